This is an optimization exercise on Yosys and OpenROAD, whose aim is small area, a short achievable clock period and few clock cycles per item, not a production implementation. RTL that was checked went through simulation tests only; none was proved equivalent to the original. Runs are listed by start time; runs that overlapped did not see each other's results, and the first one shown may already differ from the original design. Not every run is shown, and edits may drop behaviour that the tests do not exercise. No functional check of the RTL was part of runs 3 to 6, 8, 11 to 13, 21, 24, 25, 30 to 32, 38, 39, 41, 42 and 45. Power figures rest on the tool's default switching activity, not on a simulated workload.

==> design.v <==
module calculator(
    input wire clk,          
    input wire rst_n,        
    input wire start,        
    input wire[1:0] op,      
    input wire [15:0] a,     
    input wire [15:0] b,     
    output reg [15:0] result,    
    output reg overflow,
    output reg done,         
    output reg error         
);
localparam IDLE = 3'b000;
localparam CALC = 3'b001;
localparam DONE = 3'b010;
reg [2:0] state, next_state;
reg [4:0] count;
reg [15:0] temp_a, temp_b;
reg [31:0] product;
reg [15:0] quotient, remainder;
reg a_lost, mul_big;     
wire [15:0] sum  = temp_a + temp_b;
wire [15:0] diff = temp_a - temp_b;
always @(posedge clk or negedge rst_n) begin
    if (!rst_n) begin
        state <= IDLE;
        count <= 5'd0;
    end else begin
        state <= next_state;
        if (state == IDLE) begin
            count <= 5'd0;
        end
        else if (state == CALC && (op == 2'b10 || op == 2'b11)) begin
            count <= count + 1'b1;
        end
    end
end
always @(*) begin
    next_state = state;
    case (state)
        IDLE: begin
            if (start)
                next_state = CALC;
        end
        CALC: begin
            if (op == 2'b00 || op == 2'b01)    
                next_state = DONE;
            else if (count == 5'd16)          
                next_state = DONE;
        end
        DONE: begin
            if (!start)
                next_state = IDLE;
        end
        default: next_state = IDLE;
    endcase
end
always @(posedge clk or negedge rst_n) begin
    if (!rst_n) begin
        result    <= 16'd0;
        done      <= 1'b0;
        error     <= 1'b0;
        overflow  <= 1'b0;
        temp_a    <= 16'd0;
        temp_b    <= 16'd0;
        product   <= 32'd0;
        quotient  <= 16'd0;
        remainder <= 16'd0;
        a_lost    <= 1'b0;
        mul_big   <= 1'b0;
    end else begin
        case (state)
            IDLE: begin
                done     <= 1'b0;
                error    <= 1'b0;
                overflow <= 1'b0;
                if (start) begin
                    temp_a <= a;
                    temp_b <= b;
                    if (op == 2'b10) begin
                        product <= 32'd0;
                        a_lost  <= 1'b0;
                        mul_big <= 1'b0;
                    end
                    if (op == 2'b11) begin
                        quotient  <= 16'd0;
                        remainder <= 16'd0;
                    end
                end
            end
            CALC: begin
                case(op)
                    2'b00: begin     
                        result <= sum;
                        overflow <= (temp_a[15] == temp_b[15]) && (sum[15] != temp_a[15]);   
                    end
                    2'b01: begin         
                        result <= diff;
                        overflow <= (temp_a[15] != temp_b[15]) && (diff[15] != temp_a[15]);   
                    end
                    2'b10: begin         
                        if (count < 5'd16) begin
                            if (temp_b[0]) begin
                                product <= product + {16'd0, temp_a};
                                if (a_lost)
                                    mul_big <= 1'b1;
                            end
                            a_lost  <= a_lost | temp_a[15];
                            temp_b  <= temp_b >> 1;
                            temp_a  <= temp_a << 1;
                        end else begin
                            result   <= product[15:0];   
                            overflow <= (|product[31:16]) | mul_big;  
                        end
                    end
                    2'b11: begin   
                        if (temp_b == 16'd0) begin
                            error  <= 1'b1;
                            result <= 16'd0;
                        end else begin
                            if (count < 5'd16) begin
                                remainder <= {remainder[14:0], temp_a[15]};
                                temp_a    <= {temp_a[14:0], 1'b0};   
                                if ({remainder[14:0], temp_a[15]} >= temp_b) begin
                                    remainder <= {remainder[14:0], temp_a[15]} - temp_b;
                                    quotient  <= {quotient[14:0], 1'b1};   
                                end else begin
                                    quotient  <= {quotient[14:0], 1'b0};   
                                end
                            end else begin
                                result <= quotient;
                                error  <= 1'b0;
                            end
                        end
                    end
                endcase   
            end   
            DONE: begin
                done <= 1'b1;
            end
            default: begin
                result <= 16'd0;
                done <= 1'b0;
                error <= 1'b0;
                overflow <= 1'b0;
            end
        endcase
    end
end
endmodule
==> run.sh <==
#!/bin/bash
# synth_recipe.tcl (not shown) runs the flow's synth.tcl, then flattens the netlist and writes it again
# the make line also repeats each setting of config.mk as NAME=value (left out here)
make -C /OpenROAD-flow-scripts/flow DESIGN_CONFIG=/design/flow/config.mk WORK_HOME=/design/flow/orfs CLKGATE_MAP_FILE= SYNTH_SCRIPT=/design/flow/synth_recipe.tcl finish
==> config.mk <==
export PLATFORM = sky130hd
export DESIGN_NAME = calculator
export DESIGN_NICKNAME = calculator
export VERILOG_FILES = /design/flow/design.v
export SDC_FILE = /design/flow/constraint.sdc
export NUM_CORES = 4
export LEC_CHECK = 0
export CAP_MARGIN = 20
export CORE_MARGIN = 2
export CORE_UTILIZATION = 40
export SLEW_MARGIN = 20
==> constraint.sdc <==
create_clock -name core_clock -period 4.0 [get_ports {clk}]
set_input_delay 0.8000 -clock core_clock [delete_from_list [all_inputs] [get_ports {clk}]]
set_output_delay 0.8000 -clock core_clock [all_outputs]
set_load 0.01 [all_outputs]
==> out/results.tsv, run 1 <==
stage	metric	value	unit
synthesis	Yosys reg bits	123	
worst_setup_path	largest stage delay on the critical path	0.64	ns
worst_setup_path	kind of critical path	reg2reg	
synthesis	Avg Cell Area, Syn	8.52	sq um
clocking	TritonCTS clock tree	built	
run_status	status	no timing/DRC/antenna violations	
drt	drt first pass iters	5	
sta	Final Hold Fails	0	
synthesis	sequential area share after synthesis	34.1	%
synthesis	Post-synth top cells	nand2_1 (160), dfrtp_1 (123), nor2_1 (87), ha_1 (68), a21oi_1 (53)	
pwr	Logic pwr share	59.6	%
sta	worst-margin pin slew	1.04	ns
floorplan	I/O pin cnt	56	
pwr	share of power burned in registers	24.0	%
run	Max Cap Viol	0	
finish	fin nets	1204	
floorplan	Chip Height	154	um
drt	drt wl/cell	18.8	um
floorplan	initial core utilization	41.1	%
worst_setup_path	buffers and inverters on the worst path	1	
grt	All-Layer GR Usage	22.6	%
worst_setup_path	CP max-delay cell	o41ai_1	
grt	largest net degree at the start of global routing	70	
worst_setup_path	crit-path max FO	8	
sta	fin crit share	84.0	%
drt	final WL	26100	um
floorplan	row count	54	
clocking	Longest Clk Path Bufs	2	
drt	drt via density	5.86	
synthesis	post-synth design cell area	9030	sq um
placed_design	placer congestion estimate	0.892	
grt	first-pass GRT wire length	42600	um
pwr	Net Sw Power	4.39	mW
grt	vias in the first global route	7729	
floorplan	DIE AREA	23800	sq um
synthesis	number of library cell types mapped by synthesis	71	
worst_setup_path	CP delay by family, top	compound AO/OA/AOI/OAI gates	
worst_setup_path	critical-path cell list	inv_1 -> ha_1 -> nor2b_1 -> o31ai_1 -> a21oi_1 -> o41ai_1 -> mux2i_1 -> a221oi_1 -> o31ai_1	
sta	final setup vio count	0	
synthesis	cells after synthesis	1059	
synthesis	Yosys top cell by area	dfrtp_1	
hold_path	hold_sp	result[10]$_DFFE_PN0P_	
sta	relative slew slack	30.9	%
synthesis	largest cells by area after synthesis	dfrtp_1 (34%), ha_1 (9.4%), nand2_1 (6.7%)	
clocking	# hold bufs at CTS	0	
finish	diodes inserted	0	
finish	fill count	2121	
clocking	setup repair bufs after CTS	0	
worst_setup_path	CP Launch Type	register	
worst_setup_path	Crit. Startpoint	temp_b[1]$_DFFE_PN0P_	
sta	Max Fclk	0.298	GHz
placed_design	DP HPWL	19400	um
worst_setup_path	FF-to-FF Start	temp_b[1]$_DFFE_PN0P_	
sta	RSZ-0062 raised after global routing	false	
finish	Final Core Density	47.7	%
finish	Layout area overhead	15.9	%
hold_path	worst min path class	reg2reg	
sta	Min Hold Slack	0.479	ns
drt	DR DRC count	0	
finish	layout cells sized above 1	7.22	%
pwr	peak supply drop	0.000371	V
clocking	post-CTS sizing	0	
clocking	total CTS buffers	17	
pwr	Pwr per Cell Area	879	nW/um^2
floorplan	Core ar.	22000	sq um
worst_setup_path	Crit. End Element	register	
grt	initial antenna violation count	0	
worst_setup_path	crit-path most repeated cell	o31ai_1	
drt	routed vias	8137	
pwr	Int Pwr	4.81	mW
sta	Worst Skew	0.00986	ns
synthesis	Post-synth EDFFs	0	
pwr	Clock Power Share	16.4	%
clocking	clk sink count	123	
worst_setup_path	Worst Path Required	4.30	ns
pwr	switching portion of total power	47.7	%
synthesis	total number of yosys warnings	1	
synthesis	Mapped Nets	1168	
sta	max-slew violation count	0	
synthesis	count leader, synth	nand2_1	
pwr	Pleak	4.64	nW
floorplan	DIE WIDTH	154	um
drt	post-route ant nets	0	
worst_setup_path	Critical Path AT	3.65	ns
grt	global route overflow	0	
synthesis	top_reg_cell synth	dfrtp_1	
placed_design	IO buf count	55	
clocking	htree depth	4	
clocking	clock-pin slew on the worst setup and hold paths	0.06	ns
sta	crit path time final	3.36	ns
synthesis	post-synth top area share	34.1	%
sta	Final TNS setup	0	ns
clocking	clock latency at the later pin of the worst-skew pair	0.43	ns
drt	DR iter-0 viols	571	
clocking	Root Driver	clkbuf_16	
synthesis	asr flop ratio synth	100	%
## worst reg2reg max path, cell delays in order, from the launching register on
cell,delay [ns]
dfrtp_1,0.57
inv_1,0.14
ha_1,0.30
nor2b_1,0.15
o31ai_1,0.47
a21oi_1,0.22
o41ai_1,0.64
mux2i_1,0.16
a221oi_1,0.47
o31ai_1,0.11
## metrics by stage
| stage | total power, mW | std cells | setup WS (ns) | cell area (sq um) |
|---|---|---|---|---|
| 2_1_floorplan | 6.09 | 1059 | 1.24 | 9030 |
| 3_3_place_gp | 7.55 | 1354 | 0.329 | 9880 |
| 3_5_place_dp | 7.60 | 1354 | 0.257 | 9880 |
| 4_1_cts | 9.15 | 1386 | 0.702 | 10400 |
| 5_1_grt | 9.94 | 1388 | 0.431 | 10500 |
| 6_report | 9.20 | 1388 | 0.642 | 10500 |
## cells in the final DEF, fill, tap and decap left out, types with 20 or more instances in the layout
master,Yosys,routed
a21oi_1,53,53
nor2_1,87,86
nand2_1,160,160
xnor2_1,29,29
dfrtp_1,123,123
nand4_1,21,21
xor2_1,20,20
inv_1,52,52
a31oi_1,40,40
ha_1,68,68
o21ai_0,51,51
nor3_1,21,21
clkdlybuf4s50_1,0,54
## path summary, 6_finish.rpt
| kind | to | slack, ns | cells past startpoint |
|---|---|---|---|
| worst max-delay path | result[13]$_DFFE_PN0P_ | 0.64 | 9 |
| worst min-delay path | result[10]$_DFFE_PN0P_ | 0.48 | 2 |
| worst max register to register | result[13]$_DFFE_PN0P_ | 0.64 | 9 |
| worst min register to register | result[10]$_DFFE_PN0P_ | 0.48 | 2 |
| max in group asynchronous | product[6]$_DFFE_PN0P_ | 2.70 | 2 |
| min in group asynchronous | remainder[7]$_DFFE_PN0P_ | 0.49 | 1 |
## kinds of logic (layout without fill, tap and decap cells)
kind of cell | after synthesis | count (layout) | share of synthesized area, %
simple gates | 386 | 386 | 20.4
compound gates | 307 | 307 | 24.4
flops | 123 | 123 | 34.1
buf+inv | 108 | 157 | 4.52
fa+ha+maj | 72 | 72 | 10.3
xor+xnor | 49 | 49 | 4.75
mux | 14 | 14 | 1.58
## power by group through the flow
stage | logic, mW | registers (mW) | clock network (mW)
after floorplan | 4.10 | 1.99 | 0
after global placement | 5.33 | 2.22 | 0
after detailed placement | 5.38 | 2.22 | 0
after CTS | 5.41 | 2.20 | 1.53
after global routing | 6.10 | 2.26 | 1.59
final | 5.48 | 2.21 | 1.51
## cell type report
class,instances,area [sq um],share of cell area [%]
multi-input cells,828,5570,53.3
inverters,52,195,1.87
clock inverters,12,125,1.20
clock buffers,20,437,4.17
flip-flops and latches,123,3080,29.4
repair buffers,73,707,6.76
well taps,280,350,3.35
## flip-flops by register name (all words and copies together), names as in the netlist
signal	cells
a_lost	1
count	5
done	1
error	1
mul_big	1
overflow	1
product	32
quotient	16
remainder	15
result	16
state	2
temp_a	16
temp_b	16
## layer usage
metal  global-route usage (%)  wire [um]
met5                        0          0
met4                     7.17        557
met3                     3.53       1320
met2                     34.7      11500
met1                     32.9      12700
Testbench counts, summed over its fixed seeds: cycles 35,000, ops 3,200.
==> run 2, diff against run 1 <==
==> design.v (replaced) <==
module calculator(
    input  wire        clk,
    input  wire        rst_n,
    input  wire        start,
    input  wire [1:0]  op,
    input  wire [15:0] a,
    input  wire [15:0] b,
    output wire [15:0] result,
    output reg         overflow,
    output reg         done,
    output reg         error
);
reg  [15:0] X, Y, R;
reg  [4:0]  cnt;         
reg         sel_q;       
wire is_add = (op == 2'b00);
wire is_sub = (op == 2'b01);
wire is_mul = (op == 2'b10);
wire is_div = (op == 2'b11);
wire addsub = ~op[1];
wire subtr  = is_sub | is_div;
wire [16:0] A  = {R, Y[15] & ~is_mul};
wire [16:0] B  = subtr ? {1'b1, ~X} : {1'b0, X};
wire [17:0] T  = {1'b0, A} + {1'b0, B} + {17'd0, subtr};
wire        cy = T[17];                  
wire use_t  = addsub | (is_mul ? Y[15] : cy);
wire q      = is_div & cy;
wire [16:0] cmp = {1'b0, R[11:0], Y[15:12]} - {1'b0, X};
wire cnt_ge4 = |cnt[4:2];
wire skip = cnt_ge4 & (is_mul ? (Y[15:12] == 4'd0)
                              : (is_div & (R[15:12] == 4'd0) & cmp[16]));
wire last = skip ? (cnt == 5'd4) : (cnt == 5'd1);
wire busy = |cnt;
wire b_zero = (b == 16'd0);
always @(posedge clk) begin
    if (start) begin
        X     <= b;
        Y     <= {addsub ? a[0] : a[15], a[14:0]};
        R     <= addsub ? {1'b0, a[15:1]} : 16'd0;
        sel_q <= is_div & ~b_zero;
        error <= is_div & b_zero;
        overflow <= 1'b0;
    end else begin
        if (skip) begin
            R <= {R[11:0], Y[15:12]};
            Y <= {Y[11:0], 4'd0};
        end else begin
            R <= use_t ? T[15:0] : {R[14:0], Y[15]};
            Y <= {Y[14:0], q};
        end
        if (busy) begin
            if (addsub)
                overflow <= (R[14] ^ T[15]) & ~(R[14] ^ X[15] ^ is_sub);
            else if (is_mul)
                overflow <= overflow | R[15] | (skip ? |R[14:12] : (Y[15] & T[16]));
        end
    end
end
always @(posedge clk or negedge rst_n) begin
    if (!rst_n) begin
        cnt  <= 5'd0;
        done <= 1'b0;
    end else if (start) begin
        cnt  <= (is_div & b_zero) ? 5'd0 : (addsub ? 5'd1 : 5'd16);
        done <= is_div & b_zero;
    end else begin
        cnt  <= busy ? cnt - (skip ? 5'd4 : 5'd1) : 5'd0;
        done <= busy & last;
    end
end
assign result = sel_q ? Y : R;
endmodule
==> run 2 against run 1 <==
Effect of this change: still clean on timing, DRC and antenna; synthesized cell count fell by 59%; combinational power down 71%; routed wire length fell by 59%; critical path type is now in2reg.
==> out/results.tsv, run 2 <==
stage	metric	value	unit	change
pwr	Logic pwr share	52.5	%	-7.1 points
worst_setup_path	largest stage delay on the critical path	0.51	ns	-0.13 ns
worst_setup_path	Crit. End Element	register		
hold_path	worst min path class	reg2reg		
synthesis	total number of yosys warnings	1		unchanged
placed_design	IO buf count	55		unchanged
grt	largest net degree at the start of global routing	46		-34%
worst_setup_path	CP max-delay cell	clkdlybuf4s50_1		
drt	drt first pass iters	4		-1
worst_setup_path	CP Launch Type	input pin		
drt	DR iter-0 viols	123		-78%
pwr	Clock Power Share	16.6	%	+0.2 points
synthesis	number of library cell types mapped by synthesis	58		-18%
clocking	htree depth	3		-1
sta	crit path time final	3.75	ns	+0.389 ns
pwr	Net Sw Power	1.23	mW	-72%
run	Max Cap Viol	0		unchanged
pwr	share of power burned in registers	30.8	%	+6.8 points
drt	drt via density	5.39		-8.0%
floorplan	Core ar.	9730	sq um	-56%
sta	fin crit share	93.7	%	+9.7 points
finish	FF/Latch Area	1350	sq um	-56%
clocking	setup repair bufs after CTS	0		unchanged
sta	worst-margin pin slew	0.787	ns	-0.250 ns
drt	routed vias	3436		-58%
worst_setup_path	Critical Path AT	3.98	ns	+0.33 ns
synthesis	top_reg_cell synth	dfxtp_1		
sta	max-slew violation count	0		unchanged
sta	RSZ-0062 raised after global routing	false		
worst_setup_path	buffers and inverters on the worst path	3		+2
placed_design	DP HPWL	8480	um	-56%
floorplan	DIE AREA	10800	sq um	-55%
clocking	clk sink count	57		-54%
synthesis	largest cells by area after synthesis	dfxtp_1 (17%), edfxtp_1 (14%), ha_1 (11%)		
clocking	Longest Clk Path Bufs	2		unchanged
synthesis	post-synth top area share	16.5	%	-18 points
clocking	# hold bufs at CTS	0		unchanged
grt	first-pass GRT wire length	17300	um	-59%
synthesis	Post-synth top cells	nand2_1 (37), ha_1 (34), dfxtp_1 (33), o21ai_0 (32), mux2i_1 (29)		
synthesis	Yosys reg bits	57		-54%
synthesis	simple-gate share of the synthesized area	12.6	%	-7.8 points
finish	Final Cell Area	4990	sq um	-52%
worst_setup_path	kind of critical path	in2reg		
pwr	Pwr per Cell Area	614	nW/um^2	-30%
finish	commonest cells after routing, fill and taps aside	clkdlybuf4s50_1 (54), nand2_1 (37), ha_1 (34)		
synthesis	Avg Cell Area, Syn	9.25	sq um	+8.5%
clocking	Root Driver	clkbuf_8		
worst_setup_path	crit-path max FO	21		+13
sta	Final TNS setup	0	ns	unchanged
synthesis	count leader, synth	nand2_1		
run_status	status	no timing/DRC/antenna violations		
worst_setup_path	crit-path most repeated cell	xor2_1		
worst_setup_path	Worst Path Required	4.23	ns	-0.07 ns
finish	layout cells sized above 1	11.9	%	+4.7 points
synthesis	cells after synthesis	432		-59%
synthesis	sequential area share after synthesis	33.8	%	-0.28 points
synthesis	Yosys top cell by area	dfxtp_1		
pwr	Pleak	2.21	nW	-52%
placed_design	Placed Area	4790	sq um	-52%
pwr	Final Power	3.06	mW	-67%
drt	DR DRC count	0		unchanged
clocking	TritonCTS clock tree	built		
grt	global route overflow	0		unchanged
grt	initial antenna violation count	0		unchanged
drt	drt wl/cell	17.0	um	-9.7%
worst_setup_path	critical-path cell list	clkdlybuf4s50_1 -> buf_12 -> buf_4 -> xor2_1 -> ha_1 -> o21a_1 -> o31a_1 -> o41a_1 -> o311ai_4 -> o21ai_0 -> xor2_1 -> nand4_1 -> and3_1 -> a311oi_1		
synthesis	Synth Area in XOR/XNOR	6.79	%	+2.0 points
finish	Layout area overhead	24.9	%	
pwr	peak supply drop	0.000228	V	-39%
sta	relative slew slack	47.6	%	+17 points
sta	Final Hold Fails	0		unchanged
sta	Worst Skew	0.0126	ns	+0.00271 ns
finish	Regs by FF count	R (16), X (16), Y (16)		
finish	most common cell after layout, fill and taps aside	clkdlybuf4s50_1		
synthesis	Post-synth EDFFs	18		+18
synthesis	post-synthesis compound-gate area fraction	19.4	%	-4.9 points
finish	fin nets	571		-53%
pwr	switching portion of total power	40.1	%	-7.7 points
clocking	clock latency at the later pin of the worst-skew pair	0.34	ns	-0.09 ns
grt	vias in the first global route	3403		-56%
floorplan	row count	36		-33%
synthesis	Post-Synth Adder-Cell Area	11.1	%	+0.83 points
synthesis	Mapped Nets	504		-57%
synthesis	post-synth design cell area	4000	sq um	-56%
sta	Max Fclk	0.267	GHz	-10%
synthesis	main combinational cell family by area after synthesis	compound AO/OA/AOI/OAI gates		
synthesis	fraction of synthesized area in multiplexers	11.5	%	+9.9 points
worst_setup_path	CP delay by family, top	compound AO/OA/AOI/OAI gates		
pwr	Int Pwr	1.84	mW	-62%
sta	final setup vio count	0		unchanged
finish	fill count	939		-56%
clocking	total CTS buffers	9		-8
placed_design	placer congestion estimate	0.907		+1.6%
sta	Min Hold Slack	0.469	ns	-0.00932 ns
floorplan	initial core utilization	41.1	%	about the same
synthesis	asr flop ratio synth	10.5	%	-89 points
finish	Multi-input gate area	2470	sq um	-56%
finish	diodes inserted	0		unchanged
floorplan	I/O pin cnt	56		unchanged
drt	post-route ant nets	0		unchanged
drt	final WL	10800	um	-59%
clocking	clock-pin slew on the worst setup and hold paths	0.07	ns	about the same
finish	Final Core Density	51.3	%	+3.6 points
grt	All-Layer GR Usage	20.0	%	-2.6 points
floorplan	DIE WIDTH	104	um	-33%
floorplan	Chip Height	104	um	-33%
## run 2: changes by cell type after synthesis, moves of 19 or more
| cell | before | now |
|---|---|---|
| a21oi_1 | 53 | 20 |
| clkbuf_1 | 50 | 16 |
| dfxtp_1 | 0 | 33 |
| ha_1 | 68 | 34 |
| nor2_1 | 87 | 18 |
| dfrtp_1 | 123 | 6 |
| inv_1 | 52 | 21 |
| a31oi_1 | 40 | 4 |
| o21ai_0 | 51 | 32 |
| nand2_1 | 160 | 37 |
## run 2: power groups by stage
stage | registers [mW] | logic, mW | clock network (mW)
2_1_floorplan | 0.853 | 1.14 | 0
5_1_grt | 0.963 | 1.78 | 0.541
3_5_place_dp | 0.957 | 1.58 | 0
3_3_place_gp | 0.959 | 1.56 | 0
6_report | 0.944 | 1.61 | 0.510
4_1_cts | 0.946 | 1.59 | 0.518
## run 2: metal layers
metal / GRT usage, % / share of wire, % / up-vias
met5: 0 / 0 / -
met4: 6.47 / 1.1 / 0
met3: 3.07 / 4.1 / 11
met2: 32.9 / 47 / 78
met1: 27.0 / 48 / 1628
li1: - / - / 1719
## run 2: final timing paths
| kind | endpoint | slack, ns | startpoint | depth (start not counted) |
|---|---|---|---|---|
| hold reg to reg | Y[3]$_DFF_P_ | 0.47 | Y[2]$_DFF_P_ | 2 |
| min in group asynchronous | done$_DFF_PN0_ | 0.69 | rst_n | 1 |
| setup / recovery | overflow$_SDFFE_PP0P_ | 0.25 | op[0] | 14 |
| max in group asynchronous | cnt[3]$_DFF_PN0_ | 3.11 | rst_n | 1 |
| hold / removal | Y[3]$_DFF_P_ | 0.47 | Y[2]$_DFF_P_ | 2 |
| setup reg to reg | overflow$_SDFFE_PP0P_ | 0.82 | X[0]$_DFFE_PP_ | 12 |
## run 2: timing repair
action,CTS,global route
resized for setup,0,2
endpoints found under the setup margin,0,1
endpoints found under the hold margin,0,0
## run 2: cell type report
cell class	instances	share of cell area, %
Clock buffer	14	3.48
Tap cell	133	3.33
Sequential cell	57	27.1
Clock inverter	2	0.201
Multi-Input combinational cell	333	49.6
Timing Repair Buffer	77	14.7
Inverter	21	1.58
## run 2: kinds of logic (layout without fill, tap and decap cells)
group / count (synthesis) / in the layout
AO/OA/AOI/OAI: 118 / 118
AND/OR/NAND/NOR: 105 / 105
flip-flops: 57 / 57
multiplexers: 44 / 44
buffers and inverters: 42 / 114
adder cells (fa/ha/maj): 35 / 35
XOR/XNOR: 31 / 31
## run 2: tightest hold or removal path, stage by stage (launching register included)
cell and delay [ns]:
dfxtp_1 0.32, nand2_1 0.05, o21ai_0 0.05
## run 2: stage by stage
step                std cells  setup slack (ns)
finish                    637             0.253
global route              637            0.0276
CTS                       637            0.0429
detailed placement        621            -0.277
global placement          621            -0.228
floorplan                 432           0.00436
Testbench counts for the RTL of run 2, summed over its fixed seeds: cycles 19,963, ops 3,200.
==> run 3, diff against run 2 <==
--- a/design.v
+++ b/design.v
@@ -15,8 +15,4 @@
 reg         sel_q;       
-wire is_add = (op == 2'b00);
-wire is_sub = (op == 2'b01);
-wire is_mul = (op == 2'b10);
-wire is_div = (op == 2'b11);
-wire addsub = ~op[1];
-wire subtr  = is_sub | is_div;
+reg  is_sub, is_mul, is_div, subtr;
+wire addsub = ~(is_mul | is_div);
 wire [16:0] A  = {R, Y[15] & ~is_mul};
@@ -34,2 +30,4 @@
 wire b_zero = (b == 16'd0);
+wire st_div = (op == 2'b11);
+wire st_addsub = ~op[1];
 always @(posedge clk) begin
@@ -37,6 +35,10 @@
         X     <= b;
-        Y     <= {addsub ? a[0] : a[15], a[14:0]};
-        R     <= addsub ? {1'b0, a[15:1]} : 16'd0;
-        sel_q <= is_div & ~b_zero;
-        error <= is_div & b_zero;
+        Y     <= {st_addsub ? a[0] : a[15], a[14:0]};
+        R     <= st_addsub ? {1'b0, a[15:1]} : 16'd0;
+        is_sub <= (op == 2'b01);
+        is_mul <= (op == 2'b10);
+        is_div <= st_div;
+        subtr  <= op[0];
+        sel_q <= st_div & ~b_zero;
+        error <= st_div & b_zero;
         overflow <= 1'b0;
@@ -63,4 +65,4 @@
     end else if (start) begin
-        cnt  <= (is_div & b_zero) ? 5'd0 : (addsub ? 5'd1 : 5'd16);
-        done <= is_div & b_zero;
+        cnt  <= (st_div & b_zero) ? 5'd0 : (st_addsub ? 5'd1 : 5'd16);
+        done <= st_div & b_zero;
     end else begin
--- a/config.mk
+++ b/config.mk
@@ -7,2 +7,3 @@
 export LEC_CHECK = 0
+export ABC_CLOCK_PERIOD_IN_PS = 1800
 export CAP_MARGIN = 20
@@ -10,2 +11,3 @@
 export CORE_UTILIZATION = 40
+export SETUP_SLACK_MARGIN = 2.0
 export SLEW_MARGIN = 20
==> run 3 against run 2 <==
Effect of this change: maximum frequency rose by 28%; routed wire length rose by 20%; sequential power increased by 9%; total power up 35%; setup slack better by 0.81 ns; synthesized area is 4.3% higher.
==> out/results.tsv, run 3 <==
stage	metric	value	unit	change
finish	diodes inserted	0		unchanged
sta	fin crit share	73.4	%	-20 points
finish	layout cells sized above 1	30.7	%	+19 points
clocking	Root Driver	clkbuf_8		
sta	worst-margin pin slew	0.710	ns	-0.0768 ns
sta	Worst Skew	0.0159	ns	+0.00330 ns
grt	largest net degree at the start of global routing	64		+39%
pwr	peak supply drop	0.000273	V	+20%
clocking	clock-pin slew on the worst setup and hold paths	0.08	ns	about the same
sta	relative slew slack	52.7	%	+5.1 points
finish	commonest cells after routing, fill and taps aside	nand2_1 (37), clkdlybuf4s50_1 (33), buf_4 (30)		
synthesis	Post-synth top cells	nand2_1 (43), ha_1 (34), dfxtp_1 (33), o21ai_0 (33), nor2_1 (29)		
worst_setup_path	crit-path max FO	14		-33%
synthesis	top_reg_cell synth	dfxtp_1		
synthesis	total number of yosys warnings	1		unchanged
synthesis	largest cells by area after synthesis	dfxtp_1 (16%), edfxtp_1 (16%), ha_1 (10%)		
drt	drt via density	5.66		+4.8%
hold_path	worst min path class	reg2reg		
finish	Regs by FF count	R (16), X (16), Y (16)		
grt	first-pass GRT wire length	20200	um	+16%
synthesis	count leader, synth	nand2_1		
clocking	# hold bufs at CTS	0		unchanged
drt	DR iter-0 viols	162		+32%
placed_design	Placed Area	4920	sq um	+2.8%
grt	global route overflow	0		unchanged
sta	Final Hold Fails	0		unchanged
grt	vias in the first global route	3858		+13%
clocking	clk sink count	61		+7.0%
drt	routed vias	3970		+16%
synthesis	Mapped Nets	534		+6.0%
synthesis	post-synth top area share	15.9	%	-0.68 points
floorplan	DIE WIDTH	106	um	+2.0%
pwr	Pwr per Cell Area	687	nW/um^2	+12%
clocking	Longest Clk Path Bufs	2		unchanged
worst_setup_path	CP Launch Type	register		
worst_setup_path	largest stage delay on the critical path	0.41	ns	-0.10 ns
synthesis	asr flop ratio synth	9.84	%	-0.69 points
clocking	total CTS buffers	9		unchanged
worst_setup_path	kind of critical path	reg2reg		
finish	fin nets	633		+11%
floorplan	Core ar.	10200	sq um	+5.2%
worst_setup_path	critical-path cell list	buf_12 -> xor2_1 -> ha_1 -> a21o_1 -> or3_1 -> o211ai_1 -> a31oi_2 -> o21a_1 -> o21a_1 -> o31a_1 -> o21ai_1		
synthesis	cells after synthesis	462		+6.9%
drt	drt wl/cell	18.5	um	+8.5%
sta	RSZ-0062 raised after global routing	true		
sta	final setup vio count	0		unchanged
drt	DR DRC count	0		unchanged
finish	most common cell after layout, fill and taps aside	nand2_1		
placed_design	IO buf count	55		unchanged
pwr	Pleak	2.49	nW	+13%
drt	drt first pass iters	4		unchanged
floorplan	row count	37		+2.8%
clocking	clock latency at the later pin of the worst-skew pair	0.36	ns	+0.02 ns
synthesis	Avg Cell Area, Syn	9.02	sq um	-2.5%
worst_setup_path	CP max-delay cell	edfxtp_1		
worst_setup_path	Critical Path AT	3.21	ns	-0.77 ns
drt	final WL	13000	um	+20%
placed_design	DP HPWL	8650	um	+2.0%
run	Max Cap Viol	0		unchanged
grt	All-Layer GR Usage	23.1	%	+3.1 points
worst_setup_path	CP delay by family, top	compound AO/OA/AOI/OAI gates		
sta	Max Fclk	0.341	GHz	+28%
finish	Layout area overhead	44.4	%	
synthesis	Yosys reg bits	61		+7.0%
finish	Layout Cells excl Fill	702		+10%
grt	initial antenna violation count	0		unchanged
floorplan	DIE AREA	11300	sq um	+4.1%
synthesis	Post-synth EDFFs	22		+4
finish	Final Cell Area	6020	sq um	+21%
floorplan	initial core utilization	40.7	%	-0.34 points
clocking	htree depth	3		unchanged
floorplan	Chip Height	106	um	+2.0%
drt	post-route ant nets	0		unchanged
sta	crit path time final	2.94	ns	-0.810 ns
synthesis	post-synth design cell area	4170	sq um	+4.3%
placed_design	dpl cells	641		+3.2%
worst_setup_path	buffers and inverters on the worst path	1		-2
floorplan	I/O pin cnt	56		unchanged
synthesis	Yosys top cell by area	dfxtp_1		
worst_setup_path	crit-path most repeated cell	o21a_1		
worst_setup_path	Worst Path Required	4.27	ns	+0.04 ns
clocking	TritonCTS clock tree	built		
run_status	status	no timing/DRC/antenna violations		
finish	Final Core Density	58.8	%	+7.5 points
placed_design	placer congestion estimate	0.900		-0.71%
worst_setup_path	Crit. End Element	register		
sta	Final TNS setup	0	ns	unchanged
synthesis	sequential area share after synthesis	35.3	%	+1.5 points
synthesis	number of library cell types mapped by synthesis	62		+6.9%
sta	max-slew violation count	0		unchanged
## run 3: changes by cell type after synthesis, sizes merged, moves of 5 or more
cell    delta
nand3      +9
o21ai      -8
a21oi      +7
nor2      +11
inv        +7
o221ai     +7
o211ai     +5
a22oi      -8
xnor2      -8
nand2      +6
mux2i     -13
xor2       +6
## run 3: kinds of logic after synthesis
kind of cell	synth area share, %
xor gates and xnor gates	6.09
and+or+nand+nor	17.3
adders and majority gates	10.7
muxes	7.63
DFF	35.3
AOI/OAI and AO/OA	18.1
buffers and inverters	4.86
## run 3: final cells by class
type                    count  area, sq um
well taps                 136          170
inverters                  29          116
clock inverters             6         65.1
repair buffers            107         1140
flip-flops and latches     61         1480
fillers                   875         4210
multi-input cells         353         2900
clock buffers              10          149
## run 3: what timing repair did
| item | 4_1_cts | 5_1_grt |
|---|---|---|
| setup buffers | 30 | 11 |
| gates resized for setup | 133 | 47 |
| hold endpoints to repair | 0 | 0 |
| pin swaps | 22 | 19 |
| setup endpoints to repair | 60 | 56 |
| gates cloned | 4 | 0 |
## run 3: layer usage
metal | global-route usage (%) | share of wire [%] | vias up
met3 | 3.80 | 5.0 | 29
met2 | 39.9 | 49 | 140
met5 | 0 | 0 | -
li1 | - | - | 1893
met1 | 30.1 | 43 | 1908
met4 | 6.11 | 2.3 | 0
## run 3: worst paths after layout
check | slack (ns) | endpoint | start | depth (start not counted)
max in group asynchronous | 3.09 | cnt[4]$_DFF_PN0_ | rst_n | 1
setup reg to reg | 1.06 | R[14]$_DFF_P_ | subtr$_DFFE_PP_ | 11
setup / recovery | 1.06 | R[14]$_DFF_P_ | subtr$_DFFE_PP_ | 11
hold / removal | 0.49 | Y[2]$_DFF_P_ | Y[1]$_DFF_P_ | 2
min in group asynchronous | 0.68 | cnt[2]$_DFF_PN0_ | rst_n | 1
hold reg to reg | 0.49 | Y[2]$_DFF_P_ | Y[1]$_DFF_P_ | 2
## run 3: report_power, final
group          internal [mW]  switching, mW  leakage, nW
combinational           1.25           1.24         1.81
clock                  0.329          0.285        0.113
sequential             0.801          0.230        0.569
total                   2.38           1.75         2.49
## run 3: per-stage QoR
step	hold WS [ns]	setup WS, ns	power, mW
2_1_floorplan	0.445	1.23	2.33
3_3_place_gp	0.468	0.565	2.84
3_5_place_dp	0.485	0.549	2.86
4_1_cts	0.496	1.11	3.85
5_1_grt	0.509	0.961	4.39
6_report	0.487	1.06	4.14
## run 3: worst min-delay path, cell delays in order (launching register included)
cell and delay (ns):
dfxtp_1 0.33, nand2_1 0.06, o21ai_0 0.06
==> run 4, diff against run 3 <==
--- a/config.mk
+++ b/config.mk
@@ -7,3 +7,2 @@
 export LEC_CHECK = 0
-export ABC_CLOCK_PERIOD_IN_PS = 1800
 export CAP_MARGIN = 20
@@ -11,3 +10,2 @@
 export CORE_UTILIZATION = 40
-export SETUP_SLACK_MARGIN = 2.0
 export SLEW_MARGIN = 20
==> run 4 against run 3 <==
Effect of this change: largest power group unchanged; utilization fell by 9.4 points; sequential share of layout area increased by 4.6 points; maximum frequency down 18%; non-clock buffer count decreased by 47; clock power grew 3%; largest cell class unchanged; via count fell by 7.9%; first-iteration DRC count increased by 8.6%; flip-flop and latch count is the same; total power decreased by 17%.
==> out/results.tsv, run 4 <==
stage	metric	value	unit	change
run_status	status	no timing/DRC/antenna violations		
finish	commonest cells after routing, fill and taps aside	clkdlybuf4s50_1 (54), nand2_1 (43), ha_1 (34)		
grt	All-Layer GR Usage	22.1	%	-1.1 points
floorplan	Core ar.	10200	sq um	unchanged
grt	vias in the first global route	3634		-5.8%
drt	final WL	11900	um	-8.0%
synthesis	count leader, synth	nand2_1		
clocking	clock latency at the later pin of the worst-skew pair	0.35	ns	about the same
synthesis	Yosys reg bits	61		unchanged
synthesis	total number of yosys warnings	1		unchanged
pwr	peak supply drop	0.000331	V	+21%
drt	routed vias	3656		-7.9%
sta	final setup vio count	0		unchanged
drt	drt wl/cell	18.2	um	-1.4%
sta	Max Fclk	0.280	GHz	-18%
worst_setup_path	CP Launch Type	register		
synthesis	sequential area share after synthesis	35.3	%	unchanged
finish	Regs by FF count	R (16), X (16), Y (16)		
pwr	Net Sw Power	1.48	mW	-15%
grt	initial antenna violation count	0		unchanged
worst_setup_path	flop2flop setup slack	0.43	ns	-0.63 ns
synthesis	asr flop ratio synth	9.84	%	unchanged
sta	fin crit share	89.2	%	+16 points
clocking	setup repair bufs after CTS	0		-100%
floorplan	DIE AREA	11300	sq um	unchanged
finish	diodes inserted	0		unchanged
grt	largest net degree at the start of global routing	64		unchanged
synthesis	top_reg_cell synth	dfxtp_1		
drt	post-route ant nets	0		unchanged
worst_setup_path	kind of critical path	reg2reg		
synthesis	post-synth top area share	15.9	%	unchanged
synthesis	Avg Cell Area, Syn	9.02	sq um	unchanged
pwr	switching portion of total power	43.1	%	+0.73 points
drt	drt via density	5.58		-1.3%
placed_design	IO buf count	55		unchanged
pwr	Logic pwr share	51.4	%	-8.8 points
clocking	clock-pin slew on the worst setup and hold paths	0.08	ns	about the same
synthesis	Post-synth top cells	nand2_1 (43), ha_1 (34), dfxtp_1 (33), o21ai_0 (33), nor2_1 (29)		
finish	Final Core Density	49.4	%	-9.4 points
floorplan	I/O pin cnt	56		unchanged
synthesis	Mapped Nets	534		unchanged
run	Max Cap Viol	0		unchanged
finish	layout cells sized above 1	9.25	%	-21 points
worst_setup_path	largest stage delay on the critical path	0.81	ns	+0.40 ns
sta	worst-margin pin slew	0.957	ns	+0.247 ns
sta	crit path time final	3.57	ns	+0.633 ns
worst_setup_path	crit-path most repeated cell	buf_4		
finish	fin nets	586		-7.4%
sta	max-slew violation count	0		unchanged
floorplan	Chip Height	106	um	unchanged
synthesis	Yosys top cell by area	dfxtp_1		
clocking	post-CTS sizing	0		-100%
placed_design	placer congestion estimate	0.900		about the same
pwr	Int Pwr	1.96	mW	-18%
floorplan	initial core utilization	40.7	%	unchanged
placed_design	DP HPWL	9020	um	+4.3%
synthesis	cells after synthesis	462		unchanged
clocking	total CTS buffers	9		unchanged
finish	most common cell after layout, fill and taps aside	clkdlybuf4s50_1		
drt	DR DRC count	0		unchanged
worst_setup_path	Worst Path Required	4.27	ns	about the same
floorplan	DIE WIDTH	106	um	unchanged
clocking	# hold bufs at CTS	0		unchanged
worst_setup_path	crit-path max FO	16		+2
pwr	Final Power	3.44	mW	-17%
pwr	Clock Power Share	18.4	%	+3.6 points
synthesis	Post-synth EDFFs	22		unchanged
pwr	share of power burned in registers	30.3	%	+5.4 points
sta	Final Hold Fails	0		unchanged
synthesis	post-synth design cell area	4170	sq um	unchanged
worst_setup_path	Critical Path AT	3.84	ns	+0.63 ns
synthesis	number of library cell types mapped by synthesis	62		unchanged
clocking	Longest Clk Path Bufs	2		unchanged
sta	RSZ-0062 raised after global routing	false		
clocking	Root Driver	clkbuf_8		
worst_setup_path	CP delay by family, top	compound AO/OA/AOI/OAI gates		
clocking	TritonCTS clock tree	built		
drt	drt first pass iters	4		unchanged
sta	Final TNS setup	0	ns	unchanged
worst_setup_path	buffers and inverters on the worst path	2		+1
clocking	clk sink count	61		unchanged
grt	global route overflow	0		unchanged
sta	Worst Skew	0.0173	ns	+0.00142 ns
worst_setup_path	CP max-delay cell	edfxtp_1		
worst_setup_path	critical-path cell list	xor2_1 -> ha_1 -> a21oi_1 -> o21ai_0 -> a211oi_1 -> buf_4 -> nand4_2 -> a31oi_4 -> buf_4 -> nor2_1 -> a211o_1 -> o211ai_1		
clocking	htree depth	3		unchanged
hold_path	worst min path class	reg2reg		
grt	first-pass GRT wire length	19100	um	-5.5%
pwr	Pwr per Cell Area	680	nW/um^2	-1.0%
synthesis	largest cells by area after synthesis	dfxtp_1 (16%), edfxtp_1 (16%), ha_1 (10%)		
floorplan	row count	37		unchanged
finish	Layout area overhead	21.3	%	
pwr	Pleak	2.06	nW	-17%
worst_setup_path	Crit. End Element	register		
sta	relative slew slack	35.7	%	-17 points
drt	DR iter-0 viols	176		+8.6%
==> run 4: cell counts after synthesis <==
Identical to the previous run, type by type.
==> run 4: path summary, 6_finish.rpt <==
path                                     to  depth (start not counted)            start
setup / recovery               R[8]$_DFF_P_                         12  subtr$_DFFE_PP_
hold / removal                 Y[3]$_DFF_P_                          2     Y[2]$_DFF_P_
setup reg to reg               R[8]$_DFF_P_                         12  subtr$_DFFE_PP_
hold reg to reg                Y[3]$_DFF_P_                          2     Y[2]$_DFF_P_
max in group asynchronous  cnt[1]$_DFF_PN0_                          1            rst_n
min in group asynchronous  cnt[2]$_DFF_PN0_                          1            rst_n
==> run 4: layout make-up <==
cell class	instances	area (sq um)
Fill cell	962	5180
Multi-Input combinational cell	353	2490
Sequential cell	61	1470
Timing Repair Buffer	60	583
Tap cell	136	170
Clock buffer	11	163
Inverter	29	109
Clock inverter	5	63.8
==> run 4: logic make-up after synthesis <==
kind of cell | count (synthesis) | share of synthesized area, %
buffers and inverters | 48 | 4.86
muxes | 30 | 7.63
AOI/OAI and AO/OA | 114 | 18.1
adders and majority gates | 35 | 10.7
and+or+nand+nor | 145 | 17.3
DFF | 61 | 35.3
xor gates and xnor gates | 29 | 6.09
==> run 4: power by group through the flow <==
stage                     Clock (mW)  Sequential [mW]  Combinational (mW)
after detailed placement           0             1.06                1.74
after CTS                      0.642             1.04                1.76
after global placement             0             1.06                1.74
final                          0.632             1.04                1.77
after floorplan                    0            0.926                1.29
after global routing           0.673             1.06                1.96
==> run 4: metrics by stage <==
step	hold WS, ns	area [sq um]	setup WS, ns	std cells
5_1_grt	0.522	5050	0.203	655
2_1_floorplan	0.445	4170	0.736	462
3_5_place_dp	0.482	4830	0.508	639
4_1_cts	0.487	5050	0.483	655
3_3_place_gp	0.472	4830	0.465	639
6_report	0.492	5050	0.430	655
==> run 4: worst min-delay path, stage by stage (launching register included) <==
cell	delay (ns)
dfxtp_1	0.34
nand2_1	0.06
o21ai_0	0.06
==> run 4: layer usage <==
metal	share of wire (%)	vias up	global-route usage [%]
li1	-	1805	-
met5	0	-	0
met2	48	85	35.6
met1	45	1746	29.2
met3	4.4	20	5.03
met4	2.4	0	7.33
==> run 5, diff against run 4 <==
--- a/design.v
+++ b/design.v
@@ -15,7 +15,6 @@
 reg         sel_q;       
-reg  is_sub, is_mul, is_div, subtr;
+reg         is_mul, is_div, subtr;    
 wire addsub = ~(is_mul | is_div);
 wire [16:0] A  = {R, Y[15] & ~is_mul};
-wire [16:0] B  = subtr ? {1'b1, ~X} : {1'b0, X};
-wire [17:0] T  = {1'b0, A} + {1'b0, B} + {17'd0, subtr};
+wire [17:0] T  = {1'b0, A} + {1'b0, subtr, X} + {17'd0, subtr};
 wire        cy = T[17];                  
@@ -23,10 +22,10 @@
 wire q      = is_div & cy;
-wire [16:0] cmp = {1'b0, R[11:0], Y[15:12]} - {1'b0, X};
+wire [16:0] cmp = {1'b0, R[11:0], Y[15:12]} + {1'b0, X} + 17'd1;
 wire cnt_ge4 = |cnt[4:2];
 wire skip = cnt_ge4 & (is_mul ? (Y[15:12] == 4'd0)
-                              : (is_div & (R[15:12] == 4'd0) & cmp[16]));
+                              : (is_div & (R[15:12] == 4'd0) & ~cmp[16]));
 wire last = skip ? (cnt == 5'd4) : (cnt == 5'd1);
 wire busy = |cnt;
-wire b_zero = (b == 16'd0);
-wire st_div = (op == 2'b11);
+wire b_zero    = (b == 16'd0);
+wire st_div    = (op == 2'b11);
 wire st_addsub = ~op[1];
@@ -34,6 +33,5 @@
     if (start) begin
-        X     <= b;
-        Y     <= {st_addsub ? a[0] : a[15], a[14:0]};
-        R     <= st_addsub ? {1'b0, a[15:1]} : 16'd0;
-        is_sub <= (op == 2'b01);
+        X      <= op[0] ? ~b : b;
+        Y      <= {st_addsub ? a[0] : a[15], a[14:0]};
+        R      <= st_addsub ? {1'b0, a[15:1]} : 16'd0;
         is_mul <= (op == 2'b10);
@@ -41,4 +39,4 @@
         subtr  <= op[0];
-        sel_q <= st_div & ~b_zero;
-        error <= st_div & b_zero;
+        sel_q  <= st_div & ~b_zero;
+        error  <= st_div & b_zero;
         overflow <= 1'b0;
@@ -54,3 +52,3 @@
             if (addsub)
-                overflow <= (R[14] ^ T[15]) & ~(R[14] ^ X[15] ^ is_sub);
+                overflow <= ~(R[14] ^ X[15]) & (R[14] ^ T[15]);
             else if (is_mul)
--- a/config.mk
+++ b/config.mk
@@ -7,2 +7,3 @@
 export LEC_CHECK = 0
+export ABC_CLOCK_PERIOD_IN_PS = 1500
 export CAP_MARGIN = 20
@@ -10,2 +11,3 @@
 export CORE_UTILIZATION = 40
+export SETUP_SLACK_MARGIN = 1.5
 export SLEW_MARGIN = 20
==> run 5 against run 4 <==
Effect of this change: synthesized cell count fell by 6.7%; first-iteration DRC count decreased by 22%; count of clock-buffer cells in the layout increased by 1; global-route usage fell by 0.79 points; clock power fell by 16%; sequential share of layout area shrank 2.7 points; setup slack gained 0.76 ns; routed wire length rose by 1.3%; maximum frequency is 27% higher; critical path type unchanged; highest routed layer unchanged.
==> out/results.tsv, run 5 <==
stage	metric	value	unit	change
worst_setup_path	FF-to-FF path depth	12		unchanged
worst_setup_path	Critical Path AT	3.06	ns	-0.78 ns
clocking	clk sink count	60		-1.6%
floorplan	initial core utilization	41.6	%	+0.87 points
clocking	clock latency at the later pin of the worst-skew pair	0.35	ns	about the same
floorplan	Core ar.	9860	sq um	-3.6%
clocking	TritonCTS clock tree	built		
sta	Worst Skew	0.0120	ns	-0.00532 ns
synthesis	Post-Synth Adder-Cell Area	11.3	%	+0.65 points
synthesis	post-synth design cell area	4100	sq um	-1.5%
sta	final setup vio count	0		unchanged
clocking	total CTS buffers	9		unchanged
clocking	# hold bufs at CTS	0		unchanged
drt	post-route ant nets	0		unchanged
synthesis	Post-synth EDFFs	21		-4.5%
synthesis	sequential area share after synthesis	35.1	%	-0.18 points
floorplan	DIE AREA	11100	sq um	-1.5%
finish	diodes inserted	0		unchanged
drt	DR iter-0 viols	137		-22%
finish	fin nets	585		-0.17%
worst_setup_path	crit-path max FO	3		-13
sta	Final Hold Fails	0		unchanged
drt	routed vias	3615		-1.1%
finish	Regs by FF count	R (16), X (16), Y (16)		
finish	Final Core Density	55.4	%	+6.0 points
floorplan	I/O pin cnt	56		unchanged
grt	vias in the first global route	3459		-4.8%
sta	max-slew violation count	0		unchanged
floorplan	Chip Height	105	um	-0.74%
synthesis	Yosys top cell by area	dfxtp_1		
pwr	peak supply drop	0.000224	V	-32%
placed_design	DP HPWL	8580	um	-4.8%
clocking	htree depth	3		unchanged
finish	commonest cells after routing, fill and taps aside	nand2_1 (45), clkdlybuf4s50_1 (38), dfxtp_1 (30)		
sta	Min Hold Slack	0.497	ns	+0.00513 ns
drt	drt via density	5.56		-0.36%
hold_path	hold_sp	Y[0]$_DFF_P_		
grt	initial antenna violation count	0		unchanged
synthesis	main combinational cell family by area after synthesis	compound AO/OA/AOI/OAI gates		
synthesis	largest cells by area after synthesis	dfxtp_1 (16%), edfxtp_1 (15%), ha_1 (10%)		
hold_path	worst min path class	reg2reg		
pwr	Pleak	2.30	nW	+12%
synthesis	post-synthesis compound-gate area fraction	19.6	%	+1.5 points
synthesis	total number of yosys warnings	1		unchanged
floorplan	DIE WIDTH	105	um	-0.74%
clocking	clock-pin slew on the worst setup and hold paths	0.08	ns	about the same
floorplan	row count	36		-2.7%
drt	DR DRC count	0		unchanged
grt	first-pass GRT wire length	18400	um	-3.4%
hold_path	Worst Hold End	Y[1]$_DFF_P_		
synthesis	Synth Area in XOR/XNOR	6.83	%	+0.74 points
sta	RSZ-0062 raised after global routing	true		
synthesis	fraction of synthesized area in multiplexers	9.54	%	+1.9 points
sta	Final TNS setup	0	ns	unchanged
worst_setup_path	kind of critical path	reg2reg		
worst_setup_path	CP Launch Type	register		
worst_setup_path	largest stage delay on the critical path	0.37	ns	-0.44 ns
synthesis	asr flop ratio synth	10.0	%	+0.16 points
grt	All-Layer GR Usage	21.3	%	-0.79 points
sta	fin crit share	70.2	%	-19 points
worst_setup_path	Crit. End Element	register		
worst_setup_path	FF-to-FF Start	is_mul$_DFFE_PP_		
clocking	Longest Clk Path Bufs	2		unchanged
finish	layout cells sized above 1	22.6	%	+13 points
synthesis	Yosys reg bits	60		-1.6%
synthesis	Avg Cell Area, Syn	9.52	sq um	+5.6%
synthesis	top_reg_cell synth	dfxtp_1		
synthesis	Post-synth top cells	nand2_1 (45), ha_1 (34), dfxtp_1 (33), o21ai_0 (33), xor2_1 (26)		
synthesis	cells after synthesis	431		-6.7%
synthesis	Mapped Nets	504		-5.6%
grt	global route overflow	0		unchanged
sta	relative slew slack	40.6	%	+4.9 points
pwr	Pwr per Cell Area	666	nW/um^2	-2.1%
synthesis	number of library cell types mapped by synthesis	65		+4.8%
placed_design	IO buf count	55		unchanged
placed_design	placer congestion estimate	0.881		-2.2%
hold_path	Hold Crit Depth	2		unchanged
run_status	status	no timing/DRC/antenna violations		
clocking	Root Driver	clkbuf_8		
sta	Max Fclk	0.356	GHz	+27%
worst_setup_path	FF-to-FF End	overflow$_SDFFE_PP0P_		
worst_setup_path	flop2flop setup slack	1.19	ns	+0.76 ns
synthesis	count leader, synth	nand2_1		
worst_setup_path	Worst Path Required	4.25	ns	-0.02 ns
run	Max Cap Viol	0		unchanged
synthesis	simple-gate share of the synthesized area	14.0	%	-3.3 points
sta	crit path time final	2.81	ns	-0.763 ns
worst_setup_path	CP max-delay cell	edfxtp_1		
grt	largest net degree at the start of global routing	38		-41%
sta	worst-margin pin slew	0.888	ns	-0.0685 ns
finish	most common cell after layout, fill and taps aside	nand2_1		
drt	drt wl/cell	18.6	um	+2.0%
drt	drt first pass iters	4		unchanged
worst_setup_path	critical-path cell list	nand2b_4 -> fa_2 -> inv_2 -> fa_2 -> a211oi_2 -> o21bai_2 -> a211oi_2 -> o21ai_2 -> o41ai_2 -> xnor2_1 -> a31oi_1 -> nor4_1		
drt	final WL	12100	um	+1.3%
finish	Layout area overhead	33.2	%	
synthesis	post-synth top area share	16.1	%	+0.25 points
## run 5: what timing repair did
item / 4_1_cts / 5_1_grt
gates resized for setup: 39 / 23
cloned: 0 / 1
buffers inserted: 26 / 2
endpoints found under the setup margin: 50 / 37
pin swaps: 13 / 15
## run 5: worst max-delay path, delay by kind of cell (launching register included)
kind,cells,cell delay (ns)
buffers and inverters,1,0.04
AOI/OAI and AO/OA,6,1.16
DFF,1,0.37
and+or+nand+nor,2,0.40
xor gates and xnor gates,1,0.16
adders and majority gates,2,0.59
## run 5: report_power, final
part / leakage (nW) / switching, mW / internal [mW]
registers: 0.559 / 0.220 / 0.789
logic: 1.64 / 1.05 / 1.05
clock network: 0.102 / 0.257 / 0.277
total: 2.30 / 1.53 / 2.11
## run 5: logic make-up (layout without fill, tap and decap cells)
group / after synthesis / in the layout
xor gates and xnor gates: 32 / 32
muxes: 37 / 37
buffers and inverters: 31 / 117
DFF: 60 / 60
AOI/OAI and AO/OA: 116 / 116
and+or+nand+nor: 119 / 119
adders and majority gates: 36 / 36
## run 5: area by class of cell
class / count / area [sq um]
Fill cell: 909 / 4400
Clock inverter: 4 / 21.3
Tap cell: 133 / 166
Sequential cell: 60 / 1450
Timing Repair Buffer: 87 / 842
Inverter: 14 / 66.3
Clock buffer: 12 / 166
Multi-Input combinational cell: 340 / 2760
## run 5: how the worst max path moves through the flow
stage | startpoint | depth (start not counted) | endpoint | slack (ns)
2_1_floorplan | X[13]$_DFFE_PP_ | 13 | cnt[4]$_DFF_PN0_ | 1.43
3_3_place_gp | X[1]$_DFFE_PP_ | 9 | R[10]$_DFF_P_ | 1.11
3_5_place_dp | R[0]$_DFF_P_ | 9 | R[10]$_DFF_P_ | 1.04
4_1_cts | is_mul$_DFFE_PP_ | 12 | R[10]$_DFF_P_ | 1.14
5_1_grt | is_mul$_DFFE_PP_ | 12 | overflow$_SDFFE_PP0P_ | 1.03
6_report | is_mul$_DFFE_PP_ | 12 | overflow$_SDFFE_PP0P_ | 1.19
## run 5: layer usage
metal  GRT usage (%)  wire length [um]
met1            30.3              5710
met2            33.3              5470
met4            6.48               239
met5               0                 0
met3            3.15               654
## run 5: stage by stage
step / cells / area (sq um) / setup WS (ns) / power (mW)
2_1_floorplan: 431 / 4200 / 1.43 / 2.28
3_3_place_gp: 605 / 4840 / 1.11 / 2.79
3_5_place_dp: 605 / 4840 / 1.04 / 2.81
4_1_cts: 647 / 5330 / 1.14 / 3.51
5_1_grt: 650 / 5470 / 1.03 / 3.87
6_report: 650 / 5470 / 1.19 / 3.64
==> run 6, diff against run 5 <==
--- a/config.mk
+++ b/config.mk
@@ -7,3 +7,3 @@
 export LEC_CHECK = 0
-export ABC_CLOCK_PERIOD_IN_PS = 1500
+export ABC_CLOCK_PERIOD_IN_PS = 1000
 export CAP_MARGIN = 20
@@ -11,3 +11,3 @@
 export CORE_UTILIZATION = 40
-export SETUP_SLACK_MARGIN = 1.5
+export SETUP_SLACK_MARGIN = 2.0
 export SLEW_MARGIN = 20
==> run 6 against run 5 <==
Effect of this change: maximum frequency is 3.0% higher; setup slack better by 0.082 ns; global-route usage up 1.7 points; via count up 3.3%; critical path depth is 1 higher; critical path type unchanged; register-to-register slack better by 0.08 ns; utilization rose by 2.8 points; cell count increased by 1.5%; sequential power about the same; clock skew is 0.0026 ns higher; highest routed layer unchanged.
==> out/results.tsv, run 6 <==
stage	metric	value	unit	change
run_status	status	no timing/DRC/antenna violations		
clocking	htree depth	3		unchanged
finish	Layout area overhead	40.0	%	
synthesis	sequential area share after synthesis	35.1	%	unchanged
synthesis	asr flop ratio synth	10.0	%	unchanged
sta	RSZ-0062 raised after global routing	true		
worst_setup_path	FF-to-FF End	R[3]$_DFF_P_		
clocking	total CTS buffers	9		unchanged
pwr	peak supply drop	0.000211	V	-5.6%
drt	final WL	12700	um	+5.5%
synthesis	cells after synthesis	431		unchanged
hold_path	Worst Hold End	Y[1]$_DFF_P_		
grt	global route overflow	0		unchanged
sta	Max Fclk	0.367	GHz	+3.0%
sta	max-slew violation count	0		unchanged
drt	drt via density	5.66		+1.7%
finish	diodes inserted	0		unchanged
synthesis	Yosys top cell by area	dfxtp_1		
pwr	Final Power	3.88	mW	+6.5%
pwr	Pwr per Cell Area	675	nW/um^2	+1.3%
synthesis	post-synth top area share	16.1	%	unchanged
floorplan	Core ar.	9860	sq um	unchanged
grt	first-pass GRT wire length	19500	um	+6.0%
clocking	clock latency at the later pin of the worst-skew pair	0.36	ns	about the same
placed_design	DP HPWL	8590	um	about the same
synthesis	Post-synth EDFFs	21		unchanged
drt	drt wl/cell	19.3	um	+3.9%
synthesis	post-synth design cell area	4100	sq um	unchanged
sta	fin crit share	68.1	%	-2.1 points
grt	largest net degree at the start of global routing	36		-5.3%
finish	Regs by FF count	R (16), X (16), Y (16)		
synthesis	total number of yosys warnings	1		unchanged
clocking	# hold bufs at CTS	0		unchanged
sta	worst-margin pin slew	0.597	ns	-0.292 ns
worst_setup_path	flop2flop setup slack	1.28	ns	+0.08 ns
finish	most common cell after layout, fill and taps aside	nand2_1		
finish	layout cells sized above 1	28.7	%	+6.0 points
sta	Worst Skew	0.0146	ns	+0.00259 ns
hold_path	hold_sp	Y[0]$_DFF_P_		
floorplan	I/O pin cnt	56		unchanged
hold_path	worst min path class	reg2reg		
synthesis	Mapped Nets	504		unchanged
synthesis	number of library cell types mapped by synthesis	65		unchanged
finish	fin nets	595		+1.7%
placed_design	placer congestion estimate	0.873		-0.92%
sta	final setup vio count	0		unchanged
finish	fill count	850		-6.5%
synthesis	top_reg_cell synth	dfxtp_1		
drt	routed vias	3733		+3.3%
synthesis	largest cells by area after synthesis	dfxtp_1 (16%), edfxtp_1 (15%), ha_1 (10%)		
clocking	clock-pin slew on the worst setup and hold paths	0.08	ns	about the same
placed_design	IO buf count	55		unchanged
drt	DR DRC count	0		unchanged
grt	All-Layer GR Usage	23.0	%	+1.7 points
drt	drt first pass iters	5		+1
floorplan	initial core utilization	41.6	%	unchanged
sta	crit path time final	2.72	ns	-0.0823 ns
placed_design	dpl cells	606		+0.17%
finish	commonest cells after routing, fill and taps aside	nand2_1 (45), clkdlybuf4s50_1 (35), dfxtp_1 (30)		
synthesis	Yosys reg bits	60		unchanged
sta	Final TNS setup	0	ns	unchanged
worst_setup_path	CP Launch Type	register		
synthesis	Post-synth top cells	nand2_1 (45), ha_1 (34), dfxtp_1 (33), o21ai_0 (33), xor2_1 (26)		
floorplan	DIE WIDTH	105	um	unchanged
worst_setup_path	Critical Path AT	3.00	ns	-0.06 ns
clocking	Longest Clk Path Bufs	2		unchanged
worst_setup_path	FF-to-FF Start	is_mul$_DFFE_PP_		
grt	initial antenna violation count	0		unchanged
sta	Min Hold Slack	0.505	ns	+0.00738 ns
worst_setup_path	kind of critical path	reg2reg		
sta	relative slew slack	60.2	%	+20 points
hold_path	Hold Crit Depth	2		unchanged
clocking	Root Driver	clkbuf_8		
synthesis	Avg Cell Area, Syn	9.52	sq um	unchanged
floorplan	Chip Height	105	um	unchanged
worst_setup_path	Crit. End Element	register		
run	Max Cap Viol	0		unchanged
worst_setup_path	Worst Path Required	4.28	ns	+0.03 ns
finish	Layout Cells excl Fill	660		+1.5%
synthesis	count leader, synth	nand2_1		
pwr	Pleak	2.38	nW	+3.5%
drt	post-route ant nets	0		unchanged
clocking	TritonCTS clock tree	built		
worst_setup_path	FF-to-FF path depth	13		+1
grt	vias in the first global route	3674		+6.2%
clocking	clk sink count	60		unchanged
worst_setup_path	crit-path max FO	4		+1
floorplan	DIE AREA	11100	sq um	unchanged
drt	DR iter-0 viols	183		+34%
floorplan	row count	36		unchanged
sta	Final Hold Fails	0		unchanged
[run 6: cell counts after synthesis]
No cell type changed its count.
[run 6: critical path, cell delays in order, from the launching register on]
cell and delay (ns):
edfxtp_1 0.41, nand2b_4 0.17, fa_2 0.35, buf_4 0.15, nor2b_4 0.10, o31a_1 0.20, o31ai_4 0.09, a31oi_4 0.27
buf_12 0.15, o21ai_4 0.07, buf_6 0.15, a211o_4 0.28, a31oi_4 0.16, o2bb2ai_2 0.11
[run 6: per-layer routing]
layer	global-route usage [%]	vias to the layer above	routed length, um
met5	0	-	0
met4	7.52	0	319
met3	4.27	24	965
met2	37.9	172	5860
met1	30.4	1756	5590
li1	-	1781	-
[run 6: cells by family after synthesis]
kind of cell,count (synthesis),synth area share (%)
AOI/OAI and AO/OA,116,19.6
xor gates and xnor gates,32,6.83
adders and majority gates,36,11.3
buffers and inverters,31,3.57
DFF,60,35.1
muxes,37,9.54
and+or+nand+nor,119,14.0
[run 6: worst max path at each step]
stage | startpoint | end | depth (start not counted)
floorplan | X[13]$_DFFE_PP_ | cnt[4]$_DFF_PN0_ | 13
global placement | R[0]$_DFF_P_ | R[10]$_DFF_P_ | 9
detailed placement | R[0]$_DFF_P_ | R[10]$_DFF_P_ | 9
CTS | subtr$_DFFE_PP_ | overflow$_SDFFE_PP0P_ | 12
global route | subtr$_DFFE_PP_ | overflow$_SDFFE_PP0P_ | 12
finish | is_mul$_DFFE_PP_ | R[3]$_DFF_P_ | 13
[run 6: layout make-up]
cell class	instances	area, sq um	area share [%]
timing repair buffer	96	1050	18.2
multi-input combinational	341	2850	49.6
clock inverter	4	22.5	0.392
sequential	60	1450	25.2
clock buffer	12	155	2.70
inverter	14	57.6	1.00
tap	133	166	2.90
[run 6: timing repair]
| item | CTS | global route |
|---|---|---|
| cloned | 3 | 1 |
| endpoints found under the setup margin | 59 | 56 |
| buffers inserted | 21 | 13 |
| gates resized for setup | 118 | 32 |
| pin swaps | 21 | 19 |
[run 6: power breakdown]
group | switching [mW] | internal (mW)
clock | 0.266 | 0.258
combinational | 1.14 | 1.21
sequential | 0.222 | 0.788
[run 6: stage by stage]
step	setup slack (ns)	util [%]	cell area [sq um]
after floorplan	1.43	-	4210
after global placement	1.16	49.3	4860
after detailed placement	1.12	49.3	4860
after CTS	1.29	55.7	5490
after global routing	1.07	58.2	5740
final	1.28	58.2	5740
==> run 7, diff against run 6 <==
--- a/design.v
+++ b/design.v
@@ -18,3 +18,4 @@
 wire [16:0] A  = {R, Y[15] & ~is_mul};
-wire [17:0] T  = {1'b0, A} + {1'b0, subtr, X} + {17'd0, subtr};
+wire [17:0] T;
+pfx_add #(.W(17)) u_add (.a(A), .b({subtr, X}), .ci(subtr), .s(T[16:0]), .co(T[17]));
 wire        cy = T[17];                  
@@ -22,3 +23,4 @@
 wire q      = is_div & cy;
-wire [16:0] cmp = {1'b0, R[11:0], Y[15:12]} + {1'b0, X} + 17'd1;
+wire [16:0] cmp;
+pfx_add #(.W(16)) u_cmp (.a({R[11:0], Y[15:12]}), .b(X), .ci(1'b1), .s(cmp[15:0]), .co(cmp[16]));
 wire cnt_ge4 = |cnt[4:2];
@@ -26,2 +28,4 @@
                               : (is_div & (R[15:12] == 4'd0) & ~cmp[16]));
+wire [4:0] cnt_m1 = cnt - 5'd1;
+wire [4:0] cnt_m4 = cnt - 5'd4;
 wire last = skip ? (cnt == 5'd4) : (cnt == 5'd1);
@@ -66,3 +70,3 @@
     end else begin
-        cnt  <= busy ? cnt - (skip ? 5'd4 : 5'd1) : 5'd0;
+        cnt  <= ~busy ? 5'd0 : (skip ? cnt_m4 : cnt_m1);
         done <= busy & last;
@@ -72 +76,29 @@
 endmodule
+module pfx_add #(parameter W = 16) (
+    input  wire [W-1:0] a,
+    input  wire [W-1:0] b,
+    input  wire         ci,
+    output wire [W-1:0] s,
+    output wire         co
+);
+    wire [W:0] g [0:5];
+    wire [W:0] p [0:5];
+    assign g[0] = {a & b, ci};
+    assign p[0] = {a ^ b, 1'b0};
+    genvar l, i;
+    generate
+        for (l = 0; l < 5; l = l + 1) begin : lvl
+            for (i = 0; i <= W; i = i + 1) begin : bt
+                if (i >= (1 << l)) begin : mg
+                    assign g[l+1][i] = g[l][i] | (p[l][i] & g[l][i - (1 << l)]);
+                    assign p[l+1][i] = p[l][i] & p[l][i - (1 << l)];
+                end else begin : cp
+                    assign g[l+1][i] = g[l][i];
+                    assign p[l+1][i] = p[l][i];
+                end
+            end
+        end
+    endgenerate
+    assign s  = p[0][W:1] ^ g[5][W-1:0];
+    assign co = g[5][W];
+endmodule
--- a/config.mk
+++ b/config.mk
@@ -7,3 +7,3 @@
 export LEC_CHECK = 0
-export ABC_CLOCK_PERIOD_IN_PS = 1000
+export ABC_CLOCK_PERIOD_IN_PS = 1500
 export CAP_MARGIN = 20
@@ -11,3 +11,3 @@
 export CORE_UTILIZATION = 40
-export SETUP_SLACK_MARGIN = 2.0
+export SETUP_SLACK_MARGIN = 1.5
 export SLEW_MARGIN = 20
==> run 7 against run 6 <==
Effect of this change: still clean; utilization is 4.0 points lower; routed wire length up 1.6%; combinational power fell by 14%; cell count rose by 3.8%; maximum frequency up 3.3%; total power is 6.6% lower; flip-flop and latch count is the same; largest cell class unchanged; highest routed layer unchanged.
==> out/results.tsv, run 7 <==
stage	metric	value	unit	change
run_status	status	no timing/DRC/antenna violations		
placed_design	dpl cells	640		+5.6%
clocking	Longest Clk Path Bufs	2		unchanged
synthesis	count leader, synth	nand2_1		
pwr	Pleak	2.41	nW	+1.3%
sta	Worst Skew	0.0100	ns	-0.00454 ns
drt	drt via density	5.75		+1.7%
worst_setup_path	CP delay by family, top	compound AO/OA/AOI/OAI gates		
worst_setup_path	CP Launch Type	register		
clocking	# hold bufs at CTS	0		unchanged
drt	post-route ant nets	0		unchanged
clocking	total CTS buffers	9		unchanged
floorplan	initial core utilization	41.3	%	-0.33 points
floorplan	DIE WIDTH	107	um	+2.0%
synthesis	Post-synth EDFFs	21		unchanged
synthesis	post-synth top area share	15.4	%	-0.66 points
sta	max-slew violation count	0		unchanged
finish	Regs by FF count	R (16), X (16), Y (16)		
sta	Final TNS setup	0	ns	unchanged
placed_design	placer congestion estimate	0.884		+1.3%
finish	commonest cells after routing, fill and taps aside	nand2_1 (44), clkdlybuf4s50_1 (39), ha_1 (34)		
grt	vias in the first global route	3751		+2.1%
sta	worst-margin pin slew	1.07	ns	+0.474 ns
sta	fin crit share	65.9	%	-2.2 points
synthesis	Mapped Nets	534		+6.0%
floorplan	DIE AREA	11500	sq um	+4.1%
pwr	Clock Power Share	16.9	%	+3.4 points
sta	Final Hold Fails	0		unchanged
clocking	clock latency at the later pin of the worst-skew pair	0.35	ns	about the same
worst_setup_path	FF-to-FF Start	cnt[2]$_DFF_PN0_		
worst_setup_path	Critical Path AT	2.92	ns	-0.08 ns
drt	DR DRC count	0		unchanged
worst_setup_path	critical-path cell list	inv_2 -> ha_4 -> ha_4 -> or3_1 -> a2111o_1 -> a2111oi_4 -> a21oi_4 -> buf_6 -> buf_6 -> o32a_1 -> o21ai_0		
sta	final setup vio count	0		unchanged
run	Max Cap Viol	0		unchanged
placed_design	IO buf count	55		unchanged
synthesis	largest cells by area after synthesis	dfxtp_1 (15%), edfxtp_1 (15%), ha_1 (11%)		
hold_path	hold_sp	cnt[4]$_DFF_PN0_		
worst_setup_path	buffers and inverters on the worst path	3		unchanged
clocking	clk sink count	60		unchanged
finish	Layout area overhead	31.5	%	
pwr	share of power burned in registers	27.7	%	+1.6 points
worst_setup_path	FF-to-FF path depth	11		-2
drt	DR iter-0 viols	137		-25%
clocking	clock-pin slew on the worst setup and hold paths	0.08	ns	about the same
worst_setup_path	Crit. End Element	register		
grt	first-pass GRT wire length	20000	um	+2.6%
drt	routed vias	3939		+5.5%
finish	most common cell after layout, fill and taps aside	nand2_1		
worst_setup_path	flop2flop setup slack	1.36	ns	+0.09 ns
grt	largest net degree at the start of global routing	69		+92%
drt	drt first pass iters	4		-1
sta	Final WS setup	1.36	ns	+0.0869 ns
synthesis	total number of yosys warnings	3		+2
finish	fin nets	621		+4.4%
synthesis	number of library cell types mapped by synthesis	61		-6.2%
pwr	Int Pwr	2.08	mW	-7.6%
synthesis	Avg Cell Area, Syn	9.37	sq um	-1.6%
finish	diodes inserted	0		unchanged
synthesis	Yosys reg bits	60		unchanged
placed_design	pre-CTS setup slack	1.06	ns	-0.0584 ns
sta	relative slew slack	28.5	%	-32 points
floorplan	row count	37		+2.8%
hold_path	Hold Crit Depth	1		-1
grt	global route overflow	0		unchanged
hold_path	worst min path class	reg2reg		
pwr	Logic pwr share	55.4	%	-5.0 points
worst_setup_path	CP max-delay cell	dfrtp_1		
synthesis	Yosys top cell by area	dfxtp_1		
grt	initial antenna violation count	0		unchanged
drt	final WL	12900	um	+1.6%
worst_setup_path	kind of critical path	reg2reg		
synthesis	Post-synth top cells	nand2_1 (44), ha_1 (39), o21ai_0 (35), dfxtp_1 (33), a21oi_1 (28)		
worst_setup_path	largest stage delay on the critical path	0.39	ns	-0.02 ns
finish	layout cells sized above 1	18.4	%	-10 points
drt	drt wl/cell	18.9	um	-2.1%
clocking	TritonCTS clock tree	built		
synthesis	top_reg_cell synth	dfxtp_1		
worst_setup_path	Worst Path Required	4.28	ns	about the same
finish	Final Cell Area	5630	sq um	-2.0%
synthesis	cells after synthesis	457		+6.0%
synthesis	asr flop ratio synth	10.0	%	unchanged
clocking	Root Driver	clkbuf_8		
synthesis	post-synth design cell area	4280	sq um	+4.3%
floorplan	Chip Height	107	um	+2.0%
pwr	Net Sw Power	1.54	mW	-5.1%
worst_setup_path	FF-to-FF End	R[2]$_DFF_P_		
pwr	switching portion of total power	42.5	%	+0.65 points
sta	Max Fclk	0.379	GHz	+3.3%
floorplan	I/O pin cnt	56		unchanged
placed_design	DP HPWL	9200	um	+7.1%
synthesis	sequential area share after synthesis	33.7	%	-1.4 points
floorplan	Core ar.	10400	sq um	+5.1%
worst_setup_path	crit-path max FO	11		+7
sta	crit path time final	2.64	ns	-0.0869 ns
clocking	htree depth	3		unchanged
pwr	Final Power	3.62	mW	-6.6%
grt	All-Layer GR Usage	22.8	%	-0.19 points
hold_path	Worst Hold End	done$_DFF_PN0_		
finish	Layout Cells excl Fill	685		+3.8%
placed_design	Placed Area	4990	sq um	+2.6%
pwr	peak supply drop	0.000259	V	+23%
pwr	Pwr per Cell Area	644	nW/um^2	-4.6%
sta	RSZ-0062 raised after global routing	true		
[run 7: cell count changes in the layout (fill, tap and decap cells not counted), moves of 7 or more]
| cell | change |
|---|---|
| buf_6 | -18 |
| o21ai_0 | +13 |
| dlygate4sd2_1 | +12 |
| a21oi_1 | +11 |
| a22oi_1 | +10 |
| o21ai_1 | -9 |
| mux2i_1 | +7 |
[run 7: kinds of logic after synthesis]
kind of cell	Yosys count	synth area share (%)
and+or+nand+nor	125	14.6
DFF	60	33.7
muxes	42	10.4
buffers and inverters	33	3.71
AOI/OAI and AO/OA	125	19.2
adders and majority gates	40	11.9
xor gates and xnor gates	32	6.55
[run 7: metrics by stage]
stage	util, %	hold slack, ns
2_1_floorplan	-	0.431
3_3_place_gp	48.1	0.461
3_5_place_dp	48.1	0.463
4_1_cts	52.1	0.473
5_1_grt	54.3	0.495
6_report	54.3	0.466
[run 7: layout make-up]
class,count,area [sq um]
fill,975,4740
timing repair buffer,91,881
inverter,15,56.3
sequential,60,1450
tap,136,170
multi-input combinational,367,2860
clock inverter,6,67.6
clock buffer,10,149
[run 7: timing repair]
action                                  CTS  global route
pin swaps                                 8            10
gates cloned                              2             4
resized for setup                        34            23
buffers inserted                         12            11
endpoints found under the setup margin   55            40
[run 7: routing by layer]
metal / up-vias / wire length, um / global-route usage, %
met4: 0 / 290 / 5.86
met1: 1916 / 5950 / 30.7
met5: - / 0 / 0
met2: 117 / 6100 / 37.0
met3: 24 / 602 / 5.21
li1: 1882 / - / -
[run 7: worst max-delay path by stage]
stage / start / end / slack, ns / cells after the start
final: cnt[2]$_DFF_PN0_ / R[2]$_DFF_P_ / 1.36 / 11
after global routing: cnt[2]$_DFF_PN0_ / done$_DFF_PN0_ / 1.27 / 11
after CTS: cnt[2]$_DFF_PN0_ / cnt[4]$_DFF_PN0_ / 1.25 / 10
after detailed placement: cnt[2]$_DFF_PN0_ / cnt[2]$_DFF_PN0_ / 1.06 / 11
after global placement: cnt[2]$_DFF_PN0_ / R[12]$_DFF_P_ / 1.12 / 9
after floorplan: is_mul$_DFFE_PP_ / R[15]$_SDFF_PP0_ / 1.39 / 10
[run 7: power by group through the flow]
stage                     registers, mW  clock network, mW  logic [mW]
after floorplan                   0.915                  0        1.28
after global placement             1.01                  0        1.72
after detailed placement           1.01                  0        1.75
after CTS                         0.992              0.615        1.85
after global routing               1.02              0.642        2.20
final                              1.00              0.611        2.01
Testbench counts for the RTL of run 7, summed over its fixed seeds: cycles 19,963, ops 3,200.
==> run 8, diff against run 7 <==
--- a/design.v
+++ b/design.v
@@ -14,6 +14,8 @@
 reg  [4:0]  cnt;         
-reg         sel_q;       
 reg         is_mul, is_div, subtr;    
 wire addsub = ~(is_mul | is_div);
-wire [16:0] A  = {R, Y[15] & ~is_mul};
+wire cnt_ge2 = |cnt[4:1];
+wire cnt_ge4 = |cnt[4:2];
+wire sh2 = is_mul & ~Y[15] & cnt_ge2;
+wire [16:0] A = sh2 ? {R[14:0], 2'b00} : {R, Y[15] & ~is_mul};
 wire [17:0] T;
@@ -21,7 +23,7 @@
 wire        cy = T[17];                  
-wire use_t  = addsub | (is_mul ? Y[15] : cy);
-wire q      = is_div & cy;
+wire mul_bit = sh2 ? Y[14] : Y[15];
+wire use_t   = addsub | (is_mul ? mul_bit : cy);
+wire q       = is_div & cy;
 wire [16:0] cmp;
 pfx_add #(.W(16)) u_cmp (.a({R[11:0], Y[15:12]}), .b(X), .ci(1'b1), .s(cmp[15:0]), .co(cmp[16]));
-wire cnt_ge4 = |cnt[4:2];
 wire skip = cnt_ge4 & (is_mul ? (Y[15:12] == 4'd0)
@@ -29,4 +31,5 @@
 wire [4:0] cnt_m1 = cnt - 5'd1;
+wire [4:0] cnt_m2 = cnt - 5'd2;
 wire [4:0] cnt_m4 = cnt - 5'd4;
-wire last = skip ? (cnt == 5'd4) : (cnt == 5'd1);
+wire last = skip ? (cnt == 5'd4) : sh2 ? (cnt == 5'd2) : (cnt == 5'd1);
 wire busy = |cnt;
@@ -43,3 +46,2 @@
         subtr  <= op[0];
-        sel_q  <= st_div & ~b_zero;
         error  <= st_div & b_zero;
@@ -51,4 +53,4 @@
         end else begin
-            R <= use_t ? T[15:0] : {R[14:0], Y[15]};
-            Y <= {Y[14:0], q};
+            R <= use_t ? T[15:0] : A[15:0];
+            Y <= sh2 ? {Y[13:0], 2'b00} : {Y[14:0], q};
         end
@@ -58,3 +60,3 @@
             else if (is_mul)
-                overflow <= overflow | R[15] | (skip ? |R[14:12] : (Y[15] & T[16]));
+                overflow <= overflow | R[15] | (skip ? |R[14:12] : (A[16] | (use_t & T[16])));
         end
@@ -70,3 +72,3 @@
     end else begin
-        cnt  <= ~busy ? 5'd0 : (skip ? cnt_m4 : cnt_m1);
+        cnt  <= ~busy ? 5'd0 : skip ? cnt_m4 : sh2 ? cnt_m2 : cnt_m1;
         done <= busy & last;
@@ -74,3 +76,3 @@
 end
-assign result = sel_q ? Y : R;
+assign result = (is_div & ~error) ? Y : R;
 endmodule
==> run 8 against run 7 <==
Effect of this change: synthesized area grew 9.8%; routed wire length rose by 34%; die area up 9.4%; cell area up 25%; flip-flop and latch count fell by 1; largest cell class unchanged; synthesized cell count rose by 24%; utilization up 7.2 points; critical endpoint is now R[7]$_DFF_P_; non-clock buffer count grew 50; maximum frequency shrank 22%; combinational power is 95% higher; register-to-register slack worse by 0.75 ns; highest routed layer unchanged; clock skew shrank 0.0023 ns.
==> out/results.tsv, run 8 <==
stage	metric	value	unit	change
run_status	status	no timing/DRC/antenna violations		
finish	fin nets	776		+25%
clocking	Longest Clk Path Bufs	2		unchanged
floorplan	DIE AREA	12600	sq um	+9.4%
sta	max-slew violation count	0		unchanged
sta	Final Hold Fails	0		unchanged
clocking	TritonCTS clock tree	built		
drt	drt first pass iters	6		+2
floorplan	DIE WIDTH	112	um	+4.6%
synthesis	Post-synth EDFFs	20		-4.8%
synthesis	asr flop ratio synth	10.2	%	+0.17 points
drt	post-route ant nets	0		unchanged
clocking	clk sink count	59		-1.7%
worst_setup_path	kind of critical path	reg2reg		
floorplan	initial core utilization	41.0	%	-0.28 points
clocking	htree depth	3		unchanged
floorplan	Chip Height	112	um	+4.6%
sta	RSZ-0062 raised after global routing	true		
floorplan	Core ar.	11500	sq um	+11%
finish	most common cell after layout, fill and taps aside	nand2_1		
synthesis	post-synth design cell area	4700	sq um	+9.8%
drt	drt wl/cell	20.6	um	+8.8%
worst_setup_path	Crit. End Element	register		
hold_path	worst min path class	reg2reg		
clocking	# hold bufs at CTS	0		unchanged
finish	fill count	926		-5.0%
grt	first-pass GRT wire length	26100	um	+30%
synthesis	number of library cell types mapped by synthesis	69		+13%
sta	worst-margin pin slew	0.771	ns	-0.300 ns
grt	largest net degree at the start of global routing	47		-32%
clocking	Root Driver	clkbuf_16		
run	Max Cap Viol	0		unchanged
finish	Regs by FF count	R (16), X (16), Y (16)		
synthesis	main combinational cell family by area after synthesis	compound AO/OA/AOI/OAI gates		
pwr	peak supply drop	0.000374	V	+44%
synthesis	post-synth top area share	14.1	%	-1.4 points
worst_setup_path	Worst Path Required	4.26	ns	-0.02 ns
synthesis	count leader, synth	nand2_1		
clocking	clock latency at the later pin of the worst-skew pair	0.34	ns	about the same
sta	fin crit share	84.8	%	+19 points
synthesis	fraction of synthesized area in multiplexers	7.08	%	-3.3 points
pwr	Pleak	3.02	nW	+25%
drt	final WL	17400	um	+34%
pwr	Pwr per Cell Area	812	nW/um^2	+26%
drt	routed vias	5083		+29%
worst_setup_path	FF-to-FF End	R[7]$_DFF_P_		
drt	DR iter-0 viols	534		+290%
worst_setup_path	FF-to-FF Start	is_mul$_DFFE_PP_		
worst_setup_path	critical-path cell list	or2b_4 -> a21oi_4 -> buf_6 -> nand2_4 -> nand2_4 -> ha_4 -> a21o_1 -> a221o_1 -> a311oi_4 -> buf_4 -> o211ai_4 -> nor2b_4 -> buf_12 -> mux2i_4 -> o21ai_1		
finish	diodes inserted	0		unchanged
sta	crit path time final	3.39	ns	+0.753 ns
hold_path	Worst Hold End	done$_DFF_PN0_		
synthesis	Yosys reg bits	59		-1.7%
synthesis	total number of yosys warnings	3		unchanged
grt	global route overflow	0		unchanged
placed_design	pre-CTS setup slack	0.279	ns	-0.782 ns
sta	final setup vio count	0		unchanged
synthesis	Yosys top cell by area	dfxtp_1		
synthesis	Avg Cell Area, Syn	8.32	sq um	-11%
pwr	Final Power	5.73	mW	+58%
drt	DR DRC count	0		unchanged
worst_setup_path	CP max-delay cell	a221o_1		
worst_setup_path	crit-path most repeated cell	nand2_4		
floorplan	row count	39		+5.4%
hold_path	hold_sp	cnt[4]$_DFF_PN0_		
finish	Layout area overhead	50.0	%	
grt	All-Layer GR Usage	26.7	%	+3.9 points
synthesis	Mapped Nets	644		+21%
synthesis	simple-gate share of the synthesized area	20.5	%	+5.9 points
worst_setup_path	flop2flop setup slack	0.61	ns	-0.75 ns
worst_setup_path	largest stage delay on the critical path	0.39	ns	about the same
worst_setup_path	FF-to-FF path depth	15		+4
worst_setup_path	CP Launch Type	register		
drt	drt via density	6.02		+4.6%
finish	layout cells sized above 1	31.8	%	+13 points
clocking	clock-pin slew on the worst setup and hold paths	0.06	ns	-0.02 ns
synthesis	post-synthesis compound-gate area fraction	20.7	%	+1.4 points
clocking	total CTS buffers	9		unchanged
synthesis	Synth Area in XOR/XNOR	5.78	%	-0.77 points
synthesis	Post-Synth Adder-Cell Area	11.3	%	-0.53 points
floorplan	I/O pin cnt	56		unchanged
finish	commonest cells after routing, fill and taps aside	nand2_1 (96), buf_4 (65), clkdlybuf4s50_1 (38)		
worst_setup_path	crit-path max FO	5		-6
grt	initial antenna violation count	0		unchanged
grt	vias in the first global route	4886		+30%
sta	Final TNS setup	0	ns	unchanged
sta	Worst Skew	0.00776	ns	-0.00226 ns
placed_design	placer congestion estimate	0.967		+9.4%
synthesis	largest cells by area after synthesis	dfxtp_1 (14%), edfxtp_1 (13%), ha_1 (11%)		
sta	Final WS setup	0.609	ns	-0.753 ns
synthesis	Post-synth top cells	nand2_1 (113), o21ai_0 (48), ha_1 (41), a21oi_1 (37), dfxtp_1 (33)		
synthesis	top_reg_cell synth	dfxtp_1		
sta	Max Fclk	0.295	GHz	-22%
placed_design	DP HPWL	10700	um	+16%
sta	relative slew slack	48.6	%	+20 points
synthesis	cells after synthesis	565		+24%
finish	Final Core Density	61.5	%	+7.2 points
worst_setup_path	Critical Path AT	3.66	ns	+0.74 ns
placed_design	IO buf count	55		unchanged
synthesis	sequential area share after synthesis	30.0	%	-3.7 points
hold_path	Hold Crit Depth	1		unchanged
[run 8: cell types whose count changed in the layout (fill, tap and decap cells not counted), sizes merged, moves of 5 or more]
| cell | change |
|---|---|
| a21oi | +7 |
| nor2 | +9 |
| a22oi | -9 |
| nor3b | +10 |
| nand2 | +69 |
| clkbuf | +5 |
| mux2i | -13 |
| o21ai | +17 |
| dlygate4sd2 | -11 |
| buf | +54 |
[run 8: logic make-up after synthesis]
kind of cell	Yosys count
AO/OA/AOI/OAI	150
flip-flops	59
buffers and inverters	43
adder cells (fa/ha/maj)	42
XOR/XNOR	31
AND/OR/NAND/NOR	209
multiplexers	31
[run 8: layout make-up]
type,instances,area (sq um),share of cell area [%]
Clock buffer,11,254,3.60
Clock inverter,5,48.8,0.692
Inverter,15,56.3,0.798
Multi-Input combinational cell,471,3800,53.8
Sequential cell,59,1410,20.0
Tap cell,143,179,2.54
Timing Repair Buffer,141,1310,18.5
[run 8: worst max-delay path: cells and delay by family, from the launching register on]
family | cells | cell delay (ns)
compound gates | 6 | 1.38
buf+inv | 3 | 0.54
fa+ha+maj | 1 | 0.21
mux | 1 | 0.19
simple gates | 4 | 0.61
flops | 1 | 0.36
[run 8: per-stage QoR]
step / cells / area, sq um / hold slack [ns]
2_1_floorplan: 565 / 4800 / 0.453
3_3_place_gp: 744 / 5430 / 0.470
3_5_place_dp: 744 / 5430 / 0.471
4_1_cts: 814 / 6600 / 0.497
5_1_grt: 845 / 7050 / 0.556
6_report: 845 / 7050 / 0.527
[run 8: per-layer routing]
layer	track usage (%)	routed length [um]
met5	0	0
met1	32.2	6810
met3	7.40	1360
met2	44.6	8430
met4	11.9	776
[run 8: what timing repair did]
item / in CTS / in global routing
resized for setup: 108 / 72
pin swaps: 26 / 21
setup buffers: 45 / 31
endpoints found under the setup margin: 55 / 51
hold endpoints to repair: 0 / 0
cloned: 9 / 0
[run 8: power breakdown]
part	internal [mW]	switching (mW)	total [mW]
sequential	0.796	0.219	1.02
combinational	1.89	2.01	3.91
clock	0.515	0.287	0.801
[run 8: worst max-delay path by stage]
stage / startpoint / depth (start not counted) / slack [ns] / endpoint
after floorplan: is_mul$_DFFE_PP_ / 14 / 0.62 / overflow$_SDFFE_PP0P_
after global placement: is_mul$_DFFE_PP_ / 13 / 0.41 / R[12]$_DFF_P_
after detailed placement: is_mul$_DFFE_PP_ / 13 / 0.28 / R[1]$_DFF_P_
after CTS: is_mul$_DFFE_PP_ / 13 / 0.71 / overflow$_SDFFE_PP0P_
after global routing: is_mul$_DFFE_PP_ / 15 / 0.46 / overflow$_SDFFE_PP0P_
final: is_mul$_DFFE_PP_ / 15 / 0.61 / R[7]$_DFF_P_
==> run 9, diff against run 8 <==
--- a/design.v
+++ b/design.v
@@ -14,8 +14,6 @@
 reg  [4:0]  cnt;         
+reg         sel_q;       
 reg         is_mul, is_div, subtr;    
 wire addsub = ~(is_mul | is_div);
-wire cnt_ge2 = |cnt[4:1];
-wire cnt_ge4 = |cnt[4:2];
-wire sh2 = is_mul & ~Y[15] & cnt_ge2;
-wire [16:0] A = sh2 ? {R[14:0], 2'b00} : {R, Y[15] & ~is_mul};
+wire [16:0] A  = {R, Y[15] & ~is_mul};
 wire [17:0] T;
@@ -23,7 +21,7 @@
 wire        cy = T[17];                  
-wire mul_bit = sh2 ? Y[14] : Y[15];
-wire use_t   = addsub | (is_mul ? mul_bit : cy);
-wire q       = is_div & cy;
+wire use_t  = addsub | (is_mul ? Y[15] : cy);
+wire q      = is_div & cy;
 wire [16:0] cmp;
 pfx_add #(.W(16)) u_cmp (.a({R[11:0], Y[15:12]}), .b(X), .ci(1'b1), .s(cmp[15:0]), .co(cmp[16]));
+wire cnt_ge4 = |cnt[4:2];
 wire skip = cnt_ge4 & (is_mul ? (Y[15:12] == 4'd0)
@@ -31,5 +29,4 @@
 wire [4:0] cnt_m1 = cnt - 5'd1;
-wire [4:0] cnt_m2 = cnt - 5'd2;
 wire [4:0] cnt_m4 = cnt - 5'd4;
-wire last = skip ? (cnt == 5'd4) : sh2 ? (cnt == 5'd2) : (cnt == 5'd1);
+wire last = skip ? (cnt == 5'd4) : (cnt == 5'd1);
 wire busy = |cnt;
@@ -46,2 +43,3 @@
         subtr  <= op[0];
+        sel_q  <= st_div & ~b_zero;
         error  <= st_div & b_zero;
@@ -53,4 +51,4 @@
         end else begin
-            R <= use_t ? T[15:0] : A[15:0];
-            Y <= sh2 ? {Y[13:0], 2'b00} : {Y[14:0], q};
+            R <= use_t ? T[15:0] : {R[14:0], Y[15]};
+            Y <= {Y[14:0], q};
         end
@@ -60,3 +58,3 @@
             else if (is_mul)
-                overflow <= overflow | R[15] | (skip ? |R[14:12] : (A[16] | (use_t & T[16])));
+                overflow <= overflow | R[15] | (skip ? |R[14:12] : (Y[15] & T[16]));
         end
@@ -72,3 +70,3 @@
     end else begin
-        cnt  <= ~busy ? 5'd0 : skip ? cnt_m4 : sh2 ? cnt_m2 : cnt_m1;
+        cnt  <= ~busy ? 5'd0 : (skip ? cnt_m4 : cnt_m1);
         done <= busy & last;
@@ -76,3 +74,3 @@
 end
-assign result = (is_div & ~error) ? Y : R;
+assign result = sel_q ? Y : R;
 endmodule
--- a/config.mk
+++ b/config.mk
@@ -7,3 +7,3 @@
 export LEC_CHECK = 0
-export ABC_CLOCK_PERIOD_IN_PS = 1500
+export ABC_CLOCK_PERIOD_IN_PS = 2000
 export CAP_MARGIN = 20
@@ -11,3 +11,3 @@
 export CORE_UTILIZATION = 40
-export SETUP_SLACK_MARGIN = 1.5
+export SETUP_SLACK_MARGIN = 1.0
 export SLEW_MARGIN = 20
==> run 9 against run 8 <==
Effect of this change: setup slack improved by 0.50 ns; utilization fell by 11 points; largest cell class unchanged; routed wire length fell by 32%; flip-flop and latch count rose by 1; clock skew rose by 0.013 ns; highest routed layer unchanged; critical endpoint is now R[9]$_DFF_P_.
==> out/results.tsv, run 9 <==
stage	metric	value	unit	change
synthesis	post-synth design cell area	4280	sq um	-8.9%
pwr	share of power burned in registers	30.4	%	+13 points
pwr	Pwr per Cell Area	635	nW/um^2	-22%
floorplan	Chip Height	107	um	-4.4%
grt	largest net degree at the start of global routing	47		unchanged
worst_setup_path	kind of critical path	reg2reg		
synthesis	largest cells by area after synthesis	dfxtp_1 (15%), edfxtp_1 (15%), ha_1 (11%)		
floorplan	Core ar.	10400	sq um	-9.6%
synthesis	total number of yosys warnings	3		unchanged
pwr	Clock Power Share	16.0	%	+2.0 points
worst_setup_path	FF-to-FF Start	cnt[2]$_DFF_PN0_		
drt	drt wl/cell	17.8	um	-13%
floorplan	initial core utilization	41.3	%	+0.28 points
grt	initial antenna violation count	0		unchanged
synthesis	Post-synth top cells	nand2_1 (44), ha_1 (39), o21ai_0 (35), dfxtp_1 (33), a21oi_1 (28)		
pwr	Pleak	2.20	nW	-27%
clocking	Root Driver	clkbuf_8		
hold_path	hold_sp	Y[1]$_DFF_P_		
finish	fin nets	595		-23%
sta	Max Fclk	0.346	GHz	+17%
pwr	Clk power	0.530	mW	-34%
worst_setup_path	largest stage delay on the critical path	0.39	ns	about the same
sta	fin crit share	72.3	%	-13 points
worst_setup_path	critical-path cell list	inv_1 -> ha_1 -> ha_1 -> or3_1 -> a2111o_1 -> a2111oi_4 -> a21oi_4 -> buf_6 -> nor2_2 -> a22oi_1 -> o21ai_0		
pwr	Main power group	combinational logic		
sta	Final WS setup	1.11	ns	+0.500 ns
floorplan	DIE AREA	11500	sq um	-8.6%
floorplan	I/O pin cnt	56		unchanged
worst_setup_path	flop2flop setup slack	1.11	ns	+0.50 ns
drt	post-route ant nets	0		unchanged
drt	final WL	11700	um	-32%
placed_design	pre-CTS setup slack	0.924	ns	+0.645 ns
pwr	switching portion of total power	43.2	%	-0.80 points
worst_setup_path	crit-path max FO	15		+10
clocking	clk sink count	60		+1.7%
finish	diodes inserted	0		unchanged
finish	Layout area overhead	22.0	%	
finish	commonest cells after routing, fill and taps aside	clkdlybuf4s50_1 (54), nand2_1 (44), ha_1 (39)		
worst_setup_path	Crit. End Element	register		
finish	most common cell after layout, fill and taps aside	clkdlybuf4s50_1		
hold_path	worst min path class	reg2reg		
finish	Regs by FF count	R (16), X (16), Y (16)		
finish	layout cells sized above 1	10.5	%	-21 points
worst_setup_path	CP delay by family, top	compound AO/OA/AOI/OAI gates		
grt	global route overflow	0		unchanged
synthesis	sequential area share after synthesis	33.7	%	+3.7 points
drt	routed vias	3653		-28%
sta	Final Hold Fails	0		unchanged
sta	Worst Skew	0.0204	ns	+0.0127 ns
worst_setup_path	FF-to-FF path depth	11		-4
synthesis	number of library cell types mapped by synthesis	61		-12%
worst_setup_path	buffers and inverters on the worst path	2		-1
hold_path	Hold Crit Depth	2		+1
floorplan	DIE WIDTH	107	um	-4.4%
placed_design	IO buf count	55		unchanged
synthesis	Yosys top cell by area	dfxtp_1		
grt	All-Layer GR Usage	21.0	%	-5.7 points
sta	worst-margin pin slew	0.944	ns	+0.173 ns
pwr	Int Pwr	1.88	mW	-41%
finish	fill count	1015		+9.6%
drt	DR iter-0 viols	254		-52%
synthesis	count leader, synth	nand2_1		
sta	RSZ-0062 raised after global routing	false		
worst_setup_path	crit-path most repeated cell	ha_1		
worst_setup_path	Critical Path AT	3.16	ns	-0.50 ns
sta	max-slew violation count	0		unchanged
synthesis	post-synth top area share	15.4	%	+1.4 points
finish	FF/Latch Area	1440	sq um	+2.2%
grt	vias in the first global route	3479		-29%
clocking	total CTS buffers	9		unchanged
hold_path	Worst Hold End	Y[2]$_DFF_P_		
clocking	TritonCTS clock tree	built		
worst_setup_path	FF-to-FF End	R[9]$_DFF_P_		
synthesis	Post-synth EDFFs	21		+5.0%
run	Max Cap Viol	0		unchanged
pwr	Net Sw Power	1.43	mW	-43%
clocking	htree depth	3		unchanged
finish	Layout Cells excl Fill	659		-22%
sta	relative slew slack	37.0	%	-12 points
placed_design	placer congestion estimate	0.878		-9.3%
worst_setup_path	CP max-delay cell	a2111oi_4		
synthesis	cells after synthesis	457		-19%
drt	drt first pass iters	5		-1
clocking	clock latency at the later pin of the worst-skew pair	0.36	ns	+0.02 ns
clocking	Longest Clk Path Bufs	2		unchanged
placed_design	dpl cells	635		-15%
pwr	peak supply drop	0.000208	V	-44%
pwr	seq pwr	1.01	mW	about the same
sta	Final TNS setup	0	ns	unchanged
finish	Multi-input gate area	2720	sq um	-28%
pwr	Comb power	1.78	mW	-54%
worst_setup_path	Worst Path Required	4.27	ns	about the same
synthesis	Yosys reg bits	60		+1.7%
drt	DR DRC count	0		unchanged
clocking	clock-pin slew on the worst setup and hold paths	0.09	ns	+0.03 ns
synthesis	Mapped Nets	534		-17%
sta	crit path time final	2.89	ns	-0.500 ns
worst_setup_path	CP Launch Type	register		
synthesis	Avg Cell Area, Syn	9.37	sq um	+13%
clocking	# hold bufs at CTS	0		unchanged
floorplan	row count	37		-5.1%
placed_design	DP HPWL	8790	um	-18%
grt	first-pass GRT wire length	18600	um	-29%
sta	final setup vio count	0		unchanged
synthesis	asr flop ratio synth	10.0	%	-0.17 points
drt	drt via density	5.54		-7.8%
synthesis	top_reg_cell synth	dfxtp_1		
pwr	Logic pwr share	53.6	%	-15 points
run_status	status	no timing/DRC/antenna violations		
run 9: cell count changes after synthesis, moves of 9 or more:
| cell | before | now |
|---|---|---|
| nand2_1 | 113 | 44 |
| mux2i_1 | 13 | 26 |
| o21ai_0 | 48 | 35 |
| nor2_1 | 30 | 19 |
| nor3b_1 | 11 | 0 |
| a21oi_1 | 37 | 28 |
| a22oi_1 | 1 | 10 |
run 9: through the flow:
stage | util, % | instance area, sq um | hold slack (ns) | total power, mW
finish | 50.3 | 5220 | 0.480 | 3.32
global route | 50.3 | 5220 | 0.513 | 3.54
CTS | 49.7 | 5150 | 0.480 | 3.27
detailed placement | 47.7 | 4940 | 0.468 | 2.72
global placement | 47.7 | 4940 | 0.455 | 2.70
floorplan | - | 4280 | 0.431 | 2.19
run 9: layout make-up:
cell class	instances	area share (%)
Multi-Input combinational cell	366	52.1
Sequential cell	60	27.6
Timing Repair Buffer	66	12.4
Tap cell	136	3.26
Clock buffer	11	2.90
Inverter	15	1.08
Clock inverter	5	0.647
run 9: worst register-to-register path, delay by kind of cell (launching register included):
kind | cells | cell delay (ns)
compound gates | 5 | 1.07
simple gates | 2 | 0.58
fa+ha+maj | 2 | 0.46
flops | 1 | 0.38
buf+inv | 2 | 0.31
run 9: logic make-up (layout without fill, tap and decap cells):
family / after synthesis / in the layout / synth area share [%]
XOR/XNOR: 32 / 32 / 6.55
adder cells (fa/ha/maj): 40 / 40 / 11.9
buffers and inverters: 33 / 97 / 3.71
AND/OR/NAND/NOR: 125 / 126 / 14.6
AO/OA/AOI/OAI: 125 / 126 / 19.2
flip-flops: 60 / 60 / 33.7
multiplexers: 42 / 42 / 10.4
run 9: what timing repair did:
action | CTS | global route
pin swaps | 2 | 3
setup endpoints to repair | 16 | 19
cloned | 1 | 1
setup buffers | 0 | 6
gates resized for setup | 2 | 2
run 9: per-layer routing:
| metal | share of wire (%) | vias to the layer above | track usage (%) | wire length [um] |
|---|---|---|---|---|
| met2 | 43 | 120 | 31.2 | 5040 |
| met5 | 0 | - | 0 | 0 |
| met3 | 5.8 | 16 | 3.03 | 682 |
| met4 | 1.6 | 0 | 7.51 | 193 |
| li1 | - | 1812 | - | - |
| met1 | 50 | 1705 | 31.0 | 5820 |
run 9: worst max path at each step:
stage	from	end	cells past startpoint
detailed placement	cnt[2]$_DFF_PN0_	R[9]$_DFF_P_	11
finish	cnt[2]$_DFF_PN0_	R[9]$_DFF_P_	11
global placement	cnt[2]$_DFF_PN0_	R[3]$_DFF_P_	11
global route	cnt[2]$_DFF_PN0_	done$_DFF_PN0_	11
CTS	cnt[2]$_DFF_PN0_	R[9]$_DFF_P_	11
floorplan	is_mul$_DFFE_PP_	R[15]$_SDFF_PP0_	10
Testbench counts for the RTL of run 9, summed over its fixed seeds: cycles 19,963, ops 3,200.
==> run 10, diff against run 9 <==
--- a/config.mk
+++ b/config.mk
@@ -7,3 +7,3 @@
 export LEC_CHECK = 0
-export ABC_CLOCK_PERIOD_IN_PS = 2000
+export ABC_CLOCK_PERIOD_IN_PS = 1200
 export CAP_MARGIN = 20
@@ -11,3 +11,3 @@
 export CORE_UTILIZATION = 40
-export SETUP_SLACK_MARGIN = 1.0
+export SETUP_SLACK_MARGIN = 1.8
 export SLEW_MARGIN = 20
==> run 10 against run 9 <==
Effect of this change: still clean on timing, DRC and antenna; worst hold slack lost 0.0052 ns; routed wire length grew 14%; global-route usage grew 3.0 points; first-iteration DRC count grew 4.7%; critical path depth shrank 1; sequential share of layout area shrank 2.6 points; clock power grew 8.5%; critical endpoint is now R[2]$_DFF_P_.
==> out/results.tsv, run 10 <==
stage	metric	value	unit	change
worst_setup_path	Worst Path Required	4.22	ns	-0.05 ns
worst_setup_path	crit-path max FO	13		-2
synthesis	cells after synthesis	457		unchanged
finish	commonest cells after routing, fill and taps aside	nand2_1 (40), clkdlybuf4s50_1 (38), ha_1 (34)		
clocking	clk sink count	60		unchanged
floorplan	I/O pin cnt	56		unchanged
placed_design	Placed Area	5060	sq um	+2.4%
drt	routed vias	3888		+6.4%
synthesis	top_reg_cell synth	dfxtp_1		
drt	final WL	13300	um	+14%
synthesis	post-synth top area share	15.4	%	unchanged
drt	DR DRC count	0		unchanged
floorplan	Chip Height	107	um	unchanged
run_status	status	no timing/DRC/antenna violations		
grt	largest net degree at the start of global routing	56		+19%
worst_setup_path	crit-path most repeated cell	ha_4		
floorplan	Core ar.	10400	sq um	unchanged
worst_setup_path	kind of critical path	reg2reg		
drt	drt first pass iters	4		-1
drt	drt wl/cell	19.6	um	+9.9%
sta	worst-margin pin slew	0.731	ns	-0.213 ns
placed_design	placer congestion estimate	0.880		+0.28%
grt	All-Layer GR Usage	24.0	%	+3.0 points
sta	Final Hold Fails	0		unchanged
finish	Layout area overhead	34.6	%	
run	Max Cap Viol	0		unchanged
sta	fin crit share	66.2	%	-6.1 points
synthesis	Yosys reg bits	60		unchanged
finish	layout cells sized above 1	24.5	%	+14 points
drt	drt via density	5.70		+2.8%
worst_setup_path	CP max-delay cell	a2111o_1		
synthesis	Mapped Nets	534		unchanged
finish	diodes inserted	0		unchanged
grt	initial antenna violation count	0		unchanged
finish	Final Cell Area	5760	sq um	+10%
drt	DR iter-0 viols	266		+4.7%
drt	post-route ant nets	0		unchanged
worst_setup_path	Crit. End Element	register		
synthesis	Post-synth top cells	nand2_1 (44), ha_1 (39), o21ai_0 (35), dfxtp_1 (33), a21oi_1 (28)		
floorplan	initial core utilization	41.3	%	unchanged
synthesis	Yosys top cell by area	dfxtp_1		
grt	first-pass GRT wire length	21000	um	+13%
clocking	clock latency at the later pin of the worst-skew pair	0.36	ns	about the same
worst_setup_path	CP Launch Type	register		
sta	relative slew slack	51.0	%	+14 points
synthesis	Avg Cell Area, Syn	9.37	sq um	unchanged
worst_setup_path	buffers and inverters on the worst path	2		unchanged
grt	global route overflow	0		unchanged
clocking	TritonCTS clock tree	built		
sta	final setup vio count	0		unchanged
clocking	Root Driver	clkbuf_8		
synthesis	largest cells by area after synthesis	dfxtp_1 (15%), edfxtp_1 (15%), ha_1 (11%)		
sta	Max Fclk	0.378	GHz	+9.2%
clocking	clock-pin slew on the worst setup and hold paths	0.07	ns	-0.02 ns
synthesis	number of library cell types mapped by synthesis	61		unchanged
sta	max-slew violation count	0		unchanged
placed_design	DP HPWL	9360	um	+6.5%
clocking	setup repair bufs after CTS	15		+15
clocking	# hold bufs at CTS	0		unchanged
synthesis	post-synth design cell area	4280	sq um	unchanged
finish	fill count	949		-6.5%
floorplan	DIE AREA	11500	sq um	unchanged
clocking	total CTS buffers	9		unchanged
synthesis	asr flop ratio synth	10.0	%	unchanged
worst_setup_path	critical-path cell list	inv_2 -> ha_4 -> ha_4 -> or3_1 -> a2111o_1 -> a2111oi_4 -> buf_6 -> a21oi_4 -> nand2b_2 -> o21ai_0		
finish	Regs by FF count	R (16), X (16), Y (16)		
synthesis	total number of yosys warnings	3		unchanged
finish	fin nets	619		+4.0%
synthesis	count leader, synth	nand2_1		
finish	most common cell after layout, fill and taps aside	nand2_1		
sta	RSZ-0062 raised after global routing	true		
sta	crit path time final	2.65	ns	-0.242 ns
pwr	peak supply drop	0.000249	V	+20%
floorplan	DIE WIDTH	107	um	unchanged
pwr	Pleak	2.43	nW	+10%
synthesis	sequential area share after synthesis	33.7	%	unchanged
floorplan	row count	37		unchanged
clocking	post-CTS sizing	119		+117
grt	vias in the first global route	3929		+13%
worst_setup_path	CP delay by family, top	compound AO/OA/AOI/OAI gates		
clocking	Longest Clk Path Bufs	2		unchanged
placed_design	IO buf count	55		unchanged
sta	Final TNS setup	0	ns	unchanged
worst_setup_path	largest stage delay on the critical path	0.37	ns	-0.02 ns
worst_setup_path	Critical Path AT	2.87	ns	-0.29 ns
pwr	Pwr per Cell Area	647	nW/um^2	+1.8%
clocking	htree depth	3		unchanged
synthesis	Post-synth EDFFs	21		unchanged
sta	Worst Skew	0.00637	ns	-0.0141 ns
hold_path	worst min path class	reg2reg		
## run 10: cell types whose count changed in the layout (fill, tap and decap cells not counted), moves of 5 or more
cell	delta
o21ai_0	-20
ha_1	-5
o21ai_1	+19
buf_6	+21
buf_4	+12
clkdlybuf4s50_1	-16
## run 10: metrics by stage
| step | total power, mW | hold WS, ns | util, % | setup slack [ns] | std cells |
|---|---|---|---|---|---|
| 2_1_floorplan | 2.26 | 0.431 | - | 1.39 | 457 |
| 3_3_place_gp | 2.82 | 0.468 | 48.8 | 1.08 | 641 |
| 3_5_place_dp | 2.84 | 0.464 | 48.8 | 1.04 | 641 |
| 4_1_cts | 3.65 | 0.483 | 54.6 | 1.39 | 677 |
| 5_1_grt | 3.96 | 0.496 | 55.5 | 1.22 | 682 |
| 6_report | 3.73 | 0.475 | 55.5 | 1.35 | 682 |
## run 10: layer usage
layer | part of all wire [%] | up-vias | wire length, um | track usage (%)
met1 | 44 | 1862 | 5880 | 31.9
met4 | 2.8 | 0 | 379 | 9.16
met3 | 6.1 | 28 | 809 | 4.36
met2 | 47 | 128 | 6270 | 38.8
met5 | 0 | - | 0 | 0
li1 | - | 1870 | - | -
## run 10: path summary, 6_finish.rpt
path	startpoint	endpoint	slack, ns	cells after the start
min in group asynchronous	rst_n	done$_DFF_PN0_	0.68	1
worst min-delay path	cnt[4]$_DFF_PN0_	done$_DFF_PN0_	0.47	1
worst min register to register	cnt[4]$_DFF_PN0_	done$_DFF_PN0_	0.47	1
worst max-delay path	cnt[3]$_DFF_PN0_	R[2]$_DFF_P_	1.35	10
max in group asynchronous	rst_n	cnt[4]$_DFF_PN0_	3.10	1
worst max register to register	cnt[3]$_DFF_PN0_	R[2]$_DFF_P_	1.35	10
## run 10: logic make-up after synthesis
kind of cell	Yosys count	share of synthesized area (%)
DFF	60	33.7
muxes	42	10.4
AOI/OAI and AO/OA	125	19.2
and+or+nand+nor	125	14.6
xor gates and xnor gates	32	6.55
adders and majority gates	40	11.9
buffers and inverters	33	3.71
## run 10: worst reg2reg max path, cell delays in order (launching register included)
cell	delay, ns
dfrtp_1	0.36
inv_2	0.06
ha_4	0.17
ha_4	0.16
or3_1	0.31
a2111o_1	0.37
a2111oi_4	0.32
buf_6	0.20
a21oi_4	0.13
nand2b_2	0.28
o21ai_0	0.15
## run 10: where the power goes
part	switching, mW	internal [mW]
registers	0.217	0.791
clock network	0.260	0.314
logic	1.12	1.02
total	1.60	2.13
## run 10: area by class of cell
class	count	area, sq um	area share [%]
well taps	136	170	2.95
clock inverters	2	13.8	0.239
repair buffers	88	900	15.6
multi-input cells	368	2980	51.8
flip-flops and latches	60	1440	25.1
inverters	15	56.3	0.978
clock buffers	13	191	3.32
==> run 11, diff against run 10 <==
--- a/design.v
+++ b/design.v
@@ -16,2 +16,3 @@
 reg         is_mul, is_div, subtr;    
+reg         cnt_ge4;     
 wire addsub = ~(is_mul | is_div);
@@ -25,3 +26,2 @@
 pfx_add #(.W(16)) u_cmp (.a({R[11:0], Y[15:12]}), .b(X), .ci(1'b1), .s(cmp[15:0]), .co(cmp[16]));
-wire cnt_ge4 = |cnt[4:2];
 wire skip = cnt_ge4 & (is_mul ? (Y[15:12] == 4'd0)
@@ -45,2 +45,3 @@
         error  <= st_div & b_zero;
+        cnt_ge4 <= op[1] & ~(st_div & b_zero);
         overflow <= 1'b0;
@@ -54,2 +55,4 @@
         end
+        cnt_ge4 <= busy & (skip ? (cnt[4] | cnt[3])
+                                : (cnt[4] | cnt[3] | (cnt[2] & (cnt[1] | cnt[0]))));
         if (busy) begin
--- a/config.mk
+++ b/config.mk
@@ -7,3 +7,3 @@
 export LEC_CHECK = 0
-export ABC_CLOCK_PERIOD_IN_PS = 1200
+export ABC_CLOCK_PERIOD_IN_PS = 1500
 export CAP_MARGIN = 20
@@ -11,3 +11,3 @@
 export CORE_UTILIZATION = 40
-export SETUP_SLACK_MARGIN = 1.8
+export SETUP_SLACK_MARGIN = 1.5
 export SLEW_MARGIN = 20
==> run 11 against run 10 <==
Effect of this change: flip-flop and latch count grew 1; clock skew grew 0.0054 ns; total power shrank 6.6%; die area shrank 2.8%; critical path depth grew 2; worst hold slack lost 0.0036 ns; first-iteration DRC count shrank 33%; critical path type unchanged; largest cell class unchanged; highest routed layer unchanged.
==> out/results.tsv, run 11 <==
stage	metric	value	unit	change
synthesis	count leader, synth	nand2_1		
synthesis	largest cells by area after synthesis	dfxtp_1 (16%), edfxtp_1 (15%), ha_1 (11%)		
floorplan	row count	37		unchanged
floorplan	Chip Height	106	um	-1.4%
finish	diodes inserted	0		unchanged
worst_setup_path	FF-to-FF path depth	12		+2
worst_setup_path	Worst Path Required	4.24	ns	+0.02 ns
sta	Final TNS setup	0	ns	unchanged
finish	Final Core Density	53.8	%	-1.7 points
hold_path	worst min path class	reg2reg		
synthesis	post-synth top area share	16.4	%	+0.95 points
grt	largest net degree at the start of global routing	37		-34%
clocking	total CTS buffers	9		unchanged
placed_design	IO buf count	55		unchanged
drt	drt wl/cell	18.6	um	-5.1%
sta	fin crit share	70.0	%	+3.8 points
sta	Final Hold Fails	0		unchanged
synthesis	Post-synth EDFFs	21		unchanged
synthesis	cells after synthesis	435		-4.8%
sta	max-slew violation count	0		unchanged
synthesis	total number of yosys warnings	3		unchanged
finish	layout cells sized above 1	19.2	%	-5.3 points
sta	Worst Skew	0.0117	ns	+0.00537 ns
sta	final setup vio count	0		unchanged
finish	Multi-input gate area	2720	sq um	-8.9%
floorplan	DIE AREA	11200	sq um	-2.8%
worst_setup_path	Crit. End Element	register		
run_status	status	no timing/DRC/antenna violations		
placed_design	DP HPWL	8930	um	-4.6%
run	Max Cap Viol	0		unchanged
sta	Max Fclk	0.357	GHz	-5.5%
hold_path	Hold Crit Depth	2		+1
synthesis	Mapped Nets	511		-4.3%
sta	RSZ-0062 raised after global routing	true		
synthesis	Avg Cell Area, Syn	9.55	sq um	+2.0%
synthesis	Post-Synth Adder-Cell Area	11.9	%	+0.056 points
synthesis	Yosys reg bits	61		+1.7%
synthesis	sequential area share after synthesis	35.2	%	+1.5 points
worst_setup_path	crit-path max FO	8		-5
grt	first-pass GRT wire length	19300	um	-7.9%
drt	post-route ant nets	0		unchanged
drt	drt first pass iters	5		+1
floorplan	initial core utilization	40.8	%	-0.48 points
placed_design	placer congestion estimate	0.892		+1.3%
floorplan	Core ar.	10200	sq um	-1.8%
clocking	clock latency at the later pin of the worst-skew pair	0.35	ns	about the same
synthesis	fraction of synthesized area in multiplexers	11.3	%	+0.94 points
clocking	TritonCTS clock tree	built		
drt	DR iter-0 viols	178		-33%
pwr	Pwr per Cell Area	635	nW/um^2	-1.8%
synthesis	Synth Area in XOR/XNOR	6.32	%	-0.22 points
synthesis	post-synthesis compound-gate area fraction	19.0	%	-0.23 points
drt	final WL	12200	um	-8.6%
synthesis	simple-gate share of the synthesized area	13.0	%	-1.6 points
synthesis	asr flop ratio synth	9.84	%	-0.16 points
clocking	clk sink count	61		+1.7%
synthesis	Yosys top cell by area	dfxtp_1		
floorplan	DIE WIDTH	106	um	-1.4%
floorplan	I/O pin cnt	56		unchanged
worst_setup_path	Critical Path AT	3.04	ns	+0.17 ns
clocking	htree depth	3		unchanged
finish	commonest cells after routing, fill and taps aside	nand2_1 (39), clkdlybuf4s50_1 (38), ha_1 (35)		
grt	global route overflow	0		unchanged
finish	Layout area overhead	31.9	%	
pwr	peak supply drop	0.000252	V	+1.0%
finish	fill count	949		unchanged
synthesis	top_reg_cell synth	dfxtp_1		
clocking	clock-pin slew on the worst setup and hold paths	0.08	ns	about the same
finish	most common cell after layout, fill and taps aside	nand2_1		
sta	relative slew slack	35.3	%	-16 points
grt	vias in the first global route	3624		-7.8%
finish	Regs by FF count	R (16), X (16), Y (16)		
synthesis	post-synth design cell area	4160	sq um	-2.9%
synthesis	number of library cell types mapped by synthesis	60		-1.6%
finish	FF/Latch Area	1470	sq um	+1.6%
clocking	Root Driver	clkbuf_8		
sta	crit path time final	2.80	ns	+0.154 ns
pwr	Pleak	2.29	nW	-5.9%
drt	drt via density	5.66		-0.71%
finish	fin nets	592		-4.4%
clocking	Longest Clk Path Bufs	2		unchanged
worst_setup_path	kind of critical path	reg2reg		
drt	DR DRC count	0		unchanged
drt	routed vias	3719		-4.3%
sta	worst-margin pin slew	0.968	ns	+0.237 ns
grt	All-Layer GR Usage	22.5	%	-1.5 points
synthesis	main combinational cell family by area after synthesis	compound AO/OA/AOI/OAI gates		
worst_setup_path	CP Launch Type	register		
grt	initial antenna violation count	0		unchanged
synthesis	Post-synth top cells	nand2_1 (39), ha_1 (38), dfxtp_1 (34), o21ai_0 (31), mux2i_1 (29)		
==> run 11: cell families after synthesis <==
family,Yosys count
AOI/OAI and AO/OA,119
and+or+nand+nor,110
DFF,61
muxes,45
adders and majority gates,39
buffers and inverters,31
xor gates and xnor gates,30
==> run 11: per-layer routing <==
metal | up-vias | wire [um] | track usage, %
met5 | - | 0 | 0
met4 | 0 | 382 | 9.77
met3 | 28 | 557 | 3.19
met2 | 128 | 5770 | 35.8
met1 | 1781 | 5480 | 30.5
li1 | 1782 | - | -
==> run 11: what timing repair did <==
action	CTS	global route
hold buffers	0	0
setup buffers	14	8
cloned	2	0
pin swaps	11	5
setup endpoints to repair	53	35
resized for setup	48	9
==> run 11: critical path: stages (launching register included) <==
cell,delay [ns]
edfxtp_1,0.40
nand2b_4,0.17
fa_2,0.36
nor2b_2,0.13
o31a_1,0.19
o21ai_2,0.10
a2111oi_4,0.36
o21ai_2,0.13
a211oi_4,0.24
buf_4,0.16
buf_12,0.13
nor3b_2,0.05
a211o_2,0.27
==> run 11: report_power, final <==
part / internal (mW) / total [mW] / switching (mW) / leakage, nW
Clock: 0.348 / 0.635 / 0.287 / 0.112
Sequential: 0.798 / 1.02 / 0.225 / 0.568
Combinational: 0.885 / 1.82 / 0.938 / 1.61
Total: 2.03 / 3.48 / 1.45 / 2.29
==> run 11: area by class of cell <==
class,instances,area share [%]
multi-input combinational,343,49.6
sequential,61,26.8
timing repair buffer,85,15.3
tap,136,3.10
clock buffer,11,2.97
clock inverter,5,1.16
inverter,16,1.10
==> run 11: metrics by stage <==
| stage | std cells | total power [mW] | instance area (sq um) | setup slack, ns | hold WS, ns |
|---|---|---|---|---|---|
| after floorplan | 435 | 2.09 | 4170 | 1.25 | 0.432 |
| after global placement | 617 | 2.57 | 4860 | 1.12 | 0.444 |
| after detailed placement | 617 | 2.60 | 4860 | 1.02 | 0.460 |
| after CTS | 649 | 3.39 | 5380 | 1.26 | 0.479 |
| after global routing | 657 | 3.72 | 5480 | 1.07 | 0.491 |
| final | 657 | 3.48 | 5480 | 1.20 | 0.471 |
==> run 11: path summary, 6_finish.rpt <==
| path | start | slack, ns | to |
|---|---|---|---|
| min reg2reg | Y[2]$_DFF_P_ | 0.47 | Y[3]$_DFF_P_ |
| max in group asynchronous | rst_n | 3.10 | cnt[4]$_DFF_PN0_ |
| min in group asynchronous | rst_n | 0.68 | cnt[2]$_DFF_PN0_ |
| min | Y[2]$_DFF_P_ | 0.47 | Y[3]$_DFF_P_ |
| max reg2reg | is_mul$_DFFE_PP_ | 1.20 | R[11]$_DFF_P_ |
| max | is_mul$_DFFE_PP_ | 1.20 | R[11]$_DFF_P_ |
==> run 12, diff against run 11 <==
--- a/design.v
+++ b/design.v
@@ -13,17 +13,17 @@
 reg  [15:0] X, Y, R;
+reg         sgn;         
 reg  [4:0]  cnt;         
-reg         sel_q;       
 reg         is_mul, is_div, subtr;    
-reg         cnt_ge4;     
+reg         en;          
 wire addsub = ~(is_mul | is_div);
-wire [16:0] A  = {R, Y[15] & ~is_mul};
+wire cin  = subtr & ~sgn;
+wire [16:0] B = {cin, X & {16{en}}};
+wire [16:0] A = {R, Y[15] & ~is_mul};
 wire [17:0] T;
-pfx_add #(.W(17)) u_add (.a(A), .b({subtr, X}), .ci(subtr), .s(T[16:0]), .co(T[17]));
-wire        cy = T[17];                  
-wire use_t  = addsub | (is_mul ? Y[15] : cy);
-wire q      = is_div & cy;
+pfx_add #(.W(17)) u_add (.a(A), .b(B), .ci(cin), .s(T[16:0]), .co(T[17]));
 wire [16:0] cmp;
 pfx_add #(.W(16)) u_cmp (.a({R[11:0], Y[15:12]}), .b(X), .ci(1'b1), .s(cmp[15:0]), .co(cmp[16]));
+wire cnt_ge4 = |cnt[4:2];
 wire skip = cnt_ge4 & (is_mul ? (Y[15:12] == 4'd0)
-                              : (is_div & (R[15:12] == 4'd0) & ~cmp[16]));
+                              : (is_div & ~sgn & (R[15:12] == 4'd0) & ~cmp[16]));
 wire [4:0] cnt_m1 = cnt - 5'd1;
@@ -38,4 +38,6 @@
         X      <= op[0] ? ~b : b;
+        en     <= op != 2'b10 | a[15];
         Y      <= {st_addsub ? a[0] : a[15], a[14:0]};
         R      <= st_addsub ? {1'b0, a[15:1]} : 16'd0;
+        sgn    <= 1'b0;
         is_mul <= (op == 2'b10);
@@ -43,5 +45,3 @@
         subtr  <= op[0];
-        sel_q  <= st_div & ~b_zero;
         error  <= st_div & b_zero;
-        cnt_ge4 <= op[1] & ~(st_div & b_zero);
         overflow <= 1'b0;
@@ -51,8 +51,10 @@
             Y <= {Y[11:0], 4'd0};
+            en <= ~is_mul | Y[11];
         end else begin
-            R <= use_t ? T[15:0] : {R[14:0], Y[15]};
-            Y <= {Y[14:0], q};
+            R   <= T[15:0];
+            sgn <= is_div & T[16];
+            X   <= X ^ {16{is_div & (T[16] ^ sgn)}};
+            Y   <= {Y[14:0], is_div & ~T[16]};
+            en <= ~is_mul | Y[14];
         end
-        cnt_ge4 <= busy & (skip ? (cnt[4] | cnt[3])
-                                : (cnt[4] | cnt[3] | (cnt[2] & (cnt[1] | cnt[0]))));
         if (busy) begin
@@ -61,3 +63,3 @@
             else if (is_mul)
-                overflow <= overflow | R[15] | (skip ? |R[14:12] : (Y[15] & T[16]));
+                overflow <= overflow | R[15] | (skip ? |R[14:12] : T[16]);
         end
@@ -77,3 +79,3 @@
 end
-assign result = sel_q ? Y : R;
+assign result = (is_div & ~error) ? Y : R;
 endmodule
==> flow/run.sh (new file) <==
#!/bin/bash
# Own layout flow: the standard ORFS layout (standard.sh), with the port
# buffers that global placement inserts made plain buffers
# (sky130_fd_sc_hd__buf_1) instead of the delay cell buffer_ports picks by
# default. Every input and output port still gets its own buffer.
# Full tool output goes to flow.log in the work folder; ORFS's per-step logs
# stay under orfs/logs/.
set -euo pipefail
cd "$(dirname "$0")/.."
bash standard.sh "BUFFER_PORTS_ARGS=-buffer_cell sky130_fd_sc_hd__buf_1" finish > flow.log 2>&1
==> standard.sh (new file) <==
#!/bin/bash
# synth_recipe.tcl (not shown) runs the flow's synth.tcl, then flattens the netlist and writes it again
# the make line also repeats each setting of config.mk as NAME=value (left out here)
make -C /OpenROAD-flow-scripts/flow DESIGN_CONFIG=/design/flow/config.mk WORK_HOME=/design/flow/orfs CLKGATE_MAP_FILE= SYNTH_SCRIPT=/design/flow/synth_recipe.tcl "${@:-finish}"
removed: run.sh
==> run 12 against run 11 <==
Effect of this change: non-clock buffer count is 35 higher; die area increased by 9.1%; sequential share of layout area fell by 3.3 points; synthesized area increased by 9.4%; critical endpoint is now X[10]$_DFFE_PP_.
==> out/results.tsv, run 12 <==
stage	metric	value	unit	change
synthesis	post-synth design cell area	4550	sq um	+9.4%
synthesis	simple-gate share of the synthesized area	17.8	%	+4.8 points
sta	max-slew violation count	0		unchanged
clocking	TritonCTS clock tree	built		
sta	Max Fclk	0.338	GHz	-5.4%
worst_setup_path	CP delay by family, top	compound AO/OA/AOI/OAI gates		
synthesis	Avg Cell Area, Syn	8.92	sq um	-6.7%
synthesis	top_reg_cell synth	dfxtp_1		
sta	RSZ-0062 raised after global routing	true		
finish	commonest cells after routing, fill and taps aside	buf_1 (54), buf_4 (41), dfxtp_1 (32), nor2_1 (32)		
sta	fin crit share	74.0	%	+4.0 points
sta	final setup vio count	0		unchanged
worst_setup_path	Worst Path Required	4.17	ns	-0.07 ns
placed_design	pre-CTS setup slack	0.871	ns	-0.152 ns
synthesis	asr flop ratio synth	9.84	%	unchanged
finish	Regs by FF count	R (16), X (16), Y (16)		
floorplan	row count	38		+2.7%
clocking	htree depth	3		unchanged
clocking	Longest Clk Path Bufs	2		unchanged
floorplan	I/O pin cnt	56		unchanged
pwr	Pleak	2.44	nW	+6.7%
worst_setup_path	buffers and inverters on the worst path	1		-1
synthesis	Mapped Nets	586		+15%
synthesis	Post-Synth Adder-Cell Area	10.9	%	-1.0 points
finish	most common cell after layout, fill and taps aside	buf_1		
floorplan	Chip Height	111	um	+4.4%
clocking	clock-pin slew on the worst setup and hold paths	0.06	ns	-0.02 ns
grt	vias in the first global route	4351		+20%
grt	initial antenna violation count	0		unchanged
synthesis	Post-synth EDFFs	20		-4.8%
synthesis	Yosys reg bits	61		unchanged
placed_design	DP HPWL	9520	um	+6.6%
drt	drt wl/cell	19.8	um	+6.6%
pwr	Pwr per Cell Area	883	nW/um^2	+39%
clocking	# hold bufs at CTS	0		unchanged
grt	largest net degree at the start of global routing	55		+49%
finish	Multi-input gate area	3370	sq um	+24%
synthesis	post-synth top area share	15.4	%	-0.97 points
worst_setup_path	CP max-delay cell	edfxtp_1		
sta	Worst Skew	0.00730	ns	-0.00444 ns
finish	layout cells sized above 1	26.6	%	+7.4 points
worst_setup_path	kind of critical path	reg2reg		
run_status	status	no timing/DRC/antenna violations		
clocking	clock latency at the later pin of the worst-skew pair	0.33	ns	-0.02 ns
synthesis	Post-synth top cells	ha_1 (38), dfxtp_1 (35), nor2_1 (34), nand2_1 (31)		
clocking	clk sink count	61		unchanged
grt	global route overflow	0		unchanged
drt	drt first pass iters	5		unchanged
worst_setup_path	crit-path max FO	16		+8
finish	Layout area overhead	36.8	%	
clocking	Root Driver	clkbuf_16		
sta	worst-margin pin slew	0.958	ns	-0.00996 ns
pwr	share of power burned in registers	21.5	%	-7.9 points
finish	fill count	958		+0.95%
drt	routed vias	4443		+19%
synthesis	cells after synthesis	510		+17%
run	Max Cap Viol	0		unchanged
floorplan	DIE WIDTH	111	um	+4.4%
pwr	Logic pwr share	64.3	%	+12 points
sta	crit path time final	2.96	ns	+0.161 ns
synthesis	sequential area share after synthesis	31.9	%	-3.2 points
drt	post-route ant nets	0		unchanged
finish	fin nets	688		+16%
sta	Final Hold Fails	0		unchanged
worst_setup_path	critical-path cell list	and2_4 -> ha_4 -> a21o_1 -> a31oi_2 -> a21oi_2 -> or2_4 -> a221oi_4 -> xor2_2 -> buf_6 -> o21ai_1 -> a31oi_2		
pwr	Final Power	5.50	mW	+58%
drt	DR DRC count	0		unchanged
synthesis	number of library cell types mapped by synthesis	58		-3.3%
drt	drt via density	5.87		+3.7%
drt	final WL	15000	um	+23%
synthesis	main combinational cell family by area after synthesis	compound AO/OA/AOI/OAI gates		
worst_setup_path	Crit. End Element	register		
floorplan	DIE AREA	12200	sq um	+9.1%
synthesis	post-synthesis compound-gate area fraction	19.3	%	+0.29 points
pwr	switching portion of total power	43.1	%	+1.5 points
worst_setup_path	Critical Path AT	3.14	ns	+0.10 ns
synthesis	Yosys top cell by area	dfxtp_1		
sta	Final TNS setup	0	ns	unchanged
synthesis	fraction of synthesized area in multiplexers	9.49	%	-1.8 points
floorplan	Core ar.	11000	sq um	+7.8%
synthesis	total number of yosys warnings	3		unchanged
worst_setup_path	CP Launch Type	register		
drt	DR iter-0 viols	308		+73%
hold_path	worst min path class	in2async		
synthesis	count leader, synth	ha_1		
grt	first-pass GRT wire length	23500	um	+22%
synthesis	Synth Area in XOR/XNOR	6.91	%	+0.58 points
clocking	total CTS buffers	9		unchanged
pwr	Clock Power Share	14.2	%	-4.0 points
worst_setup_path	crit-path most repeated cell	a31oi_2		
placed_design	placer congestion estimate	0.878		-1.5%
synthesis	largest cells by area after synthesis	dfxtp_1 (15%), edfxtp_1 (13%), ha_1 (10%)		
worst_setup_path	FF-to-FF path depth	11		-1
finish	FF/Latch Area	1460	sq um	-0.68%
pwr	peak supply drop	0.000569	V	+130%
finish	diodes inserted	0		unchanged
placed_design	IO buf count	55		unchanged
sta	Final WS setup	1.04	ns	-0.161 ns
worst_setup_path	Crit. path cell count	11		-1
floorplan	initial core utilization	41.4	%	+0.60 points
pwr	Net Sw Power	2.37	mW	+64%
worst_setup_path	largest stage delay on the critical path	0.44	ns	+0.04 ns
grt	All-Layer GR Usage	24.2	%	+1.7 points
pwr	Int Pwr	3.13	mW	+54%
sta	relative slew slack	36.1	%	+0.80 points
-- run 12: changes by cell type after synthesis, sizes merged, moves of 8 or more --
| cell | before | now |
|---|---|---|
| or3 | 1 | 18 |
| and2 | 4 | 20 |
| a31oi | 5 | 19 |
| o22ai | 2 | 15 |
| a22oi | 11 | 0 |
| nor2 | 25 | 34 |
| clkbuf | 13 | 21 |
| inv | 16 | 8 |
| nand2 | 39 | 31 |
-- run 12: worst paths after layout --
check	from	end	slack (ns)
worst min-delay path	rst_n	cnt[2]$_DFF_PN0_	0.34
worst max-delay path	X[3]$_DFFE_PP_	X[10]$_DFFE_PP_	1.04
min in group core_clock	cnt[4]$_DFF_PN0_	done$_DFF_PN0_	0.47
worst min register to register	cnt[4]$_DFF_PN0_	done$_DFF_PN0_	0.47
worst max register to register	X[3]$_DFFE_PP_	X[10]$_DFFE_PP_	1.04
max in group asynchronous	rst_n	cnt[4]$_DFF_PN0_	3.41
-- run 12: layout make-up --
| class | instances | share of cell area, % |
|---|---|---|
| timing repair buffer | 120 | 14.2 |
| clock inverter | 4 | 0.462 |
| tap | 140 | 2.82 |
| sequential | 61 | 23.4 |
| multi-input combinational | 412 | 54.1 |
| clock buffer | 12 | 4.46 |
| inverter | 8 | 0.483 |
-- run 12: cells by family (layout without fill, tap and decap cells) --
logic type                 after synthesis  in the layout
xor gates and xnor gates                35             35
and+or+nand+nor                        157            158
AOI/OAI and AO/OA                      139            139
adders and majority gates               39             39
muxes                                   41             41
buffers and inverters                   38            144
DFF                                     61             61
-- run 12: power by group through the flow --
| stage | sequential [mW] | clock [mW] | combinational [mW] |
|---|---|---|---|
| after floorplan | 1.04 | 0 | 2.00 |
| after global placement | 1.19 | 0 | 2.40 |
| after detailed placement | 1.19 | 0 | 2.43 |
| after CTS | 1.16 | 0.786 | 3.14 |
| after global routing | 1.20 | 0.812 | 3.84 |
| final | 1.18 | 0.781 | 3.53 |
-- run 12: per-layer routing --
metal  vias to the layer above  GRT usage, %  share of wire (%)
li1                       2117             -                  -
met4                         0          8.75                2.3
met2                       164          39.7                 48
met3                        29          5.43                6.3
met1                      2133          31.2                 43
met5                         -             0                  0
-- run 12: timing repair --
item / in CTS / in global routing
resized for setup: 79 / 39
setup endpoints to repair: 88 / 73
gates cloned: 6 / 1
pin swaps: 25 / 26
buffers inserted: 40 / 11
-- run 12: through the flow --
| step | std cells | hold WS (ns) | cell area [sq um] | utilization (%) |
|---|---|---|---|---|
| after floorplan | 510 | 0.432 | 4600 | - |
| after global placement | 683 | 0.464 | 4890 | 44.6 |
| final | 757 | 0.337 | 6220 | 56.7 |
| after global routing | 757 | 0.364 | 6220 | 56.7 |
| after CTS | 745 | 0.347 | 5960 | 54.3 |
| after detailed placement | 683 | 0.463 | 4890 | 44.6 |
==> run 13, diff against run 12 <==
--- a/design.v
+++ b/design.v
@@ -16,6 +16,7 @@
 reg         is_mul, is_div, subtr;    
-reg         en;          
 wire addsub = ~(is_mul | is_div);
-wire cin  = subtr & ~sgn;
-wire [16:0] B = {cin, X & {16{en}}};
+wire flip = is_div & sgn;
+wire en   = ~is_mul | Y[15];
+wire cin  = subtr & ~flip;
+wire [16:0] B = {cin, (X ^ {16{flip}}) & {16{en}}};
 wire [16:0] A = {R, Y[15] & ~is_mul};
@@ -38,3 +39,2 @@
         X      <= op[0] ? ~b : b;
-        en     <= op != 2'b10 | a[15];
         Y      <= {st_addsub ? a[0] : a[15], a[14:0]};
@@ -51,9 +51,6 @@
             Y <= {Y[11:0], 4'd0};
-            en <= ~is_mul | Y[11];
         end else begin
             R   <= T[15:0];
-            sgn <= is_div & T[16];
-            X   <= X ^ {16{is_div & (T[16] ^ sgn)}};
+            sgn <= T[16];
             Y   <= {Y[14:0], is_div & ~T[16]};
-            en <= ~is_mul | Y[14];
         end
==> run 13 against run 12 <==
Effect of this change: still clean; sequential share of layout area grew 1.7 points; die area decreased by 7.8%; register-to-register slack gained 0.10 ns; count of clock-buffer cells in the layout fell by 3; via count fell by 12%; routed wire length decreased by 13%; sequential power is 14% lower; total power is 24% lower; global-route usage down 1.7 points; utilization fell by 0.80 points.
==> out/results.tsv, run 13 <==
stage	metric	value	unit	change
clocking	total CTS buffers	9		unchanged
placed_design	IO buf count	55		unchanged
finish	Regs by FF count	R (16), X (16), Y (16)		
clocking	Longest Clk Path Bufs	2		unchanged
synthesis	Yosys reg bits	60		-1.6%
pwr	Net Sw Power	1.80	mW	-24%
run_status	status	no timing/DRC/antenna violations		
pwr	Final Power	4.15	mW	-24%
floorplan	DIE AREA	11300	sq um	-7.8%
finish	Final Core Density	55.9	%	-0.80 points
worst_setup_path	buffers and inverters on the worst path	2		+1
grt	vias in the first global route	3596		-17%
sta	final setup vio count	0		unchanged
drt	final WL	13100	um	-13%
synthesis	post-synth design cell area	4180	sq um	-8.1%
pwr	share of power burned in registers	24.5	%	+3.0 points
finish	Layout Cells excl Fill	702		-7.3%
synthesis	total number of yosys warnings	3		unchanged
sta	Worst Skew	0.0155	ns	+0.00819 ns
worst_setup_path	largest stage delay on the critical path	0.42	ns	-0.02 ns
sta	relative slew slack	62.1	%	+26 points
clocking	clk sink count	60		-1.6%
sta	max-slew violation count	0		unchanged
sta	RSZ-0062 raised after global routing	true		
drt	drt via density	5.60		-4.7%
worst_setup_path	Critical Path AT	3.14	ns	about the same
worst_setup_path	critical-path cell list	buf_12 -> nand2_8 -> xor2_2 -> nor2_2 -> fa_2 -> a211oi_4 -> o21ai_2 -> a21oi_2 -> o31ai_2 -> xor2_1 -> buf_4 -> o2111a_1 -> a211oi_2		
synthesis	top_reg_cell synth	dfxtp_1		
finish	layout cells sized above 1	30.7	%	+4.2 points
pwr	switching portion of total power	43.3	%	+0.17 points
pwr	Int Pwr	2.35	mW	-25%
finish	fin nets	637		-7.4%
placed_design	Placed Area	4580	sq um	-6.4%
grt	global route overflow	0		unchanged
drt	DR iter-0 viols	243		-21%
placed_design	placer congestion estimate	0.911		+3.8%
clocking	Root Driver	clkbuf_8		
synthesis	asr flop ratio synth	10.0	%	+0.16 points
sta	Max Fclk	0.350	GHz	+3.5%
synthesis	count leader, synth	nand2_1		
floorplan	I/O pin cnt	56		unchanged
worst_setup_path	Worst Path Required	4.28	ns	+0.11 ns
synthesis	Post-synth top cells	nand2_1 (45), nor2_1 (39), ha_1 (38), xor2_1 (38), dfxtp_1 (34)		
sta	Final Hold Fails	0		unchanged
clocking	clock latency at the later pin of the worst-skew pair	0.36	ns	+0.03 ns
synthesis	cells after synthesis	455		-11%
drt	drt wl/cell	18.7	um	-5.7%
hold_path	worst min path class	in2async		
finish	diodes inserted	0		unchanged
worst_setup_path	FF-to-FF Start	is_div$_DFFE_PP_		
floorplan	initial core utilization	40.8	%	-0.56 points
drt	DR DRC count	0		unchanged
worst_setup_path	crit-path max FO	7		-9
sta	crit path time final	2.86	ns	-0.101 ns
worst_setup_path	CP max-delay cell	edfxtp_1		
placed_design	pre-CTS setup slack	1.07	ns	+0.196 ns
floorplan	DIE WIDTH	106	um	-4.0%
finish	most common cell after layout, fill and taps aside	buf_4		
finish	Final Cell Area	5710	sq um	-8.2%
worst_setup_path	kind of critical path	reg2reg		
pwr	peak supply drop	0.000274	V	-52%
sta	Min Hold Slack	0.310	ns	-0.0265 ns
worst_setup_path	flop2flop setup slack	1.14	ns	+0.10 ns
synthesis	Post-synth EDFFs	20		unchanged
clocking	htree depth	3		unchanged
synthesis	sequential area share after synthesis	34.3	%	+2.3 points
drt	drt first pass iters	5		unchanged
worst_setup_path	FF-to-FF End	overflow$_SDFFE_PP0P_		
finish	Layout area overhead	36.8	%	about the same
sta	Final TNS setup	0	ns	unchanged
grt	largest net degree at the start of global routing	35		-36%
synthesis	Yosys top cell by area	dfxtp_1		
sta	fin crit share	71.5	%	-2.5 points
sta	Final WS setup	1.14	ns	+0.101 ns
synthesis	Mapped Nets	531		-9.4%
worst_setup_path	CP delay by family, top	compound AO/OA/AOI/OAI gates		
sta	worst-margin pin slew	0.569	ns	-0.389 ns
run	Max Cap Viol	0		unchanged
worst_setup_path	Crit. End Element	register		
drt	routed vias	3928		-12%
drt	post-route ant nets	0		unchanged
floorplan	row count	37		-2.6%
finish	commonest cells after routing, fill and taps aside	buf_4 (44), nand2_1 (42), buf_1 (39)		
pwr	Clock Power Share	14.1	%	about the same
finish	fill count	854		-11%
grt	All-Layer GR Usage	22.5	%	-1.7 points
placed_design	DP HPWL	8560	um	-10%
clocking	clock-pin slew on the worst setup and hold paths	0.09	ns	+0.03 ns
pwr	Logic pwr share	61.4	%	-2.9 points
grt	initial antenna violation count	0		unchanged
pwr	Pleak	2.50	nW	+2.5%
worst_setup_path	FF-to-FF path depth	13		+2
synthesis	post-synth top area share	16.3	%	+0.88 points
clocking	TritonCTS clock tree	built		
synthesis	largest cells by area after synthesis	dfxtp_1 (16%), edfxtp_1 (14%), ha_1 (11%)		
worst_setup_path	CP Launch Type	register		
synthesis	number of library cell types mapped by synthesis	52		-10%
pwr	Pwr per Cell Area	726	nW/um^2	-18%
synthesis	Avg Cell Area, Syn	9.18	sq um	+3.0%
placed_design	dpl cells	639		-6.4%
floorplan	Core ar.	10200	sq um	-6.8%
grt	first-pass GRT wire length	19200	um	-18%
floorplan	Chip Height	106	um	-4.0%
run 13: changes by cell type after synthesis, moves of 4 or more:
cell | previous run | this run
and2_1 | 20 | 1
nor2b_1 | 7 | 12
clkbuf_1 | 21 | 14
o22ai_1 | 15 | 11
a31oi_1 | 19 | 2
xor2_1 | 21 | 38
mux2i_1 | 24 | 19
or3_1 | 18 | 2
and3_1 | 6 | 1
nand2_1 | 31 | 45
nor4_1 | 9 | 5
o21a_1 | 2 | 6
nor2_1 | 34 | 39
o21ai_1 | 21 | 17
run 13: cell families after synthesis:
group,count (synthesis),synth area share [%]
and+or+nand+nor,130,14.2
AOI/OAI and AO/OA,113,17.2
DFF,60,34.3
xor gates and xnor gates,49,10.3
adders and majority gates,39,11.9
muxes,35,8.86
buffers and inverters,29,3.35
run 13: worst max path at each step:
stage / depth (start not counted) / end / from / slack [ns]
after floorplan: 13 / R[14]$_DFF_P_ / is_div$_DFFE_PP_ / 1.36
after global placement: 10 / cnt[2]$_DFF_PN0_ / cnt[2]$_DFF_PN0_ / 1.11
after detailed placement: 12 / R[6]$_DFF_P_ / is_div$_DFFE_PP_ / 1.07
after CTS: 12 / overflow$_SDFFE_PP0P_ / is_div$_DFFE_PP_ / 1.29
after global routing: 13 / overflow$_SDFFE_PP0P_ / is_div$_DFFE_PP_ / 1.05
final: 13 / overflow$_SDFFE_PP0P_ / is_div$_DFFE_PP_ / 1.14
run 13: final cells by class:
type	instances	area, sq um	share of cell area [%]
Clock inverter	7	75.1	1.31
Timing Repair Buffer	111	807	14.1
Multi-Input combinational cell	370	3070	53.7
Tap cell	136	170	2.98
Inverter	9	33.8	0.591
Clock buffer	9	124	2.17
Sequential cell	60	1440	25.1
run 13: power by group through the flow:
stage / sequential, mW / clock (mW) / combinational (mW)
2_1_floorplan: 0.911 / 0 / 1.42
3_3_place_gp: 1.00 / 0 / 1.75
3_5_place_dp: 1.00 / 0 / 1.78
4_1_cts: 1.00 / 0.584 / 1.99
5_1_grt: 1.04 / 0.613 / 2.74
6_report: 1.02 / 0.583 / 2.55
run 13: routing by layer:
metal  wire [um]  vias up  GRT usage, %
li1            -     1845             -
met4         365        0          7.80
met5           0        -             0
met1        5580     1889          29.4
met2        6280      160          36.9
met3         865       34          4.48
run 13: timing repair:
action,in CTS,in global routing
setup buffers,19,24
gates resized for setup,30,110
endpoints found under the setup margin,56,55
hold buffers,0,0
gates cloned,4,0
pin swaps,26,52
endpoints found under the hold margin,0,0
==> run 14, diff against run 13 <==
--- a/design.v
+++ b/design.v
@@ -13,13 +13,12 @@
 reg  [15:0] X, Y, R;
-reg         sgn;         
 reg  [4:0]  cnt;         
+reg         sel_q;       
 reg         is_mul, is_div, subtr;    
 wire addsub = ~(is_mul | is_div);
-wire flip = is_div & sgn;
-wire en   = ~is_mul | Y[15];
-wire cin  = subtr & ~flip;
-wire [16:0] B = {cin, (X ^ {16{flip}}) & {16{en}}};
-wire [16:0] A = {R, Y[15] & ~is_mul};
+wire [16:0] A  = {R, Y[15] & ~is_mul};
 wire [17:0] T;
-pfx_add #(.W(17)) u_add (.a(A), .b(B), .ci(cin), .s(T[16:0]), .co(T[17]));
+pfx_add #(.W(17)) u_add (.a(A), .b({subtr, X}), .ci(subtr), .s(T[16:0]), .co(T[17]));
+wire        cy = T[17];                  
+wire use_t  = addsub | (is_mul ? Y[15] : cy);
+wire q      = is_div & cy;
 wire [16:0] cmp;
@@ -28,3 +27,3 @@
 wire skip = cnt_ge4 & (is_mul ? (Y[15:12] == 4'd0)
-                              : (is_div & ~sgn & (R[15:12] == 4'd0) & ~cmp[16]));
+                              : (is_div & (R[15:12] == 4'd0) & ~cmp[16]));
 wire [4:0] cnt_m1 = cnt - 5'd1;
@@ -41,3 +40,2 @@
         R      <= st_addsub ? {1'b0, a[15:1]} : 16'd0;
-        sgn    <= 1'b0;
         is_mul <= (op == 2'b10);
@@ -45,2 +43,3 @@
         subtr  <= op[0];
+        sel_q  <= st_div & ~b_zero;
         error  <= st_div & b_zero;
@@ -52,5 +51,4 @@
         end else begin
-            R   <= T[15:0];
-            sgn <= T[16];
-            Y   <= {Y[14:0], is_div & ~T[16]};
+            R <= use_t ? T[15:0] : {R[14:0], Y[15]};
+            Y <= {Y[14:0], q};
         end
@@ -60,3 +58,3 @@
             else if (is_mul)
-                overflow <= overflow | R[15] | (skip ? |R[14:12] : T[16]);
+                overflow <= overflow | R[15] | (skip ? |R[14:12] : (Y[15] & T[16]));
         end
@@ -76,3 +74,3 @@
 end
-assign result = (is_div & ~error) ? Y : R;
+assign result = sel_q ? Y : R;
 endmodule
==> run 14 against run 13 <==
Effect of this change: global-route usage decreased by 0.089 points; routed wire length down 0.49%; maximum frequency increased by 8.5%; clock skew fell by 0.0031 ns; highest routed layer unchanged; clock power increased by 2%; still clean on timing, DRC and antenna; non-clock buffer count shrank 29; first-iteration DRC count rose by 5.8%.
==> out/results.tsv, run 14 <==
stage	metric	value	unit	change
synthesis	Yosys top cell by area	dfxtp_1		
synthesis	Synth Area in XOR/XNOR	6.55	%	-3.7 points
sta	fin crit share	65.9	%	-5.6 points
sta	final setup vio count	0		unchanged
sta	Worst Skew	0.0124	ns	-0.00306 ns
finish	Final Cell Area	5310	sq um	-7.1%
run	Max Cap Viol	0		unchanged
finish	layout cells sized above 1	18.2	%	-13 points
finish	most common cell after layout, fill and taps aside	buf_1		
grt	vias in the first global route	3712		+3.2%
placed_design	IO buf count	55		unchanged
synthesis	sequential area share after synthesis	33.7	%	-0.59 points
floorplan	Core ar.	10400	sq um	+1.4%
synthesis	Avg Cell Area, Syn	9.37	sq um	+2.0%
placed_design	DP HPWL	9290	um	+8.5%
floorplan	Chip Height	107	um	+1.2%
grt	initial antenna violation count	0		unchanged
synthesis	post-synth design cell area	4280	sq um	+2.5%
drt	final WL	13000	um	-0.49%
synthesis	Mapped Nets	534		+0.56%
synthesis	simple-gate share of the synthesized area	14.6	%	+0.36 points
finish	Layout Cells excl Fill	674		-4.0%
clocking	clock latency at the later pin of the worst-skew pair	0.34	ns	-0.02 ns
drt	post-route ant nets	0		unchanged
worst_setup_path	kind of critical path	reg2reg		
clocking	clk sink count	60		unchanged
placed_design	dpl cells	635		-0.63%
finish	Regs by FF count	R (16), X (16), Y (16)		
floorplan	initial core utilization	41.3	%	+0.44 points
sta	relative slew slack	23.4	%	-39 points
clocking	total CTS buffers	9		unchanged
floorplan	row count	37		unchanged
worst_setup_path	Worst Path Required	4.23	ns	-0.05 ns
drt	drt wl/cell	19.3	um	+3.6%
pwr	Net Sw Power	1.54	mW	-14%
drt	drt first pass iters	5		unchanged
pwr	Pwr per Cell Area	678	nW/um^2	-6.6%
sta	worst-margin pin slew	1.15	ns	+0.577 ns
grt	global route overflow	0		unchanged
synthesis	largest cells by area after synthesis	dfxtp_1 (15%), edfxtp_1 (15%), ha_1 (11%)		
synthesis	cells after synthesis	457		+0.44%
drt	drt via density	5.68		+1.6%
synthesis	post-synthesis compound-gate area fraction	19.2	%	+2.1 points
pwr	Clock Power Share	16.6	%	+2.5 points
clocking	Root Driver	clkbuf_8		
hold_path	worst min path class	in2async		
synthesis	number of library cell types mapped by synthesis	61		+17%
grt	All-Layer GR Usage	22.4	%	-0.089 points
finish	Layout area overhead	24.0	%	
sta	RSZ-0062 raised after global routing	true		
worst_setup_path	Crit. End Element	register		
placed_design	placer congestion estimate	0.918		+0.74%
synthesis	Post-synth top cells	nand2_1 (44), ha_1 (39), o21ai_0 (35), dfxtp_1 (33), a21oi_1 (28)		
grt	largest net degree at the start of global routing	54		+54%
pwr	Pleak	2.23	nW	-11%
synthesis	top_reg_cell synth	dfxtp_1		
worst_setup_path	FF-to-FF path depth	10		-3
drt	DR DRC count	0		unchanged
finish	fill count	1000		+17%
pwr	Int Pwr	2.06	mW	-13%
pwr	Logic pwr share	54.8	%	-6.6 points
synthesis	Post-Synth Adder-Cell Area	11.9	%	about the same
placed_design	Placed Area	4620	sq um	+0.74%
worst_setup_path	CP Launch Type	register		
synthesis	Yosys reg bits	60		unchanged
synthesis	main combinational cell family by area after synthesis	compound AO/OA/AOI/OAI gates		
synthesis	fraction of synthesized area in multiplexers	10.4	%	+1.5 points
sta	Max Fclk	0.379	GHz	+8.5%
clocking	Longest Clk Path Bufs	2		unchanged
synthesis	asr flop ratio synth	10.0	%	unchanged
drt	routed vias	3831		-2.5%
synthesis	total number of yosys warnings	3		unchanged
clocking	htree depth	3		unchanged
floorplan	I/O pin cnt	56		unchanged
pwr	share of power burned in registers	28.6	%	+4.1 points
floorplan	DIE WIDTH	107	um	+1.2%
pwr	switching portion of total power	42.8	%	-0.46 points
sta	crit path time final	2.64	ns	-0.223 ns
synthesis	Post-synth EDFFs	21		+5.0%
grt	first-pass GRT wire length	19600	um	+2.0%
synthesis	post-synth top area share	15.4	%	-0.86 points
finish	fin nets	610		-4.2%
drt	DR iter-0 viols	257		+5.8%
sta	Final WS setup	1.36	ns	+0.223 ns
run_status	status	no timing/DRC/antenna violations		
placed_design	pre-CTS setup slack	0.979	ns	-0.0878 ns
clocking	TritonCTS clock tree	built		
worst_setup_path	crit-path max FO	8		+1
worst_setup_path	flop2flop setup slack	1.36	ns	+0.22 ns
finish	commonest cells after routing, fill and taps aside	buf_1 (54), nand2_1 (44), ha_1 (34)		
floorplan	DIE AREA	11500	sq um	+2.4%
clocking	clock-pin slew on the worst setup and hold paths	0.08	ns	about the same
sta	Min Hold Slack	0.323	ns	+0.0128 ns
sta	Final TNS setup	0	ns	unchanged
sta	Final Hold Fails	0		unchanged
sta	max-slew violation count	0		unchanged
worst_setup_path	Critical Path AT	2.86	ns	-0.28 ns
finish	diodes inserted	0		unchanged
synthesis	count leader, synth	nand2_1		
pwr	peak supply drop	0.000272	V	-1.1%
[run 14: changes by cell type in the layout (fill, tap and decap cells not counted), sizes merged, moves of 5 or more]
cell	delta
nand2b	+7
a21oi	+5
a22oi	+10
xor2	-16
o21a	-5
mux2i	+7
buf	-29
o22ai	-9
inv	+6
nor2	-18
[run 14: worst max-delay path: stages (launching register included)]
cell and delay (ns):
edfxtp_1 0.40, nand2b_4 0.16, fa_2 0.39, nor2b_4 0.15, o31ai_2 0.08, a211o_1 0.31, and3_4 0.18, o31ai_4 0.31
clkbuf_16 0.24, mux2i_1 0.20, o21ai_0 0.10
[run 14: cells by family after synthesis]
group / Yosys count
fa+ha+maj: 40
flops: 60
mux: 42
buf+inv: 33
compound gates: 125
simple gates: 125
xor+xnor: 32
[run 14: cell type report]
cell class / instances / area [sq um] / share of cell area [%]
clock buffers: 13 / 169 / 3.18
clock inverters: 3 / 42.5 / 0.801
inverters: 15 / 56.3 / 1.06
multi-input cells: 365 / 2880 / 54.3
flip-flops and latches: 60 / 1450 / 27.2
well taps: 136 / 170 / 3.21
repair buffers: 82 / 543 / 10.2
[run 14: path summary, 6_finish.rpt]
path,from,end
setup / recovery,is_mul$_DFFE_PP_,R[2]$_DFF_P_
max in group asynchronous,rst_n,cnt[4]$_DFF_PN0_
hold reg to reg,cnt[4]$_DFF_PN0_,done$_DFF_PN0_
min in group core_clock,cnt[4]$_DFF_PN0_,done$_DFF_PN0_
setup reg to reg,is_mul$_DFFE_PP_,R[2]$_DFF_P_
hold / removal,rst_n,cnt[2]$_DFF_PN0_
[run 14: power groups by stage]
stage | combinational (mW) | sequential (mW) | clock, mW
finish | 1.97 | 1.03 | 0.597
global route | 2.16 | 1.05 | 0.637
CTS | 1.78 | 1.01 | 0.606
detailed placement | 1.62 | 1.03 | 0
global placement | 1.59 | 1.04 | 0
floorplan | 1.28 | 0.915 | 0
[run 14: layer usage]
metal  wire length (um)  track usage [%]  part of all wire [%]
met3                628             3.63                   4.8
met2               6270             36.9                    48
met1               5870             29.3                    45
met5                  0                0                     0
met4                253             8.61                   1.9
[run 14: timing repair]
item / CTS / global route
setup buffers: 12 / 6
resized for setup: 21 / 37
hold buffers: 0 / 0
gates cloned: 2 / 3
pin swaps: 9 / 15
endpoints found under the setup margin: 54 / 39
[run 14: stage by stage]
step,util (%),power [mW]
floorplan,-,2.20
global placement,44.5,2.63
detailed placement,44.5,2.65
CTS,48.9,3.40
global route,51.2,3.84
finish,51.2,3.60
Testbench counts for the RTL of run 14, summed over its fixed seeds: cycles 19,963, ops 3,200.
==> run 15, diff against run 14 <==
--- a/config.mk
+++ b/config.mk
@@ -10,3 +10,3 @@
 export CORE_MARGIN = 2
-export CORE_UTILIZATION = 40
+export CORE_UTILIZATION = 65
 export SETUP_SLACK_MARGIN = 1.5
==> run 15 against run 14 <==
Effect of this change: still clean; count of clock-buffer cells in the layout rose by 1; global-route usage is 12 points higher; critical path depth up 1; cell count down 8.3%; critical path type unchanged; largest cell class unchanged.
==> out/results.tsv, run 15 <==
stage	metric	value	unit	change
sta	Final WS setup	1.26	ns	-0.104 ns
sta	crit path time final	2.74	ns	+0.104 ns
pwr	Net Sw Power	1.67	mW	+8.0%
sta	worst-margin pin slew	1.04	ns	-0.102 ns
hold_path	worst min path class	in2async		
drt	drt via density	6.79		+19%
worst_setup_path	kind of critical path	reg2reg		
placed_design	IO buf count	55		unchanged
drt	drt first pass iters	5		unchanged
pwr	Clock Power Share	15.6	%	-1.0 points
sta	Final Hold Fails	0		unchanged
clocking	clock-pin slew on the worst setup and hold paths	0.09	ns	about the same
synthesis	Yosys top cell by area	dfxtp_1		
sta	RSZ-0062 raised after global routing	true		
drt	drt wl/cell	21.8	um	+13%
floorplan	Chip Height	85.2	um	-21%
worst_setup_path	CP Launch Type	register		
grt	vias in the first global route	3848		+3.7%
finish	Multi-input gate area	2940	sq um	+1.9%
finish	most common cell after layout, fill and taps aside	buf_1		
floorplan	Core ar.	6350	sq um	-39%
clocking	TritonCTS clock tree	built		
placed_design	pre-CTS setup slack	1.04	ns	+0.0577 ns
sta	Final TNS setup	0	ns	unchanged
placed_design	placer congestion estimate	0.969		+5.5%
drt	post-route ant nets	0		unchanged
placed_design	DP HPWL	8560	um	-7.9%
worst_setup_path	FF-to-FF path depth	11		+1
synthesis	Yosys reg bits	60		unchanged
pwr	share of power burned in registers	27.1	%	-1.5 points
clocking	clock latency at the later pin of the worst-skew pair	0.36	ns	+0.02 ns
pwr	peak supply drop	0.000464	V	+71%
finish	Layout area overhead	25.8	%	
clocking	clk sink count	60		unchanged
pwr	Pleak	2.31	nW	+3.6%
pwr	Logic pwr share	57.4	%	+2.6 points
sta	fin crit share	68.5	%	+2.6 points
finish	FF/Latch Area	1450	sq um	unchanged
sta	Worst Skew	0.0208	ns	+0.00834 ns
sta	max-slew violation count	0		unchanged
synthesis	Post-synth EDFFs	21		unchanged
worst_setup_path	Worst Path Required	4.22	ns	about the same
floorplan	row count	29		-22%
pwr	Int Pwr	2.11	mW	+2.4%
synthesis	top_reg_cell synth	dfxtp_1		
grt	All-Layer GR Usage	34.7	%	+12 points
worst_setup_path	crit-path max FO	5		-3
worst_setup_path	CP max-delay cell	edfxtp_1		
clocking	Longest Clk Path Bufs	2		unchanged
sta	relative slew slack	30.3	%	+6.8 points
synthesis	Post-synth top cells	nand2_1 (44), ha_1 (39), o21ai_0 (35), dfxtp_1 (33), a21oi_1 (28)		
synthesis	Avg Cell Area, Syn	9.37	sq um	unchanged
worst_setup_path	largest stage delay on the critical path	0.48	ns	+0.08 ns
drt	routed vias	4195		+9.5%
placed_design	dpl cells	575		-9.4%
floorplan	initial core utilization	67.4	%	+26 points
synthesis	largest cells by area after synthesis	dfxtp_1 (15%), edfxtp_1 (15%), ha_1 (11%)		
synthesis	number of library cell types mapped by synthesis	61		unchanged
finish	fin nets	612		+0.33%
finish	Regs by FF count	R (16), X (16), Y (16)		
clocking	# hold bufs at CTS	0		unchanged
synthesis	Mapped Nets	534		unchanged
run_status	status	no timing/DRC/antenna violations		
finish	Layout Cells excl Fill	618		-8.3%
pwr	Pwr per Cell Area	701	nW/um^2	+3.4%
synthesis	post-synth design cell area	4280	sq um	unchanged
worst_setup_path	Critical Path AT	2.96	ns	+0.10 ns
grt	largest net degree at the start of global routing	51		-5.6%
floorplan	DIE WIDTH	85.2	um	-21%
synthesis	total number of yosys warnings	3		unchanged
sta	Max Fclk	0.365	GHz	-3.8%
drt	DR iter-0 viols	401		+56%
floorplan	DIE AREA	7250	sq um	-37%
clocking	htree depth	3		unchanged
synthesis	asr flop ratio synth	10.0	%	unchanged
floorplan	I/O pin cnt	56		unchanged
synthesis	sequential area share after synthesis	33.7	%	unchanged
finish	layout cells sized above 1	19.8	%	+1.6 points
clocking	Root Driver	clkbuf_8		
drt	DR DRC count	0		unchanged
worst_setup_path	critical-path cell list	inv_1 -> fa_2 -> nor2b_4 -> o31ai_2 -> a211o_1 -> and3_4 -> o31ai_4 -> buf_6 -> buf_12 -> mux2i_4 -> o21ai_1		
grt	initial antenna violation count	1		+1
clocking	total CTS buffers	9		unchanged
synthesis	count leader, synth	nand2_1		
pwr	switching portion of total power	44.1	%	+1.3 points
sta	final setup vio count	0		unchanged
synthesis	cells after synthesis	457		unchanged
grt	global route overflow	0		unchanged
drt	final WL	13500	um	+3.4%
grt	first-pass GRT wire length	19300	um	-1.6%
synthesis	post-synth top area share	15.4	%	unchanged
finish	commonest cells after routing, fill and taps aside	buf_1 (54), nand2_1 (41), ha_1 (36)		
run	Max Cap Viol	0		unchanged
worst_setup_path	Crit. End Element	register		
finish	fill count	361		-64%
run 15: per-stage QoR:
step | hold slack [ns] | area [sq um] | util, % | power (mW)
after floorplan | 0.431 | 4300 | - | 2.20
after global placement | 0.440 | 4540 | 71.4 | 2.57
after detailed placement | 0.451 | 4540 | 71.4 | 2.62
after CTS | 0.327 | 5080 | 80.0 | 3.42
after global routing | 0.332 | 5380 | 84.7 | 3.95
final | 0.303 | 5380 | 84.8 | 3.77
run 15: final timing paths:
path | from | to | slack, ns
worst max-delay path | subtr$_DFFE_PP_ | R[9]$_DFF_P_ | 1.26
worst min-delay path | rst_n | cnt[4]$_DFF_PN0_ | 0.30
worst max register to register | subtr$_DFFE_PP_ | R[9]$_DFF_P_ | 1.26
worst min register to register | Y[0]$_DFF_P_ | Y[1]$_DFF_P_ | 0.49
max in group asynchronous | rst_n | done$_DFF_PN0_ | 3.44
min in group core_clock | Y[0]$_DFF_P_ | Y[1]$_DFF_P_ | 0.49
run 15: worst max-delay path: cells and delay by family (launching register included):
| family | cells | cell delay (ns) |
|---|---|---|
| adder cells (fa/ha/maj) | 1 | 0.40 |
| buffers and inverters | 3 | 0.39 |
| flip-flops | 1 | 0.48 |
| multiplexers | 1 | 0.23 |
| AO/OA/AOI/OAI | 4 | 0.78 |
| AND/OR/NAND/NOR | 2 | 0.33 |
run 15: area by class of cell:
type	instances	area share [%]
Clock inverter	2	0.256
Clock buffer	14	3.63
Tap cell	77	1.79
Antenna cell	1	0.0465
Multi-Input combinational cell	365	54.5
Sequential cell	60	26.9
Timing Repair Buffer	84	11.8
Inverter	15	1.05
run 15: layer usage:
layer	up-vias	GRT usage (%)	share of wire (%)	routed length, um
met3	68	8.46	10	1390
met1	1997	43.8	38	5080
met4	0	15.0	4.7	629
met5	-	0	0	0
met2	258	56.5	47	6380
li1	1872	-	-	-
run 15: repair_timing:
| item | in CTS | in global routing |
|---|---|---|
| setup endpoints to repair | 40 | 39 |
| resized for setup | 43 | 46 |
| gates cloned | 5 | 4 |
| pin swaps | 11 | 14 |
| setup buffers | 11 | 6 |
run 15: cell families (layout without fill, tap and decap cells):
| logic type | Yosys count | in the layout | share of synthesized area, % |
|---|---|---|---|
| simple gates | 125 | 126 | 14.6 |
| xor+xnor | 32 | 32 | 6.55 |
| buf+inv | 33 | 115 | 3.71 |
| flops | 60 | 60 | 33.7 |
| compound gates | 125 | 125 | 19.2 |
| mux | 42 | 42 | 10.4 |
| other cells | 0 | 1 | 0 |
| fa+ha+maj | 40 | 40 | 11.9 |
run 15: power groups by stage:
stage                     logic [mW]  registers (mW)  clock network (mW)
after global placement          1.56            1.01                   0
after global routing            2.31            1.03               0.605
after detailed placement        1.61            1.02                   0
after floorplan                 1.28           0.915                   0
after CTS                       1.85           0.998               0.574
final                           2.16            1.02               0.587
==> run 16, diff against run 15 <==
--- a/design.v
+++ b/design.v
@@ -14,6 +14,8 @@
 reg  [4:0]  cnt;         
-reg         sel_q;       
-reg         is_mul, is_div, subtr;    
-wire addsub = ~(is_mul | is_div);
-wire [16:0] A  = {R, Y[15] & ~is_mul};
+reg  [1:0]  opr;         
+wire is_mul = (opr == 2'b10);
+wire is_div = (opr == 2'b11);
+wire subtr  = opr[0];
+wire addsub = ~opr[1];
+wire [16:0] A = {R, Y[15] & ~is_mul};
 wire [17:0] T;
@@ -21,9 +23,20 @@
 wire        cy = T[17];                  
-wire use_t  = addsub | (is_mul ? Y[15] : cy);
-wire q      = is_div & cy;
-wire [16:0] cmp;
-pfx_add #(.W(16)) u_cmp (.a({R[11:0], Y[15:12]}), .b(X), .ci(1'b1), .s(cmp[15:0]), .co(cmp[16]));
-wire cnt_ge4 = |cnt[4:2];
-wire skip = cnt_ge4 & (is_mul ? (Y[15:12] == 4'd0)
-                              : (is_div & (R[15:12] == 4'd0) & ~cmp[16]));
+wire [15:0] v = {R[11:0], Y[15:12]};
+wire [15:0] top_x;
+genvar gi;
+generate
+    for (gi = 0; gi < 16; gi = gi + 1) begin : tx
+        if (gi == 15) begin : t
+            assign top_x[gi] = 1'b1;
+        end else begin : n
+            assign top_x[gi] = &X[15:gi+1];
+        end
+    end
+endgenerate
+wire cnt_ge4  = |cnt[4:2];
+wire skip_mul = cnt_ge4 & is_mul & (Y[15:12] == 4'd0);
+wire skip_div = cnt_ge4 & is_div & (R[15:12] == 4'd0) & ~|(v & top_x);
+wire skip     = skip_mul | skip_div;
+wire use_t = addsub | (is_mul & Y[15]) | (is_div & cy);
+wire q     = is_div & cy;
 wire [4:0] cnt_m1 = cnt - 5'd1;
@@ -35,3 +48,11 @@
 wire st_addsub = ~op[1];
+wire ov_as  = busy & addsub;
+wire ov_m   = busy & is_mul;
+wire a15    = R[14];
+wire ov_next = (overflow & ~ov_as)
+             | (ov_m & (R[15] | (skip_mul & |R[14:12])))
+             | (ov_m & ~skip_mul & Y[15] & T[16])
+             | (ov_as & (a15 == X[15]) & (T[15] ^ a15));
 always @(posedge clk) begin
+    opr <= op;
     if (start) begin
@@ -40,6 +61,2 @@
         R      <= st_addsub ? {1'b0, a[15:1]} : 16'd0;
-        is_mul <= (op == 2'b10);
-        is_div <= st_div;
-        subtr  <= op[0];
-        sel_q  <= st_div & ~b_zero;
         error  <= st_div & b_zero;
@@ -54,8 +71,3 @@
         end
-        if (busy) begin
-            if (addsub)
-                overflow <= ~(R[14] ^ X[15]) & (R[14] ^ T[15]);
-            else if (is_mul)
-                overflow <= overflow | R[15] | (skip ? |R[14:12] : (Y[15] & T[16]));
-        end
+        overflow <= ov_next;
     end
@@ -74,3 +86,3 @@
 end
-assign result = sel_q ? Y : R;
+assign result = (is_div & ~error) ? Y : R;
 endmodule
--- a/config.mk
+++ b/config.mk
@@ -10,4 +10,4 @@
 export CORE_MARGIN = 2
-export CORE_UTILIZATION = 65
-export SETUP_SLACK_MARGIN = 1.5
+export CORE_UTILIZATION = 40
+export SETUP_SLACK_MARGIN = 1.2
 export SLEW_MARGIN = 20
==> run 16 against run 15 <==
Effect of this change: combinational power shrank 34%; utilization is 38 points lower; count of clock-buffer cells in the layout is 4 lower; first-iteration DRC count down 50%; clock power decreased by 14%; die area is 50% higher; still clean; maximum frequency increased by 0.52%; sequential power shrank 9.9%; total power decreased by 25%; synthesized area shrank 6.3%; sequential share of layout area up 3.0 points; critical endpoint is now R[0]$_DFF_P_.
==> out/results.tsv, run 16 <==
stage	metric	value	unit	change
run_status	status	no timing/DRC/antenna violations		
drt	drt first pass iters	5		unchanged
clocking	clock-pin slew on the worst setup and hold paths	0.07	ns	-0.02 ns
worst_setup_path	largest stage delay on the critical path	0.50	ns	+0.02 ns
synthesis	cells after synthesis	461		+0.88%
drt	DR iter-0 viols	200		-50%
finish	diodes inserted	0		-1
synthesis	simple-gate share of the synthesized area	17.1	%	+2.6 points
synthesis	count leader, synth	nand2_1		
sta	crit path time final	2.73	ns	-0.0141 ns
floorplan	row count	36		+24%
worst_setup_path	critical-path cell list	inv_1 -> ha_1 -> ha_1 -> nor3_2 -> nand4b_4 -> a211oi_2 -> a21oi_4 -> nand2b_2 -> nor4_1 -> a211oi_1		
hold_path	worst min path class	in2async		
sta	Final TNS setup	0	ns	unchanged
sta	Max Fclk	0.367	GHz	+0.52%
drt	drt via density	5.54		-18%
sta	Final WS setup	1.27	ns	+0.0141 ns
finish	Layout area overhead	13.8	%	
finish	most common cell after layout, fill and taps aside	buf_1		
synthesis	number of library cell types mapped by synthesis	65		+6.6%
sta	final setup vio count	0		unchanged
finish	layout cells sized above 1	12.6	%	-7.2 points
worst_setup_path	Critical Path AT	2.93	ns	-0.03 ns
sta	worst-margin pin slew	0.816	ns	-0.228 ns
floorplan	Chip Height	104	um	+22%
drt	drt wl/cell	17.0	um	-22%
grt	All-Layer GR Usage	20.4	%	-14 points
synthesis	Post-Synth Adder-Cell Area	7.67	%	-4.2 points
sta	Worst Skew	0.00648	ns	-0.0143 ns
drt	final WL	11000	um	-18%
floorplan	initial core utilization	41.1	%	-26 points
pwr	peak supply drop	0.000237	V	-49%
pwr	Final Power	2.84	mW	-25%
synthesis	Yosys top cell by area	dfxtp_1		
grt	largest net degree at the start of global routing	28		-45%
synthesis	Yosys reg bits	58		-3.3%
clocking	total CTS buffers	9		unchanged
clocking	clk sink count	58		-3.3%
synthesis	main combinational cell family by area after synthesis	compound AO/OA/AOI/OAI gates		
grt	initial antenna violation count	0		-1
worst_setup_path	kind of critical path	reg2reg		
synthesis	top_reg_cell synth	dfxtp_1		
clocking	TritonCTS clock tree	built		
sta	fin crit share	68.2	%	-0.35 points
worst_setup_path	CP delay by family, top	simple AND/OR/NAND/NOR gates		
clocking	setup repair bufs after CTS	0		-11
drt	post-route ant nets	0		unchanged
synthesis	post-synth top area share	17.5	%	+2.0 points
pwr	Pwr per Cell Area	621	nW/um^2	-11%
finish	commonest cells after routing, fill and taps aside	buf_1 (54), nand2_1 (46), a21oi_1 (41)		
synthesis	largest cells by area after synthesis	dfxtp_1 (17%), edfxtp_1 (13%), ha_1 (7.2%)		
clocking	Root Driver	clkbuf_8		
finish	fin nets	571		-6.7%
synthesis	post-synthesis compound-gate area fraction	21.4	%	+2.1 points
synthesis	Synth Area in XOR/XNOR	7.20	%	+0.66 points
sta	max-slew violation count	0		unchanged
grt	vias in the first global route	3431		-11%
grt	global route overflow	0		unchanged
clocking	# hold bufs at CTS	0		unchanged
worst_setup_path	CP max-delay cell	a21oi_4		
floorplan	Core ar.	9770	sq um	+54%
grt	first-pass GRT wire length	17500	um	-9.4%
floorplan	DIE WIDTH	104	um	+22%
clocking	Longest Clk Path Bufs	2		unchanged
clocking	htree depth	3		unchanged
placed_design	DP HPWL	8230	um	-3.9%
synthesis	post-synth design cell area	4010	sq um	-6.3%
floorplan	DIE AREA	10800	sq um	+50%
worst_setup_path	flop2flop setup slack	1.27	ns	about the same
synthesis	Mapped Nets	522		-2.2%
worst_setup_path	buffers and inverters on the worst path	1		-2
synthesis	Avg Cell Area, Syn	8.70	sq um	-7.1%
worst_setup_path	crit-path max FO	16		+11
sta	relative slew slack	45.2	%	+15 points
sta	RSZ-0062 raised after global routing	true		
synthesis	Post-synth top cells	nand2_1 (47), a21oi_1 (41), o21ai_0 (40), dfxtp_1 (35), nor2_1 (28)		
synthesis	total number of yosys warnings	2		-1
placed_design	IO buf count	55		unchanged
floorplan	I/O pin cnt	56		unchanged
finish	Regs by FF count	R (16), X (16), Y (16)		
synthesis	asr flop ratio synth	10.3	%	+0.34 points
worst_setup_path	CP Launch Type	register		
worst_setup_path	Crit. End Element	register		
clocking	clock latency at the later pin of the worst-skew pair	0.35	ns	about the same
worst_setup_path	crit-path most repeated cell	ha_1		
synthesis	Post-synth EDFFs	17		-19%
drt	DR DRC count	0		unchanged
placed_design	pre-CTS setup slack	1.01	ns	-0.0305 ns
pwr	Pleak	1.89	nW	-18%
run	Max Cap Viol	0		unchanged
drt	routed vias	3587		-14%
worst_setup_path	Worst Path Required	4.20	ns	-0.02 ns
sta	Final Hold Fails	0		unchanged
synthesis	fraction of synthesized area in multiplexers	7.76	%	-2.6 points
synthesis	sequential area share after synthesis	33.9	%	+0.25 points
placed_design	placer congestion estimate	0.977		+0.87%
[run 16: changes by cell type after synthesis, moves of 7 or more]
cell and change:
ha_1 -16, buf_2 +7, mux2i_1 -11, a21oi_1 +13, nor2_1 +9
[run 16: worst reg2reg max path, stage by stage (launching register included)]
cell      delay, ns
dfrtp_1        0.40
inv_1          0.10
ha_1           0.25
ha_1           0.25
nor3_2         0.08
nand4b_4       0.11
a211oi_2       0.06
a21oi_4        0.50
nand2b_2       0.31
nor4_1         0.46
a211oi_1       0.09
[run 16: area by class of cell]
type	instances	area [sq um]
Clock buffer	10	138
Clock inverter	6	40.0
Fill cell	998	5210
Inverter	20	75.1
Multi-Input combinational cell	361	2530
Sequential cell	58	1370
Tap cell	133	166
Timing Repair Buffer	60	245
[run 16: path summary, 6_finish.rpt]
check / startpoint / end / cells past startpoint
max reg2reg: cnt[2]$_DFF_PN0_ / R[0]$_DFF_P_ / 10
min in group core_clock: cnt[4]$_DFF_PN0_ / done$_DFF_PN0_ / 1
min reg2reg: cnt[4]$_DFF_PN0_ / done$_DFF_PN0_ / 1
max: cnt[2]$_DFF_PN0_ / R[0]$_DFF_P_ / 10
min: rst_n / done$_DFF_PN0_ / 1
max in group asynchronous: rst_n / cnt[4]$_DFF_PN0_ / 1
[run 16: repair_timing]
item                       4_1_cts  5_1_grt
pin swaps                        1        2
gates cloned                     0        1
setup endpoints to repair       33       29
resized for setup                6       11
[run 16: cell families (layout without fill, tap and decap cells)]
group           after synthesis  count (layout)
buf+inv                      43              96
fa+ha+maj                    24              24
xor+xnor                     33              33
mux                          29              29
simple gates                137             137
compound gates              137             138
flops                        58              58
[run 16: report_power, final]
group          leakage (nW)  internal, mW  total [mW]  switching [mW]
combinational          1.26         0.598        1.42           0.817
sequential            0.538         0.741       0.919           0.177
clock                0.0890         0.241       0.502           0.260
total                  1.89          1.58        2.84            1.25
[run 16: stage by stage]
stage          hold WS, ns  instance area (sq um)  std cells  util, %
2_1_floorplan        0.441                   4010        461        -
5_1_grt              0.347                   4560        648     46.7
4_1_cts              0.333                   4510        647     46.1
6_report             0.328                   4560        648     46.7
3_3_place_gp         0.447                   4310        631     44.1
3_5_place_dp         0.463                   4310        631     44.1
[run 16: layer usage]
| metal | part of all wire [%] | vias up | track usage, % |
|---|---|---|---|
| met4 | 1.7 | 0 | 6.47 |
| met2 | 48 | 108 | 33.5 |
| met5 | 0 | - | 0 |
| li1 | - | 1765 | - |
| met3 | 4.9 | 20 | 3.82 |
| met1 | 45 | 1694 | 27.1 |
Testbench counts for the RTL of run 16, summed over its fixed seeds: cycles 20,242, ops 3,200.
==> run 17, diff against run 16 <==
--- a/config.mk
+++ b/config.mk
@@ -11,3 +11,3 @@
 export CORE_UTILIZATION = 40
-export SETUP_SLACK_MARGIN = 1.2
+export SETUP_SLACK_MARGIN = 1.7
 export SLEW_MARGIN = 20
==> run 17 against run 16 <==
Effect of this change: flip-flop and latch count stayed put; sequential share of layout area is 5.0 points lower; first-iteration DRC count is 32% higher; via count is 12% higher; cell count is 6.9% higher; synthesized cell count stayed put; synthesized area stayed put; utilization is 10 points higher; critical path depth is 3 higher; largest power group unchanged; highest routed layer unchanged.
==> out/results.tsv, run 17 <==
stage	metric	value	unit	change
synthesis	number of library cell types mapped by synthesis	65		unchanged
synthesis	Mapped Nets	522		unchanged
sta	Max Fclk	0.413	GHz	+13%
worst_setup_path	Worst Path Required	4.29	ns	+0.09 ns
clocking	TritonCTS clock tree	built		
finish	Regs by FF count	R (16), X (16), Y (16)		
clocking	htree depth	3		unchanged
pwr	Pwr per Cell Area	625	nW/um^2	+0.52%
grt	initial antenna violation count	0		unchanged
floorplan	DIE AREA	10800	sq um	unchanged
synthesis	total number of yosys warnings	2		unchanged
grt	vias in the first global route	3875		+13%
floorplan	I/O pin cnt	56		unchanged
drt	drt via density	5.81		+4.9%
drt	routed vias	4023		+12%
finish	Final Core Density	56.7	%	+10 points
grt	All-Layer GR Usage	23.2	%	+2.8 points
worst_setup_path	FF-to-FF Start	opr[0]$_DFF_P_		
synthesis	top_reg_cell synth	dfxtp_1		
worst_setup_path	FF-to-FF path depth	13		+3
finish	most common cell after layout, fill and taps aside	nand2_1		
synthesis	sequential area share after synthesis	33.9	%	unchanged
synthesis	count leader, synth	nand2_1		
synthesis	post-synth design cell area	4010	sq um	unchanged
sta	RSZ-0062 raised after global routing	true		
worst_setup_path	kind of critical path	reg2reg		
synthesis	Yosys top cell by area	dfxtp_1		
finish	Layout Cells excl Fill	693		+6.9%
worst_setup_path	FF-to-FF End	R[12]$_DFF_P_		
placed_design	placer congestion estimate	0.945		-3.3%
floorplan	DIE WIDTH	104	um	unchanged
drt	final WL	13200	um	+19%
sta	final setup vio count	0		unchanged
finish	Layout area overhead	38.2	%	
floorplan	initial core utilization	41.1	%	unchanged
worst_setup_path	crit-path max FO	4		-12
sta	Final TNS setup	0	ns	unchanged
clocking	clock latency at the later pin of the worst-skew pair	0.36	ns	about the same
synthesis	Yosys reg bits	58		unchanged
clocking	clock-pin slew on the worst setup and hold paths	0.08	ns	about the same
synthesis	post-synth top area share	17.5	%	unchanged
sta	crit path time final	2.42	ns	-0.305 ns
clocking	Root Driver	clkbuf_8		
drt	post-route ant nets	0		unchanged
sta	worst-margin pin slew	0.924	ns	+0.108 ns
sta	Worst Skew	0.00974	ns	+0.00326 ns
finish	layout cells sized above 1	34.6	%	+22 points
worst_setup_path	Crit. End Element	register		
placed_design	dpl cells	631		unchanged
sta	relative slew slack	38.0	%	-7.3 points
placed_design	IO buf count	55		unchanged
floorplan	Chip Height	104	um	unchanged
grt	global routing usage on met1	28.8	%	+1.7 points
placed_design	DP HPWL	8380	um	+1.9%
sta	fin crit share	60.6	%	-7.6 points
clocking	total CTS buffers	9		unchanged
grt	largest net degree at the start of global routing	43		+54%
worst_setup_path	Critical Path AT	2.71	ns	-0.22 ns
synthesis	Post-synth top cells	nand2_1 (47), a21oi_1 (41), o21ai_0 (40), dfxtp_1 (35), nor2_1 (28)		
run	Max Cap Viol	0		unchanged
worst_setup_path	CP max-delay cell	dfxtp_4		
sta	Min Hold Slack	0.306	ns	-0.0222 ns
grt	GRT busiest layer	met2		
clocking	Longest Clk Path Bufs	2		unchanged
grt	global route overflow	0		unchanged
grt	first-pass GRT wire length	19800	um	+13%
worst_setup_path	largest stage delay on the critical path	0.37	ns	-0.13 ns
run_status	status	no timing/DRC/antenna violations		
drt	drt wl/cell	19.0	um	+11%
worst_setup_path	flop2flop setup slack	1.58	ns	+0.30 ns
finish	fin nets	616		+7.9%
hold_path	worst min path class	in2async		
finish	commonest cells after routing, fill and taps aside	nand2_1 (42), buf_1 (38), buf_4 (33)		
floorplan	Core ar.	9770	sq um	unchanged
synthesis	largest cells by area after synthesis	dfxtp_1 (17%), edfxtp_1 (13%), ha_1 (7.2%)		
drt	DR iter-0 viols	264		+32%
pwr	peak supply drop	0.000294	V	+24%
drt	DR DRC count	0		unchanged
grt	met2 GRT Util	38.9	%	+5.4 points
grt	met3 Use GR	4.51	%	+0.69 points
worst_setup_path	Crit. Startpoint	opr[0]$_DFF_P_		
worst_setup_path	critical-path cell list	inv_6 -> nand2_8 -> nand2_4 -> inv_2 -> ha_4 -> a21o_1 -> a41oi_2 -> nand3_2 -> a21boi_4 -> o21bai_1 -> mux2i_1 -> or3_1 -> a21oi_1		
finish	diodes inserted	0		unchanged
sta	Final Hold Fails	0		unchanged
synthesis	Avg Cell Area, Syn	8.70	sq um	unchanged
pwr	Pleak	2.32	nW	+23%
worst_setup_path	worst setup path endpoint	R[12]$_DFF_P_		
synthesis	asr flop ratio synth	10.3	%	unchanged
floorplan	row count	36		unchanged
synthesis	Post-synth EDFFs	17		unchanged
drt	drt first pass iters	5		unchanged
worst_setup_path	CP Launch Type	register		
sta	max-slew violation count	0		unchanged
synthesis	cells after synthesis	461		unchanged
clocking	clk sink count	58		unchanged
-- run 17: kinds of logic after synthesis --
kind of cell / share of synthesized area, %
simple gates: 17.1
compound gates: 21.4
mux: 7.76
fa+ha+maj: 7.67
xor+xnor: 7.20
buf+inv: 4.93
flops: 33.9
-- run 17: timing repair --
action,CTS,global route
endpoints found under the setup margin,52,49
hold buffers,0,0
pin swaps,23,26
setup buffers,31,11
hold endpoints to repair,0,0
gates resized for setup,96,92
cloned,3,1
-- run 17: routing by layer --
layer	vias up	part of all wire, %	routed length (um)
met5	-	0	0
met3	46	7.6	998
met1	1901	40	5290
met2	215	49	6400
li1	1861	-	-
met4	0	3.6	472
-- run 17: worst min-delay path by stage --
| stage | startpoint | to | slack [ns] | depth (start not counted) |
|---|---|---|---|---|
| 5_1_grt | rst_n | done$_DFF_PN0_ | 0.33 | 1 |
| 2_1_floorplan | cnt[4]$_DFF_PN0_ | done$_DFF_PN0_ | 0.44 | 1 |
| 6_report | rst_n | cnt[4]$_DFF_PN0_ | 0.31 | 1 |
| 4_1_cts | rst_n | done$_DFF_PN0_ | 0.31 | 1 |
| 3_3_place_gp | cnt[4]$_DFF_PN0_ | done$_DFF_PN0_ | 0.45 | 1 |
| 3_5_place_dp | cnt[4]$_DFF_PN0_ | done$_DFF_PN0_ | 0.46 | 1 |
-- run 17: power by group --
group | switching (mW) | internal (mW) | total [mW]
combinational | 1.03 | 0.973 | 2.00
sequential | 0.201 | 0.747 | 0.947
clock | 0.288 | 0.228 | 0.516
-- run 17: stage by stage --
step	setup slack [ns]	power [mW]	area, sq um
after CTS	1.64	3.09	5130
final	1.58	3.46	5550
after global routing	1.47	3.65	5550
after global placement	1.14	2.27	4320
after detailed placement	1.10	2.28	4320
after floorplan	1.65	1.91	4020
-- run 17: area by class of cell --
cell class | instances | area (sq um)
Clock buffer | 9 | 124
Clock inverter | 7 | 51.3
Fill cell | 872 | 4230
Inverter | 20 | 80.1
Multi-Input combinational cell | 364 | 3020
Sequential cell | 58 | 1380
Tap cell | 133 | 166
Timing Repair Buffer | 102 | 723
-- run 17: critical path: cells and delay by family (launching register included) --
kind,cells,cell delay [ns]
AOI/OAI and AO/OA,5,0.86
and+or+nand+nor,4,0.65
DFF,1,0.37
adders and majority gates,1,0.20
muxes,1,0.15
buffers and inverters,2,0.12
==> run 18, diff against run 17 <==
--- a/config.mk
+++ b/config.mk
@@ -7,3 +7,3 @@
 export LEC_CHECK = 0
-export ABC_CLOCK_PERIOD_IN_PS = 1500
+export ABC_CLOCK_PERIOD_IN_PS = 1300
 export CAP_MARGIN = 20
@@ -11,3 +11,3 @@
 export CORE_UTILIZATION = 40
-export SETUP_SLACK_MARGIN = 1.7
+export SETUP_SLACK_MARGIN = 1.9
 export SLEW_MARGIN = 20
==> run 18 against run 17 <==
Effect of this change: register-to-register slack worse by 0.05 ns; synthesized cell count stayed put; utilization is 2.9 points higher; combinational power is 8% higher; count of clock-buffer cells in the layout is 1 higher; non-clock buffer count is 9 higher; global-route usage is 0.67 points higher; first-iteration DRC count is 46% higher; cell count is 1.2% higher; synthesized area stayed put; worst hold slack better by 0.012 ns; die area stayed put.
==> out/results.tsv, run 18 <==
stage	metric	value	unit	change
sta	Final Hold Fails	0		unchanged
drt	post-route ant nets	0		unchanged
clocking	clock-pin slew on the worst setup and hold paths	0.08	ns	about the same
sta	worst-margin pin slew	0.807	ns	-0.117 ns
pwr	peak supply drop	0.000272	V	-7.3%
pwr	Final Power	3.63	mW	+4.8%
synthesis	simple-gate share of the synthesized area	17.1	%	unchanged
clocking	Root Driver	clkbuf_8		
sta	max-slew violation count	0		unchanged
pwr	Net Sw Power	1.57	mW	+3.8%
grt	vias in the first global route	3915		+1.0%
finish	Final Cell Area	5820	sq um	+5.0%
finish	layout cells sized above 1	39.3	%	+4.6 points
drt	DR DRC count	0		unchanged
finish	fin nets	624		+1.3%
pwr	Logic pwr share	59.5	%	+1.8 points
pwr	Pwr per Cell Area	623	nW/um^2	-0.24%
placed_design	DP HPWL	8360	um	-0.24%
floorplan	Chip Height	104	um	unchanged
sta	final setup vio count	0		unchanged
run	Max Cap Viol	0		unchanged
sta	Max Fclk	0.404	GHz	-2.2%
pwr	Pleak	2.44	nW	+5.2%
synthesis	count leader, synth	nand2_1		
drt	routed vias	4137		+2.8%
synthesis	number of library cell types mapped by synthesis	65		unchanged
clocking	total CTS buffers	9		unchanged
clocking	clock latency at the later pin of the worst-skew pair	0.35	ns	about the same
clocking	Longest Clk Path Bufs	2		unchanged
floorplan	Core ar.	9770	sq um	unchanged
floorplan	row count	36		unchanged
worst_setup_path	kind of critical path	reg2reg		
floorplan	initial core utilization	41.1	%	unchanged
synthesis	largest cells by area after synthesis	dfxtp_1 (17%), edfxtp_1 (13%), ha_1 (7.2%)		
finish	Layout area overhead	45.2	%	
finish	commonest cells after routing, fill and taps aside	nand2_1 (40), buf_1 (38), buf_4 (32)		
synthesis	asr flop ratio synth	10.3	%	unchanged
synthesis	main combinational cell family by area after synthesis	compound AO/OA/AOI/OAI gates		
synthesis	Yosys reg bits	58		unchanged
floorplan	DIE WIDTH	104	um	unchanged
pwr	Int Pwr	2.06	mW	+5.5%
synthesis	post-synthesis compound-gate area fraction	21.4	%	unchanged
pwr	share of power burned in registers	26.4	%	-1.0 points
grt	global route overflow	0		unchanged
worst_setup_path	CP Launch Type	register		
floorplan	I/O pin cnt	56		unchanged
finish	fill count	819		-6.1%
synthesis	post-synth top area share	17.5	%	unchanged
grt	initial antenna violation count	0		unchanged
drt	drt wl/cell	19.5	um	+2.5%
clocking	# hold bufs at CTS	0		unchanged
finish	Regs by FF count	R (16), X (16), Y (16)		
hold_path	worst min path class	in2async		
drt	drt via density	5.90		+1.7%
sta	RSZ-0062 raised after global routing	true		
sta	Worst Skew	0.0170	ns	+0.00727 ns
synthesis	Post-Synth Adder-Cell Area	7.67	%	unchanged
worst_setup_path	Crit. End Element	register		
synthesis	Post-synth EDFFs	17		unchanged
synthesis	Post-synth top cells	nand2_1 (47), a21oi_1 (41), o21ai_0 (40), dfxtp_1 (35), nor2_1 (28)		
synthesis	top_reg_cell synth	dfxtp_1		
synthesis	fraction of synthesized area in multiplexers	7.76	%	unchanged
finish	most common cell after layout, fill and taps aside	nand2_1		
worst_setup_path	crit-path max FO	4		unchanged
synthesis	total number of yosys warnings	2		unchanged
grt	All-Layer GR Usage	23.9	%	+0.67 points
run_status	status	no timing/DRC/antenna violations		
sta	fin crit share	61.9	%	+1.4 points
clocking	htree depth	3		unchanged
synthesis	sequential area share after synthesis	33.9	%	unchanged
synthesis	post-synth design cell area	4010	sq um	unchanged
placed_design	Placed Area	4360	sq um	+1.1%
drt	DR iter-0 viols	386		+46%
sta	Final TNS setup	0	ns	unchanged
pwr	Clock Power Share	14.1	%	-0.8 points
clocking	TritonCTS clock tree	built		
worst_setup_path	Worst Path Required	4.29	ns	about the same
grt	first-pass GRT wire length	20400	um	+2.9%
drt	drt first pass iters	5		unchanged
grt	largest net degree at the start of global routing	48		+12%
sta	crit path time final	2.48	ns	+0.0544 ns
worst_setup_path	Critical Path AT	2.77	ns	+0.06 ns
placed_design	IO buf count	55		unchanged
synthesis	Avg Cell Area, Syn	8.70	sq um	unchanged
synthesis	Mapped Nets	522		unchanged
drt	final WL	13600	um	+3.7%
synthesis	Yosys top cell by area	dfxtp_1		
pwr	switching portion of total power	43.4	%	-0.39 points
finish	diodes inserted	0		unchanged
sta	relative slew slack	46.1	%	+8.2 points
placed_design	placer congestion estimate	0.953		+0.90%
synthesis	Synth Area in XOR/XNOR	7.20	%	unchanged
floorplan	DIE AREA	10800	sq um	unchanged
synthesis	cells after synthesis	461		unchanged
clocking	clk sink count	58		unchanged
-- run 18: cell counts after synthesis --
No cell type changed its count.
-- run 18: layer usage --
layer	vias up	wire (um)	track usage (%)
met2	205	6810	40.5
met5	-	0	0
li1	1874	-	-
met3	40	892	4.76
met1	2018	5580	30.7
met4	0	356	7.43
-- run 18: cells by family (layout without fill, tap and decap cells) --
group,after synthesis,after routing
and+or+nand+nor,137,139
DFF,58,58
xor gates and xnor gates,33,33
buffers and inverters,43,147
adders and majority gates,24,24
muxes,29,29
AOI/OAI and AO/OA,137,138
-- run 18: power groups by stage --
stage	logic (mW)	registers [mW]	clock network, mW
3_3_place_gp	1.38	0.920	0
2_1_floorplan	1.10	0.851	0
4_1_cts	1.83	0.928	0.506
6_report	2.16	0.959	0.511
3_5_place_dp	1.39	0.924	0
5_1_grt	2.31	0.974	0.541
-- run 18: timing repair --
item / 4_1_cts / 5_1_grt
buffers inserted: 36 / 13
setup endpoints to repair: 55 / 55
gates cloned: 5 / 1
gates resized for setup: 146 / 69
pin swaps: 33 / 48
-- run 18: stage by stage --
stage / instances / setup WS [ns] / util [%] / hold WS (ns)
6_report: 701 / 1.52 / 59.6 / 0.318
5_1_grt: 701 / 1.44 / 59.6 / 0.328
4_1_cts: 687 / 1.59 / 55.6 / 0.320
3_5_place_dp: 630 / 1.05 / 44.6 / 0.450
3_3_place_gp: 630 / 1.14 / 44.6 / 0.447
2_1_floorplan: 461 / 1.78 / - / 0.441
-- run 18: layout make-up --
| cell class | count | area (sq um) | share of cell area (%) |
|---|---|---|---|
| tap | 133 | 166 | 2.86 |
| timing repair buffer | 111 | 893 | 15.3 |
| clock buffer | 10 | 138 | 2.36 |
| sequential | 58 | 1380 | 23.7 |
| inverter | 20 | 77.6 | 1.33 |
| multi-input combinational | 363 | 3130 | 53.7 |
| clock inverter | 6 | 41.3 | 0.709 |
-- run 18: final timing paths --
kind / slack, ns / start / depth (start not counted) / end
max in group asynchronous: 3.42 / rst_n / 1 / cnt[0]$_DFFE_PN0P_
setup / recovery: 1.52 / opr[0]$_DFF_P_ / 13 / R[12]$_DFF_P_
hold / removal: 0.32 / rst_n / 1 / done$_DFF_PN0_
setup reg to reg: 1.52 / opr[0]$_DFF_P_ / 13 / R[12]$_DFF_P_
hold reg to reg: 0.46 / cnt[4]$_DFF_PN0_ / 1 / done$_DFF_PN0_
min in group core_clock: 0.46 / cnt[4]$_DFF_PN0_ / 1 / done$_DFF_PN0_
-- run 18: worst max-delay path, stage by stage (launching register included) --
cell,delay (ns)
dfxtp_4,0.38
inv_4,0.06
nand2_4,0.05
nand2_4,0.07
inv_2,0.04
ha_4,0.20
a21o_1,0.20
a41oi_2,0.23
nand3_2,0.16
a21boi_4,0.24
o21bai_1,0.10
mux2i_1,0.15
or3_4,0.39
a21oi_2,0.13
==> run 19, diff against run 18 <==
--- a/config.mk
+++ b/config.mk
@@ -7,3 +7,3 @@
 export LEC_CHECK = 0
-export ABC_CLOCK_PERIOD_IN_PS = 1300
+export ABC_CLOCK_PERIOD_IN_PS = 1500
 export CAP_MARGIN = 20
@@ -11,3 +11,3 @@
 export CORE_UTILIZATION = 40
-export SETUP_SLACK_MARGIN = 1.9
+export SETUP_SLACK_MARGIN = 1.5
 export SLEW_MARGIN = 20
==> run 19 against run 18 <==
Effect of this change: critical path depth increased by 2; clock power fell by 1%; register-to-register slack about the same; sequential share of layout area grew 4.6 points; first-iteration DRC count decreased by 33%; cell area decreased by 17%; setup slack gained 0.0082 ns; synthesized area did not move; critical endpoint is now R[14]$_DFF_P_; largest power group unchanged; highest routed layer unchanged.
==> out/results.tsv, run 19 <==
stage	metric	value	unit	change
clocking	TritonCTS clock tree	built		
synthesis	Avg Cell Area, Syn	8.70	sq um	unchanged
synthesis	sequential area share after synthesis	33.9	%	unchanged
sta	RSZ-0062 raised after global routing	true		
finish	commonest cells after routing, fill and taps aside	buf_1 (54), nand2_1 (45), a21oi_1 (40)		
grt	global route overflow	0		unchanged
sta	Worst Skew	0.00747	ns	-0.00954 ns
synthesis	count leader, synth	nand2_1		
drt	final WL	11500	um	-16%
clocking	Longest Clk Path Bufs	2		unchanged
synthesis	post-synth top area share	17.5	%	unchanged
drt	drt via density	5.53		-6.3%
drt	DR iter-0 viols	258		-33%
sta	crit path time final	2.47	ns	-0.00819 ns
drt	post-route ant nets	0		unchanged
sta	worst-margin pin slew	0.837	ns	+0.0304 ns
finish	Regs by FF count	R (16), X (16), Y (16)		
worst_setup_path	crit-path most repeated cell	buf_4		
floorplan	initial core utilization	41.1	%	unchanged
grt	All-Layer GR Usage	21.1	%	-2.8 points
pwr	Net Sw Power	1.30	mW	-17%
sta	final setup vio count	0		unchanged
sta	Max Fclk	0.405	GHz	+0.33%
worst_setup_path	CP max-delay cell	dfxtp_4		
run	Max Cap Viol	0		unchanged
sta	relative slew slack	43.8	%	-2.3 points
worst_setup_path	kind of critical path	reg2reg		
clocking	Root Driver	clkbuf_8		
floorplan	DIE WIDTH	104	um	unchanged
drt	routed vias	3698		-11%
finish	most common cell after layout, fill and taps aside	buf_1		
synthesis	number of library cell types mapped by synthesis	65		unchanged
synthesis	cells after synthesis	461		unchanged
sta	max-slew violation count	0		unchanged
placed_design	DP HPWL	8230	um	-1.6%
grt	vias in the first global route	3545		-9.5%
clocking	total CTS buffers	9		unchanged
finish	Layout area overhead	21.2	%	
clocking	clk sink count	58		unchanged
drt	drt wl/cell	17.1	um	-12%
pwr	Logic pwr share	52.1	%	-7.4 points
pwr	share of power burned in registers	31.0	%	+4.6 points
synthesis	largest cells by area after synthesis	dfxtp_1 (17%), edfxtp_1 (13%), ha_1 (7.2%)		
placed_design	IO buf count	55		unchanged
synthesis	total number of yosys warnings	2		unchanged
pwr	Pwr per Cell Area	613	nW/um^2	-1.6%
sta	Final TNS setup	0	ns	unchanged
finish	layout cells sized above 1	20.3	%	-19 points
synthesis	asr flop ratio synth	10.3	%	unchanged
grt	initial antenna violation count	0		unchanged
floorplan	Core ar.	9770	sq um	unchanged
worst_setup_path	Worst Path Required	4.25	ns	-0.04 ns
placed_design	placer congestion estimate	0.977		+2.5%
sta	Final Hold Fails	0		unchanged
grt	first-pass GRT wire length	18200	um	-11%
worst_setup_path	critical-path cell list	inv_6 -> nand2_8 -> nand2_4 -> inv_4 -> ha_4 -> a21o_1 -> a41oi_2 -> nand3_2 -> buf_4 -> buf_4 -> nand4_1 -> nand3_1 -> nand3b_1 -> a21oi_1 -> a221o_1		
synthesis	Yosys top cell by area	dfxtp_1		
worst_setup_path	Critical Path AT	2.71	ns	-0.06 ns
floorplan	row count	36		unchanged
clocking	htree depth	3		unchanged
worst_setup_path	crit-path max FO	4		unchanged
pwr	Pleak	2.00	nW	-18%
finish	fin nets	592		-5.1%
synthesis	post-synth design cell area	4010	sq um	unchanged
pwr	switching portion of total power	43.7	%	+0.36 points
sta	fin crit share	61.7	%	-0.20 points
placed_design	Placed Area	4310	sq um	-1.2%
clocking	clock-pin slew on the worst setup and hold paths	0.07	ns	about the same
synthesis	Mapped Nets	522		unchanged
synthesis	Post-synth EDFFs	17		unchanged
floorplan	Chip Height	104	um	unchanged
synthesis	Yosys reg bits	58		unchanged
pwr	Int Pwr	1.68	mW	-18%
worst_setup_path	Crit. End Element	register		
synthesis	top_reg_cell synth	dfxtp_1		
floorplan	I/O pin cnt	56		unchanged
finish	diodes inserted	0		unchanged
worst_setup_path	CP Launch Type	register		
drt	DR DRC count	0		unchanged
grt	largest net degree at the start of global routing	27		-44%
floorplan	DIE AREA	10800	sq um	unchanged
hold_path	worst min path class	in2async		
drt	drt first pass iters	4		-1
pwr	peak supply drop	0.000238	V	-13%
clocking	clock latency at the later pin of the worst-skew pair	0.36	ns	about the same
synthesis	Post-synth top cells	nand2_1 (47), a21oi_1 (41), o21ai_0 (40), dfxtp_1 (35), nor2_1 (28)		
run_status	status	no timing/DRC/antenna violations		
worst_setup_path	largest stage delay on the critical path	0.37	ns	-0.02 ns
finish	Final Cell Area	4860	sq um	-17%
pwr	Clock Power Share	16.9	%	+2.8 points
-- run 19: final cells by class --
type / instances / area, sq um
fill: 957 / 4910
multi-input combinational: 362 / 2650
sequential: 58 / 1380
timing repair buffer: 80 / 412
tap: 133 / 166
clock buffer: 10 / 138
inverter: 20 / 82.6
clock inverter: 6 / 40.0
-- run 19: logic make-up (layout without fill, tap and decap cells) --
| kind of cell | after synthesis | count (layout) | share of synthesized area (%) |
|---|---|---|---|
| compound gates | 137 | 138 | 21.4 |
| buf+inv | 43 | 116 | 4.93 |
| xor+xnor | 33 | 33 | 7.20 |
| flops | 58 | 58 | 33.9 |
| mux | 29 | 29 | 7.76 |
| simple gates | 137 | 138 | 17.1 |
| fa+ha+maj | 24 | 24 | 7.67 |
-- run 19: power groups by stage --
stage	registers (mW)	clock network, mW	logic (mW)
2_1_floorplan	0.849	0	1.06
3_3_place_gp	0.925	0	1.34
3_5_place_dp	0.926	0	1.35
4_1_cts	0.918	0.509	1.43
5_1_grt	0.938	0.538	1.71
6_report	0.924	0.505	1.55
-- run 19: path summary, 6_finish.rpt --
path / startpoint / end / slack (ns) / depth (start not counted)
hold / removal: rst_n / done$_DFF_PN0_ / 0.32 / 1
setup reg to reg: opr[0]$_DFF_P_ / R[14]$_DFF_P_ / 1.53 / 15
max in group asynchronous: rst_n / cnt[4]$_DFF_PN0_ / 3.40 / 1
min in group core_clock: cnt[4]$_DFF_PN0_ / done$_DFF_PN0_ / 0.47 / 1
hold reg to reg: cnt[4]$_DFF_PN0_ / done$_DFF_PN0_ / 0.47 / 1
setup / recovery: opr[0]$_DFF_P_ / R[14]$_DFF_P_ / 1.53 / 15
-- run 19: metrics by stage --
step	util (%)	total power, mW	cells	worst slack [ns]	hold WS [ns]
after floorplan	-	1.91	461	1.55	0.441
after global routing	49.7	3.18	669	1.43	0.340
after global placement	44.1	2.27	631	1.08	0.447
after CTS	47.7	2.85	656	1.51	0.333
after detailed placement	44.1	2.27	631	1.01	0.463
final	49.7	2.98	669	1.53	0.322
-- run 19: per-layer routing --
metal  track usage (%)  share of wire, %  vias up
li1                  -                 -     1814
met3              3.76               5.1       24
met5                 0                 0        -
met1              28.1                45     1747
met4              7.43               2.1        0
met2              34.6                48      113
-- run 19: what timing repair did --
action | in CTS | in global routing
hold buffers | 0 | 0
pin swaps | 9 | 15
cloned | 2 | 0
gates resized for setup | 29 | 28
setup endpoints to repair | 45 | 30
setup buffers | 7 | 13
-- run 19: worst max-delay path, delay by kind of cell, from the launching register on --
family | cells | cell delay [ns]
fa+ha+maj | 1 | 0.22
flops | 1 | 0.37
simple gates | 6 | 0.65
compound gates | 4 | 0.72
buf+inv | 4 | 0.40
==> run 20, diff against run 19 <==
--- a/design.v
+++ b/design.v
@@ -15,2 +15,3 @@
 reg  [1:0]  opr;         
+reg         sel_q;       
 wire is_mul = (opr == 2'b10);
@@ -62,2 +63,3 @@
         error  <= st_div & b_zero;
+        sel_q  <= st_div & ~b_zero;
         overflow <= 1'b0;
@@ -86,3 +88,3 @@
 end
-assign result = (is_div & ~error) ? Y : R;
+assign result = sel_q ? Y : R;
 endmodule
==> run 20 against run 19 <==
Effect of this change: via count rose by 6.9%; global-route usage up 2.1 points; routed wire length rose by 18%; maximum frequency shrank 0.20%; total power is 12% higher; clock power up 15%; utilization rose by 3.6 points; setup slack worse by 0.0049 ns; critical path depth shrank 7; register-to-register slack barely moved; sequential power increased by 3.9%; synthesized area rose by 3.3%; critical endpoint is now R[9]$_DFF_P_.
==> out/results.tsv, run 20 <==
stage	metric	value	unit	change
worst_setup_path	Crit. End Element	register		
worst_setup_path	CP max-delay cell	edfxtp_1		
finish	fin nets	605		+2.2%
worst_setup_path	FF-to-FF End	R[9]$_DFF_P_		
floorplan	Core ar.	10200	sq um	+4.2%
floorplan	row count	37		+2.8%
worst_setup_path	crit-path max FO	9		+5
synthesis	cells after synthesis	462		+0.22%
clocking	total CTS buffers	9		unchanged
pwr	peak supply drop	0.000258	V	+8.4%
synthesis	sequential area share after synthesis	33.6	%	-0.35 points
drt	DR iter-0 viols	219		-15%
pwr	Pleak	2.10	nW	+4.8%
finish	Layout area overhead	31.1	%	
grt	first-pass GRT wire length	20000	um	+10%
worst_setup_path	Crit. Startpoint	X[15]$_DFFE_PP_		
drt	final WL	13600	um	+18%
drt	DR DRC count	0		unchanged
clocking	clk sink count	59		+1.7%
grt	largest net degree at the start of global routing	59		+120%
hold_path	worst min path class	in2async		
sta	Final TNS setup	0	ns	unchanged
worst_setup_path	Worst Path Required	4.24	ns	about the same
sta	fin crit share	61.9	%	+0.12 points
synthesis	number of library cell types mapped by synthesis	69		+6.2%
worst_setup_path	CP delay by family, top	compound AO/OA/AOI/OAI gates		
synthesis	post-synth design cell area	4140	sq um	+3.3%
pwr	Clock Power Share	17.5	%	+0.6 points
placed_design	Placed Area	4450	sq um	+3.3%
sta	final setup vio count	0		unchanged
sta	crit path time final	2.47	ns	+0.00493 ns
grt	met2 GRT Util	38.3	%	+3.7 points
worst_setup_path	buffers and inverters on the worst path	0		-4
floorplan	initial core utilization	40.7	%	-0.36 points
pwr	switching portion of total power	43.0	%	-0.76 points
pwr	Pwr per Cell Area	614	nW/um^2	+0.12%
clocking	clock-pin slew on the worst setup and hold paths	0.08	ns	about the same
synthesis	top_reg_cell synth	dfxtp_1		
floorplan	Chip Height	106	um	+1.6%
run	Max Cap Viol	0		unchanged
finish	diodes inserted	0		unchanged
finish	commonest cells after routing, fill and taps aside	buf_1 (54), nand2_1 (49), o21ai_0 (36)		
drt	post-route ant nets	0		unchanged
synthesis	post-synth top area share	16.9	%	-0.55 points
synthesis	Yosys top cell by area	dfxtp_1		
finish	Final Cell Area	5430	sq um	+12%
worst_setup_path	largest stage delay on the critical path	0.45	ns	+0.08 ns
floorplan	I/O pin cnt	56		unchanged
sta	RSZ-0062 raised after global routing	true		
worst_setup_path	CP Launch Type	register		
grt	met3 Use GR	5.69	%	+1.9 points
sta	worst-margin pin slew	0.669	ns	-0.168 ns
worst_setup_path	flop2flop setup slack	1.53	ns	about the same
worst_setup_path	FF-to-FF Start	X[15]$_DFFE_PP_		
synthesis	count leader, synth	nand2_1		
placed_design	DP HPWL	9500	um	+16%
sta	Max Fclk	0.404	GHz	-0.20%
finish	fill count	971		+1.5%
clocking	clock latency at the later pin of the worst-skew pair	0.35	ns	about the same
synthesis	total number of yosys warnings	2		unchanged
finish	layout cells sized above 1	27.9	%	+7.5 points
finish	Regs by FF count	R (16), X (16), Y (16)		
clocking	Longest Clk Path Bufs	2		unchanged
floorplan	DIE WIDTH	106	um	+1.6%
drt	drt first pass iters	5		+1
grt	initial antenna violation count	0		unchanged
placed_design	IO buf count	55		unchanged
drt	routed vias	3954		+6.9%
sta	Worst Skew	0.0137	ns	+0.00619 ns
finish	most common cell after layout, fill and taps aside	buf_1		
pwr	Int Pwr	1.90	mW	+13%
clocking	TritonCTS clock tree	built		
placed_design	placer congestion estimate	0.903		-7.6%
drt	drt wl/cell	19.8	um	+16%
clocking	# hold bufs at CTS	0		unchanged
synthesis	Mapped Nets	523		+0.19%
grt	All-Layer GR Usage	23.3	%	+2.1 points
synthesis	asr flop ratio synth	10.2	%	-0.18 points
drt	drt via density	5.77		+4.4%
worst_setup_path	Critical Path AT	2.71	ns	about the same
floorplan	DIE AREA	11200	sq um	+3.2%
grt	vias in the first global route	3743		+5.6%
pwr	Net Sw Power	1.43	mW	+10%
grt	global route overflow	0		unchanged
grt	GRT busiest layer	met2		
run_status	status	no timing/DRC/antenna violations		
synthesis	Avg Cell Area, Syn	8.97	sq um	+3.1%
clocking	htree depth	3		unchanged
worst_setup_path	FF-to-FF path depth	8		-7
synthesis	largest cells by area after synthesis	dfxtp_1 (17%), edfxtp_1 (13%), ha_1 (6.9%)		
pwr	share of power burned in registers	28.8	%	-2.2 points
synthesis	Yosys reg bits	59		+1.7%
worst_setup_path	kind of critical path	reg2reg		
sta	max-slew violation count	0		unchanged
pwr	Logic pwr share	53.7	%	+1.6 points
sta	relative slew slack	55.0	%	+11 points
sta	Final Hold Fails	0		unchanged
grt	global routing usage on met1	30.1	%	+2.0 points
worst_setup_path	critical-path cell list	ha_4 -> nand4_4 -> nor4_4 -> o311ai_2 -> o2111a_2 -> nand2_8 -> mux2_4 -> a221o_1		
clocking	Root Driver	clkbuf_8		
synthesis	Post-synth top cells	nand2_1 (52), o21ai_0 (40), dfxtp_1 (35), a21oi_1 (29), xor2_1 (25)		
synthesis	Post-synth EDFFs	18		+1
-- run 20: cell count changes after synthesis, moves of 6 or more --
cell	before	now
inv_1	20	13
nor2_1	28	19
o22ai_1	1	7
a21oi_1	41	29
a211oi_1	5	12
-- run 20: what timing repair did --
| item | in CTS | in global routing |
|---|---|---|
| pin swaps | 9 | 22 |
| endpoints found under the setup margin | 49 | 21 |
| gates resized for setup | 44 | 54 |
| buffers inserted | 12 | 21 |
| cloned | 1 | 1 |
-- run 20: routing by layer --
layer  share of wire (%)  vias up  wire [um]
met5                   0        -          0
met4                 2.4        0        329
li1                    -     1901          -
met3                 4.8       21        656
met1                  45     1898       6080
met2                  48      134       6510
-- run 20: logic make-up after synthesis --
group | share of synthesized area (%)
AND/OR/NAND/NOR | 16.8
multiplexers | 9.24
AO/OA/AOI/OAI | 21.9
adder cells (fa/ha/maj) | 7.43
XOR/XNOR | 6.55
buffers and inverters | 4.56
flip-flops | 33.6
-- run 20: final cells by class --
cell class / instances / area [sq um] / share of cell area (%)
well taps: 136 / 170 / 3.13
repair buffers: 95 / 598 / 11.0
inverters: 14 / 57.6 / 1.06
flip-flops and latches: 59 / 1410 / 25.9
multi-input cells: 365 / 2990 / 55.0
clock inverters: 2 / 16.3 / 0.299
clock buffers: 14 / 194 / 3.57
-- run 20: through the flow --
step	setup slack, ns	cells	hold slack (ns)	utilization, %	power [mW]
floorplan	1.51	462	0.445	-	1.92
global placement	1.14	634	0.470	43.7	2.30
detailed placement	1.04	634	0.481	43.7	2.31
CTS	1.46	663	0.320	49.2	3.07
global route	1.47	685	0.339	53.4	3.53
finish	1.53	685	0.316	53.4	3.34
-- run 20: how the worst max path moves through the flow --
stage | endpoint | depth (start not counted)
2_1_floorplan | R[9]$_DFF_P_ | 12
3_3_place_gp | R[9]$_DFF_P_ | 10
3_5_place_dp | R[9]$_DFF_P_ | 10
4_1_cts | R[9]$_DFF_P_ | 11
5_1_grt | R[9]$_DFF_P_ | 8
6_report | R[9]$_DFF_P_ | 8
-- run 20: power by group through the flow --
stage          combinational [mW]  sequential, mW  clock (mW)
2_1_floorplan                1.06           0.859           0
3_3_place_gp                 1.36           0.942           0
3_5_place_dp                 1.37           0.940           0
4_1_cts                      1.55           0.930       0.587
5_1_grt                      1.94           0.976       0.611
6_report                     1.79           0.960       0.583
Testbench counts for the RTL of run 20, summed over its fixed seeds: cycles 20,242, ops 3,200.
==> run 21, diff against run 20 <==
--- a/design.v
+++ b/design.v
@@ -14,8 +14,4 @@
 reg  [4:0]  cnt;         
-reg  [1:0]  opr;         
+reg         is_mul, is_div, subtr, addsub;    
 reg         sel_q;       
-wire is_mul = (opr == 2'b10);
-wire is_div = (opr == 2'b11);
-wire subtr  = opr[0];
-wire addsub = ~opr[1];
 wire [16:0] A = {R, Y[15] & ~is_mul};
@@ -57,3 +53,6 @@
 always @(posedge clk) begin
-    opr <= op;
+    is_mul <= (op == 2'b10);
+    is_div <= (op == 2'b11);
+    subtr  <= op[0];
+    addsub <= ~op[1];
     if (start) begin
==> run 21 against run 20 <==
Effect of this change: cell count is 5.7% lower; cell area is 9.0% lower; maximum frequency is 8.4% lower; synthesized cell count is 5.4% lower; worst hold slack worse by 0.0031 ns; clock power is 3% lower; global-route usage is 1.4 points lower; largest cell class unchanged; still clean on timing, DRC and antenna; sequential share of layout area is 3.3 points higher.
==> out/results.tsv, run 21 <==
stage	metric	value	unit	change
worst_setup_path	Critical Path AT	2.96	ns	+0.25 ns
pwr	Pleak	1.96	nW	-6.7%
floorplan	Core ar.	9730	sq um	-4.5%
synthesis	Avg Cell Area, Syn	9.11	sq um	+1.6%
synthesis	Post-synth top cells	nand2_1 (40), dfxtp_1 (37), nor2_1 (30), mux2i_1 (27), o21ai_1 (26)		
grt	first-pass GRT wire length	18400	um	-7.8%
synthesis	sequential area share after synthesis	36.0	%	+2.4 points
grt	largest net degree at the start of global routing	34		-42%
grt	vias in the first global route	3570		-4.6%
sta	Min Hold Slack	0.313	ns	-0.00312 ns
finish	most common cell after layout, fill and taps aside	buf_1		
pwr	peak supply drop	0.000256	V	-0.77%
clocking	Root Driver	clkbuf_8		
finish	Final Cell Area	4950	sq um	-9.0%
drt	drt first pass iters	4		-1
drt	drt via density	5.66		-1.9%
floorplan	I/O pin cnt	56		unchanged
grt	met3 Use GR	4.72	%	-0.97 points
sta	crit path time final	2.70	ns	+0.228 ns
synthesis	Mapped Nets	498		-4.8%
synthesis	Yosys reg bits	61		+3.4%
drt	drt wl/cell	18.2	um	-8.0%
grt	global routing usage on met1	27.2	%	-2.9 points
synthesis	largest cells by area after synthesis	dfxtp_1 (19%), edfxtp_1 (14%), ha_1 (7.2%)		
placed_design	IO buf count	55		unchanged
clocking	total CTS buffers	9		unchanged
grt	GRT busiest layer	met2		
synthesis	Post-synth EDFFs	18		unchanged
finish	diodes inserted	0		unchanged
floorplan	row count	36		-2.7%
clocking	TritonCTS clock tree	built		
clocking	# hold bufs at CTS	0		unchanged
placed_design	Placed Area	4380	sq um	-1.7%
synthesis	cells after synthesis	437		-5.4%
grt	All-Layer GR Usage	21.9	%	-1.4 points
sta	Final Hold Fails	0		unchanged
drt	final WL	11800	um	-13%
sta	RSZ-0062 raised after global routing	true		
synthesis	count leader, synth	nand2_1		
floorplan	initial core utilization	40.9	%	+0.23 points
synthesis	number of library cell types mapped by synthesis	60		-13%
placed_design	DP HPWL	8540	um	-10%
drt	DR iter-0 viols	142		-35%
drt	post-route ant nets	0		unchanged
worst_setup_path	Worst Path Required	4.26	ns	+0.02 ns
floorplan	DIE WIDTH	104	um	-1.9%
worst_setup_path	crit-path max FO	7		-2
worst_setup_path	CP Launch Type	register		
worst_setup_path	kind of critical path	reg2reg		
clocking	clock-pin slew on the worst setup and hold paths	0.08	ns	about the same
floorplan	Chip Height	104	um	-1.9%
finish	fill count	954		-1.8%
worst_setup_path	Crit. End Element	register		
clocking	htree depth	3		unchanged
sta	relative slew slack	61.5	%	+6.5 points
synthesis	post-synth design cell area	3980	sq um	-3.9%
hold_path	worst min path class	in2async		
synthesis	total number of yosys warnings	2		unchanged
clocking	Longest Clk Path Bufs	2		unchanged
floorplan	DIE AREA	10800	sq um	-3.8%
grt	met2 GRT Util	36.7	%	-1.6 points
synthesis	top_reg_cell synth	dfxtp_1		
sta	Worst Skew	0.0126	ns	-0.00102 ns
sta	Max Fclk	0.370	GHz	-8.4%
finish	commonest cells after routing, fill and taps aside	buf_1 (54), nand2_1 (39), dfxtp_1 (31)		
pwr	Pwr per Cell Area	623	nW/um^2	+1.5%
synthesis	asr flop ratio synth	9.84	%	-0.33 points
sta	Final TNS setup	0	ns	unchanged
finish	Regs by FF count	R (16), X (16), Y (16)		
placed_design	placer congestion estimate	0.906		+0.28%
synthesis	post-synth top area share	18.6	%	+1.7 points
finish	layout cells sized above 1	18.5	%	-9.4 points
synthesis	Yosys top cell by area	dfxtp_1		
clocking	clock latency at the later pin of the worst-skew pair	0.35	ns	about the same
run	Max Cap Viol	0		unchanged
finish	Layout area overhead	24.2	%	
run_status	status	no timing/DRC/antenna violations		
sta	max-slew violation count	0		unchanged
drt	routed vias	3658		-7.5%
sta	worst-margin pin slew	0.572	ns	-0.0963 ns
sta	final setup vio count	0		unchanged
grt	global route overflow	0		unchanged
clocking	clk sink count	61		+3.4%
finish	fin nets	569		-6.0%
sta	fin crit share	67.6	%	+5.7 points
drt	DR DRC count	0		unchanged
grt	initial antenna violation count	0		unchanged
[run 21: changes by cell type in the layout (fill, tap and decap cells not counted), moves of 8 or more]
cell	change
buf_4	-14
a21oi_1	-12
o21ai_1	+23
ha_1	+8
a31oi_1	+14
nand2_1	-10
o21ai_0	-25
mux2i_1	+8
nor2_1	+11
[run 21: final timing paths]
path	start	endpoint	slack, ns	cells past startpoint
min in group core_clock	cnt[4]$_DFF_PN0_	done$_DFF_PN0_	0.47	1
max	X[10]$_DFFE_PP_	R[15]$_SDFF_PP0_	1.30	7
max in group asynchronous	rst_n	cnt[4]$_DFF_PN0_	3.44	1
min reg2reg	cnt[4]$_DFF_PN0_	done$_DFF_PN0_	0.47	1
min	rst_n	cnt[2]$_DFF_PN0_	0.31	1
max reg2reg	X[10]$_DFFE_PP_	R[15]$_SDFF_PP0_	1.30	7
[run 21: logic make-up (layout without fill, tap and decap cells)]
kind of cell             after synthesis  in the layout  share of synthesized area [%]
AO/OA/AOI/OAI                        122            122                           20.0
AND/OR/NAND/NOR                      122            122                           14.8
flip-flops                            61             61                           36.0
multiplexers                          42             42                           11.0
buffers and inverters                 34            110                           3.46
XOR/XNOR                              32             32                           7.04
adder cells (fa/ha/maj)               24             24                           7.73
[run 21: per-layer routing]
layer / up-vias / routed length (um)
met5: - / 0
met4: 0 / 286
met3: 24 / 479
met2: 90 / 5870
met1: 1781 / 5150
li1: 1763 / -
[run 21: final cells by class]
class	count	area [sq um]	area share [%]
Inverter	15	56.3	1.14
Timing Repair Buffer	79	432	8.73
Clock inverter	4	27.5	0.557
Multi-Input combinational cell	342	2640	53.5
Sequential cell	61	1440	29.2
Tap cell	133	166	3.36
Clock buffer	12	176	3.57
[run 21: report_power, final]
group	internal (mW)	switching (mW)
combinational	0.716	0.796
sequential	0.780	0.220
clock	0.297	0.271
total	1.79	1.29
[run 21: worst max-delay path, cell delays in order, from the launching register on]
cell      delay [ns]
edfxtp_1        0.46
ha_4            0.34
nand4_1         0.17
or3_4           0.44
a311o_1         0.35
o21a_4          0.23
or3b_1          0.36
a311oi_2        0.26
[run 21: what timing repair did]
| item | CTS | global route |
|---|---|---|
| setup endpoints to repair | 44 | 29 |
| buffers inserted | 9 | 7 |
| pin swaps | 8 | 6 |
| hold endpoints to repair | 0 | 0 |
| resized for setup | 25 | 26 |
[run 21: per-stage QoR]
stage	instances	setup slack [ns]	power [mW]	util, %
floorplan	437	1.32	1.92	-
global placement	614	1.08	2.30	45.0
detailed placement	614	0.987	2.31	45.0
CTS	639	1.32	2.97	48.9
global route	646	1.21	3.28	50.8
finish	646	1.30	3.08	50.8
==> run 22, diff against run 21 <==
--- a/design.v
+++ b/design.v
@@ -14,4 +14,7 @@
 reg  [4:0]  cnt;         
-reg         is_mul, is_div, subtr, addsub;    
-reg         sel_q;       
+reg  [1:0]  opr;         
+wire is_mul = (opr == 2'b10);
+wire is_div = (opr == 2'b11);
+wire subtr  = opr[0];
+wire addsub = ~opr[1];
 wire [16:0] A = {R, Y[15] & ~is_mul};
@@ -53,6 +56,3 @@
 always @(posedge clk) begin
-    is_mul <= (op == 2'b10);
-    is_div <= (op == 2'b11);
-    subtr  <= op[0];
-    addsub <= ~op[1];
+    opr <= op;
     if (start) begin
@@ -62,3 +62,2 @@
         error  <= st_div & b_zero;
-        sel_q  <= st_div & ~b_zero;
         overflow <= 1'b0;
@@ -87,3 +86,3 @@
 end
-assign result = sel_q ? Y : R;
+assign result = (is_div & ~error) ? Y : R;
 endmodule
--- a/config.mk
+++ b/config.mk
@@ -11,2 +11,4 @@
 export CORE_UTILIZATION = 40
+export CTS_CLUSTER_DIAMETER = 80
+export CTS_CLUSTER_SIZE = 30
 export SETUP_SLACK_MARGIN = 1.5
==> run 22 against run 21 <==
Effect of this change: utilization is 1.1 points lower; worst hold slack better by 0.0095 ns; cell count is 3.6% higher; sequential share of layout area is 0.89 points lower; synthesized area is 0.79% higher; count of clock-buffer cells in the layout is 2 lower; critical endpoint is now R[14]$_DFF_P_; largest power group unchanged.
==> out/results.tsv, run 22 <==
stage	metric	value	unit	change
sta	RSZ-0062 raised after global routing	true		
synthesis	largest cells by area after synthesis	dfxtp_1 (17%), edfxtp_1 (13%), ha_1 (7.2%)		
worst_setup_path	Critical Path AT	2.71	ns	-0.25 ns
grt	vias in the first global route	3545		-0.70%
placed_design	DP HPWL	8230	um	-3.7%
finish	fin nets	592		+4.0%
grt	GRT busiest layer	met2		
sta	relative slew slack	43.8	%	-18 points
grt	global routing usage on met1	28.1	%	+0.90 points
floorplan	Chip Height	104	um	+0.38%
synthesis	Post-synth top cells	nand2_1 (47), a21oi_1 (41), o21ai_0 (40), dfxtp_1 (35), nor2_1 (28)		
worst_setup_path	CP delay by family, top	compound AO/OA/AOI/OAI gates		
drt	met3 WL	580	um	+21%
drt	routed vias	3698		+1.1%
sta	Final TNS setup	0	ns	unchanged
pwr	Net Sw Power	1.30	mW	+1.2%
worst_setup_path	kind of critical path	reg2reg		
pwr	switching portion of total power	43.7	%	+1.9 points
finish	diodes inserted	0		unchanged
worst_setup_path	buffers and inverters on the worst path	4		+4
sta	worst-margin pin slew	0.837	ns	+0.265 ns
placed_design	IO buf count	55		unchanged
floorplan	DIE AREA	10800	sq um	+0.75%
synthesis	Mapped Nets	522		+4.8%
run_status	status	no timing/DRC/antenna violations		
worst_setup_path	critical-path cell list	inv_6 -> nand2_8 -> nand2_4 -> inv_4 -> ha_4 -> a21o_1 -> a41oi_2 -> nand3_2 -> buf_4 -> buf_4 -> nand4_1 -> nand3_1 -> nand3b_1 -> a21oi_1 -> a221o_1		
clocking	total CTS buffers	9		unchanged
synthesis	cells after synthesis	461		+5.5%
synthesis	top_reg_cell synth	dfxtp_1		
drt	met2 wire len	5450	um	-7.1%
sta	crit path time final	2.47	ns	-0.233 ns
grt	initial antenna violation count	0		unchanged
finish	Final Cell Area	4860	sq um	-1.7%
worst_setup_path	CP max-delay cell	dfxtp_4		
synthesis	Post-synth EDFFs	17		-1
drt	post-route ant nets	0		unchanged
drt	Metal-1 WL	5190	um	+0.83%
pwr	Int Pwr	1.68	mW	-6.5%
synthesis	post-synth design cell area	4010	sq um	+0.79%
sta	max-slew violation count	0		unchanged
worst_setup_path	largest stage delay on the critical path	0.37	ns	-0.09 ns
clocking	Longest Clk Path Bufs	2		unchanged
worst_setup_path	crit-path most repeated cell	buf_4		
synthesis	asr flop ratio synth	10.3	%	+0.51 points
finish	Layout area overhead	21.2	%	
finish	Regs by FF count	R (16), X (16), Y (16)		
finish	layout cells sized above 1	20.3	%	+1.8 points
synthesis	Yosys top cell by area	dfxtp_1		
synthesis	count leader, synth	nand2_1		
floorplan	row count	36		unchanged
grt	first-pass GRT wire length	18200	um	-1.5%
clocking	htree depth	3		unchanged
sta	fin crit share	61.7	%	-5.8 points
clocking	Root Driver	clkbuf_8		
floorplan	initial core utilization	41.1	%	+0.13 points
worst_setup_path	CP Launch Type	register		
finish	most common cell after layout, fill and taps aside	buf_1		
pwr	Clock Power Share	16.9	%	-1.5 points
drt	drt via density	5.53		-2.4%
floorplan	Core ar.	9770	sq um	+0.46%
clocking	clock latency at the later pin of the worst-skew pair	0.36	ns	about the same
clocking	clock-pin slew on the worst setup and hold paths	0.07	ns	about the same
sta	Worst Skew	0.00747	ns	-0.00517 ns
sta	final setup vio count	0		unchanged
sta	Max Fclk	0.405	GHz	+9.4%
worst_setup_path	Worst Path Required	4.25	ns	about the same
pwr	Pwr per Cell Area	613	nW/um^2	-1.6%
synthesis	sequential area share after synthesis	33.9	%	-2.0 points
grt	met2 GRT Util	34.6	%	-2.1 points
drt	DR iter-0 viols	258		+82%
synthesis	post-synth top area share	17.5	%	-1.1 points
synthesis	Avg Cell Area, Syn	8.70	sq um	-4.5%
pwr	Pleak	2.00	nW	+2.2%
finish	commonest cells after routing, fill and taps aside	buf_1 (54), nand2_1 (45), a21oi_1 (40)		
synthesis	number of library cell types mapped by synthesis	65		+8.3%
synthesis	Yosys reg bits	58		-4.9%
synthesis	total number of yosys warnings	2		unchanged
drt	drt first pass iters	4		unchanged
drt	DR DRC count	0		unchanged
grt	global route overflow	0		unchanged
clocking	TritonCTS clock tree	built		
drt	DR top layer	met4		
placed_design	Placed Area	4310	sq um	-1.5%
grt	All-Layer GR Usage	21.1	%	-0.72 points
worst_setup_path	crit-path max FO	4		-3
floorplan	I/O pin cnt	56		unchanged
placed_design	placer congestion estimate	0.977		+7.9%
sta	Final Hold Fails	0		unchanged
drt	final WL	11500	um	-2.7%
clocking	clk sink count	58		-4.9%
clocking	# hold bufs at CTS	0		unchanged
pwr	Logic pwr share	52.1	%	+3.0 points
grt	met3 Use GR	3.76	%	-0.96 points
grt	largest net degree at the start of global routing	27		-21%
pwr	share of power burned in registers	31.0	%	-1.5 points
run	Max Cap Viol	0		unchanged
pwr	peak supply drop	0.000238	V	-7.0%
drt	drt wl/cell	17.1	um	-6.0%
worst_setup_path	Crit. End Element	register		
floorplan	DIE WIDTH	104	um	+0.38%
hold_path	worst min path class	in2async		
run 22: cell types whose count changed in the layout (fill, tap and decap cells not counted), sizes merged, moves of 6 or more:
cell and delta:
a21oi +29, a31oi -14, inv +6, mux2i -12
nand2 +7, nand2b +6, o21a -8, o21ai +6
run 22: final timing paths:
kind	slack [ns]	to	startpoint	depth (start not counted)
min in group core_clock	0.47	done$_DFF_PN0_	cnt[4]$_DFF_PN0_	1
worst min register to register	0.47	done$_DFF_PN0_	cnt[4]$_DFF_PN0_	1
max in group asynchronous	3.40	cnt[4]$_DFF_PN0_	rst_n	1
worst max register to register	1.53	R[14]$_DFF_P_	opr[0]$_DFF_P_	15
worst min-delay path	0.32	done$_DFF_PN0_	rst_n	1
worst max-delay path	1.53	R[14]$_DFF_P_	opr[0]$_DFF_P_	15
run 22: logic make-up (layout without fill, tap and decap cells):
family	count (synthesis)	after routing	synth area share, %
DFF	58	58	33.9
adders and majority gates	24	24	7.67
muxes	29	29	7.76
AOI/OAI and AO/OA	137	138	21.4
and+or+nand+nor	137	138	17.1
buffers and inverters	43	116	4.93
xor gates and xnor gates	33	33	7.20
run 22: power by group through the flow:
stage          Combinational [mW]  Clock [mW]  Sequential [mW]
6_report                     1.55       0.505            0.924
5_1_grt                      1.71       0.538            0.938
4_1_cts                      1.43       0.509            0.918
3_5_place_dp                 1.35           0            0.926
3_3_place_gp                 1.34           0            0.925
2_1_floorplan                1.06           0            0.849
run 22: layout make-up:
class	count	area, sq um
clock buffers	10	138
fillers	957	4910
inverters	20	82.6
repair buffers	80	412
well taps	133	166
clock inverters	6	40.0
multi-input cells	362	2650
flip-flops and latches	58	1380
run 22: through the flow:
step	hold slack (ns)	worst slack [ns]	utilization (%)	std cells	power [mW]
final	0.322	1.53	49.7	669	2.98
after detailed placement	0.463	1.01	44.1	631	2.27
after global placement	0.447	1.08	44.1	631	2.27
after CTS	0.333	1.51	47.7	656	2.85
after global routing	0.340	1.43	49.7	669	3.18
after floorplan	0.441	1.55	-	461	1.91
run 22: worst register-to-register path: stages (launching register included):
cell	delay (ns)
dfxtp_4	0.37
inv_6	0.07
nand2_8	0.06
nand2_4	0.09
inv_4	0.04
ha_4	0.22
a21o_1	0.18
a41oi_2	0.22
nand3_2	0.17
buf_4	0.17
buf_4	0.12
nand4_1	0.10
nand3_1	0.12
nand3b_1	0.11
a21oi_1	0.07
a221o_1	0.25
run 22: timing repair:
item,in CTS,in global routing
setup endpoints to repair,45,30
resized for setup,29,28
pin swaps,9,15
gates cloned,2,0
endpoints found under the hold margin,0,0
buffers inserted,7,13
Testbench counts for the RTL of run 22, summed over its fixed seeds: cycles 20,242, ops 3,200.
==> run 23, diff against run 22 <==
--- a/config.mk
+++ b/config.mk
@@ -7,3 +7,3 @@
 export LEC_CHECK = 0
-export ABC_CLOCK_PERIOD_IN_PS = 1500
+export ABC_CLOCK_PERIOD_IN_PS = 1800
 export CAP_MARGIN = 20
@@ -11,4 +11,2 @@
 export CORE_UTILIZATION = 40
-export CTS_CLUSTER_DIAMETER = 80
-export CTS_CLUSTER_SIZE = 30
 export SETUP_SLACK_MARGIN = 1.5
==> run 23 against run 22 <==
Effect of this change: clock power is essentially flat; synthesized area is the same; combinational power is essentially flat; critical endpoint unchanged.
==> out/results.tsv, run 23 <==
stage	metric	value	unit	change
grt	initial antenna violation count	0		unchanged
hold_path	worst min path class	in2async		
pwr	Pleak	2.00	nW	unchanged
finish	layout cells sized above 1	20.3	%	unchanged
worst_setup_path	largest stage delay on the critical path	0.37	ns	about the same
sta	Final Hold Fails	0		unchanged
drt	post-route ant nets	0		unchanged
floorplan	DIE AREA	10800	sq um	unchanged
worst_setup_path	buffers and inverters on the worst path	4		unchanged
clocking	clk sink count	58		unchanged
sta	Final TNS setup	0	ns	unchanged
floorplan	row count	36		unchanged
synthesis	largest cells by area after synthesis	dfxtp_1 (17%), edfxtp_1 (13%), ha_1 (7.2%)		
placed_design	pre-CTS setup slack	1.01	ns	unchanged
finish	Layout area overhead	21.2	%	unchanged
placed_design	Placed Area	4310	sq um	unchanged
finish	Layout Cells excl Fill	669		unchanged
drt	drt wl/cell	17.1	um	unchanged
sta	crit path time final	2.47	ns	unchanged
grt	largest net degree at the start of global routing	27		unchanged
worst_setup_path	crit-path most repeated cell	buf_4		
grt	All-Layer GR Usage	21.1	%	unchanged
finish	fin nets	592		unchanged
floorplan	I/O pin cnt	56		unchanged
placed_design	dpl cells	631		unchanged
synthesis	Post-synth top cells	nand2_1 (47), a21oi_1 (41), o21ai_0 (40), dfxtp_1 (35), nor2_1 (28)		
worst_setup_path	critical-path cell list	inv_6 -> nand2_8 -> nand2_4 -> inv_4 -> ha_4 -> a21o_1 -> a41oi_2 -> nand3_2 -> buf_4 -> buf_4 -> nand4_1 -> nand3_1 -> nand3b_1 -> a21oi_1 -> a221o_1		
worst_setup_path	kind of critical path	reg2reg		
floorplan	initial core utilization	41.1	%	unchanged
synthesis	post-synth design cell area	4010	sq um	unchanged
synthesis	cells after synthesis	461		unchanged
synthesis	Mapped Nets	522		unchanged
clocking	clock-pin slew on the worst setup and hold paths	0.07	ns	about the same
worst_setup_path	Crit. End Element	register		
clocking	htree depth	3		unchanged
synthesis	number of library cell types mapped by synthesis	65		unchanged
floorplan	DIE WIDTH	104	um	unchanged
pwr	Final Power	2.98	mW	unchanged
clocking	Longest Clk Path Bufs	2		unchanged
finish	commonest cells after routing, fill and taps aside	buf_1 (54), nand2_1 (45), a21oi_1 (40)		
clocking	TritonCTS clock tree	built		
sta	final setup vio count	0		unchanged
sta	relative slew slack	43.8	%	unchanged
placed_design	IO buf count	55		unchanged
worst_setup_path	CP max-delay cell	dfxtp_4		
synthesis	sequential area share after synthesis	33.9	%	unchanged
run_status	status	no timing/DRC/antenna violations		
synthesis	post-synth top area share	17.5	%	unchanged
synthesis	asr flop ratio synth	10.3	%	unchanged
clocking	total CTS buffers	9		unchanged
synthesis	Post-synth EDFFs	17		unchanged
drt	drt first pass iters	4		unchanged
worst_setup_path	Worst Path Required	4.25	ns	about the same
finish	Final Cell Area	4860	sq um	unchanged
drt	DR DRC count	0		unchanged
run	Max Cap Viol	0		unchanged
drt	final WL	11500	um	unchanged
finish	Multi-input gate area	2650	sq um	unchanged
finish	fill count	957		unchanged
worst_setup_path	CP Launch Type	register		
synthesis	Yosys top cell by area	dfxtp_1		
pwr	peak supply drop	0.000238	V	unchanged
pwr	Pwr per Cell Area	613	nW/um^2	unchanged
sta	worst-margin pin slew	0.837	ns	unchanged
grt	vias in the first global route	3545		unchanged
grt	first-pass GRT wire length	18200	um	unchanged
drt	drt via density	5.53		unchanged
clocking	Root Driver	clkbuf_8		
sta	Max Fclk	0.405	GHz	unchanged
sta	Final WS setup	1.53	ns	unchanged
clocking	clock latency at the later pin of the worst-skew pair	0.36	ns	about the same
synthesis	Yosys reg bits	58		unchanged
sta	max-slew violation count	0		unchanged
sta	fin crit share	61.7	%	unchanged
clocking	# hold bufs at CTS	0		unchanged
worst_setup_path	Critical Path AT	2.71	ns	about the same
finish	FF/Latch Area	1380	sq um	unchanged
finish	diodes inserted	0		unchanged
synthesis	total number of yosys warnings	2		unchanged
worst_setup_path	crit-path max FO	4		unchanged
drt	routed vias	3698		unchanged
sta	Worst Skew	0.00747	ns	unchanged
finish	most common cell after layout, fill and taps aside	buf_1		
sta	Min Hold Slack	0.322	ns	unchanged
synthesis	Avg Cell Area, Syn	8.70	sq um	unchanged
finish	Regs by FF count	R (16), X (16), Y (16)		
sta	RSZ-0062 raised after global routing	true		
drt	DR iter-0 viols	258		unchanged
floorplan	Core ar.	9770	sq um	unchanged
placed_design	DP HPWL	8230	um	unchanged
synthesis	top_reg_cell synth	dfxtp_1		
finish	Final Core Density	49.7	%	unchanged
floorplan	Chip Height	104	um	unchanged
worst_setup_path	CP delay by family, top	compound AO/OA/AOI/OAI gates		
synthesis	count leader, synth	nand2_1		
grt	global route overflow	0		unchanged
placed_design	placer congestion estimate	0.977		unchanged
[run 23: cell counts in the layout (fill, tap and decap cells not counted)]
No cell type changed its count.
[run 23: logic make-up (layout without fill, tap and decap cells)]
| family | Yosys count | after routing | synth area share [%] |
|---|---|---|---|
| flops | 58 | 58 | 33.9 |
| xor+xnor | 33 | 33 | 7.20 |
| buf+inv | 43 | 116 | 4.93 |
| compound gates | 137 | 138 | 21.4 |
| fa+ha+maj | 24 | 24 | 7.67 |
| simple gates | 137 | 138 | 17.1 |
| mux | 29 | 29 | 7.76 |
[run 23: cell type report]
type | count | area share, %
timing repair buffer | 80 | 8.47
multi-input combinational | 362 | 54.5
sequential | 58 | 28.3
inverter | 20 | 1.70
tap | 133 | 3.42
clock buffer | 10 | 2.83
clock inverter | 6 | 0.823
[run 23: final timing paths]
check / from / end / slack, ns / cells after the start
max in group asynchronous: rst_n / cnt[4]$_DFF_PN0_ / 3.40 / 1
max: opr[0]$_DFF_P_ / R[14]$_DFF_P_ / 1.53 / 15
min reg2reg: cnt[4]$_DFF_PN0_ / done$_DFF_PN0_ / 0.47 / 1
min: rst_n / done$_DFF_PN0_ / 0.32 / 1
min in group core_clock: cnt[4]$_DFF_PN0_ / done$_DFF_PN0_ / 0.47 / 1
max reg2reg: opr[0]$_DFF_P_ / R[14]$_DFF_P_ / 1.53 / 15
[run 23: layer usage]
metal | share of wire [%] | wire length, um | global-route usage (%)
met2 | 48 | 5450 | 34.6
met1 | 45 | 5190 | 28.1
met5 | 0 | 0 | 0
met3 | 5.1 | 580 | 3.76
met4 | 2.1 | 241 | 7.43
[run 23: report_power, final]
| part | internal (mW) | total, mW | switching, mW |
|---|---|---|---|
| combinational | 0.693 | 1.55 | 0.859 |
| sequential | 0.743 | 0.924 | 0.181 |
| clock | 0.241 | 0.505 | 0.263 |
| total | 1.68 | 2.98 | 1.30 |
[run 23: timing repair]
item                       CTS  global route
hold endpoints to repair     0             0
setup endpoints to repair   45            30
cloned                       2             0
pin swaps                    9            15
gates resized for setup     29            28
setup buffers                7            13
==> run 24, diff against run 23 <==
--- a/design.v
+++ b/design.v
@@ -14,7 +14,4 @@
 reg  [4:0]  cnt;         
-reg  [1:0]  opr;         
-wire is_mul = (opr == 2'b10);
-wire is_div = (opr == 2'b11);
-wire subtr  = opr[0];
-wire addsub = ~opr[1];
+reg         is_mul, is_div, subtr, addsub;    
+reg         sel_q;       
 wire [16:0] A = {R, Y[15] & ~is_mul};
@@ -56,3 +53,6 @@
 always @(posedge clk) begin
-    opr <= op;
+    is_mul <= (op == 2'b10);
+    is_div <= (op == 2'b11);
+    subtr  <= op[0];
+    addsub <= ~op[1];
     if (start) begin
@@ -62,2 +62,3 @@
         error  <= st_div & b_zero;
+        sel_q  <= st_div & ~b_zero;
         overflow <= 1'b0;
@@ -86,3 +87,3 @@
 end
-assign result = (is_div & ~error) ? Y : R;
+assign result = sel_q ? Y : R;
 endmodule
--- a/config.mk
+++ b/config.mk
@@ -7,3 +7,3 @@
 export LEC_CHECK = 0
-export ABC_CLOCK_PERIOD_IN_PS = 1800
+export ABC_CLOCK_PERIOD_IN_PS = 2000
 export CAP_MARGIN = 20
==> run 24 against run 23 <==
Effect of this change: critical path depth down 8; sequential power rose by 8%; worst hold slack worse by 0.0095 ns; critical endpoint is now R[15]$_SDFF_PP0_; maximum frequency decreased by 8.6%; largest cell class unchanged; register-to-register slack worse by 0.23 ns; global-route usage rose by 0.72 points; cell area increased by 1.7%; total power increased by 3.4%; clock power grew 12%.
==> out/results.tsv, run 24 <==
stage	metric	value	unit	change
synthesis	total number of yosys warnings	2		unchanged
synthesis	asr flop ratio synth	9.84	%	-0.51 points
pwr	Logic pwr share	49.1	%	-3.0 points
finish	most common cell after layout, fill and taps aside	buf_1		
finish	Final Core Density	50.8	%	+1.1 points
drt	drt via density	5.66		+2.4%
finish	diodes inserted	0		unchanged
drt	drt first pass iters	4		unchanged
floorplan	I/O pin cnt	56		unchanged
pwr	Final Power	3.08	mW	+3.4%
synthesis	Yosys reg bits	61		+5.2%
clocking	htree depth	3		unchanged
drt	DR DRC count	0		unchanged
sta	max-slew violation count	0		unchanged
finish	Regs by FF count	R (16), X (16), Y (16)		
synthesis	Post-synth EDFFs	18		+1
worst_setup_path	crit-path max FO	7		+3
run	Max Cap Viol	0		unchanged
floorplan	DIE AREA	10800	sq um	-0.75%
worst_setup_path	Crit. End Element	register		
synthesis	top_reg_cell synth	dfxtp_1		
drt	routed vias	3658		-1.1%
grt	largest net degree at the start of global routing	34		+26%
pwr	Net Sw Power	1.29	mW	-1.2%
sta	Final TNS setup	0	ns	unchanged
drt	DR iter-0 viols	142		-45%
finish	layout cells sized above 1	18.5	%	-1.8 points
finish	Layout area overhead	24.2	%	
clocking	# hold bufs at CTS	0		unchanged
run_status	status	no timing/DRC/antenna violations		
pwr	Int Pwr	1.79	mW	+6.9%
grt	initial antenna violation count	0		unchanged
finish	commonest cells after routing, fill and taps aside	buf_1 (54), nand2_1 (39), dfxtp_1 (31)		
drt	post-route ant nets	0		unchanged
worst_setup_path	Crit. Startpoint	X[10]$_DFFE_PP_		
clocking	clock-pin slew on the worst setup and hold paths	0.08	ns	about the same
synthesis	largest cells by area after synthesis	dfxtp_1 (19%), edfxtp_1 (14%), ha_1 (7.2%)		
placed_design	Placed Area	4380	sq um	+1.6%
pwr	share of power burned in registers	32.5	%	+1.5 points
grt	All-Layer GR Usage	21.9	%	+0.72 points
placed_design	placer congestion estimate	0.906		-7.3%
grt	vias in the first global route	3570		+0.71%
worst_setup_path	kind of critical path	reg2reg		
floorplan	DIE WIDTH	104	um	-0.37%
finish	Final Cell Area	4950	sq um	+1.7%
clocking	Root Driver	clkbuf_8		
hold_path	worst min path class	in2async		
grt	global route overflow	0		unchanged
synthesis	post-synth design cell area	3980	sq um	-0.78%
synthesis	Post-synth top cells	nand2_1 (40), dfxtp_1 (37), nor2_1 (30), mux2i_1 (27), o21ai_1 (26)		
drt	final WL	11800	um	+2.8%
placed_design	IO buf count	55		unchanged
worst_setup_path	Critical Path AT	2.96	ns	+0.25 ns
grt	first-pass GRT wire length	18400	um	+1.5%
sta	Worst Skew	0.0126	ns	+0.00517 ns
worst_setup_path	CP Launch Type	register		
worst_setup_path	Worst Path Required	4.26	ns	about the same
pwr	switching portion of total power	41.8	%	-1.9 points
worst_setup_path	FF-to-FF Start	X[10]$_DFFE_PP_		
finish	fin nets	569		-3.9%
placed_design	DP HPWL	8540	um	+3.8%
floorplan	row count	36		unchanged
sta	final setup vio count	0		unchanged
sta	worst-margin pin slew	0.572	ns	-0.265 ns
pwr	peak supply drop	0.000256	V	+7.5%
pwr	Clock Power Share	18.4	%	+1.5 points
clocking	Longest Clk Path Bufs	2		unchanged
sta	Final Hold Fails	0		unchanged
synthesis	number of library cell types mapped by synthesis	60		-7.7%
synthesis	count leader, synth	nand2_1		
synthesis	post-synth top area share	18.6	%	+1.1 points
sta	fin crit share	67.6	%	+5.8 points
sta	Max Fclk	0.370	GHz	-8.6%
synthesis	Yosys top cell by area	dfxtp_1		
sta	crit path time final	2.70	ns	+0.233 ns
sta	RSZ-0062 raised after global routing	true		
floorplan	Chip Height	104	um	-0.37%
synthesis	Avg Cell Area, Syn	9.11	sq um	+4.7%
clocking	clock latency at the later pin of the worst-skew pair	0.35	ns	about the same
sta	relative slew slack	61.5	%	+18 points
drt	drt wl/cell	18.2	um	+6.4%
clocking	clk sink count	61		+5.2%
clocking	TritonCTS clock tree	built		
pwr	Pleak	1.96	nW	-2.2%
clocking	total CTS buffers	9		unchanged
pwr	Pwr per Cell Area	623	nW/um^2	+1.6%
synthesis	cells after synthesis	437		-5.2%
floorplan	Core ar.	9730	sq um	-0.46%
synthesis	Mapped Nets	498		-4.6%
synthesis	sequential area share after synthesis	36.0	%	+2.0 points
floorplan	initial core utilization	40.9	%	-0.13 points
-- run 24: cell type report --
type,count,area (sq um)
repair buffers,79,432
clock inverters,4,27.5
multi-input cells,342,2640
fillers,954,4780
clock buffers,12,176
well taps,133,166
inverters,15,56.3
flip-flops and latches,61,1440
-- run 24: power groups by stage --
stage                     Sequential [mW]  Clock (mW)  Combinational [mW]
after floorplan                     0.897           0                1.02
after global placement              0.993           0                1.30
after detailed placement            0.995           0                1.31
after CTS                           0.989       0.575                1.40
after global routing                 1.02       0.600                1.66
final                                1.00       0.568                1.51
-- run 24: routing by layer --
metal / global-route usage [%] / routed length [um]
met1: 27.2 / 5150
met2: 36.7 / 5870
met3: 4.72 / 479
met4: 9.27 / 286
met5: 0 / 0
-- run 24: logic make-up after synthesis --
group	Yosys count	share of synthesized area (%)
xor gates and xnor gates	32	7.04
buffers and inverters	34	3.46
DFF	61	36.0
AOI/OAI and AO/OA	122	20.0
muxes	42	11.0
adders and majority gates	24	7.73
and+or+nand+nor	122	14.8
-- run 24: worst paths after layout --
kind,end,slack (ns),cells past startpoint
max reg2reg,R[15]$_SDFF_PP0_,1.30,7
max in group asynchronous,cnt[4]$_DFF_PN0_,3.44,1
min reg2reg,done$_DFF_PN0_,0.47,1
min in group core_clock,done$_DFF_PN0_,0.47,1
max,R[15]$_SDFF_PP0_,1.30,7
min,cnt[2]$_DFF_PN0_,0.31,1
-- run 24: repair_timing --
action | CTS | global route
endpoints found under the setup margin | 44 | 29
pin swaps | 8 | 6
resized for setup | 25 | 26
setup buffers | 9 | 7
cloned | 0 | 0
endpoints found under the hold margin | 0 | 0
-- run 24: through the flow --
stage | std cells | hold slack (ns) | setup WS (ns)
3_5_place_dp | 614 | 0.460 | 0.987
5_1_grt | 646 | 0.343 | 1.21
6_report | 646 | 0.313 | 1.30
2_1_floorplan | 437 | 0.433 | 1.32
4_1_cts | 639 | 0.323 | 1.32
3_3_place_gp | 614 | 0.442 | 1.08
-- run 24: critical path, cell delays in order (launching register included) --
cell	delay (ns)
edfxtp_1	0.46
ha_4	0.34
nand4_1	0.17
or3_4	0.44
a311o_1	0.35
o21a_4	0.23
or3b_1	0.36
a311oi_2	0.26
==> run 25, diff against run 24 <==
==> design.v (replaced) <==
module calculator(
    input  wire        clk,
    input  wire        rst_n,
    input  wire        start,
    input  wire [1:0]  op,
    input  wire [15:0] a,
    input  wire [15:0] b,
    output wire [15:0] result,
    output reg         overflow,
    output reg         done,
    output reg         error
);
reg  [15:0] X, Y;
reg  [16:0] Z;
reg         lost;        
reg  [4:0]  cnt;         
reg         sel_q;       
reg         is_mul, is_div, subtr, addsub;    
wire [17:0] T;
pfx_add #(.W(17)) u_add (.a(Z), .b({subtr, X}), .ci(subtr), .s(T[16:0]), .co(T[17]));
wire        cy = T[17];                  
wire [15:0] v = {Z[12:0], Y[15:13]};
wire [15:0] top_x;
genvar gi;
generate
    for (gi = 0; gi < 16; gi = gi + 1) begin : tx
        if (gi == 15) begin : t
            assign top_x[gi] = 1'b1;
        end else begin : n
            assign top_x[gi] = &X[15:gi+1];
        end
    end
endgenerate
wire cnt_ge4 = |cnt[4:2];
wire skip = is_div & cnt_ge4 & (Z[16:13] == 4'd0) & ~|(v & top_x);
wire q    = is_div & cy;
wire k1 = Y[14];
wire k2 = ~Y[14] & Y[13];
wire k3 = ~Y[14] & ~Y[13] & Y[12];
wire madd = Y[15];
wire [3:0] xout = k1 ? {3'b000, X[15]} : k2 ? {2'b00, X[15:14]}
                : k3 ? {1'b0, X[15:13]} : X[15:12];
wire ys1 = is_div ? ~skip : k1;
wire ys2 = ~is_div & k2;
wire ys3 = ~is_div & k3;
wire last = is_mul ? (Y[14:0] == 15'd0)
          : is_div ? (skip ? (cnt == 5'd4) : (cnt == 5'd1))
          : 1'b1;
wire busy = |cnt;
wire b_zero    = (b == 16'd0);
wire st_div    = (op == 2'b11);
wire st_mul    = (op == 2'b10);
wire st_addsub = ~op[1];
integer i;
reg [15:0] a_rev;
always @(*) for (i = 0; i < 16; i = i + 1) a_rev[i] = a[15 - i];
always @(posedge clk) begin
    is_mul <= st_mul;
    is_div <= st_div;
    subtr  <= op[0];
    addsub <= st_addsub;
    if (start) begin
        X      <= op[0] ? ~b : b;
        Y      <= st_mul ? a_rev : {a[14:0], 1'b0};
        Z      <= st_addsub ? {1'b0, a} : {16'd0, st_div & a[15] & ~b_zero};
        lost   <= 1'b0;
        error  <= st_div & b_zero;
        sel_q  <= st_div & ~b_zero;
        overflow <= 1'b0;
    end else begin
        if (is_div)
            Z <= skip ? {Z[12:0], Y[15:12]} : {cy ? T[15:0] : Z[15:0], Y[15]};
        else if (addsub | madd)
            Z <= T[16:0];
        Y <= ys1 ? {Y[14:0], q} : ys2 ? {Y[13:0], 2'b00}
           : ys3 ? {Y[12:0], 3'b000} : {Y[11:0], 4'b0000};
        if (is_mul) begin
            X <= k1 ? {X[14:0], 1'b0} : k2 ? {X[13:0], 2'b00}
               : k3 ? {X[12:0], 3'b000} : {X[11:0], 4'b0000};
            lost <= lost | (|xout);
        end
        if (busy) begin
            if (is_mul)
                overflow <= overflow | (madd & (T[16] | lost));
            else if (addsub)
                overflow <= ~(Z[15] ^ X[15]) & (Z[15] ^ T[15]);
        end
    end
end
always @(posedge clk or negedge rst_n) begin
    if (!rst_n) begin
        cnt  <= 5'd0;
        done <= 1'b0;
    end else if (start) begin
        cnt  <= (st_div & b_zero) ? 5'd0 : (st_div ? 5'd16 : 5'd1);
        done <= st_div & b_zero;
    end else begin
        cnt  <= (~busy | last) ? 5'd0 : ~is_div ? cnt : skip ? cnt - 5'd4 : cnt - 5'd1;
        done <= busy & last;
    end
end
assign result = sel_q ? Y : Z[15:0];
endmodule
module pfx_add #(parameter W = 16) (
    input  wire [W-1:0] a,
    input  wire [W-1:0] b,
    input  wire         ci,
    output wire [W-1:0] s,
    output wire         co
);
    wire [W:0] g [0:5];
    wire [W:0] p [0:5];
    assign g[0] = {a & b, ci};
    assign p[0] = {a ^ b, 1'b0};
    genvar l, i;
    generate
        for (l = 0; l < 5; l = l + 1) begin : lvl
            for (i = 0; i <= W; i = i + 1) begin : bt
                if (i >= (1 << l)) begin : mg
                    assign g[l+1][i] = g[l][i] | (p[l][i] & g[l][i - (1 << l)]);
                    assign p[l+1][i] = p[l][i] & p[l][i - (1 << l)];
                end else begin : cp
                    assign g[l+1][i] = g[l][i];
                    assign p[l+1][i] = p[l][i];
                end
            end
        end
    endgenerate
    assign s  = p[0][W:1] ^ g[5][W-1:0];
    assign co = g[5][W];
endmodule
--- a/config.mk
+++ b/config.mk
@@ -7,3 +7,3 @@
 export LEC_CHECK = 0
-export ABC_CLOCK_PERIOD_IN_PS = 2000
+export ABC_CLOCK_PERIOD_IN_PS = 1500
 export CAP_MARGIN = 20
==> run 25 against run 24 <==
Effect of this change: sequential power grew 5%; combinational power is 58% higher; cell count increased by 41%; critical path type unchanged; routed wire length grew 74%; cell area rose by 43%.
==> out/results.tsv, run 25 <==
stage	metric	value	unit	change
finish	Layout area overhead	30.3	%	
worst_setup_path	CP max-delay cell	edfxtp_1		
synthesis	top_reg_cell synth	edfxtp_1		
pwr	Logic pwr share	56.3	%	+7.2 points
floorplan	Core ar.	13200	sq um	+36%
drt	drt wl/cell	22.4	um	+23%
synthesis	Post-synth EDFFs	35		+17
grt	first-pass GRT wire length	30800	um	+67%
placed_design	Placed Area	5850	sq um	+34%
worst_setup_path	crit-path max FO	6		-1
worst_setup_path	Worst Path Required	4.10	ns	-0.16 ns
sta	Final WS setup	1.35	ns	+0.0507 ns
drt	DR DRC count	0		unchanged
synthesis	Post-synth top cells	a21oi_1 (56), nand2_1 (54), nor2_1 (48), a211oi_1 (35), edfxtp_1 (35)		
synthesis	cells after synthesis	643		+47%
grt	largest net degree at the start of global routing	84		+150%
pwr	Net Sw Power	1.86	mW	+45%
floorplan	DIE WIDTH	121	um	+16%
sta	fin crit share	66.3	%	-1.3 points
placed_design	DP HPWL	13300	um	+56%
synthesis	number of library cell types mapped by synthesis	63		+5.0%
drt	final WL	20500	um	+74%
worst_setup_path	kind of critical path	reg2reg		
drt	routed vias	5908		+62%
drt	drt via density	6.46		+14%
synthesis	Mapped Nets	704		+41%
finish	layout cells sized above 1	23.2	%	+4.7 points
floorplan	Chip Height	121	um	+16%
synthesis	total number of yosys warnings	2		unchanged
worst_setup_path	CP Launch Type	register		
floorplan	row count	42		+17%
finish	commonest cells after routing, fill and taps aside	a21oi_1 (55), buf_1 (54), buf_4 (52)		
drt	drt first pass iters	7		+3
pwr	Pwr per Cell Area	599	nW/um^2	-3.8%
clocking	TritonCTS clock tree	built		
clocking	clock-pin slew on the worst setup and hold paths	0.06	ns	-0.02 ns
floorplan	initial core utilization	41.0	%	+0.11 points
finish	fin nets	794		+40%
floorplan	I/O pin cnt	56		unchanged
grt	global route overflow	0		unchanged
finish	Largest register FFs	17		
placed_design	dpl cells	838		+36%
drt	DR iter-0 viols	633		+350%
sta	Max Fclk	0.377	GHz	+1.9%
finish	Layout Cells excl Fill	914		+41%
pwr	peak supply drop	0.000312	V	+22%
finish	diodes inserted	0		unchanged
grt	vias in the first global route	5449		+53%
finish	largest reg by FF count	Z		
synthesis	Yosys top cell by area	edfxtp_1		
finish	Final Cell Area	7080	sq um	+43%
pwr	Pleak	2.66	nW	+36%
finish	Final Core Density	53.4	%	+2.6 points
synthesis	asr flop ratio synth	9.52	%	-0.31 points
sta	RSZ-0062 raised after global routing	true		
clocking	total CTS buffers	9		unchanged
synthesis	count leader, synth	a21oi_1		
clocking	# hold bufs at CTS	0		unchanged
run	Max Cap Viol	0		unchanged
sta	final setup vio count	0		unchanged
worst_setup_path	critical-path cell list	ha_4 -> a211oi_2 -> nor2_2 -> o41a_1 -> a211o_4 -> a2111o_1 -> o211ai_1 -> a21oi_1		
grt	initial antenna violation count	0		unchanged
pwr	switching portion of total power	44.0	%	+2.2 points
worst_setup_path	Crit. End Element	register		
sta	Min Hold Slack	0.312	ns	-0.000483 ns
clocking	clk sink count	63		+3.3%
clocking	Root Driver	clkbuf_16		
grt	All-Layer GR Usage	27.8	%	+6.0 points
placed_design	IO buf count	55		unchanged
drt	post-route ant nets	0		unchanged
sta	worst-margin pin slew	0.869	ns	+0.296 ns
sta	crit path time final	2.65	ns	-0.0507 ns
clocking	Longest Clk Path Bufs	2		unchanged
placed_design	pre-CTS setup slack	0.989	ns	+0.00161 ns
sta	Worst Skew	0.0102	ns	-0.00244 ns
placed_design	placer congestion estimate	0.967		+6.7%
worst_setup_path	largest stage delay on the critical path	0.51	ns	+0.05 ns
worst_setup_path	Critical Path AT	2.75	ns	-0.21 ns
sta	max-slew violation count	0		unchanged
hold_path	worst min path class	in2async		
sta	Final Hold Fails	0		unchanged
clocking	clock latency at the later pin of the worst-skew pair	0.35	ns	about the same
pwr	Clock Power Share	18.9	%	+0.5 points
finish	Regs by FF count	Z (17), X (16), Y (16)		
finish	most common cell after layout, fill and taps aside	a21oi_1		
synthesis	post-synth design cell area	5430	sq um	+36%
sta	Final TNS setup	0	ns	unchanged
run_status	status	no timing/DRC/antenna violations		
pwr	share of power burned in registers	24.8	%	-7.7 points
clocking	htree depth	3		unchanged
floorplan	DIE AREA	14500	sq um	+35%
synthesis	Yosys reg bits	63		+3.3%
synthesis	post-synth top area share	19.3	%	+0.74 points
sta	relative slew slack	42.0	%	-19 points
pwr	Int Pwr	2.38	mW	+32%
synthesis	sequential area share after synthesis	30.2	%	-5.7 points
synthesis	largest cells by area after synthesis	edfxtp_1 (19%), dfxtp_1 (8.1%), ha_1 (5.3%)		
pwr	Final Power	4.24	mW	+38%
synthesis	Avg Cell Area, Syn	8.45	sq um	-7.2%
[run 25: changes by cell type after synthesis, sizes merged, moves of 14 or more]
cell and delta:
a21o +15, nand2 +14, dfxtp -15, a211oi +31, edfxtp +17, xor2 -19, nor2 +18, xnor2 +18
a21oi +43, clkbuf +20
[run 25: final timing paths]
check	start	end	slack, ns	cells after the start
worst min-delay path	rst_n	cnt[0]$_DFFE_PN0P_	0.31	1
worst max-delay path	X[8]$_DFFE_PP_	Z[15]$_DFFE_PP_	1.35	8
worst min register to register	lost$_SDFFE_PP0P_	lost$_SDFFE_PP0P_	0.56	2
max in group asynchronous	rst_n	cnt[4]$_DFFE_PN0P_	3.43	1
min in group core_clock	lost$_SDFFE_PP0P_	lost$_SDFFE_PP0P_	0.56	2
worst max register to register	X[8]$_DFFE_PP_	Z[15]$_DFFE_PP_	1.35	8
[run 25: layer usage]
layer / global-route usage [%] / up-vias / routed length (um)
li1: - / 2662 / -
met1: 37.8 / 2834 / 8370
met2: 43.1 / 339 / 9270
met3: 5.00 / 73 / 1930
met4: 12.4 / 0 / 935
met5: 0 / - / 0
[run 25: layout make-up]
class                   instances  area (sq um)
clock inverters                 6          61.3
repair buffers                117           741
fillers                      1257          6160
multi-input cells             524          4110
inverters                      18          67.6
clock buffers                  10           229
well taps                     176           220
flip-flops and latches         63          1650
[run 25: kinds of logic after synthesis]
logic type                 Yosys count  share of synthesized area, %
AOI/OAI and AO/OA                  241                          30.2
xor gates and xnor gates            31                          5.00
adders and majority gates           24                          5.66
buffers and inverters               60                          4.47
DFF                                 63                          30.2
muxes                               44                          8.57
and+or+nand+nor                    180                          15.9
[run 25: worst max-delay path: cells and delay by family, from the launching register on]
| family | cells | cell delay [ns] |
|---|---|---|
| adder cells (fa/ha/maj) | 1 | 0.29 |
| AND/OR/NAND/NOR | 1 | 0.07 |
| flip-flops | 1 | 0.51 |
| AO/OA/AOI/OAI | 6 | 1.53 |
[run 25: timing repair]
| item | 4_1_cts | 5_1_grt |
|---|---|---|
| gates cloned | 3 | 1 |
| endpoints found under the setup margin | 55 | 39 |
| gates resized for setup | 48 | 41 |
| buffers inserted | 41 | 15 |
| pin swaps | 33 | 21 |
| endpoints found under the hold margin | 0 | 0 |
[run 25: power by group through the flow]
stage | clock network, mW | registers, mW | logic [mW]
2_1_floorplan | 0 | 0.971 | 1.35
3_3_place_gp | 0 | 1.11 | 1.67
3_5_place_dp | 0 | 1.11 | 1.71
4_1_cts | 0.799 | 1.04 | 2.11
5_1_grt | 0.830 | 1.06 | 2.53
6_report | 0.801 | 1.05 | 2.39
==> run 26, diff against run 25 <==
==> design.v: back to that of run 16 <==
--- a/config.mk
+++ b/config.mk
@@ -7,3 +7,3 @@
 export LEC_CHECK = 0
-export ABC_CLOCK_PERIOD_IN_PS = 1500
+export ABC_AREA = 1
 export CAP_MARGIN = 20
==> run 26 against run 25 <==
Effect of this change: critical endpoint is now result[11]; highest routed layer unchanged; register-to-register slack better by 0.24 ns; cell area fell by 31%; setup slack better by 0.20 ns; total power is 30% lower; flip-flop and latch count is 5 lower; count of clock-buffer cells in the layout up 2; sequential power down 13%; utilization shrank 6.7 points; synthesized cell count increased by 0.31%; critical path depth is 4 lower.
==> out/results.tsv, run 26 <==
stage	metric	value	unit	change
run_status	status	no timing/DRC/antenna violations		
worst_setup_path	Crit. End Element	output port		
clocking	Longest Clk Path Bufs	2		unchanged
worst_setup_path	buffers and inverters on the worst path	1		+1
drt	DR DRC count	0		unchanged
drt	drt via density	5.30		-18%
synthesis	cells after synthesis	645		+0.31%
clocking	Root Driver	clkbuf_8		
drt	final WL	13400	um	-35%
finish	diodes inserted	0		unchanged
worst_setup_path	CP Launch Type	register		
synthesis	Mapped Nets	706		+0.28%
drt	DR iter-0 viols	344		-46%
finish	commonest cells after routing, fill and taps aside	nand2_1 (193), inv_1 (68), nand3_1 (68)		
clocking	clock latency at the later pin of the worst-skew pair	0.36	ns	about the same
sta	RSZ-0062 raised after global routing	true		
sta	final setup vio count	0		unchanged
floorplan	row count	37		-12%
pwr	Final Power	2.97	mW	-30%
worst_setup_path	largest stage delay on the critical path	0.41	ns	-0.10 ns
finish	Multi-input gate area	2560	sq um	-38%
floorplan	I/O pin cnt	56		unchanged
synthesis	fraction of synthesized area in multiplexers	0	%	-8.6 points
grt	largest net degree at the start of global routing	47		-44%
hold_path	worst min path class	in2async		
floorplan	DIE AREA	11600	sq um	-20%
synthesis	main combinational cell family by area after synthesis	simple AND/OR/NAND/NOR gates		
worst_setup_path	crit-path max FO	8		+2
synthesis	Post-Synth Adder-Cell Area	7.16	%	+1.5 points
sta	Final TNS setup	0	ns	unchanged
sta	max-slew violation count	0		unchanged
floorplan	Chip Height	108	um	-11%
floorplan	DIE WIDTH	108	um	-11%
drt	post-route ant nets	0		unchanged
floorplan	Core ar.	10400	sq um	-22%
finish	Regs by FF count	R (16), X (16), Y (16)		
drt	drt wl/cell	16.0	um	-29%
clocking	# hold bufs at CTS	0		unchanged
synthesis	sequential area share after synthesis	31.7	%	+1.5 points
synthesis	Synth Area in XOR/XNOR	5.30	%	+0.30 points
clocking	clock-pin slew on the worst setup and hold paths	0.07	ns	about the same
synthesis	post-synth top area share	17.0	%	-2.3 points
drt	met3 WL	1010	um	-48%
clocking	htree depth	3		unchanged
synthesis	Yosys reg bits	58		-7.9%
finish	Layout area overhead	12.9	%	
drt	DR top layer	met4		
synthesis	count leader, synth	nand2_1		
worst_setup_path	CP max-delay cell	dfxtp_2		
synthesis	total number of yosys warnings	2		unchanged
synthesis	post-synth design cell area	4300	sq um	-21%
sta	Final Hold Fails	0		unchanged
worst_setup_path	critical-path cell list	nand2_2 -> or2_4 -> o21ai_0 -> buf_1		
drt	met2 wire len	6050	um	-35%
placed_design	IO buf count	55		unchanged
worst_setup_path	kind of critical path	reg2out		
sta	crit path time final	2.45	ns	-0.203 ns
worst_setup_path	CP delay by family, top	simple AND/OR/NAND/NOR gates		
synthesis	post-synthesis compound-gate area fraction	13.0	%	-17 points
finish	layout cells sized above 1	7.09	%	-16 points
drt	drt first pass iters	5		-2
synthesis	Yosys top cell by area	nand2_1		
worst_setup_path	Critical Path AT	1.65	ns	-1.10 ns
finish	FF/Latch Area	1370	sq um	-17%
pwr	Pwr per Cell Area	613	nW/um^2	+2.3%
sta	relative slew slack	41.9	%	-0.12 points
synthesis	number of library cell types mapped by synthesis	40		-37%
synthesis	top_reg_cell synth	dfxtp_1		
grt	All-Layer GR Usage	23.9	%	-3.9 points
synthesis	simple-gate share of the synthesized area	33.2	%	+17 points
placed_design	placer congestion estimate	0.898		-7.1%
synthesis	asr flop ratio synth	10.3	%	+0.82 points
sta	Max Fclk	0.408	GHz	+8.3%
clocking	clk sink count	58		-7.9%
floorplan	initial core utilization	41.5	%	+0.42 points
sta	Worst Skew	0.0123	ns	+0.00211 ns
drt	routed vias	4460		-25%
finish	fin nets	761		-4.2%
grt	vias in the first global route	4243		-22%
pwr	peak supply drop	0.000283	V	-9.3%
worst_setup_path	Worst Path Required	3.20	ns	-0.90 ns
drt	Metal-1 WL	6080	um	-27%
finish	most common cell after layout, fill and taps aside	nand2_1		
synthesis	Post-synth top cells	nand2_1 (195), inv_1 (69), nand3_1 (69), nor2_1 (47), a21oi_1 (41)		
synthesis	Avg Cell Area, Syn	6.67	sq um	-21%
placed_design	DP HPWL	10200	um	-23%
finish	fill count	1150		-8.5%
sta	worst-margin pin slew	0.871	ns	+0.00280 ns
clocking	total CTS buffers	9		unchanged
sta	fin crit share	61.2	%	-5.1 points
pwr	Pleak	2.34	nW	-12%
clocking	TritonCTS clock tree	built		
synthesis	Post-synth EDFFs	17		-51%
run	Max Cap Viol	0		unchanged
grt	global route overflow	0		unchanged
grt	initial antenna violation count	0		unchanged
synthesis	largest cells by area after synthesis	nand2_1 (17%), dfxtp_1 (16%), edfxtp_1 (12%)		
grt	first-pass GRT wire length	21300	um	-31%
==> run 26: cells by family (layout without fill, tap and decap cells) <==
| logic type | count (synthesis) | in the layout |
|---|---|---|
| buffers and inverters | 96 | 154 |
| xor gates and xnor gates | 26 | 26 |
| DFF | 58 | 58 |
| AOI/OAI and AO/OA | 104 | 104 |
| and+or+nand+nor | 337 | 339 |
| adders and majority gates | 24 | 24 |
==> run 26: worst paths after layout <==
kind,startpoint,to,slack (ns),cells past startpoint
hold reg to reg,Y[3]$_DFF_P_,Y[4]$_DFF_P_,0.50,2
min in group core_clock,Y[3]$_DFF_P_,Y[4]$_DFF_P_,0.50,2
setup reg to reg,R[7]$_DFF_P_,R[2]$_DFF_P_,1.59,13
max in group asynchronous,rst_n,cnt[4]$_DFF_PN0_,3.48,1
setup / recovery,opr[0]$_DFF_P_,result[11],1.55,4
hold / removal,rst_n,done$_DFF_PN0_,0.29,1
==> run 26: timing repair <==
| action | 4_1_cts | 5_1_grt |
|---|---|---|
| gates cloned | 0 | 2 |
| pin swaps | 0 | 2 |
| setup buffers | 0 | 7 |
| resized for setup | 4 | 14 |
| endpoints found under the hold margin | 0 | 0 |
| endpoints found under the setup margin | 49 | 47 |
==> run 26: layer usage <==
metal / track usage, % / vias up
met5: 0 / -
li1: - / 2216
met3: 5.81 / 30
met4: 9.71 / 0
met2: 36.9 / 180
met1: 32.1 / 2034
==> run 26: final cells by class <==
cell class / count / share of cell area (%)
repair buffers: 66 / 6.06
clock buffers: 12 / 2.99
inverters: 72 / 5.65
well taps: 136 / 3.51
multi-input cells: 493 / 52.8
flip-flops and latches: 58 / 28.2
clock inverters: 4 / 0.877
==> run 26: stage by stage <==
| step | setup WS (ns) | cells | area, sq um | hold slack, ns | util [%] |
|---|---|---|---|---|---|
| floorplan | 1.88 | 645 | 4300 | 0.453 | - |
| global placement | 1.39 | 816 | 4560 | 0.467 | 44.0 |
| detailed placement | 1.31 | 816 | 4560 | 0.485 | 44.0 |
| CTS | 1.46 | 832 | 4760 | 0.283 | 45.9 |
| global route | 1.43 | 841 | 4850 | 0.320 | 46.8 |
| finish | 1.55 | 841 | 4850 | 0.286 | 46.8 |
==> run 26: power breakdown <==
group	internal [mW]	switching (mW)	total (mW)
combinational	0.536	0.978	1.51
sequential	0.745	0.171	0.916
clock	0.300	0.244	0.543
Testbench counts for the RTL of run 26, summed over its fixed seeds: cycles 20,242, ops 3,200.
==> run 27, diff against run 26 <==
--- a/config.mk
+++ b/config.mk
@@ -11,3 +11,3 @@
 export CORE_UTILIZATION = 40
-export SETUP_SLACK_MARGIN = 1.5
+export SETUP_SLACK_MARGIN = 1.6
 export SLEW_MARGIN = 20
==> run 27 against run 26 <==
Effect of this change: utilization increased by 1.0 points; critical path depth unchanged; clock skew is 0.0010 ns higher; count of clock-buffer cells in the layout unchanged; still clean; worst hold slack gained 0.0012 ns.
==> out/results.tsv, run 27 <==
stage	metric	value	unit	change
synthesis	post-synth top area share	17.0	%	unchanged
placed_design	placer congestion estimate	0.898		unchanged
synthesis	asr flop ratio synth	10.3	%	unchanged
floorplan	Core ar.	10400	sq um	unchanged
drt	final WL	13600	um	+1.5%
finish	fin nets	765		+0.53%
sta	fin crit share	60.0	%	-1.2 points
finish	most common cell after layout, fill and taps aside	nand2_1		
synthesis	largest cells by area after synthesis	nand2_1 (17%), dfxtp_1 (16%), edfxtp_1 (12%)		
sta	crit path time final	2.40	ns	-0.0493 ns
floorplan	initial core utilization	41.5	%	unchanged
synthesis	Avg Cell Area, Syn	6.67	sq um	unchanged
finish	diodes inserted	0		unchanged
worst_setup_path	crit-path max FO	8		unchanged
synthesis	sequential area share after synthesis	31.7	%	unchanged
finish	layout cells sized above 1	11.3	%	+4.2 points
grt	All-Layer GR Usage	24.5	%	+0.61 points
synthesis	Yosys top cell by area	nand2_1		
finish	Layout area overhead	15.3	%	
floorplan	DIE WIDTH	108	um	unchanged
finish	fill count	1137		-1.1%
sta	Worst Skew	0.0133	ns	+0.00103 ns
finish	Multi-input gate area	2620	sq um	+2.2%
run_status	status	no timing/DRC/antenna violations		
finish	Regs by FF count	R (16), X (16), Y (16)		
sta	RSZ-0062 raised after global routing	true		
clocking	Longest Clk Path Bufs	2		unchanged
synthesis	Mapped Nets	706		unchanged
placed_design	IO buf count	55		unchanged
synthesis	count leader, synth	nand2_1		
sta	Min Hold Slack	0.287	ns	+0.00120 ns
worst_setup_path	Critical Path AT	1.60	ns	-0.05 ns
sta	Max Fclk	0.417	GHz	+2.1%
grt	first-pass GRT wire length	21700	um	+2.2%
pwr	Pwr per Cell Area	610	nW/um^2	-0.43%
grt	global route overflow	0		unchanged
drt	DR DRC count	0		unchanged
clocking	TritonCTS clock tree	built		
floorplan	row count	37		unchanged
synthesis	cells after synthesis	645		unchanged
drt	post-route ant nets	0		unchanged
sta	relative slew slack	39.5	%	-2.4 points
floorplan	DIE AREA	11600	sq um	unchanged
sta	Final Hold Fails	0		unchanged
grt	vias in the first global route	4266		+0.54%
clocking	total CTS buffers	9		unchanged
clocking	clock-pin slew on the worst setup and hold paths	0.07	ns	about the same
worst_setup_path	Crit. End Element	output port		
worst_setup_path	CP Launch Type	register		
hold_path	worst min path class	in2async		
clocking	clock latency at the later pin of the worst-skew pair	0.36	ns	about the same
grt	largest net degree at the start of global routing	47		unchanged
synthesis	Post-synth top cells	nand2_1 (195), inv_1 (69), nand3_1 (69), nor2_1 (47), a21oi_1 (41)		
sta	final setup vio count	0		unchanged
floorplan	I/O pin cnt	56		unchanged
pwr	Pleak	2.40	nW	+2.5%
finish	FF/Latch Area	1370	sq um	+0.27%
worst_setup_path	kind of critical path	reg2out		
placed_design	DP HPWL	10200	um	unchanged
sta	max-slew violation count	0		unchanged
synthesis	top_reg_cell synth	dfxtp_1		
sta	worst-margin pin slew	0.907	ns	+0.0356 ns
clocking	clk sink count	58		unchanged
synthesis	Yosys reg bits	58		unchanged
synthesis	number of library cell types mapped by synthesis	40		unchanged
drt	DR iter-0 viols	418		+22%
synthesis	post-synth design cell area	4300	sq um	unchanged
sta	Final TNS setup	0	ns	unchanged
floorplan	Chip Height	108	um	unchanged
clocking	# hold bufs at CTS	0		unchanged
finish	commonest cells after routing, fill and taps aside	nand2_1 (193), inv_1 (68), nand3_1 (67)		
clocking	htree depth	3		unchanged
worst_setup_path	Worst Path Required	3.20	ns	about the same
drt	drt first pass iters	5		unchanged
run	Max Cap Viol	0		unchanged
synthesis	Post-synth EDFFs	17		unchanged
pwr	peak supply drop	0.000292	V	+3.3%
drt	drt wl/cell	16.1	um	+0.97%
clocking	Root Driver	clkbuf_8		
drt	drt via density	5.28		-0.47%
drt	routed vias	4460		unchanged
grt	initial antenna violation count	0		unchanged
synthesis	total number of yosys warnings	2		unchanged
==> run 27: cell counts after synthesis <==
Identical to the previous run, type by type.
==> run 27: timing repair <==
item,4_1_cts,5_1_grt
pin swaps,2,4
endpoints found under the setup margin,51,45
buffers inserted,0,9
resized for setup,18,35
cloned,2,2
==> run 27: cells by family after synthesis <==
| kind of cell | synth area share [%] |
|---|---|
| compound gates | 13.0 |
| buf+inv | 9.66 |
| xor+xnor | 5.30 |
| fa+ha+maj | 7.16 |
| simple gates | 33.2 |
| flops | 31.7 |
==> run 27: path summary, 6_finish.rpt <==
path                             startpoint                  to  slack [ns]  cells after the start
min reg2reg                    Y[3]$_DFF_P_        Y[4]$_DFF_P_        0.49                      2
max in group asynchronous             rst_n    cnt[4]$_DFF_PN0_        3.48                      1
max reg2reg                cnt[2]$_DFF_PN0_  cnt[1]$_DFFE_PN0P_        1.68                     14
min                                   rst_n      done$_DFF_PN0_        0.29                      1
max                          opr[0]$_DFF_P_          result[12]        1.60                      4
min in group core_clock        Y[3]$_DFF_P_        Y[4]$_DFF_P_        0.49                      2
==> run 27: layout make-up <==
class / instances / share of cell area [%]
Tap cell: 136 / 3.43
Multi-Input combinational cell: 495 / 52.8
Clock buffer: 12 / 2.93
Clock inverter: 4 / 0.858
Timing Repair Buffer: 68 / 6.86
Inverter: 72 / 5.53
Sequential cell: 58 / 27.6
==> run 27: through the flow <==
step / total power, mW / cell area (sq um) / setup WS [ns] / instances / utilization (%)
2_1_floorplan: 1.96 / 4300 / 1.88 / 645 / -
3_3_place_gp: 2.38 / 4560 / 1.39 / 816 / 44.0
3_5_place_dp: 2.39 / 4560 / 1.31 / 816 / 44.0
4_1_cts: 2.96 / 4800 / 1.60 / 834 / 46.3
5_1_grt: 3.29 / 4960 / 1.55 / 845 / 47.8
6_report: 3.03 / 4960 / 1.60 / 845 / 47.8
==> run 27: layer usage <==
metal	share of wire, %	track usage [%]	vias to the layer above	wire [um]
li1	-	-	2227	-
met1	44	33.6	2037	6060
met2	46	37.6	176	6280
met3	7.6	5.39	20	1030
met4	1.8	9.52	0	247
met5	0	0	-	0
==> run 27: power by group <==
group / switching [mW] / internal [mW] / total (mW)
sequential: 0.174 / 0.746 / 0.919
clock: 0.243 / 0.300 / 0.543
combinational: 0.994 / 0.570 / 1.56
total: 1.41 / 1.62 / 3.03
==> run 27: worst max-delay path: stages (launching register included) <==
cell,delay [ns]
dfxtp_4,0.40
nand2_2,0.14
or2_4,0.34
o21ai_1,0.19
clkbuf_2,0.17
==> run 28, diff against run 27 <==
--- a/config.mk
+++ b/config.mk
@@ -10,4 +10,4 @@
 export CORE_MARGIN = 2
-export CORE_UTILIZATION = 40
-export SETUP_SLACK_MARGIN = 1.6
+export CORE_UTILIZATION = 50
+export SETUP_SLACK_MARGIN = 1.5
 export SLEW_MARGIN = 20
==> run 28 against run 27 <==
Effect of this change: die area is 19% lower; combinational power is 4% lower; worst hold slack better by 0.016 ns; maximum frequency is 1.4% lower; flip-flop and latch count stayed put; synthesized area stayed put; non-clock buffer count is 8 lower; via count is 3.0% lower; first-iteration DRC count is 36% lower.
==> out/results.tsv, run 28 <==
stage	metric	value	unit	change
worst_setup_path	Crit. End Element	output port		
synthesis	count leader, synth	nand2_1		
grt	vias in the first global route	4052		-5.0%
drt	drt first pass iters	5		unchanged
sta	Final Hold Fails	0		unchanged
finish	fin nets	755		-1.3%
worst_setup_path	largest stage delay on the critical path	0.39	ns	about the same
finish	diodes inserted	0		unchanged
finish	commonest cells after routing, fill and taps aside	nand2_1 (194), nand3_1 (69), inv_1 (68)		
floorplan	Core ar.	8260	sq um	-20%
clocking	clk sink count	58		unchanged
synthesis	number of library cell types mapped by synthesis	40		unchanged
finish	layout cells sized above 1	6.29	%	-5.0 points
synthesis	post-synth design cell area	4300	sq um	unchanged
sta	relative slew slack	37.4	%	-2.1 points
clocking	Longest Clk Path Bufs	2		unchanged
drt	DR iter-0 viols	267		-36%
sta	Min Hold Slack	0.303	ns	+0.0161 ns
worst_setup_path	Worst Path Required	3.20	ns	about the same
finish	Layout area overhead	11.4	%	
worst_setup_path	crit-path max FO	16		+8
drt	drt wl/cell	15.9	um	-1.4%
grt	first-pass GRT wire length	20100	um	-7.4%
sta	crit path time final	2.43	ns	+0.0346 ns
synthesis	Post-synth top cells	nand2_1 (195), inv_1 (69), nand3_1 (69), nor2_1 (47), a21oi_1 (41)		
placed_design	DP HPWL	9550	um	-6.6%
drt	DR DRC count	0		unchanged
grt	initial antenna violation count	0		unchanged
synthesis	Post-synth EDFFs	17		unchanged
drt	drt via density	5.38		+1.9%
pwr	switching portion of total power	46.9	%	+0.24 points
drt	final WL	12800	um	-6.2%
run_status	status	no timing/DRC/antenna violations		
run	Max Cap Viol	0		unchanged
pwr	Pleak	2.32	nW	-3.4%
worst_setup_path	CP max-delay cell	dfxtp_2		
worst_setup_path	CP Launch Type	register		
synthesis	Yosys reg bits	58		unchanged
worst_setup_path	FF-to-FF path depth	12		-2
clocking	clock-pin slew on the worst setup and hold paths	0.08	ns	about the same
synthesis	Mapped Nets	706		unchanged
pwr	Int Pwr	1.59	mW	-1.7%
worst_setup_path	FF-to-FF End	Y[2]$_DFF_P_		
pwr	Net Sw Power	1.40	mW	-0.73%
synthesis	largest cells by area after synthesis	nand2_1 (17%), dfxtp_1 (16%), edfxtp_1 (12%)		
worst_setup_path	Critical Path AT	1.63	ns	+0.03 ns
synthesis	Yosys top cell by area	nand2_1		
synthesis	total number of yosys warnings	2		unchanged
floorplan	I/O pin cnt	56		unchanged
synthesis	top_reg_cell synth	dfxtp_1		
worst_setup_path	flop2flop setup slack	1.66	ns	-0.02 ns
floorplan	initial core utilization	52.1	%	+11 points
clocking	total CTS buffers	9		unchanged
hold_path	worst min path class	in2async		
finish	most common cell after layout, fill and taps aside	nand2_1		
pwr	Logic pwr share	50.3	%	-1.4 points
floorplan	Chip Height	96.7	um	-10%
worst_setup_path	kind of critical path	reg2out		
clocking	Root Driver	clkbuf_8		
sta	fin crit share	60.8	%	+0.87 points
sta	worst-margin pin slew	0.939	ns	+0.0318 ns
clocking	# hold bufs at CTS	0		unchanged
finish	fill count	871		-23%
placed_design	IO buf count	55		unchanged
grt	largest net degree at the start of global routing	47		unchanged
floorplan	DIE WIDTH	96.7	um	-10%
synthesis	Avg Cell Area, Syn	6.67	sq um	unchanged
floorplan	DIE AREA	9360	sq um	-19%
grt	All-Layer GR Usage	26.7	%	+2.2 points
finish	Regs by FF count	R (16), X (16), Y (16)		
pwr	share of power burned in registers	30.4	%	about the same
pwr	peak supply drop	0.000292	V	-0.15%
pwr	Clock Power Share	19.3	%	+1.4 points
synthesis	sequential area share after synthesis	31.7	%	unchanged
synthesis	cells after synthesis	645		unchanged
pwr	Pwr per Cell Area	624	nW/um^2	+2.2%
floorplan	row count	33		-11%
sta	Final TNS setup	0	ns	unchanged
worst_setup_path	critical-path cell list	nand2_2 -> or2_4 -> o21ai_1 -> buf_1		
synthesis	asr flop ratio synth	10.3	%	unchanged
sta	final setup vio count	0		unchanged
worst_setup_path	FF-to-FF Start	cnt[2]$_DFF_PN0_		
sta	RSZ-0062 raised after global routing	true		
sta	Worst Skew	0.0125	ns	-0.000858 ns
grt	global route overflow	0		unchanged
drt	post-route ant nets	0		unchanged
clocking	clock latency at the later pin of the worst-skew pair	0.34	ns	-0.02 ns
drt	routed vias	4325		-3.0%
placed_design	placer congestion estimate	0.915		+1.9%
synthesis	post-synth top area share	17.0	%	unchanged
sta	max-slew violation count	0		unchanged
clocking	TritonCTS clock tree	built		
sta	Max Fclk	0.411	GHz	-1.4%
clocking	htree depth	3		unchanged
run 28: cell counts after synthesis:
No cell type changed its count.
run 28: area by class of cell:
type	count	area, sq um	share of cell area [%]
multi-input cells	492	2540	53.1
repair buffers	60	258	5.38
inverters	72	274	5.72
clock buffers	13	191	4.00
flip-flops and latches	58	1360	28.5
repair inverters	1	7.51	0.157
clock inverters	3	18.8	0.392
well taps	105	131	2.74
run 28: worst max path at each step:
stage                     startpoint               end  depth (start not counted)
floorplan             opr[0]$_DFF_P_         result[0]                          5
detailed placement  cnt[2]$_DFF_PN0_  cnt[4]$_DFF_PN0_                         14
CTS                   opr[0]$_DFF_P_        result[15]                          4
finish                opr[0]$_DFF_P_        result[14]                          4
global placement      opr[0]$_DFF_P_        result[15]                          4
global route        cnt[2]$_DFF_PN0_  cnt[4]$_DFF_PN0_                         14
run 28: through the flow:
step / instance area (sq um) / setup WS, ns / instances / power, mW / utilization (%)
floorplan: 4300 / 1.88 / 645 / 1.96 / -
global placement: 4520 / 1.57 / 785 / 2.35 / 54.8
detailed placement: 4520 / 1.56 / 785 / 2.37 / 54.8
CTS: 4740 / 1.49 / 801 / 2.95 / 57.3
global route: 4790 / 1.47 / 804 / 3.23 / 58.0
finish: 4790 / 1.57 / 804 / 2.99 / 58.0
run 28: what timing repair did:
item | CTS | global route
buffers inserted | 0 | 1
pin swaps | 0 | 1
endpoints found under the setup margin | 16 | 52
resized for setup | 4 | 13
cloned | 0 | 2
run 28: cells by family (layout without fill, tap and decap cells):
kind of cell / count (synthesis) / after routing / share of synthesized area (%)
AND/OR/NAND/NOR: 337 / 338 / 33.2
AO/OA/AOI/OAI: 104 / 104 / 13.0
buffers and inverters: 96 / 149 / 9.66
flip-flops: 58 / 58 / 31.7
XOR/XNOR: 26 / 26 / 5.30
adder cells (fa/ha/maj): 24 / 24 / 7.16
run 28: metal layers:
metal | part of all wire (%) | wire length [um] | global-route usage (%)
met5 | 0 | 0 | 0
met4 | 2.2 | 281 | 8.99
met3 | 6.6 | 844 | 5.13
met2 | 46 | 5870 | 42.3
met1 | 45 | 5780 | 36.6
run 28: worst max-delay path, delay by kind of cell, from the launching register on:
kind / cells / cell delay, ns
AOI/OAI and AO/OA: 1 / 0.23
and+or+nand+nor: 2 / 0.49
buffers and inverters: 1 / 0.18
DFF: 1 / 0.39
run 28: power groups by stage:
stage          Sequential (mW)  Combinational (mW)  Clock (mW)
3_3_place_gp             0.915                1.44           0
2_1_floorplan            0.846                1.11           0
6_report                 0.908                1.50       0.578
3_5_place_dp             0.916                1.45           0
4_1_cts                  0.904                1.47       0.583
5_1_grt                  0.919                1.70       0.608
==> run 29, diff against run 28 <==
--- a/config.mk
+++ b/config.mk
@@ -11,3 +11,3 @@
 export CORE_UTILIZATION = 50
-export SETUP_SLACK_MARGIN = 1.5
+export SETUP_SLACK_MARGIN = 1.6
 export SLEW_MARGIN = 20
==> run 29 against run 28 <==
Effect of this change: cell area increased by 2.4%; combinational power is 4% higher; critical path depth shrank 1; critical path type unchanged; via count increased by 3.5%; largest power group unchanged; sequential power about the same; routed wire length increased by 5.0%; count of clock-buffer cells in the layout unchanged; first-iteration DRC count increased by 28%; flip-flop and latch count did not move; highest routed layer unchanged; clock power is 1% higher; register-to-register slack improved by 0.09 ns.
==> out/results.tsv, run 29 <==
stage	metric	value	unit	change
run_status	status	no timing/DRC/antenna violations		
drt	DR iter-0 viols	343		+28%
floorplan	initial core utilization	52.1	%	unchanged
synthesis	Yosys top cell by area	nand2_1		
synthesis	Post-synth EDFFs	17		unchanged
sta	final setup vio count	0		unchanged
drt	drt first pass iters	5		unchanged
pwr	Pleak	2.35	nW	+1.5%
worst_setup_path	kind of critical path	reg2out		
sta	worst-margin pin slew	1.05	ns	+0.113 ns
synthesis	simple-gate share of the synthesized area	33.2	%	unchanged
synthesis	Post-synth top cells	nand2_1 (195), inv_1 (69), nand3_1 (69), nor2_1 (47), a21oi_1 (41)		
synthesis	largest cells by area after synthesis	nand2_1 (17%), dfxtp_1 (16%), edfxtp_1 (12%)		
synthesis	asr flop ratio synth	10.3	%	unchanged
sta	max-slew violation count	0		unchanged
finish	Layout area overhead	14.1	%	
clocking	setup repair bufs after CTS	0		unchanged
synthesis	main combinational cell family by area after synthesis	simple AND/OR/NAND/NOR gates		
clocking	# hold bufs at CTS	0		unchanged
drt	final WL	13400	um	+5.0%
clocking	clock-pin slew on the worst setup and hold paths	0.08	ns	about the same
synthesis	post-synth design cell area	4300	sq um	unchanged
synthesis	top_reg_cell synth	dfxtp_1		
clocking	total CTS buffers	9		unchanged
worst_setup_path	Critical Path AT	1.60	ns	-0.03 ns
drt	routed vias	4477		+3.5%
grt	All-Layer GR Usage	27.6	%	+0.94 points
finish	commonest cells after routing, fill and taps aside	nand2_1 (193), inv_1 (68), nand3_1 (68)		
finish	layout cells sized above 1	8.38	%	+2.1 points
placed_design	IO buf count	55		unchanged
placed_design	pre-CTS setup slack	1.56	ns	unchanged
synthesis	count leader, synth	nand2_1		
pwr	share of power burned in registers	29.8	%	-0.6 points
pwr	Clock Power Share	19.2	%	about the same
clocking	clk sink count	58		unchanged
placed_design	DP HPWL	9550	um	unchanged
floorplan	Core ar.	8260	sq um	unchanged
drt	post-route ant nets	0		unchanged
synthesis	Yosys reg bits	58		unchanged
clocking	Longest Clk Path Bufs	2		unchanged
grt	met3 Use GR	4.48	%	-0.65 points
grt	GRT busiest layer	met2		
synthesis	Avg Cell Area, Syn	6.67	sq um	unchanged
sta	Max Fclk	0.416	GHz	+1.3%
sta	crit path time final	2.40	ns	-0.0307 ns
sta	relative slew slack	29.8	%	-7.6 points
pwr	switching portion of total power	47.0	%	+0.16 points
finish	Final Core Density	59.4	%	+1.4 points
grt	first-pass GRT wire length	20700	um	+3.0%
hold_path	worst min path class	in2async		
grt	met2 GRT Util	43.8	%	+1.5 points
drt	drt wl/cell	16.6	um	+4.3%
sta	Final TNS setup	0	ns	unchanged
sta	fin crit share	60.1	%	-0.77 points
placed_design	placer congestion estimate	0.915		unchanged
pwr	Logic pwr share	51.0	%	+0.7 points
synthesis	post-synthesis compound-gate area fraction	13.0	%	unchanged
pwr	peak supply drop	0.000302	V	+3.4%
synthesis	cells after synthesis	645		unchanged
pwr	Net Sw Power	1.43	mW	+2.3%
sta	Final WS setup	1.60	ns	+0.0307 ns
worst_setup_path	CP Launch Type	register		
run	Max Cap Viol	0		unchanged
synthesis	total number of yosys warnings	2		unchanged
placed_design	Placed Area	4520	sq um	unchanged
synthesis	post-synth top area share	17.0	%	unchanged
finish	fin nets	760		+0.66%
synthesis	Mapped Nets	706		unchanged
synthesis	Synth Area in XOR/XNOR	5.30	%	unchanged
grt	initial antenna violation count	0		unchanged
clocking	Root Driver	clkbuf_8		
sta	RSZ-0062 raised after global routing	true		
finish	Final Cell Area	4910	sq um	+2.4%
floorplan	DIE WIDTH	96.7	um	unchanged
worst_setup_path	Worst Path Required	3.20	ns	about the same
finish	Regs by FF count	R (16), X (16), Y (16)		
floorplan	row count	33		unchanged
clocking	htree depth	3		unchanged
synthesis	number of library cell types mapped by synthesis	40		unchanged
floorplan	DIE AREA	9360	sq um	unchanged
finish	diodes inserted	0		unchanged
pwr	Int Pwr	1.62	mW	+1.7%
drt	drt via density	5.53		+2.9%
synthesis	fraction of synthesized area in multiplexers	0	%	unchanged
synthesis	sequential area share after synthesis	31.7	%	unchanged
pwr	Pwr per Cell Area	621	nW/um^2	-0.42%
grt	global routing usage on met1	38.6	%	+2.0 points
worst_setup_path	Crit. End Element	output port		
clocking	clock latency at the later pin of the worst-skew pair	0.35	ns	about the same
floorplan	I/O pin cnt	56		unchanged
grt	vias in the first global route	4090		+0.94%
worst_setup_path	crit-path max FO	8		-8
finish	most common cell after layout, fill and taps aside	nand2_1		
grt	global route overflow	0		unchanged
drt	DR DRC count	0		unchanged
sta	Worst Skew	0.0138	ns	+0.00134 ns
clocking	TritonCTS clock tree	built		
worst_setup_path	FF-to-FF path depth	12		unchanged
synthesis	Post-Synth Adder-Cell Area	7.16	%	unchanged
grt	largest net degree at the start of global routing	47		unchanged
sta	Final Hold Fails	0		unchanged
floorplan	Chip Height	96.7	um	unchanged
==> run 29: cell counts after synthesis <==
No cell type changed its count.
==> run 29: critical path, cell delays in order, from the launching register on <==
cell	delay (ns)
edfxtp_1	0.51
or2_4	0.36
o21ai_1	0.22
clkbuf_2	0.17
==> run 29: per-layer routing <==
layer | vias up | part of all wire, %
met5 | - | 0
met4 | 0 | 2.7
met3 | 29 | 8.0
met2 | 198 | 45
met1 | 2038 | 44
li1 | 2212 | -
==> run 29: what timing repair did <==
item                                    in CTS  in global routing
pin swaps                                    1                  5
resized for setup                           13                 24
endpoints found under the setup margin      36                 51
cloned                                       3                  5
==> run 29: path summary, 6_finish.rpt <==
path / from / endpoint / slack (ns)
max in group asynchronous: rst_n / cnt[1]$_DFFE_PN0P_ / 3.46
worst min register to register: Y[4]$_DFF_P_ / Y[5]$_DFF_P_ / 0.49
worst max-delay path: error$_DFFE_PP_ / result[14] / 1.60
worst max register to register: cnt[2]$_DFF_PN0_ / Y[2]$_DFF_P_ / 1.75
min in group core_clock: Y[4]$_DFF_P_ / Y[5]$_DFF_P_ / 0.49
worst min-delay path: rst_n / cnt[2]$_DFF_PN0_ / 0.30
==> run 29: final cells by class <==
type                    count  area [sq um]
inverters                  72           274
fillers                   855          3350
clock buffers              13           191
multi-input cells         494          2600
repair buffers             61           305
flip-flops and latches     58          1360
repair inverters            3          22.5
clock inverters             3          18.8
well taps                 105           131
==> run 29: kinds of logic after synthesis <==
kind of cell | count (synthesis)
adder cells (fa/ha/maj) | 24
flip-flops | 58
AO/OA/AOI/OAI | 104
AND/OR/NAND/NOR | 337
XOR/XNOR | 26
buffers and inverters | 96
==> run 29: power by group through the flow <==
| stage | Combinational (mW) | Clock, mW | Sequential [mW] |
|---|---|---|---|
| 6_report | 1.56 | 0.584 | 0.909 |
| 2_1_floorplan | 1.11 | 0 | 0.846 |
| 3_3_place_gp | 1.44 | 0 | 0.915 |
| 5_1_grt | 1.75 | 0.609 | 0.921 |
| 4_1_cts | 1.48 | 0.583 | 0.904 |
| 3_5_place_dp | 1.45 | 0 | 0.916 |
==> run 29: through the flow <==
step	hold slack [ns]	cells	total power, mW
2_1_floorplan	0.453	645	1.96
3_3_place_gp	0.477	785	2.35
3_5_place_dp	0.482	785	2.37
4_1_cts	0.302	804	2.97
5_1_grt	0.327	809	3.28
6_report	0.296	809	3.05
==> run 30, diff against run 29 <==
--- a/design.v
+++ b/design.v
@@ -15,2 +15,3 @@
 reg  [1:0]  opr;         
+reg         sel_q;       
 wire is_mul = (opr == 2'b10);
@@ -39,2 +40,3 @@
 wire skip     = skip_mul | skip_div;
+wire skip16   = is_div & (cnt == 5'd16) & ~|(Y & top_x);    
 wire use_t = addsub | (is_mul & Y[15]) | (is_div & cy);
@@ -43,3 +45,3 @@
 wire [4:0] cnt_m4 = cnt - 5'd4;
-wire last = skip ? (cnt == 5'd4) : (cnt == 5'd1);
+wire last = skip16 | (skip ? (cnt == 5'd4) : (cnt == 5'd1));
 wire busy = |cnt;
@@ -62,2 +64,3 @@
         error  <= st_div & b_zero;
+        sel_q  <= st_div & ~b_zero;
         overflow <= 1'b0;
@@ -66,6 +69,6 @@
             R <= {R[11:0], Y[15:12]};
-            Y <= {Y[11:0], 4'd0};
+            Y <= {Y[11:0], 4'd0} & {16{~skip16}};
         end else begin
             R <= use_t ? T[15:0] : {R[14:0], Y[15]};
-            Y <= {Y[14:0], q};
+            Y <= {Y[14:0], q} & {16{~skip16}};
         end
@@ -82,3 +85,3 @@
     end else begin
-        cnt  <= ~busy ? 5'd0 : (skip ? cnt_m4 : cnt_m1);
+        cnt  <= (~busy | skip16) ? 5'd0 : (skip ? cnt_m4 : cnt_m1);
         done <= busy & last;
@@ -86,3 +89,3 @@
 end
-assign result = (is_div & ~error) ? Y : R;
+assign result = sel_q ? Y : R;
 endmodule
==> run 30 against run 29 <==
Effect of this change: cell count grew 9.9%; utilization fell by 0.15 points; setup slack better by 0.13 ns; non-clock buffer count up 15; total power hardly changed; critical endpoint is now R[2]$_DFF_P_.
==> out/results.tsv, run 30 <==
stage	metric	value	unit	change
sta	relative slew slack	57.6	%	+28 points
synthesis	Mapped Nets	773		+9.5%
worst_setup_path	largest stage delay on the critical path	0.47	ns	-0.04 ns
clocking	htree depth	3		unchanged
clocking	clk sink count	59		+1.7%
synthesis	number of library cell types mapped by synthesis	37		-7.5%
sta	Worst Skew	0.00870	ns	-0.00512 ns
clocking	total CTS buffers	9		unchanged
synthesis	count leader, synth	nand2_1		
drt	drt via density	5.49		-0.81%
worst_setup_path	critical-path cell list	ha_1 -> nand2_1 -> inv_1 -> nand3_1 -> nor3_1 -> nand2_1 -> nand2_1 -> nand2_4 -> buf_4 -> nand3_1 -> nand3_1 -> nand2_1 -> nand2_1		
grt	global route overflow	0		unchanged
worst_setup_path	crit-path max FO	7		-1
sta	Final Hold Fails	0		unchanged
sta	max-slew violation count	0		unchanged
pwr	Net Sw Power	1.41	mW	-1.7%
clocking	clock latency at the later pin of the worst-skew pair	0.35	ns	about the same
grt	initial antenna violation count	0		unchanged
worst_setup_path	CP max-delay cell	edfxtp_1		
drt	DR DRC count	0		unchanged
worst_setup_path	kind of critical path	reg2reg		
pwr	Int Pwr	1.64	mW	+1.4%
floorplan	I/O pin cnt	56		unchanged
synthesis	asr flop ratio synth	10.2	%	-0.18 points
synthesis	total number of yosys warnings	2		unchanged
synthesis	Post-synth top cells	nand2_1 (258), nand3_1 (85), inv_1 (68), nor2_1 (45), a21oi_1 (42)		
clocking	Longest Clk Path Bufs	2		unchanged
run_status	status	no timing/DRC/antenna violations		
placed_design	IO buf count	55		unchanged
synthesis	Post-synth EDFFs	18		+1
drt	drt first pass iters	12		+7
worst_setup_path	Worst Path Required	4.24	ns	+1.04 ns
floorplan	Core ar.	8810	sq um	+6.6%
drt	post-route ant nets	0		unchanged
grt	vias in the first global route	4624		+13%
floorplan	DIE AREA	9930	sq um	+6.1%
synthesis	largest cells by area after synthesis	nand2_1 (21%), dfxtp_1 (15%), edfxtp_1 (12%)		
worst_setup_path	CP Launch Type	register		
clocking	Root Driver	clkbuf_8		
worst_setup_path	Crit. End Element	register		
worst_setup_path	crit-path most repeated cell	nand2_1		
drt	drt wl/cell	16.5	um	-0.52%
finish	commonest cells after routing, fill and taps aside	nand2_1 (258), nand3_1 (85), inv_1 (67)		
sta	Max Fclk	0.440	GHz	+5.7%
hold_path	worst min path class	in2async		
pwr	switching portion of total power	46.2	%	-0.77 points
placed_design	pre-CTS setup slack	1.27	ns	-0.297 ns
pwr	peak supply drop	0.000264	V	-12%
finish	Layout Cells excl Fill	889		+9.9%
pwr	Pwr per Cell Area	584	nW/um^2	-6.1%
floorplan	row count	34		+3.0%
grt	All-Layer GR Usage	30.6	%	+3.0 points
grt	largest net degree at the start of global routing	33		-30%
sta	final setup vio count	0		unchanged
sta	worst-margin pin slew	0.635	ns	-0.418 ns
floorplan	initial core utilization	51.9	%	-0.11 points
placed_design	DP HPWL	11200	um	+17%
finish	Multi-input gate area	2840	sq um	+9.2%
pwr	share of power burned in registers	29.9	%	about the same
clocking	clock-pin slew on the worst setup and hold paths	0.07	ns	about the same
synthesis	cells after synthesis	712		+10%
finish	FF/Latch Area	1400	sq um	+2.4%
synthesis	sequential area share after synthesis	30.4	%	-1.2 points
grt	first-pass GRT wire length	23400	um	+13%
synthesis	top_reg_cell synth	dfxtp_1		
synthesis	Avg Cell Area, Syn	6.42	sq um	-3.6%
finish	Regs by FF count	R (16), X (16), Y (16)		
finish	fill count	903		+5.6%
sta	Final TNS setup	0	ns	unchanged
placed_design	Placed Area	4810	sq um	+6.3%
finish	fin nets	837		+10%
pwr	Logic pwr share	50.2	%	-0.8 points
worst_setup_path	CP delay by family, top	simple AND/OR/NAND/NOR gates		
finish	Layout area overhead	14.1	%	about the same
synthesis	Yosys top cell by area	nand2_1		
pwr	Clock Power Share	19.9	%	+0.7 points
finish	Final Cell Area	5220	sq um	+6.4%
finish	layout cells sized above 1	7.68	%	-0.70 points
synthesis	Yosys reg bits	59		+1.7%
run	Max Cap Viol	0		unchanged
drt	final WL	14700	um	+9.3%
clocking	TritonCTS clock tree	built		
drt	routed vias	4880		+9.0%
placed_design	placer congestion estimate	0.972		+6.2%
pwr	Pleak	2.61	nW	+11%
sta	fin crit share	56.8	%	-3.2 points
placed_design	dpl cells	854		+8.8%
floorplan	DIE WIDTH	99.7	um	+3.0%
floorplan	Chip Height	99.7	um	+3.0%
worst_setup_path	Critical Path AT	2.51	ns	+0.91 ns
finish	most common cell after layout, fill and taps aside	nand2_1		
drt	DR iter-0 viols	373		+8.7%
synthesis	post-synth top area share	21.2	%	+4.1 points
sta	crit path time final	2.27	ns	-0.129 ns
sta	RSZ-0062 raised after global routing	false		
synthesis	post-synth design cell area	4570	sq um	+6.4%
sta	Final WS setup	1.73	ns	+0.129 ns
finish	diodes inserted	0		unchanged
worst_setup_path	buffers and inverters on the worst path	2		+1
## run 30: final timing paths
kind	start	slack [ns]	depth (start not counted)	end
max in group asynchronous	rst_n	3.48	1	cnt[1]$_DFFE_PN0P_
min in group core_clock	Y[2]$_DFF_P_	0.51	2	Y[3]$_DFF_P_
worst max register to register	X[10]$_DFFE_PP_	1.73	13	R[2]$_DFF_P_
worst min-delay path	rst_n	0.30	1	cnt[2]$_DFF_PN0_
worst max-delay path	X[10]$_DFFE_PP_	1.73	13	R[2]$_DFF_P_
worst min register to register	Y[2]$_DFF_P_	0.51	2	Y[3]$_DFF_P_
## run 30: what timing repair did
action | CTS | global route
hold buffers | 0 | 0
resized for setup | 4 | 10
pin swaps | 2 | 3
hold endpoints to repair | 0 | 0
setup buffers | 5 | 13
gates cloned | 1 | 0
setup endpoints to repair | 47 | 39
## run 30: cell families (layout without fill, tap and decap cells)
group                      Yosys count  in the layout  share of synthesized area, %
and+or+nand+nor                    425            426                          39.9
buffers and inverters               95            163                          8.73
AOI/OAI and AO/OA                   83             83                          9.30
DFF                                 59             59                          30.4
xor gates and xnor gates            26             26                          4.98
adders and majority gates           24             24                          6.73
## run 30: power groups by stage
stage / combinational [mW] / clock, mW / sequential [mW]
final: 1.53 / 0.605 / 0.911
after floorplan: 1.09 / 0 / 0.853
after CTS: 1.46 / 0.603 / 0.909
after global placement: 1.42 / 0 / 0.929
after global routing: 1.74 / 0.635 / 0.923
after detailed placement: 1.43 / 0 / 0.928
## run 30: per-layer routing
metal / vias to the layer above / wire length (um) / track usage (%) / part of all wire (%)
met5: - / 0 / 0 / 0
met2: 209 / 6460 / 48.2 / 44
met1: 2204 / 6730 / 43.0 / 46
li1: 2439 / - / - / -
met4: 0 / 386 / 11.8 / 2.6
met3: 28 / 1090 / 3.72 / 7.4
## run 30: per-stage QoR
stage                     total power [mW]  hold WS (ns)  util, %
after floorplan                       1.95         0.456        -
after global placement                2.35         0.481     54.6
after detailed placement              2.36         0.499     54.6
after CTS                             2.97         0.306     57.7
after global routing                  3.30         0.334     59.3
final                                 3.05         0.297     59.3
## run 30: worst register-to-register path, cell delays in order (launching register included)
cell and delay (ns):
edfxtp_1 0.47, ha_1 0.41, nand2_1 0.07, inv_1 0.09, nand3_1 0.12, nor3_1 0.21, nand2_1 0.09, nand2_1 0.12
nand2_4 0.10, buf_4 0.15, nand3_1 0.08, nand3_1 0.10, nand2_1 0.10, nand2_1 0.06
## run 30: cell type report
type	count	area share [%]
clock buffers	10	2.45
clock inverters	6	1.53
inverters	71	5.27
multi-input cells	559	54.4
flip-flops and latches	59	26.8
well taps	108	2.59
repair buffers	76	7.00
==> run 31, diff against run 30 <==
--- a/config.mk
+++ b/config.mk
@@ -11,3 +11,3 @@
 export CORE_UTILIZATION = 50
-export SETUP_SLACK_MARGIN = 1.6
+export SETUP_SLACK_MARGIN = 1.8
 export SLEW_MARGIN = 20
==> run 31 against run 30 <==
Effect of this change: still clean; global-route usage rose by 0.44 points; via count rose by 4.2%; die area did not move; first-iteration DRC count rose by 31%; cell area rose by 8.5%; maximum frequency rose by 5.8%; flip-flop and latch count did not move; critical path depth fell by 10; total power rose by 9.5%; setup slack improved by 0.12 ns; critical path type is now reg2out; largest power group unchanged; highest routed layer unchanged.
==> out/results.tsv, run 31 <==
stage	metric	value	unit	change
grt	met2 GRT Util	48.6	%	+0.42 points
finish	diodes inserted	0		unchanged
placed_design	IO buf count	55		unchanged
pwr	Pleak	2.72	nW	+4.3%
pwr	Final Power	3.34	mW	+9.5%
sta	crit path time final	2.15	ns	-0.124 ns
sta	Final TNS setup	0	ns	unchanged
finish	Layout area overhead	23.8	%	
drt	post-route ant nets	0		unchanged
synthesis	Post-Synth Adder-Cell Area	6.73	%	unchanged
clocking	TritonCTS clock tree	built		
synthesis	sequential area share after synthesis	30.4	%	unchanged
worst_setup_path	Critical Path AT	1.35	ns	-1.16 ns
clocking	total CTS buffers	9		unchanged
placed_design	Placed Area	4810	sq um	unchanged
drt	drt first pass iters	7		-5
sta	Max Fclk	0.465	GHz	+5.8%
synthesis	top_reg_cell synth	dfxtp_1		
floorplan	DIE WIDTH	99.7	um	unchanged
pwr	Pwr per Cell Area	589	nW/um^2	+0.90%
floorplan	I/O pin cnt	56		unchanged
synthesis	count leader, synth	nand2_1		
grt	GRT busiest layer	met2		
finish	most common cell after layout, fill and taps aside	nand2_1		
floorplan	initial core utilization	51.9	%	unchanged
worst_setup_path	kind of critical path	reg2out		
synthesis	Synth Area in XOR/XNOR	4.98	%	unchanged
synthesis	post-synth design cell area	4570	sq um	unchanged
grt	largest net degree at the start of global routing	33		unchanged
finish	fin nets	852		+1.8%
run	Max Cap Viol	0		unchanged
synthesis	largest cells by area after synthesis	nand2_1 (21%), dfxtp_1 (15%), edfxtp_1 (12%)		
synthesis	cells after synthesis	712		unchanged
synthesis	Yosys reg bits	59		unchanged
worst_setup_path	Worst Path Required	3.20	ns	-1.04 ns
placed_design	placer congestion estimate	0.972		unchanged
synthesis	total number of yosys warnings	2		unchanged
worst_setup_path	crit-path max FO	16		+9
finish	fill count	842		-6.8%
finish	Multi-input gate area	3120	sq um	+9.9%
grt	vias in the first global route	4664		+0.87%
synthesis	Yosys top cell by area	nand2_1		
sta	final setup vio count	0		unchanged
clocking	Longest Clk Path Bufs	2		unchanged
grt	global route overflow	0		unchanged
synthesis	simple-gate share of the synthesized area	39.9	%	unchanged
clocking	Root Driver	clkbuf_8		
pwr	peak supply drop	0.000260	V	-1.4%
drt	DR DRC count	0		unchanged
synthesis	fraction of synthesized area in multiplexers	0	%	unchanged
run_status	status	no timing/DRC/antenna violations		
sta	fin crit share	53.7	%	-3.1 points
sta	relative slew slack	53.6	%	-4.0 points
grt	global routing usage on met1	43.7	%	+0.62 points
finish	Regs by FF count	R (16), X (16), Y (16)		
hold_path	worst min path class	in2async		
floorplan	DIE AREA	9930	sq um	unchanged
clocking	clock latency at the later pin of the worst-skew pair	0.35	ns	about the same
worst_setup_path	Crit. End Element	output port		
finish	FF/Latch Area	1400	sq um	+0.36%
synthesis	post-synth top area share	21.2	%	unchanged
sta	RSZ-0062 raised after global routing	true		
drt	drt via density	5.63		+2.5%
drt	DR iter-0 viols	488		+31%
finish	layout cells sized above 1	15.8	%	+8.1 points
floorplan	Chip Height	99.7	um	unchanged
grt	first-pass GRT wire length	23800	um	+1.4%
synthesis	asr flop ratio synth	10.2	%	unchanged
sta	worst-margin pin slew	0.695	ns	+0.0600 ns
clocking	# hold bufs at CTS	0		unchanged
sta	Final Hold Fails	0		unchanged
grt	All-Layer GR Usage	31.1	%	+0.44 points
synthesis	Avg Cell Area, Syn	6.42	sq um	unchanged
placed_design	DP HPWL	11200	um	unchanged
sta	max-slew violation count	0		unchanged
synthesis	Post-synth top cells	nand2_1 (258), nand3_1 (85), inv_1 (68), nor2_1 (45), a21oi_1 (42)		
synthesis	post-synthesis compound-gate area fraction	9.30	%	unchanged
finish	Final Cell Area	5660	sq um	+8.5%
synthesis	Mapped Nets	773		unchanged
worst_setup_path	CP Launch Type	register		
synthesis	main combinational cell family by area after synthesis	simple AND/OR/NAND/NOR gates		
grt	met3 Use GR	3.94	%	+0.21 points
synthesis	number of library cell types mapped by synthesis	37		unchanged
floorplan	row count	34		unchanged
clocking	clock-pin slew on the worst setup and hold paths	0.07	ns	about the same
finish	commonest cells after routing, fill and taps aside	nand2_1 (244), nand3_1 (81), inv_1 (61)		
clocking	htree depth	3		unchanged
grt	initial antenna violation count	0		unchanged
drt	final WL	15300	um	+4.3%
drt	drt wl/cell	16.9	um	+2.6%
sta	Worst Skew	0.0103	ns	+0.00160 ns
floorplan	Core ar.	8810	sq um	unchanged
drt	routed vias	5085		+4.2%
synthesis	Post-synth EDFFs	18		unchanged
clocking	clk sink count	59		unchanged
-- run 31: changes by cell type in the layout (fill, tap and decap cells not counted), moves of 5 or more --
cell and change:
nand2_1 -14, ha_1 -13, nand2_2 +12, ha_4 +11, o21ai_0 -8, buf_4 +7, o21ai_1 +7, inv_1 -6
inv_2 +6, buf_6 +5
-- run 31: path summary, 6_finish.rpt --
kind / start / end / slack (ns) / cells after the start
worst max-delay path: sel_q$_DFFE_PP_ / result[8] / 1.85 / 3
worst min-delay path: rst_n / cnt[2]$_DFF_PN0_ / 0.30 / 1
worst max register to register: X[13]$_DFFE_PP_ / R[2]$_DFF_P_ / 1.85 / 11
worst min register to register: Y[2]$_DFF_P_ / Y[3]$_DFF_P_ / 0.51 / 2
max in group asynchronous: rst_n / cnt[4]$_DFF_PN0_ / 3.46 / 1
min in group core_clock: Y[2]$_DFF_P_ / Y[3]$_DFF_P_ / 0.51 / 2
-- run 31: logic make-up (layout without fill, tap and decap cells) --
logic type | count (synthesis) | count (layout)
AND/OR/NAND/NOR | 425 | 427
flip-flops | 59 | 59
XOR/XNOR | 26 | 26
buffers and inverters | 95 | 177
adder cells (fa/ha/maj) | 24 | 24
AO/OA/AOI/OAI | 83 | 83
-- run 31: cell type report --
| cell class | instances | share of cell area, % |
|---|---|---|
| Clock buffer | 10 | 2.25 |
| Clock inverter | 6 | 1.41 |
| Inverter | 71 | 4.90 |
| Multi-Input combinational cell | 560 | 55.1 |
| Sequential cell | 59 | 24.7 |
| Tap cell | 108 | 2.39 |
| Timing Repair Buffer | 90 | 9.21 |
-- run 31: stage by stage --
step / instances / hold WS, ns / worst slack, ns / utilization, %
2_1_floorplan: 712 / 0.456 / 2.02 / -
6_report: 904 / 0.300 / 1.85 / 64.3
3_5_place_dp: 854 / 0.499 / 1.27 / 54.6
4_1_cts: 882 / 0.306 / 1.81 / 58.9
3_3_place_gp: 854 / 0.481 / 1.31 / 54.6
5_1_grt: 904 / 0.334 / 1.73 / 64.3
-- run 31: power by group --
part           internal, mW  total [mW]  switching (mW)
Combinational         0.700        1.79            1.09
Sequential            0.757       0.935           0.178
Clock                 0.346       0.606           0.260
-- run 31: per-layer routing --
metal / share of wire [%] / routed length (um)
met3: 8.8 / 1340
met5: 0 / 0
met1: 43 / 6650
met4: 3.6 / 555
met2: 44 / 6750
-- run 31: worst max-delay path, stage by stage (launching register included) --
cell	delay (ns)
edfxtp_1	0.39
buf_4	0.21
o21ai_0	0.21
buf_1	0.19
-- run 31: what timing repair did --
| action | in CTS | in global routing |
|---|---|---|
| setup endpoints to repair | 55 | 46 |
| gates resized for setup | 13 | 75 |
| pin swaps | 4 | 22 |
| cloned | 1 | 2 |
| buffers inserted | 11 | 20 |
==> run 32, diff against run 31 <==
--- a/config.mk
+++ b/config.mk
@@ -11,3 +11,3 @@
 export CORE_UTILIZATION = 50
-export SETUP_SLACK_MARGIN = 1.8
+export SETUP_SLACK_MARGIN = 1.5
 export SLEW_MARGIN = 20
==> run 32 against run 31 <==
Effect of this change: total power decreased by 9.3%; register-to-register slack got worse by 0.12 ns; sequential share of layout area increased by 2.2 points; via count decreased by 3.4%; die area unchanged; synthesized area unchanged; worst hold slack got worse by 0.00065 ns; critical endpoint is now R[2]$_DFF_P_; largest cell class unchanged.
==> out/results.tsv, run 32 <==
stage	metric	value	unit	change
synthesis	Post-synth top cells	nand2_1 (258), nand3_1 (85), inv_1 (68), nor2_1 (45), a21oi_1 (42)		
sta	max-slew violation count	0		unchanged
finish	diodes inserted	0		unchanged
clocking	TritonCTS clock tree	built		
worst_setup_path	kind of critical path	reg2reg		
synthesis	number of library cell types mapped by synthesis	37		unchanged
synthesis	cells after synthesis	712		unchanged
floorplan	DIE WIDTH	99.7	um	unchanged
finish	fin nets	834		-2.1%
floorplan	Core ar.	8810	sq um	unchanged
clocking	# hold bufs at CTS	0		unchanged
drt	final WL	14500	um	-4.9%
worst_setup_path	largest stage delay on the critical path	0.40	ns	about the same
sta	relative slew slack	58.8	%	+5.2 points
floorplan	Chip Height	99.7	um	unchanged
worst_setup_path	CP Launch Type	register		
sta	RSZ-0062 raised after global routing	false		
worst_setup_path	critical-path cell list	inv_2 -> nor2_1 -> inv_1 -> fa_1 -> inv_1 -> nand3_1 -> nand3_1 -> nand2_1 -> nand2_1 -> nand2_4 -> buf_4 -> nand3_1 -> nand3_1 -> nand2_1 -> nand2_1		
worst_setup_path	CP delay by family, top	simple AND/OR/NAND/NOR gates		
worst_setup_path	Critical Path AT	2.51	ns	+1.16 ns
floorplan	I/O pin cnt	56		unchanged
synthesis	largest cells by area after synthesis	nand2_1 (21%), dfxtp_1 (15%), edfxtp_1 (12%)		
sta	Worst Skew	0.0104	ns	+0.0000568 ns
grt	initial antenna violation count	0		unchanged
worst_setup_path	Worst Path Required	4.24	ns	+1.04 ns
drt	drt wl/cell	16.4	um	-3.0%
worst_setup_path	FF-to-FF Start	Y[15]$_DFF_P_		
clocking	clock latency at the later pin of the worst-skew pair	0.35	ns	about the same
sta	Final WS setup	1.73	ns	-0.123 ns
drt	DR DRC count	0		unchanged
finish	Regs by FF count	R (16), X (16), Y (16)		
clocking	clk sink count	59		unchanged
synthesis	count leader, synth	nand2_1		
worst_setup_path	crit-path max FO	7		-9
synthesis	top_reg_cell synth	dfxtp_1		
sta	crit path time final	2.27	ns	+0.123 ns
pwr	Pleak	2.59	nW	-4.7%
grt	first-pass GRT wire length	23300	um	-1.8%
sta	Final Hold Fails	0		unchanged
synthesis	Mapped Nets	773		unchanged
worst_setup_path	flop2flop setup slack	1.73	ns	-0.12 ns
finish	Layout area overhead	13.2	%	
synthesis	asr flop ratio synth	10.2	%	unchanged
clocking	htree depth	3		unchanged
placed_design	pre-CTS setup slack	1.27	ns	unchanged
grt	largest net degree at the start of global routing	33		unchanged
worst_setup_path	CP max-delay cell	fa_1		
placed_design	placer congestion estimate	0.972		unchanged
worst_setup_path	FF-to-FF path depth	15		+4
placed_design	DP HPWL	11200	um	unchanged
floorplan	DIE AREA	9930	sq um	unchanged
floorplan	row count	34		unchanged
sta	Final TNS setup	0	ns	unchanged
run	Max Cap Viol	0		unchanged
pwr	peak supply drop	0.000264	V	+1.3%
worst_setup_path	buffers and inverters on the worst path	4		+2
synthesis	Yosys top cell by area	nand2_1		
drt	drt first pass iters	7		unchanged
synthesis	Avg Cell Area, Syn	6.42	sq um	unchanged
worst_setup_path	Crit. End Element	register		
grt	vias in the first global route	4606		-1.2%
finish	layout cells sized above 1	7.07	%	-8.8 points
synthesis	post-synth design cell area	4570	sq um	unchanged
run_status	status	no timing/DRC/antenna violations		
sta	Max Fclk	0.440	GHz	-5.4%
sta	final setup vio count	0		unchanged
clocking	clock-pin slew on the worst setup and hold paths	0.07	ns	about the same
sta	worst-margin pin slew	0.617	ns	-0.0779 ns
drt	post-route ant nets	0		unchanged
clocking	total CTS buffers	9		unchanged
sta	fin crit share	56.8	%	+3.1 points
grt	All-Layer GR Usage	30.5	%	-0.59 points
floorplan	initial core utilization	51.9	%	unchanged
drt	routed vias	4914		-3.4%
synthesis	Yosys reg bits	59		unchanged
placed_design	IO buf count	55		unchanged
drt	DR iter-0 viols	392		-20%
synthesis	sequential area share after synthesis	30.4	%	unchanged
synthesis	total number of yosys warnings	2		unchanged
pwr	Pwr per Cell Area	585	nW/um^2	-0.75%
hold_path	worst min path class	in2async		
synthesis	post-synth top area share	21.2	%	unchanged
clocking	Longest Clk Path Bufs	2		unchanged
worst_setup_path	FF-to-FF End	R[2]$_DFF_P_		
grt	global route overflow	0		unchanged
clocking	Root Driver	clkbuf_8		
finish	commonest cells after routing, fill and taps aside	nand2_1 (258), nand3_1 (85), inv_1 (67)		
drt	drt via density	5.55		-1.4%
synthesis	Post-synth EDFFs	18		unchanged
finish	most common cell after layout, fill and taps aside	nand2_1		
## run 32: cell types whose count changed in the layout (fill, tap and decap cells not counted), sizes merged
cell / previous run / this run
clkbuf: 14 / 11
nand2: 265 / 264
buf: 86 / 72
## run 32: repair_timing
item | in CTS | in global routing
pin swaps | 1 | 4
endpoints found under the setup margin | 38 | 47
setup buffers | 4 | 11
resized for setup | 2 | 7
cloned | 1 | 0
## run 32: how the worst max path moves through the flow
stage / startpoint / end / depth (start not counted)
after detailed placement: cnt[2]$_DFF_PN0_ / R[15]$_SDFF_PP0_ / 11
after CTS: sel_q$_DFFE_PP_ / result[11] / 4
final: Y[15]$_DFF_P_ / R[2]$_DFF_P_ / 15
after floorplan: opr[0]$_DFF_P_ / R[7]$_DFF_P_ / 15
after global routing: Y[15]$_DFF_P_ / R[15]$_SDFF_PP0_ / 16
after global placement: cnt[2]$_DFF_PN0_ / R[15]$_SDFF_PP0_ / 11
## run 32: worst register-to-register path: stages, from the launching register on
cell and delay (ns):
dfxtp_1 0.39, inv_2 0.08, nor2_1 0.15, inv_1 0.07, fa_1 0.40, inv_1 0.09, nand3_1 0.10, nand3_1 0.13
nand2_1 0.07, nand2_1 0.11, nand2_4 0.10, buf_4 0.15, nand3_1 0.08, nand3_1 0.11, nand2_1 0.10, nand2_1 0.05
## run 32: stage by stage
stage	std cells	hold slack (ns)	total power, mW	utilization, %	instance area, sq um
6_report	886	0.300	3.03	58.8	5180
5_1_grt	886	0.334	3.28	58.8	5180
4_1_cts	875	0.306	2.97	57.5	5070
3_5_place_dp	854	0.499	2.36	54.6	4810
3_3_place_gp	854	0.481	2.35	54.6	4810
2_1_floorplan	712	0.456	1.95	-	4570
## run 32: kinds of logic after synthesis
group                    count (synthesis)  synth area share [%]
AO/OA/AOI/OAI                           83                  9.30
AND/OR/NAND/NOR                        425                  39.9
adder cells (fa/ha/maj)                 24                  6.73
flip-flops                              59                  30.4
buffers and inverters                   95                  8.73
XOR/XNOR                                26                  4.98
## run 32: per-layer routing
metal  up-vias  routed length (um)  track usage [%]
met1      2230                6650             42.8
li1       2431                   -                -
met3        31                1040             3.87
met4         0                 404             12.3
met2       222                6450             47.6
met5         -                   0                0
## run 32: area by class of cell
type / count / area, sq um
Fill cell: 905 / 3630
Multi-Input combinational cell: 559 / 2830
Sequential cell: 59 / 1390
Timing Repair Buffer: 73 / 343
Inverter: 71 / 273
Tap cell: 108 / 135
Clock buffer: 10 / 128
Clock inverter: 6 / 80.1
## run 32: power breakdown
| group | internal [mW] | switching [mW] |
|---|---|---|
| combinational | 0.524 | 0.988 |
| sequential | 0.754 | 0.156 |
| clock | 0.346 | 0.259 |
| total | 1.62 | 1.40 |
==> run 33, diff against run 32 <==
--- a/design.v
+++ b/design.v
@@ -40,3 +40,2 @@
 wire skip     = skip_mul | skip_div;
-wire skip16   = is_div & (cnt == 5'd16) & ~|(Y & top_x);    
 wire use_t = addsub | (is_mul & Y[15]) | (is_div & cy);
@@ -45,3 +44,3 @@
 wire [4:0] cnt_m4 = cnt - 5'd4;
-wire last = skip16 | (skip ? (cnt == 5'd4) : (cnt == 5'd1));
+wire last = skip ? (cnt == 5'd4) : (cnt == 5'd1);
 wire busy = |cnt;
@@ -69,6 +68,6 @@
             R <= {R[11:0], Y[15:12]};
-            Y <= {Y[11:0], 4'd0} & {16{~skip16}};
+            Y <= {Y[11:0], 4'd0};
         end else begin
             R <= use_t ? T[15:0] : {R[14:0], Y[15]};
-            Y <= {Y[14:0], q} & {16{~skip16}};
+            Y <= {Y[14:0], q};
         end
@@ -85,3 +84,3 @@
     end else begin
-        cnt  <= (~busy | skip16) ? 5'd0 : (skip ? cnt_m4 : cnt_m1);
+        cnt  <= ~busy ? 5'd0 : (skip ? cnt_m4 : cnt_m1);
         done <= busy & last;
--- a/config.mk
+++ b/config.mk
@@ -11,3 +11,3 @@
 export CORE_UTILIZATION = 50
-export SETUP_SLACK_MARGIN = 1.5
+export SETUP_SLACK_MARGIN = 1.75
 export SLEW_MARGIN = 20
==> run 33 against run 32 <==
Effect of this change: critical path depth fell by 12; register-to-register slack improved by 0.10 ns; maximum frequency rose by 4.7%; count of clock-buffer cells in the layout did not move; clock power fell by 2%; setup slack improved by 0.10 ns; total power rose by 5.5%; largest cell class unchanged; largest power group unchanged; highest routed layer unchanged.
==> out/results.tsv, run 33 <==
stage	metric	value	unit	change
worst_setup_path	critical-path cell list	buf_4 -> o21ai_0 -> buf_1		
synthesis	total number of yosys warnings	2		unchanged
pwr	share of power burned in registers	28.8	%	-1.3 points
worst_setup_path	Worst Path Required	3.20	ns	-1.04 ns
finish	Regs by FF count	R (16), X (16), Y (16)		
worst_setup_path	CP delay by family, top	flip-flops		
finish	most common cell after layout, fill and taps aside	nand2_1		
sta	max-slew violation count	0		unchanged
grt	All-Layer GR Usage	27.6	%	-2.8 points
worst_setup_path	largest stage delay on the critical path	0.44	ns	+0.04 ns
worst_setup_path	kind of critical path	reg2out		
drt	met3 WL	981	um	-5.8%
pwr	switching portion of total power	45.7	%	-0.63 points
grt	initial antenna violation count	0		unchanged
finish	commonest cells after routing, fill and taps aside	nand2_1 (227), nand3_1 (79), inv_1 (66)		
worst_setup_path	CP Launch Type	register		
clocking	Longest Clk Path Bufs	2		unchanged
floorplan	Core ar.	8300	sq um	-5.8%
pwr	Pwr per Cell Area	609	nW/um^2	+4.1%
sta	Max Fclk	0.461	GHz	+4.7%
synthesis	Mapped Nets	722		-6.6%
synthesis	cells after synthesis	661		-7.2%
pwr	Pleak	2.58	nW	-0.26%
finish	layout cells sized above 1	13.0	%	+5.9 points
synthesis	top_reg_cell synth	dfxtp_1		
grt	global route overflow	0		unchanged
synthesis	largest cells by area after synthesis	nand2_1 (20%), dfxtp_1 (16%), edfxtp_1 (12%)		
clocking	TritonCTS clock tree	built		
pwr	Clock Power Share	18.5	%	-1.5 points
finish	Layout area overhead	21.3	%	
clocking	clock latency at the later pin of the worst-skew pair	0.35	ns	about the same
placed_design	placer congestion estimate	0.931		-4.3%
floorplan	initial core utilization	52.1	%	+0.19 points
drt	Metal-1 WL	6120	um	-8.0%
finish	Multi-input gate area	2840	sq um	+0.40%
pwr	peak supply drop	0.000265	V	+0.48%
floorplan	Chip Height	97.0	um	-2.6%
placed_design	DP HPWL	9760	um	-13%
synthesis	Yosys top cell by area	nand2_1		
pwr	Final Power	3.19	mW	+5.5%
synthesis	Post-synth EDFFs	18		unchanged
sta	final setup vio count	0		unchanged
floorplan	I/O pin cnt	56		unchanged
grt	vias in the first global route	4372		-5.1%
sta	relative slew slack	32.9	%	-26 points
clocking	clk sink count	59		unchanged
worst_setup_path	flop2flop setup slack	1.83	ns	+0.10 ns
finish	Final Core Density	63.2	%	+4.4 points
worst_setup_path	Critical Path AT	1.37	ns	-1.14 ns
clocking	# hold bufs at CTS	0		unchanged
pwr	Int Pwr	1.73	mW	+6.7%
drt	drt via density	5.55		+0.12%
drt	DR DRC count	0		unchanged
worst_setup_path	CP max-delay cell	edfxtp_1		
synthesis	Post-synth top cells	nand2_1 (232), nand3_1 (81), inv_1 (71), a21oi_1 (40), nor2_1 (36)		
drt	drt wl/cell	16.3	um	-0.69%
clocking	clock-pin slew on the worst setup and hold paths	0.07	ns	about the same
sta	Final TNS setup	0	ns	unchanged
worst_setup_path	crit-path max FO	16		+9
clocking	total CTS buffers	9		unchanged
synthesis	number of library cell types mapped by synthesis	36		-2.7%
placed_design	Placed Area	4580	sq um	-4.7%
floorplan	DIE AREA	9410	sq um	-5.2%
floorplan	row count	33		-2.9%
finish	fin nets	796		-4.6%
synthesis	post-synth design cell area	4330	sq um	-5.4%
floorplan	DIE WIDTH	97.0	um	-2.6%
drt	DR iter-0 viols	382		-2.6%
sta	RSZ-0062 raised after global routing	true		
drt	DR top layer	met4		
synthesis	post-synth top area share	20.1	%	-1.0 points
pwr	Logic pwr share	52.7	%	+2.7 points
placed_design	IO buf count	55		unchanged
worst_setup_path	Crit. End Element	output port		
drt	post-route ant nets	0		unchanged
sta	Final Hold Fails	0		unchanged
pwr	Net Sw Power	1.46	mW	+4.1%
finish	fill count	801		-11%
drt	routed vias	4692		-4.5%
drt	met2 wire len	6290	um	-2.5%
clocking	htree depth	3		unchanged
run	Max Cap Viol	0		unchanged
hold_path	worst min path class	in2async		
drt	final WL	13800	um	-5.3%
finish	FF/Latch Area	1400	sq um	+0.72%
finish	Final Cell Area	5250	sq um	+1.4%
run_status	status	no timing/DRC/antenna violations		
synthesis	asr flop ratio synth	10.2	%	unchanged
worst_setup_path	buffers and inverters on the worst path	2		-2
finish	diodes inserted	0		unchanged
synthesis	Avg Cell Area, Syn	6.55	sq um	+1.9%
drt	drt first pass iters	5		-2
sta	Worst Skew	0.0106	ns	+0.000283 ns
grt	first-pass GRT wire length	20900	um	-10%
synthesis	count leader, synth	nand2_1		
sta	worst-margin pin slew	1.01	ns	+0.390 ns
sta	fin crit share	54.3	%	-2.6 points
synthesis	sequential area share after synthesis	32.2	%	+1.7 points
synthesis	Yosys reg bits	59		unchanged
sta	crit path time final	2.17	ns	-0.102 ns
grt	largest net degree at the start of global routing	40		+21%
clocking	Root Driver	clkbuf_8		
[run 33: final timing paths]
| check | startpoint | to | cells past startpoint |
|---|---|---|---|
| hold reg to reg | Y[2]$_DFF_P_ | Y[3]$_DFF_P_ | 2 |
| setup reg to reg | X[14]$_DFFE_PP_ | R[11]$_DFF_P_ | 11 |
| max in group asynchronous | rst_n | cnt[4]$_DFF_PN0_ | 1 |
| min in group core_clock | Y[2]$_DFF_P_ | Y[3]$_DFF_P_ | 2 |
| hold / removal | rst_n | cnt[2]$_DFF_PN0_ | 1 |
| setup / recovery | sel_q$_DFFE_PP_ | result[8] | 3 |
[run 33: power by group through the flow]
stage / logic (mW) / clock network [mW] / registers (mW)
3_3_place_gp: 1.42 / 0 / 0.912
2_1_floorplan: 1.09 / 0 / 0.848
4_1_cts: 1.46 / 0.601 / 0.896
3_5_place_dp: 1.43 / 0 / 0.914
5_1_grt: 1.89 / 0.629 / 0.933
6_report: 1.68 / 0.591 / 0.919
[run 33: cell type report]
| class | instances | area share, % |
|---|---|---|
| timing repair buffer | 79 | 7.49 |
| tap | 105 | 2.50 |
| inverter | 73 | 5.22 |
| multi-input combinational | 513 | 54.1 |
| sequential | 59 | 26.7 |
| clock buffer | 10 | 2.43 |
| clock inverter | 6 | 1.55 |
[run 33: cells by family (layout without fill, tap and decap cells)]
kind of cell | after synthesis | after routing | share of synthesized area (%)
XOR/XNOR | 27 | 27 | 5.47
AND/OR/NAND/NOR | 375 | 381 | 36.6
AO/OA/AOI/OAI | 81 | 81 | 9.86
flip-flops | 59 | 59 | 32.2
buffers and inverters | 95 | 168 | 8.82
adder cells (fa/ha/maj) | 24 | 24 | 7.11
[run 33: worst register-to-register path, cell delays in order, from the launching register on]
cell	delay [ns]
edfxtp_1	0.47
ha_1	0.38
a21oi_1	0.21
o21ai_0	0.12
a21oi_2	0.17
nand2_4	0.13
nand2_8	0.14
nand2_4	0.09
nand2_1	0.12
nand3_1	0.09
nand2_1	0.08
nand2_1	0.05
[run 33: stage by stage]
| stage | instances | setup WS (ns) | hold slack (ns) |
|---|---|---|---|
| after floorplan | 661 | 1.98 | 0.478 |
| after global placement | 802 | 1.57 | 0.501 |
| after detailed placement | 802 | 1.53 | 0.506 |
| after CTS | 821 | 1.75 | 0.313 |
| after global routing | 845 | 1.73 | 0.334 |
| final | 845 | 1.83 | 0.317 |
[run 33: timing repair]
item,CTS,global route
pin swaps,0,16
resized for setup,10,45
endpoints found under the setup margin,51,40
cloned,0,7
setup buffers,3,16
[run 33: routing by layer]
layer  global-route usage [%]  up-vias
met4                     11.1        0
met3                     4.41       30
met1                     37.0     2180
li1                         -     2295
met2                     44.7      187
met5                        0        -
Testbench counts for the RTL of run 33, summed over its fixed seeds: cycles 20,242, ops 3,200.
==> run 34, diff against run 33 <==
--- a/config.mk
+++ b/config.mk
@@ -11,3 +11,3 @@
 export CORE_UTILIZATION = 50
-export SETUP_SLACK_MARGIN = 1.75
+export SETUP_SLACK_MARGIN = 1.6
 export SLEW_MARGIN = 20
==> run 34 against run 33 <==
Effect of this change: critical path depth is 10 higher; clock skew is 0.0023 ns lower; still clean on timing, DRC and antenna; clock power hardly changed; setup slack worse by 0.074 ns; utilization is 3.3 points lower; count of clock-buffer cells in the layout stayed put; critical endpoint is now R[14]$_DFF_P_; synthesized area stayed put; largest cell class unchanged; cell area is 5.3% lower.
==> out/results.tsv, run 34 <==
stage	metric	value	unit	change
drt	drt via density	5.50		-0.99%
sta	crit path time final	2.24	ns	+0.0745 ns
worst_setup_path	FF-to-FF path depth	13		+2
synthesis	cells after synthesis	661		unchanged
pwr	Net Sw Power	1.38	mW	-5.3%
clocking	Root Driver	clkbuf_8		
finish	diodes inserted	0		unchanged
run_status	status	no timing/DRC/antenna violations		
grt	largest net degree at the start of global routing	40		unchanged
synthesis	Yosys top cell by area	nand2_1		
sta	relative slew slack	39.4	%	+6.6 points
floorplan	DIE AREA	9410	sq um	unchanged
synthesis	Mapped Nets	722		unchanged
synthesis	largest cells by area after synthesis	nand2_1 (20%), dfxtp_1 (16%), edfxtp_1 (12%)		
run	Max Cap Viol	0		unchanged
finish	Multi-input gate area	2660	sq um	-6.2%
clocking	total CTS buffers	9		unchanged
pwr	share of power burned in registers	29.8	%	+1.0 points
floorplan	row count	33		unchanged
finish	FF/Latch Area	1390	sq um	-0.62%
floorplan	DIE WIDTH	97.0	um	unchanged
sta	Max Fclk	0.445	GHz	-3.3%
synthesis	asr flop ratio synth	10.2	%	unchanged
clocking	TritonCTS clock tree	built		
grt	initial antenna violation count	0		unchanged
finish	most common cell after layout, fill and taps aside	nand2_1		
worst_setup_path	Critical Path AT	2.53	ns	+1.16 ns
pwr	Clock Power Share	19.4	%	+0.9 points
drt	final WL	13000	um	-5.9%
pwr	peak supply drop	0.000260	V	-1.9%
finish	fin nets	779		-2.1%
pwr	Int Pwr	1.66	mW	-4.5%
drt	DR DRC count	0		unchanged
clocking	htree depth	3		unchanged
finish	layout cells sized above 1	7.75	%	-5.2 points
synthesis	post-synth design cell area	4330	sq um	unchanged
worst_setup_path	Worst Path Required	4.28	ns	+1.08 ns
sta	final setup vio count	0		unchanged
worst_setup_path	CP Launch Type	register		
drt	routed vias	4552		-3.0%
finish	fill count	841		+5.0%
grt	vias in the first global route	4351		-0.48%
synthesis	post-synth top area share	20.1	%	unchanged
synthesis	number of library cell types mapped by synthesis	36		unchanged
finish	commonest cells after routing, fill and taps aside	nand2_1 (229), nand3_1 (80), inv_1 (70)		
synthesis	top_reg_cell synth	dfxtp_1		
synthesis	count leader, synth	nand2_1		
synthesis	Post-synth EDFFs	18		unchanged
worst_setup_path	kind of critical path	reg2reg		
grt	first-pass GRT wire length	20900	um	about the same
sta	Min Hold Slack	0.318	ns	+0.00131 ns
sta	RSZ-0062 raised after global routing	false		
sta	worst-margin pin slew	0.908	ns	-0.0983 ns
pwr	Pleak	2.48	nW	-4.0%
finish	Regs by FF count	R (16), X (16), Y (16)		
floorplan	I/O pin cnt	56		unchanged
sta	Worst Skew	0.00832	ns	-0.00233 ns
grt	All-Layer GR Usage	27.6	%	unchanged
placed_design	IO buf count	55		unchanged
clocking	clock latency at the later pin of the worst-skew pair	0.34	ns	about the same
drt	post-route ant nets	0		unchanged
worst_setup_path	FF-to-FF End	R[14]$_DFF_P_		
sta	max-slew violation count	0		unchanged
sta	Final Hold Fails	0		unchanged
worst_setup_path	Crit. End Element	register		
synthesis	Avg Cell Area, Syn	6.55	sq um	unchanged
clocking	Longest Clk Path Bufs	2		unchanged
clocking	# hold bufs at CTS	0		unchanged
synthesis	Yosys reg bits	59		unchanged
pwr	Pwr per Cell Area	611	nW/um^2	+0.45%
worst_setup_path	flop2flop setup slack	1.76	ns	-0.07 ns
finish	Layout area overhead	14.9	%	
sta	Final TNS setup	0	ns	unchanged
synthesis	Post-synth top cells	nand2_1 (232), nand3_1 (81), inv_1 (71), a21oi_1 (40), nor2_1 (36)		
placed_design	placer congestion estimate	0.931		unchanged
placed_design	DP HPWL	9760	um	unchanged
grt	global route overflow	0		unchanged
pwr	Logic pwr share	50.8	%	-1.9 points
worst_setup_path	crit-path max FO	18		+2
pwr	switching portion of total power	45.5	%	-0.21 points
drt	drt first pass iters	5		unchanged
sta	fin crit share	56.1	%	+1.9 points
worst_setup_path	FF-to-FF Start	X[10]$_DFFE_PP_		
clocking	clk sink count	59		unchanged
floorplan	Core ar.	8300	sq um	unchanged
hold_path	worst min path class	in2async		
drt	drt wl/cell	15.6	um	-4.0%
floorplan	initial core utilization	52.1	%	unchanged
synthesis	total number of yosys warnings	2		unchanged
synthesis	sequential area share after synthesis	32.2	%	unchanged
clocking	clock-pin slew on the worst setup and hold paths	0.07	ns	about the same
drt	DR iter-0 viols	387		+1.3%
floorplan	Chip Height	97.0	um	unchanged
run 34: kinds of logic (layout without fill, tap and decap cells):
logic type | count (synthesis) | count (layout) | synth area share, %
fa+ha+maj | 24 | 24 | 7.11
compound gates | 81 | 81 | 9.86
buf+inv | 95 | 156 | 8.82
xor+xnor | 27 | 27 | 5.47
simple gates | 375 | 376 | 36.6
flops | 59 | 59 | 32.2
run 34: worst max path at each step:
stage	cells after the start	to	from
final	13	R[14]$_DFF_P_	X[10]$_DFFE_PP_
after floorplan	15	R[10]$_DFF_P_	Y[15]$_DFF_P_
after global placement	6	Y[6]$_DFF_P_	start
after detailed placement	13	Y[15]$_DFF_P_	cnt[2]$_DFF_PN0_
after global routing	13	R[8]$_DFF_P_	X[4]$_DFFE_PP_
after CTS	16	overflow$_SDFF_PP0_	opr[0]$_DFF_P_
run 34: cell type report:
| cell class | count | area share [%] |
|---|---|---|
| Clock buffer | 10 | 2.57 |
| Clock inverter | 6 | 1.64 |
| Inverter | 73 | 5.51 |
| Multi-Input combinational cell | 508 | 53.5 |
| Sequential cell | 59 | 28.0 |
| Tap cell | 105 | 2.64 |
| Timing Repair Buffer | 67 | 6.07 |
run 34: power groups by stage:
stage	Sequential (mW)	Combinational (mW)	Clock, mW
2_1_floorplan	0.848	1.09	0
3_3_place_gp	0.912	1.42	0
3_5_place_dp	0.914	1.43	0
4_1_cts	0.896	1.45	0.601
5_1_grt	0.919	1.75	0.629
6_report	0.905	1.54	0.590
run 34: worst max-delay path: stages (launching register included):
cell      delay [ns]
edfxtp_1        0.50
ha_4            0.34
nand2_1         0.10
inv_1           0.08
nand3_1         0.16
nor3_1          0.20
nand2_1         0.09
nand2_2         0.12
nand2_8         0.13
nand2_8         0.14
nand2_1         0.07
nand3_1         0.12
nand2_1         0.07
nand2_1         0.05
run 34: metal layers:
layer / GRT usage, % / routed length (um) / up-vias
li1: - / - / 2253
met1: 37.2 / 5820 / 2088
met2: 44.8 / 5980 / 181
met3: 4.26 / 835 / 30
met4: 10.6 / 320 / 0
met5: 0 / 0 / -
run 34: repair_timing:
action                                  4_1_cts  5_1_grt
gates resized for setup                       2       18
endpoints found under the setup margin       48       35
pin swaps                                     0        3
buffers inserted                              3        5
cloned                                        0        1
run 34: metrics by stage:
step	worst slack (ns)	power [mW]	cell area (sq um)	cells	util, %
3_3_place_gp	1.57	2.33	4580	802	55.2
3_5_place_dp	1.53	2.34	4580	802	55.2
6_report	1.76	3.04	4970	828	59.9
2_1_floorplan	1.98	1.94	4330	661	-
5_1_grt	1.59	3.30	4970	828	59.9
4_1_cts	1.62	2.95	4820	821	58.1
==> run 35, diff against run 34 <==
--- a/config.mk
+++ b/config.mk
@@ -11,2 +11,3 @@
 export CORE_UTILIZATION = 50
+export PLACE_DENSITY = 0.75
 export SETUP_SLACK_MARGIN = 1.6
==> run 35 against run 34 <==
Effect of this change: clock skew barely moved; critical path depth did not move; sequential power barely moved; critical path type unchanged; highest routed layer unchanged.
==> out/results.tsv, run 35 <==
stage	metric	value	unit	change
pwr	peak supply drop	0.000351	V	+35%
sta	max-slew violation count	0		unchanged
pwr	Pleak	2.52	nW	+1.4%
pwr	Final Power	3.04	mW	+0.18%
run_status	status	no timing/DRC/antenna violations		
grt	first-pass GRT wire length	20100	um	-4.0%
sta	Min Hold Slack	0.296	ns	-0.0222 ns
worst_setup_path	kind of critical path	reg2reg		
worst_setup_path	Crit. End Element	register		
floorplan	DIE AREA	9410	sq um	unchanged
grt	All-Layer GR Usage	26.3	%	-1.3 points
worst_setup_path	CP max-delay cell	dfrtp_1		
synthesis	Mapped Nets	722		unchanged
synthesis	largest cells by area after synthesis	nand2_1 (20%), dfxtp_1 (16%), edfxtp_1 (12%)		
sta	Worst Skew	0.00851	ns	+0.000191 ns
synthesis	Post-synth EDFFs	18		unchanged
floorplan	Chip Height	97.0	um	unchanged
clocking	Longest Clk Path Bufs	2		unchanged
sta	Final WS setup	1.69	ns	-0.0671 ns
sta	fin crit share	57.8	%	+1.7 points
drt	DR DRC count	0		unchanged
sta	RSZ-0062 raised after global routing	false		
worst_setup_path	buffers and inverters on the worst path	2		+1
finish	diodes inserted	0		unchanged
sta	Max Fclk	0.433	GHz	-2.9%
grt	vias in the first global route	4267		-1.9%
sta	worst-margin pin slew	0.861	ns	-0.0475 ns
synthesis	total number of yosys warnings	2		unchanged
synthesis	count leader, synth	nand2_1		
synthesis	cells after synthesis	661		unchanged
synthesis	asr flop ratio synth	10.2	%	unchanged
drt	DR iter-0 viols	443		+14%
placed_design	Placed Area	4580	sq um	unchanged
placed_design	IO buf count	55		unchanged
synthesis	Yosys reg bits	59		unchanged
finish	Final Cell Area	5040	sq um	+1.5%
grt	initial antenna violation count	0		unchanged
worst_setup_path	CP delay by family, top	simple AND/OR/NAND/NOR gates		
grt	largest net degree at the start of global routing	46		+15%
synthesis	post-synth top area share	20.1	%	unchanged
floorplan	initial core utilization	52.1	%	unchanged
floorplan	I/O pin cnt	56		unchanged
synthesis	Post-synth top cells	nand2_1 (232), nand3_1 (81), inv_1 (71), a21oi_1 (40), nor2_1 (36)		
pwr	switching portion of total power	47.0	%	+1.5 points
worst_setup_path	Worst Path Required	4.25	ns	-0.03 ns
placed_design	placer congestion estimate	0.974		+4.6%
finish	fill count	772		-8.2%
pwr	Logic pwr share	51.8	%	+1.0 points
clocking	Root Driver	clkbuf_8		
clocking	htree depth	3		unchanged
clocking	clock-pin slew on the worst setup and hold paths	0.08	ns	about the same
finish	Final Core Density	60.8	%	+0.87 points
sta	relative slew slack	42.6	%	+3.2 points
placed_design	DP HPWL	9400	um	-3.7%
run	Max Cap Viol	0		unchanged
placed_design	pre-CTS setup slack	1.51	ns	-0.0195 ns
floorplan	DIE WIDTH	97.0	um	unchanged
synthesis	post-synth design cell area	4330	sq um	unchanged
synthesis	sequential area share after synthesis	32.2	%	unchanged
drt	drt via density	5.58		+1.5%
worst_setup_path	critical-path cell list	inv_1 -> ha_2 -> ha_1 -> inv_1 -> nand3_1 -> nor2_2 -> o2111ai_1 -> nor2_2 -> nand2_4 -> nand2_4 -> nand2_1 -> nand3b_1 -> nand2_1		
worst_setup_path	CP Launch Type	register		
floorplan	row count	33		unchanged
finish	fin nets	785		+0.77%
synthesis	top_reg_cell synth	dfxtp_1		
pwr	share of power burned in registers	29.7	%	about the same
worst_setup_path	crit-path max FO	9		-9
pwr	Pwr per Cell Area	604	nW/um^2	-1.3%
worst_setup_path	largest stage delay on the critical path	0.39	ns	-0.11 ns
sta	crit path time final	2.31	ns	+0.0671 ns
finish	Regs by FF count	R (16), X (16), Y (16)		
drt	routed vias	4652		+2.2%
finish	layout cells sized above 1	9.19	%	+1.4 points
pwr	Clock Power Share	18.5	%	-0.9 points
worst_setup_path	Critical Path AT	2.56	ns	+0.03 ns
hold_path	worst min path class	in2async		
pwr	Int Pwr	1.61	mW	-2.5%
placed_design	dpl cells	802		unchanged
synthesis	number of library cell types mapped by synthesis	36		unchanged
finish	Layout area overhead	16.6	%	
synthesis	Avg Cell Area, Syn	6.55	sq um	unchanged
sta	final setup vio count	0		unchanged
synthesis	Yosys top cell by area	nand2_1		
grt	global route overflow	0		unchanged
clocking	TritonCTS clock tree	built		
clocking	clk sink count	59		unchanged
finish	most common cell after layout, fill and taps aside	nand2_1		
floorplan	Core ar.	8300	sq um	unchanged
sta	Final Hold Fails	0		unchanged
drt	post-route ant nets	0		unchanged
sta	Final TNS setup	0	ns	unchanged
clocking	total CTS buffers	9		unchanged
pwr	Net Sw Power	1.43	mW	+3.4%
drt	drt wl/cell	15.5	um	-0.87%
drt	drt first pass iters	7		+2
finish	Layout Cells excl Fill	834		+0.72%
finish	commonest cells after routing, fill and taps aside	nand2_1 (230), nand3_1 (80), inv_1 (70)		
drt	final WL	12900	um	-0.15%
clocking	clock latency at the later pin of the worst-skew pair	0.36	ns	+0.02 ns
-- run 35: cell count changes in the layout (fill, tap and decap cells not counted), sizes merged --
cell / change
clkbuf: -1
bufinv: -1
inv: +3
buf: +4
clkinvlp: +1
nand2: +2
clkinv: -2
-- run 35: final cells by class --
type | count | area (sq um) | share of cell area (%)
sequential | 59 | 1390 | 27.6
multi-input combinational | 510 | 2700 | 53.6
tap | 105 | 131 | 2.60
clock buffer | 9 | 124 | 2.46
clock inverter | 7 | 75.1 | 1.49
timing repair buffer | 71 | 344 | 6.82
inverter | 73 | 274 | 5.43
-- run 35: power by group through the flow --
| stage | Combinational (mW) | Sequential [mW] | Clock (mW) |
|---|---|---|---|
| 2_1_floorplan | 1.09 | 0.848 | 0 |
| 3_3_place_gp | 1.40 | 0.907 | 0 |
| 3_5_place_dp | 1.42 | 0.909 | 0 |
| 4_1_cts | 1.45 | 0.891 | 0.566 |
| 5_1_grt | 1.76 | 0.915 | 0.587 |
| 6_report | 1.58 | 0.904 | 0.563 |
-- run 35: worst reg2reg max path, stage by stage, from the launching register on --
cell and delay (ns):
dfrtp_1 0.39, inv_1 0.07, ha_2 0.21, ha_1 0.17, inv_1 0.09, nand3_1 0.12
nor2_2 0.12, o2111ai_1 0.14, nor2_2 0.28, nand2_4 0.17, nand2_4 0.19, nand2_1 0.09
nand3b_1 0.11, nand2_1 0.06
-- run 35: repair_timing --
action | 4_1_cts | 5_1_grt
gates cloned | 0 | 3
buffers inserted | 2 | 11
resized for setup | 5 | 22
hold buffers | 0 | 0
pin swaps | 0 | 5
setup endpoints to repair | 51 | 39
-- run 35: layer usage --
layer / vias up / GRT usage, % / wire [um]
li1: 2269 / - / -
met1: 2076 / 35.5 / 5430
met2: 277 / 40.9 / 5850
met3: 30 / 5.56 / 1320
met4: 0 / 11.2 / 338
met5: - / 0 / 0
-- run 35: cells by family after synthesis --
group | count (synthesis) | share of synthesized area (%)
and+or+nand+nor | 375 | 36.6
buffers and inverters | 95 | 8.82
AOI/OAI and AO/OA | 81 | 9.86
DFF | 59 | 32.2
xor gates and xnor gates | 27 | 5.47
adders and majority gates | 24 | 7.11
-- run 35: final timing paths --
check,from,endpoint,slack (ns),depth (start not counted)
worst max-delay path,cnt[2]$_DFF_PN0_,done$_DFF_PN0_,1.69,13
worst min-delay path,rst_n,cnt[3]$_DFF_PN0_,0.30,1
worst max register to register,cnt[2]$_DFF_PN0_,done$_DFF_PN0_,1.69,13
worst min register to register,Y[2]$_DFF_P_,Y[3]$_DFF_P_,0.55,2
max in group asynchronous,rst_n,cnt[4]$_DFF_PN0_,3.47,1
min in group core_clock,Y[2]$_DFF_P_,Y[3]$_DFF_P_,0.55,2
==> run 36, diff against run 35 <==
--- a/config.mk
+++ b/config.mk
@@ -10,5 +10,4 @@
 export CORE_MARGIN = 2
-export CORE_UTILIZATION = 50
-export PLACE_DENSITY = 0.75
-export SETUP_SLACK_MARGIN = 1.6
+export CORE_UTILIZATION = 55
+export SETUP_SLACK_MARGIN = 1.65
 export SLEW_MARGIN = 20
==> run 36 against run 35 <==
Effect of this change: register-to-register slack improved by 0.03 ns; flip-flop and latch count unchanged; synthesized area unchanged; cell area decreased by 0.15%; via count decreased by 0.21%; routed wire length increased by 2.5%; synthesized cell count unchanged; utilization increased by 4.7 points; count of clock-buffer cells in the layout increased by 1; clock power increased by 11%; critical path type unchanged; largest power group unchanged.
==> out/results.tsv, run 36 <==
stage	metric	value	unit	change
run_status	status	no timing/DRC/antenna violations		
run	Max Cap Viol	0		unchanged
sta	Final Hold Fails	0		unchanged
pwr	Final Power	3.10	mW	+1.8%
floorplan	Core ar.	7690	sq um	-7.4%
finish	Layout Cells excl Fill	831		-0.36%
clocking	total CTS buffers	9		unchanged
synthesis	top_reg_cell synth	dfxtp_1		
synthesis	number of library cell types mapped by synthesis	36		unchanged
synthesis	asr flop ratio synth	10.2	%	unchanged
finish	Regs by FF count	R (16), X (16), Y (16)		
drt	final WL	13300	um	+2.5%
placed_design	pre-CTS setup slack	1.51	ns	+0.00290 ns
sta	crit path time final	2.28	ns	-0.0301 ns
worst_setup_path	Worst Path Required	4.24	ns	about the same
worst_setup_path	crit-path max FO	16		+7
clocking	clk sink count	59		unchanged
sta	Worst Skew	0.0129	ns	+0.00437 ns
finish	fill count	753		-2.5%
synthesis	Avg Cell Area, Syn	6.55	sq um	unchanged
finish	most common cell after layout, fill and taps aside	nand2_1		
grt	global route overflow	0		unchanged
drt	drt first pass iters	5		-2
placed_design	placer congestion estimate	0.922		-5.3%
sta	relative slew slack	29.5	%	-13 points
synthesis	Mapped Nets	722		unchanged
synthesis	post-synth design cell area	4330	sq um	unchanged
clocking	# hold bufs at CTS	0		unchanged
clocking	htree depth	3		unchanged
sta	fin crit share	57.0	%	-0.75 points
pwr	peak supply drop	0.000313	V	-11%
floorplan	Chip Height	92.7	um	-4.5%
clocking	Longest Clk Path Bufs	2		unchanged
finish	FF/Latch Area	1400	sq um	+0.27%
drt	DR DRC count	0		unchanged
finish	diodes inserted	0		unchanged
pwr	Pwr per Cell Area	615	nW/um^2	+2.0%
synthesis	largest cells by area after synthesis	nand2_1 (20%), dfxtp_1 (16%), edfxtp_1 (12%)		
clocking	Root Driver	clkbuf_8		
worst_setup_path	Critical Path AT	2.52	ns	-0.04 ns
sta	max-slew violation count	0		unchanged
drt	routed vias	4642		-0.21%
clocking	clock-pin slew on the worst setup and hold paths	0.09	ns	about the same
placed_design	DP HPWL	9680	um	+3.0%
synthesis	sequential area share after synthesis	32.2	%	unchanged
finish	Layout area overhead	16.4	%	
sta	Final WS setup	1.72	ns	+0.0301 ns
synthesis	post-synth top area share	20.1	%	unchanged
synthesis	total number of yosys warnings	2		unchanged
synthesis	Post-synth EDFFs	18		unchanged
drt	post-route ant nets	0		unchanged
finish	commonest cells after routing, fill and taps aside	nand2_1 (229), nand3_1 (80), inv_1 (71)		
synthesis	Yosys reg bits	59		unchanged
floorplan	DIE AREA	8590	sq um	-8.7%
hold_path	worst min path class	in2async		
sta	final setup vio count	0		unchanged
synthesis	Yosys top cell by area	nand2_1		
floorplan	I/O pin cnt	56		unchanged
sta	RSZ-0062 raised after global routing	true		
worst_setup_path	CP Launch Type	register		
sta	Max Fclk	0.438	GHz	+1.3%
synthesis	Post-synth top cells	nand2_1 (232), nand3_1 (81), inv_1 (71), a21oi_1 (40), nor2_1 (36)		
drt	DR iter-0 viols	393		-11%
finish	layout cells sized above 1	9.19	%	unchanged
floorplan	row count	32		-3.0%
worst_setup_path	kind of critical path	reg2reg		
grt	All-Layer GR Usage	30.9	%	+4.6 points
pwr	Pleak	2.52	nW	about the same
placed_design	Placed Area	4570	sq um	-0.25%
placed_design	dpl cells	798		-0.50%
sta	worst-margin pin slew	1.06	ns	+0.196 ns
finish	Final Cell Area	5040	sq um	-0.15%
sta	Final TNS setup	0	ns	unchanged
drt	drt via density	5.59		+0.15%
finish	Multi-input gate area	2680	sq um	-0.83%
grt	largest net degree at the start of global routing	57		+24%
grt	first-pass GRT wire length	20600	um	+2.5%
finish	fin nets	785		unchanged
placed_design	IO buf count	55		unchanged
floorplan	initial core utilization	56.3	%	+4.1 points
drt	drt wl/cell	16.0	um	+2.8%
synthesis	cells after synthesis	661		unchanged
worst_setup_path	Crit. End Element	register		
clocking	clock latency at the later pin of the worst-skew pair	0.35	ns	about the same
clocking	TritonCTS clock tree	built		
synthesis	count leader, synth	nand2_1		
floorplan	DIE WIDTH	92.7	um	-4.5%
grt	vias in the first global route	4149		-2.8%
grt	initial antenna violation count	0		unchanged
==> run 36: cell counts after synthesis <==
Identical to the previous run, type by type.
==> run 36: power by group <==
part | switching (mW) | internal (mW) | total [mW]
combinational | 1.01 | 0.558 | 1.57
sequential | 0.150 | 0.756 | 0.906
clock | 0.295 | 0.332 | 0.626
total | 1.45 | 1.65 | 3.10
==> run 36: what timing repair did <==
item,CTS,global route
setup endpoints to repair,50,39
buffers inserted,3,12
cloned,0,2
gates resized for setup,3,22
pin swaps,0,4
==> run 36: final cells by class <==
class                      count  area share [%]
inverter                      73            5.44
timing repair buffer          72            6.73
clock buffer                  10            2.96
clock inverter                 6            1.39
multi-input combinational    509            53.2
sequential                    59            27.8
tap                          102            2.53
==> run 36: worst max-delay path: stages, from the launching register on <==
cell and delay, ns:
edfxtp_1 0.45, ha_1 0.42, nand2_1 0.13, o21ai_0 0.28
a21oi_1 0.15, nand2_2 0.15, nand2_8 0.12, buf_4 0.16
nand3_1 0.06, nand3_1 0.10, nand2_1 0.10, nand2_1 0.05
==> run 36: worst paths after layout <==
| path | slack, ns | end | cells past startpoint | start |
|---|---|---|---|---|
| hold / removal | 0.31 | cnt[3]$_DFF_PN0_ | 1 | rst_n |
| max in group asynchronous | 3.47 | cnt[4]$_DFF_PN0_ | 1 | rst_n |
| setup / recovery | 1.72 | R[14]$_DFF_P_ | 11 | X[11]$_DFFE_PP_ |
| min in group core_clock | 0.52 | Y[3]$_DFF_P_ | 2 | Y[2]$_DFF_P_ |
| hold reg to reg | 0.52 | Y[3]$_DFF_P_ | 2 | Y[2]$_DFF_P_ |
| setup reg to reg | 1.72 | R[14]$_DFF_P_ | 11 | X[11]$_DFFE_PP_ |
==> run 36: stage by stage <==
step                      hold WS [ns]  util (%)
after CTS                        0.306      62.7
after floorplan                  0.478         -
final                            0.306      65.5
after global routing             0.326      65.5
after detailed placement         0.507      59.4
after global placement           0.500      59.4
==> run 36: metal layers <==
metal  track usage, %  vias to the layer above  share of wire (%)
met5                0                        -                  0
met4             9.44                        0                2.5
met3             4.15                       30                7.6
met2             50.8                      226                 46
met1             42.4                     2122                 44
li1                 -                     2264                  -
==> run 36: cells by family (layout without fill, tap and decap cells) <==
kind of cell,count (synthesis),after routing,synth area share (%)
flip-flops,59,59,32.2
AO/OA/AOI/OAI,81,81,9.86
XOR/XNOR,27,27,5.47
buffers and inverters,95,161,8.82
AND/OR/NAND/NOR,375,377,36.6
adder cells (fa/ha/maj),24,24,7.11
==> run 37, diff against run 36 <==
--- a/config.mk
+++ b/config.mk
@@ -8,6 +8,6 @@
 export ABC_AREA = 1
-export CAP_MARGIN = 20
+export CAP_MARGIN = 10
 export CORE_MARGIN = 2
-export CORE_UTILIZATION = 55
-export SETUP_SLACK_MARGIN = 1.65
-export SLEW_MARGIN = 20
+export CORE_UTILIZATION = 50
+export SETUP_SLACK_MARGIN = 1.6
+export SLEW_MARGIN = 10
==> run 37 against run 36 <==
Effect of this change: total power is 2.0% lower; count of clock-buffer cells in the layout stayed put; non-clock buffer count is 6 lower; synthesized cell count stayed put; worst hold slack better by 0.011 ns; cell area is 1.5% lower; sequential share of layout area is 0.35 points higher; maximum frequency is 1.8% higher; combinational power hardly changed.
==> out/results.tsv, run 37 <==
stage	metric	value	unit	change
run_status	status	no timing/DRC/antenna violations		
synthesis	Post-synth EDFFs	18		unchanged
pwr	peak supply drop	0.000260	V	-17%
clocking	total CTS buffers	9		unchanged
grt	vias in the first global route	4351		+4.9%
sta	final setup vio count	0		unchanged
finish	commonest cells after routing, fill and taps aside	nand2_1 (229), nand3_1 (80), inv_1 (70)		
placed_design	placer congestion estimate	0.931		+0.95%
synthesis	Yosys reg bits	59		unchanged
synthesis	total number of yosys warnings	2		unchanged
finish	diodes inserted	0		unchanged
worst_setup_path	FF-to-FF Start	X[4]$_DFFE_PP_		
placed_design	IO buf count	55		unchanged
drt	DR DRC count	0		unchanged
grt	first-pass GRT wire length	20900	um	+1.6%
grt	initial antenna violation count	0		unchanged
grt	global route overflow	0		unchanged
synthesis	number of library cell types mapped by synthesis	36		unchanged
synthesis	top_reg_cell synth	dfxtp_1		
drt	routed vias	4544		-2.1%
sta	Max Fclk	0.446	GHz	+1.8%
sta	Final TNS setup	0	ns	unchanged
run	Max Cap Viol	0		unchanged
sta	RSZ-0062 raised after global routing	false		
worst_setup_path	kind of critical path	reg2reg		
clocking	clk sink count	59		unchanged
grt	largest net degree at the start of global routing	40		-30%
synthesis	Yosys top cell by area	nand2_1		
pwr	Final Power	3.04	mW	-2.0%
worst_setup_path	FF-to-FF path depth	13		+2
synthesis	cells after synthesis	661		unchanged
floorplan	Chip Height	97.0	um	+4.7%
synthesis	Avg Cell Area, Syn	6.55	sq um	unchanged
placed_design	DP HPWL	9760	um	+0.74%
clocking	clock latency at the later pin of the worst-skew pair	0.34	ns	about the same
synthesis	Post-synth top cells	nand2_1 (232), nand3_1 (81), inv_1 (71), a21oi_1 (40), nor2_1 (36)		
drt	drt first pass iters	5		unchanged
worst_setup_path	Crit. End Element	register		
finish	fin nets	778		-0.89%
floorplan	DIE AREA	9410	sq um	+9.6%
worst_setup_path	critical-path cell list	ha_1 -> a21oi_1 -> nand2_1 -> nand2_1 -> nand3_2 -> nand2_1 -> nand2_2 -> nand2_8 -> nand2_8 -> nand2_1 -> nand3_1 -> nand2_1 -> nand2_1		
clocking	htree depth	3		unchanged
drt	post-route ant nets	0		unchanged
worst_setup_path	crit-path max FO	18		+2
worst_setup_path	Critical Path AT	2.48	ns	-0.04 ns
floorplan	initial core utilization	52.1	%	-4.1 points
floorplan	I/O pin cnt	56		unchanged
synthesis	post-synth design cell area	4330	sq um	unchanged
drt	drt wl/cell	15.7	um	-1.7%
grt	All-Layer GR Usage	27.6	%	-3.2 points
clocking	TritonCTS clock tree	built		
drt	DR iter-0 viols	347		-12%
worst_setup_path	flop2flop setup slack	1.76	ns	+0.04 ns
finish	Regs by FF count	R (16), X (16), Y (16)		
worst_setup_path	crit-path most repeated cell	nand2_1		
hold_path	worst min path class	in2async		
synthesis	largest cells by area after synthesis	nand2_1 (20%), dfxtp_1 (16%), edfxtp_1 (12%)		
sta	worst-margin pin slew	1.09	ns	+0.0287 ns
floorplan	DIE WIDTH	97.0	um	+4.7%
synthesis	sequential area share after synthesis	32.2	%	unchanged
synthesis	asr flop ratio synth	10.2	%	unchanged
drt	drt via density	5.49		-1.6%
sta	max-slew violation count	0		unchanged
clocking	Longest Clk Path Bufs	2		unchanged
pwr	Pwr per Cell Area	613	nW/um^2	-0.47%
sta	relative slew slack	27.6	%	-1.9 points
worst_setup_path	largest stage delay on the critical path	0.44	ns	about the same
floorplan	Core ar.	8300	sq um	+8.0%
worst_setup_path	CP delay by family, top	simple AND/OR/NAND/NOR gates		
finish	Layout area overhead	14.6	%	
floorplan	row count	33		+3.1%
finish	fill count	840		+12%
worst_setup_path	buffers and inverters on the worst path	0		-1
finish	most common cell after layout, fill and taps aside	nand2_1		
finish	Final Cell Area	4960	sq um	-1.5%
clocking	clock-pin slew on the worst setup and hold paths	0.07	ns	-0.02 ns
worst_setup_path	Worst Path Required	4.24	ns	about the same
worst_setup_path	CP Launch Type	register		
worst_setup_path	CP max-delay cell	edfxtp_1		
worst_setup_path	FF-to-FF End	R[14]$_DFF_P_		
pwr	Pleak	2.48	nW	-1.7%
sta	Final Hold Fails	0		unchanged
synthesis	post-synth top area share	20.1	%	unchanged
clocking	# hold bufs at CTS	0		unchanged
sta	fin crit share	56.0	%	-1.0 points
sta	crit path time final	2.24	ns	-0.0406 ns
finish	layout cells sized above 1	7.62	%	-1.6 points
worst_setup_path	Crit. Startpoint	X[4]$_DFFE_PP_		
sta	Worst Skew	0.00867	ns	-0.00421 ns
clocking	Root Driver	clkbuf_8		
synthesis	Mapped Nets	722		unchanged
placed_design	Placed Area	4580	sq um	+0.25%
drt	final WL	13000	um	-2.1%
synthesis	count leader, synth	nand2_1		
## run 37: cells by family (layout without fill, tap and decap cells)
| family | Yosys count | count (layout) | synth area share [%] |
|---|---|---|---|
| buffers and inverters | 95 | 155 | 8.82 |
| AND/OR/NAND/NOR | 375 | 376 | 36.6 |
| XOR/XNOR | 27 | 27 | 5.47 |
| adder cells (fa/ha/maj) | 24 | 24 | 7.11 |
| flip-flops | 59 | 59 | 32.2 |
| AO/OA/AOI/OAI | 81 | 81 | 9.86 |
## run 37: worst max-delay path by stage
stage | to | slack [ns] | cells past startpoint
4_1_cts | overflow$_SDFF_PP0_ | 1.62 | 16
2_1_floorplan | R[10]$_DFF_P_ | 1.98 | 15
6_report | R[14]$_DFF_P_ | 1.76 | 13
3_3_place_gp | Y[6]$_DFF_P_ | 1.57 | 6
5_1_grt | R[8]$_DFF_P_ | 1.59 | 13
3_5_place_dp | Y[15]$_DFF_P_ | 1.53 | 13
## run 37: layout make-up
class / count / area (sq um) / share of cell area [%]
clock buffers: 10 / 128 / 2.57
clock inverters: 6 / 81.3 / 1.64
inverters: 73 / 274 / 5.52
flip-flops and latches: 59 / 1390 / 28.1
multi-input cells: 508 / 2660 / 53.7
repair buffers: 66 / 290 / 5.85
well taps: 105 / 131 / 2.65
## run 37: metal layers
metal	share of wire (%)	track usage [%]	up-vias
li1	-	-	2250
met1	45	37.2	2080
met2	46	44.8	184
met3	6.5	4.26	30
met4	2.4	10.6	0
met5	0	0	-
## run 37: worst register-to-register path, stage by stage (launching register included)
cell,delay (ns)
edfxtp_1,0.44
ha_1,0.37
a21oi_1,0.25
nand2_1,0.09
nand2_1,0.07
nand3_2,0.09
nand2_1,0.09
nand2_2,0.09
nand2_8,0.16
nand2_8,0.12
nand2_1,0.11
nand3_1,0.12
nand2_1,0.10
nand2_1,0.04
## run 37: stage by stage
stage | cells | hold slack [ns] | worst slack (ns) | util (%)
global route | 827 | 0.334 | 1.59 | 59.8
detailed placement | 802 | 0.506 | 1.53 | 55.2
CTS | 821 | 0.313 | 1.62 | 58.1
finish | 827 | 0.317 | 1.76 | 59.8
global placement | 802 | 0.501 | 1.57 | 55.2
floorplan | 661 | 0.478 | 1.98 | -
## run 37: power by group
part	internal (mW)	total (mW)	switching [mW]
combinational	0.553	1.54	0.991
sequential	0.756	0.905	0.149
clock	0.347	0.590	0.243
total	1.66	3.04	1.38
## run 37: what timing repair did
action                                  in CTS  in global routing
pin swaps                                    0                  3
gates cloned                                 0                  1
gates resized for setup                      2                 18
endpoints found under the setup margin      48                 35
setup buffers                                3                  5
==> run 38, diff against run 37 <==
--- a/design.v
+++ b/design.v
@@ -14,8 +14,4 @@
 reg  [4:0]  cnt;         
-reg  [1:0]  opr;         
+reg         is_mul, is_div, subtr, addsub;    
 reg         sel_q;       
-wire is_mul = (opr == 2'b10);
-wire is_div = (opr == 2'b11);
-wire subtr  = opr[0];
-wire addsub = ~opr[1];
 wire [16:0] A = {R, Y[15] & ~is_mul};
@@ -57,3 +53,6 @@
 always @(posedge clk) begin
-    opr <= op;
+    is_mul <= (op == 2'b10);
+    is_div <= (op == 2'b11);
+    subtr  <= op[0];
+    addsub <= ~op[1];
     if (start) begin
--- a/config.mk
+++ b/config.mk
@@ -8,3 +8,3 @@
 export ABC_AREA = 1
-export CAP_MARGIN = 10
+export CAP_MARGIN = 20
 export CORE_MARGIN = 2
@@ -12,2 +12,2 @@
 export SETUP_SLACK_MARGIN = 1.6
-export SLEW_MARGIN = 10
+export SLEW_MARGIN = 20
==> run 38 against run 37 <==
Effect of this change: setup slack lost 0.044 ns; flip-flop and latch count grew 2; maximum frequency shrank 1.9%; combinational power shrank 6%; via count shrank 1.3%; utilization shrank 2.2 points; worst hold slack lost 0.0086 ns; clock power shrank 4.2%; still clean.
==> out/results.tsv, run 38 <==
stage	metric	value	unit	change
synthesis	post-synthesis compound-gate area fraction	11.7	%	+1.8 points
drt	DR iter-0 viols	336		-3.2%
floorplan	Core ar.	8590	sq um	+3.5%
pwr	Final Power	2.94	mW	-3.4%
synthesis	simple-gate share of the synthesized area	34.3	%	-2.2 points
synthesis	total number of yosys warnings	2		unchanged
drt	drt first pass iters	8		+3
sta	crit path time final	2.28	ns	+0.0436 ns
pwr	Pwr per Cell Area	594	nW/um^2	-3.1%
worst_setup_path	crit-path max FO	8		-10
clocking	Root Driver	clkbuf_8		
drt	drt via density	5.50		+0.15%
sta	max-slew violation count	0		unchanged
grt	vias in the first global route	4271		-1.8%
synthesis	top_reg_cell synth	dfxtp_1		
drt	post-route ant nets	0		unchanged
synthesis	Mapped Nets	707		-2.1%
grt	largest net degree at the start of global routing	41		+2.5%
floorplan	initial core utilization	50.8	%	-1.3 points
synthesis	count leader, synth	nand2_1		
finish	layout cells sized above 1	7.07	%	-0.55 points
clocking	clock latency at the later pin of the worst-skew pair	0.34	ns	about the same
synthesis	post-synth top area share	18.5	%	-1.6 points
sta	RSZ-0062 raised after global routing	true		
pwr	Pleak	2.38	nW	-3.8%
sta	Final TNS setup	0	ns	unchanged
drt	DR DRC count	0		unchanged
grt	first-pass GRT wire length	21300	um	+1.9%
finish	diodes inserted	0		unchanged
worst_setup_path	CP Launch Type	register		
synthesis	post-synth design cell area	4360	sq um	+0.87%
drt	drt wl/cell	16.3	um	+3.7%
floorplan	Chip Height	97.4	um	+0.41%
synthesis	fraction of synthesized area in multiplexers	0	%	unchanged
grt	global route overflow	0		unchanged
sta	worst-margin pin slew	0.996	ns	-0.0893 ns
floorplan	DIE WIDTH	97.4	um	+0.41%
sta	relative slew slack	33.6	%	+6.0 points
run_status	status	no timing/DRC/antenna violations		
clocking	total CTS buffers	9		unchanged
finish	most common cell after layout, fill and taps aside	nand2_1		
worst_setup_path	FF-to-FF path depth	13		unchanged
drt	final WL	13300	um	+2.2%
grt	initial antenna violation count	0		unchanged
synthesis	asr flop ratio synth	9.84	%	-0.33 points
clocking	TritonCTS clock tree	built		
grt	met3 Use GR	4.32	%	+0.054 points
synthesis	Post-Synth Adder-Cell Area	7.05	%	-0.061 points
drt	DR top layer	met4		
finish	fin nets	763		-1.9%
sta	Max Fclk	0.438	GHz	-1.9%
drt	met3 WL	866	um	+2.6%
worst_setup_path	Crit. End Element	register		
worst_setup_path	kind of critical path	reg2reg		
hold_path	worst min path class	in2async		
drt	routed vias	4485		-1.3%
worst_setup_path	Critical Path AT	2.52	ns	+0.04 ns
drt	Metal-1 WL	5920	um	+1.4%
grt	All-Layer GR Usage	28.5	%	+0.81 points
synthesis	Post-synth top cells	nand2_1 (215), nand3_1 (71), inv_1 (65), a21oi_1 (40)		
sta	Final Hold Fails	0		unchanged
placed_design	IO buf count	55		unchanged
finish	Layout area overhead	13.3	%	
grt	GRT busiest layer	met2		
sta	fin crit share	57.1	%	+1.1 points
floorplan	row count	34		+3.0%
synthesis	main combinational cell family by area after synthesis	simple AND/OR/NAND/NOR gates		
grt	global routing usage on met1	38.5	%	+1.3 points
synthesis	number of library cell types mapped by synthesis	36		unchanged
sta	Worst Skew	0.0119	ns	+0.00325 ns
synthesis	Synth Area in XOR/XNOR	5.22	%	-0.25 points
synthesis	Post-synth EDFFs	18		unchanged
finish	commonest cells after routing, fill and taps aside	nand2_1 (213), nand3_1 (70), inv_1 (64)		
placed_design	placer congestion estimate	0.899		-3.3%
placed_design	DP HPWL	10100	um	+3.8%
finish	Regs by FF count	R (16), X (16), Y (16)		
run	Max Cap Viol	0		unchanged
floorplan	DIE AREA	9490	sq um	+0.83%
sta	final setup vio count	0		unchanged
clocking	htree depth	3		unchanged
clocking	clk sink count	61		+3.4%
grt	met2 GRT Util	46.7	%	+1.9 points
synthesis	Yosys reg bits	61		+3.4%
clocking	Longest Clk Path Bufs	2		unchanged
floorplan	I/O pin cnt	56		unchanged
synthesis	sequential area share after synthesis	32.8	%	+0.64 points
synthesis	Yosys top cell by area	nand2_1		
synthesis	largest cells by area after synthesis	nand2_1 (18%), dfxtp_1 (17%), edfxtp_1 (12%)		
drt	met2 wire len	6190	um	+3.4%
synthesis	cells after synthesis	646		-2.3%
pwr	peak supply drop	0.000272	V	+4.7%
clocking	clock-pin slew on the worst setup and hold paths	0.08	ns	about the same
worst_setup_path	Worst Path Required	4.24	ns	about the same
synthesis	Avg Cell Area, Syn	6.76	sq um	+3.2%
[run 38: cell count changes in the layout (fill, tap and decap cells not counted), moves of 3 or more]
cell        previous run  this run
nand2_1              229       213
nand3_1               80        70
o211ai_1               0         9
inv_1                 70        64
clkinvlp_4             0         4
o21ai_0               29        33
dfxtp_1               33        36
ha_1                  18        21
[run 38: stage by stage]
stage	utilization, %	hold slack (ns)	cells	instance area (sq um)	worst slack [ns]
CTS	56.4	0.308	810	4850	1.59
global route	57.6	0.326	815	4950	1.59
floorplan	-	0.468	646	4360	2.04
global placement	53.5	0.504	789	4590	1.52
detailed placement	53.5	0.505	789	4590	1.51
finish	57.6	0.308	815	4950	1.72
[run 38: power breakdown]
group          internal (mW)  leakage (nW)  total [mW]  switching (mW)
sequential             0.775         0.564       0.929           0.154
clock                  0.290         0.100       0.565           0.275
combinational          0.512          1.72        1.44           0.930
[run 38: cell type report]
class / instances / area [sq um]
Clock buffer: 9 / 124
Clock inverter: 7 / 71.3
Fill cell: 867 / 3650
Inverter: 67 / 255
Multi-Input combinational cell: 495 / 2590
Sequential cell: 61 / 1440
Tap cell: 108 / 135
Timing Repair Buffer: 66 / 315
Timing Repair inverter: 2 / 15.0
[run 38: path summary, 6_finish.rpt]
check | startpoint | slack (ns) | endpoint
worst max-delay path | cnt[2]$_DFF_PN0_ | 1.72 | R[15]$_SDFF_PP0_
worst max register to register | cnt[2]$_DFF_PN0_ | 1.72 | R[15]$_SDFF_PP0_
max in group asynchronous | rst_n | 3.46 | cnt[4]$_DFF_PN0_
worst min-delay path | rst_n | 0.31 | cnt[0]$_DFFE_PN0P_
worst min register to register | Y[1]$_DFF_P_ | 0.52 | Y[2]$_DFF_P_
min in group core_clock | Y[1]$_DFF_P_ | 0.52 | Y[2]$_DFF_P_
[run 38: worst max-delay path, stage by stage, from the launching register on]
cell	delay [ns]
dfrtp_1	0.39
inv_1	0.08
ha_1	0.25
ha_1	0.22
inv_1	0.06
nand4_1	0.09
nor2_1	0.12
nand3_1	0.09
nor2_1	0.10
nand2_1	0.10
nand2_4	0.16
clkinvlp_4	0.24
o21ai_0	0.22
nor2_1	0.06
[run 38: repair_timing]
| item | in CTS | in global routing |
|---|---|---|
| pin swaps | 0 | 1 |
| setup buffers | 4 | 4 |
| resized for setup | 5 | 13 |
| hold endpoints to repair | 0 | 0 |
| gates cloned | 1 | 1 |
| hold buffers | 0 | 0 |
| endpoints found under the setup margin | 46 | 32 |
[run 38: cell families (layout without fill, tap and decap cells)]
kind of cell	Yosys count	after routing
compound gates	93	93
fa+ha+maj	24	24
buf+inv	90	151
flops	61	61
simple gates	352	352
xor+xnor	26	26
==> run 39, diff against run 38 <==
--- a/design.v
+++ b/design.v
@@ -14,4 +14,8 @@
 reg  [4:0]  cnt;         
-reg         is_mul, is_div, subtr, addsub;    
+reg  [1:0]  opr;         
 reg         sel_q;       
+wire is_mul = (opr == 2'b10);
+wire is_div = (opr == 2'b11);
+wire subtr  = opr[0];
+wire addsub = ~opr[1];
 wire [16:0] A = {R, Y[15] & ~is_mul};
@@ -36,2 +40,3 @@
 wire skip     = skip_mul | skip_div;
+wire skip16   = is_div & (cnt == 5'd16) & ~|(Y & top_x);    
 wire use_t = addsub | (is_mul & Y[15]) | (is_div & cy);
@@ -40,3 +45,3 @@
 wire [4:0] cnt_m4 = cnt - 5'd4;
-wire last = skip ? (cnt == 5'd4) : (cnt == 5'd1);
+wire last = skip16 | (skip ? (cnt == 5'd4) : (cnt == 5'd1));
 wire busy = |cnt;
@@ -53,6 +58,3 @@
 always @(posedge clk) begin
-    is_mul <= (op == 2'b10);
-    is_div <= (op == 2'b11);
-    subtr  <= op[0];
-    addsub <= ~op[1];
+    opr <= op;
     if (start) begin
@@ -67,6 +69,6 @@
             R <= {R[11:0], Y[15:12]};
-            Y <= {Y[11:0], 4'd0};
+            Y <= {Y[11:0], 4'd0} & {16{~skip16}};
         end else begin
             R <= use_t ? T[15:0] : {R[14:0], Y[15]};
-            Y <= {Y[14:0], q};
+            Y <= {Y[14:0], q} & {16{~skip16}};
         end
@@ -83,3 +85,3 @@
     end else begin
-        cnt  <= ~busy ? 5'd0 : (skip ? cnt_m4 : cnt_m1);
+        cnt  <= (~busy | skip16) ? 5'd0 : (skip ? cnt_m4 : cnt_m1);
         done <= busy & last;
--- a/config.mk
+++ b/config.mk
@@ -10,3 +10,3 @@
 export CORE_MARGIN = 2
-export CORE_UTILIZATION = 50
+export CORE_UTILIZATION = 40
 export SETUP_SLACK_MARGIN = 1.6
==> run 39 against run 38 <==
Effect of this change: utilization shrank 9.9 points; register-to-register slack about the same; critical endpoint is now R[2]$_DFF_P_; via count up 12%; die area grew 30%.
==> out/results.tsv, run 39 <==
stage	metric	value	unit	change
worst_setup_path	FF-to-FF Start	Y[15]$_DFF_P_		
drt	DR DRC count	0		unchanged
floorplan	initial core utilization	40.6	%	-10 points
synthesis	Yosys reg bits	59		-3.3%
sta	Worst Skew	0.00815	ns	-0.00377 ns
finish	layout cells sized above 1	8.10	%	+1.0 points
placed_design	placer congestion estimate	0.940		+4.5%
synthesis	count leader, synth	nand2_1		
finish	Regs by FF count	R (16), X (16), Y (16)		
synthesis	total number of yosys warnings	2		unchanged
sta	relative slew slack	29.0	%	-4.6 points
clocking	total CTS buffers	9		unchanged
sta	worst-margin pin slew	1.06	ns	+0.0685 ns
placed_design	IO buf count	55		unchanged
clocking	Root Driver	clkbuf_16		
run_status	status	no timing/DRC/antenna violations		
floorplan	Core ar.	11300	sq um	+31%
drt	drt via density	5.44		-1.1%
pwr	peak supply drop	0.000220	V	-19%
worst_setup_path	Critical Path AT	2.52	ns	about the same
drt	final WL	15200	um	+15%
finish	Layout area overhead	17.4	%	
placed_design	pre-CTS setup slack	1.28	ns	-0.226 ns
worst_setup_path	CP Launch Type	register		
grt	largest net degree at the start of global routing	38		-7.3%
floorplan	DIE AREA	12300	sq um	+30%
sta	Max Fclk	0.436	GHz	-0.32%
sta	Final WS setup	1.71	ns	-0.00729 ns
synthesis	top_reg_cell synth	dfxtp_1		
pwr	Pleak	2.63	nW	+11%
synthesis	Yosys top cell by area	nand2_1		
synthesis	sequential area share after synthesis	30.4	%	-2.4 points
drt	DR iter-0 viols	500		+49%
clocking	clk sink count	59		-3.3%
floorplan	Chip Height	111	um	+14%
worst_setup_path	kind of critical path	reg2reg		
synthesis	Post-synth top cells	nand2_1 (258), nand3_1 (85), inv_1 (68), nor2_1 (45), a21oi_1 (42)		
clocking	Longest Clk Path Bufs	2		unchanged
worst_setup_path	FF-to-FF path depth	14		+1
placed_design	DP HPWL	11500	um	+13%
grt	initial antenna violation count	0		unchanged
drt	drt wl/cell	16.5	um	+1.5%
worst_setup_path	Worst Path Required	4.23	ns	about the same
synthesis	cells after synthesis	712		+10%
finish	most common cell after layout, fill and taps aside	nand2_1		
sta	Final Hold Fails	0		unchanged
sta	final setup vio count	0		unchanged
clocking	# hold bufs at CTS	0		unchanged
sta	Min Hold Slack	0.318	ns	+0.0102 ns
synthesis	Avg Cell Area, Syn	6.42	sq um	-4.9%
synthesis	largest cells by area after synthesis	nand2_1 (21%), dfxtp_1 (15%), edfxtp_1 (12%)		
worst_setup_path	crit-path max FO	9		+1
sta	max-slew violation count	0		unchanged
clocking	clock latency at the later pin of the worst-skew pair	0.34	ns	about the same
synthesis	Post-synth EDFFs	18		unchanged
grt	first-pass GRT wire length	23700	um	+11%
finish	commonest cells after routing, fill and taps aside	nand2_1 (258), nand3_1 (84), inv_1 (67)		
hold_path	worst min path class	in2async		
pwr	Pwr per Cell Area	596	nW/um^2	+0.39%
finish	fin nets	834		+9.3%
grt	global route overflow	0		unchanged
finish	diodes inserted	0		unchanged
synthesis	number of library cell types mapped by synthesis	37		+2.8%
floorplan	row count	39		+15%
sta	RSZ-0062 raised after global routing	false		
placed_design	Placed Area	4840	sq um	+5.3%
synthesis	post-synth design cell area	4570	sq um	+4.8%
sta	fin crit share	57.3	%	+0.18 points
worst_setup_path	flop2flop setup slack	1.71	ns	about the same
finish	Final Core Density	47.6	%	-9.9 points
run	Max Cap Viol	0		unchanged
synthesis	asr flop ratio synth	10.2	%	+0.33 points
clocking	clock-pin slew on the worst setup and hold paths	0.06	ns	-0.02 ns
worst_setup_path	Crit. End Element	register		
clocking	htree depth	3		unchanged
drt	drt first pass iters	11		+3
sta	crit path time final	2.29	ns	+0.00729 ns
finish	Final Cell Area	5370	sq um	+8.6%
grt	All-Layer GR Usage	24.3	%	-4.2 points
worst_setup_path	FF-to-FF End	R[2]$_DFF_P_		
synthesis	post-synth top area share	21.2	%	+2.7 points
grt	vias in the first global route	4629		+8.4%
floorplan	I/O pin cnt	56		unchanged
clocking	TritonCTS clock tree	built		
sta	Final TNS setup	0	ns	unchanged
drt	post-route ant nets	0		unchanged
floorplan	DIE WIDTH	111	um	+14%
synthesis	Mapped Nets	773		+9.3%
drt	routed vias	5013		+12%
## run 39: how the worst max path moves through the flow
stage / cells after the start / endpoint / slack [ns] / start
4_1_cts: 11 / R[15]$_SDFF_PP0_ / 1.56 / cnt[2]$_DFF_PN0_
3_5_place_dp: 11 / R[15]$_SDFF_PP0_ / 1.28 / cnt[2]$_DFF_PN0_
2_1_floorplan: 15 / R[7]$_DFF_P_ / 2.02 / opr[0]$_DFF_P_
3_3_place_gp: 11 / R[15]$_SDFF_PP0_ / 1.27 / cnt[2]$_DFF_PN0_
5_1_grt: 14 / R[1]$_DFF_P_ / 1.57 / Y[15]$_DFF_P_
6_report: 14 / R[2]$_DFF_P_ / 1.71 / Y[15]$_DFF_P_
## run 39: final cells by class
class | count | area, sq um
fillers | 1196 | 5900
multi-input cells | 561 | 2890
flip-flops and latches | 59 | 1390
repair buffers | 71 | 357
inverters | 71 | 275
clock buffers | 9 | 225
well taps | 143 | 179
clock inverters | 7 | 52.6
## run 39: repair_timing
item                       CTS  global route
setup buffers                3            12
cloned                       1             2
resized for setup            4            14
setup endpoints to repair   49            39
pin swaps                    1             3
## run 39: logic make-up (layout without fill, tap and decap cells)
kind of cell,Yosys count,count (layout),share of synthesized area [%]
XOR/XNOR,26,26,4.98
AND/OR/NAND/NOR,425,428,39.9
flip-flops,59,59,30.4
buffers and inverters,95,158,8.73
adder cells (fa/ha/maj),24,24,6.73
AO/OA/AOI/OAI,83,83,9.30
## run 39: power breakdown
part / internal, mW / switching, mW
clock network: 0.422 / 0.304
logic: 0.550 / 1.00
registers: 0.756 / 0.165
## run 39: through the flow
step                      power (mW)  cells
after CTS                       3.11    907
after global placement          2.36    887
after floorplan                 1.95    712
after global routing            3.44    921
final                           3.20    921
after detailed placement        2.36    887
## run 39: layer usage
layer  vias to the layer above  wire length (um)  global-route usage [%]
met2                       269              6620                    36.1
met1                      2263              6760                    34.7
met5                         -                 0                       0
li1                       2433                 -                       -
met4                         0               539                    10.5
met3                        48              1290                    3.99
## run 39: critical path, stage by stage (launching register included)
cell and delay [ns]:
dfxtp_2 0.38, inv_2 0.08, nor2_1 0.15, inv_1 0.07, fa_1 0.40, inv_1 0.09
nand3_1 0.08, nand3_1 0.13, nand2_1 0.07, nand2_1 0.19, nand2_2 0.20, nand3_1 0.11
nand3_1 0.10, nand2_1 0.08, nand2_1 0.05
==> run 40, diff against run 39 <==
--- a/design.v
+++ b/design.v
@@ -40,3 +40,2 @@
 wire skip     = skip_mul | skip_div;
-wire skip16   = is_div & (cnt == 5'd16) & ~|(Y & top_x);    
 wire use_t = addsub | (is_mul & Y[15]) | (is_div & cy);
@@ -45,3 +44,3 @@
 wire [4:0] cnt_m4 = cnt - 5'd4;
-wire last = skip16 | (skip ? (cnt == 5'd4) : (cnt == 5'd1));
+wire last = skip ? (cnt == 5'd4) : (cnt == 5'd1);
 wire busy = |cnt;
@@ -69,6 +68,6 @@
             R <= {R[11:0], Y[15:12]};
-            Y <= {Y[11:0], 4'd0} & {16{~skip16}};
+            Y <= {Y[11:0], 4'd0};
         end else begin
             R <= use_t ? T[15:0] : {R[14:0], Y[15]};
-            Y <= {Y[14:0], q} & {16{~skip16}};
+            Y <= {Y[14:0], q};
         end
@@ -85,3 +84,3 @@
     end else begin
-        cnt  <= (~busy | skip16) ? 5'd0 : (skip ? cnt_m4 : cnt_m1);
+        cnt  <= ~busy ? 5'd0 : (skip ? cnt_m4 : cnt_m1);
         done <= busy & last;
--- a/config.mk
+++ b/config.mk
@@ -10,3 +10,4 @@
 export CORE_MARGIN = 2
-export CORE_UTILIZATION = 40
+export CORE_UTILIZATION = 50
+export GPL_ROUTABILITY_DRIVEN = 0
 export SETUP_SLACK_MARGIN = 1.6
==> run 40 against run 39 <==
Effect of this change: maximum frequency is 1.6% higher; critical path depth is 2 higher; synthesized area is 5.4% lower; sequential power is 2% lower; count of clock-buffer cells in the layout is 1 higher; largest power group unchanged.
==> out/results.tsv, run 40 <==
stage	metric	value	unit	change
drt	drt via density	5.47		+0.50%
drt	DR DRC count	0		unchanged
synthesis	sequential area share after synthesis	32.2	%	+1.7 points
synthesis	Post-synth EDFFs	18		unchanged
synthesis	number of library cell types mapped by synthesis	36		-2.7%
sta	Min Hold Slack	0.315	ns	-0.00337 ns
synthesis	Synth Area in XOR/XNOR	5.47	%	+0.49 points
clocking	clk sink count	59		unchanged
run	Max Cap Viol	0		unchanged
finish	layout cells sized above 1	8.25	%	+0.16 points
sta	fin crit share	56.4	%	-0.89 points
synthesis	post-synth top area share	20.1	%	-1.0 points
sta	Final WS setup	1.74	ns	+0.0357 ns
floorplan	DIE AREA	9410	sq um	-24%
synthesis	post-synth design cell area	4330	sq um	-5.4%
floorplan	initial core utilization	52.1	%	+12 points
synthesis	asr flop ratio synth	10.2	%	unchanged
synthesis	main combinational cell family by area after synthesis	simple AND/OR/NAND/NOR gates		
synthesis	simple-gate share of the synthesized area	36.6	%	-3.3 points
synthesis	Avg Cell Area, Syn	6.55	sq um	+1.9%
synthesis	post-synthesis compound-gate area fraction	9.86	%	+0.56 points
floorplan	Chip Height	97.0	um	-13%
placed_design	dpl cells	802		-9.6%
placed_design	DP HPWL	9810	um	-15%
grt	vias in the first global route	4254		-8.1%
sta	max-slew violation count	0		unchanged
clocking	htree depth	3		unchanged
run_status	status	no timing/DRC/antenna violations		
synthesis	total number of yosys warnings	2		unchanged
grt	All-Layer GR Usage	27.7	%	+3.4 points
finish	Final Core Density	60.2	%	+13 points
placed_design	IO buf count	55		unchanged
synthesis	fraction of synthesized area in multiplexers	0	%	unchanged
pwr	Pleak	2.50	nW	-5.0%
synthesis	Post-Synth Adder-Cell Area	7.11	%	+0.39 points
sta	RSZ-0062 raised after global routing	false		
synthesis	top_reg_cell synth	dfxtp_1		
synthesis	count leader, synth	nand2_1		
finish	most common cell after layout, fill and taps aside	nand2_1		
clocking	Root Driver	clkbuf_8		
finish	commonest cells after routing, fill and taps aside	nand2_1 (229), nand3_1 (80), inv_1 (71)		
finish	Regs by FF count	R (16), X (16), Y (16)		
synthesis	largest cells by area after synthesis	nand2_1 (20%), dfxtp_1 (16%), edfxtp_1 (12%)		
drt	drt wl/cell	15.9	um	-3.6%
floorplan	I/O pin cnt	56		unchanged
worst_setup_path	Worst Path Required	4.29	ns	+0.06 ns
grt	global route overflow	0		unchanged
pwr	Pwr per Cell Area	597	nW/um^2	+0.25%
sta	worst-margin pin slew	1.11	ns	+0.0404 ns
worst_setup_path	Critical Path AT	2.55	ns	+0.03 ns
clocking	clock-pin slew on the worst setup and hold paths	0.07	ns	about the same
hold_path	worst min path class	in2async		
drt	post-route ant nets	0		unchanged
pwr	share of power burned in registers	30.3	%	+1.5 points
grt	initial antenna violation count	0		unchanged
grt	largest net degree at the start of global routing	40		+5.3%
pwr	Net Sw Power	1.40	mW	-5.0%
floorplan	Core ar.	8300	sq um	-26%
clocking	clock latency at the later pin of the worst-skew pair	0.34	ns	about the same
finish	diodes inserted	0		unchanged
synthesis	Yosys reg bits	59		unchanged
grt	first-pass GRT wire length	21000	um	-11%
sta	Final TNS setup	0	ns	unchanged
synthesis	Yosys top cell by area	nand2_1		
drt	final WL	13200	um	-13%
clocking	Longest Clk Path Bufs	2		unchanged
drt	drt first pass iters	8		-3
sta	Max Fclk	0.443	GHz	+1.6%
finish	Final Cell Area	4990	sq um	-7.0%
sta	relative slew slack	26.3	%	-2.7 points
placed_design	Placed Area	4580	sq um	-5.3%
drt	routed vias	4551		-9.2%
pwr	Clock Power Share	17.8	%	-4.9 points
floorplan	DIE WIDTH	97.0	um	-13%
worst_setup_path	crit-path max FO	10		+1
drt	DR iter-0 viols	372		-26%
finish	Layout area overhead	15.4	%	
worst_setup_path	kind of critical path	reg2reg		
pwr	Logic pwr share	51.9	%	+3.4 points
pwr	Final Power	2.98	mW	-6.7%
sta	Final Hold Fails	0		unchanged
finish	fin nets	783		-6.1%
pwr	Int Pwr	1.59	mW	-8.2%
pwr	switching portion of total power	46.8	%	+0.84 points
worst_setup_path	CP Launch Type	register		
sta	final setup vio count	0		unchanged
synthesis	cells after synthesis	661		-7.2%
pwr	peak supply drop	0.000306	V	+39%
finish	Layout Cells excl Fill	832		-9.7%
sta	Worst Skew	0.0101	ns	+0.00191 ns
synthesis	Post-synth top cells	nand2_1 (232), nand3_1 (81), inv_1 (71), a21oi_1 (40), nor2_1 (36)		
clocking	total CTS buffers	9		unchanged
clocking	TritonCTS clock tree	built		
placed_design	pre-CTS setup slack	1.52	ns	+0.237 ns
sta	crit path time final	2.26	ns	-0.0357 ns
synthesis	Mapped Nets	722		-6.6%
worst_setup_path	Crit. End Element	register		
floorplan	row count	33		-15%
[run 40: changes by cell type in the layout (fill, tap and decap cells not counted), sizes merged, moves of 2 or more]
| cell | previous run | this run |
|---|---|---|
| nand2 | 266 | 240 |
| o21ai | 37 | 35 |
| nand3b | 3 | 1 |
| inv | 71 | 73 |
| nor2 | 49 | 38 |
| nor3 | 12 | 5 |
| nand3 | 86 | 82 |
| clkinvlp | 2 | 0 |
| buf | 70 | 68 |
[run 40: layout make-up]
type                            instances  area, sq um
Fill cell                             867         3300
Multi-Input combinational cell        510         2690
Sequential cell                        59         1400
Timing Repair Buffer                   69          317
Inverter                               73          274
Tap cell                              105          131
Clock buffer                           10          128
Clock inverter                          6         57.6
[run 40: what timing repair did]
action / 4_1_cts / 5_1_grt
gates cloned: 0 / 3
setup buffers: 3 / 7
hold endpoints to repair: 0 / 0
pin swaps: 0 / 6
resized for setup: 3 / 20
endpoints found under the setup margin: 46 / 35
hold buffers: 0 / 0
[run 40: final timing paths]
| path | startpoint | endpoint | slack (ns) | depth (start not counted) |
|---|---|---|---|---|
| worst max-delay path | opr[1]$_DFF_P_ | R[0]$_DFF_P_ | 1.74 | 16 |
| worst min-delay path | rst_n | cnt[1]$_DFFE_PN0P_ | 0.31 | 1 |
| worst max register to register | opr[1]$_DFF_P_ | R[0]$_DFF_P_ | 1.74 | 16 |
| worst min register to register | Y[2]$_DFF_P_ | Y[3]$_DFF_P_ | 0.53 | 2 |
| max in group asynchronous | rst_n | cnt[4]$_DFF_PN0_ | 3.45 | 1 |
| min in group core_clock | Y[2]$_DFF_P_ | Y[3]$_DFF_P_ | 0.53 | 2 |
[run 40: layer usage]
metal / track usage (%) / share of wire [%] / vias to the layer above
met1: 36.9 / 43 / 2053
met2: 46.1 / 47 / 200
li1: - / - / 2279
met4: 8.56 / 1.7 / 0
met5: 0 / 0 / -
met3: 4.41 / 8.4 / 19
[run 40: critical path: stages, from the launching register on]
cell and delay [ns]:
dfxtp_1 0.32, inv_1 0.10, nor2_1 0.08, nor2_1 0.16, inv_1 0.08, fa_2 0.37
inv_1 0.08, nand3_1 0.11, nand3_2 0.13, nand2_1 0.10, nand2_4 0.15, nand2_8 0.12
nand2_8 0.11, nand2_1 0.07, nand3_1 0.09, nand2_1 0.09, nand2_1 0.06
[run 40: power by group through the flow]
stage	Combinational, mW	Sequential (mW)	Clock (mW)
4_1_cts	1.45	0.896	0.543
2_1_floorplan	1.09	0.848	0
3_5_place_dp	1.43	0.914	0
5_1_grt	1.77	0.916	0.562
3_3_place_gp	1.42	0.912	0
6_report	1.55	0.903	0.531
Testbench counts for the RTL of run 40, summed over its fixed seeds: cycles 20,242, ops 3,200.
==> run 41, diff against run 40 <==
--- a/design.v
+++ b/design.v
@@ -10,3 +10,3 @@
     output reg         done,
-    output reg         error
+    output wire        error
 );
@@ -40,2 +40,3 @@
 wire skip     = skip_mul | skip_div;
+wire skip16   = is_div & (cnt == 5'd16) & ~|(Y & top_x);    
 wire use_t = addsub | (is_mul & Y[15]) | (is_div & cy);
@@ -44,3 +45,3 @@
 wire [4:0] cnt_m4 = cnt - 5'd4;
-wire last = skip ? (cnt == 5'd4) : (cnt == 5'd1);
+wire last = skip16 | (skip ? (cnt == 5'd4) : (cnt == 5'd1));
 wire busy = |cnt;
@@ -62,3 +63,2 @@
         R      <= st_addsub ? {1'b0, a[15:1]} : 16'd0;
-        error  <= st_div & b_zero;
         sel_q  <= st_div & ~b_zero;
@@ -68,6 +68,6 @@
             R <= {R[11:0], Y[15:12]};
-            Y <= {Y[11:0], 4'd0};
+            Y <= {Y[11:0], 4'd0} & {16{~skip16}};
         end else begin
             R <= use_t ? T[15:0] : {R[14:0], Y[15]};
-            Y <= {Y[14:0], q};
+            Y <= {Y[14:0], q} & {16{~skip16}};
         end
@@ -84,3 +84,3 @@
     end else begin
-        cnt  <= ~busy ? 5'd0 : (skip ? cnt_m4 : cnt_m1);
+        cnt  <= (~busy | skip16) ? 5'd0 : (skip ? cnt_m4 : cnt_m1);
         done <= busy & last;
@@ -89,2 +89,3 @@
 assign result = sel_q ? Y : R;
+assign error  = is_div & ~sel_q;         
 endmodule
--- a/config.mk
+++ b/config.mk
@@ -11,3 +11,2 @@
 export CORE_UTILIZATION = 50
-export GPL_ROUTABILITY_DRIVEN = 0
 export SETUP_SLACK_MARGIN = 1.6
==> run 41 against run 40 <==
Effect of this change: critical path depth down 13; still clean on timing, DRC and antenna; first-iteration DRC count up 58%; sequential share of layout area down 3.0 points; register-to-register slack worse by 0.04 ns; largest power group unchanged; total power up 0.71%; count of clock-buffer cells in the layout up 1; die area up 5.7%; cell count up 8.5%; cell area up 9.5%.
==> out/results.tsv, run 41 <==
stage	metric	value	unit	change
run_status	status	no timing/DRC/antenna violations		
worst_setup_path	CP Launch Type	register		
clocking	# hold bufs at CTS	0		unchanged
finish	fin nets	851		+8.7%
worst_setup_path	FF-to-FF Start	cnt[2]$_DFF_PN0_		
drt	DR iter-0 viols	586		+58%
sta	Max Fclk	0.434	GHz	-2.1%
worst_setup_path	buffers and inverters on the worst path	2		-1
finish	Layout Cells excl Fill	903		+8.5%
synthesis	Yosys top cell by area	nand2_1		
sta	Final TNS setup	0	ns	unchanged
grt	first-pass GRT wire length	25000	um	+19%
worst_setup_path	largest stage delay on the critical path	0.47	ns	+0.10 ns
synthesis	asr flop ratio synth	10.3	%	+0.18 points
sta	Min Hold Slack	0.312	ns	-0.00254 ns
synthesis	cells after synthesis	709		+7.3%
synthesis	Mapped Nets	770		+6.6%
finish	FF/Latch Area	1370	sq um	-2.1%
clocking	clk sink count	58		-1.7%
placed_design	DP HPWL	11700	um	+19%
clocking	TritonCTS clock tree	built		
worst_setup_path	flop2flop setup slack	1.70	ns	-0.04 ns
drt	DR DRC count	0		unchanged
floorplan	Chip Height	99.7	um	+2.8%
finish	Regs by FF count	R (16), X (16), Y (16)		
finish	fill count	880		+1.5%
worst_setup_path	Worst Path Required	3.20	ns	-1.09 ns
finish	Final Core Density	62.1	%	+2.0 points
drt	drt first pass iters	12		+4
finish	Layout area overhead	19.4	%	
synthesis	number of library cell types mapped by synthesis	36		unchanged
synthesis	Post-synth top cells	nand2_1 (215), nand3_1 (96), nor2_1 (76), inv_1 (74), dfxtp_1 (35)		
run	Max Cap Viol	0		unchanged
drt	final WL	16500	um	+25%
pwr	peak supply drop	0.000270	V	-12%
synthesis	Post-synth EDFFs	17		-1
placed_design	IO buf count	55		unchanged
clocking	Longest Clk Path Bufs	2		unchanged
pwr	Final Power	3.00	mW	+0.71%
sta	fin crit share	57.6	%	+1.2 points
synthesis	count leader, synth	nand2_1		
worst_setup_path	FF-to-FF End	Y[0]$_DFF_P_		
finish	Multi-input gate area	3070	sq um	+14%
finish	diodes inserted	0		unchanged
grt	vias in the first global route	4910		+15%
worst_setup_path	FF-to-FF path depth	15		-1
sta	Final Hold Fails	0		unchanged
synthesis	post-synth design cell area	4580	sq um	+5.9%
sta	Worst Skew	0.0101	ns	+0.00000270 ns
worst_setup_path	Crit. End Element	output port		
finish	most common cell after layout, fill and taps aside	nand2_1		
clocking	total CTS buffers	9		unchanged
grt	All-Layer GR Usage	32.8	%	+5.1 points
synthesis	largest cells by area after synthesis	nand2_1 (18%), dfxtp_1 (15%), edfxtp_1 (11%)		
worst_setup_path	kind of critical path	reg2out		
floorplan	Core ar.	8810	sq um	+6.1%
synthesis	post-synth top area share	17.6	%	-2.5 points
drt	drt via density	5.82		+6.5%
worst_setup_path	Critical Path AT	1.51	ns	-1.04 ns
floorplan	DIE WIDTH	99.7	um	+2.8%
synthesis	Avg Cell Area, Syn	6.46	sq um	-1.2%
worst_setup_path	CP delay by family, top	flip-flops		
worst_setup_path	crit-path max FO	4		-6
sta	relative slew slack	26.6	%	+0.32 points
floorplan	row count	34		+3.0%
drt	drt wl/cell	18.3	um	+15%
synthesis	top_reg_cell synth	dfxtp_1		
grt	global route overflow	0		unchanged
drt	routed vias	5258		+16%
finish	layout cells sized above 1	12.2	%	+3.9 points
drt	post-route ant nets	0		unchanged
clocking	clock latency at the later pin of the worst-skew pair	0.36	ns	+0.02 ns
sta	max-slew violation count	0		unchanged
hold_path	worst min path class	in2async		
floorplan	initial core utilization	52.0	%	-0.087 points
placed_design	placer congestion estimate	0.944		
floorplan	DIE AREA	9950	sq um	+5.7%
sta	crit path time final	2.31	ns	+0.0490 ns
grt	initial antenna violation count	0		unchanged
sta	worst-margin pin slew	1.09	ns	-0.0120 ns
synthesis	Yosys reg bits	58		-1.7%
worst_setup_path	CP max-delay cell	edfxtp_1		
grt	largest net degree at the start of global routing	47		+18%
placed_design	dpl cells	854		+6.5%
sta	final setup vio count	0		unchanged
clocking	htree depth	3		unchanged
finish	commonest cells after routing, fill and taps aside	nand2_1 (208), nand3_1 (92), nor2_1 (73)		
floorplan	I/O pin cnt	56		unchanged
pwr	Pleak	2.60	nW	+3.7%
clocking	Root Driver	clkbuf_8		
clocking	clock-pin slew on the worst setup and hold paths	0.08	ns	about the same
synthesis	sequential area share after synthesis	29.7	%	-2.5 points
sta	RSZ-0062 raised after global routing	true		
worst_setup_path	critical-path cell list	buf_4 -> o21ai_0 -> buf_1		
pwr	Pwr per Cell Area	549	nW/um^2	-8.1%
synthesis	total number of yosys warnings	2		unchanged
## run 41: cell count changes after synthesis, moves of 6 or more
cell | before | now
nand3_1 | 81 | 96
nand2_1 | 232 | 215
nand4_1 | 4 | 14
a21oi_1 | 40 | 31
nor2_1 | 36 | 76
nand3b_1 | 1 | 7
## run 41: metal layers
layer  wire [um]  part of all wire (%)  global-route usage (%)  vias up
met5           0                     0                       0        -
met4         631                   3.8                    12.8        0
met3        1660                    10                    6.54       45
met2        7410                    45                    53.1      330
met1        6800                    41                    43.3     2391
li1            -                     -                       -     2492
## run 41: repair_timing
| action | 4_1_cts | 5_1_grt |
|---|---|---|
| endpoints found under the setup margin | 56 | 40 |
| resized for setup | 16 | 41 |
| pin swaps | 2 | 19 |
| gates cloned | 4 | 5 |
| setup buffers | 9 | 15 |
## run 41: worst reg2reg max path: cells and delay by family, from the launching register on
family | cells | cell delay (ns)
fa+ha+maj | 2 | 0.33
buf+inv | 2 | 0.11
flops | 1 | 0.37
simple gates | 11 | 1.38
## run 41: worst max path at each step
stage | start | depth (start not counted) | slack [ns] | end
final | sel_q$_DFFE_PP_ | 3 | 1.69 | result[8]
after global routing | X[7]$_DFFE_PP_ | 14 | 1.59 | R[1]$_DFF_P_
after CTS | cnt[2]$_DFF_PN0_ | 12 | 1.63 | overflow$_SDFF_PP0_
after detailed placement | Y[15]$_DFF_P_ | 15 | 0.87 | R[13]$_DFF_P_
after global placement | Y[15]$_DFF_P_ | 15 | 0.93 | R[13]$_DFF_P_
after floorplan | opr[0]$_DFF_P_ | 14 | 1.89 | overflow$_SDFF_PP0_
## run 41: power breakdown
group          internal (mW)  switching [mW]  total, mW
clock network          0.286           0.274      0.560
registers              0.737           0.146      0.883
logic                  0.569           0.992       1.56
total                   1.59            1.41       3.00
## run 41: metrics by stage
step,instance area [sq um],setup slack (ns)
floorplan,4580,1.89
global placement,4820,0.932
detailed placement,4820,0.873
CTS,5180,1.63
global route,5470,1.59
finish,5470,1.69
## run 41: final cells by class
cell class,instances,share of cell area [%]
clock buffer,11,2.40
clock inverter,5,1.01
inverter,74,5.08
multi-input combinational,566,56.1
sequential,58,25.0
tap,108,2.47
timing repair buffer,81,7.94
## run 41: logic make-up (layout without fill, tap and decap cells)
group	Yosys count	count (layout)	share of synthesized area (%)
AO/OA/AOI/OAI	73	73	8.27
XOR/XNOR	27	27	5.16
adder cells (fa/ha/maj)	24	24	6.72
buffers and inverters	94	171	8.74
flip-flops	58	58	29.7
AND/OR/NAND/NOR	433	442	41.4
==> run 42, diff against run 41 <==
--- a/design.v
+++ b/design.v
@@ -40,3 +40,2 @@
 wire skip     = skip_mul | skip_div;
-wire skip16   = is_div & (cnt == 5'd16) & ~|(Y & top_x);    
 wire use_t = addsub | (is_mul & Y[15]) | (is_div & cy);
@@ -45,3 +44,3 @@
 wire [4:0] cnt_m4 = cnt - 5'd4;
-wire last = skip16 | (skip ? (cnt == 5'd4) : (cnt == 5'd1));
+wire last = skip ? (cnt == 5'd4) : (cnt == 5'd1);
 wire busy = |cnt;
@@ -68,6 +67,6 @@
             R <= {R[11:0], Y[15:12]};
-            Y <= {Y[11:0], 4'd0} & {16{~skip16}};
+            Y <= {Y[11:0], 4'd0};
         end else begin
             R <= use_t ? T[15:0] : {R[14:0], Y[15]};
-            Y <= {Y[14:0], q} & {16{~skip16}};
+            Y <= {Y[14:0], q};
         end
@@ -84,3 +83,3 @@
     end else begin
-        cnt  <= (~busy | skip16) ? 5'd0 : (skip ? cnt_m4 : cnt_m1);
+        cnt  <= ~busy ? 5'd0 : (skip ? cnt_m4 : cnt_m1);
         done <= busy & last;
--- a/config.mk
+++ b/config.mk
@@ -13 +13,2 @@
 export SLEW_MARGIN = 20
+export TNS_END_PERCENT = 10
==> run 42 against run 41 <==
Effect of this change: synthesized area decreased by 4.5%; cell area decreased by 9.5%; routed wire length decreased by 21%; global-route usage decreased by 5.2 points; maximum frequency decreased by 2.2%; via count decreased by 16%; critical path depth increased by 8; worst hold slack got worse by 0.0085 ns; sequential share of layout area increased by 2.6 points; critical path type is now reg2reg.
==> out/results.tsv, run 42 <==
stage	metric	value	unit	change
finish	most common cell after layout, fill and taps aside	nand2_1		
placed_design	pre-CTS setup slack	1.54	ns	+0.668 ns
grt	All-Layer GR Usage	27.6	%	-5.2 points
synthesis	number of library cell types mapped by synthesis	38		+5.6%
clocking	Longest Clk Path Bufs	2		unchanged
grt	GRT busiest layer	met2		
floorplan	DIE WIDTH	97.5	um	-2.2%
floorplan	I/O pin cnt	56		unchanged
worst_setup_path	crit-path max FO	37		+33
finish	fill count	867		-1.5%
worst_setup_path	FF-to-FF End	Y[13]$_DFF_P_		
synthesis	largest cells by area after synthesis	nand2_1 (18%), dfxtp_1 (16%), edfxtp_1 (12%)		
clocking	Root Driver	clkbuf_8		
worst_setup_path	Worst Path Required	4.24	ns	+1.04 ns
drt	DR iter-0 viols	309		-47%
worst_setup_path	crit-path most repeated cell	nand2_1		
grt	met2 GRT Util	45.6	%	-7.4 points
worst_setup_path	Critical Path AT	2.60	ns	+1.09 ns
grt	global routing usage on met1	37.1	%	-6.2 points
finish	diodes inserted	0		unchanged
synthesis	Avg Cell Area, Syn	6.62	sq um	+2.4%
placed_design	dpl cells	805		-5.7%
worst_setup_path	flop2flop setup slack	1.64	ns	-0.06 ns
floorplan	Chip Height	97.5	um	-2.2%
drt	routed vias	4442		-16%
clocking	# hold bufs at CTS	0		unchanged
pwr	Pwr per Cell Area	628	nW/um^2	+14%
clocking	total CTS buffers	9		unchanged
drt	drt first pass iters	5		-7
sta	Final WS setup	1.64	ns	-0.0511 ns
clocking	TritonCTS clock tree	built		
placed_design	IO buf count	55		unchanged
placed_design	placer congestion estimate	0.928		-1.6%
grt	global route overflow	0		unchanged
finish	Layout Cells excl Fill	826		-8.5%
grt	met3 Use GR	4.53	%	-2.0 points
sta	fin crit share	58.9	%	+1.3 points
placed_design	DP HPWL	9900	um	-15%
sta	final setup vio count	0		unchanged
floorplan	initial core utilization	50.9	%	-1.1 points
pwr	peak supply drop	0.000292	V	+8.3%
worst_setup_path	FF-to-FF Start	cnt[2]$_DFF_PN0_		
synthesis	post-synth top area share	18.3	%	+0.66 points
drt	post-route ant nets	0		unchanged
clocking	htree depth	3		unchanged
sta	Final Hold Fails	0		unchanged
synthesis	Post-synth EDFFs	17		unchanged
synthesis	asr flop ratio synth	10.3	%	unchanged
drt	drt via density	5.38		-7.6%
run	Max Cap Viol	0		unchanged
sta	crit path time final	2.36	ns	+0.0511 ns
synthesis	cells after synthesis	661		-6.8%
worst_setup_path	critical-path cell list	inv_1 -> ha_1 -> ha_1 -> nor3_1 -> o2111ai_1 -> nor2_2 -> nand2_1 -> nand2_8 -> nand2_1 -> nand3_1 -> nand2_1		
synthesis	Post-synth top cells	nand2_1 (213), nand3_1 (80), inv_1 (70), a21oi_1 (42), dfxtp_1 (35)		
hold_path	worst min path class	in2async		
synthesis	Yosys reg bits	58		unchanged
finish	Layout area overhead	13.2	%	
synthesis	post-synth design cell area	4380	sq um	-4.5%
worst_setup_path	FF-to-FF path depth	11		-4
sta	Final TNS setup	0	ns	unchanged
synthesis	total number of yosys warnings	2		unchanged
clocking	clock-pin slew on the worst setup and hold paths	0.08	ns	about the same
worst_setup_path	largest stage delay on the critical path	0.41	ns	-0.06 ns
clocking	clock latency at the later pin of the worst-skew pair	0.35	ns	about the same
clocking	clk sink count	58		unchanged
sta	Max Fclk	0.424	GHz	-2.2%
grt	first-pass GRT wire length	21000	um	-16%
sta	max-slew violation count	0		unchanged
worst_setup_path	Crit. Startpoint	cnt[2]$_DFF_PN0_		
synthesis	Yosys top cell by area	nand2_1		
drt	drt wl/cell	15.8	um	-13%
run_status	status	no timing/DRC/antenna violations		
finish	fin nets	774		-9.0%
drt	DR DRC count	0		unchanged
grt	vias in the first global route	4207		-14%
floorplan	DIE AREA	9520	sq um	-4.4%
worst_setup_path	kind of critical path	reg2reg		
synthesis	Mapped Nets	722		-6.2%
sta	relative slew slack	53.0	%	+26 points
finish	Regs by FF count	R (16), X (16), Y (16)		
grt	initial antenna violation count	0		unchanged
finish	layout cells sized above 1	8.50	%	-3.7 points
synthesis	sequential area share after synthesis	31.1	%	+1.4 points
pwr	Pleak	2.48	nW	-4.6%
sta	worst-margin pin slew	0.704	ns	-0.389 ns
synthesis	count leader, synth	nand2_1		
synthesis	top_reg_cell synth	dfxtp_1		
sta	RSZ-0062 raised after global routing	true		
sta	Min Hold Slack	0.304	ns	-0.00845 ns
floorplan	Core ar.	8590	sq um	-2.4%
worst_setup_path	Crit. End Element	register		
sta	Worst Skew	0.0151	ns	+0.00505 ns
worst_setup_path	CP max-delay cell	dfrtp_1		
grt	largest net degree at the start of global routing	38		-19%
floorplan	row count	34		unchanged
drt	final WL	13100	um	-21%
finish	commonest cells after routing, fill and taps aside	nand2_1 (213), nand3_1 (79), inv_1 (70)		
worst_setup_path	CP Launch Type	register		
==> run 42: routing by layer <==
metal,part of all wire (%),vias to the layer above
met5,0,-
met3,5.3,35
met2,46,177
li1,-,2243
met1,46,1987
met4,2.8,0
==> run 42: logic make-up (layout without fill, tap and decap cells) <==
| family | Yosys count | in the layout | synth area share, % |
|---|---|---|---|
| AND/OR/NAND/NOR | 368 | 368 | 37.1 |
| flip-flops | 58 | 58 | 31.1 |
| AO/OA/AOI/OAI | 85 | 85 | 10.2 |
| buffers and inverters | 99 | 156 | 9.15 |
| XOR/XNOR | 27 | 27 | 5.40 |
| adder cells (fa/ha/maj) | 24 | 24 | 7.03 |
==> run 42: worst max-delay path by stage <==
stage	to	slack (ns)
finish	Y[13]$_DFF_P_	1.64
global route	R[13]$_DFF_P_	1.49
CTS	R[15]$_SDFF_PP0_	1.55
detailed placement	Y[6]$_DFF_P_	1.54
global placement	Y[6]$_DFF_P_	1.55
floorplan	R[11]$_DFF_P_	1.98
==> run 42: final cells by class <==
type                       instances  area (sq um)  share of cell area [%]
sequential                        58          1370                    27.6
inverter                          77           289                    5.83
timing repair buffer              63           275                    5.56
multi-input combinational        504          2650                    53.5
clock buffer                      11           174                    3.51
tap                              108           135                    2.73
clock inverter                     5          65.1                    1.31
==> run 42: repair_timing <==
action / 4_1_cts / 5_1_grt
endpoints found under the setup margin: 21 / 32
setup buffers: 2 / 2
gates resized for setup: 0 / 10
==> run 42: through the flow <==
step | instance area [sq um] | util [%] | power [mW]
4_1_cts | 4880 | 56.8 | 3.06
3_5_place_dp | 4630 | 53.9 | 2.41
6_report | 4950 | 57.6 | 3.11
5_1_grt | 4950 | 57.6 | 3.35
3_3_place_gp | 4630 | 53.9 | 2.40
2_1_floorplan | 4380 | - | 1.99
==> run 42: power breakdown <==
part	leakage, nW	internal [mW]	switching, mW	total [mW]
combinational	1.82	0.544	1.02	1.57
clock	0.121	0.370	0.279	0.649
sequential	0.537	0.743	0.150	0.893
total	2.48	1.66	1.45	3.11
==> run 42: worst max-delay path, delay by kind of cell (launching register included) <==
kind / cells / cell delay (ns)
and+or+nand+nor: 7 / 1.06
adders and majority gates: 2 / 0.49
DFF: 1 / 0.41
AOI/OAI and AO/OA: 1 / 0.19
buffers and inverters: 1 / 0.08
==> run 43, diff against run 42 <==
--- a/design.v
+++ b/design.v
@@ -10,3 +10,3 @@
     output reg         done,
-    output wire        error
+    output reg         error
 );
@@ -62,2 +62,3 @@
         R      <= st_addsub ? {1'b0, a[15:1]} : 16'd0;
+        error  <= st_div & b_zero;
         sel_q  <= st_div & ~b_zero;
@@ -88,3 +89,2 @@
 assign result = sel_q ? Y : R;
-assign error  = is_div & ~sel_q;         
 endmodule
==> run 43 against run 42 <==
Effect of this change: setup slack better by 0.13 ns; utilization up 1.5 points; sequential share of layout area up 0.83 points; count of clock-buffer cells in the layout is 1 lower; via count grew 0.54%; clock skew fell by 0.0067 ns; largest power group unchanged.
==> out/results.tsv, run 43 <==
stage	metric	value	unit	change
grt	vias in the first global route	4342		+3.2%
synthesis	post-synth top area share	20.1	%	+1.9 points
synthesis	Mapped Nets	722		unchanged
worst_setup_path	FF-to-FF Start	X[4]$_DFFE_PP_		
floorplan	I/O pin cnt	56		unchanged
floorplan	DIE WIDTH	97.0	um	-0.53%
finish	Multi-input gate area	2620	sq um	-1.1%
finish	Regs by FF count	R (16), X (16), Y (16)		
synthesis	top_reg_cell synth	dfxtp_1		
worst_setup_path	Crit. End Element	register		
synthesis	Synth Area in XOR/XNOR	5.47	%	+0.061 points
placed_design	DP HPWL	9760	um	-1.4%
finish	fin nets	775		+0.13%
drt	drt first pass iters	5		unchanged
sta	Max Fclk	0.448	GHz	+5.6%
clocking	htree depth	3		unchanged
clocking	clock-pin slew on the worst setup and hold paths	0.07	ns	about the same
finish	layout cells sized above 1	6.54	%	-2.0 points
floorplan	Core ar.	8300	sq um	-3.4%
grt	met2 GRT Util	45.0	%	-0.64 points
synthesis	post-synth design cell area	4330	sq um	-1.1%
sta	Final Hold Fails	0		unchanged
worst_setup_path	kind of critical path	reg2reg		
synthesis	Yosys top cell by area	nand2_1		
drt	DR iter-0 viols	320		+3.6%
synthesis	sequential area share after synthesis	32.2	%	+1.0 points
finish	fill count	852		-1.7%
worst_setup_path	largest stage delay on the critical path	0.44	ns	+0.03 ns
grt	met3 Use GR	4.48	%	-0.053 points
clocking	Longest Clk Path Bufs	2		unchanged
synthesis	simple-gate share of the synthesized area	36.6	%	-0.48 points
clocking	Root Driver	clkbuf_8		
synthesis	number of library cell types mapped by synthesis	36		-5.3%
synthesis	fraction of synthesized area in multiplexers	0	%	unchanged
clocking	TritonCTS clock tree	built		
synthesis	count leader, synth	nand2_1		
synthesis	asr flop ratio synth	10.2	%	-0.18 points
grt	global routing usage on met1	37.1	%	+0.037 points
grt	global route overflow	0		unchanged
finish	FF/Latch Area	1390	sq um	+2.0%
synthesis	Avg Cell Area, Syn	6.55	sq um	-1.1%
synthesis	largest cells by area after synthesis	nand2_1 (20%), dfxtp_1 (16%), edfxtp_1 (12%)		
sta	final setup vio count	0		unchanged
finish	diodes inserted	0		unchanged
synthesis	Post-synth top cells	nand2_1 (232), nand3_1 (81), inv_1 (71), a21oi_1 (40), nor2_1 (36)		
worst_setup_path	Critical Path AT	2.46	ns	-0.14 ns
drt	routed vias	4466		+0.54%
drt	drt via density	5.42		+0.78%
run_status	status	no timing/DRC/antenna violations		
pwr	Pwr per Cell Area	610	nW/um^2	-2.7%
placed_design	IO buf count	55		unchanged
drt	post-route ant nets	0		unchanged
worst_setup_path	crit-path most repeated cell	nand2_1		
synthesis	total number of yosys warnings	2		unchanged
floorplan	initial core utilization	52.1	%	+1.2 points
floorplan	DIE AREA	9410	sq um	-1.1%
sta	max-slew violation count	0		unchanged
sta	relative slew slack	40.8	%	-12 points
sta	worst-margin pin slew	0.888	ns	+0.184 ns
placed_design	pre-CTS setup slack	1.53	ns	-0.0164 ns
sta	crit path time final	2.23	ns	-0.126 ns
pwr	peak supply drop	0.000260	V	-11%
worst_setup_path	Crit. Startpoint	X[4]$_DFFE_PP_		
grt	GRT busiest layer	met2		
placed_design	placer congestion estimate	0.931		+0.23%
worst_setup_path	CP Launch Type	register		
floorplan	row count	33		-2.9%
grt	initial antenna violation count	0		unchanged
worst_setup_path	critical-path cell list	ha_1 -> a21oi_1 -> nand2_1 -> nand2_1 -> nand3_2 -> nand2_1 -> nand2_2 -> nand2_8 -> nand2_8 -> nand2_1 -> nand3_1 -> nand2_1 -> nand2_1		
synthesis	Post-synth EDFFs	18		+1
synthesis	main combinational cell family by area after synthesis	simple AND/OR/NAND/NOR gates		
clocking	clk sink count	59		+1.7%
floorplan	Chip Height	97.0	um	-0.53%
finish	Layout area overhead	13.4	%	
grt	largest net degree at the start of global routing	40		+5.3%
synthesis	post-synthesis compound-gate area fraction	9.86	%	-0.38 points
finish	most common cell after layout, fill and taps aside	nand2_1		
pwr	Pleak	2.46	nW	-0.68%
worst_setup_path	Worst Path Required	4.23	ns	about the same
grt	All-Layer GR Usage	27.6	%	-0.039 points
sta	RSZ-0062 raised after global routing	true		
synthesis	Yosys reg bits	59		+1.7%
run	Max Cap Viol	0		unchanged
sta	Worst Skew	0.00838	ns	-0.00674 ns
clocking	clock latency at the later pin of the worst-skew pair	0.34	ns	about the same
grt	first-pass GRT wire length	20900	um	-0.23%
worst_setup_path	CP max-delay cell	edfxtp_1		
hold_path	worst min path class	in2async		
worst_setup_path	buffers and inverters on the worst path	0		-1
worst_setup_path	crit-path max FO	18		-51%
drt	DR DRC count	0		unchanged
synthesis	cells after synthesis	661		unchanged
clocking	total CTS buffers	9		unchanged
worst_setup_path	CP delay by family, top	simple AND/OR/NAND/NOR gates		
clocking	# hold bufs at CTS	0		unchanged
finish	Final Core Density	59.1	%	+1.5 points
drt	final WL	12600	um	-3.3%
sta	Final TNS setup	0	ns	unchanged
finish	commonest cells after routing, fill and taps aside	nand2_1 (230), nand3_1 (80), inv_1 (71)		
sta	fin crit share	55.8	%	-3.1 points
synthesis	Post-Synth Adder-Cell Area	7.11	%	+0.079 points
sta	Final WS setup	1.77	ns	+0.126 ns
drt	drt wl/cell	15.3	um	-3.1%
-- run 43: kinds of logic (layout without fill, tap and decap cells) --
kind of cell               count (synthesis)  in the layout
AOI/OAI and AO/OA                         81             81
xor gates and xnor gates                  27             27
adders and majority gates                 24             24
buffers and inverters                     95            153
DFF                                       59             59
and+or+nand+nor                          375            375
-- run 43: worst paths after layout --
kind,end,slack (ns),cells past startpoint
max in group asynchronous,cnt[4]$_DFF_PN0_,3.45,1
max reg2reg,R[14]$_DFF_P_,1.77,13
min in group core_clock,Y[3]$_DFF_P_,0.51,2
min,cnt[2]$_DFF_PN0_,0.32,1
max,R[14]$_DFF_P_,1.77,13
min reg2reg,Y[3]$_DFF_P_,0.51,2
-- run 43: metal layers --
layer,vias to the layer above,wire length [um]
met1,2031,5650
met2,172,5920
met3,20,818
met4,0,249
li1,2243,-
met5,-,0
-- run 43: what timing repair did --
item | in CTS | in global routing
gates resized for setup | 0 | 15
buffers inserted | 3 | 2
endpoints found under the setup margin | 48 | 38
pin swaps | 0 | 3
-- run 43: worst reg2reg max path: cells and delay by family (launching register included) --
kind | cells | cell delay, ns
AND/OR/NAND/NOR | 11 | 1.06
flip-flops | 1 | 0.44
adder cells (fa/ha/maj) | 1 | 0.37
AO/OA/AOI/OAI | 1 | 0.25
-- run 43: through the flow --
step	instances	cell area (sq um)	total power, mW	hold WS (ns)
floorplan	661	4330	1.94	0.478
global placement	802	4580	2.33	0.501
detailed placement	802	4580	2.34	0.506
CTS	821	4810	2.95	0.313
global route	824	4910	3.26	0.335
finish	824	4910	3.00	0.319
-- run 43: cell type report --
type / instances / area share, %
flip-flops and latches: 59 / 28.4
repair buffers: 64 / 5.69
clock buffers: 10 / 2.60
inverters: 73 / 5.59
well taps: 105 / 2.68
multi-input cells: 507 / 53.4
clock inverters: 6 / 1.66
-- run 43: where the power goes --
part | internal, mW | leakage [nW] | switching [mW] | total, mW
combinational | 0.533 | 1.81 | 0.973 | 1.51
sequential | 0.756 | 0.547 | 0.145 | 0.901
clock | 0.347 | 0.105 | 0.242 | 0.589
Testbench counts for the RTL of run 43, summed over its fixed seeds: cycles 20,242, ops 3,200.
==> run 44, diff against run 43 <==
--- a/config.mk
+++ b/config.mk
@@ -11,4 +11,4 @@
 export CORE_UTILIZATION = 50
-export SETUP_SLACK_MARGIN = 1.6
+export SETUP_SLACK_MARGIN = 1.7
 export SLEW_MARGIN = 20
-export TNS_END_PERCENT = 10
+export TNS_END_PERCENT = 5
==> run 44 against run 43 <==
Effect of this change: die area unchanged; synthesized area unchanged; still clean; utilization increased by 2.7 points; largest cell class unchanged; cell count increased by 1.2%; critical endpoint is now result[15]; total power increased by 4.6%; critical path type is now reg2out; largest power group unchanged; via count increased by 2.4%; routed wire length increased by 6.1%; highest routed layer unchanged; synthesized cell count unchanged; non-clock buffer count increased by 6.
==> out/results.tsv, run 44 <==
stage	metric	value	unit	change
finish	Regs by FF count	R (16), X (16), Y (16)		
drt	drt wl/cell	16.1	um	+4.8%
synthesis	Avg Cell Area, Syn	6.55	sq um	unchanged
worst_setup_path	largest stage delay on the critical path	0.43	ns	about the same
drt	drt via density	5.48		+1.1%
synthesis	cells after synthesis	661		unchanged
worst_setup_path	critical-path cell list	buf_4 -> o21ai_0 -> buf_1		
sta	max-slew violation count	0		unchanged
clocking	Root Driver	clkbuf_8		
grt	largest net degree at the start of global routing	40		unchanged
drt	post-route ant nets	0		unchanged
worst_setup_path	FF-to-FF Start	X[8]$_DFFE_PP_		
synthesis	Mapped Nets	722		unchanged
worst_setup_path	Critical Path AT	1.41	ns	-1.05 ns
drt	DR DRC count	0		unchanged
sta	worst-margin pin slew	0.905	ns	+0.0169 ns
run	Max Cap Viol	0		unchanged
run_status	status	no timing/DRC/antenna violations		
clocking	total CTS buffers	9		unchanged
floorplan	DIE WIDTH	97.0	um	unchanged
sta	relative slew slack	39.6	%	-1.1 points
clocking	Longest Clk Path Bufs	2		unchanged
synthesis	count leader, synth	nand2_1		
drt	drt first pass iters	5		unchanged
finish	fin nets	785		+1.3%
worst_setup_path	FF-to-FF End	R[14]$_DFF_P_		
placed_design	Placed Area	4580	sq um	unchanged
worst_setup_path	flop2flop setup slack	1.82	ns	+0.05 ns
placed_design	DP HPWL	9760	um	unchanged
grt	global route overflow	0		unchanged
drt	DR iter-0 viols	345		+7.8%
floorplan	DIE AREA	9410	sq um	unchanged
worst_setup_path	Crit. End Element	output port		
sta	Worst Skew	0.00808	ns	-0.000298 ns
clocking	clock-pin slew on the worst setup and hold paths	0.07	ns	about the same
floorplan	Core ar.	8300	sq um	unchanged
sta	Final TNS setup	0	ns	unchanged
synthesis	total number of yosys warnings	2		unchanged
synthesis	post-synth top area share	20.1	%	unchanged
finish	Layout area overhead	18.7	%	
sta	Max Fclk	0.452	GHz	+0.88%
clocking	clock latency at the later pin of the worst-skew pair	0.34	ns	about the same
clocking	clk sink count	59		unchanged
floorplan	I/O pin cnt	56		unchanged
grt	GRT busiest layer	met2		
drt	final WL	13400	um	+6.1%
worst_setup_path	FF-to-FF path depth	13		unchanged
finish	layout cells sized above 1	10.3	%	+3.8 points
synthesis	asr flop ratio synth	10.2	%	unchanged
placed_design	IO buf count	55		unchanged
finish	diodes inserted	0		unchanged
clocking	TritonCTS clock tree	built		
drt	routed vias	4571		+2.4%
synthesis	number of library cell types mapped by synthesis	36		unchanged
finish	most common cell after layout, fill and taps aside	nand2_1		
synthesis	Post-synth top cells	nand2_1 (232), nand3_1 (81), inv_1 (71), a21oi_1 (40), nor2_1 (36)		
floorplan	Chip Height	97.0	um	unchanged
worst_setup_path	CP max-delay cell	edfxtp_1		
synthesis	Yosys top cell by area	nand2_1		
worst_setup_path	kind of critical path	reg2out		
grt	met3 Use GR	4.48	%	unchanged
sta	final setup vio count	0		unchanged
hold_path	worst min path class	in2async		
grt	All-Layer GR Usage	27.6	%	unchanged
grt	global routing usage on met1	37.1	%	unchanged
worst_setup_path	CP Launch Type	register		
synthesis	Yosys reg bits	59		unchanged
floorplan	row count	33		unchanged
pwr	Pleak	2.53	nW	+2.8%
worst_setup_path	Worst Path Required	3.20	ns	-1.03 ns
grt	vias in the first global route	4342		unchanged
synthesis	Post-synth EDFFs	18		unchanged
grt	first-pass GRT wire length	20900	um	unchanged
sta	RSZ-0062 raised after global routing	true		
grt	initial antenna violation count	0		unchanged
clocking	htree depth	3		unchanged
synthesis	sequential area share after synthesis	32.2	%	unchanged
synthesis	largest cells by area after synthesis	nand2_1 (20%), dfxtp_1 (16%), edfxtp_1 (12%)		
pwr	peak supply drop	0.000263	V	+1.0%
finish	Final Cell Area	5130	sq um	+4.6%
placed_design	placer congestion estimate	0.931		unchanged
synthesis	post-synth design cell area	4330	sq um	unchanged
synthesis	top_reg_cell synth	dfxtp_1		
pwr	Pwr per Cell Area	610	nW/um^2	about the same
sta	crit path time final	2.21	ns	-0.0194 ns
sta	Final Hold Fails	0		unchanged
grt	met2 GRT Util	45.0	%	unchanged
sta	fin crit share	55.3	%	-0.48 points
worst_setup_path	crit-path max FO	5		-13
finish	Final Core Density	61.9	%	+2.7 points
finish	commonest cells after routing, fill and taps aside	nand2_1 (228), nand3_1 (79), inv_1 (70)		
floorplan	initial core utilization	52.1	%	unchanged
## run 44: metrics by stage
step / cells / total power, mW / setup slack, ns / hold WS, ns
finish: 834 / 3.13 / 1.79 / 0.319
global route: 834 / 3.39 / 1.65 / 0.335
CTS: 821 / 2.95 / 1.50 / 0.313
detailed placement: 802 / 2.34 / 1.53 / 0.506
global placement: 802 / 2.33 / 1.57 / 0.501
floorplan: 661 / 1.94 / 1.98 / 0.478
## run 44: worst max-delay path: cells and delay by family (launching register included)
family	cells	cell delay (ns)
flops	1	0.43
compound gates	1	0.27
buf+inv	2	0.38
## run 44: per-layer routing
| metal | routed length [um] | vias to the layer above | part of all wire [%] |
|---|---|---|---|
| met2 | 6170 | 190 | 46 |
| met3 | 964 | 27 | 7.2 |
| li1 | - | 2267 | - |
| met4 | 330 | 0 | 2.5 |
| met1 | 5950 | 2087 | 44 |
| met5 | 0 | - | 0 |
## run 44: how the worst max path moves through the flow
stage                     start       endpoint  cells after the start
6_report        sel_q$_DFFE_PP_     result[15]                      3
5_1_grt            R[6]$_DFF_P_   R[5]$_DFF_P_                     13
4_1_cts        cnt[2]$_DFF_PN0_  Y[15]$_DFF_P_                     13
3_5_place_dp   cnt[2]$_DFF_PN0_  Y[15]$_DFF_P_                     13
3_3_place_gp              start   Y[6]$_DFF_P_                      6
2_1_floorplan     Y[15]$_DFF_P_  R[10]$_DFF_P_                     15
## run 44: area by class of cell
type	instances	area, sq um
Fill cell	815	3170
Multi-Input combinational cell	511	2790
Sequential cell	59	1400
Timing Repair Buffer	70	328
Inverter	73	274
Tap cell	105	131
Clock buffer	10	128
Clock inverter	6	81.3
## run 44: report_power, final
| group | leakage [nW] | switching (mW) | total (mW) | internal [mW] |
|---|---|---|---|---|
| clock | 0.105 | 0.243 | 0.590 | 0.347 |
| sequential | 0.547 | 0.160 | 0.917 | 0.757 |
| combinational | 1.88 | 1.02 | 1.62 | 0.604 |
| total | 2.53 | 1.42 | 3.13 | 1.71 |
## run 44: kinds of logic after synthesis
family                     share of synthesized area, %
adders and majority gates                          7.11
buffers and inverters                              8.82
DFF                                                32.2
xor gates and xnor gates                           5.47
and+or+nand+nor                                    36.6
AOI/OAI and AO/OA                                  9.86
## run 44: what timing repair did
item	4_1_cts	5_1_grt
setup endpoints to repair	51	40
pin swaps	0	9
hold buffers	0	0
gates resized for setup	0	40
gates cloned	0	4
buffers inserted	3	8
==> run 45, diff against run 44 <==
--- a/design.v
+++ b/design.v
@@ -40,2 +40,3 @@
 wire skip     = skip_mul | skip_div;
+wire skip16   = is_div & (cnt == 5'd16) & ~|(Y & top_x);    
 wire use_t = addsub | (is_mul & Y[15]) | (is_div & cy);
@@ -44,3 +45,3 @@
 wire [4:0] cnt_m4 = cnt - 5'd4;
-wire last = skip ? (cnt == 5'd4) : (cnt == 5'd1);
+wire last = skip16 | (skip ? (cnt == 5'd4) : (cnt == 5'd1));
 wire busy = |cnt;
@@ -68,6 +69,6 @@
             R <= {R[11:0], Y[15:12]};
-            Y <= {Y[11:0], 4'd0};
+            Y <= {Y[11:0], 4'd0} & {16{~skip16}};
         end else begin
             R <= use_t ? T[15:0] : {R[14:0], Y[15]};
-            Y <= {Y[14:0], q};
+            Y <= {Y[14:0], q} & {16{~skip16}};
         end
@@ -84,3 +85,3 @@
     end else begin
-        cnt  <= ~busy ? 5'd0 : (skip ? cnt_m4 : cnt_m1);
+        cnt  <= (~busy | skip16) ? 5'd0 : (skip ? cnt_m4 : cnt_m1);
         done <= busy & last;
--- a/config.mk
+++ b/config.mk
@@ -11,4 +11,4 @@
 export CORE_UTILIZATION = 50
-export SETUP_SLACK_MARGIN = 1.7
+export SETUP_SLACK_MARGIN = 1.6
 export SLEW_MARGIN = 20
-export TNS_END_PERCENT = 5
+export TNS_END_PERCENT = 10
==> run 45 against run 44 <==
Effect of this change: still clean on timing, DRC and antenna; non-clock buffer count shrank 2; maximum frequency shrank 6.9%; worst hold slack worse by 0.016 ns; register-to-register slack got worse by 0.19 ns; utilization fell by 3.5 points; die area rose by 5.5%; clock skew rose by 0.0034 ns; critical path depth increased by 10; critical endpoint is now R[2]$_DFF_P_; largest power group unchanged; highest routed layer unchanged.
==> out/results.tsv, run 45 <==
stage	metric	value	unit	change
pwr	share of power burned in registers	30.3	%	+1.0 points
worst_setup_path	critical-path cell list	ha_1 -> a21oi_1 -> nand2_1 -> nand2_1 -> nand3_1 -> nand2_1 -> nand2_1 -> nand2_4 -> nand2_4 -> nand2_1 -> nand3_1 -> nand2_1 -> nand2_1		
grt	GRT busiest layer	met2		
drt	DR DRC count	0		unchanged
pwr	Int Pwr	1.62	mW	-5.4%
clocking	total CTS buffers	9		unchanged
sta	crit path time final	2.37	ns	+0.163 ns
grt	vias in the first global route	4609		+6.1%
worst_setup_path	crit-path max FO	19		+14
floorplan	Core ar.	8810	sq um	+6.1%
finish	layout cells sized above 1	6.34	%	-3.9 points
sta	Final TNS setup	0	ns	unchanged
worst_setup_path	buffers and inverters on the worst path	0		-2
sta	max-slew violation count	0		unchanged
clocking	Root Driver	clkbuf_8		
placed_design	placer congestion estimate	0.972		+4.4%
sta	RSZ-0062 raised after global routing	true		
floorplan	DIE WIDTH	99.7	um	+2.7%
synthesis	asr flop ratio synth	10.2	%	unchanged
synthesis	number of library cell types mapped by synthesis	37		+2.8%
pwr	Pleak	2.57	nW	+1.6%
worst_setup_path	Crit. End Element	register		
finish	most common cell after layout, fill and taps aside	nand2_1		
pwr	Final Power	3.01	mW	-4.0%
floorplan	Chip Height	99.7	um	+2.7%
sta	final setup vio count	0		unchanged
pwr	switching portion of total power	46.3	%	+0.79 points
synthesis	post-synth top area share	21.2	%	+1.0 points
sta	Worst Skew	0.0115	ns	+0.00342 ns
clocking	Longest Clk Path Bufs	2		unchanged
sta	Min Hold Slack	0.303	ns	-0.0157 ns
finish	Layout area overhead	12.3	%	
floorplan	initial core utilization	51.9	%	-0.19 points
finish	Regs by FF count	R (16), X (16), Y (16)		
drt	DR iter-0 viols	383		+11%
floorplan	I/O pin cnt	56		unchanged
drt	drt wl/cell	16.4	um	+2.0%
placed_design	pre-CTS setup slack	1.27	ns	-0.260 ns
pwr	Clock Power Share	19.9	%	+1.1 points
grt	met2 GRT Util	47.7	%	+2.7 points
pwr	Pwr per Cell Area	585	nW/um^2	-4.1%
worst_setup_path	Worst Path Required	4.24	ns	+1.04 ns
drt	final WL	14400	um	+7.7%
sta	Final Hold Fails	0		unchanged
drt	post-route ant nets	0		unchanged
synthesis	largest cells by area after synthesis	nand2_1 (21%), dfxtp_1 (15%), edfxtp_1 (12%)		
grt	initial antenna violation count	0		unchanged
sta	Max Fclk	0.421	GHz	-6.9%
synthesis	cells after synthesis	712		+7.7%
finish	commonest cells after routing, fill and taps aside	nand2_1 (258), nand3_1 (85), inv_1 (67)		
worst_setup_path	CP Launch Type	register		
drt	drt first pass iters	5		unchanged
finish	fin nets	829		+5.6%
clocking	clock-pin slew on the worst setup and hold paths	0.07	ns	about the same
drt	routed vias	4916		+7.5%
pwr	Net Sw Power	1.39	mW	-2.3%
sta	fin crit share	59.4	%	+4.1 points
run	Max Cap Viol	0		unchanged
placed_design	IO buf count	55		unchanged
pwr	peak supply drop	0.000262	V	-0.28%
worst_setup_path	largest stage delay on the critical path	0.50	ns	+0.07 ns
worst_setup_path	FF-to-FF path depth	13		unchanged
sta	relative slew slack	57.9	%	+18 points
clocking	clk sink count	59		unchanged
grt	global routing usage on met1	42.8	%	+5.7 points
worst_setup_path	Crit. path cell count	13		+10
clocking	clock latency at the later pin of the worst-skew pair	0.35	ns	about the same
run_status	status	no timing/DRC/antenna violations		
synthesis	Avg Cell Area, Syn	6.42	sq um	-1.8%
pwr	Logic pwr share	49.8	%	-2.1 points
floorplan	row count	34		+3.0%
synthesis	Post-synth top cells	nand2_1 (258), nand3_1 (85), inv_1 (68), nor2_1 (45), a21oi_1 (42)		
synthesis	sequential area share after synthesis	30.4	%	-1.7 points
synthesis	top_reg_cell synth	dfxtp_1		
worst_setup_path	CP max-delay cell	edfxtp_1		
clocking	TritonCTS clock tree	built		
synthesis	post-synth design cell area	4570	sq um	+5.7%
worst_setup_path	kind of critical path	reg2reg		
hold_path	worst min path class	in2async		
sta	Final WS setup	1.63	ns	-0.163 ns
drt	drt via density	5.58		+1.8%
sta	worst-margin pin slew	0.630	ns	-0.275 ns
worst_setup_path	Critical Path AT	2.61	ns	+1.20 ns
synthesis	Mapped Nets	773		+7.1%
synthesis	Yosys top cell by area	nand2_1		
worst_setup_path	CP delay by family, top	simple AND/OR/NAND/NOR gates		
grt	All-Layer GR Usage	30.5	%	+2.9 points
worst_setup_path	crit-path most repeated cell	nand2_1		
grt	global route overflow	0		unchanged
finish	diodes inserted	0		unchanged
grt	met3 Use GR	3.87	%	-0.61 points
synthesis	Post-synth EDFFs	18		unchanged
clocking	htree depth	3		unchanged
synthesis	total number of yosys warnings	2		unchanged
placed_design	DP HPWL	11200	um	+15%
floorplan	DIE AREA	9930	sq um	+5.5%
synthesis	count leader, synth	nand2_1		
grt	first-pass GRT wire length	23300	um	+12%
synthesis	Yosys reg bits	59		unchanged
grt	largest net degree at the start of global routing	33		-18%
==> run 45: stage by stage <==
step | std cells | util (%) | cell area, sq um
floorplan | 712 | - | 4570
global placement | 854 | 54.6 | 4810
detailed placement | 854 | 54.6 | 4810
CTS | 875 | 57.7 | 5080
global route | 881 | 58.4 | 5140
finish | 881 | 58.4 | 5140
==> run 45: worst register-to-register path, delay by kind of cell (launching register included) <==
family / cells / cell delay (ns)
AOI/OAI and AO/OA: 1 / 0.25
adders and majority gates: 1 / 0.38
and+or+nand+nor: 11 / 1.16
DFF: 1 / 0.50
==> run 45: power by group through the flow <==
stage	sequential [mW]	combinational [mW]	clock (mW)
floorplan	0.853	1.09	0
global route	0.925	1.71	0.633
detailed placement	0.928	1.43	0
finish	0.912	1.50	0.599
CTS	0.913	1.46	0.603
global placement	0.929	1.42	0
==> run 45: path summary, 6_finish.rpt <==
kind,endpoint,slack [ns],startpoint
setup / recovery,R[2]$_DFF_P_,1.63,X[4]$_DFFE_PP_
hold / removal,cnt[2]$_DFF_PN0_,0.30,rst_n
setup reg to reg,R[2]$_DFF_P_,1.63,X[4]$_DFFE_PP_
hold reg to reg,Y[3]$_DFF_P_,0.51,Y[2]$_DFF_P_
max in group asynchronous,cnt[0]$_DFFE_PN0P_,3.48,rst_n
min in group core_clock,Y[3]$_DFF_P_,0.51,Y[2]$_DFF_P_
==> run 45: what timing repair did <==
item	4_1_cts	5_1_grt
hold buffers	0	0
resized for setup	4	4
setup endpoints to repair	47	48
pin swaps	2	2
gates cloned	1	0
buffers inserted	4	6
==> run 45: cell type report <==
cell class,instances,area [sq um]
Fill cell,905,3670
Multi-Input combinational cell,559,2830
Sequential cell,59,1390
Timing Repair Buffer,68,305
Inverter,71,273
Tap cell,108,135
Clock buffer,10,128
Clock inverter,6,80.1
==> run 45: kinds of logic (layout without fill, tap and decap cells) <==
family	count (synthesis)	in the layout	share of synthesized area, %
AND/OR/NAND/NOR	425	426	39.9
buffers and inverters	95	155	8.73
AO/OA/AOI/OAI	83	83	9.30
flip-flops	59	59	30.4
XOR/XNOR	26	26	4.98
adder cells (fa/ha/maj)	24	24	6.73
==> run 45: routing by layer <==
metal  part of all wire (%)  routed length (um)
met1                     45                6530
met2                     45                6450
met3                    7.5                1090
met4                    2.6                 380
met5                      0                   0
==> run 46, diff against run 45 <==
--- a/design.v
+++ b/design.v
@@ -40,3 +40,2 @@
 wire skip     = skip_mul | skip_div;
-wire skip16   = is_div & (cnt == 5'd16) & ~|(Y & top_x);    
 wire use_t = addsub | (is_mul & Y[15]) | (is_div & cy);
@@ -45,3 +44,3 @@
 wire [4:0] cnt_m4 = cnt - 5'd4;
-wire last = skip16 | (skip ? (cnt == 5'd4) : (cnt == 5'd1));
+wire last = skip ? (cnt == 5'd4) : (cnt == 5'd1);
 wire busy = |cnt;
@@ -69,6 +68,6 @@
             R <= {R[11:0], Y[15:12]};
-            Y <= {Y[11:0], 4'd0} & {16{~skip16}};
+            Y <= {Y[11:0], 4'd0};
         end else begin
             R <= use_t ? T[15:0] : {R[14:0], Y[15]};
-            Y <= {Y[14:0], q} & {16{~skip16}};
+            Y <= {Y[14:0], q};
         end
@@ -85,3 +84,3 @@
     end else begin
-        cnt  <= (~busy | skip16) ? 5'd0 : (skip ? cnt_m4 : cnt_m1);
+        cnt  <= ~busy ? 5'd0 : (skip ? cnt_m4 : cnt_m1);
         done <= busy & last;
--- a/config.mk
+++ b/config.mk
@@ -11,3 +11,3 @@
 export CORE_UTILIZATION = 50
-export SETUP_SLACK_MARGIN = 1.6
+export SETUP_SLACK_MARGIN = 1.5
 export SLEW_MARGIN = 20
==> run 46 against run 45 <==
Effect of this change: sequential share of layout area up 1.7 points; still clean; utilization about the same; clock power fell by 1%; routed wire length is 12% lower; cell area fell by 5.7%; largest power group unchanged; register-to-register slack got worse by 0.03 ns; critical path depth grew 3.
==> out/results.tsv, run 46 <==
stage	metric	value	unit	change
finish	fin nets	772		-6.9%
floorplan	DIE WIDTH	97.0	um	-2.6%
clocking	clock latency at the later pin of the worst-skew pair	0.35	ns	about the same
synthesis	count leader, synth	nand2_1		
worst_setup_path	CP Launch Type	register		
floorplan	I/O pin cnt	56		unchanged
synthesis	post-synth design cell area	4330	sq um	-5.4%
sta	crit path time final	2.41	ns	+0.0349 ns
finish	diodes inserted	0		unchanged
worst_setup_path	buffers and inverters on the worst path	3		+3
sta	Worst Skew	0.0122	ns	+0.000708 ns
synthesis	sequential area share after synthesis	32.2	%	+1.7 points
finish	commonest cells after routing, fill and taps aside	nand2_1 (232), nand3_1 (81), inv_1 (71)		
clocking	clock-pin slew on the worst setup and hold paths	0.08	ns	about the same
synthesis	Post-synth top cells	nand2_1 (232), nand3_1 (81), inv_1 (71), a21oi_1 (40), nor2_1 (36)		
finish	most common cell after layout, fill and taps aside	nand2_1		
sta	worst-margin pin slew	0.822	ns	+0.191 ns
worst_setup_path	critical-path cell list	nor2_1 -> nor2_1 -> inv_1 -> fa_1 -> inv_1 -> nand3_1 -> nand3_1 -> nand3_1 -> nand2_1 -> nand2_1 -> nand2_1 -> nand2_1 -> nand3_1 -> nand2_1 -> inv_1 -> a21oi_1		
clocking	total CTS buffers	9		unchanged
drt	routed vias	4449		-9.5%
worst_setup_path	FF-to-FF Start	opr[0]$_DFF_P_		
synthesis	Avg Cell Area, Syn	6.55	sq um	+1.9%
finish	fill count	855		-5.5%
synthesis	Yosys reg bits	59		unchanged
floorplan	initial core utilization	52.1	%	+0.19 points
worst_setup_path	FF-to-FF path depth	16		+3
drt	drt first pass iters	5		unchanged
sta	final setup vio count	0		unchanged
worst_setup_path	kind of critical path	reg2reg		
placed_design	placer congestion estimate	0.931		-4.3%
floorplan	row count	33		-2.9%
worst_setup_path	flop2flop setup slack	1.59	ns	-0.03 ns
synthesis	number of library cell types mapped by synthesis	36		-2.7%
synthesis	Mapped Nets	722		-6.6%
finish	layout cells sized above 1	4.89	%	-1.5 points
sta	Final Hold Fails	0		unchanged
pwr	peak supply drop	0.000262	V	about the same
clocking	htree depth	3		unchanged
synthesis	asr flop ratio synth	10.2	%	unchanged
floorplan	Core ar.	8300	sq um	-5.8%
drt	drt via density	5.42		-2.9%
sta	max-slew violation count	0		unchanged
synthesis	post-synth top area share	20.1	%	-1.0 points
grt	initial antenna violation count	0		unchanged
synthesis	largest cells by area after synthesis	nand2_1 (20%), dfxtp_1 (16%), edfxtp_1 (12%)		
synthesis	Post-synth EDFFs	18		unchanged
hold_path	worst min path class	in2async		
pwr	Pwr per Cell Area	611	nW/um^2	+4.3%
synthesis	total number of yosys warnings	2		unchanged
sta	relative slew slack	45.2	%	-13 points
floorplan	DIE AREA	9410	sq um	-5.2%
drt	drt wl/cell	15.4	um	-6.1%
drt	DR iter-0 viols	294		-23%
clocking	clk sink count	59		unchanged
finish	Final Cell Area	4840	sq um	-5.7%
finish	Regs by FF count	R (16), X (16), Y (16)		
grt	first-pass GRT wire length	20900	um	-11%
placed_design	DP HPWL	9760	um	-13%
worst_setup_path	crit-path max FO	5		-14
worst_setup_path	CP delay by family, top	simple AND/OR/NAND/NOR gates		
run_status	status	no timing/DRC/antenna violations		
synthesis	cells after synthesis	661		-7.2%
worst_setup_path	largest stage delay on the critical path	0.44	ns	-0.06 ns
clocking	Root Driver	clkbuf_8		
pwr	Pleak	2.46	nW	-4.4%
synthesis	top_reg_cell synth	dfxtp_1		
worst_setup_path	FF-to-FF End	overflow$_SDFF_PP0_		
clocking	Longest Clk Path Bufs	2		unchanged
drt	DR DRC count	0		unchanged
sta	fin crit share	60.2	%	+0.87 points
worst_setup_path	Critical Path AT	2.60	ns	about the same
worst_setup_path	crit-path most repeated cell	nand2_1		
sta	Final TNS setup	0	ns	unchanged
grt	All-Layer GR Usage	27.5	%	-2.9 points
worst_setup_path	Crit. End Element	register		
placed_design	IO buf count	55		unchanged
worst_setup_path	CP max-delay cell	dfxtp_1		
drt	final WL	12600	um	-12%
sta	Max Fclk	0.415	GHz	-1.4%
synthesis	Yosys top cell by area	nand2_1		
drt	post-route ant nets	0		unchanged
grt	vias in the first global route	4348		-5.7%
run	Max Cap Viol	0		unchanged
grt	global route overflow	0		unchanged
grt	largest net degree at the start of global routing	40		+21%
sta	RSZ-0062 raised after global routing	true		
worst_setup_path	Worst Path Required	4.19	ns	-0.05 ns
placed_design	Placed Area	4580	sq um	-4.7%
clocking	TritonCTS clock tree	built		
finish	Layout area overhead	11.9	%	
floorplan	Chip Height	97.0	um	-2.6%
[run 46: changes by cell type after synthesis, moves of 2 or more]
cell | previous run | this run
nand3b_1 | 3 | 1
nand3_1 | 85 | 81
buf_6 | 3 | 1
o21ai_0 | 33 | 30
nor2_1 | 45 | 36
a21oi_1 | 42 | 40
nand2_1 | 258 | 232
nor3_1 | 10 | 5
inv_1 | 68 | 71
[run 46: stage by stage]
step	total power, mW	util [%]	setup WS [ns]	hold WS, ns	instances
detailed placement	2.34	55.2	1.53	0.506	802
global route	3.22	58.4	1.38	0.335	821
floorplan	1.94	-	1.98	0.478	661
CTS	2.94	57.8	1.42	0.313	819
global placement	2.33	55.2	1.57	0.501	802
finish	2.96	58.4	1.59	0.316	821
[run 46: how the worst max path moves through the flow]
stage | slack [ns] | from | cells after the start | endpoint
after floorplan | 1.98 | Y[15]$_DFF_P_ | 15 | R[10]$_DFF_P_
after global placement | 1.57 | start | 6 | Y[6]$_DFF_P_
after detailed placement | 1.53 | cnt[2]$_DFF_PN0_ | 13 | Y[15]$_DFF_P_
after CTS | 1.42 | sel_q$_DFFE_PP_ | 4 | result[3]
after global routing | 1.38 | opr[0]$_DFF_P_ | 17 | R[15]$_SDFF_PP0_
final | 1.59 | opr[0]$_DFF_P_ | 16 | overflow$_SDFF_PP0_
[run 46: cell type report]
| type | count | area, sq um | area share, % |
|---|---|---|---|
| Timing Repair Buffer | 61 | 269 | 5.55 |
| Clock inverter | 6 | 81.3 | 1.68 |
| Clock buffer | 10 | 128 | 2.63 |
| Tap cell | 105 | 131 | 2.71 |
| Multi-Input combinational cell | 507 | 2570 | 53.0 |
| Sequential cell | 59 | 1390 | 28.8 |
| Inverter | 73 | 274 | 5.66 |
[run 46: cell families after synthesis]
group,share of synthesized area (%)
fa+ha+maj,7.11
flops,32.2
compound gates,9.86
xor+xnor,5.47
buf+inv,8.82
simple gates,36.6
[run 46: routing by layer]
layer  part of all wire [%]  GRT usage, %
met5                      0             0
met3                    5.7          4.77
met1                     45          36.5
met2                     47          45.4
met4                    2.1          9.64
[run 46: repair_timing]
action / in CTS / in global routing
pin swaps: 0 / 0
setup endpoints to repair: 16 / 47
hold buffers: 0 / 0
setup buffers: 1 / 1
gates resized for setup: 0 / 4
[run 46: power by group]
group          leakage, nW  switching (mW)  internal [mW]
combinational         1.80           0.961          0.508
clock                0.105           0.244          0.347
sequential           0.547           0.141          0.756
total                 2.46            1.35           1.61
Testbench counts for the RTL of run 46, summed over its fixed seeds: cycles 20,242, ops 3,200.
==> run 47, diff against run 46 <==
--- a/config.mk
+++ b/config.mk
@@ -10,5 +10,5 @@
 export CORE_MARGIN = 2
-export CORE_UTILIZATION = 50
-export SETUP_SLACK_MARGIN = 1.5
+export CORE_UTILIZATION = 45
+export SETUP_SLACK_MARGIN = 1.6
 export SLEW_MARGIN = 20
-export TNS_END_PERCENT = 10
+export TNS_END_PERCENT = 20
==> run 47 against run 46 <==
Effect of this change: still clean on timing, DRC and antenna; flip-flop and latch count unchanged; cell area grew 1.5%; via count rose by 1.4%; register-to-register slack improved by 0.11 ns; routed wire length is 6.2% higher; largest power group unchanged.
==> out/results.tsv, run 47 <==
stage	metric	value	unit	change
finish	layout cells sized above 1	6.42	%	+1.5 points
finish	commonest cells after routing, fill and taps aside	nand2_1 (231), nand3_1 (80), inv_1 (71)		
finish	Layout area overhead	13.6	%	
grt	All-Layer GR Usage	26.6	%	-0.98 points
finish	diodes inserted	0		unchanged
floorplan	DIE WIDTH	102	um	+5.2%
clocking	clock latency at the later pin of the worst-skew pair	0.35	ns	about the same
placed_design	DP HPWL	10100	um	+3.2%
drt	met2 wire len	6130	um	+3.0%
synthesis	Avg Cell Area, Syn	6.55	sq um	unchanged
clocking	clk sink count	59		unchanged
finish	fill count	993		+16%
sta	Final Hold Fails	0		unchanged
synthesis	Post-synth EDFFs	18		unchanged
floorplan	I/O pin cnt	56		unchanged
synthesis	top_reg_cell synth	dfxtp_1		
synthesis	total number of yosys warnings	2		unchanged
pwr	peak supply drop	0.000244	V	-6.8%
synthesis	Yosys reg bits	59		unchanged
synthesis	Mapped Nets	722		unchanged
floorplan	Chip Height	102	um	+5.2%
placed_design	IO buf count	55		unchanged
hold_path	worst min path class	in2async		
sta	fin crit share	57.4	%	-2.8 points
synthesis	cells after synthesis	661		unchanged
grt	largest net degree at the start of global routing	41		+2.5%
worst_setup_path	kind of critical path	reg2reg		
synthesis	Post-synth top cells	nand2_1 (232), nand3_1 (81), inv_1 (71), a21oi_1 (40), nor2_1 (36)		
drt	routed vias	4510		+1.4%
drt	DR top layer	met4		
pwr	Pwr per Cell Area	615	nW/um^2	+0.75%
sta	relative slew slack	30.3	%	-15 points
drt	DR DRC count	0		unchanged
drt	drt first pass iters	6		+1
sta	crit path time final	2.30	ns	-0.113 ns
drt	drt via density	5.34		-1.5%
sta	Worst Skew	0.0150	ns	+0.00276 ns
synthesis	Yosys top cell by area	nand2_1		
placed_design	dpl cells	825		+2.9%
sta	Max Fclk	0.436	GHz	+4.9%
floorplan	Core ar.	9280	sq um	+12%
clocking	clock-pin slew on the worst setup and hold paths	0.08	ns	about the same
grt	initial antenna violation count	0		unchanged
worst_setup_path	Critical Path AT	2.55	ns	-0.05 ns
synthesis	post-synth design cell area	4330	sq um	unchanged
floorplan	initial core utilization	46.6	%	-5.5 points
grt	first-pass GRT wire length	21100	um	+1.2%
sta	worst-margin pin slew	1.05	ns	+0.224 ns
clocking	TritonCTS clock tree	built		
worst_setup_path	critical-path cell list	inv_1 -> ha_1 -> ha_1 -> inv_1 -> nand3_1 -> nor2_1 -> o2111ai_1 -> nor2_2 -> a21oi_2 -> buf_4 -> nand2_2 -> nand2_1 -> nand2_1 -> nand2_1		
floorplan	DIE AREA	10400	sq um	+11%
worst_setup_path	CP Launch Type	register		
worst_setup_path	Crit. End Element	register		
worst_setup_path	crit-path most repeated cell	nand2_1		
drt	met3 WL	929	um	+30%
clocking	htree depth	3		unchanged
sta	max-slew violation count	0		unchanged
placed_design	placer congestion estimate	0.962		+3.4%
clocking	Root Driver	clkbuf_8		
finish	Layout Cells excl Fill	845		+2.9%
clocking	# hold bufs at CTS	0		unchanged
clocking	total CTS buffers	9		unchanged
grt	vias in the first global route	4201		-3.4%
worst_setup_path	largest stage delay on the critical path	0.40	ns	-0.04 ns
synthesis	asr flop ratio synth	10.2	%	unchanged
pwr	Pleak	2.45	nW	about the same
synthesis	number of library cell types mapped by synthesis	36		unchanged
sta	Min Hold Slack	0.300	ns	-0.0160 ns
worst_setup_path	crit-path max FO	32		+27
pwr	Final Power	3.02	mW	+2.2%
finish	fin nets	772		unchanged
worst_setup_path	Worst Path Required	4.26	ns	+0.07 ns
sta	final setup vio count	0		unchanged
synthesis	post-synth top area share	20.1	%	unchanged
drt	final WL	13400	um	+6.2%
floorplan	row count	35		+6.1%
synthesis	count leader, synth	nand2_1		
synthesis	sequential area share after synthesis	32.2	%	unchanged
drt	DR iter-0 viols	485		+65%
drt	Metal-1 WL	5950	um	+4.3%
worst_setup_path	CP max-delay cell	dfrtp_1		
grt	global route overflow	0		unchanged
finish	Regs by FF count	R (16), X (16), Y (16)		
run_status	status	no timing/DRC/antenna violations		
sta	Final TNS setup	0	ns	unchanged
finish	most common cell after layout, fill and taps aside	nand2_1		
sta	RSZ-0062 raised after global routing	true		
run	Max Cap Viol	0		unchanged
synthesis	largest cells by area after synthesis	nand2_1 (20%), dfxtp_1 (16%), edfxtp_1 (12%)		
clocking	Longest Clk Path Bufs	2		unchanged
drt	drt wl/cell	15.9	um	+3.1%
drt	post-route ant nets	0		unchanged
==> run 47: cell counts after synthesis <==
Identical to the previous run, type by type.
==> run 47: path summary, 6_finish.rpt <==
path,from,end,slack (ns),cells past startpoint
worst max-delay path,cnt[2]$_DFF_PN0_,Y[6]$_DFF_P_,1.70,14
max in group asynchronous,rst_n,done$_DFF_PN0_,3.46,1
worst max register to register,cnt[2]$_DFF_PN0_,Y[6]$_DFF_P_,1.70,14
worst min register to register,Y[2]$_DFF_P_,Y[3]$_DFF_P_,0.52,2
worst min-delay path,rst_n,cnt[1]$_DFFE_PN0P_,0.30,1
min in group core_clock,Y[2]$_DFF_P_,Y[3]$_DFF_P_,0.52,2
==> run 47: area by class of cell <==
type | count | area, sq um | area share [%]
multi-input combinational | 508 | 2620 | 53.3
sequential | 59 | 1400 | 28.4
tap | 129 | 161 | 3.28
inverter | 73 | 274 | 5.58
timing repair buffer | 60 | 245 | 4.99
clock buffer | 10 | 149 | 3.03
clock inverter | 6 | 70.1 | 1.43
==> run 47: logic make-up after synthesis <==
kind of cell | after synthesis | share of synthesized area (%)
flops | 59 | 32.2
simple gates | 375 | 36.6
compound gates | 81 | 9.86
buf+inv | 95 | 8.82
xor+xnor | 27 | 5.47
fa+ha+maj | 24 | 7.11
==> run 47: routing by layer <==
metal  up-vias  GRT usage [%]
met5         -              0
met3        32           4.79
met1      2054           36.8
met2       184           41.4
li1       2240              -
met4         0           10.2
==> run 47: what timing repair did <==
item | CTS | global route
gates resized for setup | 0 | 15
pin swaps | 0 | 1
setup buffers | 3 | 0
cloned | 0 | 1
setup endpoints to repair | 48 | 39
==> run 47: metrics by stage <==
| step | setup slack [ns] | util [%] | cell area [sq um] |
|---|---|---|---|
| 6_report | 1.70 | 52.9 | 4910 |
| 5_1_grt | 1.56 | 52.9 | 4910 |
| 4_1_cts | 1.53 | 52.2 | 4840 |
| 3_5_place_dp | 1.52 | 49.6 | 4600 |
| 3_3_place_gp | 1.57 | 49.6 | 4600 |
| 2_1_floorplan | 1.98 | - | 4330 |
==> run 47: power breakdown <==
group          leakage [nW]  internal (mW)  switching (mW)
Clock                 0.112          0.330           0.282
Sequential            0.547          0.756           0.144
Combinational          1.80          0.516           0.996
==> run 47: critical path: cells and delay by family, from the launching register on <==
family | cells | cell delay (ns)
AND/OR/NAND/NOR | 7 | 0.74
adder cells (fa/ha/maj) | 2 | 0.43
flip-flops | 1 | 0.40
AO/OA/AOI/OAI | 2 | 0.20
buffers and inverters | 3 | 0.43
==> run 48, diff against run 47 <==
--- a/config.mk
+++ b/config.mk
@@ -10,5 +10,5 @@
 export CORE_MARGIN = 2
-export CORE_UTILIZATION = 45
-export SETUP_SLACK_MARGIN = 1.6
+export CORE_UTILIZATION = 50
+export SETUP_SLACK_MARGIN = 1.65
 export SLEW_MARGIN = 20
-export TNS_END_PERCENT = 20
+export TNS_END_PERCENT = 10
==> run 48 against run 47 <==
Effect of this change: still clean; cell count fell by 1.9%; global-route usage rose by 1.0 points; setup slack improved by 0.057 ns; combinational power rose by 3%; flip-flop and latch count did not move; clock power fell by 3.8%; critical path type unchanged; critical endpoint is now R[14]$_DFF_P_.
==> out/results.tsv, run 48 <==
stage	metric	value	unit	change
run_status	status	no timing/DRC/antenna violations		
sta	Worst Skew	0.0105	ns	-0.00442 ns
clocking	TritonCTS clock tree	built		
grt	first-pass GRT wire length	20900	um	-1.0%
floorplan	DIE WIDTH	97.0	um	-4.9%
floorplan	Core ar.	8300	sq um	-11%
worst_setup_path	Crit. End Element	register		
finish	fill count	844		-15%
sta	crit path time final	2.24	ns	-0.0568 ns
synthesis	largest cells by area after synthesis	nand2_1 (20%), dfxtp_1 (16%), edfxtp_1 (12%)		
synthesis	top_reg_cell synth	dfxtp_1		
sta	final setup vio count	0		unchanged
worst_setup_path	FF-to-FF Start	X[4]$_DFFE_PP_		
grt	largest net degree at the start of global routing	40		-2.4%
pwr	Pleak	2.49	nW	+1.4%
placed_design	pre-CTS setup slack	1.53	ns	+0.00257 ns
finish	most common cell after layout, fill and taps aside	nand2_1		
synthesis	Avg Cell Area, Syn	6.55	sq um	unchanged
grt	global route overflow	0		unchanged
placed_design	Placed Area	4580	sq um	-0.49%
pwr	peak supply drop	0.000262	V	+7.1%
drt	post-route ant nets	0		unchanged
hold_path	worst min path class	in2async		
worst_setup_path	FF-to-FF path depth	13		-1
finish	Final Core Density	60.0	%	+7.1 points
worst_setup_path	Critical Path AT	2.47	ns	-0.08 ns
finish	layout cells sized above 1	7.87	%	+1.4 points
clocking	total CTS buffers	9		unchanged
floorplan	I/O pin cnt	56		unchanged
synthesis	number of library cell types mapped by synthesis	36		unchanged
finish	Regs by FF count	R (16), X (16), Y (16)		
finish	diodes inserted	0		unchanged
synthesis	Post-synth top cells	nand2_1 (232), nand3_1 (81), inv_1 (71), a21oi_1 (40), nor2_1 (36)		
grt	vias in the first global route	4342		+3.4%
synthesis	sequential area share after synthesis	32.2	%	unchanged
synthesis	Yosys reg bits	59		unchanged
sta	Max Fclk	0.447	GHz	+2.5%
finish	commonest cells after routing, fill and taps aside	nand2_1 (229), nand3_1 (80), inv_1 (70)		
drt	drt wl/cell	15.7	um	-0.92%
drt	drt first pass iters	5		-1
clocking	Longest Clk Path Bufs	2		unchanged
worst_setup_path	Worst Path Required	4.23	ns	-0.03 ns
sta	Final TNS setup	0	ns	unchanged
sta	RSZ-0062 raised after global routing	true		
run	Max Cap Viol	0		unchanged
sta	fin crit share	56.0	%	-1.4 points
clocking	htree depth	3		unchanged
synthesis	asr flop ratio synth	10.2	%	unchanged
sta	relative slew slack	39.6	%	+9.3 points
synthesis	Mapped Nets	722		unchanged
floorplan	Chip Height	97.0	um	-4.9%
synthesis	Yosys top cell by area	nand2_1		
worst_setup_path	Crit. Startpoint	X[4]$_DFFE_PP_		
clocking	clock-pin slew on the worst setup and hold paths	0.07	ns	about the same
drt	final WL	13000	um	-2.8%
finish	Layout area overhead	15.2	%	
sta	Final WS setup	1.76	ns	+0.0568 ns
drt	DR iter-0 viols	385		-21%
worst_setup_path	CP Launch Type	register		
drt	drt via density	5.46		+2.3%
synthesis	Post-synth EDFFs	18		unchanged
drt	routed vias	4526		+0.35%
finish	Final Cell Area	4980	sq um	+1.4%
worst_setup_path	crit-path max FO	18		-44%
synthesis	post-synth design cell area	4330	sq um	unchanged
clocking	Root Driver	clkbuf_8		
worst_setup_path	kind of critical path	reg2reg		
finish	FF/Latch Area	1390	sq um	-0.18%
sta	max-slew violation count	0		unchanged
placed_design	IO buf count	55		unchanged
grt	initial antenna violation count	0		unchanged
placed_design	DP HPWL	9760	um	-3.1%
sta	Final Hold Fails	0		unchanged
synthesis	count leader, synth	nand2_1		
grt	All-Layer GR Usage	27.6	%	+1.0 points
drt	DR DRC count	0		unchanged
sta	worst-margin pin slew	0.906	ns	-0.139 ns
floorplan	DIE AREA	9410	sq um	-9.6%
finish	Multi-input gate area	2670	sq um	+2.1%
clocking	clk sink count	59		unchanged
clocking	clock latency at the later pin of the worst-skew pair	0.34	ns	about the same
floorplan	initial core utilization	52.1	%	+5.5 points
floorplan	row count	33		-5.7%
synthesis	cells after synthesis	661		unchanged
placed_design	placer congestion estimate	0.931		-3.3%
pwr	Pwr per Cell Area	611	nW/um^2	-0.76%
finish	fin nets	780		+1.0%
pwr	Final Power	3.04	mW	+0.61%
synthesis	total number of yosys warnings	2		unchanged
synthesis	post-synth top area share	20.1	%	unchanged
## run 48: cell counts after synthesis
Identical to the previous run, type by type.
## run 48: report_power, final
part / internal (mW) / switching, mW / total (mW) / leakage (nW)
clock: 0.347 / 0.242 / 0.589 / 0.105
combinational: 0.555 / 0.993 / 1.55 / 1.84
sequential: 0.756 / 0.149 / 0.905 / 0.547
## run 48: cells by family after synthesis
group | after synthesis | synth area share (%)
buffers and inverters | 95 | 8.82
flip-flops | 59 | 32.2
adder cells (fa/ha/maj) | 24 | 7.11
AO/OA/AOI/OAI | 81 | 9.86
XOR/XNOR | 27 | 5.47
AND/OR/NAND/NOR | 375 | 36.6
## run 48: worst paths after layout
kind	to	slack [ns]
max in group asynchronous	cnt[4]$_DFF_PN0_	3.45
setup reg to reg	R[14]$_DFF_P_	1.76
setup / recovery	R[14]$_DFF_P_	1.76
hold / removal	cnt[2]$_DFF_PN0_	0.32
min in group core_clock	Y[3]$_DFF_P_	0.52
hold reg to reg	Y[3]$_DFF_P_	0.52
## run 48: final cells by class
class                           instances  share of cell area (%)
Sequential cell                        59                    28.0
Timing Repair Buffer                   67                    6.05
Inverter                               73                    5.50
Tap cell                              105                    2.64
Clock buffer                           10                    2.56
Clock inverter                          6                    1.63
Multi-Input combinational cell        509                    53.6
## run 48: metal layers
layer	GRT usage (%)	routed length (um)	part of all wire [%]	up-vias
met2	45.0	6060	46	177
met4	9.53	273	2.1	0
met5	0	0	0	-
li1	-	-	-	2256
met1	37.1	5850	45	2070
met3	4.48	868	6.7	23
## run 48: repair_timing
| item | CTS | global route |
|---|---|---|
| gates cloned | 0 | 2 |
| buffers inserted | 3 | 5 |
| endpoints found under the setup margin | 51 | 38 |
| gates resized for setup | 0 | 21 |
| hold buffers | 0 | 0 |
| pin swaps | 0 | 5 |
## run 48: critical path, stage by stage (launching register included)
cell and delay, ns:
edfxtp_1 0.44, ha_1 0.37, a21oi_1 0.25, nand2_1 0.09
nand2_1 0.07, nand3_2 0.09, nand2_1 0.09, nand2_2 0.09
nand2_8 0.16, nand2_8 0.11, nand2_1 0.11, nand3_1 0.12
nand2_1 0.10, nand2_1 0.04
## run 48: stage by stage
| stage | instances | hold WS, ns |
|---|---|---|
| finish | 829 | 0.318 |
| global route | 829 | 0.335 |
| CTS | 821 | 0.313 |
| detailed placement | 802 | 0.506 |
| global placement | 802 | 0.501 |
| floorplan | 661 | 0.478 |

==> what the ideal ports hide <==
Ports are ideal in the flow. The routed layouts listed here were re-timed in OpenROAD. Step 1 (the two cells are an assumption about what drives the block):
set clk [get_ports {clk}]
set_driving_cell -lib_cell sky130_fd_sc_hd__clkbuf_16 $clk
set_driving_cell -lib_cell sky130_fd_sc_hd__buf_2 [delete_from_list [all_inputs] $clk]
Step 2 moves the port delays by t, midway between the first and last clock arrival at a register: inputs arrive t later, outputs are due t later. That takes back most of the time a late clock gives input paths. Slacks: ideal / step 1 / step 2; pairs: ideal / step 1.
run	t, ns	setup WS [ns]	worst slew at a driven data input, ns	cell pins on the clock port's net
run 1	0.468	0.642 / 0.642 / 0.514	0.05	1
run 2	0.364	0.253 / 0.257 / -0.107	0.04	1
run 3	0.381	1.063 / 1.063 / 1.063	0.04	1
run 4	0.376	0.430 / 0.430 / 0.430	0.04	1
run 5	0.372	1.194 / 1.194 / 1.194	0.04	1
run 6	0.382	1.276 / 1.276 / 1.276	0.04	1
run 7	0.381	1.363 / 1.363 / 1.353	0.04	1
run 8	0.378	0.609 / 0.609 / 0.609	0.04	1
run 9	0.389	1.110 / 1.110 / 1.110	0.03	1
run 10	0.386	1.352 / 1.352 / 1.352	0.04	1
run 11	0.377	1.199 / 1.199 / 1.199	0.04	1
run 12	0.371	1.038 / 1.038 / 1.038	0.04	1
run 13	0.386	1.139 / 1.139 / 1.139	0.03	1
run 14	0.373	1.362 / 1.362 / 1.362	0.04	1
run 15	0.381	1.258 / 1.258 / 1.258	0.04	1
run 16	0.382	1.272 / 1.272 / 1.272	0.04	1
run 17	0.389	1.577 / 1.564 / 1.431	0.03	1
run 18	0.379	1.523 / 1.523 / 1.523	0.04	1
run 19	0.388	1.531 / 1.526 / 1.531	0.04	1
run 20	0.376	1.526 / 1.526 / 1.526	0.05	1
run 21	0.377	1.298 / 1.298 / 1.298	0.04	1
run 22	0.388	1.531 / 1.526 / 1.531	0.04	1
run 23	0.388	1.531 / 1.526 / 1.531	0.04	1
run 24	0.377	1.298 / 1.298 / 1.298	0.04	1
run 25	0.390	1.348 / 1.348 / 1.302	0.03	1
run 26	0.393	1.552 / 1.513 / 1.466	0.03	1
run 27	0.387	1.601 / 1.566 / 1.456	0.03	1
run 28	0.374	1.566 / 1.531 / 1.604	0.04	1
run 29	0.381	1.597 / 1.561 / 1.565	0.04	1
run 30	0.382	1.726 / 1.726 / 1.726	0.03	1
run 31	0.382	1.850 / 1.816 / 1.721	0.03	1
run 32	0.380	1.728 / 1.728 / 1.728	0.03	1
run 33	0.373	1.830 / 1.797 / 1.594	0.04	1
run 34	0.371	1.755 / 1.755 / 1.585	0.04	1
run 35	0.388	1.688 / 1.688 / 1.688	0.03	1
run 36	0.373	1.718 / 1.718 / 1.718	0.04	1
run 37	0.371	1.759 / 1.759 / 1.577	0.04	1
run 38	0.366	1.715 / 1.715 / 1.592	0.03	1
run 39	0.371	1.708 / 1.708 / 1.645	0.04	1
run 40	0.372	1.744 / 1.714 / 1.615	0.03	1
run 41	0.383	1.695 / 1.664 / 1.471	0.03	1
run 42	0.378	1.643 / 1.644 / 1.559	0.03	1
run 43	0.367	1.769 / 1.757 / 1.580	0.04	1
run 44	0.368	1.789 / 1.756 / 1.577	0.04	1
run 45	0.374	1.626 / 1.626 / 1.626	0.03	1
run 46	0.372	1.591 / 1.591 / 1.527	0.04	1
run 47	0.382	1.704 / 1.704 / 1.600	0.03	1
run 48	0.368	1.761 / 1.744 / 1.586	0.04	1
Met with ideal ports but missed after step 2: setup timing in run 2. For run 2, which loses most, drivers alone change the setup slack by +0.004 ns; drivers and shift together by -0.360 ns.
